This design comes from an exercise in tuning for small area and a short achievable clock period on the open sky130 flow, not from production work.
Where RTL was checked, it was by simulation tests only, not by an equivalence proof against the original.
Runs are listed by start time; runs that overlapped did not see each other's results, and the first one shown may already differ from the original design.
Not every run is shown, and edits may drop behaviour that the tests do not exercise.
Function not checked in runs 1 to 5, 7, 9 to 31, 33, 34, 36, 39 and 44: the RTL went through the layout flow alone.
Power is estimated from default activity; no workload was simulated.

**flow/config.mk**
```make
export PLATFORM = sky130hd
export DESIGN_NAME = mul32_pipe
export DESIGN_NICKNAME = mul32_pipe
export VERILOG_FILES = /design/flow/design.v
export SDC_FILE = /design/flow/constraint.sdc
export NUM_CORES = 4
export LEC_CHECK = 0
export ABC_AREA = 1
export CAP_MARGIN = 20
export CORE_MARGIN = 2
export CORE_UTILIZATION = 40
export SLEW_MARGIN = 20
```
**flow/constraint.sdc**
```tcl
create_clock -name core_clock -period 2.5 [get_ports {clk}]
set_input_delay 0.5000 -clock core_clock [delete_from_list [all_inputs] [get_ports {clk}]]
set_output_delay 0.5000 -clock core_clock [all_outputs]
set_load 0.01 [all_outputs]
```
**flow/design.v**
```verilog
module mul32_pipe(clk, rst, in_valid, a, b, out_valid, p);
  input clk, rst, in_valid;
  input [31:0] a, b;
  output out_valid;
  output [63:0] p;
  reg [2:0] vpipe;
  always @(posedge clk)
    if (rst) vpipe <= 3'd0;
    else vpipe <= {vpipe[1:0], in_valid};
  assign out_valid = vpipe[2];
  reg [63:0] rk1;
  reg [221:0] rk2;
  reg [63:0] rk3;
  wire n1 = rk1[33] & ~rk1[32];
  wire n2 = ((rk1[32] & rk1[0])) ^ rk1[33];
  wire n3 = ((rk1[32] & rk1[1]) | (n1 & rk1[0])) ^ rk1[33];
  wire n4 = ((rk1[32] & rk1[2]) | (n1 & rk1[1])) ^ rk1[33];
  wire n5 = ((rk1[32] & rk1[3]) | (n1 & rk1[2])) ^ rk1[33];
  wire n6 = ((rk1[32] & rk1[4]) | (n1 & rk1[3])) ^ rk1[33];
  wire n7 = ((rk1[32] & rk1[5]) | (n1 & rk1[4])) ^ rk1[33];
  wire n8 = ((rk1[32] & rk1[6]) | (n1 & rk1[5])) ^ rk1[33];
  wire n9 = ((rk1[32] & rk1[7]) | (n1 & rk1[6])) ^ rk1[33];
  wire n10 = ((rk1[32] & rk1[8]) | (n1 & rk1[7])) ^ rk1[33];
  wire n11 = ((rk1[32] & rk1[9]) | (n1 & rk1[8])) ^ rk1[33];
  wire n12 = ((rk1[32] & rk1[10]) | (n1 & rk1[9])) ^ rk1[33];
  wire n13 = ((rk1[32] & rk1[11]) | (n1 & rk1[10])) ^ rk1[33];
  wire n14 = ((rk1[32] & rk1[12]) | (n1 & rk1[11])) ^ rk1[33];
  wire n15 = ((rk1[32] & rk1[13]) | (n1 & rk1[12])) ^ rk1[33];
  wire n16 = ((rk1[32] & rk1[14]) | (n1 & rk1[13])) ^ rk1[33];
  wire n17 = ((rk1[32] & rk1[15]) | (n1 & rk1[14])) ^ rk1[33];
  wire n18 = ((rk1[32] & rk1[16]) | (n1 & rk1[15])) ^ rk1[33];
  wire n19 = ((rk1[32] & rk1[17]) | (n1 & rk1[16])) ^ rk1[33];
  wire n20 = ((rk1[32] & rk1[18]) | (n1 & rk1[17])) ^ rk1[33];
  wire n21 = ((rk1[32] & rk1[19]) | (n1 & rk1[18])) ^ rk1[33];
  wire n22 = ((rk1[32] & rk1[20]) | (n1 & rk1[19])) ^ rk1[33];
  wire n23 = ((rk1[32] & rk1[21]) | (n1 & rk1[20])) ^ rk1[33];
  wire n24 = ((rk1[32] & rk1[22]) | (n1 & rk1[21])) ^ rk1[33];
  wire n25 = ((rk1[32] & rk1[23]) | (n1 & rk1[22])) ^ rk1[33];
  wire n26 = ((rk1[32] & rk1[24]) | (n1 & rk1[23])) ^ rk1[33];
  wire n27 = ((rk1[32] & rk1[25]) | (n1 & rk1[24])) ^ rk1[33];
  wire n28 = ((rk1[32] & rk1[26]) | (n1 & rk1[25])) ^ rk1[33];
  wire n29 = ((rk1[32] & rk1[27]) | (n1 & rk1[26])) ^ rk1[33];
  wire n30 = ((rk1[32] & rk1[28]) | (n1 & rk1[27])) ^ rk1[33];
  wire n31 = ((rk1[32] & rk1[29]) | (n1 & rk1[28])) ^ rk1[33];
  wire n32 = ((rk1[32] & rk1[30]) | (n1 & rk1[29])) ^ rk1[33];
  wire n33 = ((rk1[32] & rk1[31]) | (n1 & rk1[30])) ^ rk1[33];
  wire n34 = ((n1 & rk1[31])) ^ rk1[33];
  wire n35 = ~rk1[33];
  wire n36 = rk1[34] ^ rk1[33];
  wire n37 = (rk1[35] & ~rk1[34] & ~rk1[33]) | (~rk1[35] & rk1[34] & rk1[33]);
  wire n38 = ((n36 & rk1[0])) ^ rk1[35];
  wire n39 = ((n36 & rk1[1]) | (n37 & rk1[0])) ^ rk1[35];
  wire n40 = ((n36 & rk1[2]) | (n37 & rk1[1])) ^ rk1[35];
  wire n41 = ((n36 & rk1[3]) | (n37 & rk1[2])) ^ rk1[35];
  wire n42 = ((n36 & rk1[4]) | (n37 & rk1[3])) ^ rk1[35];
  wire n43 = ((n36 & rk1[5]) | (n37 & rk1[4])) ^ rk1[35];
  wire n44 = ((n36 & rk1[6]) | (n37 & rk1[5])) ^ rk1[35];
  wire n45 = ((n36 & rk1[7]) | (n37 & rk1[6])) ^ rk1[35];
  wire n46 = ((n36 & rk1[8]) | (n37 & rk1[7])) ^ rk1[35];
  wire n47 = ((n36 & rk1[9]) | (n37 & rk1[8])) ^ rk1[35];
  wire n48 = ((n36 & rk1[10]) | (n37 & rk1[9])) ^ rk1[35];
  wire n49 = ((n36 & rk1[11]) | (n37 & rk1[10])) ^ rk1[35];
  wire n50 = ((n36 & rk1[12]) | (n37 & rk1[11])) ^ rk1[35];
  wire n51 = ((n36 & rk1[13]) | (n37 & rk1[12])) ^ rk1[35];
  wire n52 = ((n36 & rk1[14]) | (n37 & rk1[13])) ^ rk1[35];
  wire n53 = ((n36 & rk1[15]) | (n37 & rk1[14])) ^ rk1[35];
  wire n54 = ((n36 & rk1[16]) | (n37 & rk1[15])) ^ rk1[35];
  wire n55 = ((n36 & rk1[17]) | (n37 & rk1[16])) ^ rk1[35];
  wire n56 = ((n36 & rk1[18]) | (n37 & rk1[17])) ^ rk1[35];
  wire n57 = ((n36 & rk1[19]) | (n37 & rk1[18])) ^ rk1[35];
  wire n58 = ((n36 & rk1[20]) | (n37 & rk1[19])) ^ rk1[35];
  wire n59 = ((n36 & rk1[21]) | (n37 & rk1[20])) ^ rk1[35];
  wire n60 = ((n36 & rk1[22]) | (n37 & rk1[21])) ^ rk1[35];
  wire n61 = ((n36 & rk1[23]) | (n37 & rk1[22])) ^ rk1[35];
  wire n62 = ((n36 & rk1[24]) | (n37 & rk1[23])) ^ rk1[35];
  wire n63 = ((n36 & rk1[25]) | (n37 & rk1[24])) ^ rk1[35];
  wire n64 = ((n36 & rk1[26]) | (n37 & rk1[25])) ^ rk1[35];
  wire n65 = ((n36 & rk1[27]) | (n37 & rk1[26])) ^ rk1[35];
  wire n66 = ((n36 & rk1[28]) | (n37 & rk1[27])) ^ rk1[35];
  wire n67 = ((n36 & rk1[29]) | (n37 & rk1[28])) ^ rk1[35];
  wire n68 = ((n36 & rk1[30]) | (n37 & rk1[29])) ^ rk1[35];
  wire n69 = ((n36 & rk1[31]) | (n37 & rk1[30])) ^ rk1[35];
  wire n70 = ((n37 & rk1[31])) ^ rk1[35];
  wire n71 = ~rk1[35];
  wire n72 = rk1[36] ^ rk1[35];
  wire n73 = (rk1[37] & ~rk1[36] & ~rk1[35]) | (~rk1[37] & rk1[36] & rk1[35]);
  wire n74 = ((n72 & rk1[0])) ^ rk1[37];
  wire n75 = ((n72 & rk1[1]) | (n73 & rk1[0])) ^ rk1[37];
  wire n76 = ((n72 & rk1[2]) | (n73 & rk1[1])) ^ rk1[37];
  wire n77 = ((n72 & rk1[3]) | (n73 & rk1[2])) ^ rk1[37];
  wire n78 = ((n72 & rk1[4]) | (n73 & rk1[3])) ^ rk1[37];
  wire n79 = ((n72 & rk1[5]) | (n73 & rk1[4])) ^ rk1[37];
  wire n80 = ((n72 & rk1[6]) | (n73 & rk1[5])) ^ rk1[37];
  wire n81 = ((n72 & rk1[7]) | (n73 & rk1[6])) ^ rk1[37];
  wire n82 = ((n72 & rk1[8]) | (n73 & rk1[7])) ^ rk1[37];
  wire n83 = ((n72 & rk1[9]) | (n73 & rk1[8])) ^ rk1[37];
  wire n84 = ((n72 & rk1[10]) | (n73 & rk1[9])) ^ rk1[37];
  wire n85 = ((n72 & rk1[11]) | (n73 & rk1[10])) ^ rk1[37];
  wire n86 = ((n72 & rk1[12]) | (n73 & rk1[11])) ^ rk1[37];
  wire n87 = ((n72 & rk1[13]) | (n73 & rk1[12])) ^ rk1[37];
  wire n88 = ((n72 & rk1[14]) | (n73 & rk1[13])) ^ rk1[37];
  wire n89 = ((n72 & rk1[15]) | (n73 & rk1[14])) ^ rk1[37];
  wire n90 = ((n72 & rk1[16]) | (n73 & rk1[15])) ^ rk1[37];
  wire n91 = ((n72 & rk1[17]) | (n73 & rk1[16])) ^ rk1[37];
  wire n92 = ((n72 & rk1[18]) | (n73 & rk1[17])) ^ rk1[37];
  wire n93 = ((n72 & rk1[19]) | (n73 & rk1[18])) ^ rk1[37];
  wire n94 = ((n72 & rk1[20]) | (n73 & rk1[19])) ^ rk1[37];
  wire n95 = ((n72 & rk1[21]) | (n73 & rk1[20])) ^ rk1[37];
  wire n96 = ((n72 & rk1[22]) | (n73 & rk1[21])) ^ rk1[37];
  wire n97 = ((n72 & rk1[23]) | (n73 & rk1[22])) ^ rk1[37];
  wire n98 = ((n72 & rk1[24]) | (n73 & rk1[23])) ^ rk1[37];
  wire n99 = ((n72 & rk1[25]) | (n73 & rk1[24])) ^ rk1[37];
  wire n100 = ((n72 & rk1[26]) | (n73 & rk1[25])) ^ rk1[37];
  wire n101 = ((n72 & rk1[27]) | (n73 & rk1[26])) ^ rk1[37];
  wire n102 = ((n72 & rk1[28]) | (n73 & rk1[27])) ^ rk1[37];
  wire n103 = ((n72 & rk1[29]) | (n73 & rk1[28])) ^ rk1[37];
  wire n104 = ((n72 & rk1[30]) | (n73 & rk1[29])) ^ rk1[37];
  wire n105 = ((n72 & rk1[31]) | (n73 & rk1[30])) ^ rk1[37];
  wire n106 = ((n73 & rk1[31])) ^ rk1[37];
  wire n107 = ~rk1[37];
  wire n108 = rk1[38] ^ rk1[37];
  wire n109 = (rk1[39] & ~rk1[38] & ~rk1[37]) | (~rk1[39] & rk1[38] & rk1[37]);
  wire n110 = ((n108 & rk1[0])) ^ rk1[39];
  wire n111 = ((n108 & rk1[1]) | (n109 & rk1[0])) ^ rk1[39];
  wire n112 = ((n108 & rk1[2]) | (n109 & rk1[1])) ^ rk1[39];
  wire n113 = ((n108 & rk1[3]) | (n109 & rk1[2])) ^ rk1[39];
  wire n114 = ((n108 & rk1[4]) | (n109 & rk1[3])) ^ rk1[39];
  wire n115 = ((n108 & rk1[5]) | (n109 & rk1[4])) ^ rk1[39];
  wire n116 = ((n108 & rk1[6]) | (n109 & rk1[5])) ^ rk1[39];
  wire n117 = ((n108 & rk1[7]) | (n109 & rk1[6])) ^ rk1[39];
  wire n118 = ((n108 & rk1[8]) | (n109 & rk1[7])) ^ rk1[39];
  wire n119 = ((n108 & rk1[9]) | (n109 & rk1[8])) ^ rk1[39];
  wire n120 = ((n108 & rk1[10]) | (n109 & rk1[9])) ^ rk1[39];
  wire n121 = ((n108 & rk1[11]) | (n109 & rk1[10])) ^ rk1[39];
  wire n122 = ((n108 & rk1[12]) | (n109 & rk1[11])) ^ rk1[39];
  wire n123 = ((n108 & rk1[13]) | (n109 & rk1[12])) ^ rk1[39];
  wire n124 = ((n108 & rk1[14]) | (n109 & rk1[13])) ^ rk1[39];
  wire n125 = ((n108 & rk1[15]) | (n109 & rk1[14])) ^ rk1[39];
  wire n126 = ((n108 & rk1[16]) | (n109 & rk1[15])) ^ rk1[39];
  wire n127 = ((n108 & rk1[17]) | (n109 & rk1[16])) ^ rk1[39];
  wire n128 = ((n108 & rk1[18]) | (n109 & rk1[17])) ^ rk1[39];
  wire n129 = ((n108 & rk1[19]) | (n109 & rk1[18])) ^ rk1[39];
  wire n130 = ((n108 & rk1[20]) | (n109 & rk1[19])) ^ rk1[39];
  wire n131 = ((n108 & rk1[21]) | (n109 & rk1[20])) ^ rk1[39];
  wire n132 = ((n108 & rk1[22]) | (n109 & rk1[21])) ^ rk1[39];
  wire n133 = ((n108 & rk1[23]) | (n109 & rk1[22])) ^ rk1[39];
  wire n134 = ((n108 & rk1[24]) | (n109 & rk1[23])) ^ rk1[39];
  wire n135 = ((n108 & rk1[25]) | (n109 & rk1[24])) ^ rk1[39];
  wire n136 = ((n108 & rk1[26]) | (n109 & rk1[25])) ^ rk1[39];
  wire n137 = ((n108 & rk1[27]) | (n109 & rk1[26])) ^ rk1[39];
  wire n138 = ((n108 & rk1[28]) | (n109 & rk1[27])) ^ rk1[39];
  wire n139 = ((n108 & rk1[29]) | (n109 & rk1[28])) ^ rk1[39];
  wire n140 = ((n108 & rk1[30]) | (n109 & rk1[29])) ^ rk1[39];
  wire n141 = ((n108 & rk1[31]) | (n109 & rk1[30])) ^ rk1[39];
  wire n142 = ((n109 & rk1[31])) ^ rk1[39];
  wire n143 = ~rk1[39];
  wire n144 = rk1[40] ^ rk1[39];
  wire n145 = (rk1[41] & ~rk1[40] & ~rk1[39]) | (~rk1[41] & rk1[40] & rk1[39]);
  wire n146 = ((n144 & rk1[0])) ^ rk1[41];
  wire n147 = ((n144 & rk1[1]) | (n145 & rk1[0])) ^ rk1[41];
  wire n148 = ((n144 & rk1[2]) | (n145 & rk1[1])) ^ rk1[41];
  wire n149 = ((n144 & rk1[3]) | (n145 & rk1[2])) ^ rk1[41];
  wire n150 = ((n144 & rk1[4]) | (n145 & rk1[3])) ^ rk1[41];
  wire n151 = ((n144 & rk1[5]) | (n145 & rk1[4])) ^ rk1[41];
  wire n152 = ((n144 & rk1[6]) | (n145 & rk1[5])) ^ rk1[41];
  wire n153 = ((n144 & rk1[7]) | (n145 & rk1[6])) ^ rk1[41];
  wire n154 = ((n144 & rk1[8]) | (n145 & rk1[7])) ^ rk1[41];
  wire n155 = ((n144 & rk1[9]) | (n145 & rk1[8])) ^ rk1[41];
  wire n156 = ((n144 & rk1[10]) | (n145 & rk1[9])) ^ rk1[41];
  wire n157 = ((n144 & rk1[11]) | (n145 & rk1[10])) ^ rk1[41];
  wire n158 = ((n144 & rk1[12]) | (n145 & rk1[11])) ^ rk1[41];
  wire n159 = ((n144 & rk1[13]) | (n145 & rk1[12])) ^ rk1[41];
  wire n160 = ((n144 & rk1[14]) | (n145 & rk1[13])) ^ rk1[41];
  wire n161 = ((n144 & rk1[15]) | (n145 & rk1[14])) ^ rk1[41];
  wire n162 = ((n144 & rk1[16]) | (n145 & rk1[15])) ^ rk1[41];
  wire n163 = ((n144 & rk1[17]) | (n145 & rk1[16])) ^ rk1[41];
  wire n164 = ((n144 & rk1[18]) | (n145 & rk1[17])) ^ rk1[41];
  wire n165 = ((n144 & rk1[19]) | (n145 & rk1[18])) ^ rk1[41];
  wire n166 = ((n144 & rk1[20]) | (n145 & rk1[19])) ^ rk1[41];
  wire n167 = ((n144 & rk1[21]) | (n145 & rk1[20])) ^ rk1[41];
  wire n168 = ((n144 & rk1[22]) | (n145 & rk1[21])) ^ rk1[41];
  wire n169 = ((n144 & rk1[23]) | (n145 & rk1[22])) ^ rk1[41];
  wire n170 = ((n144 & rk1[24]) | (n145 & rk1[23])) ^ rk1[41];
  wire n171 = ((n144 & rk1[25]) | (n145 & rk1[24])) ^ rk1[41];
  wire n172 = ((n144 & rk1[26]) | (n145 & rk1[25])) ^ rk1[41];
  wire n173 = ((n144 & rk1[27]) | (n145 & rk1[26])) ^ rk1[41];
  wire n174 = ((n144 & rk1[28]) | (n145 & rk1[27])) ^ rk1[41];
  wire n175 = ((n144 & rk1[29]) | (n145 & rk1[28])) ^ rk1[41];
  wire n176 = ((n144 & rk1[30]) | (n145 & rk1[29])) ^ rk1[41];
  wire n177 = ((n144 & rk1[31]) | (n145 & rk1[30])) ^ rk1[41];
  wire n178 = ((n145 & rk1[31])) ^ rk1[41];
  wire n179 = ~rk1[41];
  wire n180 = rk1[42] ^ rk1[41];
  wire n181 = (rk1[43] & ~rk1[42] & ~rk1[41]) | (~rk1[43] & rk1[42] & rk1[41]);
  wire n182 = ((n180 & rk1[0])) ^ rk1[43];
  wire n183 = ((n180 & rk1[1]) | (n181 & rk1[0])) ^ rk1[43];
  wire n184 = ((n180 & rk1[2]) | (n181 & rk1[1])) ^ rk1[43];
  wire n185 = ((n180 & rk1[3]) | (n181 & rk1[2])) ^ rk1[43];
  wire n186 = ((n180 & rk1[4]) | (n181 & rk1[3])) ^ rk1[43];
  wire n187 = ((n180 & rk1[5]) | (n181 & rk1[4])) ^ rk1[43];
  wire n188 = ((n180 & rk1[6]) | (n181 & rk1[5])) ^ rk1[43];
  wire n189 = ((n180 & rk1[7]) | (n181 & rk1[6])) ^ rk1[43];
  wire n190 = ((n180 & rk1[8]) | (n181 & rk1[7])) ^ rk1[43];
  wire n191 = ((n180 & rk1[9]) | (n181 & rk1[8])) ^ rk1[43];
  wire n192 = ((n180 & rk1[10]) | (n181 & rk1[9])) ^ rk1[43];
  wire n193 = ((n180 & rk1[11]) | (n181 & rk1[10])) ^ rk1[43];
  wire n194 = ((n180 & rk1[12]) | (n181 & rk1[11])) ^ rk1[43];
  wire n195 = ((n180 & rk1[13]) | (n181 & rk1[12])) ^ rk1[43];
  wire n196 = ((n180 & rk1[14]) | (n181 & rk1[13])) ^ rk1[43];
  wire n197 = ((n180 & rk1[15]) | (n181 & rk1[14])) ^ rk1[43];
  wire n198 = ((n180 & rk1[16]) | (n181 & rk1[15])) ^ rk1[43];
  wire n199 = ((n180 & rk1[17]) | (n181 & rk1[16])) ^ rk1[43];
  wire n200 = ((n180 & rk1[18]) | (n181 & rk1[17])) ^ rk1[43];
  wire n201 = ((n180 & rk1[19]) | (n181 & rk1[18])) ^ rk1[43];
  wire n202 = ((n180 & rk1[20]) | (n181 & rk1[19])) ^ rk1[43];
  wire n203 = ((n180 & rk1[21]) | (n181 & rk1[20])) ^ rk1[43];
  wire n204 = ((n180 & rk1[22]) | (n181 & rk1[21])) ^ rk1[43];
  wire n205 = ((n180 & rk1[23]) | (n181 & rk1[22])) ^ rk1[43];
  wire n206 = ((n180 & rk1[24]) | (n181 & rk1[23])) ^ rk1[43];
  wire n207 = ((n180 & rk1[25]) | (n181 & rk1[24])) ^ rk1[43];
  wire n208 = ((n180 & rk1[26]) | (n181 & rk1[25])) ^ rk1[43];
  wire n209 = ((n180 & rk1[27]) | (n181 & rk1[26])) ^ rk1[43];
  wire n210 = ((n180 & rk1[28]) | (n181 & rk1[27])) ^ rk1[43];
  wire n211 = ((n180 & rk1[29]) | (n181 & rk1[28])) ^ rk1[43];
  wire n212 = ((n180 & rk1[30]) | (n181 & rk1[29])) ^ rk1[43];
  wire n213 = ((n180 & rk1[31]) | (n181 & rk1[30])) ^ rk1[43];
  wire n214 = ((n181 & rk1[31])) ^ rk1[43];
  wire n215 = ~rk1[43];
  wire n216 = rk1[44] ^ rk1[43];
  wire n217 = (rk1[45] & ~rk1[44] & ~rk1[43]) | (~rk1[45] & rk1[44] & rk1[43]);
  wire n218 = ((n216 & rk1[0])) ^ rk1[45];
  wire n219 = ((n216 & rk1[1]) | (n217 & rk1[0])) ^ rk1[45];
  wire n220 = ((n216 & rk1[2]) | (n217 & rk1[1])) ^ rk1[45];
  wire n221 = ((n216 & rk1[3]) | (n217 & rk1[2])) ^ rk1[45];
  wire n222 = ((n216 & rk1[4]) | (n217 & rk1[3])) ^ rk1[45];
  wire n223 = ((n216 & rk1[5]) | (n217 & rk1[4])) ^ rk1[45];
  wire n224 = ((n216 & rk1[6]) | (n217 & rk1[5])) ^ rk1[45];
  wire n225 = ((n216 & rk1[7]) | (n217 & rk1[6])) ^ rk1[45];
  wire n226 = ((n216 & rk1[8]) | (n217 & rk1[7])) ^ rk1[45];
  wire n227 = ((n216 & rk1[9]) | (n217 & rk1[8])) ^ rk1[45];
  wire n228 = ((n216 & rk1[10]) | (n217 & rk1[9])) ^ rk1[45];
  wire n229 = ((n216 & rk1[11]) | (n217 & rk1[10])) ^ rk1[45];
  wire n230 = ((n216 & rk1[12]) | (n217 & rk1[11])) ^ rk1[45];
  wire n231 = ((n216 & rk1[13]) | (n217 & rk1[12])) ^ rk1[45];
  wire n232 = ((n216 & rk1[14]) | (n217 & rk1[13])) ^ rk1[45];
  wire n233 = ((n216 & rk1[15]) | (n217 & rk1[14])) ^ rk1[45];
  wire n234 = ((n216 & rk1[16]) | (n217 & rk1[15])) ^ rk1[45];
  wire n235 = ((n216 & rk1[17]) | (n217 & rk1[16])) ^ rk1[45];
  wire n236 = ((n216 & rk1[18]) | (n217 & rk1[17])) ^ rk1[45];
  wire n237 = ((n216 & rk1[19]) | (n217 & rk1[18])) ^ rk1[45];
  wire n238 = ((n216 & rk1[20]) | (n217 & rk1[19])) ^ rk1[45];
  wire n239 = ((n216 & rk1[21]) | (n217 & rk1[20])) ^ rk1[45];
  wire n240 = ((n216 & rk1[22]) | (n217 & rk1[21])) ^ rk1[45];
  wire n241 = ((n216 & rk1[23]) | (n217 & rk1[22])) ^ rk1[45];
  wire n242 = ((n216 & rk1[24]) | (n217 & rk1[23])) ^ rk1[45];
  wire n243 = ((n216 & rk1[25]) | (n217 & rk1[24])) ^ rk1[45];
  wire n244 = ((n216 & rk1[26]) | (n217 & rk1[25])) ^ rk1[45];
  wire n245 = ((n216 & rk1[27]) | (n217 & rk1[26])) ^ rk1[45];
  wire n246 = ((n216 & rk1[28]) | (n217 & rk1[27])) ^ rk1[45];
  wire n247 = ((n216 & rk1[29]) | (n217 & rk1[28])) ^ rk1[45];
  wire n248 = ((n216 & rk1[30]) | (n217 & rk1[29])) ^ rk1[45];
  wire n249 = ((n216 & rk1[31]) | (n217 & rk1[30])) ^ rk1[45];
  wire n250 = ((n217 & rk1[31])) ^ rk1[45];
  wire n251 = ~rk1[45];
  wire n252 = rk1[46] ^ rk1[45];
  wire n253 = (rk1[47] & ~rk1[46] & ~rk1[45]) | (~rk1[47] & rk1[46] & rk1[45]);
  wire n254 = ((n252 & rk1[0])) ^ rk1[47];
  wire n255 = ((n252 & rk1[1]) | (n253 & rk1[0])) ^ rk1[47];
  wire n256 = ((n252 & rk1[2]) | (n253 & rk1[1])) ^ rk1[47];
  wire n257 = ((n252 & rk1[3]) | (n253 & rk1[2])) ^ rk1[47];
  wire n258 = ((n252 & rk1[4]) | (n253 & rk1[3])) ^ rk1[47];
  wire n259 = ((n252 & rk1[5]) | (n253 & rk1[4])) ^ rk1[47];
  wire n260 = ((n252 & rk1[6]) | (n253 & rk1[5])) ^ rk1[47];
  wire n261 = ((n252 & rk1[7]) | (n253 & rk1[6])) ^ rk1[47];
  wire n262 = ((n252 & rk1[8]) | (n253 & rk1[7])) ^ rk1[47];
  wire n263 = ((n252 & rk1[9]) | (n253 & rk1[8])) ^ rk1[47];
  wire n264 = ((n252 & rk1[10]) | (n253 & rk1[9])) ^ rk1[47];
  wire n265 = ((n252 & rk1[11]) | (n253 & rk1[10])) ^ rk1[47];
  wire n266 = ((n252 & rk1[12]) | (n253 & rk1[11])) ^ rk1[47];
  wire n267 = ((n252 & rk1[13]) | (n253 & rk1[12])) ^ rk1[47];
  wire n268 = ((n252 & rk1[14]) | (n253 & rk1[13])) ^ rk1[47];
  wire n269 = ((n252 & rk1[15]) | (n253 & rk1[14])) ^ rk1[47];
  wire n270 = ((n252 & rk1[16]) | (n253 & rk1[15])) ^ rk1[47];
  wire n271 = ((n252 & rk1[17]) | (n253 & rk1[16])) ^ rk1[47];
  wire n272 = ((n252 & rk1[18]) | (n253 & rk1[17])) ^ rk1[47];
  wire n273 = ((n252 & rk1[19]) | (n253 & rk1[18])) ^ rk1[47];
  wire n274 = ((n252 & rk1[20]) | (n253 & rk1[19])) ^ rk1[47];
  wire n275 = ((n252 & rk1[21]) | (n253 & rk1[20])) ^ rk1[47];
  wire n276 = ((n252 & rk1[22]) | (n253 & rk1[21])) ^ rk1[47];
  wire n277 = ((n252 & rk1[23]) | (n253 & rk1[22])) ^ rk1[47];
  wire n278 = ((n252 & rk1[24]) | (n253 & rk1[23])) ^ rk1[47];
  wire n279 = ((n252 & rk1[25]) | (n253 & rk1[24])) ^ rk1[47];
  wire n280 = ((n252 & rk1[26]) | (n253 & rk1[25])) ^ rk1[47];
  wire n281 = ((n252 & rk1[27]) | (n253 & rk1[26])) ^ rk1[47];
  wire n282 = ((n252 & rk1[28]) | (n253 & rk1[27])) ^ rk1[47];
  wire n283 = ((n252 & rk1[29]) | (n253 & rk1[28])) ^ rk1[47];
  wire n284 = ((n252 & rk1[30]) | (n253 & rk1[29])) ^ rk1[47];
  wire n285 = ((n252 & rk1[31]) | (n253 & rk1[30])) ^ rk1[47];
  wire n286 = ((n253 & rk1[31])) ^ rk1[47];
  wire n287 = ~rk1[47];
  wire n288 = rk1[48] ^ rk1[47];
  wire n289 = (rk1[49] & ~rk1[48] & ~rk1[47]) | (~rk1[49] & rk1[48] & rk1[47]);
  wire n290 = ((n288 & rk1[0])) ^ rk1[49];
  wire n291 = ((n288 & rk1[1]) | (n289 & rk1[0])) ^ rk1[49];
  wire n292 = ((n288 & rk1[2]) | (n289 & rk1[1])) ^ rk1[49];
  wire n293 = ((n288 & rk1[3]) | (n289 & rk1[2])) ^ rk1[49];
  wire n294 = ((n288 & rk1[4]) | (n289 & rk1[3])) ^ rk1[49];
  wire n295 = ((n288 & rk1[5]) | (n289 & rk1[4])) ^ rk1[49];
  wire n296 = ((n288 & rk1[6]) | (n289 & rk1[5])) ^ rk1[49];
  wire n297 = ((n288 & rk1[7]) | (n289 & rk1[6])) ^ rk1[49];
  wire n298 = ((n288 & rk1[8]) | (n289 & rk1[7])) ^ rk1[49];
  wire n299 = ((n288 & rk1[9]) | (n289 & rk1[8])) ^ rk1[49];
  wire n300 = ((n288 & rk1[10]) | (n289 & rk1[9])) ^ rk1[49];
  wire n301 = ((n288 & rk1[11]) | (n289 & rk1[10])) ^ rk1[49];
  wire n302 = ((n288 & rk1[12]) | (n289 & rk1[11])) ^ rk1[49];
  wire n303 = ((n288 & rk1[13]) | (n289 & rk1[12])) ^ rk1[49];
  wire n304 = ((n288 & rk1[14]) | (n289 & rk1[13])) ^ rk1[49];
  wire n305 = ((n288 & rk1[15]) | (n289 & rk1[14])) ^ rk1[49];
  wire n306 = ((n288 & rk1[16]) | (n289 & rk1[15])) ^ rk1[49];
  wire n307 = ((n288 & rk1[17]) | (n289 & rk1[16])) ^ rk1[49];
  wire n308 = ((n288 & rk1[18]) | (n289 & rk1[17])) ^ rk1[49];
  wire n309 = ((n288 & rk1[19]) | (n289 & rk1[18])) ^ rk1[49];
  wire n310 = ((n288 & rk1[20]) | (n289 & rk1[19])) ^ rk1[49];
  wire n311 = ((n288 & rk1[21]) | (n289 & rk1[20])) ^ rk1[49];
  wire n312 = ((n288 & rk1[22]) | (n289 & rk1[21])) ^ rk1[49];
  wire n313 = ((n288 & rk1[23]) | (n289 & rk1[22])) ^ rk1[49];
  wire n314 = ((n288 & rk1[24]) | (n289 & rk1[23])) ^ rk1[49];
  wire n315 = ((n288 & rk1[25]) | (n289 & rk1[24])) ^ rk1[49];
  wire n316 = ((n288 & rk1[26]) | (n289 & rk1[25])) ^ rk1[49];
  wire n317 = ((n288 & rk1[27]) | (n289 & rk1[26])) ^ rk1[49];
  wire n318 = ((n288 & rk1[28]) | (n289 & rk1[27])) ^ rk1[49];
  wire n319 = ((n288 & rk1[29]) | (n289 & rk1[28])) ^ rk1[49];
  wire n320 = ((n288 & rk1[30]) | (n289 & rk1[29])) ^ rk1[49];
  wire n321 = ((n288 & rk1[31]) | (n289 & rk1[30])) ^ rk1[49];
  wire n322 = ((n289 & rk1[31])) ^ rk1[49];
  wire n323 = ~rk1[49];
  wire n324 = rk1[50] ^ rk1[49];
  wire n325 = (rk1[51] & ~rk1[50] & ~rk1[49]) | (~rk1[51] & rk1[50] & rk1[49]);
  wire n326 = ((n324 & rk1[0])) ^ rk1[51];
  wire n327 = ((n324 & rk1[1]) | (n325 & rk1[0])) ^ rk1[51];
  wire n328 = ((n324 & rk1[2]) | (n325 & rk1[1])) ^ rk1[51];
  wire n329 = ((n324 & rk1[3]) | (n325 & rk1[2])) ^ rk1[51];
  wire n330 = ((n324 & rk1[4]) | (n325 & rk1[3])) ^ rk1[51];
  wire n331 = ((n324 & rk1[5]) | (n325 & rk1[4])) ^ rk1[51];
  wire n332 = ((n324 & rk1[6]) | (n325 & rk1[5])) ^ rk1[51];
  wire n333 = ((n324 & rk1[7]) | (n325 & rk1[6])) ^ rk1[51];
  wire n334 = ((n324 & rk1[8]) | (n325 & rk1[7])) ^ rk1[51];
  wire n335 = ((n324 & rk1[9]) | (n325 & rk1[8])) ^ rk1[51];
  wire n336 = ((n324 & rk1[10]) | (n325 & rk1[9])) ^ rk1[51];
  wire n337 = ((n324 & rk1[11]) | (n325 & rk1[10])) ^ rk1[51];
  wire n338 = ((n324 & rk1[12]) | (n325 & rk1[11])) ^ rk1[51];
  wire n339 = ((n324 & rk1[13]) | (n325 & rk1[12])) ^ rk1[51];
  wire n340 = ((n324 & rk1[14]) | (n325 & rk1[13])) ^ rk1[51];
  wire n341 = ((n324 & rk1[15]) | (n325 & rk1[14])) ^ rk1[51];
  wire n342 = ((n324 & rk1[16]) | (n325 & rk1[15])) ^ rk1[51];
  wire n343 = ((n324 & rk1[17]) | (n325 & rk1[16])) ^ rk1[51];
  wire n344 = ((n324 & rk1[18]) | (n325 & rk1[17])) ^ rk1[51];
  wire n345 = ((n324 & rk1[19]) | (n325 & rk1[18])) ^ rk1[51];
  wire n346 = ((n324 & rk1[20]) | (n325 & rk1[19])) ^ rk1[51];
  wire n347 = ((n324 & rk1[21]) | (n325 & rk1[20])) ^ rk1[51];
  wire n348 = ((n324 & rk1[22]) | (n325 & rk1[21])) ^ rk1[51];
  wire n349 = ((n324 & rk1[23]) | (n325 & rk1[22])) ^ rk1[51];
  wire n350 = ((n324 & rk1[24]) | (n325 & rk1[23])) ^ rk1[51];
  wire n351 = ((n324 & rk1[25]) | (n325 & rk1[24])) ^ rk1[51];
  wire n352 = ((n324 & rk1[26]) | (n325 & rk1[25])) ^ rk1[51];
  wire n353 = ((n324 & rk1[27]) | (n325 & rk1[26])) ^ rk1[51];
  wire n354 = ((n324 & rk1[28]) | (n325 & rk1[27])) ^ rk1[51];
  wire n355 = ((n324 & rk1[29]) | (n325 & rk1[28])) ^ rk1[51];
  wire n356 = ((n324 & rk1[30]) | (n325 & rk1[29])) ^ rk1[51];
  wire n357 = ((n324 & rk1[31]) | (n325 & rk1[30])) ^ rk1[51];
  wire n358 = ((n325 & rk1[31])) ^ rk1[51];
  wire n359 = ~rk1[51];
  wire n360 = rk1[52] ^ rk1[51];
  wire n361 = (rk1[53] & ~rk1[52] & ~rk1[51]) | (~rk1[53] & rk1[52] & rk1[51]);
  wire n362 = ((n360 & rk1[0])) ^ rk1[53];
  wire n363 = ((n360 & rk1[1]) | (n361 & rk1[0])) ^ rk1[53];
  wire n364 = ((n360 & rk1[2]) | (n361 & rk1[1])) ^ rk1[53];
  wire n365 = ((n360 & rk1[3]) | (n361 & rk1[2])) ^ rk1[53];
  wire n366 = ((n360 & rk1[4]) | (n361 & rk1[3])) ^ rk1[53];
  wire n367 = ((n360 & rk1[5]) | (n361 & rk1[4])) ^ rk1[53];
  wire n368 = ((n360 & rk1[6]) | (n361 & rk1[5])) ^ rk1[53];
  wire n369 = ((n360 & rk1[7]) | (n361 & rk1[6])) ^ rk1[53];
  wire n370 = ((n360 & rk1[8]) | (n361 & rk1[7])) ^ rk1[53];
  wire n371 = ((n360 & rk1[9]) | (n361 & rk1[8])) ^ rk1[53];
  wire n372 = ((n360 & rk1[10]) | (n361 & rk1[9])) ^ rk1[53];
  wire n373 = ((n360 & rk1[11]) | (n361 & rk1[10])) ^ rk1[53];
  wire n374 = ((n360 & rk1[12]) | (n361 & rk1[11])) ^ rk1[53];
  wire n375 = ((n360 & rk1[13]) | (n361 & rk1[12])) ^ rk1[53];
  wire n376 = ((n360 & rk1[14]) | (n361 & rk1[13])) ^ rk1[53];
  wire n377 = ((n360 & rk1[15]) | (n361 & rk1[14])) ^ rk1[53];
  wire n378 = ((n360 & rk1[16]) | (n361 & rk1[15])) ^ rk1[53];
  wire n379 = ((n360 & rk1[17]) | (n361 & rk1[16])) ^ rk1[53];
  wire n380 = ((n360 & rk1[18]) | (n361 & rk1[17])) ^ rk1[53];
  wire n381 = ((n360 & rk1[19]) | (n361 & rk1[18])) ^ rk1[53];
  wire n382 = ((n360 & rk1[20]) | (n361 & rk1[19])) ^ rk1[53];
  wire n383 = ((n360 & rk1[21]) | (n361 & rk1[20])) ^ rk1[53];
  wire n384 = ((n360 & rk1[22]) | (n361 & rk1[21])) ^ rk1[53];
  wire n385 = ((n360 & rk1[23]) | (n361 & rk1[22])) ^ rk1[53];
  wire n386 = ((n360 & rk1[24]) | (n361 & rk1[23])) ^ rk1[53];
  wire n387 = ((n360 & rk1[25]) | (n361 & rk1[24])) ^ rk1[53];
  wire n388 = ((n360 & rk1[26]) | (n361 & rk1[25])) ^ rk1[53];
  wire n389 = ((n360 & rk1[27]) | (n361 & rk1[26])) ^ rk1[53];
  wire n390 = ((n360 & rk1[28]) | (n361 & rk1[27])) ^ rk1[53];
  wire n391 = ((n360 & rk1[29]) | (n361 & rk1[28])) ^ rk1[53];
  wire n392 = ((n360 & rk1[30]) | (n361 & rk1[29])) ^ rk1[53];
  wire n393 = ((n360 & rk1[31]) | (n361 & rk1[30])) ^ rk1[53];
  wire n394 = ((n361 & rk1[31])) ^ rk1[53];
  wire n395 = ~rk1[53];
  wire n396 = rk1[54] ^ rk1[53];
  wire n397 = (rk1[55] & ~rk1[54] & ~rk1[53]) | (~rk1[55] & rk1[54] & rk1[53]);
  wire n398 = ((n396 & rk1[0])) ^ rk1[55];
  wire n399 = ((n396 & rk1[1]) | (n397 & rk1[0])) ^ rk1[55];
  wire n400 = ((n396 & rk1[2]) | (n397 & rk1[1])) ^ rk1[55];
  wire n401 = ((n396 & rk1[3]) | (n397 & rk1[2])) ^ rk1[55];
  wire n402 = ((n396 & rk1[4]) | (n397 & rk1[3])) ^ rk1[55];
  wire n403 = ((n396 & rk1[5]) | (n397 & rk1[4])) ^ rk1[55];
  wire n404 = ((n396 & rk1[6]) | (n397 & rk1[5])) ^ rk1[55];
  wire n405 = ((n396 & rk1[7]) | (n397 & rk1[6])) ^ rk1[55];
  wire n406 = ((n396 & rk1[8]) | (n397 & rk1[7])) ^ rk1[55];
  wire n407 = ((n396 & rk1[9]) | (n397 & rk1[8])) ^ rk1[55];
  wire n408 = ((n396 & rk1[10]) | (n397 & rk1[9])) ^ rk1[55];
  wire n409 = ((n396 & rk1[11]) | (n397 & rk1[10])) ^ rk1[55];
  wire n410 = ((n396 & rk1[12]) | (n397 & rk1[11])) ^ rk1[55];
  wire n411 = ((n396 & rk1[13]) | (n397 & rk1[12])) ^ rk1[55];
  wire n412 = ((n396 & rk1[14]) | (n397 & rk1[13])) ^ rk1[55];
  wire n413 = ((n396 & rk1[15]) | (n397 & rk1[14])) ^ rk1[55];
  wire n414 = ((n396 & rk1[16]) | (n397 & rk1[15])) ^ rk1[55];
  wire n415 = ((n396 & rk1[17]) | (n397 & rk1[16])) ^ rk1[55];
  wire n416 = ((n396 & rk1[18]) | (n397 & rk1[17])) ^ rk1[55];
  wire n417 = ((n396 & rk1[19]) | (n397 & rk1[18])) ^ rk1[55];
  wire n418 = ((n396 & rk1[20]) | (n397 & rk1[19])) ^ rk1[55];
  wire n419 = ((n396 & rk1[21]) | (n397 & rk1[20])) ^ rk1[55];
  wire n420 = ((n396 & rk1[22]) | (n397 & rk1[21])) ^ rk1[55];
  wire n421 = ((n396 & rk1[23]) | (n397 & rk1[22])) ^ rk1[55];
  wire n422 = ((n396 & rk1[24]) | (n397 & rk1[23])) ^ rk1[55];
  wire n423 = ((n396 & rk1[25]) | (n397 & rk1[24])) ^ rk1[55];
  wire n424 = ((n396 & rk1[26]) | (n397 & rk1[25])) ^ rk1[55];
  wire n425 = ((n396 & rk1[27]) | (n397 & rk1[26])) ^ rk1[55];
  wire n426 = ((n396 & rk1[28]) | (n397 & rk1[27])) ^ rk1[55];
  wire n427 = ((n396 & rk1[29]) | (n397 & rk1[28])) ^ rk1[55];
  wire n428 = ((n396 & rk1[30]) | (n397 & rk1[29])) ^ rk1[55];
  wire n429 = ((n396 & rk1[31]) | (n397 & rk1[30])) ^ rk1[55];
  wire n430 = ((n397 & rk1[31])) ^ rk1[55];
  wire n431 = ~rk1[55];
  wire n432 = rk1[56] ^ rk1[55];
  wire n433 = (rk1[57] & ~rk1[56] & ~rk1[55]) | (~rk1[57] & rk1[56] & rk1[55]);
  wire n434 = ((n432 & rk1[0])) ^ rk1[57];
  wire n435 = ((n432 & rk1[1]) | (n433 & rk1[0])) ^ rk1[57];
  wire n436 = ((n432 & rk1[2]) | (n433 & rk1[1])) ^ rk1[57];
  wire n437 = ((n432 & rk1[3]) | (n433 & rk1[2])) ^ rk1[57];
  wire n438 = ((n432 & rk1[4]) | (n433 & rk1[3])) ^ rk1[57];
  wire n439 = ((n432 & rk1[5]) | (n433 & rk1[4])) ^ rk1[57];
  wire n440 = ((n432 & rk1[6]) | (n433 & rk1[5])) ^ rk1[57];
  wire n441 = ((n432 & rk1[7]) | (n433 & rk1[6])) ^ rk1[57];
  wire n442 = ((n432 & rk1[8]) | (n433 & rk1[7])) ^ rk1[57];
  wire n443 = ((n432 & rk1[9]) | (n433 & rk1[8])) ^ rk1[57];
  wire n444 = ((n432 & rk1[10]) | (n433 & rk1[9])) ^ rk1[57];
  wire n445 = ((n432 & rk1[11]) | (n433 & rk1[10])) ^ rk1[57];
  wire n446 = ((n432 & rk1[12]) | (n433 & rk1[11])) ^ rk1[57];
  wire n447 = ((n432 & rk1[13]) | (n433 & rk1[12])) ^ rk1[57];
  wire n448 = ((n432 & rk1[14]) | (n433 & rk1[13])) ^ rk1[57];
  wire n449 = ((n432 & rk1[15]) | (n433 & rk1[14])) ^ rk1[57];
  wire n450 = ((n432 & rk1[16]) | (n433 & rk1[15])) ^ rk1[57];
  wire n451 = ((n432 & rk1[17]) | (n433 & rk1[16])) ^ rk1[57];
  wire n452 = ((n432 & rk1[18]) | (n433 & rk1[17])) ^ rk1[57];
  wire n453 = ((n432 & rk1[19]) | (n433 & rk1[18])) ^ rk1[57];
  wire n454 = ((n432 & rk1[20]) | (n433 & rk1[19])) ^ rk1[57];
  wire n455 = ((n432 & rk1[21]) | (n433 & rk1[20])) ^ rk1[57];
  wire n456 = ((n432 & rk1[22]) | (n433 & rk1[21])) ^ rk1[57];
  wire n457 = ((n432 & rk1[23]) | (n433 & rk1[22])) ^ rk1[57];
  wire n458 = ((n432 & rk1[24]) | (n433 & rk1[23])) ^ rk1[57];
  wire n459 = ((n432 & rk1[25]) | (n433 & rk1[24])) ^ rk1[57];
  wire n460 = ((n432 & rk1[26]) | (n433 & rk1[25])) ^ rk1[57];
  wire n461 = ((n432 & rk1[27]) | (n433 & rk1[26])) ^ rk1[57];
  wire n462 = ((n432 & rk1[28]) | (n433 & rk1[27])) ^ rk1[57];
  wire n463 = ((n432 & rk1[29]) | (n433 & rk1[28])) ^ rk1[57];
  wire n464 = ((n432 & rk1[30]) | (n433 & rk1[29])) ^ rk1[57];
  wire n465 = ((n432 & rk1[31]) | (n433 & rk1[30])) ^ rk1[57];
  wire n466 = ((n433 & rk1[31])) ^ rk1[57];
  wire n467 = ~rk1[57];
  wire n468 = rk1[58] ^ rk1[57];
  wire n469 = (rk1[59] & ~rk1[58] & ~rk1[57]) | (~rk1[59] & rk1[58] & rk1[57]);
  wire n470 = ((n468 & rk1[0])) ^ rk1[59];
  wire n471 = ((n468 & rk1[1]) | (n469 & rk1[0])) ^ rk1[59];
  wire n472 = ((n468 & rk1[2]) | (n469 & rk1[1])) ^ rk1[59];
  wire n473 = ((n468 & rk1[3]) | (n469 & rk1[2])) ^ rk1[59];
  wire n474 = ((n468 & rk1[4]) | (n469 & rk1[3])) ^ rk1[59];
  wire n475 = ((n468 & rk1[5]) | (n469 & rk1[4])) ^ rk1[59];
  wire n476 = ((n468 & rk1[6]) | (n469 & rk1[5])) ^ rk1[59];
  wire n477 = ((n468 & rk1[7]) | (n469 & rk1[6])) ^ rk1[59];
  wire n478 = ((n468 & rk1[8]) | (n469 & rk1[7])) ^ rk1[59];
  wire n479 = ((n468 & rk1[9]) | (n469 & rk1[8])) ^ rk1[59];
  wire n480 = ((n468 & rk1[10]) | (n469 & rk1[9])) ^ rk1[59];
  wire n481 = ((n468 & rk1[11]) | (n469 & rk1[10])) ^ rk1[59];
  wire n482 = ((n468 & rk1[12]) | (n469 & rk1[11])) ^ rk1[59];
  wire n483 = ((n468 & rk1[13]) | (n469 & rk1[12])) ^ rk1[59];
  wire n484 = ((n468 & rk1[14]) | (n469 & rk1[13])) ^ rk1[59];
  wire n485 = ((n468 & rk1[15]) | (n469 & rk1[14])) ^ rk1[59];
  wire n486 = ((n468 & rk1[16]) | (n469 & rk1[15])) ^ rk1[59];
  wire n487 = ((n468 & rk1[17]) | (n469 & rk1[16])) ^ rk1[59];
  wire n488 = ((n468 & rk1[18]) | (n469 & rk1[17])) ^ rk1[59];
  wire n489 = ((n468 & rk1[19]) | (n469 & rk1[18])) ^ rk1[59];
  wire n490 = ((n468 & rk1[20]) | (n469 & rk1[19])) ^ rk1[59];
  wire n491 = ((n468 & rk1[21]) | (n469 & rk1[20])) ^ rk1[59];
  wire n492 = ((n468 & rk1[22]) | (n469 & rk1[21])) ^ rk1[59];
  wire n493 = ((n468 & rk1[23]) | (n469 & rk1[22])) ^ rk1[59];
  wire n494 = ((n468 & rk1[24]) | (n469 & rk1[23])) ^ rk1[59];
  wire n495 = ((n468 & rk1[25]) | (n469 & rk1[24])) ^ rk1[59];
  wire n496 = ((n468 & rk1[26]) | (n469 & rk1[25])) ^ rk1[59];
  wire n497 = ((n468 & rk1[27]) | (n469 & rk1[26])) ^ rk1[59];
  wire n498 = ((n468 & rk1[28]) | (n469 & rk1[27])) ^ rk1[59];
  wire n499 = ((n468 & rk1[29]) | (n469 & rk1[28])) ^ rk1[59];
  wire n500 = ((n468 & rk1[30]) | (n469 & rk1[29])) ^ rk1[59];
  wire n501 = ((n468 & rk1[31]) | (n469 & rk1[30])) ^ rk1[59];
  wire n502 = ((n469 & rk1[31])) ^ rk1[59];
  wire n503 = ~rk1[59];
  wire n504 = rk1[60] ^ rk1[59];
  wire n505 = (rk1[61] & ~rk1[60] & ~rk1[59]) | (~rk1[61] & rk1[60] & rk1[59]);
  wire n506 = ((n504 & rk1[0])) ^ rk1[61];
  wire n507 = ((n504 & rk1[1]) | (n505 & rk1[0])) ^ rk1[61];
  wire n508 = ((n504 & rk1[2]) | (n505 & rk1[1])) ^ rk1[61];
  wire n509 = ((n504 & rk1[3]) | (n505 & rk1[2])) ^ rk1[61];
  wire n510 = ((n504 & rk1[4]) | (n505 & rk1[3])) ^ rk1[61];
  wire n511 = ((n504 & rk1[5]) | (n505 & rk1[4])) ^ rk1[61];
  wire n512 = ((n504 & rk1[6]) | (n505 & rk1[5])) ^ rk1[61];
  wire n513 = ((n504 & rk1[7]) | (n505 & rk1[6])) ^ rk1[61];
  wire n514 = ((n504 & rk1[8]) | (n505 & rk1[7])) ^ rk1[61];
  wire n515 = ((n504 & rk1[9]) | (n505 & rk1[8])) ^ rk1[61];
  wire n516 = ((n504 & rk1[10]) | (n505 & rk1[9])) ^ rk1[61];
  wire n517 = ((n504 & rk1[11]) | (n505 & rk1[10])) ^ rk1[61];
  wire n518 = ((n504 & rk1[12]) | (n505 & rk1[11])) ^ rk1[61];
  wire n519 = ((n504 & rk1[13]) | (n505 & rk1[12])) ^ rk1[61];
  wire n520 = ((n504 & rk1[14]) | (n505 & rk1[13])) ^ rk1[61];
  wire n521 = ((n504 & rk1[15]) | (n505 & rk1[14])) ^ rk1[61];
  wire n522 = ((n504 & rk1[16]) | (n505 & rk1[15])) ^ rk1[61];
  wire n523 = ((n504 & rk1[17]) | (n505 & rk1[16])) ^ rk1[61];
  wire n524 = ((n504 & rk1[18]) | (n505 & rk1[17])) ^ rk1[61];
  wire n525 = ((n504 & rk1[19]) | (n505 & rk1[18])) ^ rk1[61];
  wire n526 = ((n504 & rk1[20]) | (n505 & rk1[19])) ^ rk1[61];
  wire n527 = ((n504 & rk1[21]) | (n505 & rk1[20])) ^ rk1[61];
  wire n528 = ((n504 & rk1[22]) | (n505 & rk1[21])) ^ rk1[61];
  wire n529 = ((n504 & rk1[23]) | (n505 & rk1[22])) ^ rk1[61];
  wire n530 = ((n504 & rk1[24]) | (n505 & rk1[23])) ^ rk1[61];
  wire n531 = ((n504 & rk1[25]) | (n505 & rk1[24])) ^ rk1[61];
  wire n532 = ((n504 & rk1[26]) | (n505 & rk1[25])) ^ rk1[61];
  wire n533 = ((n504 & rk1[27]) | (n505 & rk1[26])) ^ rk1[61];
  wire n534 = ((n504 & rk1[28]) | (n505 & rk1[27])) ^ rk1[61];
  wire n535 = ((n504 & rk1[29]) | (n505 & rk1[28])) ^ rk1[61];
  wire n536 = ((n504 & rk1[30]) | (n505 & rk1[29])) ^ rk1[61];
  wire n537 = ((n504 & rk1[31]) | (n505 & rk1[30])) ^ rk1[61];
  wire n538 = ((n505 & rk1[31])) ^ rk1[61];
  wire n539 = ~rk1[61];
  wire n540 = rk1[62] ^ rk1[61];
  wire n541 = (rk1[63] & ~rk1[62] & ~rk1[61]) | (~rk1[63] & rk1[62] & rk1[61]);
  wire n542 = ((n540 & rk1[0])) ^ rk1[63];
  wire n543 = ((n540 & rk1[1]) | (n541 & rk1[0])) ^ rk1[63];
  wire n544 = ((n540 & rk1[2]) | (n541 & rk1[1])) ^ rk1[63];
  wire n545 = ((n540 & rk1[3]) | (n541 & rk1[2])) ^ rk1[63];
  wire n546 = ((n540 & rk1[4]) | (n541 & rk1[3])) ^ rk1[63];
  wire n547 = ((n540 & rk1[5]) | (n541 & rk1[4])) ^ rk1[63];
  wire n548 = ((n540 & rk1[6]) | (n541 & rk1[5])) ^ rk1[63];
  wire n549 = ((n540 & rk1[7]) | (n541 & rk1[6])) ^ rk1[63];
  wire n550 = ((n540 & rk1[8]) | (n541 & rk1[7])) ^ rk1[63];
  wire n551 = ((n540 & rk1[9]) | (n541 & rk1[8])) ^ rk1[63];
  wire n552 = ((n540 & rk1[10]) | (n541 & rk1[9])) ^ rk1[63];
  wire n553 = ((n540 & rk1[11]) | (n541 & rk1[10])) ^ rk1[63];
  wire n554 = ((n540 & rk1[12]) | (n541 & rk1[11])) ^ rk1[63];
  wire n555 = ((n540 & rk1[13]) | (n541 & rk1[12])) ^ rk1[63];
  wire n556 = ((n540 & rk1[14]) | (n541 & rk1[13])) ^ rk1[63];
  wire n557 = ((n540 & rk1[15]) | (n541 & rk1[14])) ^ rk1[63];
  wire n558 = ((n540 & rk1[16]) | (n541 & rk1[15])) ^ rk1[63];
  wire n559 = ((n540 & rk1[17]) | (n541 & rk1[16])) ^ rk1[63];
  wire n560 = ((n540 & rk1[18]) | (n541 & rk1[17])) ^ rk1[63];
  wire n561 = ((n540 & rk1[19]) | (n541 & rk1[18])) ^ rk1[63];
  wire n562 = ((n540 & rk1[20]) | (n541 & rk1[19])) ^ rk1[63];
  wire n563 = ((n540 & rk1[21]) | (n541 & rk1[20])) ^ rk1[63];
  wire n564 = ((n540 & rk1[22]) | (n541 & rk1[21])) ^ rk1[63];
  wire n565 = ((n540 & rk1[23]) | (n541 & rk1[22])) ^ rk1[63];
  wire n566 = ((n540 & rk1[24]) | (n541 & rk1[23])) ^ rk1[63];
  wire n567 = ((n540 & rk1[25]) | (n541 & rk1[24])) ^ rk1[63];
  wire n568 = ((n540 & rk1[26]) | (n541 & rk1[25])) ^ rk1[63];
  wire n569 = ((n540 & rk1[27]) | (n541 & rk1[26])) ^ rk1[63];
  wire n570 = ((n540 & rk1[28]) | (n541 & rk1[27])) ^ rk1[63];
  wire n571 = ((n540 & rk1[29]) | (n541 & rk1[28])) ^ rk1[63];
  wire n572 = ((n540 & rk1[30]) | (n541 & rk1[29])) ^ rk1[63];
  wire n573 = ((n540 & rk1[31]) | (n541 & rk1[30])) ^ rk1[63];
  wire n574 = ((n541 & rk1[31])) ^ rk1[63];
  wire n575 = ~rk1[63];
  wire n576 = rk1[0] & rk1[63];
  wire n577 = rk1[1] & rk1[63];
  wire n578 = rk1[2] & rk1[63];
  wire n579 = rk1[3] & rk1[63];
  wire n580 = rk1[4] & rk1[63];
  wire n581 = rk1[5] & rk1[63];
  wire n582 = rk1[6] & rk1[63];
  wire n583 = rk1[7] & rk1[63];
  wire n584 = rk1[8] & rk1[63];
  wire n585 = rk1[9] & rk1[63];
  wire n586 = rk1[10] & rk1[63];
  wire n587 = rk1[11] & rk1[63];
  wire n588 = rk1[12] & rk1[63];
  wire n589 = rk1[13] & rk1[63];
  wire n590 = rk1[14] & rk1[63];
  wire n591 = rk1[15] & rk1[63];
  wire n592 = rk1[16] & rk1[63];
  wire n593 = rk1[17] & rk1[63];
  wire n594 = rk1[18] & rk1[63];
  wire n595 = rk1[19] & rk1[63];
  wire n596 = rk1[20] & rk1[63];
  wire n597 = rk1[21] & rk1[63];
  wire n598 = rk1[22] & rk1[63];
  wire n599 = rk1[23] & rk1[63];
  wire n600 = rk1[24] & rk1[63];
  wire n601 = rk1[25] & rk1[63];
  wire n602 = rk1[26] & rk1[63];
  wire n603 = rk1[27] & rk1[63];
  wire n604 = rk1[28] & rk1[63];
  wire n605 = rk1[29] & rk1[63];
  wire n606 = rk1[30] & rk1[63];
  wire n607 = rk1[31] & rk1[63];
  wire n608 = n4 ^ n38 ^ rk1[35];
  wire n609 = (n4 & n38) | (n38 & rk1[35]) | (n4 & rk1[35]);
  wire n610 = n6 ^ n40 ^ n74;
  wire n611 = (n6 & n40) | (n40 & n74) | (n6 & n74);
  wire n612 = n7 ^ n41 ^ n75;
  wire n613 = (n7 & n41) | (n41 & n75) | (n7 & n75);
  wire n614 = n8 ^ n42 ^ n76;
  wire n615 = (n8 & n42) | (n42 & n76) | (n8 & n76);
  wire n616 = n9 ^ n43 ^ n77;
  wire n617 = (n9 & n43) | (n43 & n77) | (n9 & n77);
  wire n618 = n10 ^ n44 ^ n78;
  wire n619 = (n10 & n44) | (n44 & n78) | (n10 & n78);
  wire n620 = n112 ^ n146 ^ rk1[41];
  wire n621 = (n112 & n146) | (n146 & rk1[41]) | (n112 & rk1[41]);
  wire n622 = n11 ^ n45 ^ n79;
  wire n623 = (n11 & n45) | (n45 & n79) | (n11 & n79);
  wire n624 = n12 ^ n46 ^ n80;
  wire n625 = (n12 & n46) | (n46 & n80) | (n12 & n80);
  wire n626 = n114 ^ n148 ^ n182;
  wire n627 = (n114 & n148) | (n148 & n182) | (n114 & n182);
  wire n628 = n13 ^ n47 ^ n81;
  wire n629 = (n13 & n47) | (n47 & n81) | (n13 & n81);
  wire n630 = n115 ^ n149 ^ n183;
  wire n631 = (n115 & n149) | (n149 & n183) | (n115 & n183);
  wire n632 = n14 ^ n48 ^ n82;
  wire n633 = (n14 & n48) | (n48 & n82) | (n14 & n82);
  wire n634 = n116 ^ n150 ^ n184;
  wire n635 = (n116 & n150) | (n150 & n184) | (n116 & n184);
  wire n636 = n15 ^ n49 ^ n83;
  wire n637 = (n15 & n49) | (n49 & n83) | (n15 & n83);
  wire n638 = n117 ^ n151 ^ n185;
  wire n639 = (n117 & n151) | (n151 & n185) | (n117 & n185);
  wire n640 = n16 ^ n50 ^ n84;
  wire n641 = (n16 & n50) | (n50 & n84) | (n16 & n84);
  wire n642 = n118 ^ n152 ^ n186;
  wire n643 = (n118 & n152) | (n152 & n186) | (n118 & n186);
  wire n644 = n220 ^ n254 ^ rk1[47];
  wire n645 = (n220 & n254) | (n254 & rk1[47]) | (n220 & rk1[47]);
  wire n646 = n17 ^ n51 ^ n85;
  wire n647 = (n17 & n51) | (n51 & n85) | (n17 & n85);
  wire n648 = n119 ^ n153 ^ n187;
  wire n649 = (n119 & n153) | (n153 & n187) | (n119 & n187);
  wire n650 = n18 ^ n52 ^ n86;
  wire n651 = (n18 & n52) | (n52 & n86) | (n18 & n86);
  wire n652 = n120 ^ n154 ^ n188;
  wire n653 = (n120 & n154) | (n154 & n188) | (n120 & n188);
  wire n654 = n222 ^ n256 ^ n290;
  wire n655 = (n222 & n256) | (n256 & n290) | (n222 & n290);
  wire n656 = n19 ^ n53 ^ n87;
  wire n657 = (n19 & n53) | (n53 & n87) | (n19 & n87);
  wire n658 = n121 ^ n155 ^ n189;
  wire n659 = (n121 & n155) | (n155 & n189) | (n121 & n189);
  wire n660 = n223 ^ n257 ^ n291;
  wire n661 = (n223 & n257) | (n257 & n291) | (n223 & n291);
  wire n662 = n20 ^ n54 ^ n88;
  wire n663 = (n20 & n54) | (n54 & n88) | (n20 & n88);
  wire n664 = n122 ^ n156 ^ n190;
  wire n665 = (n122 & n156) | (n156 & n190) | (n122 & n190);
  wire n666 = n224 ^ n258 ^ n292;
  wire n667 = (n224 & n258) | (n258 & n292) | (n224 & n292);
  wire n668 = n21 ^ n55 ^ n89;
  wire n669 = (n21 & n55) | (n55 & n89) | (n21 & n89);
  wire n670 = n123 ^ n157 ^ n191;
  wire n671 = (n123 & n157) | (n157 & n191) | (n123 & n191);
  wire n672 = n225 ^ n259 ^ n293;
  wire n673 = (n225 & n259) | (n259 & n293) | (n225 & n293);
  wire n674 = n22 ^ n56 ^ n90;
  wire n675 = (n22 & n56) | (n56 & n90) | (n22 & n90);
  wire n676 = n124 ^ n158 ^ n192;
  wire n677 = (n124 & n158) | (n158 & n192) | (n124 & n192);
  wire n678 = n226 ^ n260 ^ n294;
  wire n679 = (n226 & n260) | (n260 & n294) | (n226 & n294);
  wire n680 = n328 ^ n362 ^ rk1[53];
  wire n681 = (n328 & n362) | (n362 & rk1[53]) | (n328 & rk1[53]);
  wire n682 = n23 ^ n57 ^ n91;
  wire n683 = (n23 & n57) | (n57 & n91) | (n23 & n91);
  wire n684 = n125 ^ n159 ^ n193;
  wire n685 = (n125 & n159) | (n159 & n193) | (n125 & n193);
  wire n686 = n227 ^ n261 ^ n295;
  wire n687 = (n227 & n261) | (n261 & n295) | (n227 & n295);
  wire n688 = n24 ^ n58 ^ n92;
  wire n689 = (n24 & n58) | (n58 & n92) | (n24 & n92);
  wire n690 = n126 ^ n160 ^ n194;
  wire n691 = (n126 & n160) | (n160 & n194) | (n126 & n194);
  wire n692 = n228 ^ n262 ^ n296;
  wire n693 = (n228 & n262) | (n262 & n296) | (n228 & n296);
  wire n694 = n330 ^ n364 ^ n398;
  wire n695 = (n330 & n364) | (n364 & n398) | (n330 & n398);
  wire n696 = n25 ^ n59 ^ n93;
  wire n697 = (n25 & n59) | (n59 & n93) | (n25 & n93);
  wire n698 = n127 ^ n161 ^ n195;
  wire n699 = (n127 & n161) | (n161 & n195) | (n127 & n195);
  wire n700 = n229 ^ n263 ^ n297;
  wire n701 = (n229 & n263) | (n263 & n297) | (n229 & n297);
  wire n702 = n331 ^ n365 ^ n399;
  wire n703 = (n331 & n365) | (n365 & n399) | (n331 & n399);
  wire n704 = n26 ^ n60 ^ n94;
  wire n705 = (n26 & n60) | (n60 & n94) | (n26 & n94);
  wire n706 = n128 ^ n162 ^ n196;
  wire n707 = (n128 & n162) | (n162 & n196) | (n128 & n196);
  wire n708 = n230 ^ n264 ^ n298;
  wire n709 = (n230 & n264) | (n264 & n298) | (n230 & n298);
  wire n710 = n332 ^ n366 ^ n400;
  wire n711 = (n332 & n366) | (n366 & n400) | (n332 & n400);
  wire n712 = n27 ^ n61 ^ n95;
  wire n713 = (n27 & n61) | (n61 & n95) | (n27 & n95);
  wire n714 = n129 ^ n163 ^ n197;
  wire n715 = (n129 & n163) | (n163 & n197) | (n129 & n197);
  wire n716 = n231 ^ n265 ^ n299;
  wire n717 = (n231 & n265) | (n265 & n299) | (n231 & n299);
  wire n718 = n333 ^ n367 ^ n401;
  wire n719 = (n333 & n367) | (n367 & n401) | (n333 & n401);
  wire n720 = n28 ^ n62 ^ n96;
  wire n721 = (n28 & n62) | (n62 & n96) | (n28 & n96);
  wire n722 = n130 ^ n164 ^ n198;
  wire n723 = (n130 & n164) | (n164 & n198) | (n130 & n198);
  wire n724 = n232 ^ n266 ^ n300;
  wire n725 = (n232 & n266) | (n266 & n300) | (n232 & n300);
  wire n726 = n334 ^ n368 ^ n402;
  wire n727 = (n334 & n368) | (n368 & n402) | (n334 & n402);
  wire n728 = n436 ^ n470 ^ rk1[59];
  wire n729 = (n436 & n470) | (n470 & rk1[59]) | (n436 & rk1[59]);
  wire n730 = n29 ^ n63 ^ n97;
  wire n731 = (n29 & n63) | (n63 & n97) | (n29 & n97);
  wire n732 = n131 ^ n165 ^ n199;
  wire n733 = (n131 & n165) | (n165 & n199) | (n131 & n199);
  wire n734 = n233 ^ n267 ^ n301;
  wire n735 = (n233 & n267) | (n267 & n301) | (n233 & n301);
  wire n736 = n335 ^ n369 ^ n403;
  wire n737 = (n335 & n369) | (n369 & n403) | (n335 & n403);
  wire n738 = n30 ^ n64 ^ n98;
  wire n739 = (n30 & n64) | (n64 & n98) | (n30 & n98);
  wire n740 = n132 ^ n166 ^ n200;
  wire n741 = (n132 & n166) | (n166 & n200) | (n132 & n200);
  wire n742 = n234 ^ n268 ^ n302;
  wire n743 = (n234 & n268) | (n268 & n302) | (n234 & n302);
  wire n744 = n336 ^ n370 ^ n404;
  wire n745 = (n336 & n370) | (n370 & n404) | (n336 & n404);
  wire n746 = n438 ^ n472 ^ n506;
  wire n747 = (n438 & n472) | (n472 & n506) | (n438 & n506);
  wire n748 = n31 ^ n65 ^ n99;
  wire n749 = (n31 & n65) | (n65 & n99) | (n31 & n99);
  wire n750 = n133 ^ n167 ^ n201;
  wire n751 = (n133 & n167) | (n167 & n201) | (n133 & n201);
  wire n752 = n235 ^ n269 ^ n303;
  wire n753 = (n235 & n269) | (n269 & n303) | (n235 & n303);
  wire n754 = n337 ^ n371 ^ n405;
  wire n755 = (n337 & n371) | (n371 & n405) | (n337 & n405);
  wire n756 = n439 ^ n473 ^ n507;
  wire n757 = (n439 & n473) | (n473 & n507) | (n439 & n507);
  wire n758 = n32 ^ n66 ^ n100;
  wire n759 = (n32 & n66) | (n66 & n100) | (n32 & n100);
  wire n760 = n134 ^ n168 ^ n202;
  wire n761 = (n134 & n168) | (n168 & n202) | (n134 & n202);
  wire n762 = n236 ^ n270 ^ n304;
  wire n763 = (n236 & n270) | (n270 & n304) | (n236 & n304);
  wire n764 = n338 ^ n372 ^ n406;
  wire n765 = (n338 & n372) | (n372 & n406) | (n338 & n406);
  wire n766 = n440 ^ n474 ^ n508;
  wire n767 = (n440 & n474) | (n474 & n508) | (n440 & n508);
  wire n768 = n33 ^ n67 ^ n101;
  wire n769 = (n33 & n67) | (n67 & n101) | (n33 & n101);
  wire n770 = n135 ^ n169 ^ n203;
  wire n771 = (n135 & n169) | (n169 & n203) | (n135 & n203);
  wire n772 = n237 ^ n271 ^ n305;
  wire n773 = (n237 & n271) | (n271 & n305) | (n237 & n305);
  wire n774 = n339 ^ n373 ^ n407;
  wire n775 = (n339 & n373) | (n373 & n407) | (n339 & n407);
  wire n776 = n441 ^ n475 ^ n509;
  wire n777 = (n441 & n475) | (n475 & n509) | (n441 & n509);
  wire n778 = n34 ^ n68 ^ n102;
  wire n779 = (n34 & n68) | (n68 & n102) | (n34 & n102);
  wire n780 = n136 ^ n170 ^ n204;
  wire n781 = (n136 & n170) | (n170 & n204) | (n136 & n204);
  wire n782 = n238 ^ n272 ^ n306;
  wire n783 = (n238 & n272) | (n272 & n306) | (n238 & n306);
  wire n784 = n340 ^ n374 ^ n408;
  wire n785 = (n340 & n374) | (n374 & n408) | (n340 & n408);
  wire n786 = n442 ^ n476 ^ n510;
  wire n787 = (n442 & n476) | (n476 & n510) | (n442 & n510);
  wire n788 = n35 ^ n69 ^ n103;
  wire n789 = (n35 & n69) | (n69 & n103) | (n35 & n103);
  wire n790 = n137 ^ n171 ^ n205;
  wire n791 = (n137 & n171) | (n171 & n205) | (n137 & n205);
  wire n792 = n239 ^ n273 ^ n307;
  wire n793 = (n239 & n273) | (n273 & n307) | (n239 & n307);
  wire n794 = n341 ^ n375 ^ n409;
  wire n795 = (n341 & n375) | (n375 & n409) | (n341 & n409);
  wire n796 = n443 ^ n477 ^ n511;
  wire n797 = (n443 & n477) | (n477 & n511) | (n443 & n511);
  wire n798 = n545 ^ n577 ^ 1'b1;
  wire n799 = (n545 & n577) | (n577 & 1'b1) | (n545 & 1'b1);
  wire n800 = n70 ^ n104 ^ n138;
  wire n801 = (n70 & n104) | (n104 & n138) | (n70 & n138);
  wire n802 = n172 ^ n206 ^ n240;
  wire n803 = (n172 & n206) | (n206 & n240) | (n172 & n240);
  wire n804 = n274 ^ n308 ^ n342;
  wire n805 = (n274 & n308) | (n308 & n342) | (n274 & n342);
  wire n806 = n376 ^ n410 ^ n444;
  wire n807 = (n376 & n410) | (n410 & n444) | (n376 & n444);
  wire n808 = n478 ^ n512 ^ n546;
  wire n809 = (n478 & n512) | (n512 & n546) | (n478 & n546);
  wire n810 = n71 ^ n105 ^ n139;
  wire n811 = (n71 & n105) | (n105 & n139) | (n71 & n139);
  wire n812 = n173 ^ n207 ^ n241;
  wire n813 = (n173 & n207) | (n207 & n241) | (n173 & n241);
  wire n814 = n275 ^ n309 ^ n343;
  wire n815 = (n275 & n309) | (n309 & n343) | (n275 & n343);
  wire n816 = n377 ^ n411 ^ n445;
  wire n817 = (n377 & n411) | (n411 & n445) | (n377 & n445);
  wire n818 = n479 ^ n513 ^ n547;
  wire n819 = (n479 & n513) | (n513 & n547) | (n479 & n547);
  wire n820 = n106 ^ n140 ^ n174;
  wire n821 = (n106 & n140) | (n140 & n174) | (n106 & n174);
  wire n822 = n208 ^ n242 ^ n276;
  wire n823 = (n208 & n242) | (n242 & n276) | (n208 & n276);
  wire n824 = n310 ^ n344 ^ n378;
  wire n825 = (n310 & n344) | (n344 & n378) | (n310 & n378);
  wire n826 = n412 ^ n446 ^ n480;
  wire n827 = (n412 & n446) | (n446 & n480) | (n412 & n480);
  wire n828 = n514 ^ n548 ^ n580;
  wire n829 = (n514 & n548) | (n548 & n580) | (n514 & n580);
  wire n830 = n107 ^ n141 ^ n175;
  wire n831 = (n107 & n141) | (n141 & n175) | (n107 & n175);
  wire n832 = n209 ^ n243 ^ n277;
  wire n833 = (n209 & n243) | (n243 & n277) | (n209 & n277);
  wire n834 = n311 ^ n345 ^ n379;
  wire n835 = (n311 & n345) | (n345 & n379) | (n311 & n379);
  wire n836 = n413 ^ n447 ^ n481;
  wire n837 = (n413 & n447) | (n447 & n481) | (n413 & n481);
  wire n838 = n515 ^ n549 ^ n581;
  wire n839 = (n515 & n549) | (n549 & n581) | (n515 & n581);
  wire n840 = n142 ^ n176 ^ n210;
  wire n841 = (n142 & n176) | (n176 & n210) | (n142 & n210);
  wire n842 = n244 ^ n278 ^ n312;
  wire n843 = (n244 & n278) | (n278 & n312) | (n244 & n312);
  wire n844 = n346 ^ n380 ^ n414;
  wire n845 = (n346 & n380) | (n380 & n414) | (n346 & n414);
  wire n846 = n448 ^ n482 ^ n516;
  wire n847 = (n448 & n482) | (n482 & n516) | (n448 & n516);
  wire n848 = n550 ^ n582 ^ 1'b1;
  wire n849 = (n550 & n582) | (n582 & 1'b1) | (n550 & 1'b1);
  wire n850 = n143 ^ n177 ^ n211;
  wire n851 = (n143 & n177) | (n177 & n211) | (n143 & n211);
  wire n852 = n245 ^ n279 ^ n313;
  wire n853 = (n245 & n279) | (n279 & n313) | (n245 & n313);
  wire n854 = n347 ^ n381 ^ n415;
  wire n855 = (n347 & n381) | (n381 & n415) | (n347 & n415);
  wire n856 = n449 ^ n483 ^ n517;
  wire n857 = (n449 & n483) | (n483 & n517) | (n449 & n517);
  wire n858 = n178 ^ n212 ^ n246;
  wire n859 = (n178 & n212) | (n212 & n246) | (n178 & n246);
  wire n860 = n280 ^ n314 ^ n348;
  wire n861 = (n280 & n314) | (n314 & n348) | (n280 & n348);
  wire n862 = n382 ^ n416 ^ n450;
  wire n863 = (n382 & n416) | (n416 & n450) | (n382 & n450);
  wire n864 = n484 ^ n518 ^ n552;
  wire n865 = (n484 & n518) | (n518 & n552) | (n484 & n552);
  wire n866 = n179 ^ n213 ^ n247;
  wire n867 = (n179 & n213) | (n213 & n247) | (n179 & n247);
  wire n868 = n281 ^ n315 ^ n349;
  wire n869 = (n281 & n315) | (n315 & n349) | (n281 & n349);
  wire n870 = n383 ^ n417 ^ n451;
  wire n871 = (n383 & n417) | (n417 & n451) | (n383 & n451);
  wire n872 = n485 ^ n519 ^ n553;
  wire n873 = (n485 & n519) | (n519 & n553) | (n485 & n553);
  wire n874 = n214 ^ n248 ^ n282;
  wire n875 = (n214 & n248) | (n248 & n282) | (n214 & n282);
  wire n876 = n316 ^ n350 ^ n384;
  wire n877 = (n316 & n350) | (n350 & n384) | (n316 & n384);
  wire n878 = n418 ^ n452 ^ n486;
  wire n879 = (n418 & n452) | (n452 & n486) | (n418 & n486);
  wire n880 = n520 ^ n554 ^ n586;
  wire n881 = (n520 & n554) | (n554 & n586) | (n520 & n586);
  wire n882 = n215 ^ n249 ^ n283;
  wire n883 = (n215 & n249) | (n249 & n283) | (n215 & n283);
  wire n884 = n317 ^ n351 ^ n385;
  wire n885 = (n317 & n351) | (n351 & n385) | (n317 & n385);
  wire n886 = n419 ^ n453 ^ n487;
  wire n887 = (n419 & n453) | (n453 & n487) | (n419 & n487);
  wire n888 = n521 ^ n555 ^ n587;
  wire n889 = (n521 & n555) | (n555 & n587) | (n521 & n587);
  wire n890 = n250 ^ n284 ^ n318;
  wire n891 = (n250 & n284) | (n284 & n318) | (n250 & n318);
  wire n892 = n352 ^ n386 ^ n420;
  wire n893 = (n352 & n386) | (n386 & n420) | (n352 & n420);
  wire n894 = n454 ^ n488 ^ n522;
  wire n895 = (n454 & n488) | (n488 & n522) | (n454 & n522);
  wire n896 = n556 ^ n588 ^ 1'b1;
  wire n897 = (n556 & n588) | (n588 & 1'b1) | (n556 & 1'b1);
  wire n898 = n251 ^ n285 ^ n319;
  wire n899 = (n251 & n285) | (n285 & n319) | (n251 & n319);
  wire n900 = n353 ^ n387 ^ n421;
  wire n901 = (n353 & n387) | (n387 & n421) | (n353 & n421);
  wire n902 = n455 ^ n489 ^ n523;
  wire n903 = (n455 & n489) | (n489 & n523) | (n455 & n523);
  wire n904 = n286 ^ n320 ^ n354;
  wire n905 = (n286 & n320) | (n320 & n354) | (n286 & n354);
  wire n906 = n388 ^ n422 ^ n456;
  wire n907 = (n388 & n422) | (n422 & n456) | (n388 & n456);
  wire n908 = n490 ^ n524 ^ n558;
  wire n909 = (n490 & n524) | (n524 & n558) | (n490 & n558);
  wire n910 = n287 ^ n321 ^ n355;
  wire n911 = (n287 & n321) | (n321 & n355) | (n287 & n355);
  wire n912 = n389 ^ n423 ^ n457;
  wire n913 = (n389 & n423) | (n423 & n457) | (n389 & n457);
  wire n914 = n491 ^ n525 ^ n559;
  wire n915 = (n491 & n525) | (n525 & n559) | (n491 & n559);
  wire n916 = n322 ^ n356 ^ n390;
  wire n917 = (n322 & n356) | (n356 & n390) | (n322 & n390);
  wire n918 = n424 ^ n458 ^ n492;
  wire n919 = (n424 & n458) | (n458 & n492) | (n424 & n492);
  wire n920 = n526 ^ n560 ^ n592;
  wire n921 = (n526 & n560) | (n560 & n592) | (n526 & n592);
  wire n922 = n323 ^ n357 ^ n391;
  wire n923 = (n323 & n357) | (n357 & n391) | (n323 & n391);
  wire n924 = n425 ^ n459 ^ n493;
  wire n925 = (n425 & n459) | (n459 & n493) | (n425 & n493);
  wire n926 = n527 ^ n561 ^ n593;
  wire n927 = (n527 & n561) | (n561 & n593) | (n527 & n593);
  wire n928 = n358 ^ n392 ^ n426;
  wire n929 = (n358 & n392) | (n392 & n426) | (n358 & n426);
  wire n930 = n460 ^ n494 ^ n528;
  wire n931 = (n460 & n494) | (n494 & n528) | (n460 & n528);
  wire n932 = n562 ^ n594 ^ 1'b1;
  wire n933 = (n562 & n594) | (n594 & 1'b1) | (n562 & 1'b1);
  wire n934 = n359 ^ n393 ^ n427;
  wire n935 = (n359 & n393) | (n393 & n427) | (n359 & n427);
  wire n936 = n461 ^ n495 ^ n529;
  wire n937 = (n461 & n495) | (n495 & n529) | (n461 & n529);
  wire n938 = n394 ^ n428 ^ n462;
  wire n939 = (n394 & n428) | (n428 & n462) | (n394 & n462);
  wire n940 = n496 ^ n530 ^ n564;
  wire n941 = (n496 & n530) | (n530 & n564) | (n496 & n564);
  wire n942 = n395 ^ n429 ^ n463;
  wire n943 = (n395 & n429) | (n429 & n463) | (n395 & n463);
  wire n944 = n497 ^ n531 ^ n565;
  wire n945 = (n497 & n531) | (n531 & n565) | (n497 & n565);
  wire n946 = n430 ^ n464 ^ n498;
  wire n947 = (n430 & n464) | (n464 & n498) | (n430 & n498);
  wire n948 = n532 ^ n566 ^ n598;
  wire n949 = (n532 & n566) | (n566 & n598) | (n532 & n598);
  wire n950 = n431 ^ n465 ^ n499;
  wire n951 = (n431 & n465) | (n465 & n499) | (n431 & n499);
  wire n952 = n533 ^ n567 ^ n599;
  wire n953 = (n533 & n567) | (n567 & n599) | (n533 & n599);
  wire n954 = n466 ^ n500 ^ n534;
  wire n955 = (n466 & n500) | (n500 & n534) | (n466 & n534);
  wire n956 = n568 ^ n600 ^ 1'b1;
  wire n957 = (n568 & n600) | (n600 & 1'b1) | (n568 & 1'b1);
  wire n958 = n467 ^ n501 ^ n535;
  wire n959 = (n467 & n501) | (n501 & n535) | (n467 & n535);
  wire n960 = n502 ^ n536 ^ n570;
  wire n961 = (n502 & n536) | (n536 & n570) | (n502 & n570);
  wire n962 = n503 ^ n537 ^ n571;
  wire n963 = (n503 & n537) | (n537 & n571) | (n503 & n571);
  wire n964 = n538 ^ n572 ^ n604;
  wire n965 = (n538 & n572) | (n572 & n604) | (n538 & n604);
  wire n966 = n539 ^ n573 ^ n605;
  wire n967 = (n539 & n573) | (n573 & n605) | (n539 & n605);
  wire n968 = n574 ^ n606 ^ 1'b1;
  wire n969 = (n574 & n606) | (n606 & 1'b1) | (n574 & 1'b1);
  wire n970 = n609 ^ n5 ^ n39;
  wire n971 = (n609 & n5) | (n5 & n39) | (n609 & n39);
  wire n972 = n613 ^ n614 ^ n110;
  wire n973 = (n613 & n614) | (n614 & n110) | (n613 & n110);
  wire n974 = n615 ^ n616 ^ n111;
  wire n975 = (n615 & n616) | (n616 & n111) | (n615 & n111);
  wire n976 = n617 ^ n618 ^ n620;
  wire n977 = (n617 & n618) | (n618 & n620) | (n617 & n620);
  wire n978 = n619 ^ n621 ^ n622;
  wire n979 = (n619 & n621) | (n621 & n622) | (n619 & n622);
  wire n980 = n623 ^ n624 ^ n626;
  wire n981 = (n623 & n624) | (n624 & n626) | (n623 & n626);
  wire n982 = n625 ^ n627 ^ n628;
  wire n983 = (n625 & n627) | (n627 & n628) | (n625 & n628);
  wire n984 = n629 ^ n631 ^ n632;
  wire n985 = (n629 & n631) | (n631 & n632) | (n629 & n632);
  wire n986 = n634 ^ n218 ^ rk1[45];
  wire n987 = (n634 & n218) | (n218 & rk1[45]) | (n634 & rk1[45]);
  wire n988 = n633 ^ n635 ^ n636;
  wire n989 = (n633 & n635) | (n635 & n636) | (n633 & n636);
  wire n990 = n637 ^ n639 ^ n640;
  wire n991 = (n637 & n639) | (n639 & n640) | (n637 & n640);
  wire n992 = n641 ^ n643 ^ n645;
  wire n993 = (n641 & n643) | (n643 & n645) | (n641 & n645);
  wire n994 = n646 ^ n648 ^ n221;
  wire n995 = (n646 & n648) | (n648 & n221) | (n646 & n221);
  wire n996 = n647 ^ n649 ^ n650;
  wire n997 = (n647 & n649) | (n649 & n650) | (n647 & n650);
  wire n998 = n652 ^ n654 ^ rk1[49];
  wire n999 = (n652 & n654) | (n654 & rk1[49]) | (n652 & rk1[49]);
  wire n1000 = n651 ^ n653 ^ n655;
  wire n1001 = (n651 & n653) | (n653 & n655) | (n651 & n655);
  wire n1002 = n656 ^ n658 ^ n660;
  wire n1003 = (n656 & n658) | (n658 & n660) | (n656 & n660);
  wire n1004 = n657 ^ n659 ^ n661;
  wire n1005 = (n657 & n659) | (n659 & n661) | (n657 & n661);
  wire n1006 = n662 ^ n664 ^ n666;
  wire n1007 = (n662 & n664) | (n664 & n666) | (n662 & n666);
  wire n1008 = n663 ^ n665 ^ n667;
  wire n1009 = (n663 & n665) | (n665 & n667) | (n663 & n667);
  wire n1010 = n668 ^ n670 ^ n672;
  wire n1011 = (n668 & n670) | (n670 & n672) | (n668 & n672);
  wire n1012 = n669 ^ n671 ^ n673;
  wire n1013 = (n669 & n671) | (n671 & n673) | (n669 & n673);
  wire n1014 = n674 ^ n676 ^ n678;
  wire n1015 = (n674 & n676) | (n676 & n678) | (n674 & n678);
  wire n1016 = n675 ^ n677 ^ n679;
  wire n1017 = (n675 & n677) | (n677 & n679) | (n675 & n679);
  wire n1018 = n681 ^ n682 ^ n684;
  wire n1019 = (n681 & n682) | (n682 & n684) | (n681 & n684);
  wire n1020 = n686 ^ n329 ^ n363;
  wire n1021 = (n686 & n329) | (n329 & n363) | (n686 & n363);
  wire n1022 = n683 ^ n685 ^ n687;
  wire n1023 = (n683 & n685) | (n685 & n687) | (n683 & n687);
  wire n1024 = n688 ^ n690 ^ n692;
  wire n1025 = (n688 & n690) | (n690 & n692) | (n688 & n692);
  wire n1026 = n689 ^ n691 ^ n693;
  wire n1027 = (n689 & n691) | (n691 & n693) | (n689 & n693);
  wire n1028 = n695 ^ n696 ^ n698;
  wire n1029 = (n695 & n696) | (n696 & n698) | (n695 & n698);
  wire n1030 = n697 ^ n699 ^ n701;
  wire n1031 = (n697 & n699) | (n699 & n701) | (n697 & n701);
  wire n1032 = n703 ^ n704 ^ n706;
  wire n1033 = (n703 & n704) | (n704 & n706) | (n703 & n706);
  wire n1034 = n708 ^ n710 ^ n434;
  wire n1035 = (n708 & n710) | (n710 & n434) | (n708 & n434);
  wire n1036 = n705 ^ n707 ^ n709;
  wire n1037 = (n705 & n707) | (n707 & n709) | (n705 & n709);
  wire n1038 = n711 ^ n712 ^ n714;
  wire n1039 = (n711 & n712) | (n712 & n714) | (n711 & n714);
  wire n1040 = n716 ^ n718 ^ n435;
  wire n1041 = (n716 & n718) | (n718 & n435) | (n716 & n435);
  wire n1042 = n713 ^ n715 ^ n717;
  wire n1043 = (n713 & n715) | (n715 & n717) | (n713 & n717);
  wire n1044 = n719 ^ n720 ^ n722;
  wire n1045 = (n719 & n720) | (n720 & n722) | (n719 & n722);
  wire n1046 = n724 ^ n726 ^ n728;
  wire n1047 = (n724 & n726) | (n726 & n728) | (n724 & n728);
  wire n1048 = n721 ^ n723 ^ n725;
  wire n1049 = (n721 & n723) | (n723 & n725) | (n721 & n725);
  wire n1050 = n727 ^ n729 ^ n730;
  wire n1051 = (n727 & n729) | (n729 & n730) | (n727 & n730);
  wire n1052 = n732 ^ n734 ^ n736;
  wire n1053 = (n732 & n734) | (n734 & n736) | (n732 & n736);
  wire n1054 = n731 ^ n733 ^ n735;
  wire n1055 = (n731 & n733) | (n733 & n735) | (n731 & n735);
  wire n1056 = n737 ^ n738 ^ n740;
  wire n1057 = (n737 & n738) | (n738 & n740) | (n737 & n740);
  wire n1058 = n742 ^ n744 ^ n746;
  wire n1059 = (n742 & n744) | (n744 & n746) | (n742 & n746);
  wire n1060 = n739 ^ n741 ^ n743;
  wire n1061 = (n739 & n741) | (n741 & n743) | (n739 & n743);
  wire n1062 = n745 ^ n747 ^ n748;
  wire n1063 = (n745 & n747) | (n747 & n748) | (n745 & n748);
  wire n1064 = n750 ^ n752 ^ n754;
  wire n1065 = (n750 & n752) | (n752 & n754) | (n750 & n754);
  wire n1066 = n749 ^ n751 ^ n753;
  wire n1067 = (n749 & n751) | (n751 & n753) | (n749 & n753);
  wire n1068 = n755 ^ n757 ^ n758;
  wire n1069 = (n755 & n757) | (n757 & n758) | (n755 & n758);
  wire n1070 = n760 ^ n762 ^ n764;
  wire n1071 = (n760 & n762) | (n762 & n764) | (n760 & n764);
  wire n1072 = n766 ^ n542 ^ rk1[63];
  wire n1073 = (n766 & n542) | (n542 & rk1[63]) | (n766 & rk1[63]);
  wire n1074 = n759 ^ n761 ^ n763;
  wire n1075 = (n759 & n761) | (n761 & n763) | (n759 & n763);
  wire n1076 = n765 ^ n767 ^ n768;
  wire n1077 = (n765 & n767) | (n767 & n768) | (n765 & n768);
  wire n1078 = n770 ^ n772 ^ n774;
  wire n1079 = (n770 & n772) | (n772 & n774) | (n770 & n774);
  wire n1080 = n769 ^ n771 ^ n773;
  wire n1081 = (n769 & n771) | (n771 & n773) | (n769 & n773);
  wire n1082 = n775 ^ n777 ^ n778;
  wire n1083 = (n775 & n777) | (n777 & n778) | (n775 & n778);
  wire n1084 = n780 ^ n782 ^ n784;
  wire n1085 = (n780 & n782) | (n782 & n784) | (n780 & n784);
  wire n1086 = n786 ^ n544 ^ n576;
  wire n1087 = (n786 & n544) | (n544 & n576) | (n786 & n576);
  wire n1088 = n779 ^ n781 ^ n783;
  wire n1089 = (n779 & n781) | (n781 & n783) | (n779 & n783);
  wire n1090 = n785 ^ n787 ^ n788;
  wire n1091 = (n785 & n787) | (n787 & n788) | (n785 & n788);
  wire n1092 = n790 ^ n792 ^ n794;
  wire n1093 = (n790 & n792) | (n792 & n794) | (n790 & n794);
  wire n1094 = n789 ^ n791 ^ n793;
  wire n1095 = (n789 & n791) | (n791 & n793) | (n789 & n793);
  wire n1096 = n795 ^ n797 ^ n799;
  wire n1097 = (n795 & n797) | (n797 & n799) | (n795 & n799);
  wire n1098 = n800 ^ n802 ^ n804;
  wire n1099 = (n800 & n802) | (n802 & n804) | (n800 & n804);
  wire n1100 = n806 ^ n808 ^ n578;
  wire n1101 = (n806 & n808) | (n808 & n578) | (n806 & n578);
  wire n1102 = n801 ^ n803 ^ n805;
  wire n1103 = (n801 & n803) | (n803 & n805) | (n801 & n805);
  wire n1104 = n807 ^ n809 ^ n810;
  wire n1105 = (n807 & n809) | (n809 & n810) | (n807 & n810);
  wire n1106 = n812 ^ n814 ^ n816;
  wire n1107 = (n812 & n814) | (n814 & n816) | (n812 & n816);
  wire n1108 = n811 ^ n813 ^ n815;
  wire n1109 = (n811 & n813) | (n813 & n815) | (n811 & n815);
  wire n1110 = n817 ^ n819 ^ n820;
  wire n1111 = (n817 & n819) | (n819 & n820) | (n817 & n820);
  wire n1112 = n822 ^ n824 ^ n826;
  wire n1113 = (n822 & n824) | (n824 & n826) | (n822 & n826);
  wire n1114 = n821 ^ n823 ^ n825;
  wire n1115 = (n821 & n823) | (n823 & n825) | (n821 & n825);
  wire n1116 = n827 ^ n829 ^ n830;
  wire n1117 = (n827 & n829) | (n829 & n830) | (n827 & n830);
  wire n1118 = n832 ^ n834 ^ n836;
  wire n1119 = (n832 & n834) | (n834 & n836) | (n832 & n836);
  wire n1120 = n831 ^ n833 ^ n835;
  wire n1121 = (n831 & n833) | (n833 & n835) | (n831 & n835);
  wire n1122 = n837 ^ n839 ^ n840;
  wire n1123 = (n837 & n839) | (n839 & n840) | (n837 & n840);
  wire n1124 = n842 ^ n844 ^ n846;
  wire n1125 = (n842 & n844) | (n844 & n846) | (n842 & n846);
  wire n1126 = n841 ^ n843 ^ n845;
  wire n1127 = (n841 & n843) | (n843 & n845) | (n841 & n845);
  wire n1128 = n847 ^ n849 ^ n850;
  wire n1129 = (n847 & n849) | (n849 & n850) | (n847 & n850);
  wire n1130 = n852 ^ n854 ^ n856;
  wire n1131 = (n852 & n854) | (n854 & n856) | (n852 & n856);
  wire n1132 = n851 ^ n853 ^ n855;
  wire n1133 = (n851 & n853) | (n853 & n855) | (n851 & n855);
  wire n1134 = n857 ^ n858 ^ n860;
  wire n1135 = (n857 & n858) | (n858 & n860) | (n857 & n860);
  wire n1136 = n862 ^ n864 ^ n584;
  wire n1137 = (n862 & n864) | (n864 & n584) | (n862 & n584);
  wire n1138 = n859 ^ n861 ^ n863;
  wire n1139 = (n859 & n861) | (n861 & n863) | (n859 & n863);
  wire n1140 = n865 ^ n866 ^ n868;
  wire n1141 = (n865 & n866) | (n866 & n868) | (n865 & n868);
  wire n1142 = n870 ^ n872 ^ n585;
  wire n1143 = (n870 & n872) | (n872 & n585) | (n870 & n585);
  wire n1144 = n867 ^ n869 ^ n871;
  wire n1145 = (n867 & n869) | (n869 & n871) | (n867 & n871);
  wire n1146 = n873 ^ n874 ^ n876;
  wire n1147 = (n873 & n874) | (n874 & n876) | (n873 & n876);
  wire n1148 = n878 ^ n880 ^ 1'b1;
  wire n1149 = (n878 & n880) | (n880 & 1'b1) | (n878 & 1'b1);
  wire n1150 = n875 ^ n877 ^ n879;
  wire n1151 = (n875 & n877) | (n877 & n879) | (n875 & n879);
  wire n1152 = n881 ^ n882 ^ n884;
  wire n1153 = (n881 & n882) | (n882 & n884) | (n881 & n884);
  wire n1154 = n883 ^ n885 ^ n887;
  wire n1155 = (n883 & n885) | (n885 & n887) | (n883 & n887);
  wire n1156 = n889 ^ n890 ^ n892;
  wire n1157 = (n889 & n890) | (n890 & n892) | (n889 & n892);
  wire n1158 = n891 ^ n893 ^ n895;
  wire n1159 = (n891 & n893) | (n893 & n895) | (n891 & n895);
  wire n1160 = n897 ^ n898 ^ n900;
  wire n1161 = (n897 & n898) | (n898 & n900) | (n897 & n900);
  wire n1162 = n902 ^ n557 ^ n589;
  wire n1163 = (n902 & n557) | (n557 & n589) | (n902 & n589);
  wire n1164 = n899 ^ n901 ^ n903;
  wire n1165 = (n899 & n901) | (n901 & n903) | (n899 & n903);
  wire n1166 = n904 ^ n906 ^ n908;
  wire n1167 = (n904 & n906) | (n906 & n908) | (n904 & n908);
  wire n1168 = n905 ^ n907 ^ n909;
  wire n1169 = (n905 & n907) | (n907 & n909) | (n905 & n909);
  wire n1170 = n910 ^ n912 ^ n914;
  wire n1171 = (n910 & n912) | (n912 & n914) | (n910 & n914);
  wire n1172 = n911 ^ n913 ^ n915;
  wire n1173 = (n911 & n913) | (n913 & n915) | (n911 & n915);
  wire n1174 = n916 ^ n918 ^ n920;
  wire n1175 = (n916 & n918) | (n918 & n920) | (n916 & n920);
  wire n1176 = n917 ^ n919 ^ n921;
  wire n1177 = (n917 & n919) | (n919 & n921) | (n917 & n921);
  wire n1178 = n922 ^ n924 ^ n926;
  wire n1179 = (n922 & n924) | (n924 & n926) | (n922 & n926);
  wire n1180 = n923 ^ n925 ^ n927;
  wire n1181 = (n923 & n925) | (n925 & n927) | (n923 & n927);
  wire n1182 = n928 ^ n930 ^ n932;
  wire n1183 = (n928 & n930) | (n930 & n932) | (n928 & n932);
  wire n1184 = n929 ^ n931 ^ n933;
  wire n1185 = (n929 & n931) | (n931 & n933) | (n929 & n933);
  wire n1186 = n934 ^ n936 ^ n563;
  wire n1187 = (n934 & n936) | (n936 & n563) | (n934 & n563);
  wire n1188 = n935 ^ n937 ^ n938;
  wire n1189 = (n935 & n937) | (n937 & n938) | (n935 & n938);
  wire n1190 = n940 ^ n596 ^ 1'b1;
  wire n1191 = (n940 & n596) | (n596 & 1'b1) | (n940 & 1'b1);
  wire n1192 = n939 ^ n941 ^ n942;
  wire n1193 = (n939 & n941) | (n941 & n942) | (n939 & n942);
  wire n1194 = n943 ^ n945 ^ n946;
  wire n1195 = (n943 & n945) | (n945 & n946) | (n943 & n946);
  wire n1196 = n947 ^ n949 ^ n950;
  wire n1197 = (n947 & n949) | (n949 & n950) | (n947 & n950);
  wire n1198 = n951 ^ n953 ^ n954;
  wire n1199 = (n951 & n953) | (n953 & n954) | (n951 & n954);
  wire n1200 = n955 ^ n957 ^ n958;
  wire n1201 = (n955 & n957) | (n957 & n958) | (n955 & n958);
  wire n1202 = n959 ^ n960 ^ n602;
  wire n1203 = (n959 & n960) | (n960 & n602) | (n959 & n602);
  wire n1204 = n961 ^ n962 ^ n603;
  wire n1205 = (n961 & n962) | (n962 & n603) | (n961 & n603);
  wire n1206 = n963 ^ n964 ^ 1'b1;
  wire n1207 = (n963 & n964) | (n964 & 1'b1) | (n963 & 1'b1);
  wire n1208 = n969 ^ n575 ^ n607;
  wire n1209 = n971 ^ n610 ^ rk1[37];
  wire n1210 = (n971 & n610) | (n610 & rk1[37]) | (n971 & rk1[37]);
  wire n1211 = n977 ^ n978 ^ n113;
  wire n1212 = (n977 & n978) | (n978 & n113) | (n977 & n113);
  wire n1213 = n979 ^ n980 ^ rk1[43];
  wire n1214 = (n979 & n980) | (n980 & rk1[43]) | (n979 & rk1[43]);
  wire n1215 = n981 ^ n982 ^ n630;
  wire n1216 = (n981 & n982) | (n982 & n630) | (n981 & n630);
  wire n1217 = n983 ^ n984 ^ n986;
  wire n1218 = (n983 & n984) | (n984 & n986) | (n983 & n986);
  wire n1219 = n985 ^ n987 ^ n988;
  wire n1220 = (n985 & n987) | (n987 & n988) | (n985 & n988);
  wire n1221 = n989 ^ n990 ^ n642;
  wire n1222 = (n989 & n990) | (n990 & n642) | (n989 & n642);
  wire n1223 = n991 ^ n992 ^ n994;
  wire n1224 = (n991 & n992) | (n992 & n994) | (n991 & n994);
  wire n1225 = n993 ^ n995 ^ n996;
  wire n1226 = (n993 & n995) | (n995 & n996) | (n993 & n996);
  wire n1227 = n997 ^ n999 ^ n1000;
  wire n1228 = (n997 & n999) | (n999 & n1000) | (n997 & n1000);
  wire n1229 = n1001 ^ n1003 ^ n1004;
  wire n1230 = (n1001 & n1003) | (n1003 & n1004) | (n1001 & n1004);
  wire n1231 = n1006 ^ n326 ^ rk1[51];
  wire n1232 = (n1006 & n326) | (n326 & rk1[51]) | (n1006 & rk1[51]);
  wire n1233 = n1005 ^ n1007 ^ n1008;
  wire n1234 = (n1005 & n1007) | (n1007 & n1008) | (n1005 & n1008);
  wire n1235 = n1009 ^ n1011 ^ n1012;
  wire n1236 = (n1009 & n1011) | (n1011 & n1012) | (n1009 & n1012);
  wire n1237 = n1013 ^ n1015 ^ n1016;
  wire n1238 = (n1013 & n1015) | (n1015 & n1016) | (n1013 & n1016);
  wire n1239 = n1017 ^ n1019 ^ n1021;
  wire n1240 = (n1017 & n1019) | (n1019 & n1021) | (n1017 & n1021);
  wire n1241 = n1022 ^ n1024 ^ n694;
  wire n1242 = (n1022 & n1024) | (n1024 & n694) | (n1022 & n694);
  wire n1243 = n1023 ^ n1025 ^ n1026;
  wire n1244 = (n1023 & n1025) | (n1025 & n1026) | (n1023 & n1026);
  wire n1245 = n1028 ^ n700 ^ n702;
  wire n1246 = (n1028 & n700) | (n700 & n702) | (n1028 & n702);
  wire n1247 = n1027 ^ n1029 ^ n1030;
  wire n1248 = (n1027 & n1029) | (n1029 & n1030) | (n1027 & n1030);
  wire n1249 = n1032 ^ n1034 ^ rk1[57];
  wire n1250 = (n1032 & n1034) | (n1034 & rk1[57]) | (n1032 & rk1[57]);
  wire n1251 = n1031 ^ n1033 ^ n1035;
  wire n1252 = (n1031 & n1033) | (n1033 & n1035) | (n1031 & n1035);
  wire n1253 = n1036 ^ n1038 ^ n1040;
  wire n1254 = (n1036 & n1038) | (n1038 & n1040) | (n1036 & n1040);
  wire n1255 = n1037 ^ n1039 ^ n1041;
  wire n1256 = (n1037 & n1039) | (n1039 & n1041) | (n1037 & n1041);
  wire n1257 = n1042 ^ n1044 ^ n1046;
  wire n1258 = (n1042 & n1044) | (n1044 & n1046) | (n1042 & n1046);
  wire n1259 = n1043 ^ n1045 ^ n1047;
  wire n1260 = (n1043 & n1045) | (n1045 & n1047) | (n1043 & n1047);
  wire n1261 = n1048 ^ n1050 ^ n1052;
  wire n1262 = (n1048 & n1050) | (n1050 & n1052) | (n1048 & n1052);
  wire n1263 = n1049 ^ n1051 ^ n1053;
  wire n1264 = (n1049 & n1051) | (n1051 & n1053) | (n1049 & n1053);
  wire n1265 = n1054 ^ n1056 ^ n1058;
  wire n1266 = (n1054 & n1056) | (n1056 & n1058) | (n1054 & n1058);
  wire n1267 = n1055 ^ n1057 ^ n1059;
  wire n1268 = (n1055 & n1057) | (n1057 & n1059) | (n1055 & n1059);
  wire n1269 = n1060 ^ n1062 ^ n1064;
  wire n1270 = (n1060 & n1062) | (n1062 & n1064) | (n1060 & n1064);
  wire n1271 = n1061 ^ n1063 ^ n1065;
  wire n1272 = (n1061 & n1063) | (n1063 & n1065) | (n1061 & n1065);
  wire n1273 = n1066 ^ n1068 ^ n1070;
  wire n1274 = (n1066 & n1068) | (n1068 & n1070) | (n1066 & n1070);
  wire n1275 = n1067 ^ n1069 ^ n1071;
  wire n1276 = (n1067 & n1069) | (n1069 & n1071) | (n1067 & n1071);
  wire n1277 = n1073 ^ n1074 ^ n1076;
  wire n1278 = (n1073 & n1074) | (n1074 & n1076) | (n1073 & n1076);
  wire n1279 = n1078 ^ n776 ^ n543;
  wire n1280 = (n1078 & n776) | (n776 & n543) | (n1078 & n543);
  wire n1281 = n1075 ^ n1077 ^ n1079;
  wire n1282 = (n1075 & n1077) | (n1077 & n1079) | (n1075 & n1079);
  wire n1283 = n1080 ^ n1082 ^ n1084;
  wire n1284 = (n1080 & n1082) | (n1082 & n1084) | (n1080 & n1084);
  wire n1285 = n1081 ^ n1083 ^ n1085;
  wire n1286 = (n1081 & n1083) | (n1083 & n1085) | (n1081 & n1085);
  wire n1287 = n1087 ^ n1088 ^ n1090;
  wire n1288 = (n1087 & n1088) | (n1088 & n1090) | (n1087 & n1090);
  wire n1289 = n1092 ^ n796 ^ n798;
  wire n1290 = (n1092 & n796) | (n796 & n798) | (n1092 & n798);
  wire n1291 = n1089 ^ n1091 ^ n1093;
  wire n1292 = (n1089 & n1091) | (n1091 & n1093) | (n1089 & n1093);
  wire n1293 = n1094 ^ n1096 ^ n1098;
  wire n1294 = (n1094 & n1096) | (n1096 & n1098) | (n1094 & n1098);
  wire n1295 = n1100 ^ 1'b1;
  wire n1296 = n1100 & 1'b1;
  wire n1297 = n1095 ^ n1097 ^ n1099;
  wire n1298 = (n1095 & n1097) | (n1097 & n1099) | (n1095 & n1099);
  wire n1299 = n1101 ^ n1102 ^ n1104;
  wire n1300 = (n1101 & n1102) | (n1102 & n1104) | (n1101 & n1104);
  wire n1301 = n1106 ^ n818 ^ n579;
  wire n1302 = (n1106 & n818) | (n818 & n579) | (n1106 & n579);
  wire n1303 = n1103 ^ n1105 ^ n1107;
  wire n1304 = (n1103 & n1105) | (n1105 & n1107) | (n1103 & n1107);
  wire n1305 = n1108 ^ n1110 ^ n1112;
  wire n1306 = (n1108 & n1110) | (n1110 & n1112) | (n1108 & n1112);
  wire n1307 = n828 ^ 1'b1;
  wire n1308 = n828 & 1'b1;
  wire n1309 = n1109 ^ n1111 ^ n1113;
  wire n1310 = (n1109 & n1111) | (n1111 & n1113) | (n1109 & n1113);
  wire n1311 = n1114 ^ n1116 ^ n1118;
  wire n1312 = (n1114 & n1116) | (n1116 & n1118) | (n1114 & n1118);
  wire n1313 = n1115 ^ n1117 ^ n1119;
  wire n1314 = (n1115 & n1117) | (n1117 & n1119) | (n1115 & n1119);
  wire n1315 = n1120 ^ n1122 ^ n1124;
  wire n1316 = (n1120 & n1122) | (n1122 & n1124) | (n1120 & n1124);
  wire n1317 = n1121 ^ n1123 ^ n1125;
  wire n1318 = (n1121 & n1123) | (n1123 & n1125) | (n1121 & n1125);
  wire n1319 = n1126 ^ n1128 ^ n1130;
  wire n1320 = (n1126 & n1128) | (n1128 & n1130) | (n1126 & n1130);
  wire n1321 = n1127 ^ n1129 ^ n1131;
  wire n1322 = (n1127 & n1129) | (n1129 & n1131) | (n1127 & n1131);
  wire n1323 = n1132 ^ n1134 ^ n1136;
  wire n1324 = (n1132 & n1134) | (n1134 & n1136) | (n1132 & n1136);
  wire n1325 = n1133 ^ n1135 ^ n1137;
  wire n1326 = (n1133 & n1135) | (n1135 & n1137) | (n1133 & n1137);
  wire n1327 = n1138 ^ n1140 ^ n1142;
  wire n1328 = (n1138 & n1140) | (n1140 & n1142) | (n1138 & n1142);
  wire n1329 = n1139 ^ n1141 ^ n1143;
  wire n1330 = (n1139 & n1141) | (n1141 & n1143) | (n1139 & n1143);
  wire n1331 = n1144 ^ n1146 ^ n1148;
  wire n1332 = (n1144 & n1146) | (n1146 & n1148) | (n1144 & n1148);
  wire n1333 = n1145 ^ n1147 ^ n1149;
  wire n1334 = (n1145 & n1147) | (n1147 & n1149) | (n1145 & n1149);
  wire n1335 = n1150 ^ n1152 ^ n886;
  wire n1336 = (n1150 & n1152) | (n1152 & n886) | (n1150 & n886);
  wire n1337 = n1151 ^ n1153 ^ n1154;
  wire n1338 = (n1151 & n1153) | (n1153 & n1154) | (n1151 & n1154);
  wire n1339 = n1156 ^ n894 ^ n896;
  wire n1340 = (n1156 & n894) | (n894 & n896) | (n1156 & n896);
  wire n1341 = n1155 ^ n1157 ^ n1158;
  wire n1342 = (n1155 & n1157) | (n1157 & n1158) | (n1155 & n1158);
  wire n1343 = n1159 ^ n1161 ^ n1163;
  wire n1344 = (n1159 & n1161) | (n1161 & n1163) | (n1159 & n1163);
  wire n1345 = n1164 ^ n1166 ^ n590;
  wire n1346 = (n1164 & n1166) | (n1166 & n590) | (n1164 & n590);
  wire n1347 = n1165 ^ n1167 ^ n1168;
  wire n1348 = (n1165 & n1167) | (n1167 & n1168) | (n1165 & n1168);
  wire n1349 = n1169 ^ n1171 ^ n1172;
  wire n1350 = (n1169 & n1171) | (n1171 & n1172) | (n1169 & n1172);
  wire n1351 = n1173 ^ n1175 ^ n1176;
  wire n1352 = (n1173 & n1175) | (n1175 & n1176) | (n1173 & n1176);
  wire n1353 = n1177 ^ n1179 ^ n1180;
  wire n1354 = (n1177 & n1179) | (n1179 & n1180) | (n1177 & n1180);
  wire n1355 = n1181 ^ n1183 ^ n1184;
  wire n1356 = (n1181 & n1183) | (n1183 & n1184) | (n1181 & n1184);
  wire n1357 = n1185 ^ n1187 ^ n1188;
  wire n1358 = (n1185 & n1187) | (n1187 & n1188) | (n1185 & n1188);
  wire n1359 = n1189 ^ n1191 ^ n1192;
  wire n1360 = (n1189 & n1191) | (n1191 & n1192) | (n1189 & n1192);
  wire n1361 = n1193 ^ n1194 ^ n948;
  wire n1362 = (n1193 & n1194) | (n1194 & n948) | (n1193 & n948);
  wire n1363 = n1195 ^ n1196 ^ n952;
  wire n1364 = (n1195 & n1196) | (n1196 & n952) | (n1195 & n952);
  wire n1365 = n1197 ^ n1198 ^ n956;
  wire n1366 = (n1197 & n1198) | (n1198 & n956) | (n1197 & n956);
  wire n1367 = n1199 ^ n1200 ^ n569;
  wire n1368 = (n1199 & n1200) | (n1200 & n569) | (n1199 & n569);
  wire n1369 = n1201 ^ n1202 ^ 1'b1;
  wire n1370 = (n1201 & n1202) | (n1202 & 1'b1) | (n1201 & 1'b1);
  wire n1371 = n1207 ^ n965 ^ n966;
  wire n1372 = (n1207 & n965) | (n965 & n966) | (n1207 & n966);
  wire n1373 = rk2[6] ^ rk2[7] ^ rk2[8];
  wire n1374 = (rk2[6] & rk2[7]) | (rk2[7] & rk2[8]) | (rk2[6] & rk2[8]);
  wire n1375 = rk2[23] ^ rk2[24] ^ rk2[25];
  wire n1376 = (rk2[23] & rk2[24]) | (rk2[24] & rk2[25]) | (rk2[23] & rk2[25]);
  wire n1377 = rk2[27] ^ rk2[28] ^ rk2[29];
  wire n1378 = (rk2[27] & rk2[28]) | (rk2[28] & rk2[29]) | (rk2[27] & rk2[29]);
  wire n1379 = rk2[30] ^ rk2[31] ^ rk2[32];
  wire n1380 = (rk2[30] & rk2[31]) | (rk2[31] & rk2[32]) | (rk2[30] & rk2[32]);
  wire n1381 = rk2[33] ^ rk2[34] ^ rk2[35];
  wire n1382 = (rk2[33] & rk2[34]) | (rk2[34] & rk2[35]) | (rk2[33] & rk2[35]);
  wire n1383 = rk2[36] ^ rk2[37] ^ rk2[38];
  wire n1384 = (rk2[36] & rk2[37]) | (rk2[37] & rk2[38]) | (rk2[36] & rk2[38]);
  wire n1385 = rk2[39] ^ rk2[40] ^ rk2[41];
  wire n1386 = (rk2[39] & rk2[40]) | (rk2[40] & rk2[41]) | (rk2[39] & rk2[41]);
  wire n1387 = rk2[42] ^ rk2[43] ^ rk2[44];
  wire n1388 = (rk2[42] & rk2[43]) | (rk2[43] & rk2[44]) | (rk2[42] & rk2[44]);
  wire n1389 = rk2[47] ^ rk2[48] ^ rk2[49];
  wire n1390 = (rk2[47] & rk2[48]) | (rk2[48] & rk2[49]) | (rk2[47] & rk2[49]);
  wire n1391 = rk2[51] ^ rk2[52] ^ rk2[53];
  wire n1392 = (rk2[51] & rk2[52]) | (rk2[52] & rk2[53]) | (rk2[51] & rk2[53]);
  wire n1393 = rk2[55] ^ rk2[56] ^ rk2[57];
  wire n1394 = (rk2[55] & rk2[56]) | (rk2[56] & rk2[57]) | (rk2[55] & rk2[57]);
  wire n1395 = rk2[59] ^ rk2[60] ^ rk2[61];
  wire n1396 = (rk2[59] & rk2[60]) | (rk2[60] & rk2[61]) | (rk2[59] & rk2[61]);
  wire n1397 = rk2[63] ^ rk2[64] ^ rk2[65];
  wire n1398 = (rk2[63] & rk2[64]) | (rk2[64] & rk2[65]) | (rk2[63] & rk2[65]);
  wire n1399 = rk2[67] ^ rk2[68] ^ rk2[69];
  wire n1400 = (rk2[67] & rk2[68]) | (rk2[68] & rk2[69]) | (rk2[67] & rk2[69]);
  wire n1401 = rk2[71] ^ rk2[72] ^ rk2[73];
  wire n1402 = (rk2[71] & rk2[72]) | (rk2[72] & rk2[73]) | (rk2[71] & rk2[73]);
  wire n1403 = rk2[75] ^ rk2[76] ^ rk2[77];
  wire n1404 = (rk2[75] & rk2[76]) | (rk2[76] & rk2[77]) | (rk2[75] & rk2[77]);
  wire n1405 = rk2[78] ^ rk2[79] ^ rk2[80];
  wire n1406 = (rk2[78] & rk2[79]) | (rk2[79] & rk2[80]) | (rk2[78] & rk2[80]);
  wire n1407 = rk2[81] ^ rk2[82] ^ rk2[83];
  wire n1408 = (rk2[81] & rk2[82]) | (rk2[82] & rk2[83]) | (rk2[81] & rk2[83]);
  wire n1409 = rk2[84] ^ rk2[85];
  wire n1410 = rk2[84] & rk2[85];
  wire n1411 = rk2[86] ^ rk2[87] ^ rk2[88];
  wire n1412 = (rk2[86] & rk2[87]) | (rk2[87] & rk2[88]) | (rk2[86] & rk2[88]);
  wire n1413 = rk2[89] ^ rk2[90];
  wire n1414 = rk2[89] & rk2[90];
  wire n1415 = rk2[91] ^ rk2[92] ^ rk2[93];
  wire n1416 = (rk2[91] & rk2[92]) | (rk2[92] & rk2[93]) | (rk2[91] & rk2[93]);
  wire n1417 = rk2[94] ^ rk2[95];
  wire n1418 = rk2[94] & rk2[95];
  wire n1419 = rk2[96] ^ rk2[97] ^ rk2[98];
  wire n1420 = (rk2[96] & rk2[97]) | (rk2[97] & rk2[98]) | (rk2[96] & rk2[98]);
  wire n1421 = rk2[99] ^ rk2[100];
  wire n1422 = rk2[99] & rk2[100];
  wire n1423 = rk2[101] ^ rk2[102] ^ rk2[103];
  wire n1424 = (rk2[101] & rk2[102]) | (rk2[102] & rk2[103]) | (rk2[101] & rk2[103]);
  wire n1425 = rk2[104] ^ rk2[105] ^ rk2[106];
  wire n1426 = (rk2[104] & rk2[105]) | (rk2[105] & rk2[106]) | (rk2[104] & rk2[106]);
  wire n1427 = rk2[107] ^ rk2[108] ^ rk2[109];
  wire n1428 = (rk2[107] & rk2[108]) | (rk2[108] & rk2[109]) | (rk2[107] & rk2[109]);
  wire n1429 = rk2[110] ^ rk2[111];
  wire n1430 = rk2[110] & rk2[111];
  wire n1431 = rk2[112] ^ rk2[113] ^ rk2[114];
  wire n1432 = (rk2[112] & rk2[113]) | (rk2[113] & rk2[114]) | (rk2[112] & rk2[114]);
  wire n1433 = rk2[115] ^ rk2[116] ^ rk2[117];
  wire n1434 = (rk2[115] & rk2[116]) | (rk2[116] & rk2[117]) | (rk2[115] & rk2[117]);
  wire n1435 = rk2[118] ^ rk2[119] ^ rk2[120];
  wire n1436 = (rk2[118] & rk2[119]) | (rk2[119] & rk2[120]) | (rk2[118] & rk2[120]);
  wire n1437 = rk2[121] ^ rk2[122] ^ rk2[123];
  wire n1438 = (rk2[121] & rk2[122]) | (rk2[122] & rk2[123]) | (rk2[121] & rk2[123]);
  wire n1439 = rk2[124] ^ rk2[125] ^ rk2[126];
  wire n1440 = (rk2[124] & rk2[125]) | (rk2[125] & rk2[126]) | (rk2[124] & rk2[126]);
  wire n1441 = rk2[127] ^ rk2[128] ^ rk2[129];
  wire n1442 = (rk2[127] & rk2[128]) | (rk2[128] & rk2[129]) | (rk2[127] & rk2[129]);
  wire n1443 = rk2[130] ^ rk2[131] ^ rk2[132];
  wire n1444 = (rk2[130] & rk2[131]) | (rk2[131] & rk2[132]) | (rk2[130] & rk2[132]);
  wire n1445 = rk2[133] ^ rk2[134] ^ rk2[135];
  wire n1446 = (rk2[133] & rk2[134]) | (rk2[134] & rk2[135]) | (rk2[133] & rk2[135]);
  wire n1447 = rk2[136] ^ rk2[137] ^ rk2[138];
  wire n1448 = (rk2[136] & rk2[137]) | (rk2[137] & rk2[138]) | (rk2[136] & rk2[138]);
  wire n1449 = rk2[139] ^ rk2[140];
  wire n1450 = rk2[139] & rk2[140];
  wire n1451 = rk2[141] ^ rk2[142] ^ rk2[143];
  wire n1452 = (rk2[141] & rk2[142]) | (rk2[142] & rk2[143]) | (rk2[141] & rk2[143]);
  wire n1453 = rk2[144] ^ rk2[145] ^ rk2[146];
  wire n1454 = (rk2[144] & rk2[145]) | (rk2[145] & rk2[146]) | (rk2[144] & rk2[146]);
  wire n1455 = rk2[147] ^ rk2[148] ^ rk2[149];
  wire n1456 = (rk2[147] & rk2[148]) | (rk2[148] & rk2[149]) | (rk2[147] & rk2[149]);
  wire n1457 = rk2[150] ^ 1'b1;
  wire n1458 = rk2[150] & 1'b1;
  wire n1459 = rk2[151] ^ rk2[152] ^ rk2[153];
  wire n1460 = (rk2[151] & rk2[152]) | (rk2[152] & rk2[153]) | (rk2[151] & rk2[153]);
  wire n1461 = rk2[155] ^ rk2[156] ^ rk2[157];
  wire n1462 = (rk2[155] & rk2[156]) | (rk2[156] & rk2[157]) | (rk2[155] & rk2[157]);
  wire n1463 = rk2[159] ^ rk2[160] ^ rk2[161];
  wire n1464 = (rk2[159] & rk2[160]) | (rk2[160] & rk2[161]) | (rk2[159] & rk2[161]);
  wire n1465 = rk2[164] ^ rk2[165] ^ rk2[166];
  wire n1466 = (rk2[164] & rk2[165]) | (rk2[165] & rk2[166]) | (rk2[164] & rk2[166]);
  wire n1467 = rk2[168] ^ rk2[169] ^ rk2[170];
  wire n1468 = (rk2[168] & rk2[169]) | (rk2[169] & rk2[170]) | (rk2[168] & rk2[170]);
  wire n1469 = rk2[173] ^ rk2[174] ^ rk2[175];
  wire n1470 = (rk2[173] & rk2[174]) | (rk2[174] & rk2[175]) | (rk2[173] & rk2[175]);
  wire n1471 = rk2[176] ^ rk2[177] ^ rk2[178];
  wire n1472 = (rk2[176] & rk2[177]) | (rk2[177] & rk2[178]) | (rk2[176] & rk2[178]);
  wire n1473 = rk2[181] ^ rk2[182] ^ rk2[183];
  wire n1474 = (rk2[181] & rk2[182]) | (rk2[182] & rk2[183]) | (rk2[181] & rk2[183]);
  wire n1475 = rk2[184] ^ rk2[185] ^ rk2[186];
  wire n1476 = (rk2[184] & rk2[185]) | (rk2[185] & rk2[186]) | (rk2[184] & rk2[186]);
  wire n1477 = rk2[187] ^ rk2[188] ^ rk2[189];
  wire n1478 = (rk2[187] & rk2[188]) | (rk2[188] & rk2[189]) | (rk2[187] & rk2[189]);
  wire n1479 = rk2[190] ^ rk2[191] ^ rk2[192];
  wire n1480 = (rk2[190] & rk2[191]) | (rk2[191] & rk2[192]) | (rk2[190] & rk2[192]);
  wire n1481 = rk2[194] ^ rk2[195] ^ rk2[196];
  wire n1482 = (rk2[194] & rk2[195]) | (rk2[195] & rk2[196]) | (rk2[194] & rk2[196]);
  wire n1483 = rk2[197] ^ rk2[198] ^ rk2[199];
  wire n1484 = (rk2[197] & rk2[198]) | (rk2[198] & rk2[199]) | (rk2[197] & rk2[199]);
  wire n1485 = rk2[201] ^ rk2[202] ^ 1'b1;
  wire n1486 = (rk2[201] & rk2[202]) | (rk2[202] & 1'b1) | (rk2[201] & 1'b1);
  wire n1487 = rk2[207] ^ rk2[208] ^ rk2[209];
  wire n1488 = (rk2[207] & rk2[208]) | (rk2[208] & rk2[209]) | (rk2[207] & rk2[209]);
  wire n1489 = rk2[212] ^ rk2[213] ^ rk2[214];
  wire n1490 = (rk2[212] & rk2[213]) | (rk2[213] & rk2[214]) | (rk2[212] & rk2[214]);
  wire n1491 = rk2[218] ^ rk2[219] ^ rk2[220];
  wire n1492 = (rk2[218] & rk2[219]) | (rk2[219] & rk2[220]) | (rk2[218] & rk2[220]);
  wire n1493 = n1374 ^ rk2[9] ^ rk2[10];
  wire n1494 = (n1374 & rk2[9]) | (rk2[9] & rk2[10]) | (n1374 & rk2[10]);
  wire n1495 = n1386 ^ n1387 ^ rk2[45];
  wire n1496 = (n1386 & n1387) | (n1387 & rk2[45]) | (n1386 & rk2[45]);
  wire n1497 = n1388 ^ n1389 ^ rk2[50];
  wire n1498 = (n1388 & n1389) | (n1389 & rk2[50]) | (n1388 & rk2[50]);
  wire n1499 = n1390 ^ n1391 ^ rk2[54];
  wire n1500 = (n1390 & n1391) | (n1391 & rk2[54]) | (n1390 & rk2[54]);
  wire n1501 = n1392 ^ n1393 ^ rk2[58];
  wire n1502 = (n1392 & n1393) | (n1393 & rk2[58]) | (n1392 & rk2[58]);
  wire n1503 = n1394 ^ n1395 ^ rk2[62];
  wire n1504 = (n1394 & n1395) | (n1395 & rk2[62]) | (n1394 & rk2[62]);
  wire n1505 = n1396 ^ n1397 ^ rk2[66];
  wire n1506 = (n1396 & n1397) | (n1397 & rk2[66]) | (n1396 & rk2[66]);
  wire n1507 = n1398 ^ n1399 ^ rk2[70];
  wire n1508 = (n1398 & n1399) | (n1399 & rk2[70]) | (n1398 & rk2[70]);
  wire n1509 = n1400 ^ n1401 ^ rk2[74];
  wire n1510 = (n1400 & n1401) | (n1401 & rk2[74]) | (n1400 & rk2[74]);
  wire n1511 = n1402 ^ n1403 ^ n1405;
  wire n1512 = (n1402 & n1403) | (n1403 & n1405) | (n1402 & n1405);
  wire n1513 = n1404 ^ n1406 ^ n1407;
  wire n1514 = (n1404 & n1406) | (n1406 & n1407) | (n1404 & n1407);
  wire n1515 = n1408 ^ n1410 ^ n1411;
  wire n1516 = (n1408 & n1410) | (n1410 & n1411) | (n1408 & n1411);
  wire n1517 = n1412 ^ n1414 ^ n1415;
  wire n1518 = (n1412 & n1414) | (n1414 & n1415) | (n1412 & n1415);
  wire n1519 = n1416 ^ n1418 ^ n1419;
  wire n1520 = (n1416 & n1418) | (n1418 & n1419) | (n1416 & n1419);
  wire n1521 = n1420 ^ n1422 ^ n1423;
  wire n1522 = (n1420 & n1422) | (n1422 & n1423) | (n1420 & n1423);
  wire n1523 = n1424 ^ n1426 ^ n1427;
  wire n1524 = (n1424 & n1426) | (n1426 & n1427) | (n1424 & n1427);
  wire n1525 = n1428 ^ n1430 ^ n1431;
  wire n1526 = (n1428 & n1430) | (n1430 & n1431) | (n1428 & n1431);
  wire n1527 = n1432 ^ n1434 ^ n1435;
  wire n1528 = (n1432 & n1434) | (n1434 & n1435) | (n1432 & n1435);
  wire n1529 = n1436 ^ n1438 ^ n1439;
  wire n1530 = (n1436 & n1438) | (n1438 & n1439) | (n1436 & n1439);
  wire n1531 = n1440 ^ n1442 ^ n1443;
  wire n1532 = (n1440 & n1442) | (n1442 & n1443) | (n1440 & n1443);
  wire n1533 = n1444 ^ n1446 ^ n1447;
  wire n1534 = (n1444 & n1446) | (n1446 & n1447) | (n1444 & n1447);
  wire n1535 = n1448 ^ n1450 ^ n1451;
  wire n1536 = (n1448 & n1450) | (n1450 & n1451) | (n1448 & n1451);
  wire n1537 = n1452 ^ n1454 ^ n1455;
  wire n1538 = (n1452 & n1454) | (n1454 & n1455) | (n1452 & n1455);
  wire n1539 = n1456 ^ n1458 ^ n1459;
  wire n1540 = (n1456 & n1458) | (n1458 & n1459) | (n1456 & n1459);
  wire n1541 = n1460 ^ n1461 ^ rk2[158];
  wire n1542 = (n1460 & n1461) | (n1461 & rk2[158]) | (n1460 & rk2[158]);
  wire n1543 = n1462 ^ n1463 ^ rk2[162];
  wire n1544 = (n1462 & n1463) | (n1463 & rk2[162]) | (n1462 & rk2[162]);
  wire n1545 = n1464 ^ n1465 ^ rk2[167];
  wire n1546 = (n1464 & n1465) | (n1465 & rk2[167]) | (n1464 & rk2[167]);
  wire n1547 = n1466 ^ n1467 ^ rk2[171];
  wire n1548 = (n1466 & n1467) | (n1467 & rk2[171]) | (n1466 & rk2[171]);
  wire n1549 = n1468 ^ n1469 ^ 1'b1;
  wire n1550 = (n1468 & n1469) | (n1469 & 1'b1) | (n1468 & 1'b1);
  wire n1551 = n1470 ^ n1471 ^ rk2[179];
  wire n1552 = (n1470 & n1471) | (n1471 & rk2[179]) | (n1470 & rk2[179]);
  wire n1553 = n1472 ^ n1473 ^ 1'b1;
  wire n1554 = (n1472 & n1473) | (n1473 & 1'b1) | (n1472 & 1'b1);
  wire n1555 = n1478 ^ n1479 ^ rk2[193];
  wire n1556 = (n1478 & n1479) | (n1479 & rk2[193]) | (n1478 & rk2[193]);
  wire n1557 = n1482 ^ n1483 ^ rk2[200];
  wire n1558 = (n1482 & n1483) | (n1483 & rk2[200]) | (n1482 & rk2[200]);
  wire n1559 = n1486 ^ rk2[203] ^ rk2[204];
  wire n1560 = (n1486 & rk2[203]) | (rk2[203] & rk2[204]) | (n1486 & rk2[204]);
  wire n1561 = n1488 ^ rk2[210] ^ rk2[211];
  wire n1562 = (n1488 & rk2[210]) | (rk2[210] & rk2[211]) | (n1488 & rk2[211]);
  wire n1563 = n1490 ^ rk2[215] ^ rk2[216];
  wire n1564 = (n1490 & rk2[215]) | (rk2[215] & rk2[216]) | (n1490 & rk2[216]);
  wire n1565 = n1494 ^ rk2[11] ^ rk2[12];
  wire n1566 = (n1494 & rk2[11]) | (rk2[11] & rk2[12]) | (n1494 & rk2[12]);
  wire n1567 = rk2[13] ^ rk2[14];
  wire n1568 = rk2[13] & rk2[14];
  wire n1569 = rk2[15] ^ rk2[16];
  wire n1570 = rk2[15] & rk2[16];
  wire n1571 = rk2[17] ^ rk2[18];
  wire n1572 = rk2[17] & rk2[18];
  wire n1573 = rk2[19] ^ rk2[20];
  wire n1574 = rk2[19] & rk2[20];
  wire n1575 = rk2[21] ^ rk2[22];
  wire n1576 = rk2[21] & rk2[22];
  wire n1577 = n1375 ^ rk2[26];
  wire n1578 = n1375 & rk2[26];
  wire n1579 = n1376 ^ n1377;
  wire n1580 = n1376 & n1377;
  wire n1581 = n1378 ^ n1379;
  wire n1582 = n1378 & n1379;
  wire n1583 = n1380 ^ n1381;
  wire n1584 = n1380 & n1381;
  wire n1585 = n1382 ^ n1383;
  wire n1586 = n1382 & n1383;
  wire n1587 = n1384 ^ n1385;
  wire n1588 = n1384 & n1385;
  wire n1589 = n1495 ^ rk2[46];
  wire n1590 = n1495 & rk2[46];
  wire n1591 = n1496 ^ n1497;
  wire n1592 = n1496 & n1497;
  wire n1593 = n1498 ^ n1499;
  wire n1594 = n1498 & n1499;
  wire n1595 = n1500 ^ n1501;
  wire n1596 = n1500 & n1501;
  wire n1597 = n1502 ^ n1503;
  wire n1598 = n1502 & n1503;
  wire n1599 = n1504 ^ n1505;
  wire n1600 = n1504 & n1505;
  wire n1601 = n1506 ^ n1507;
  wire n1602 = n1506 & n1507;
  wire n1603 = n1508 ^ n1509;
  wire n1604 = n1508 & n1509;
  wire n1605 = n1510 ^ n1511;
  wire n1606 = n1510 & n1511;
  wire n1607 = n1512 ^ n1513 ^ n1409;
  wire n1608 = (n1512 & n1513) | (n1513 & n1409) | (n1512 & n1409);
  wire n1609 = n1514 ^ n1515 ^ n1413;
  wire n1610 = (n1514 & n1515) | (n1515 & n1413) | (n1514 & n1413);
  wire n1611 = n1516 ^ n1517 ^ n1417;
  wire n1612 = (n1516 & n1517) | (n1517 & n1417) | (n1516 & n1417);
  wire n1613 = n1518 ^ n1519 ^ n1421;
  wire n1614 = (n1518 & n1519) | (n1519 & n1421) | (n1518 & n1421);
  wire n1615 = n1520 ^ n1521 ^ n1425;
  wire n1616 = (n1520 & n1521) | (n1521 & n1425) | (n1520 & n1425);
  wire n1617 = n1522 ^ n1523 ^ n1429;
  wire n1618 = (n1522 & n1523) | (n1523 & n1429) | (n1522 & n1429);
  wire n1619 = n1524 ^ n1525 ^ n1433;
  wire n1620 = (n1524 & n1525) | (n1525 & n1433) | (n1524 & n1433);
  wire n1621 = n1526 ^ n1527 ^ n1437;
  wire n1622 = (n1526 & n1527) | (n1527 & n1437) | (n1526 & n1437);
  wire n1623 = n1528 ^ n1529 ^ n1441;
  wire n1624 = (n1528 & n1529) | (n1529 & n1441) | (n1528 & n1441);
  wire n1625 = n1530 ^ n1531 ^ n1445;
  wire n1626 = (n1530 & n1531) | (n1531 & n1445) | (n1530 & n1445);
  wire n1627 = n1532 ^ n1533 ^ n1449;
  wire n1628 = (n1532 & n1533) | (n1533 & n1449) | (n1532 & n1449);
  wire n1629 = n1534 ^ n1535 ^ n1453;
  wire n1630 = (n1534 & n1535) | (n1535 & n1453) | (n1534 & n1453);
  wire n1631 = n1536 ^ n1537 ^ n1457;
  wire n1632 = (n1536 & n1537) | (n1537 & n1457) | (n1536 & n1457);
  wire n1633 = n1538 ^ n1539 ^ rk2[154];
  wire n1634 = (n1538 & n1539) | (n1539 & rk2[154]) | (n1538 & rk2[154]);
  wire n1635 = n1540 ^ n1541;
  wire n1636 = n1540 & n1541;
  wire n1637 = n1542 ^ n1543 ^ rk2[163];
  wire n1638 = (n1542 & n1543) | (n1543 & rk2[163]) | (n1542 & rk2[163]);
  wire n1639 = n1544 ^ n1545;
  wire n1640 = n1544 & n1545;
  wire n1641 = n1546 ^ n1547 ^ rk2[172];
  wire n1642 = (n1546 & n1547) | (n1547 & rk2[172]) | (n1546 & rk2[172]);
  wire n1643 = n1548 ^ n1549;
  wire n1644 = n1548 & n1549;
  wire n1645 = n1550 ^ n1551 ^ rk2[180];
  wire n1646 = (n1550 & n1551) | (n1551 & rk2[180]) | (n1550 & rk2[180]);
  wire n1647 = n1552 ^ n1553;
  wire n1648 = n1552 & n1553;
  wire n1649 = n1554 ^ n1474 ^ n1475;
  wire n1650 = (n1554 & n1474) | (n1474 & n1475) | (n1554 & n1475);
  wire n1651 = n1476 ^ n1477;
  wire n1652 = n1476 & n1477;
  wire n1653 = n1556 ^ n1480 ^ n1481;
  wire n1654 = (n1556 & n1480) | (n1480 & n1481) | (n1556 & n1481);
  wire n1655 = n1558 ^ n1484 ^ n1485;
  wire n1656 = (n1558 & n1484) | (n1484 & n1485) | (n1558 & n1485);
  wire n1657 = n1560 ^ rk2[205] ^ rk2[206];
  wire n1658 = (n1560 & rk2[205]) | (rk2[205] & rk2[206]) | (n1560 & rk2[206]);
  wire [64:0] s1659;
  assign s1659 = {n1492, n1491, n1564, n1563, n1562, n1561, n1658, n1657, n1656, n1655, n1654, n1653, n1652, n1650, n1648, n1646, n1644, n1642, n1640, n1638, n1636, n1634, n1632, n1630, n1628, n1626, n1624, n1622, n1620, n1618, n1616, n1614, n1612, n1610, n1608, n1606, n1604, n1602, n1600, n1598, n1596, n1594, n1592, n1590, n1588, n1586, n1584, n1582, n1580, n1578, n1576, n1574, n1572, n1570, n1568, n1566, n1565, n1493, n1373, rk2[5], rk2[4], rk2[3], rk2[2], rk2[0]} + {rk2[221], 1'b0, rk2[217], 1'b0, n1489, 1'b0, n1487, 1'b0, n1559, 1'b0, n1557, 1'b0, n1555, n1651, n1649, n1647, n1645, n1643, n1641, n1639, n1637, n1635, n1633, n1631, n1629, n1627, n1625, n1623, n1621, n1619, n1617, n1615, n1613, n1611, n1609, n1607, n1605, n1603, n1601, n1599, n1597, n1595, n1593, n1591, n1589, n1587, n1585, n1583, n1581, n1579, n1577, n1575, n1573, n1571, n1569, n1567, 1'b0, 1'b0, 1'b0, 1'b0, 1'b0, 1'b0, 1'b0, rk2[1]} + 1'b0;
  always @(posedge clk) rk1 <= {b[31], b[30], b[29], b[28], b[27], b[26], b[25], b[24], b[23], b[22], b[21], b[20], b[19], b[18], b[17], b[16], b[15], b[14], b[13], b[12], b[11], b[10], b[9], b[8], b[7], b[6], b[5], b[4], b[3], b[2], b[1], b[0], a[31], a[30], a[29], a[28], a[27], a[26], a[25], a[24], a[23], a[22], a[21], a[20], a[19], a[18], a[17], a[16], a[15], a[14], a[13], a[12], a[11], a[10], a[9], a[8], a[7], a[6], a[5], a[4], a[3], a[2], a[1], a[0]};
  always @(posedge clk) rk2 <= {n1208, n968, n967, n1372, n1371, n1206, n1205, n1204, n1203, n1370, n1369, n1368, n601, n1367, n1366, n1365, n1364, n1363, n1362, n1361, n1360, n597, n944, n1359, n1358, n1190, n1357, n1356, n595, n1186, n1355, n1354, n1182, n1353, n1352, n1178, n1351, n1350, n1174, n1349, n1348, n591, n1170, n1347, n1346, n1344, n1345, n1343, n1342, n1162, n1160, n1341, n1340, n1338, n1339, n1337, n1336, n1334, n888, n1335, n1333, n1332, n1330, n1331, n1329, n1328, n1326, n1327, n1325, n1324, n1322, n1323, n1321, n1320, n1318, n583, n551, n1319, n1317, n1316, n1314, n848, n1315, n1313, n1312, n1310, n838, n1311, n1309, n1308, n1306, n1304, n1307, n1305, n1303, n1302, n1300, n1298, n1301, n1299, n1297, n1296, n1294, n1292, n1295, n1293, n1291, n1290, n1288, n1286, n1289, n1287, n1285, n1284, n1282, n1086, n1283, n1281, n1280, n1278, n1276, n1279, n1277, n1275, n1274, n1272, n1072, n1273, n1271, n1270, n1268, n756, n1269, n1267, n1266, n1264, rk1[61], n1265, n1263, n1262, n1260, n471, n437, n1261, n1259, n1258, n1256, n1257, n1255, n1254, n1252, n1253, n1251, n1250, n1248, n1249, n1247, n1246, n1244, n1245, n1243, n1242, n1240, rk1[55], n1241, n1239, n1238, n1020, n1018, n1237, n1236, n680, n1014, n1235, n1234, n327, n1010, n1233, n1232, n1230, n1231, n1229, n1228, n1002, n1227, n1226, n998, n1225, n1224, n255, n1223, n1222, n644, n1221, n1220, n219, n638, n1219, n1218, n1217, n1216, n1215, n1214, n1213, n1212, n147, n1211, n976, n975, n974, n973, rk1[39], n972, n612, n611, n1210, n1209, n970, n608, n3, rk1[33], n2};
  always @(posedge clk) rk3 <= {s1659[63], s1659[62], s1659[61], s1659[60], s1659[59], s1659[58], s1659[57], s1659[56], s1659[55], s1659[54], s1659[53], s1659[52], s1659[51], s1659[50], s1659[49], s1659[48], s1659[47], s1659[46], s1659[45], s1659[44], s1659[43], s1659[42], s1659[41], s1659[40], s1659[39], s1659[38], s1659[37], s1659[36], s1659[35], s1659[34], s1659[33], s1659[32], s1659[31], s1659[30], s1659[29], s1659[28], s1659[27], s1659[26], s1659[25], s1659[24], s1659[23], s1659[22], s1659[21], s1659[20], s1659[19], s1659[18], s1659[17], s1659[16], s1659[15], s1659[14], s1659[13], s1659[12], s1659[11], s1659[10], s1659[9], s1659[8], s1659[7], s1659[6], s1659[5], s1659[4], s1659[3], s1659[2], s1659[1], s1659[0]};
  assign p = {rk3[63], rk3[62], rk3[61], rk3[60], rk3[59], rk3[58], rk3[57], rk3[56], rk3[55], rk3[54], rk3[53], rk3[52], rk3[51], rk3[50], rk3[49], rk3[48], rk3[47], rk3[46], rk3[45], rk3[44], rk3[43], rk3[42], rk3[41], rk3[40], rk3[39], rk3[38], rk3[37], rk3[36], rk3[35], rk3[34], rk3[33], rk3[32], rk3[31], rk3[30], rk3[29], rk3[28], rk3[27], rk3[26], rk3[25], rk3[24], rk3[23], rk3[22], rk3[21], rk3[20], rk3[19], rk3[18], rk3[17], rk3[16], rk3[15], rk3[14], rk3[13], rk3[12], rk3[11], rk3[10], rk3[9], rk3[8], rk3[7], rk3[6], rk3[5], rk3[4], rk3[3], rk3[2], rk3[1], rk3[0]};
endmodule
```
**flow/run.sh**
```bash
#!/bin/bash
# synth_recipe.tcl (not shown) runs the flow's synth.tcl, then flattens the netlist and writes it again
# the make line also repeats each setting of config.mk as NAME=value (left out here)
make -C /OpenROAD-flow-scripts/flow DESIGN_CONFIG=/design/flow/config.mk WORK_HOME=/design/flow/orfs CLKGATE_MAP_FILE= SYNTH_SCRIPT=/design/flow/synth_recipe.tcl finish
```
==> run summary, run 1 <==
RSZ-0062 raised after global routing=true; area leader, netlist=fa_1; CTS H-tree depth=2; Ports=between 100 and 150; Slew HR=between 50% and 60%; CP endpoint kind=flip-flop; Starting Density=40.43%; number of flops mapped to enable cells by yosys=0; post-synth top area share=between 20% and 30%; share of cells above drive strength 1=49.47%; CTS tree=done; total CTS buffers=between 40 and 50; Core Footprint=between 80000 and 90000 sq um; max_cap viols=0; vias in the first global route=30500; worst setup margin=-0.9110 ns; Fin Setup TNS=-121.50 ns; Final Hold Fails=0; Worst Skew=0.02730 ns; initial antenna violation count=3; Critical Path AT=3.91 ns; DP Worst Slack=-1.033 ns; Hold Crit Class=in -> reg; #FFs+latches synth=around 350; detailed-route via count=between 30000 and 40000; FP Rows=107; Max Root-Sink Buffers=3; dominant cells by area after synthesis=fa_1 (27%), dfxtp_1 (20%), xor2_1 (14%); status=finished with violations; Post-Synth Adder-Cell Area=30.65%; reg-to-reg slack, setup=-0.91 ns; Hold-fix buffers, CTS=0; hold path depth=1; synth warn=1; ANT nets after route=0; DRT Wirelength=roughly 140000 microns; Tightest Pin Transition=0.6514 ns; xor and xnor area share after synthesis=about 14%; final setup fails=between 200 and 250; Clock Tree Root=clkbuf_16; drt drc=0; count of input and output buffers=131; detailed-placement wirelength estimate=98440 microns; final net count=around 5300; Post-Syn Area per Cell=approximately 8.7 sq um; sequential fraction of the synthesis area=about 20%; DRT Pass-1 Iters=6; Distinct cells, synth=44; main combinational cell family by area after synthesis=adder cells; initial DRC count=2536; crit-path max FO=3; Placer Congestion=roughly 0.95; max-slew violations=0; die area=88700 sq um; Max Clock Freq=around 290 MHz; P&R area growth vs syn=52.97%; CP startpoint kind=flip-flop; largest net degree at the start of global routing=33; compound-cell area share of the yosys netlist=a little under an eighth; CTS Sinks=roughly 350; post-synthesis mux area share=less than 1%; Layout Utilization=between 60% and 70%; Die Height=between 200 and 300 microns; die width=roughly 300 microns; Cell Area, Synth=about 35000 sq um; clock latency on the worst-skew pair=~0.61 ns; routed len/inst=about 23 microns; Tot GR Track Use=between 20% and 30%; drt via density=5.263; Post-Syn Instances=about 4000; Async S/R FF share, synth=0%; Top FF cell, synth=dfxtp_1; Worst R2R Path Depth=17; Layout Check Failures=negative setup slack; GR Overflow Total=0; first-pass GRT wire length=approximately 190000 microns; clock slew at reported path FFs=0.08 ns; simple-gate share of the synthesized area=roughly a tenth; post-layout min period=3.411 ns; critical path class=reg -> reg; Required @ worst endpoint=~3.0 ns; fin crit share=136.4%
## final timing paths
path / from / endpoint
setup / recovery: rk2[118] / rk3[57]
hold / removal: b[17] / rk1[49]
setup reg to reg: rk2[118] / rk3[57]
hold reg to reg: vpipe[0] / vpipe[1]
## critical path: stages (launching register included)
cell     delay, ns
dfxtp_2       0.32
inv_2         0.03
fa_1          0.49
fa_1          0.53
inv_2         0.04
fa_1          0.50
ha_4          0.33
nand2_4       0.08
nor2_4        0.12
inv_2         0.06
buf_4         0.13
buf_6         0.11
nor2_4        0.14
nand2_2       0.11
nand2_1       0.10
nand2_1       0.08
nand4_1       0.09
nand2_1       0.06
## Yosys cell counts, drive strengths merged (2+ instances only)
cell and number:
buf 192, nand3 63, nor2 160, clkbuf 66
dfxtp 353, ha 94, and3 2, a22oi 3
nand3b 2, nand4 19, fa 470, nand2 570
mux2i 2, inv 821, and2 3, a21oi 65
xnor2 6, or2 2, clkinv 3, o21bai 10
o22ai 496, o21ai 19, nor3 17, xor2 548
## cell type report
type,instances,area [sq um]
fill,6799,32590
multi-input combinational,2557,29740
timing repair buffer,926,9758
sequential,353,7186
inverter,824,3184
tap,1144,1431
clock buffer,52,1192
clock inverter,23,322.8
timing repair inverter,1,7.507
antenna,2,5.005
## routing by layer
layer | routed length, microns | vias up | part of all wire, % | global-route usage [%]
li1 | - | 13720 | - | -
met1 | 53340 | 15140 | 39 | 36.95
met2 | 60730 | 1629 | 45 | 44.05
met3 | 13900 | 469 | 10 | 7.759
met4 | 7759 | 4 | 5.7 | 9.859
met5 | 30 | - | 0.022 | 0
## placed cells by master (no fill, tap or decap), types with 131 or more instances in the layout
master,n
clkdlybuf4s50_1,131
inv_2,230
fa_2,247
o22ai_2,197
inv_1,566
xor2_1,432
nand2_2,149
dfxtp_1,292
o22ai_1,199
fa_1,223
buf_4,529
nand2_1,332
## stage by stage
step	std cells	instance area, sq um	hold slack (ns)
after floorplan	3991	37110	0.3405
after global placement	5640	44050	0.3952
after detailed placement	5640	44050	0.4034
after CTS	5753	47510	0.2977
after global routing	5880	52820	0.3171
final	5882	52830	0.3170
## sequential cells by signal, indices dropped and copies added, names as in the netlist
signal and cells:
rk2 222, rk1 64, rk3 64, vpipe 3
## repair_timing
item,4_1_cts,5_1_grt
resized for setup,429,945
cloned,7,23
setup endpoints to repair,234,243
setup buffers,35,120
pin swaps,250,514
endpoints found under the hold margin,0,0
## cell families (layout without fill, tap and decap cells)
group,Yosys count,count (layout)
adders and majority gates,564,564
DFF,353,353
other,0,2
buffers and inverters,1082,1826
xor gates and xnor gates,554,554
muxes,2,2
and+or+nand+nor,839,839
AOI/OAI and AO/OA,597,598
Power of run 1 is not shown: default switching activity piles up to over one toggle a cycle in this logic, so the estimate is an artifact.
## Run 2: large edit since run 1, in outline
flow/design.v: 1678 -> 1680 lines; modules unchanged: 0
  mul32_pipe: edited, 1678 -> 1680 lines, shown in part
==> module mul32_pipe, changes in run 2, first 29 of 895 lines <==
@@ -5,10 +5,11 @@
   output [63:0] p;
-  reg [2:0] vpipe;
+  reg [3:0] vpipe;
   always @(posedge clk)
-    if (rst) vpipe <= 3'd0;
-    else vpipe <= {vpipe[1:0], in_valid};
-  assign out_valid = vpipe[2];
+    if (rst) vpipe <= 4'd0;
+    else vpipe <= {vpipe[2:0], in_valid};
+  assign out_valid = vpipe[3];
   reg [63:0] rk1;
-  reg [221:0] rk2;
-  reg [63:0] rk3;
+  reg [298:0] rk2;
+  reg [170:0] rk3;
+  reg [63:0] rk4;
   wire n1 = rk1[33] & ~rk1[32];
@@ -1221,384 +1222,384 @@
   wire n1208 = n969 ^ n575 ^ n607;
-  wire n1209 = n971 ^ n610 ^ rk1[37];
-  wire n1210 = (n971 & n610) | (n610 & rk1[37]) | (n971 & rk1[37]);
-  wire n1211 = n977 ^ n978 ^ n113;
-  wire n1212 = (n977 & n978) | (n978 & n113) | (n977 & n113);
-  wire n1213 = n979 ^ n980 ^ rk1[43];
-  wire n1214 = (n979 & n980) | (n980 & rk1[43]) | (n979 & rk1[43]);
-  wire n1215 = n981 ^ n982 ^ n630;
-  wire n1216 = (n981 & n982) | (n982 & n630) | (n981 & n630);
-  wire n1217 = n983 ^ n984 ^ n986;
==> run 2 against run 1 <==
First-iteration DRC count up 28%. Flip-flop and latch count increased by 249. Still fails the layout checks on negative setup slack. Via count rose by 3.6%. Register-to-register slack better by 0.59 ns. Area after synthesis grew 13%. Non-clock buffer count down 211. Largest cell class unchanged. Sequential share of layout area increased by 8.4 points. Global-route usage is 0.42 points lower. Hold slack got worse by 0.028 ns. Worst setup slack better by 0.59 ns.
==> run summary, run 2 <==
CP cell instances=fa_1 > fa_1 > ha_4 > buf_6 > nand2_4 > nand2_4 > a21oi_4 > buf_4 > nand2_2 > buf_6 > nand2_4 > nand2_2 > nand2_2 > nand3_2 > nand2_1 > nand2_1; max reg flops=around 300; CP top delay family=adder cells; #FFs+latches synth=602; Distinct cells, synth=between 40 and 50; GR Overflow Total=0; Multi-input gate area=~28000 sq um; max_cap viols=0; number of flops mapped to enable cells by yosys=0; largest net degree at the start of global routing=34; CP startpoint kind=flip-flop; die width=between 300 and 400 microns; initial DRC count=approximately 3300; CTS Sinks=approximately 600; Post-Syn Area per Cell=just over 9 sq um; area leader, netlist=dfxtp_1; Cell Area, Synth=~40000 sq um; sequential cell area=roughly 12000 sq um; routed len/inst=23.94 microns; Layout Check Failures=negative setup slack; dominant cells by area after synthesis=dfxtp_1 (31%), fa_1 (24%), xor2_1 (12%); detailed-route via count=~32000; top flop regs=rk2 (299), rk3 (171); Most flops, register=rk2; Starting Density=approximately two fifths; count of input and output buffers=about 130; Tot GR Track Use=between 20% and 30%; crit-path max FO=3; Worst R2R Path Depth=16; Max Clock Freq=between 300 and 400 MHz; Max Root-Sink Buffers=3; sequential fraction of the synthesis area=30.86%; initial antenna violation count=6; Worst Skew=~0.024 ns; clock latency on the worst-skew pair=around 0.65 ns; Clock Tree Root=clkbuf_16; most frequent cells in the layout=inv_1 (663), dfxtp_1 (563), xor2_1 (461); Fin Setup TNS=-14.91 ns; Worst R2R Start=rk3[84]; post-layout min period=roughly 2.8 ns; CP endpoint kind=flip-flop; critical path class=reg -> reg; count leader, synth=inv_1; Hold Crit Class=in -> reg; Ports=132; final net count=5364; clock slew at reported path FFs=roughly 0.060 ns; Core Footprint=96710 sq um; worst setup margin=-0.3206 ns; vias in the first global route=about 32000; CP Buf/Inv Count=3; Final Hold Fails=0; post-synth top area share=30.86%; Top FF cell, synth=dfxtp_1; Required @ worst endpoint=about 3.0 ns; Slew HR=54.04%; Placed Cells=5791; Critical Path AT=around 3.4 ns; DP Worst Slack=-0.5862 ns; Async S/R FF share, synth=0%; share of cells above drive strength 1=about a third; hold path depth=1; Hold-fix buffers, CTS=0; ANT nets after route=0; CP max stage delay=between 0.5 and 0.6 ns; RSZ-0062 raised after global routing=true; hold path start=b[17]; Worst path slowest cell=fa_1; Post-Syn Instances=about 4200; drt drc=0; Non-Filler Instances=a little over 6000; total CTS buffers=70; list of most frequent post-synthesis cells=inv_1 (758), dfxtp_1 (602), nand2_1 (562), xor2_1 (550), fa_1 (471); hold slack=0.2888 ns; max-slew violations=0; P&R area growth vs syn=41.00%; Final Instance Area=55070 sq um; Placer Congestion=~0.9; most common cell after layout, fill and taps aside=inv_1; synth warn=1; final setup fails=124; CTS tree=done; Layout Utilization=a little under three fifths; FP Rows=roughly 110; detailed-placement wirelength estimate=about 97000 microns; fin crit share=112.8%; die area=approximately 100000 sq um; first-pass GRT wire length=a little over 200000 microns; status=finished with violations; worst r2r dst=rk4[60]; DRT Wirelength=145200 microns; reg-to-reg slack, setup=-0.32 ns; drt via density=5.288; # fillers=7935; WHS Endpoint=rk1[49]; CTS H-tree depth=3; Tightest Pin Transition=roughly 0.69 ns; DRT Pass-1 Iters=6; Die Height=approximately 320 microns; DP Area=between 40000 and 50000 sq um
==> run 2: cell count changes in the layout (fill, tap and decap cells not counted), moves of 55 or more <==
cell,delta
buf_4,-198
fa_2,-140
nand2_1,+57
fa_1,+141
o22ai_2,-55
o22ai_1,+83
inv_1,+97
dfxtp_1,+271
inv_2,-120
==> run 2: final cells by class <==
type	instances	share of cell area, %
diodes	4	0.01818
clock inverters	37	0.9042
flip-flops and latches	602	22.04
inverters	789	5.450
well taps	1276	2.899
repair buffers	715	14.86
clock buffers	87	3.556
repair inverters	1	0.01136
multi-input cells	2553	50.26
==> run 2: cells by family (layout without fill, tap and decap cells) <==
| logic type | Yosys count | after routing | share of synthesized area (%) |
|---|---|---|---|
| flops | 602 | 602 | 30.86 |
| xor+xnor | 554 | 554 | 12.42 |
| mux | 1 | 1 | 0.02563 |
| simple gates | 835 | 835 | 8.835 |
| buf+inv | 1043 | 1629 | 10.57 |
| other cells | 0 | 4 | 0 |
| fa+ha+maj | 565 | 565 | 27.15 |
| compound gates | 598 | 598 | 10.14 |
==> run 2: worst max-delay path by stage <==
stage,start,end,cells past startpoint
after detailed placement,rk3[44],rk4[56],15
after floorplan,rk3[114],rk4[63],14
after global placement,rk3[44],rk4[56],15
final,rk3[84],rk4[60],16
after global routing,rk3[84],rk4[60],16
after CTS,rk3[84],rk4[56],14
==> run 2: worst register-to-register path: cells and delay by family, from the launching register on <==
family / cells / cell delay, ns
flops: 1 / 0.32
simple gates: 9 / 0.53
compound gates: 1 / 0.19
fa+ha+maj: 3 / 1.29
buf+inv: 3 / 0.38
==> run 2: timing repair <==
item	CTS	global route
gates resized for setup	462	776
buffers inserted	56	68
pin swaps	223	404
endpoints found under the setup margin	204	237
cloned	18	12
==> run 2: routing by layer <==
metal / global-route usage (%) / part of all wire (%) / up-vias
li1: - / - / 14040
met2: 42.16 / 44 / 1981
met3: 8.738 / 12 / 564
met1: 35.39 / 38 / 15470
met4: 13.30 / 6.2 / 4
met5: 0 / 0.016 / -
Power of run 2 is not shown: the default activity estimate is doubtful for this run.
--- run 3: outline of the changes from run 2 ---
flow/design.v: 1680 -> 1693 lines; modules unchanged: 0
  mul32_pipe: edited, 1680 -> 1681 lines, not shown
  mul_fa: new, 6 lines, not shown
  mul_ha: new, 6 lines
==> module mul_ha as of run 3 <==
module mul_ha(x, y, s, c);
  input x, y;
  output s, c;
  assign s = x ^ y;
  assign c = x & y;
endmodule
removed: flow/run.sh
==> flow/flow/run.sh (new file) <==
#!/bin/bash
# Own layout flow: the standard ORFS flow (standard.sh), unchanged except that the
# port buffers that global placement inserts on every input and output use a plain buffer
# (buf_4) instead of the delay cell buffer_ports picks by default.
set -euo pipefail
export BUFFER_PORTS_ARGS="-buffer_cell sky130_fd_sc_hd__buf_4"
bash standard.sh finish > standard_flow.log 2>&1
==> flow/standard.sh (new file) <==
#!/bin/bash
# synth_recipe.tcl (not shown) runs the flow's synth.tcl, then flattens the netlist and writes it again
# the make line also repeats each setting of config.mk as NAME=value (left out here)
make -C /OpenROAD-flow-scripts/flow DESIGN_CONFIG=/design/flow/config.mk WORK_HOME=/design/flow/orfs CLKGATE_MAP_FILE= SYNTH_SCRIPT=/design/flow/synth_recipe.tcl "${@:-finish}"
--- a/flow/config.mk
+++ b/flow/config.mk
@@ -12 +12,2 @@
 export SLEW_MARGIN = 20
+export SYNTH_HIERARCHICAL = 1
==> run 3 against run 2 <==
Hold slack lost 0.22 ns. The run now finishes clean. Sequential share of layout area grew 6.3 points. Non-clock buffer count shrank 259. Worst setup slack gained 0.58 ns. Clock-buffer cell count grew 3. Register-to-register slack gained 0.64 ns. Largest cell class unchanged. Die area shrank 1.2%. Routed wire length shrank 10%. Final cell count shrank 10%. Utilization shrank 8.6 points. Design area shrank 16%. Critical endpoint is now rk1[241]. Via count shrank 9.3%.
==> run summary, run 3 <==
Post-Route M1 WL=a little over 50000 microns; final setup fails=0; Post-Syn Area per Cell=~10 sq um; DRT Pass-1 Iters=6; CP cell instances=buf_4 > buf_4 > nor2_1 > a21oi_2 > buf_4 > o22ai_1 > xor2_1 > fa_1 > fa_1; clock latency on the worst-skew pair=around 0.64 ns; DRT Wirelength=~130000 microns; main combinational cell family by area after synthesis=adder cells; Non-Filler Instances=roughly 5500; Top FF cell, synth=dfxtp_1; most used cell, CP=buf_4; max_cap viols=0; CP max stage delay=approximately 0.5 ns; reg-to-reg slack, setup=0.32 ns; share of cells above drive strength 1=roughly 17%; Layout Utilization=approximately 48%; sequential cell area=roughly 13000 sq um; Multi-input gate area=~23000 sq um; list of most frequent post-synthesis cells=dfxtp_1 (653), nand2_1 (562), xor2_1 (542), o22ai_1 (496), fa_1 (492); grt met2 use=a little over two fifths; max reg flops=between 200 and 300; GR Overflow Total=0; critical path class=in -> reg; P&R area growth vs syn=19.56%; Final Hold Fails=0; Post-Syn Instances=~3900; Fin Setup TNS=0 ns; fin crit share=between 80% and 90%; Async S/R FF share, synth=0%; Worst path slowest cell=fa_1; gr busiest metal=met2; count of input and output buffers=between 100 and 150; Most flops, register=rk1; clock slew at reported path FFs=approximately 0.06 ns; worst setup margin=between 0.2 and 0.3 ns; RSZ-0062 raised after global routing=false; post-synthesis mux area share=0%; post-CTS setup buffers=0; Worst R2R Path Depth=11; vias in the first global route=about 30000; crit-path max FO=13; CTS H-tree depth=3; uppermost layer routed=met4; initial DRC count=approximately 3000; Placed Cells=roughly 5300; Hold Crit Class=in -> reg; drt drc=0; CTS tree=done; CP startpoint kind=input pin; Required @ worst endpoint=roughly 3.0 ns; die width=around 310 microns; die area=between 90000 and 100000 sq um; drt via density=5.332; area leader, netlist=dfxtp_1; largest net degree at the start of global routing=34; Post-Synth Adder-Cell Area=28.30%; simple-gate share of the synthesized area=between 9 and 10%; CP top delay family=adder cells; post-synth top area share=between 30% and 40%; top flop regs=rk1 (299), rk2 (171), rk3 (115); Cell Area, Synth=approximately 39000 sq um; worst r2r dst=rk4[55]; Critical Path AT=~2.7 ns; hold path depth=2; most frequent cells in the layout=dfxtp_1 (653), nand2_1 (562), xor2_1 (542); Starting Density=40.47%; CP Buf/Inv Count=3; most common cell after layout, fill and taps aside=dfxtp_1; Pwr Density=1287 nW/um^2; Ports=approximately 130; Tot GR Track Use=a little over a quarter; Die Height=314.5 microns; dominant cells by area after synthesis=dfxtp_1 (34%), fa_1 (26%), xor2_1 (12%); DR WL met3=between 10000 and 15000 microns; sequential fraction of the synthesis area=between 30% and 40%; number of flops mapped to enable cells by yosys=0; CP endpoint kind=flip-flop; FP Rows=113; xor and xnor area share after synthesis=~12%; wire length on met2=between 50000 and 60000 microns; Hold-fix buffers, CTS=0; routed len/inst=around 24 microns; CTS Sinks=~650; post-layout min period=between 2 and 2.5 ns; hold path start=rst; Placer Congestion=0.9447; status=finished clean; Leakage Power=approximately 0.021 uW; max-slew violations=0; detailed-route via count=between 20000 and 30000; ANT nets after route=0; Worst R2R Start=rk3[11]; # fillers=roughly 8700; initial antenna violation count=9; Worst Skew=approximately 0.037 ns; Max Clock Freq=between 400 and 500 MHz; first-pass GRT wire length=about 190000 microns; WHS Endpoint=vpipe[2]; detailed-placement wirelength estimate=roughly 99000 microns; Core Footprint=around 95000 sq um; total CTS buffers=70; met1 Usage GRT=between 30% and 40%; compound-cell area share of the yosys netlist=9.613%; Slew HR=59.31%; Distinct cells, synth=36; #FFs+latches synth=about 650; final net count=~4800; DP Worst Slack=-0.3526 ns; cts repair resizes=0; Worst VDD drop=between 0.0006 and 0.0007 V; Clock Tree Root=clkbuf_16; synth warn=7; Max Root-Sink Buffers=3; Tightest Pin Transition=approximately 0.61 ns; met3 Usage GRT=6.199%; count leader, synth=dfxtp_1
==> run 3: cell types whose count changed after synthesis, sizes merged, moves of 5 or more <==
cell / delta
buf: -34
clkbuf: +41
clkinv: -5
dfxtp: +51
fa: +21
ha: -9
inv: -402
nand2: +8
nand3: +6
nor2: -7
xor2: -8
==> run 3: stage by stage <==
stage	total power, uW	instance area (sq um)	hold slack, ns
floorplan	35120	38690	0.3096
global placement	47570	43650	0.3102
detailed placement	48130	43650	0.3121
CTS	59350	46110	0.04018
global route	63970	46110	0.05686
finish	59350	46110	0.07246
==> run 3: power breakdown <==
part / total (uW) / leakage, uW / internal [uW] / switching [uW]
sequential: 18600 / 0.00550 / 16000 / 2570
clock: 11000 / 0.00120 / 6480 / 4540
combinational: 29700 / 0.0142 / 11600 / 18100
==> run 3: per-module statistics from Yosys, one instance, submodules excluded <==
| module | cells | cell area (sq um) | copies in the design | flops+latches |
|---|---|---|---|---|
| mul_fa | 1 | 20.02 | 492 | 0 |
| mul32_pipe | 3325 | 28290 | 1 | 653 |
| mul_ha | 1 | 12.51 | 34 | 0 |
==> run 3: kinds of logic after synthesis <==
kind of cell | after synthesis
other | 1
adder cells (fa/ha/maj) | 577
flip-flops | 653
buffers and inverters | 643
AND/OR/NAND/NOR | 837
AO/OA/AOI/OAI | 595
XOR/XNOR | 545
==> run 3: worst max path at each step <==
| stage | from | endpoint | slack, ns | cells past startpoint |
|---|---|---|---|---|
| floorplan | b[15] | rk1[169] | -0.01 | 9 |
| global placement | b[25] | rk1[241] | -0.34 | 9 |
| detailed placement | b[25] | rk1[241] | -0.35 | 9 |
| CTS | b[25] | rk1[241] | 0.29 | 9 |
| global route | rk3[0] | rk4[54] | 0.19 | 11 |
| finish | b[25] | rk1[241] | 0.26 | 9 |
==> run 3: final cells by class <==
class	instances	share of cell area (%)
Antenna cell	2	0.01085
Clock buffer	90	4.247
Clock inverter	37	1.085
Inverter	382	3.110
Multi-Input combinational cell	2570	49.93
Sequential cell	653	28.35
Tap cell	1265	3.433
Timing Repair Buffer	456	9.839
==> run 4: too many edits to list; what changed since run 3 <==
flow/design.v: 1693 -> 1693 lines; modules unchanged: 2
  mul32_pipe: edited, 1681 -> 1681 lines, not shown
==> run 4 against run 3 <==
Fmax shrank 8.0%. Hold slack lost 0.061 ns. Utilization shrank 0.35 points. Routed wire length shrank 2.1%. First-iteration DRC count shrank 6.1%. Die area shrank 3.7%. Worst setup slack lost 0.20 ns. Global-route usage grew 0.28 points. Non-clock buffer count shrank 121. Synthesized cell count shrank 2.1%.
==> run summary, run 4 <==
status=finished clean; max reg flops=roughly 300; final net count=between 4000 and 5000; count of input and output buffers=131; list of most frequent post-synthesis cells=dfxtp_1 (584), xor2_1 (557), nand2_1 (550), o22ai_1 (496), fa_1 (492); multi-input combinational area share=around 53%; Worst Skew=approximately 0.026 ns; drt via density=~5.4; reg-to-reg slack, setup=approximately 0.060 ns; Cell Area, Synth=37140 sq um; post-layout min period=around 2.4 ns; Starting Density=40.45%; die area=~95000 sq um; Required @ worst endpoint=around 3.0 ns; antenna diode count=2; buffering overhead=under 10%; Critical Path AT=just under 3 ns; top cell category=multi-input gates; Die Height=a little over 300 microns; met1 Usage GRT=approximately a third; crit-path max FO=4; GR Overflow Total=0; vias in the first global route=between 20000 and 30000; layout sequential cell count=584; sequential fraction of the synthesis area=between 30% and 40%; Worst R2R Start=rk3[52]; final setup fails=0; # fillers=~8500; critical path class=reg -> reg; Multi-input gate area=23240 sq um; detailed-route via count=around 28000; detailed-placement wirelength estimate=~90000 microns; met3 Usage GRT=under 10%; Clock Tree Root=clkbuf_16; Tightest Pin Transition=around 0.62 ns; Core Footprint=~92000 sq um; Tot GR Track Use=26.81%; Post-Syn Instances=between 3000 and 4000; most common cell after layout, fill and taps aside=dfxtp_1; max_cap viols=0; Slew HR=between 50% and 60%; gr busiest metal=met2; share of cells above drive strength 1=between 10 and 15%; WHS Endpoint=rk1[46]; routed len/inst=around 24 microns; ANT nets after route=0; Ports=around 130; area leader, netlist=dfxtp_1; DRT Wirelength=roughly 130000 microns; FP Rows=approximately 110; first-pass GRT wire length=approximately 190000 microns; clock buffers=89; total CTS buffers=70; Post-Syn Area per Cell=slightly below 10 sq um; count leader, synth=dfxtp_1; DP Area=about 40000 sq um; Hold Crit Class=in -> reg; #FFs+latches synth=584; Non-clk invs=roughly 400; clk tree area frac=roughly 5.5%; hold path depth=1; CTS H-tree depth=3; number of flops mapped to enable cells by yosys=0; CP endpoint kind=flip-flop; initial DRC count=between 2000 and 3000; Async S/R FF share, synth=0%; worst r2r dst=rk4[61]; Seq area share=a little over a quarter; fin crit share=97.60%; CP startpoint kind=flip-flop; clock slew at reported path FFs=roughly 0.060 ns; hold slack=0.01191 ns; Distinct cells, synth=31; Most flops, register=rk2; Final Instance Area=44100 sq um; CTS Sinks=between 500 and 600; hold path start=b[9]; DRT Pass-1 Iters=6; Non-clk bufs=roughly 340; synth warn=7; Worst R2R Path Depth=14; top flop regs=rk2 (299), rk3 (137), rk1 (80); Multi-In Gates=around 2500; Final Hold Fails=0; Tapcell Cnt=around 1200; P&R area growth vs syn=18.76%; most frequent cells in the layout=dfxtp_1 (568), xor2_1 (557), nand2_1 (544); Top FF cell, synth=dfxtp_1; Max Clock Freq=about 410 MHz; grt met2 use=between 40% and 50%; dominant cells by area after synthesis=dfxtp_1 (31%), fa_1 (27%), xor2_1 (13%); CTS tree=done; clock latency on the worst-skew pair=~0.64 ns; max-slew violations=0; Placer Congestion=between 0.9 and 1; largest net degree at the start of global routing=34; Max Root-Sink Buffers=3; die width=between 300 and 400 microns; drt drc=0; RSZ-0062 raised after global routing=true; post-CTS setup buffers=0; sequential cell area=between 10000 and 15000 sq um; initial antenna violation count=7; post-synth top area share=roughly a third
[run 4: metrics by stage]
stage | utilization, % | setup slack [ns] | setup TNS [ns] | std cells
2_1_floorplan | - | 0.2876 | 0 | 3785
3_5_place_dp | 44.60 | -0.1955 | -0.7529 | 5058
5_1_grt | 48.04 | -0.02628 | -0.08429 | 5232
3_3_place_gp | 44.60 | -0.2366 | -0.9120 | 5058
4_1_cts | 47.78 | 0.01862 | 0 | 5231
6_report | 48.04 | 0.05988 | 0 | 5233
[run 4: routing by layer]
layer | wire length, microns | vias up | share of wire, %
met5 | 14 | - | 0.011
met4 | 7024 | 2 | 5.5
met3 | 14020 | 427 | 11
met2 | 56570 | 1752 | 44
met1 | 49730 | 13860 | 39
li1 | - | 12390 | -
[run 4: worst max-delay path by stage]
stage                          to  slack (ns)  cells after the start  startpoint
final                     rk4[61]        0.06                     14     rk3[52]
after global routing      rk4[47]       -0.03                     11     rk3[52]
after CTS                 rk4[47]        0.02                     11     rk3[52]
after detailed placement  rk4[47]       -0.20                     11     rk3[58]
after global placement    rk4[47]       -0.24                     11     rk3[58]
after floorplan           rk2[49]        0.29                      7      rk1[0]
[run 4: critical path, stage by stage, from the launching register on]
cell,delay (ns)
dfxtp_1,0.32
fa_1,0.54
ha_2,0.31
nand2_1,0.15
inv_1,0.05
nand2_1,0.06
nand2_1,0.10
inv_1,0.07
nand2_1,0.12
a21oi_1,0.18
nand2_2,0.16
nand2_1,0.12
nand2_1,0.05
nand2_1,0.05
nand2_1,0.04
[run 4: repair_timing]
item,CTS,global route
resized for setup,12,47
endpoints found under the hold margin,46,0
hold buffers,46,0
pin swaps,0,1
endpoints found under the setup margin,9,21
[run 4: logic make-up (layout without fill, tap and decap cells)]
kind of cell	Yosys count	after routing	synth area share [%]
DFF	584	584	31.48
AOI/OAI and AO/OA	563	563	9.390
and+or+nand+nor	814	814	9.252
buffers and inverters	655	858	6.792
other	1	18	0.01010
muxes	15	15	0.4548
xor gates and xnor gates	561	561	13.23
adders and majority gates	577	577	29.39
[run 4: per-module statistics from Yosys, one instance, submodules excluded]
| module | cells inside | cell area (sq um) |
|---|---|---|
| mul32_pipe | 3244 | 26860 |
| mul_fa | 1 | 20.02 |
| mul_ha | 1 | 12.51 |
Power of run 4 is not shown: the default activity estimate is doubtful for this run.
==> run 5, diff against run 4 <==
--- a/flow/config.mk
+++ b/flow/config.mk
@@ -11,2 +11,3 @@
 export CORE_UTILIZATION = 40
+export SETUP_SLACK_MARGIN = 0.4
 export SLEW_MARGIN = 20
==> run 5 against run 4 <==
Still clean. Final cell count up 3.0%. Utilization up 7.4 points. Worst setup slack better by 0.033 ns. Die area unchanged. Clock skew up 0.0052 ns. Critical path type unchanged. Critical endpoint is now rk2[169].
==> run summary, run 5 <==
Async S/R FF share, synth=0%; detailed-placement wirelength estimate=between 80000 and 90000 microns; final setup fails=0; CP endpoint kind=flip-flop; xor and xnor area share after synthesis=a little over an eighth; post-layout min period=2.407 ns; Max Clock Freq=approximately 420 MHz; simple-gate share of the synthesized area=9.252%; Worst Skew=about 0.031 ns; count of input and output buffers=131; ANT nets after route=0; CP startpoint kind=flip-flop; initial DRC count=about 4200; Core Footprint=just over 90000 sq um; main combinational cell family by area after synthesis=adder cells; fin crit share=96.30%; clock slew at reported path FFs=0.06 ns; most frequent cells in the layout=dfxtp_1 (510), xor2_1 (476), fa_1 (425); Post-Synth Adder-Cell Area=between 20% and 30%; Die Height=308.7 microns; critical path class=reg -> reg; Worst path slowest cell=fa_1; DP Worst Slack=-0.2131 ns; Hold Crit Class=in -> reg; Post-Syn Instances=3770; clock latency on the worst-skew pair=about 0.66 ns; initial antenna violation count=16; Ports=about 130; synth warn=7; Clock Tree Root=clkbuf_16; Tot GR Track Use=between 20% and 30%; count leader, synth=dfxtp_1; largest net degree at the start of global routing=34; Placer Congestion=0.9304; most used cell, CP=fa_1; max_cap viols=0; Placed Cells=about 5100; Tightest Pin Transition=0.5963 ns; FP Rows=111; die width=between 300 and 400 microns; Most flops, register=rk2; status=finished clean; routed len/inst=between 20 and 30 microns; CP cell instances=clkinvlp_4 > buf_12 > clkbuf_16 > o22ai_1 > xor2_1 > fa_1 > fa_1; final net count=around 4700; Starting Density=between 40 and 50%; detailed-route via count=around 32000; most common cell after layout, fill and taps aside=dfxtp_1; area leader, netlist=dfxtp_1; worst setup margin=0.09254 ns; CTS tree=done; Required @ worst endpoint=a little over 3 ns; Cell Area, Synth=37140 sq um; top flop regs=rk2 (299), rk3 (137), rk1 (80); DRT Pass-1 Iters=9; CTS Sinks=between 500 and 600; Top FF cell, synth=dfxtp_1; post-synth top area share=a little under a third; Distinct cells, synth=31; drt drc=0; crit-path max FO=8; compound-cell area share of the yosys netlist=9.390%; #FFs+latches synth=584; drt via density=5.884; max reg flops=299; GR Overflow Total=0; DRT Wirelength=between 150000 and 200000 microns; CP top delay family=adder cells; CP Buf/Inv Count=3; Critical Path AT=approximately 2.9 ns; post-synthesis mux area share=less than 1%; vias in the first global route=between 30000 and 40000; Non-Filler Instances=between 5000 and 6000; P&R area growth vs syn=37.05%; total CTS buffers=69; share of cells above drive strength 1=35.20%; die area=between 90000 and 100000 sq um; Slew HR=60.21%; list of most frequent post-synthesis cells=dfxtp_1 (584), xor2_1 (557), nand2_1 (550), o22ai_1 (496), fa_1 (492); RSZ-0062 raised after global routing=true; CTS H-tree depth=3; Post-Syn Area per Cell=between 9 and 10 sq um; max-slew violations=0; sequential fraction of the synthesis area=between 30% and 40%; number of flops mapped to enable cells by yosys=0; CP max stage delay=between 0.4 and 0.5 ns; Final Hold Fails=0; dominant cells by area after synthesis=dfxtp_1 (31%), fa_1 (27%), xor2_1 (13%); first-pass GRT wire length=193600 microns; Max Root-Sink Buffers=3
-- run 5: what timing repair did --
item / CTS / global route
resized for setup: 355 / 715
setup buffers: 25 / 49
hold endpoints to repair: 47 / 0
endpoints found under the setup margin: 223 / 277
hold buffers: 47 / 0
gates cloned: 2 / 74
pin swaps: 109 / 312
-- run 5: per-layer routing --
| layer | track usage [%] | share of wire (%) | vias up |
|---|---|---|---|
| met4 | 16.04 | 9.5 | 26 |
| met1 | 34.28 | 34 | 15220 |
| li1 | - | - | 12660 |
| met3 | 8.324 | 15 | 1030 |
| met5 | 0 | 0.33 | - |
| met2 | 42.40 | 41 | 2771 |
-- run 5: cell families after synthesis --
| kind of cell | count (synthesis) |
|---|---|
| multiplexers | 15 |
| adder cells (fa/ha/maj) | 577 |
| flip-flops | 584 |
| AND/OR/NAND/NOR | 814 |
| other | 1 |
| AO/OA/AOI/OAI | 563 |
| XOR/XNOR | 561 |
| buffers and inverters | 655 |
-- run 5: final timing paths --
path	from	slack [ns]	cells past startpoint	end
max	rk1[51]	0.09	7	rk2[169]
min	b[9]	0.02	1	rk1[46]
max reg2reg	rk1[51]	0.09	7	rk2[169]
min reg2reg	rk2[12]	0.32	0	rk3[9]
-- run 5: Yosys stat by module (local to each module, per instance) --
module      copies in the design  area, sq um
mul32_pipe                     1        26860
mul_ha                        34        12.51
mul_fa                       492        20.02
-- run 5: layout make-up --
class | count | area (sq um)
sequential | 584 | 11820
timing repair buffer | 483 | 6060
fill | 7471 | 40910
clock buffer | 97 | 2033
multi-input combinational | 2546 | 27460
clock inverter | 28 | 336.6
tap | 1243 | 1555
antenna | 11 | 27.53
inverter | 396 | 1604
-- run 5: per-stage QoR --
step / area [sq um] / util, % / setup TNS (ns) / hold WS [ns]
2_1_floorplan: 37200 / - / 0 / 0.3096
3_3_place_gp: 40880 / 44.53 / -0.4918 / 0.3112
3_5_place_dp: 40880 / 44.53 / -0.4306 / 0.3121
4_1_cts: 45480 / 49.54 / 0 / 0.01047
5_1_grt: 50870 / 55.41 / 0 / 0.01432
6_report: 50890 / 55.44 / 0 / 0.01936
Power of run 5 is not shown: the default activity estimate is doubtful for this run.
## Run 6: large edit since run 5, in outline
flow/design.v: 1693 -> 1701 lines; modules unchanged: 2
  mul32_pipe: edited, 1681 -> 1679 lines, not shown
  mul_xor2: new, 5 lines
  mul_maj3: new, 5 lines
==> module mul_xor2 as of run 6 <==
module mul_xor2(x, y, s);
  input x, y;
  output s;
  assign s = x ^ y;
endmodule
==> module mul_maj3 as of run 6 <==
module mul_maj3(x, y, z, c);
  input x, y, z;
  output c;
  assign c = (x & y) | (y & z) | (x & z);
endmodule
--- a/flow/config.mk
+++ b/flow/config.mk
@@ -10,4 +10,4 @@
 export CORE_MARGIN = 2
-export CORE_UTILIZATION = 40
-export SETUP_SLACK_MARGIN = 0.4
+export CORE_UTILIZATION = 55
+export GPL_TIMING_DRIVEN = 0
 export SLEW_MARGIN = 20
==> run 6 against run 5 <==
The layout now fails its checks (negative setup slack). Synthesized cell count fell by 1.7%. Area after synthesis fell by 4.0%. Clock skew is 0.011 ns lower. Fmax shrank 5.7%. Worst setup slack got worse by 0.15 ns. Sequential share of layout area grew 1.8 points. Critical path depth rose by 1. Critical path type is now in -> reg. Critical endpoint is now rk1[75]. Largest cell class unchanged. Highest routed layer unchanged.
==> run summary, run 6 <==
status=finished with violations; Layout Check Failures=negative setup slack; CP startpoint kind=input pin; max reg flops=around 310; routed len/inst=approximately 29 microns; Final Hold Fails=0; count leader, synth=nand2_1; #FFs+latches synth=510; total CTS buffers=52; fin crit share=102.1%; Top FF cell, synth=dfxtp_1; number of flops mapped to enable cells by yosys=0; hold path depth=2; P&R area growth vs syn=14.53%; dominant cells by area after synthesis=dfxtp_1 (29%), fa_1 (28%), xor2_1 (13%); most common cell after layout, fill and taps aside=nand2_1; final net count=4565; hold slack=0.03415 ns; Starting Density=approximately 56%; ANT nets after route=0; DP Worst Slack=-1.055 ns; RSZ-0062 raised after global routing=true; reg-to-reg slack, setup=about 0.08 ns; Slew HR=29.08%; largest net degree at the start of global routing=16; detailed-route via count=just under 30000; CP Buf/Inv Count=3; die area=66900 sq um; die width=roughly 260 microns; Fin Setup TNS=-0.4419 ns; Cell Area, Synth=35670 sq um; Worst Skew=0.02004 ns; top flop regs=rk1 (306), rk2 (137), rk3 (64); sequential fraction of the synthesis area=28.63%; CTS H-tree depth=2; Layout Utilization=between 60% and 70%; share of cells above drive strength 1=between 10% and 20%; WHS Endpoint=vpipe[2]; Clock Tree Root=clkbuf_16; crit-path max FO=10; clock latency on the worst-skew pair=approximately 0.63 ns; synth warn=7; initial DRC count=3710; Worst R2R Start=rk2[96]; clock slew at reported path FFs=roughly 0.07 ns; GR Overflow Total=0; Post-Syn Area per Cell=a little under 10 sq um; Post-Syn Instances=3706; Hold Crit Class=in -> reg; Worst R2R Path Depth=9; worst r2r dst=rk3[48]; FP Rows=93; first-pass GRT wire length=roughly 200000 microns; critical path class=in -> reg; CTS Sinks=510; DRT Pass-1 Iters=9; Max Clock Freq=391.7 MHz; Most flops, register=rk1; post-layout min period=between 2 and 3 ns; detailed-placement wirelength estimate=about 110000 microns; Worst path slowest cell=fa_1; DRT Wirelength=around 140000 microns; drt drc=0; Final Instance Area=40850 sq um; Placed Cells=around 4700; list of most frequent post-synthesis cells=nand2_1 (563), xor2_1 (542), dfxtp_1 (510), o22ai_1 (496), fa_1 (492); Critical Path AT=3.06 ns; final setup fails=20; Distinct cells, synth=36; Max Root-Sink Buffers=3; worst setup margin=-0.05289 ns; drt via density=approximately 6.0; max-slew violations=0; Placer Congestion=approximately 1.1; initial antenna violation count=8; Tot GR Track Use=between 40% and 50%; max_cap viols=0; count of input and output buffers=around 130; post-synth top area share=28.63%; DP Area=between 30000 and 40000 sq um; # fillers=5301; Async S/R FF share, synth=0%; Non-Filler Instances=just under 5000; CP max stage delay=~0.55 ns; area leader, netlist=dfxtp_1; Ports=~130; CP cell instances=buf_4 > clkinvlp_4 > nand2_1 > clkbuf_2 > o22ai_2 > xor2_2 > fa_1 > fa_1; Required @ worst endpoint=~3 ns; most used cell, CP=fa_1; Core Footprint=between 60000 and 70000 sq um; most frequent cells in the layout=nand2_1 (550), xor2_1 (527), dfxtp_1 (509); hold path start=rst; Die Height=about 260 microns; CP endpoint kind=flip-flop; vias in the first global route=just under 30000; Tightest Pin Transition=1.064 ns; CTS tree=done; CP top delay family=adder cells
## run 6: cell count changes after synthesis, sizes merged, moves of 15 or more
cell | previous run | this run
buf | 51 | 162
o21ai | 14 | 32
xor2 | 557 | 542
nor2 | 147 | 164
inv | 396 | 376
a21oi | 38 | 53
mux2 | 15 | 0
dfxtp | 584 | 510
clkbuf | 208 | 99
## run 6: how the worst max path moves through the flow
| stage | start | to | slack, ns | cells past startpoint |
|---|---|---|---|---|
| after global routing | rk2[58] | rk3[48] | -0.05 | 13 |
| after CTS | b[1] | rk1[114] | 0.002 | 10 |
| after floorplan | b[13] | rk1[115] | -0.01 | 9 |
| final | b[0] | rk1[75] | -0.05 | 8 |
| after global placement | b[0] | rk1[75] | -1.03 | 7 |
| after detailed placement | b[0] | rk1[75] | -1.05 | 7 |
## run 6: timing repair
action	4_1_cts	5_1_grt
hold buffers	1	1
buffers inserted	5	11
endpoints found under the hold margin	1	1
gates resized for setup	106	202
setup endpoints to repair	155	108
pin swaps	2	28
## run 6: worst register-to-register path, stage by stage (launching register included)
cell     delay [ns]
dfxtp_1        0.32
fa_2           0.57
ha_4           0.35
nand2_1        0.15
nor2_4         0.19
nand2_1        0.13
nor2_2         0.22
nand3_1        0.16
nand4_1        0.14
nand2_1        0.07
## run 6: kinds of logic after synthesis
logic type,Yosys count,synth area share [%]
AO/OA/AOI/OAI,596,10.41
XOR/XNOR,546,13.41
adder cells (fa/ha/maj),577,30.60
buffers and inverters,639,7.213
flip-flops,510,28.63
other,1,0.01051
AND/OR/NAND/NOR,837,9.735
## run 6: final cells by class
cell class	count	area, sq um	area share (%)
Tap cell	855	1070	2.619
Inverter	378	1428	3.495
Antenna cell	1	2.502	0.006126
Multi-Input combinational cell	2572	23770	58.18
Timing Repair Buffer	147	1109	2.714
Sequential cell	510	10210	25.00
Clock inverter	23	446.7	1.093
Clock buffer	73	1460	3.574
Buffer	260	1358	3.323
## run 6: layer usage
| metal | global-route usage, % | wire, microns | vias up |
|---|---|---|---|
| met5 | 0 | 40 | - |
| met4 | 24.34 | 10860 | 6 |
| met3 | 13.25 | 16770 | 532 |
| met2 | 63.01 | 59890 | 2019 |
| met1 | 50.13 | 50130 | 14100 |
| li1 | - | - | 12320 |
Power of run 6 is not shown: the default activity estimate is doubtful for this run.
## Run 7: large edit since run 6, in outline
flow/design.v: 1701 -> 2153 lines; modules unchanged: 4
  mul32_pipe: edited, 1679 -> 2131 lines, shown in part
==> module mul32_pipe, changes in run 7, first 25 of 696 lines <==
@@ -621,5 +621,5 @@
   wire fs608, fc608;
-  mul_fa u608(n34, n66, b[3], fs608, fc608);
+  mul_fa u608(b[3], n34, n66, fs608, fc608);
   wire fs609, fc609;
-  mul_fa u609(n36, n68, n100, fs609, fc609);
+  mul_fa u609(b[5], n36, n68, fs609, fc609);
   wire fs610, fc610;
@@ -627,3 +627,3 @@
   wire fs611, fc611;
-  mul_fa u611(n38, n70, n102, fs611, fc611);
+  mul_fa u611(b[7], n38, n70, fs611, fc611);
   wire fs612, fc612;
@@ -631,5 +631,5 @@
   wire fs613, fc613;
-  mul_fa u613(n40, n72, n104, fs613, fc613);
+  mul_fa u613(b[9], n40, n72, fs613, fc613);
   wire fs614, fc614;
-  mul_fa u614(n136, n168, b[9], fs614, fc614);
+  mul_fa u614(n104, n136, n168, fs614, fc614);
   wire fs615, fc615;
@@ -637,5 +637,5 @@
   wire fs616, fc616;
-  mul_fa u616(n42, n74, n106, fs616, fc616);
+  mul_fa u616(b[11], n42, n74, fs616, fc616);
--- a/flow/config.mk
+++ b/flow/config.mk
@@ -10,4 +10,3 @@
 export CORE_MARGIN = 2
-export CORE_UTILIZATION = 55
-export GPL_TIMING_DRIVEN = 0
+export CORE_UTILIZATION = 40
 export SLEW_MARGIN = 20
==> run 7 against run 6 <==
Utilization fell by 14 points. First-iteration DRC count is 35% lower. Clock-buffer cell count grew 3. Largest cell class unchanged. Highest routed layer unchanged. Sequential share of layout area decreased by 0.33 points. Design area rose by 1.3%. The run now finishes clean. Critical path depth increased by 5. Register-to-register slack got worse by 0.05 ns. Global-route usage is 16 points lower. Non-clock buffer count grew 39.
==> run summary, run 7 <==
worst setup path startpoint=rk2[21]; Worst path slowest cell=fa_2; FP Rows=roughly 110; final setup fails=0; top flop regs=rk1 (306), rk2 (137), rk3 (64); most used cell, CP=nand2_1; CP startpoint kind=flip-flop; CTS tree=done; Most flops, register=rk1; Tot GR Track Use=around 25%; P&R area growth vs syn=22.80%; crit-path max FO=4; detailed-route via count=about 25000; Worst VDD drop=roughly 0.00086 V; initial antenna violation count=8; count of input and output buffers=between 100 and 150; GR Overflow Total=0; Async S/R FF share, synth=0%; Cell Area, Synth=about 34000 sq um; Non-Filler Instances=approximately 4600; Ports=132; sequential fraction of the synthesis area=just over 30%; CTS H-tree depth=2; DRT Wirelength=106000 microns; hold path start=in_valid; routed len/inst=between 20 and 25 microns; clock latency on the worst-skew pair=approximately 0.64 ns; area leader, netlist=dfxtp_1; largest net degree at the start of global routing=37; detailed-placement wirelength estimate=between 70000 and 80000 microns; number of flops mapped to enable cells by yosys=0; Starting Density=~40%; Pwr Density=between 1000 and 1500 nW/um^2; status=finished clean; post-layout min period=approximately 2.5 ns; Placed Cells=about 4500; DP Area=38680 sq um; Final Instance Area=between 40000 and 50000 sq um; die width=294.3 microns; Required @ worst endpoint=between 3 and 4 ns; Pwr Total=around 60000 uW; list of most frequent post-synthesis cells=xor2_1 (527), dfxtp_1 (510), o22ai_1 (496), fa_1 (495), nand2_1 (336); hold slack=~0.076 ns; Max Clock Freq=404.9 MHz; Hold Crit Class=in -> reg; Critical Path AT=3.01 ns; #FFs+latches synth=510; Post-Syn Instances=~3200; CTS Sinks=510; count leader, synth=xor2_1; max-slew violations=0; DRT Pass-1 Iters=5; first-pass GRT wire length=between 150000 and 200000 microns; drt via density=roughly 5.5; CP cell instances=ha_1 > ha_4 > nand2_1 > nor2_2 > inv_1 > nor2_1 > nand2_1 > nand3_4 > nand2_4 > nand2_8 > inv_4 > fa_2 > inv_2; max reg flops=about 310; drt drc=0; reg-to-reg slack, setup=between 0.03 and 0.04 ns; Top FF cell, synth=dfxtp_1; Layout Utilization=49.55%; share of cells above drive strength 1=approximately a fifth; Max Root-Sink Buffers=3; Tightest Pin Transition=around 0.7 ns; Distinct cells, synth=39; ANT nets after route=0; Post-Syn Area per Cell=10.40 sq um; Clock Tree Root=clkbuf_16; Fin Setup TNS=0 ns; CP max stage delay=between 0.5 and 0.6 ns; Die Height=a little under 300 microns; critical path class=reg -> reg; DP Worst Slack=-0.2423 ns; Slew HR=around half; Placer Congestion=0.9193; vias in the first global route=around 27000; Worst Skew=0.03057 ns; Leakage Power=~0.018 uW; fin crit share=between 90 and 100%; worst setup margin=a little over 0.03 ns; CP endpoint kind=flip-flop; clock slew at reported path FFs=approximately 0.06 ns; most common cell after layout, fill and taps aside=xor2_1; final net count=roughly 4100; RSZ-0062 raised after global routing=true; synth warn=7; total CTS buffers=57; most frequent cells in the layout=xor2_1 (527), dfxtp_1 (507), fa_1 (491); post-synth top area share=a little under a third; Core Footprint=83560 sq um; Worst R2R Start=rk2[21]; dominant cells by area after synthesis=dfxtp_1 (30%), fa_1 (29%), xor2_1 (14%); die area=a little under 90000 sq um; max_cap viols=0; Final Hold Fails=0; initial DRC count=between 2000 and 2500
[run 7: cell count changes in the layout (fill, tap and decap cells not counted), moves of 22 or more]
cell,change
buf_2,-71
clkbuf_1,-62
buf_1,-28
clkbuf_2,-48
buf_4,+172
nor2_2,-40
nand2_1,-236
buf_12,+88
inv_2,-22
inv_1,-124
[run 7: power by group]
group	total [uW]	internal (uW)	switching, uW
sequential	14700	12700	2020
combinational	34800	15500	19300
clock	9540	5890	3650
[run 7: final cells by class]
| type | instances | area [sq um] |
|---|---|---|
| tap | 1080 | 1351 |
| fill | 7565 | 42160 |
| multi-input combinational | 2250 | 22350 |
| antenna | 2 | 5.005 |
| clock buffer | 76 | 1618 |
| inverter | 230 | 865.8 |
| timing repair buffer | 446 | 4481 |
| sequential | 510 | 10210 |
| clock inverter | 29 | 513.0 |
[run 7: metal layers]
metal | up-vias | wire [microns] | track usage [%]
li1 | 11100 | - | -
met1 | 12660 | 42600 | 32.70
met2 | 1326 | 47920 | 38.31
met3 | 272 | 11180 | 7.262
met4 | 10 | 4183 | 9.059
met5 | - | 96 | 0.3971
[run 7: Yosys stat by module, one instance, submodules excluded]
| module | flip-flops and latches | cells inside | cell area, sq um |
|---|---|---|---|
| mul32_pipe | 510 | 2716 | 23440 |
| mul_fa | 0 | 1 | 20.02 |
| mul_ha | 0 | 1 | 12.51 |
[run 7: cell families after synthesis]
logic type | synth area share (%)
other cells | 0.01112
xor+xnor | 13.85
flops | 30.28
simple gates | 6.317
compound gates | 10.98
fa+ha+maj | 32.62
buf+inv | 5.942
[run 7: worst paths after layout]
path | to | cells past startpoint
hold reg to reg | rk2[0] | 0
setup / recovery | rk3[32] | 13
hold / removal | vpipe[0] | 3
setup reg to reg | rk3[32] | 13
[run 7: timing repair]
item	4_1_cts	5_1_grt
gates cloned	0	1
hold buffers	1	0
gates resized for setup	9	90
buffers inserted	0	3
setup endpoints to repair	36	37
pin swaps	2	19
endpoints found under the hold margin	1	0
[run 7: critical path, delay by kind of cell (launching register included)]
family / cells / cell delay (ns)
and+or+nand+nor: 7 / 0.81
adders and majority gates: 3 / 1.14
DFF: 1 / 0.30
buffers and inverters: 3 / 0.12
==> run 8, diff against run 7 <==
==> flow/design.v: back to that of run 6 <==
==> run 8 against run 7 <==
Global-route usage increased by 2.8 points. Die area increased by 5.7%. Hold slack got worse by 0.039 ns. Design area increased by 4.4%. Via count increased by 11%. Flip-flop and latch count unchanged. Clock-buffer cell count unchanged. Routed wire length increased by 18%.
==> run summary, run 8 <==
FP Rows=~110; GR Overflow Total=0; Worst R2R Path Depth=11; total CTS buffers=between 50 and 60; DRT Wirelength=125600 microns; max-slew violations=0; worst setup margin=between 0.07 and 0.08 ns; die width=302.6 microns; worst setup path startpoint=rk2[106]; CTS tree=done; RSZ-0062 raised after global routing=true; synth warn=7; ANT nets after route=0; detailed-placement wirelength estimate=about 95000 microns; Die Height=a little over 300 microns; list of most frequent post-synthesis cells=nand2_1 (563), xor2_1 (542), dfxtp_1 (510), o22ai_1 (496), fa_1 (492); Starting Density=between 40% and 50%; die area=between 90000 and 100000 sq um; drt via density=5.411; Cell Area, Synth=35670 sq um; dominant cells by area after synthesis=dfxtp_1 (29%), fa_1 (28%), xor2_1 (13%); worst r2r dst=rk3[48]; count leader, synth=nand2_1; DP Worst Slack=-0.3073 ns; largest net degree at the start of global routing=37; hold slack=approximately 0.036 ns; # fillers=8134; most common cell after layout, fill and taps aside=nand2_1; Top FF cell, synth=dfxtp_1; Distinct cells, synth=36; Required @ worst endpoint=3.02 ns; Max Clock Freq=roughly 400 MHz; CTS Sinks=a little over 500; Placer Congestion=0.9577; WHS Endpoint=vpipe[2]; sequential fraction of the synthesis area=around 29%; max_cap viols=0; max reg flops=just over 300; Critical Path AT=approximately 3.0 ns; initial antenna violation count=2; Tot GR Track Use=27.52%; CTS H-tree depth=2; status=finished clean; Tightest Pin Transition=roughly 0.60 ns; Most flops, register=rk1; vias in the first global route=28900; first-pass GRT wire length=roughly 190000 microns; DP Area=40900 sq um; count of input and output buffers=approximately 130; Worst Skew=around 0.017 ns; drt drc=0; share of cells above drive strength 1=18.65%; hold path start=rst; P&R area growth vs syn=21.20%; Final Hold Fails=0; DRT Pass-1 Iters=6; area leader, netlist=dfxtp_1; Worst R2R Start=rk2[106]; clock slew at reported path FFs=approximately 0.060 ns; Async S/R FF share, synth=0%; initial DRC count=between 2000 and 3000; number of flops mapped to enable cells by yosys=0; Final Instance Area=between 40000 and 50000 sq um; Ports=132; Clock Tree Root=clkbuf_16; Post-Syn Area per Cell=approximately 9.6 sq um; reg-to-reg slack, setup=~0.075 ns; Core Footprint=a little under 90000 sq um; CP endpoint kind=flip-flop; final setup fails=0; CP startpoint kind=flip-flop; Slew HR=about three fifths; detailed-route via count=28150; #FFs+latches synth=between 500 and 600; Max Root-Sink Buffers=3; top flop regs=rk1 (306), rk2 (137), rk3 (64); post-synth top area share=28.63%; crit-path max FO=4; post-layout min period=2.425 ns; critical path class=reg -> reg; Placed Cells=5093; Non-Filler Instances=5202; final net count=4634; antenna diode count=0; hold path depth=2; routed len/inst=about 24 microns; CP endpoint=rk3[48]; fin crit share=97.02%; clock latency on the worst-skew pair=between 0.6 and 0.7 ns; most frequent cells in the layout=nand2_1 (554), xor2_1 (542), dfxtp_1 (510); Post-Syn Instances=3706; Hold Crit Class=in -> reg
run 8: changes by cell type in the layout (fill, tap and decap cells not counted), moves of 15 or more:
cell     before  now
inv_1       219  345
nor2_2       18   53
o22ai_2      36    0
o22ai_1     460  496
inv_2         9   31
nor2_1       82  105
nand4_1       2   17
nand2_1     314  554
buf_12       88  104
xor2_1      527  542
run 8: area by class of cell:
cell class                 instances  area (sq um)  area share [%]
clock buffer                      76          1608           3.719
sequential                       510         10210           23.62
tap                             1165          1458           3.372
multi-input combinational       2572         23330           53.97
inverter                         378          1419           3.282
clock inverter                    30         365.4          0.8452
timing repair buffer             471          4837           11.19
run 8: cell families (layout without fill, tap and decap cells):
| family | Yosys count | count (layout) | synth area share, % |
|---|---|---|---|
| buffers and inverters | 639 | 955 | 7.213 |
| adder cells (fa/ha/maj) | 577 | 577 | 30.60 |
| AND/OR/NAND/NOR | 837 | 837 | 9.735 |
| XOR/XNOR | 546 | 546 | 13.41 |
| other | 1 | 16 | 0.01051 |
| flip-flops | 510 | 510 | 28.63 |
| AO/OA/AOI/OAI | 596 | 596 | 10.41 |
run 8: critical path, stage by stage (launching register included):
cell	delay [ns]
dfxtp_1	0.32
fa_2	0.65
ha_2	0.34
nand2_2	0.11
inv_1	0.06
a21oi_2	0.15
nand2_1	0.13
a21oi_2	0.20
buf_4	0.15
nand3_1	0.07
nand2_1	0.06
nand2_1	0.07
run 8: per-module statistics from Yosys (local to each module, per instance):
module	flops+latches	cells inside
mul32_pipe	510	3180
mul_ha	0	1
mul_fa	0	1
run 8: through the flow:
stage | utilization, % | TNS [ns]
final | 48.91 | 0
after global routing | 48.91 | -0.04147
after CTS | 48.56 | 0
after detailed placement | 46.28 | -29.26
after global placement | 46.28 | -26.19
after floorplan | - | -0.4304
run 8: repair_timing:
action | in CTS | in global routing
buffers inserted | 0 | 3
pin swaps | 0 | 8
gates resized for setup | 4 | 70
hold buffers | 0 | 0
endpoints found under the setup margin | 4 | 25
run 8: layer usage:
layer	global-route usage [%]	wire length, microns	up-vias	part of all wire, %
met2	42.97	55540	1601	44
met3	5.421	12840	371	10
met5	0	0	-	0
met4	12.91	6954	0	5.5
li1	-	-	12470	-
met1	36.88	50240	13700	40
Power of run 8 is not shown: the default activity estimate is doubtful for this run.
## Run 9: large edit since run 8, in outline
flow/design.v: 1701 -> 2009 lines; modules unchanged: 4
  mul32_pipe: edited, 1679 -> 1987 lines, shown in part
==> module mul32_pipe, changes in run 9, first 31 of 552 lines <==
@@ -621,5 +621,5 @@
   wire fs608, fc608;
-  mul_fa u608(n34, n66, b[3], fs608, fc608);
+  mul_fa u608(b[3], n34, n66, fs608, fc608);
   wire fs609, fc609;
-  mul_fa u609(n36, n68, n100, fs609, fc609);
+  mul_fa u609(b[5], n36, n68, fs609, fc609);
   wire fs610, fc610;
@@ -627,3 +627,3 @@
   wire fs611, fc611;
-  mul_fa u611(n38, n70, n102, fs611, fc611);
+  mul_fa u611(b[7], n38, n70, fs611, fc611);
   wire fs612, fc612;
@@ -631,5 +631,5 @@
   wire fs613, fc613;
-  mul_fa u613(n40, n72, n104, fs613, fc613);
+  mul_fa u613(b[9], n40, n72, fs613, fc613);
   wire fs614, fc614;
-  mul_fa u614(n136, n168, b[9], fs614, fc614);
+  mul_fa u614(n104, n136, n168, fs614, fc614);
   wire fs615, fc615;
@@ -637,5 +637,5 @@
   wire fs616, fc616;
-  mul_fa u616(n42, n74, n106, fs616, fc616);
+  mul_fa u616(b[11], n42, n74, fs616, fc616);
   wire fs617, fc617;
-  mul_fa u617(n138, n170, n202, fs617, fc617);
+  mul_fa u617(n106, n138, n170, fs617, fc617);
   wire fs618, fc618;
@@ -645,5 +645,5 @@
   wire fs620, fc620;
==> run 9 against run 8 <==
Synthesized cell count is 22% lower. Sequential share of layout area rose by 1.2 points. Routed wire length down 15%. Global-route usage is 1.9 points lower. Hold slack improved by 0.039 ns. Via count is 14% lower. Worst setup slack got worse by 0.57 ns. Utilization grew 2.1 points. Clock-buffer cell count increased by 6. Area after synthesis is 8.3% lower. Critical endpoint is now rk3[63]. Now fails the layout checks on negative setup slack. Non-clock buffer count rose by 38.
==> run summary, run 9 <==
status=finished with violations; Layout Check Failures=negative setup slack; Sequential Power=roughly 15000 uW; detailed-placement wirelength estimate=75520 microns; Post-Syn Instances=2900; Die Height=between 200 and 300 microns; Gate power share=58.0%; sequential fraction of the synthesis area=about 31%; initial DRC count=2358; Pwr Density=between 1000 and 1500 nW/um^2; Final Hold Fails=0; post-layout min period=~3 ns; CTS tree=done; simple-gate share of the synthesized area=under 10%; worst setup margin=-0.4917 ns; drt drc=0; max_cap viols=0; CTS H-tree depth=2; Comb. pwr=32900 uW; routed len/inst=between 20 and 25 microns; GR Overflow Total=0; final net count=3899; main combinational cell family by area after synthesis=adder cells; clock latency on the worst-skew pair=0.64 ns; Ports=roughly 130; Starting Density=40.52%; critical path class=reg -> reg; most used cell, CP=nand2_4; ANT nets after route=0; post-synth top area share=roughly a third; CP startpoint kind=flip-flop; top power group=combinational logic; DRT Wirelength=107400 microns; number of flops mapped to enable cells by yosys=0; xor and xnor area share after synthesis=14.57%; CP endpoint kind=flip-flop; Seq pwr share=26.0%; Worst R2R Path Depth=18; uppermost layer routed=met4; Layout Utilization=between 50% and 60%; CTS Sinks=510; Clock group=roughly 9100 uW; DR WL met3=9607 microns; Clock Power Share=between 15 and 20%; Cell Area, Synth=roughly 33000 sq um; P&R area growth vs syn=25.82%; DP Worst Slack=-0.6153 ns; Pwr Total=around 57000 uW; Int Pwr=34240 uW; Core Footprint=a little over 80000 sq um; Placer Congestion=around 0.90; RSZ-0062 raised after global routing=true; first-pass GRT wire length=163700 microns; Tot GR Track Use=roughly 26%; clock slew at reported path FFs=0.06 ns; share of cells above drive strength 1=between 20% and 30%; Post-Synth Adder-Cell Area=35.07%; Worst Skew=approximately 0.023 ns; largest net degree at the start of global routing=42; Leakage Power=about 0.018 uW; FP Rows=approximately 100; list of most frequent post-synthesis cells=xor2_1 (537), fa_1 (514), dfxtp_1 (510), o22ai_1 (496), clkbuf_1 (159); post-synthesis mux area share=0%; total CTS buffers=59; Max Clock Freq=approximately 330 MHz; hold path depth=3; max-slew violations=0; Async S/R FF share, synth=0%; Worst VDD drop=approximately 0.0010 V; Most flops, register=rk1; top flop regs=rk1 (306), rk2 (137), rk3 (64); count of input and output buffers=131; Worst path slowest cell=fa_1; Required @ worst endpoint=roughly 3 ns; final setup fails=39; Top FF cell, synth=dfxtp_1; CP cell instances=fa_1 > ha_4 > a21o_1 > nor2_2 > nand2_2 > a21oi_4 > nand2_8 > buf_6 > nand2_4 > nand2_8 > nand2_4 > nand2_8 > nand2_4 > nand2_4 > nand2_2 > nand2_2 > ha_4 > xnor2_1; die area=84040 sq um; most common cell after layout, fill and taps aside=xor2_1; DRT Pass-1 Iters=5; Post-Route M1 WL=40780 microns; #FFs+latches synth=between 500 and 600; Hold Crit Class=in -> reg; compound-cell area share of the yosys netlist=~11%; Sw Share=between 30% and 40%; NetSw=around 22000 uW; Clock Tree Root=clkbuf_16; max reg flops=306; count leader, synth=xor2_1; die width=a little under 300 microns; most frequent cells in the layout=xor2_1 (536), dfxtp_1 (505), fa_1 (499); detailed-route via count=24180; initial antenna violation count=0; Post-Syn Area per Cell=between 10 and 15 sq um; fin crit share=119.7%; vias in the first global route=between 20000 and 30000; CP max stage delay=around 0.60 ns; area leader, netlist=fa_1; dominant cells by area after synthesis=fa_1 (31%), dfxtp_1 (31%), xor2_1 (14%); Max Root-Sink Buffers=3; synth warn=7; wire length on met2=between 50000 and 60000 microns; antenna diode count=0; Distinct cells, synth=36; drt via density=5.581; crit-path max FO=3; Critical Path AT=approximately 3.5 ns
run 9: critical path: cells and delay by family (launching register included):
family / cells / cell delay, ns
fa+ha+maj: 3 / 0.98
simple gates: 11 / 0.89
xor+xnor: 1 / 0.12
compound gates: 2 / 0.42
buf+inv: 1 / 0.13
flops: 1 / 0.32
run 9: final cells by class:
| class | instances | area, sq um |
|---|---|---|
| Clock buffer | 82 | 1674 |
| Fill cell | 7043 | 39540 |
| Timing Repair Buffer | 509 | 4851 |
| Inverter | 158 | 595.6 |
| Tap cell | 1060 | 1326 |
| Sequential cell | 510 | 10220 |
| Clock inverter | 28 | 369.1 |
| Multi-Input combinational cell | 1986 | 22110 |
run 9: worst paths after layout:
check	startpoint	end	slack [ns]
setup reg to reg	rk2[60]	rk3[63]	-0.49
hold / removal	in_valid	vpipe[0]	0.08
setup / recovery	rk2[60]	rk3[63]	-0.49
hold reg to reg	rk1[15]	rk2[12]	0.32
run 9: cells by family (layout without fill, tap and decap cells):
logic type	Yosys count	after routing
xor gates and xnor gates	544	544
other	1	16
buffers and inverters	419	777
adders and majority gates	608	608
and+or+nand+nor	255	255
DFF	510	510
AOI/OAI and AO/OA	563	563
run 9: metal layers:
metal / vias up / global-route usage (%)
met3: 380 / 5.070
met1: 12160 / 32.27
met5: - / 0
met4: 0 / 12.50
met2: 1399 / 42.18
li1: 10240 / -
run 9: per-stage QoR:
| stage | setup TNS (ns) | hold WS, ns | area [sq um] | instances |
|---|---|---|---|---|
| after global routing | -17.40 | 0.08494 | 41140 | 4333 |
| final | -13.08 | 0.07545 | 41140 | 4333 |
| after floorplan | -1.316 | 0.3096 | 33940 | 2915 |
| after global placement | -53.60 | 0.3129 | 38490 | 4214 |
| after CTS | -13.47 | 0.03946 | 40950 | 4331 |
| after detailed placement | -61.17 | 0.3121 | 38490 | 4214 |
run 9: Yosys stat by module (local to each module, per instance):
module	times used	cells inside
mul32_pipe	1	2374
mul_fa	492	1
mul_ha	34	1
run 9: timing repair:
item / CTS / global route
hold endpoints to repair: 1 / 0
gates resized for setup: 70 / 34
pin swaps: 46 / 26
setup endpoints to repair: 46 / 40
setup buffers: 7 / 5
hold buffers: 1 / 0
==> run 10, diff against run 9 <==
==> flow/design.v: back to that of run 7 <==
--- a/flow/config.mk
+++ b/flow/config.mk
@@ -11,2 +11,3 @@
 export CORE_UTILIZATION = 40
+export GPL_TIMING_DRIVEN = 0
 export SLEW_MARGIN = 20
==> run 10 against run 9 <==
The layout still fails its checks (negative setup slack). Critical path depth is 6 lower. Die area is 3.1% higher. Total power is 5.7% higher. Via count is 6.0% higher. Flip-flop and latch count stayed put. Clock-buffer cell count is 4 lower. Sequential share of layout area is 0.48 points higher. Synthesized cell count is 12% higher. Sequential power hardly changed. Final cell count is 6.4% higher. Critical path type unchanged. Largest power group unchanged.
==> run summary, run 10 <==
fin crit share=104.5%; Post-Syn Instances=~3200; dominant cells by area after synthesis=dfxtp_1 (30%), fa_1 (29%), xor2_1 (14%); CTS Sinks=between 500 and 600; NetSw=~26000 uW; clock latency on the worst-skew pair=slightly above 0.6 ns; max_cap viols=0; Tightest Pin Transition=slightly above 1 ns; Post-Route M1 WL=47180 microns; list of most frequent post-synthesis cells=xor2_1 (527), dfxtp_1 (510), o22ai_1 (496), fa_1 (495), nand2_1 (336); GR Overflow Total=0; count leader, synth=xor2_1; Hold Crit Class=in -> reg; CP startpoint kind=flip-flop; crit-path max FO=5; Most flops, register=rk1; critical path class=reg -> reg; Clock group=8860 uW; synth warn=7; most frequent cells in the layout=xor2_1 (511), dfxtp_1 (505), fa_1 (487); Placed Cells=about 4500; die width=roughly 300 microns; max-slew violations=0; final net count=~4100; Critical Path AT=between 3 and 4 ns; drt via density=between 5 and 6; CP endpoint=rk3[32]; Ports=roughly 130; Core Footprint=~84000 sq um; Cell Area, Synth=33710 sq um; Multi-input gate area=22870 sq um; top flop regs=rk1 (306), rk2 (137), rk3 (64); DR WL met3=12290 microns; DRT Pass-1 Iters=7; DRT Wirelength=roughly 120000 microns; Async S/R FF share, synth=0%; first-pass GRT wire length=168500 microns; grt met2 use=roughly two fifths; Hold-fix buffers, CTS=0; # fillers=between 7000 and 8000; Gate power share=61.1%; CTS H-tree depth=2; Worst VDD drop=0.0008781 V; count of input and output buffers=129; number of flops mapped to enable cells by yosys=0; RSZ-0062 raised after global routing=true; DP Area=36660 sq um; DP Worst Slack=-0.9029 ns; largest net degree at the start of global routing=15; Starting Density=40.35%; Leakage Power=between 0.015 and 0.02 uW; number of cells on the critical path=12; Worst R2R Path Depth=12; routed len/inst=25.34 microns; most common cell after layout, fill and taps aside=xor2_1; initial antenna violation count=3; Layout Check Failures=negative setup slack; worst setup path startpoint=rk2[61]; Clock Tree Root=clkbuf_16; hold slack=about 0.056 ns; Final Hold Fails=0; worst setup margin=-0.1114 ns; final setup fails=35; ANT nets after route=0; FP Rows=106; Sw Share=a little over two fifths; CP top delay family=adder cells; Comb. pwr=between 30000 and 40000 uW; Worst R2R Start=rk2[61]; max reg flops=~310; sequential cell area=between 10000 and 15000 sq um; Clock Power Share=about 15%; drt drc=0; Die Height=just under 300 microns; share of cells above drive strength 1=approximately 20%; Top FF cell, synth=dfxtp_1; worst r2r dst=rk3[32]; Post-Syn Area per Cell=~10 sq um; total CTS buffers=between 50 and 60; most used cell, CP=fa_2; reg-to-reg slack, setup=-0.11 ns; met3 Usage GRT=7.330%; #FFs+latches synth=510; area leader, netlist=dfxtp_1; clock slew at reported path FFs=roughly 0.06 ns; top power group=combinational logic; initial DRC count=~2800; Tot GR Track Use=26.72%; Placer Congestion=between 1 and 1.5; CP cell instances=fa_2 > ha_4 > inv_2 > o21bai_1 > nor2_1 > nand2_2 > a21oi_4 > nand2_8 > buf_12 > clkinv_4 > fa_2 > inv_1; post-synth top area share=between 30 and 40%; Int Pwr=roughly 34000 uW; wire length on met2=52030 microns; Worst Skew=about 0.021 ns; Slew HR=roughly a third; gr busiest metal=met2; uppermost layer routed=met4; CP endpoint kind=flip-flop; detailed-route via count=~26000; Layout Utilization=approximately 48%; Required @ worst endpoint=about 3.1 ns; Non-Filler Instances=about 4600; Pwr Density=~1500 nW/um^2; Sequential Power=about 15000 uW; met1 Usage GRT=a little over a third; detailed-placement wirelength estimate=92090 microns; Final Instance Area=around 40000 sq um; status=finished with violations; Distinct cells, synth=39; Seq pwr share=between 20% and 30%; vias in the first global route=roughly 26000; CP Buf/Inv Count=4; die area=just under 90000 sq um; CP max stage delay=about 0.63 ns; sequential fraction of the synthesis area=a little under a third; post-layout min period=approximately 2.6 ns; CTS tree=done; Max Clock Freq=around 380 MHz; Max Root-Sink Buffers=3; Worst path slowest cell=fa_2; P&R area growth vs syn=19.71%
==> run 10: cell count changes in the layout (fill, tap and decap cells not counted), moves of 25 or more <==
cell,before,now
clkbuf_2,0,58
clkbuf_1,13,73
buf_12,80,5
nand3_1,6,44
xor2_1,536,511
a21oi_1,10,41
buf_4,421,220
inv_1,152,208
o22ai_2,79,53
nand2_1,131,311
==> run 10: cell type report <==
type                    instances  area share [%]
clock inverters                26          0.9735
diodes                          2         0.01240
repair buffers                170           3.382
inverters                     230           2.170
multi-input cells            2250           56.66
clock buffers                  78           4.055
well taps                    1080           3.348
plain buffers                 266           4.089
flip-flops and latches        510           25.31
==> run 10: metrics by stage <==
| step | power [uW] | setup TNS [ns] |
|---|---|---|
| final | 59970 | -1.094 |
| after global routing | 65430 | -3.787 |
| after CTS | 57830 | -1.163 |
| after detailed placement | 46010 | -163.46 |
| after global placement | 45560 | -162.72 |
| after floorplan | 35030 | -0.5010 |
==> run 10: kinds of logic (layout without fill, tap and decap cells) <==
group | Yosys count | after routing | share of synthesized area [%]
adder cells (fa/ha/maj) | 582 | 582 | 32.62
AO/OA/AOI/OAI | 601 | 601 | 10.98
buffers and inverters | 497 | 770 | 5.942
AND/OR/NAND/NOR | 518 | 518 | 6.317
flip-flops | 510 | 510 | 30.28
other | 1 | 18 | 0.01112
XOR/XNOR | 533 | 533 | 13.85
==> run 10: Yosys stat by module (local to each module, per instance) <==
module | times used | flip-flops and latches | area (sq um) | cells
mul_fa | 492 | 0 | 20.02 | 1
mul32_pipe | 1 | 510 | 23440 | 2716
mul_ha | 34 | 0 | 12.51 | 1
==> run 10: what timing repair did <==
action	CTS	global route
pin swaps	26	47
gates resized for setup	124	249
cloned	1	3
endpoints found under the setup margin	128	146
setup buffers	9	28
==> run 10: how the worst min path moves through the flow <==
stage / slack [ns] / cells past startpoint / to / start
after floorplan: 0.31 / 0 / rk2[0] / rk1[0]
after global placement: 0.31 / 0 / rk2[10] / rk1[13]
after detailed placement: 0.31 / 0 / rk2[11] / rk1[14]
after CTS: 0.03 / 2 / vpipe[1] / rst
after global routing: 0.04 / 2 / vpipe[2] / rst
final: 0.06 / 2 / vpipe[1] / rst
## Run 11: large edit since run 10, in outline
flow/design.v: 2153 -> 2084 lines; modules unchanged: 4
  mul32_pipe: edited, 2131 -> 2062 lines, shown in part
==> module mul32_pipe, changes in run 11, first 29 of 1814 lines <==
@@ -5,10 +5,12 @@
   output [63:0] p;
-  reg [2:0] vpipe;
+  reg [4:0] vpipe;
   always @(posedge clk)
-    if (rst) vpipe <= 3'd0;
-    else vpipe <= {vpipe[1:0], in_valid};
-  assign out_valid = vpipe[2];
-  reg [305:0] rk1;
-  reg [136:0] rk2;
-  reg [63:0] rk3;
+    if (rst) vpipe <= 5'd0;
+    else vpipe <= {vpipe[3:0], in_valid};
+  assign out_valid = vpipe[4];
+  reg [416:0] rk1;
+  reg [225:0] rk2;
+  reg [136:0] rk3;
+  reg [98:0] rk4;
+  reg [63:0] rk5;
   wire n1 = b[1] & ~b[0];
@@ -983,543 +985,543 @@
   wire fs789, fc789;
-  mul_fa u789(n35, n67, fc608, fs789, fc789);
+  mul_fa u789(rk1[4], rk1[5], rk1[6], fs789, fc789);
   wire fs790, fc790;
-  mul_fa u790(n102, n134, fc610, fs790, fc790);
+  mul_fa u790(rk1[11], rk1[12], rk1[13], fs790, fc790);
   wire fs791, fc791;
-  mul_fa u791(n135, fc611, fs612, fs791, fc791);
--- a/flow/config.mk
+++ b/flow/config.mk
@@ -11,3 +11,2 @@
 export CORE_UTILIZATION = 40
-export GPL_TIMING_DRIVEN = 0
 export SLEW_MARGIN = 20
==> run 11 against run 10 <==
Clock power up 69%. Critical path type unchanged. Flip-flop and latch count rose by 438. Synthesized cell count up 7.5%. Clock-buffer cell count increased by 59. Combinational power decreased by 42%. Utilization decreased by 1.2 points. Clock skew grew 0.013 ns. Design area is 21% higher. Largest cell class unchanged. Global-route usage fell by 5.3 points. The run now finishes clean. Via count up 3.6%. Total power is 2.1% higher. Highest routed layer is now met5.
==> run summary, run 11 <==
crit-path max FO=7; Int Pwr=40210 uW; Sw Share=34.35%; gr busiest metal=met2; Layout Utilization=between 40% and 50%; Clock Tree Root=clkbuf_16; max reg flops=~420; Worst R2R Path Depth=15; routed len/inst=~22 microns; Tightest Pin Transition=between 0.7 and 0.8 ns; CP cell instances=inv_2 > fa_2 > fa_2 > inv_2 > nand2_2 > nand2_2 > nand3_2 > nand2_4 > nand2_2 > nand2_2 > buf_12 > nand2_1 > nand2_4 > ha_4 > xor2_1; CTS tree=done; count of input and output buffers=approximately 130; post-layout min period=about 2.4 ns; Max Root-Sink Buffers=3; CP endpoint kind=flip-flop; Post-Syn Instances=approximately 3500; most used cell, CP=nand2_2; largest net degree at the start of global routing=66; number of cells on the critical path=15; initial DRC count=between 2000 and 2500; NetSw=between 20000 and 25000 uW; grt met2 use=34.37%; P&R area growth vs syn=16.85%; post-synth top area share=between 40% and 50%; Distinct cells, synth=36; fin crit share=94.80%; max-slew violations=0; Comb. pwr=between 20000 and 25000 uW; Post-Syn Area per Cell=11.99 sq um; Sequential Power=25100 uW; final net count=roughly 4300; Ports=132; Final Hold Fails=0; Clock Power Share=approximately 25%; Required @ worst endpoint=about 3.1 ns; Fin Setup TNS=0 ns; Async S/R FF share, synth=0%; clock slew at reported path FFs=about 0.060 ns; total CTS buffers=roughly 100; DRT Pass-1 Iters=5; met3 Usage GRT=around 4.6%; detailed-route via count=26550; hold path depth=3; final setup fails=0; dominant cells by area after synthesis=dfxtp_1 (45%), fa_1 (24%), xor2_1 (11%); number of flops mapped to enable cells by yosys=0; CTS H-tree depth=3; Die Height=roughly 330 microns; #FFs+latches synth=roughly 950; die width=327.3 microns; CP max stage delay=between 0.3 and 0.4 ns; Top FF cell, synth=dfxtp_1; Final Instance Area=between 40000 and 50000 sq um; sequential fraction of the synthesis area=between 40 and 50%; Slew HR=51.59%; Critical Path AT=between 2 and 3 ns; status=finished clean; count leader, synth=dfxtp_1; Pwr Density=roughly 1300 nW/um^2; vias in the first global route=about 28000; Gate power share=between 30% and 40%; max_cap viols=0; die area=107100 sq um; Starting Density=around two fifths; Max Clock Freq=between 400 and 500 MHz; DP Area=approximately 45000 sq um; Cell Area, Synth=between 40000 and 50000 sq um; Leakage Power=0.02109 uW; Worst Skew=0.03356 ns; Seq pwr share=between 40% and 50%; Most flops, register=rk1; top flop regs=rk1 (417), rk2 (226), rk3 (137); CP top delay family=adder cells; drt drc=0; clock latency on the worst-skew pair=between 0.6 and 0.7 ns; top power group=sequential cells; synth warn=7; drt via density=between 5 and 6; RSZ-0062 raised after global routing=true; DRT Wirelength=~110000 microns; Hold Crit Class=in -> reg; Placer Congestion=0.8526; CTS Sinks=approximately 950; detailed-placement wirelength estimate=75930 microns; share of cells above drive strength 1=about 14%; CP startpoint kind=flip-flop; CP Buf/Inv Count=3; met1 Usage GRT=roughly 28%; list of most frequent post-synthesis cells=dfxtp_1 (948), xor2_1 (534), fa_1 (500), o22ai_1 (496), nand2_1 (227); Worst VDD drop=slightly above 0.0008 V; Tot GR Track Use=between 20 and 25%; first-pass GRT wire length=roughly 170000 microns; most common cell after layout, fill and taps aside=dfxtp_1; most frequent cells in the layout=dfxtp_1 (947), xor2_1 (534), fa_1 (498); Worst path slowest cell=fa_2; Core Footprint=103600 sq um; FP Rows=about 120; Clock group=about 15000 uW; initial antenna violation count=5; GR Overflow Total=0; critical path class=reg -> reg; ANT nets after route=0; area leader, netlist=dfxtp_1
==> run 11: what timing repair did <==
| action | 4_1_cts | 5_1_grt |
|---|---|---|
| setup endpoints to repair | 9 | 22 |
| hold buffers | 7 | 0 |
| endpoints found under the hold margin | 10 | 0 |
| pin swaps | 1 | 3 |
| setup buffers | 2 | 0 |
| resized for setup | 4 | 9 |
==> run 11: per-module statistics from Yosys (local to each module, per instance) <==
module	area (sq um)	times used
mul_fa	20.02	492
mul32_pipe	31520	1
mul_ha	12.51	34
==> run 11: layout make-up <==
type	count	area [sq um]
multi-input cells	2087	20990
well taps	1380	1727
diodes	2	5.005
repair buffers	291	3007
flip-flops and latches	948	18980
fillers	9350	54810
clock buffers	137	2884
inverters	204	765.7
clock inverters	51	483.0
==> run 11: final timing paths <==
path                 start       end  slack [ns]
setup / recovery   rk4[98]   rk5[57]        0.13
hold reg to reg   rk3[136]   rk4[73]        0.32
setup reg to reg   rk4[98]   rk5[57]        0.13
hold / removal        a[3]  rk1[243]        0.04
==> run 11: tightest hold or removal path: cells and delay by family <==
kind | cells | cell delay, ns
buffers and inverters | 2 | 0.14
AND/OR/NAND/NOR | 1 | 0.05
==> run 11: metrics by stage <==
step | setup WS (ns) | hold slack (ns) | instances | power [uW]
6_report | 0.1299 | 0.03506 | 5100 | 61250
5_1_grt | -0.003682 | 0.03278 | 5099 | 66140
3_3_place_gp | -0.01827 | 0.3101 | 4901 | 46470
2_1_floorplan | 0.2279 | 0.3096 | 3501 | 37920
4_1_cts | 0.01246 | 0.003928 | 5098 | 62340
3_5_place_dp | -0.06728 | 0.3121 | 4901 | 46950
==> run 11: logic make-up after synthesis <==
| family | Yosys count | synth area share, % |
|---|---|---|
| other | 1 | 0.008972 |
| buffers and inverters | 466 | 4.613 |
| XOR/XNOR | 540 | 11.32 |
| flip-flops | 948 | 45.41 |
| adder cells (fa/ha/maj) | 586 | 26.52 |
| AND/OR/NAND/NOR | 366 | 3.523 |
| AO/OA/AOI/OAI | 579 | 8.612 |
==> run 11: per-layer routing <==
metal	up-vias	wire, microns
met5	-	23
met4	4	4552
met3	272	9704
met2	1283	52930
met1	13310	46570
li1	11690	-
## Run 12: large edit since run 11, in outline
flow/design.v: 2084 -> 2040 lines; modules unchanged: 4
  mul32_pipe: edited, 2062 -> 2018 lines, shown in part
==> module mul32_pipe, changes in run 12, first 33 of 1634 lines <==
@@ -5,12 +5,11 @@
   output [63:0] p;
-  reg [4:0] vpipe;
+  reg [3:0] vpipe;
   always @(posedge clk)
-    if (rst) vpipe <= 5'd0;
-    else vpipe <= {vpipe[3:0], in_valid};
-  assign out_valid = vpipe[4];
-  reg [416:0] rk1;
-  reg [225:0] rk2;
-  reg [136:0] rk3;
-  reg [98:0] rk4;
-  reg [63:0] rk5;
+    if (rst) vpipe <= 4'd0;
+    else vpipe <= {vpipe[2:0], in_valid};
+  assign out_valid = vpipe[3];
+  reg [305:0] rk1;
+  reg [136:0] rk2;
+  reg [92:0] rk3;
+  reg [63:0] rk4;
   wire n1 = b[1] & ~b[0];
@@ -985,543 +984,543 @@
   wire fs789, fc789;
-  mul_fa u789(rk1[4], rk1[5], rk1[6], fs789, fc789);
+  mul_fa u789(n35, n67, fc608, fs789, fc789);
   wire fs790, fc790;
-  mul_fa u790(rk1[11], rk1[12], rk1[13], fs790, fc790);
+  mul_fa u790(n102, n134, fc610, fs790, fc790);
   wire fs791, fc791;
-  mul_fa u791(rk1[15], rk1[16], rk1[17], fs791, fc791);
+  mul_fa u791(n135, fc611, fs612, fs791, fc791);
   wire fs792, fc792;
-  mul_fa u792(rk1[18], rk1[19], rk1[20], fs792, fc792);
==> run 12 against run 11 <==
The layout now fails its checks (negative setup slack). Register-to-register slack lost 0.14 ns. Sequential power decreased by 32%. Final cell count shrank 6.8%. First-iteration DRC count fell by 25%. Area after synthesis is 8.4% lower. Clock power decreased by 29%. Design area down 4.9%. Critical path depth is 1 lower. Clock-buffer cell count fell by 45. Flip-flop and latch count down 344. Critical path type unchanged. Critical endpoint is now rk4[50]. Largest power group is now combinational logic. Highest routed layer is now met4.
==> run summary, run 12 <==
Non-Filler Instances=4753; crit-path max FO=3; Post-Syn Instances=3075; Pwr Total=53730 uW; status=finished with violations; CP max stage delay=~0.42 ns; Clock Power Share=between 20% and 30%; detailed-placement wirelength estimate=between 80000 and 90000 microns; final net count=slightly above 4000; Ports=132; Worst R2R Path Depth=14; Slew HR=a little over half; worst r2r dst=rk4[50]; RSZ-0062 raised after global routing=true; CP endpoint kind=flip-flop; Async S/R FF share, synth=0%; Hold Crit Class=in -> reg; CP endpoint=rk4[50]; DRT Wirelength=110600 microns; reg-to-reg slack, setup=-0.01 ns; Sw Share=a little under two fifths; antenna diode count=0; die width=about 310 microns; NetSw=between 20000 and 25000 uW; DRT Pass-1 Iters=6; GR Overflow Total=0; Int Pwr=roughly 33000 uW; share of cells above drive strength 1=a little over a third; Worst Skew=approximately 0.035 ns; synth warn=7; grt met2 use=between 30% and 40%; Top FF cell, synth=dfxtp_1; drt via density=5.128; number of flops mapped to enable cells by yosys=0; area leader, netlist=dfxtp_1; count of input and output buffers=between 100 and 150; met3 Usage GRT=4.282%; Most flops, register=rk1; P&R area growth vs syn=21.35%; #FFs+latches synth=just over 600; CP cell instances=inv_2 > fa_2 > fa_2 > inv_2 > nand2_2 > nand2_4 > nand3_4 > nand2_8 > nand2_4 > nand2_4 > buf_6 > inv_4 > o21bai_4 > fa_1; CP startpoint kind=flip-flop; Critical Path AT=between 3 and 4 ns; number of cells on the critical path=14; most common cell after layout, fill and taps aside=dfxtp_1; DP Area=~44000 sq um; Starting Density=between 40% and 50%; Final Instance Area=between 40000 and 50000 sq um; gr busiest metal=met2; die area=~100000 sq um; CP Buf/Inv Count=4; CP top delay family=adder cells; total CTS buffers=71; Core Footprint=94870 sq um; Seq pwr share=between 30% and 40%; Tightest Pin Transition=between 0.6 and 0.7 ns; Max Clock Freq=398.3 MHz; Gate power share=48.1%; post-synth top area share=approximately a third; initial DRC count=1685; Comb. pwr=25900 uW; first-pass GRT wire length=168600 microns; max reg flops=slightly above 300; Worst VDD drop=just over 0.0008 V; Worst R2R Start=rk3[92]; final setup fails=2; Placer Congestion=between 0.8 and 0.9; Leakage Power=about 0.020 uW; Worst path slowest cell=fa_1; Die Height=around 310 microns; max_cap viols=0; vias in the first global route=between 20000 and 30000; Sequential Power=around 17000 uW; worst setup margin=-0.01098 ns; Clock group=10700 uW; drt drc=0; CTS tree=done; largest net degree at the start of global routing=49; Final Hold Fails=0; Layout Utilization=around half; Clock Tree Root=clkbuf_16; post-layout min period=about 2.5 ns; fin crit share=100.4%; Tot GR Track Use=23.04%; list of most frequent post-synthesis cells=dfxtp_1 (604), xor2_1 (530), fa_1 (506), o22ai_2 (420), nand2_1 (176); top power group=combinational logic; Placed Cells=about 4600; max-slew violations=0; met1 Usage GRT=about 30%; ANT nets after route=0; dominant cells by area after synthesis=dfxtp_1 (32%), fa_1 (26%), o22ai_2 (14%); clock slew at reported path FFs=approximately 0.060 ns; Required @ worst endpoint=3.03 ns; most used cell, CP=nand2_4; sequential fraction of the synthesis area=31.58%; critical path class=reg -> reg; Layout Check Failures=negative setup slack; Max Root-Sink Buffers=3; FP Rows=approximately 110; Pwr Density=between 1000 and 1500 nW/um^2; worst setup path startpoint=rk3[92]; Cell Area, Synth=between 30000 and 40000 sq um; clock latency on the worst-skew pair=approximately 0.65 ns; top flop regs=rk1 (306), rk2 (137), rk3 (93); CTS H-tree depth=3; detailed-route via count=roughly 24000; DP Worst Slack=-0.3348 ns; count leader, synth=dfxtp_1; initial antenna violation count=1; Distinct cells, synth=41; CTS Sinks=604; Post-Syn Area per Cell=12.45 sq um; routed len/inst=approximately 23 microns; most frequent cells in the layout=dfxtp_1 (603), xor2_1 (530), fa_1 (503)
==> run 12: through the flow <==
step	hold WS (ns)	setup TNS, ns
6_report	0.05327	-0.01403
2_1_floorplan	0.3096	-0.2821
3_3_place_gp	0.3095	-30.88
4_1_cts	0.02379	-0.5374
3_5_place_dp	0.3121	-34.84
5_1_grt	0.06572	-0.8870
==> run 12: Yosys stat by module, one instance, submodules excluded <==
| module | flip-flops and latches | cells inside | cell area (sq um) | times used |
|---|---|---|---|---|
| mul_fa | 0 | 1 | 20.02 | 492 |
| mul32_pipe | 604 | 2549 | 28020 | 1 |
| mul_ha | 0 | 1 | 12.51 | 34 |
==> run 12: final cells by class <==
class / count / area (sq um)
Tap cell: 1265 / 1583
Sequential cell: 604 / 12090
Fill cell: 8446 / 48410
Clock buffer: 92 / 1977
Multi-Input combinational cell: 2036 / 24050
Clock inverter: 33 / 430.4
Timing Repair Buffer: 535 / 5619
Inverter: 188 / 708.2
==> run 12: per-layer routing <==
layer	share of wire, %	vias up
met5	0	-
met4	3.4	0
met3	5.9	229
met2	49	780
met1	42	12570
li1	-	10790
==> run 12: how the worst min path moves through the flow <==
| stage | endpoint | slack [ns] | cells past startpoint | startpoint |
|---|---|---|---|---|
| after floorplan | rk2[0] | 0.31 | 0 | rk1[0] |
| after global placement | rk4[10] | 0.31 | 0 | rk3[72] |
| after detailed placement | rk4[17] | 0.31 | 0 | rk3[79] |
| after CTS | vpipe[0] | 0.02 | 3 | in_valid |
| after global routing | vpipe[0] | 0.07 | 3 | in_valid |
| final | vpipe[0] | 0.05 | 3 | in_valid |
==> run 12: kinds of logic (layout without fill, tap and decap cells) <==
| kind of cell | after synthesis | after routing | synth area share, % |
|---|---|---|---|
| AOI/OAI and AO/OA | 576 | 576 | 16.61 |
| xor gates and xnor gates | 539 | 539 | 12.33 |
| adders and majority gates | 597 | 597 | 29.43 |
| buffers and inverters | 450 | 848 | 6.294 |
| DFF | 604 | 604 | 31.58 |
| other | 1 | 16 | 0.009794 |
| and+or+nand+nor | 308 | 308 | 3.751 |
==> run 12: repair_timing <==
item                                    CTS  global route
pin swaps                                 8            12
hold buffers                              1             0
hold endpoints to repair                  3             0
buffers inserted                          1             2
gates resized for setup                  31            14
endpoints found under the setup margin   24            22
==> run 13: too many edits to list; what changed since run 12 <==
flow/design.v: 2040 -> 1711 lines; modules unchanged: 4
  mul32_pipe: edited, 2018 -> 1683 lines, not shown
  mul_enc: new, 6 lines
==> module mul_enc as of run 13 <==
module mul_enc(b1, b0, bm, one, two);
  input b1, b0, bm;
  output one, two;
  assign one = b0 ^ bm;
  assign two = (b1 & ~b0 & ~bm) | (~b1 & b0 & bm);
endmodule
==> run 13 against run 12 <==
The run now finishes clean. Sequential share of layout area is 11 points higher. Non-clock buffer count is 268 lower. Via count increased by 24%. Final cell count up 23%. Largest power group unchanged. Clock skew shrank 0.0021 ns. Critical path type unchanged. First-iteration DRC count increased by 72%. Fmax is 8.8% higher.
==> run summary, run 13 <==
Tot GR Track Use=24.07%; die width=339.0 microns; GR Overflow Total=0; Fin Setup TNS=0 ns; Tightest Pin Transition=~0.76 ns; Int Pwr=around 43000 uW; Pwr Density=1342 nW/um^2; most common cell after layout, fill and taps aside=dfxtp_1; number of flops mapped to enable cells by yosys=0; max_cap viols=0; Multi-input gate area=between 20000 and 25000 sq um; Hold Crit Class=in -> reg; DRT Pass-1 Iters=7; most frequent cells in the layout=dfxtp_1 (964), nand2_1 (558), xor2_1 (542); Worst R2R Start=rk4[31]; CTS tree=done; critical path class=reg -> reg; Clock Tree Root=clkbuf_16; detailed-route via count=just over 30000; Worst Skew=around 0.033 ns; fin crit share=92.34%; Post-Syn Area per Cell=approximately 11 sq um; RSZ-0062 raised after global routing=false; die area=114900 sq um; CP endpoint kind=flip-flop; Required @ worst endpoint=3.04 ns; worst setup margin=between 0.15 and 0.2 ns; ANT nets after route=0; routed len/inst=23.69 microns; post-synth top area share=around 43%; first-pass GRT wire length=between 200000 and 250000 microns; drt drc=0; Max Root-Sink Buffers=3; Async S/R FF share, synth=0%; dominant cells by area after synthesis=dfxtp_1 (43%), fa_1 (22%), xor2_1 (11%); Seq pwr share=a little under two fifths; NetSw=roughly 27000 uW; Post-Syn Instances=around 4200; DP Worst Slack=roughly 0.2 ns; status=finished clean; crit-path max FO=4; list of most frequent post-synthesis cells=dfxtp_1 (964), nand2_1 (558), xor2_1 (542), o22ai_1 (496), fa_1 (492); Layout Utilization=~47%; DRT Wirelength=138700 microns; initial DRC count=2894; total CTS buffers=around 100; max reg flops=approximately 420; Max Clock Freq=between 400 and 500 MHz; vias in the first global route=approximately 31000; initial antenna violation count=8; Clock Power Share=approximately 23%; post-CTS setup buffers=0; Leakage Power=roughly 0.023 uW; area leader, netlist=dfxtp_1; CTS H-tree depth=3; Non-Filler Instances=slightly below 6000; P&R area growth vs syn=15.74%; Final Hold Fails=0; Placed Cells=roughly 5700; Slew HR=49.60%; largest net degree at the start of global routing=66; hold path start=a[9]; share of cells above drive strength 1=12.64%; Core Footprint=111000 sq um; Critical Path AT=about 2.9 ns; Gate power share=40.5%; sequential cell area=19300 sq um; Cell Area, Synth=44890 sq um; FP Rows=122; #FFs+latches synth=964; Worst VDD drop=0.0006894 V; post-layout min period=approximately 2.3 ns; clock slew at reported path FFs=~0.06 ns; final setup fails=0; count of input and output buffers=131; drt via density=5.156; top flop regs=rk1 (417), rk2 (226), rk3 (137); Die Height=roughly 340 microns; Top FF cell, synth=dfxtp_1; worst setup path startpoint=rk4[31]; final net count=between 4000 and 5000; clock latency on the worst-skew pair=0.69 ns; max-slew violations=0; sequential fraction of the synthesis area=between 40% and 50%; hold slack=0.01966 ns; Most flops, register=rk1; CTS Sinks=approximately 960; Ports=around 130; Distinct cells, synth=39; synth warn=7; Sw Share=between 30 and 40%; Placer Congestion=0.9134; detailed-placement wirelength estimate=around 98000 microns; count leader, synth=dfxtp_1; Starting Density=40.45%; # fillers=approximately 10000; CP startpoint kind=flip-flop
run 13: layer usage:
layer  vias to the layer above  global-route usage (%)  share of wire, %
li1                      13570                       -                 -
met1                     14790                   31.70                41
met2                      1513                   37.96                45
met3                       337                   5.468               9.0
met4                         0                   10.42               4.6
met5                         -                       0                 0
run 13: worst paths after layout:
path	endpoint	slack, ns	cells past startpoint
worst max-delay path	rk5[56]	0.19	11
worst min-delay path	rk1[302]	0.02	3
worst max register to register	rk5[56]	0.19	11
worst min register to register	rk3[16]	0.32	0
run 13: logic make-up (layout without fill, tap and decap cells):
family	after synthesis	in the layout	share of synthesized area, %
compound gates	593	593	8.237
xor+xnor	546	546	10.65
fa+ha+maj	577	577	24.31
buf+inv	638	825	5.770
flops	964	964	42.99
other cells	1	19	0.008355
simple gates	846	846	8.023
run 13: through the flow:
step	power (uW)	cell area, sq um
floorplan	41320	44940
global placement	53620	48390
detailed placement	54150	48390
CTS	69840	51940
global route	74380	51950
finish	69700	51950
run 13: layout make-up:
| type | count | area share (%) |
|---|---|---|
| Multi-Input combinational cell | 2578 | 44.38 |
| Sequential cell | 964 | 37.15 |
| Clock buffer | 138 | 5.518 |
| Timing Repair Buffer | 267 | 5.429 |
| Tap cell | 1488 | 3.584 |
| Inverter | 377 | 2.724 |
| Clock inverter | 43 | 1.202 |
| Antenna cell | 3 | 0.01445 |
run 13: Yosys stat by module, one instance, submodules excluded:
module	copies in the design	cells	area (sq um)
mul_ha	34	1	12.51
mul_fa	492	1	20.02
mul32_pipe	1	3639	34610
run 13: what timing repair did:
action,CTS,global route
endpoints found under the hold margin,9,0
resized for setup,0,0
hold buffers,6,0
run 13: worst max-delay path, stage by stage (launching register included):
cell,delay [ns]
dfxtp_1,0.30
ha_1,0.37
nand2_1,0.16
inv_1,0.05
nand2_1,0.06
nand2_1,0.09
a21oi_1,0.41
nand3_2,0.29
nand2_1,0.21
nand3_1,0.09
nand2_1,0.06
nand2_1,0.08
run 13: power groups by stage:
stage                     Combinational, uW  Clock [uW]  Sequential [uW]
after global placement                27600           0            26000
after CTS                             28100       15900            25800
after detailed placement              28000           0            26100
after global routing                  31400       16500            26400
after floorplan                       16000           0            25300
final                                 28200       15700            25800
==> run 14, diff against run 13 <==
--- a/flow/design.v
+++ b/flow/design.v
@@ -13,3 +13,3 @@
   reg [136:0] rk3;
-  reg [114:0] rk4;
+  reg [98:0] rk4;
   reg [63:0] rk5;
@@ -1674,4 +1674,6 @@
   mul_fa u1133(rk3[124], rk3[125], rk3[126], fs1133, fc1133);
-  wire [64:0] s1134;
-  assign s1134 = {rk4[113], rk4[112], rk4[110], rk4[109], rk4[107], rk4[106], rk4[104], rk4[103], rk4[101], rk4[100], rk4[98], rk4[97], rk4[95], rk4[93], rk4[91], rk4[89], rk4[87], rk4[85], rk4[83], rk4[81], rk4[79], rk4[77], rk4[75], rk4[73], rk4[71], rk4[69], rk4[67], rk4[65], rk4[63], rk4[61], rk4[59], rk4[57], rk4[55], rk4[53], rk4[51], rk4[49], rk4[47], rk4[45], rk4[43], rk4[41], rk4[39], rk4[37], rk4[35], rk4[33], rk4[31], rk4[29], rk4[27], rk4[25], rk4[23], rk4[21], rk4[19], rk4[17], rk4[15], rk4[13], rk4[11], rk4[9], rk4[8], rk4[7], rk4[6], rk4[5], rk4[4], rk4[3], rk4[2], rk4[0]} + {rk4[114], 1'b0, rk4[111], 1'b0, rk4[108], 1'b0, rk4[105], 1'b0, rk4[102], 1'b0, rk4[99], 1'b0, rk4[96], rk4[94], rk4[92], rk4[90], rk4[88], rk4[86], rk4[84], rk4[82], rk4[80], rk4[78], rk4[76], rk4[74], rk4[72], rk4[70], rk4[68], rk4[66], rk4[64], rk4[62], rk4[60], rk4[58], rk4[56], rk4[54], rk4[52], rk4[50], rk4[48], rk4[46], rk4[44], rk4[42], rk4[40], rk4[38], rk4[36], rk4[34], rk4[32], rk4[30], rk4[28], rk4[26], rk4[24], rk4[22], rk4[20], rk4[18], rk4[16], rk4[14], rk4[12], rk4[10], 1'b0, 1'b0, 1'b0, 1'b0, 1'b0, 1'b0, 1'b0, rk4[1]} + 1'b0;
+  wire [24:0] s1134;
+  assign s1134 = {hc1102, hc1101, hc1100, hc1099, hc1098, hc1097, hc1096, hc1095, hc1094, hc1093, hc1092, hc1091, hc1090, hc1089, hc1088, fc1087, fs1087, rk3[7], rk3[6], rk3[5], rk3[4], rk3[3], rk3[2], rk3[0]} + {hs1103, hs1102, hs1101, hs1100, hs1099, hs1098, hs1097, hs1096, hs1095, hs1094, hs1093, hs1092, hs1091, hs1090, hs1089, hs1088, 1'b0, 1'b0, 1'b0, 1'b0, 1'b0, 1'b0, 1'b0, rk3[1]} + 1'b0;
+  wire [40:0] s1135;
+  assign s1135 = {rk4[72], rk4[71], rk4[69], rk4[68], rk4[66], rk4[65], rk4[63], rk4[62], rk4[60], rk4[59], rk4[57], rk4[56], rk4[54], rk4[52], rk4[50], rk4[48], rk4[46], rk4[44], rk4[42], rk4[40], rk4[38], rk4[36], rk4[34], rk4[32], rk4[30], rk4[28], rk4[26], rk4[24], rk4[22], rk4[20], rk4[18], rk4[16], rk4[14], rk4[12], rk4[10], rk4[8], rk4[6], rk4[4], rk4[2], rk4[0]} + {rk4[73], 1'b0, rk4[70], 1'b0, rk4[67], 1'b0, rk4[64], 1'b0, rk4[61], 1'b0, rk4[58], 1'b0, rk4[55], rk4[53], rk4[51], rk4[49], rk4[47], rk4[45], rk4[43], rk4[41], rk4[39], rk4[37], rk4[35], rk4[33], rk4[31], rk4[29], rk4[27], rk4[25], rk4[23], rk4[21], rk4[19], rk4[17], rk4[15], rk4[13], rk4[11], rk4[9], rk4[7], rk4[5], rk4[3], rk4[1]} + rk4[98];
   always @(posedge clk) rk1 <= {n607, n575, fc788, fs788, fc787, fs787, fc786, fs786, fc785, n603, fs785, fc784, n602, fs784, fc783, n601, n569, fs783, fc782, fc781, fs782, fs781, fc780, fc779, fs780, fs779, fc778, fc777, fs778, fs777, fc776, fc775, n597, fs776, fs775, fc774, fc773, n596, fs774, fs773, fc772, fc771, n595, n563, fs772, fs771, fc770, fc769, fc768, fs770, fs769, fs768, fc767, fc766, fc765, fs767, fs766, fs765, fc764, fc763, fc762, fs764, fs763, fs762, fc761, fc760, fc759, n591, fs761, fs760, fs759, fc758, fc757, fc756, n590, fs758, fs757, fs756, fc755, fc754, fc753, n589, n557, fs755, fs754, fs753, fc752, fc751, fc750, fc749, fs752, fs751, fs750, fs749, fc748, fc747, fc746, fc745, fs748, fs747, fs746, fs745, fc744, fc743, fc742, fc741, fs744, fs743, fs742, fs741, fc740, fc739, fc738, fc737, n585, fs740, fs739, fs738, fs737, fc736, fc735, fc734, fc733, n584, fs736, fs735, fs734, fs733, fc732, fc731, fc730, fc729, n583, n551, fs732, fs731, fs730, fs729, fc728, fc727, fc726, fc725, fc724, fs728, fs727, fs726, fs725, fs724, fc723, fc722, fc721, fc720, fc719, fs723, fs722, fs721, fs720, fs719, fc718, fc717, fc716, fc715, fc714, fs718, fs717, fs716, fs715, fs714, fc713, fc712, fc711, fc710, fc709, n579, fs713, fs712, fs711, fs710, fs709, fc708, fc707, fc706, fc705, fc704, n578, fs708, fs707, fs706, fs705, fs704, fc703, fc702, fc701, fc700, fc699, fc698, fs703, fs702, fs701, fs700, fs699, fs698, fc697, fc696, fc695, fc694, fc693, n576, n544, fs697, fs696, fs695, fs694, fs693, fc692, fc691, fc690, fc689, fc688, n543, fs692, fs691, fs690, fs689, fs688, fc687, fc686, fc685, fc684, fc683, n542, n510, fs687, fs686, fs685, fs684, fs683, fc682, fc681, fc680, fc679, fc678, fs682, fs681, fs680, fs679, fs678, fc677, fc676, fc675, fc674, fc673, n508, fs677, fs676, fs675, fs674, fs673, fc672, fc671, fc670, fc669, n475, n443, fs672, fs671, fs670, fs669, fc668, fc667, fc666, fc665, fc664, fs668, fs667, fs666, fs665, fs664, fc663, fc662, fc661, fc660, n441, fs663, fs662, fs661, fs660, fc659, fc658, fc657, fc656, n440, n408, fs659, fs658, fs657, fs656, fc655, fc654, fc653, fc652, fs655, fs654, fs653, fs652, fc651, fc650, fc649, fc648, n406, fs651, fs650, fs649, fs648, fc647, fc646, fc645, n373, n341, fs647, fs646, fs645, fc644, fc643, fc642, fc641, fs644, fs643, fs642, fs641, fc640, fc639, fc638, n339, fs640, fs639, fs638, fc637, fc636, fc635, n338, n306, fs637, fs636, fs635, fc634, fc633, fc632, fs634, fs633, fs632, fc631, fc630, fc629, n304, fs631, fs630, fs629, fc628, fc627, n271, n239, fs628, fs627, fc626, fc625, fc624, fs626, fs625, fs624, fc623, fc622, n237, fs623, fs622, fc621, fc620, n236, n204, fs621, fs620, fc619, fc618, fs619, fs618, fc617, fc616, n202, fs617, fs616, fc615, n169, n137, fs615, fc614, fc613, fs614, fs613, fc612, n135, fs612, fc611, n134, n102, fs611, fc610, fs610, fc609, n100, fs609, n67, n35, fc608, fs608, n33, n32, b[1]};
@@ -1679,4 +1681,4 @@
   always @(posedge clk) rk3 <= {fc1050, rk2[225], fs1050, rk2[221], fc1086, fs1086, fs1049, fc1085, fs1085, fs1048, rk2[210], rk2[209], fc1084, fs1084, fs1047, fc1046, fc1083, fs1083, fs1045, fc1044, fc1082, fs1082, fs1043, fc1042, fs1042, fc1041, fc1081, fs1081, fc1080, fs1040, fs1080, fc1079, fs1079, fc1078, fs1038, fs1078, fc1077, fs1077, fc1076, fs1036, fs1076, fc1075, fs1075, fc1074, fs1034, fs1074, fc1073, fs1032, fs1073, fc1072, fs1031, fs1072, fc1071, fs1028, fs1071, fc1070, fs1027, fs1070, fc1069, fs1025, fs1069, fc1068, fs1023, fs1068, fc1067, fs1021, fs1067, fc1066, fs1018, fs1066, fc1065, fs1017, fs1065, fc1064, fs1014, fs1064, fc1063, fs1012, fs1063, fc1062, fs1010, fs1062, fc1061, fs1008, fs1061, fc1060, fs1060, fc1059, fs1059, fc1058, fs1058, fc1057, fs1057, fc1056, fs1056, fc1055, fs1055, fc1054, fs1054, fc1053, fs1053, fc1052, fs998, fs1052, fs997, fc996, fs996, fc995, fs995, fc994, fs994, fc993, fs993, fc992, fs992, rk2[26], rk2[22], rk2[21], rk2[20], rk2[19], rk2[18], rk2[17], rk2[16], rk2[15], rk2[14], rk2[13], rk2[12], rk2[11], fc1051, fs1051, fs991, rk2[5], rk2[4], rk2[3], rk2[2], rk2[1], rk2[0]};
-  always @(posedge clk) rk4 <= {rk3[136], rk3[135], rk3[134], rk3[133], rk3[132], rk3[131], rk3[130], rk3[129], rk3[128], rk3[127], fc1133, fs1133, rk3[123], fc1132, fs1132, rk3[119], fc1131, fs1131, rk3[115], hc1130, hs1130, fc1129, fs1129, hc1128, hs1128, fc1127, fs1127, hc1126, hs1126, fc1125, fs1125, hc1124, hs1124, fc1123, fs1123, hc1122, hs1122, fc1121, fs1121, fc1120, fs1120, fc1119, fs1119, fc1118, fs1118, fc1117, fs1117, fc1116, fs1116, fc1115, fs1115, fc1114, fs1114, fc1113, fs1113, fc1112, fs1112, fc1111, fs1111, fc1110, fs1110, fc1109, fs1109, fc1108, fs1108, hc1107, hs1107, hc1106, hs1106, hc1105, hs1105, hc1104, hs1104, hc1103, hs1103, hc1102, hs1102, hc1101, hs1101, hc1100, hs1100, hc1099, hs1099, hc1098, hs1098, hc1097, hs1097, hc1096, hs1096, hc1095, hs1095, hc1094, hs1094, hc1093, hs1093, hc1092, hs1092, hc1091, hs1091, hc1090, hs1090, hc1089, hs1089, hc1088, hs1088, fc1087, fs1087, rk3[7], rk3[6], rk3[5], rk3[4], rk3[3], rk3[2], rk3[1], rk3[0]};
-  always @(posedge clk) rk5 <= {s1134[63], s1134[62], s1134[61], s1134[60], s1134[59], s1134[58], s1134[57], s1134[56], s1134[55], s1134[54], s1134[53], s1134[52], s1134[51], s1134[50], s1134[49], s1134[48], s1134[47], s1134[46], s1134[45], s1134[44], s1134[43], s1134[42], s1134[41], s1134[40], s1134[39], s1134[38], s1134[37], s1134[36], s1134[35], s1134[34], s1134[33], s1134[32], s1134[31], s1134[30], s1134[29], s1134[28], s1134[27], s1134[26], s1134[25], s1134[24], s1134[23], s1134[22], s1134[21], s1134[20], s1134[19], s1134[18], s1134[17], s1134[16], s1134[15], s1134[14], s1134[13], s1134[12], s1134[11], s1134[10], s1134[9], s1134[8], s1134[7], s1134[6], s1134[5], s1134[4], s1134[3], s1134[2], s1134[1], s1134[0]};
+  always @(posedge clk) rk4 <= {s1134[24], s1134[23], s1134[22], s1134[21], s1134[20], s1134[19], s1134[18], s1134[17], s1134[16], s1134[15], s1134[14], s1134[13], s1134[12], s1134[11], s1134[10], s1134[9], s1134[8], s1134[7], s1134[6], s1134[5], s1134[4], s1134[3], s1134[2], s1134[1], s1134[0], rk3[136], rk3[135], rk3[134], rk3[133], rk3[132], rk3[131], rk3[130], rk3[129], rk3[128], rk3[127], fc1133, fs1133, rk3[123], fc1132, fs1132, rk3[119], fc1131, fs1131, rk3[115], hc1130, hs1130, fc1129, fs1129, hc1128, hs1128, fc1127, fs1127, hc1126, hs1126, fc1125, fs1125, hc1124, hs1124, fc1123, fs1123, hc1122, hs1122, fc1121, fs1121, fc1120, fs1120, fc1119, fs1119, fc1118, fs1118, fc1117, fs1117, fc1116, fs1116, fc1115, fs1115, fc1114, fs1114, fc1113, fs1113, fc1112, fs1112, fc1111, fs1111, fc1110, fs1110, fc1109, fs1109, fc1108, fs1108, hc1107, hs1107, hc1106, hs1106, hc1105, hs1105, hc1104, hs1104, hc1103};
+  always @(posedge clk) rk5 <= {s1135[39], s1135[38], s1135[37], s1135[36], s1135[35], s1135[34], s1135[33], s1135[32], s1135[31], s1135[30], s1135[29], s1135[28], s1135[27], s1135[26], s1135[25], s1135[24], s1135[23], s1135[22], s1135[21], s1135[20], s1135[19], s1135[18], s1135[17], s1135[16], s1135[15], s1135[14], s1135[13], s1135[12], s1135[11], s1135[10], s1135[9], s1135[8], s1135[7], s1135[6], s1135[5], s1135[4], s1135[3], s1135[2], s1135[1], s1135[0], rk4[97], rk4[96], rk4[95], rk4[94], rk4[93], rk4[92], rk4[91], rk4[90], rk4[89], rk4[88], rk4[87], rk4[86], rk4[85], rk4[84], rk4[83], rk4[82], rk4[81], rk4[80], rk4[79], rk4[78], rk4[77], rk4[76], rk4[75], rk4[74]};
   assign p = {rk5[63], rk5[62], rk5[61], rk5[60], rk5[59], rk5[58], rk5[57], rk5[56], rk5[55], rk5[54], rk5[53], rk5[52], rk5[51], rk5[50], rk5[49], rk5[48], rk5[47], rk5[46], rk5[45], rk5[44], rk5[43], rk5[42], rk5[41], rk5[40], rk5[39], rk5[38], rk5[37], rk5[36], rk5[35], rk5[34], rk5[33], rk5[32], rk5[31], rk5[30], rk5[29], rk5[28], rk5[27], rk5[26], rk5[25], rk5[24], rk5[23], rk5[22], rk5[21], rk5[20], rk5[19], rk5[18], rk5[17], rk5[16], rk5[15], rk5[14], rk5[13], rk5[12], rk5[11], rk5[10], rk5[9], rk5[8], rk5[7], rk5[6], rk5[5], rk5[4], rk5[3], rk5[2], rk5[1], rk5[0]};
==> run 14 against run 13 <==
Design area decreased by 3.0%. Clock skew decreased by 0.0030 ns. Via count decreased by 5.8%.
==> run summary, run 14 <==
Sequential Power=between 20000 and 30000 uW; Seq pwr share=a little under two fifths; most frequent cells in the layout=dfxtp_1 (948), xor2_1 (543), fa_1 (494); Slew HR=between 40% and 50%; Placer Congestion=about 0.85; max-slew violations=0; CP endpoint kind=flip-flop; clock latency on the worst-skew pair=between 0.6 and 0.7 ns; Worst R2R Start=rk3[34]; CP Buf/Inv Count=1; vias in the first global route=29740; critical path class=reg -> reg; hold path start=a[13]; CTS Sinks=948; max reg flops=around 420; detailed-placement wirelength estimate=around 90000 microns; RSZ-0062 raised after global routing=false; most common cell after layout, fill and taps aside=dfxtp_1; max_cap viols=0; Top FF cell, synth=dfxtp_1; CP startpoint kind=flip-flop; count of input and output buffers=131; Hold Crit Class=in -> reg; Gate power share=between 30% and 40%; most used cell, CP=nand2_1; clock slew at reported path FFs=approximately 0.07 ns; cts repair resizes=0; dominant cells by area after synthesis=dfxtp_1 (44%), fa_1 (23%), xor2_1 (11%); Sw Share=a little under two fifths; met1 Usage GRT=31.45%; Clock Power Share=between 20% and 30%; final net count=between 4000 and 5000; P&R area growth vs syn=15.69%; GR Overflow Total=0; Worst Skew=between 0.02 and 0.03 ns; initial DRC count=2567; Pwr Density=about 1300 nW/um^2; Max Clock Freq=~430 MHz; routed len/inst=between 20 and 25 microns; fin crit share=between 90% and 100%; Most flops, register=rk1; Die Height=333.9 microns; Async S/R FF share, synth=0%; Starting Density=40.17%; CTS H-tree depth=3; top power group=sequential cells; met3 Usage GRT=4.668%; DRT Pass-1 Iters=5; Ports=~130; top flop regs=rk1 (417), rk2 (226), rk3 (137); crit-path max FO=6; list of most frequent post-synthesis cells=dfxtp_1 (948), xor2_1 (543), fa_1 (494), o22ai_1 (439), nand2_1 (397); CP top delay family=simple AND/OR/NAND/NOR gates; ANT nets after route=0; #FFs+latches synth=948; worst setup path startpoint=rk3[34]; Worst VDD drop=a little under 0.0006 V; Fin Setup TNS=0 ns; DRT Wirelength=between 100000 and 150000 microns; Critical Path AT=2.93 ns; post-layout min period=roughly 2.3 ns; final setup fails=0; grt met2 use=~35%; largest net degree at the start of global routing=66; worst setup margin=between 0.15 and 0.2 ns; Pwr Total=about 66000 uW; Clock Tree Root=clkbuf_16; FP Rows=121; Worst path slowest cell=ha_1; Layout Utilization=~46%; NetSw=roughly 25000 uW; sequential fraction of the synthesis area=43.58%; synth warn=7; gr busiest metal=met2; detailed-route via count=roughly 28000; CP cell instances=ha_1 > ha_1 > nand2_1 > nor2_1 > nand2_1 > nor2_1 > nand2_1 > o211ai_1 > nand2_1 > nand2_1 > buf_12; die area=111500 sq um; post-synth top area share=between 40% and 50%; drt via density=between 5 and 6; Max Root-Sink Buffers=3; Post-Syn Area per Cell=11.43 sq um; number of flops mapped to enable cells by yosys=0; drt drc=0; Post-Syn Instances=3811; initial antenna violation count=6; Required @ worst endpoint=3.12 ns; Leakage Power=0.02182 uW; CP max stage delay=~0.40 ns; DP Worst Slack=0.1876 ns; CTS tree=done; die width=333.9 microns; reg-to-reg slack, setup=~0.19 ns; Final Hold Fails=0; share of cells above drive strength 1=between 10% and 20%; Distinct cells, synth=39; area leader, netlist=dfxtp_1; Core Footprint=~110000 sq um; count leader, synth=dfxtp_1; Tot GR Track Use=22.84%; Comb. pwr=around 25000 uW; Cell Area, Synth=between 40000 and 50000 sq um; Int Pwr=between 40000 and 50000 uW; status=finished clean; Clock group=about 16000 uW; total CTS buffers=101; Tightest Pin Transition=0.8066 ns; first-pass GRT wire length=~190000 microns
run 14: cell types whose count changed after synthesis, moves of 22 or more:
cell,before,now
o22ai_2,0,57
inv_1,347,244
o22ai_1,496,439
nor2_1,127,99
nand2_1,558,397
clkbuf_1,106,84
run 14: logic make-up after synthesis:
| family | share of synthesized area, % |
|---|---|
| xor gates and xnor gates | 11.06 |
| and+or+nand+nor | 5.750 |
| DFF | 43.58 |
| AOI/OAI and AO/OA | 9.393 |
| other | 0.008612 |
| adders and majority gates | 25.12 |
| buffers and inverters | 5.077 |
run 14: metal layers:
layer	part of all wire, %	vias up
met2	45	1278
met4	3.6	4
met3	7.9	256
met1	44	14290
li1	-	12620
met5	0.017	-
run 14: timing repair:
item | CTS | global route
endpoints found under the hold margin | 9 | 0
buffers inserted | 0 | 0
hold buffers | 6 | 0
run 14: path summary, 6_finish.rpt:
path,end,depth (start not counted)
setup / recovery,rk4[98],11
hold / removal,rk1[335],3
setup reg to reg,rk4[98],11
hold reg to reg,rk3[14],0
run 14: per-stage QoR:
| step | instance area [sq um] | hold slack [ns] | cells |
|---|---|---|---|
| 2_1_floorplan | 43600 | 0.3096 | 3826 |
| 3_3_place_gp | 46850 | 0.3111 | 5226 |
| 3_5_place_dp | 46850 | 0.3121 | 5226 |
| 4_1_cts | 50370 | 0.0005708 | 5419 |
| 5_1_grt | 50380 | 0.01893 | 5422 |
| 6_report | 50380 | 0.03427 | 5422 |
run 14: Yosys stat by module, one instance, submodules excluded:
module	area [sq um]	cells	copies in the design
mul_fa	20.02	1	492
mul_ha	12.51	1	34
mul32_pipe	33270	3285	1
run 14: worst min-delay path: cells and delay by family:
family | cells | cell delay, ns
buffers and inverters | 2 | 0.15
AND/OR/NAND/NOR | 1 | 0.05
run 14: area by class of cell:
cell class	count	area, sq um
Timing Repair Buffer	253	2753
Multi-Input combinational cell	2355	22420
Clock inverter	52	616.8
Fill cell	9929	58020
Clock buffer	135	2845
Antenna cell	3	7.507
Sequential cell	948	18980
Inverter	262	983.4
Tap cell	1414	1769
--- run 15: outline of the changes from run 14 ---
flow/design.v: 1713 -> 1711 lines; modules unchanged: 5
  mul32_pipe: edited, 1685 -> 1683 lines, shown in part
==> module mul32_pipe, changes in run 15, first 33 of 1037 lines <==
@@ -5,12 +5,11 @@
   output [63:0] p;
-  reg [4:0] vpipe;
+  reg [3:0] vpipe;
   always @(posedge clk)
-    if (rst) vpipe <= 5'd0;
-    else vpipe <= {vpipe[3:0], in_valid};
-  assign out_valid = vpipe[4];
-  reg [416:0] rk1;
-  reg [225:0] rk2;
-  reg [136:0] rk3;
-  reg [98:0] rk4;
-  reg [63:0] rk5;
+    if (rst) vpipe <= 4'd0;
+    else vpipe <= {vpipe[2:0], in_valid};
+  assign out_valid = vpipe[3];
+  reg [305:0] rk1;
+  reg [136:0] rk2;
+  reg [92:0] rk3;
+  reg [63:0] rk4;
   wire n1 = b[1] & ~b[0];
@@ -985,543 +984,543 @@
   wire fs789, fc789;
-  mul_fa u789(rk1[4], rk1[5], rk1[6], fs789, fc789);
+  mul_fa u789(n35, n67, fc608, fs789, fc789);
   wire fs790, fc790;
-  mul_fa u790(rk1[11], rk1[12], rk1[13], fs790, fc790);
+  mul_fa u790(n102, n134, fc610, fs790, fc790);
   wire fs791, fc791;
-  mul_fa u791(rk1[15], rk1[16], rk1[17], fs791, fc791);
+  mul_fa u791(n135, fc611, fs612, fs791, fc791);
   wire fs792, fc792;
-  mul_fa u792(rk1[18], rk1[19], rk1[20], fs792, fc792);
==> run 15 against run 14 <==
Largest power group is now combinational logic. Design area is 9.7% lower. Worst setup slack worse by 0.068 ns. Clock power down 31%. Critical endpoint is now rk3[90]. Via count decreased by 7.0%. Global-route usage increased by 0.53 points. Hold slack better by 0.015 ns. Sequential share of layout area fell by 11 points. Die area down 12%. Clock-buffer cell count shrank 43.
==> run summary, run 15 <==
max reg flops=~310; count of input and output buffers=131; count leader, synth=dfxtp_1; Required @ worst endpoint=around 3.0 ns; clock slew at reported path FFs=about 0.060 ns; # fillers=8641; Post-Syn Area per Cell=roughly 11 sq um; Tot GR Track Use=between 20% and 30%; drt via density=roughly 5.2; Slew HR=a little over half; final net count=about 4400; Die Height=between 300 and 400 microns; Worst R2R Start=rk2[9]; post-layout min period=2.374 ns; first-pass GRT wire length=roughly 170000 microns; Fin Setup TNS=0 ns; Top FF cell, synth=dfxtp_1; ANT nets after route=0; Worst Skew=about 0.026 ns; critical path class=reg -> reg; Final Hold Fails=0; Final Instance Area=about 45000 sq um; routed len/inst=roughly 23 microns; met1 Usage GRT=between 30% and 40%; share of cells above drive strength 1=24.85%; reg-to-reg slack, setup=around 0.13 ns; CP endpoint kind=flip-flop; gr busiest metal=met2; Ports=132; DRT Wirelength=between 100000 and 150000 microns; sequential fraction of the synthesis area=about a third; DRT Pass-1 Iters=5; max_cap viols=0; initial DRC count=between 2000 and 2500; Multi-input gate area=roughly 24000 sq um; hold path start=rst; CTS tree=done; total CTS buffers=69; CP endpoint=rk3[90]; Placer Congestion=around 0.9; final setup fails=0; Tightest Pin Transition=between 0.6 and 0.7 ns; fin crit share=94.97%; CTS Sinks=between 600 and 700; Hold Crit Class=in -> reg; GR Overflow Total=0; die width=313.2 microns; max-slew violations=0; most frequent cells in the layout=dfxtp_1 (604), xor2_1 (541), fa_1 (493); Critical Path AT=~2.9 ns; Most flops, register=rk1; Max Clock Freq=421.2 MHz; hold path depth=2; met3 Usage GRT=5.697%; Distinct cells, synth=38; Pwr Density=between 1000 and 1500 nW/um^2; Core Footprint=94870 sq um; grt met2 use=35.63%; top flop regs=rk1 (306), rk2 (137), rk3 (93); area leader, netlist=dfxtp_1; Leakage Power=between 0.015 and 0.02 uW; drt drc=0; Async S/R FF share, synth=0%; post-synth top area share=31.62%; Worst R2R Path Depth=11; number of flops mapped to enable cells by yosys=0; Max Root-Sink Buffers=3; Cell Area, Synth=38250 sq um; Starting Density=between 40% and 50%; crit-path max FO=4; status=finished clean; Clock Tree Root=clkbuf_16; list of most frequent post-synthesis cells=dfxtp_1 (604), xor2_1 (541), fa_1 (494), nand2_1 (338), o22ai_1 (253); die area=just under 100000 sq um; P&R area growth vs syn=18.89%; initial antenna violation count=3; FP Rows=~110; DP Area=between 40000 and 50000 sq um; worst r2r dst=rk3[90]; #FFs+latches synth=a little over 600; vias in the first global route=about 27000; CP startpoint kind=flip-flop; most common cell after layout, fill and taps aside=dfxtp_1; detailed-route via count=26470; detailed-placement wirelength estimate=about 86000 microns; largest net degree at the start of global routing=between 40 and 50; Worst VDD drop=around 0.00065 V; clock latency on the worst-skew pair=~0.64 ns; dominant cells by area after synthesis=dfxtp_1 (32%), fa_1 (26%), xor2_1 (12%); RSZ-0062 raised after global routing=false; CTS H-tree depth=3; post-CTS setup buffers=0; WHS Endpoint=vpipe[0]; Post-Syn Instances=3435; worst setup path startpoint=rk2[9]; sequential cell area=approximately 12000 sq um; synth warn=7
==> run 15: cell count changes after synthesis, moves of 18 or more <==
cell,change
buf_6,+46
clkbuf_1,-50
dfxtp_1,-344
nand2_1,-59
nor2_1,-21
nor2_2,+18
o21ai_0,+20
o22ai_1,-186
o22ai_2,+186
==> run 15: power by group <==
part	internal (uW)	switching [uW]
clock	6450	4280
combinational	12100	17200
sequential	15000	2280
total	33500	23700
==> run 15: critical path, stage by stage (launching register included) <==
cell	delay, ns
dfxtp_1	0.31
fa_1	0.42
ha_1	0.23
a21oi_1	0.26
buf_4	0.16
nor2_1	0.03
nor2_1	0.32
o21ai_2	0.22
nand2_1	0.14
nand3_1	0.07
nand2_1	0.06
nand2_1	0.04
==> run 15: repair_timing <==
action / CTS / global route
endpoints found under the setup margin: 5 / 6
hold endpoints to repair: 1 / 0
hold buffers: 1 / 0
resized for setup: 1 / 6
==> run 15: through the flow <==
step                total power (uW)  setup slack [ns]  std cells  hold slack (ns)  util, %
finish                         57230            0.1258       5049          0.04891    47.93
detailed placement             46860           -0.2380       4921           0.3121    45.31
CTS                            57980           0.02261       5047         0.003530    47.91
global route                   62110           0.01126       5049          0.02651    47.93
global placement               46360           -0.2521       4921           0.3096    45.31
floorplan                      35040          -0.01599       3450           0.3096        -
==> run 15: layout make-up <==
class,instances,area share [%]
antenna,2,0.01101
tap,1265,3.481
sequential,604,26.59
clock buffer,92,4.320
multi-input combinational,2335,52.18
clock inverter,33,1.065
inverter,250,2.064
timing repair buffer,468,10.29
==> run 15: per-module statistics from Yosys (local to each module, per instance) <==
module      flops+latches  times used
mul_ha                  0          34
mul_fa                  0         492
mul32_pipe            604           1
==> run 15: cells by family after synthesis <==
family	synth area share (%)
compound gates	14.19
xor+xnor	12.50
fa+ha+maj	28.61
buf+inv	6.572
flops	31.62
other cells	0.009805
simple gates	6.500
==> run 15: metal layers <==
metal / share of wire (%) / wire, microns / vias up
met1: 44 / 50360 / 13330
met5: 0 / 0 / -
met2: 45 / 50850 / 1149
met4: 2.6 / 3000 / 0
met3: 8.7 / 9987 / 174
li1: - / - / 11820
## Run 16: large edit since run 15, in outline
flow/design.v: 1711 -> 2324 lines; modules unchanged: 5
  mul32_pipe: edited, 1683 -> 2291 lines, shown in part
  mul_ao21: new, 5 lines
==> module mul32_pipe, changes in run 16, first 30 of 1643 lines <==
@@ -5,11 +5,12 @@
   output [63:0] p;
-  reg [3:0] vpipe;
+  reg [4:0] vpipe;
   always @(posedge clk)
-    if (rst) vpipe <= 4'd0;
-    else vpipe <= {vpipe[2:0], in_valid};
-  assign out_valid = vpipe[3];
-  reg [305:0] rk1;
-  reg [136:0] rk2;
-  reg [92:0] rk3;
-  reg [63:0] rk4;
+    if (rst) vpipe <= 5'd0;
+    else vpipe <= {vpipe[3:0], in_valid};
+  assign out_valid = vpipe[4];
+  reg [416:0] rk1;
+  reg [225:0] rk2;
+  reg [136:0] rk3;
+  reg [98:0] rk4;
+  reg [63:0] rk5;
   wire n1 = b[1] & ~b[0];
@@ -984,543 +985,543 @@
   wire fs789, fc789;
-  mul_fa u789(n35, n67, fc608, fs789, fc789);
+  mul_fa u789(rk1[4], rk1[5], rk1[6], fs789, fc789);
   wire fs790, fc790;
-  mul_fa u790(n102, n134, fc610, fs790, fc790);
+  mul_fa u790(rk1[11], rk1[12], rk1[13], fs790, fc790);
   wire fs791, fc791;
-  mul_fa u791(n135, fc611, fs612, fs791, fc791);
==> module mul_ao21 as of run 16 <==
module mul_ao21(g, p, c, y);
  input g, p, c;
  output y;
  assign y = g | (p & c);
endmodule
==> run 16 against run 15 <==
Area after synthesis rose by 18%. Combinational power fell by 11%. Clock-buffer cell count up 46. Utilization down 1.4 points. Critical path type unchanged. Largest cell class unchanged. Largest power group unchanged. Highest routed layer is now met5.
==> run summary, run 16 <==
Clock Power Share=24.4%; most common cell after layout, fill and taps aside=dfxtp_1; drt via density=roughly 5; post-CTS setup buffers=0; initial antenna violation count=7; Post-Route M1 WL=around 56000 microns; P&R area growth vs syn=15.63%; met1 Usage GRT=between 30% and 40%; CTS Sinks=about 950; final setup fails=0; Final Hold Fails=0; Max Clock Freq=between 400 and 500 MHz; die area=around 120000 sq um; Required @ worst endpoint=just over 3 ns; Seq pwr share=a little under two fifths; compound-cell area share of the yosys netlist=between 10% and 20%; dominant cells by area after synthesis=dfxtp_1 (42%), fa_1 (22%), xor2_1 (11%); DRT Wirelength=between 100000 and 150000 microns; post-layout min period=2.254 ns; Slew HR=49.62%; DP Area=between 40000 and 50000 sq um; main combinational cell family by area after synthesis=adder cells; drt drc=0; max-slew violations=0; detailed-placement wirelength estimate=slightly above 90000 microns; met3 Usage GRT=between 3 and 4%; Most flops, register=rk1; most used cell, CP=nand2_1; CP cell instances=ha_1 > nand2_1 > nand2_1 > fa_2 > inv_1 > nor2_2 > or2_4 > nand2_1 > nand2_2 > nand2_1 > nand2_2 > nand2_1 > nand2_1 > nand2_1 > nand2_1; critical path class=reg -> reg; number of cells on the critical path=15; Top FF cell, synth=dfxtp_1; die width=roughly 340 microns; uppermost layer routed=met5; DRT Pass-1 Iters=8; synth warn=7; #FFs+latches synth=approximately 950; RSZ-0062 raised after global routing=false; status=finished clean; max_cap viols=0; count leader, synth=dfxtp_1; Worst VDD drop=roughly 0.0006 V; Core Footprint=roughly 110000 sq um; CP endpoint kind=flip-flop; area leader, netlist=dfxtp_1; crit-path max FO=4; CP top delay family=simple AND/OR/NAND/NOR gates; clock slew at reported path FFs=about 0.060 ns; Distinct cells, synth=between 40 and 50; count of input and output buffers=between 100 and 150; wire length on met2=~59000 microns; Starting Density=approximately two fifths; sequential fraction of the synthesis area=a little over two fifths; xor and xnor area share after synthesis=between 10% and 20%; Worst path slowest cell=fa_2; simple-gate share of the synthesized area=5.712%; Cell Area, Synth=roughly 45000 sq um; vias in the first global route=29440; gr busiest metal=met2; largest net degree at the start of global routing=between 60 and 70; Tot GR Track Use=between 20% and 30%; Post-Syn Instances=3811; Gate power share=38.3%; Placed Cells=5322; top flop regs=rk1 (417), rk2 (226), rk3 (137); list of most frequent post-synthesis cells=dfxtp_1 (948), xor2_1 (543), fa_1 (493), nand2_1 (371), o22ai_1 (254); detailed-route via count=27960; Leakage Power=~0.022 uW; post-synthesis mux area share=0%; Max Root-Sink Buffers=3; initial DRC count=around 2000; CTS H-tree depth=3; Sw Share=a little under two fifths; Non-Filler Instances=approximately 5500; Die Height=roughly 340 microns; hold path depth=3; GR Overflow Total=0; Placer Congestion=~0.9; Tightest Pin Transition=about 0.76 ns; Critical Path AT=2.83 ns; clock latency on the worst-skew pair=around 0.68 ns; Fin Setup TNS=0 ns; NetSw=~25000 uW; Clock Tree Root=clkbuf_16; fin crit share=between 90 and 100%; CP max stage delay=about 0.39 ns; Pwr Total=slightly below 70000 uW; ANT nets after route=0; Worst Skew=between 0.02 and 0.025 ns; Ports=about 130; Hold Crit Class=in -> reg; number of flops mapped to enable cells by yosys=0; CP startpoint kind=flip-flop; first-pass GRT wire length=191400 microns; Post-Syn Area per Cell=between 10 and 15 sq um; Int Pwr=approximately 43000 uW; Async S/R FF share, synth=0%; total CTS buffers=102; most frequent cells in the layout=dfxtp_1 (948), xor2_1 (543), fa_1 (492); routed len/inst=roughly 23 microns; Layout Utilization=between 40% and 50%; FP Rows=about 120; Post-Synth Adder-Cell Area=approximately a quarter; CP Buf/Inv Count=1; grt met2 use=35.57%; max reg flops=between 400 and 500; Final Instance Area=between 50000 and 60000 sq um; DR WL met3=approximately 7400 microns; final net count=about 4600; CTS tree=done; share of cells above drive strength 1=roughly a fifth; Pwr Density=1309 nW/um^2; post-synth top area share=42.00%; Worst R2R Path Depth=15
run 16: cell types whose count changed in the layout (fill, tap and decap cells not counted), sizes merged, moves of 9 or more:
cell / before / now
bufinv: 8 / 19
buf: 467 / 257
inv: 256 / 267
o21ai: 59 / 40
nand4: 18 / 9
a21oi: 71 / 62
clkbuf: 92 / 138
dfxtp: 604 / 948
clkinv: 11 / 26
nand2: 355 / 391
run 16: final timing paths:
kind | slack, ns | start | to
max | 0.25 | rk4[0] | rk5[56]
max reg2reg | 0.25 | rk4[0] | rk5[56]
min reg2reg | 0.32 | rk1[412] | rk2[223]
min | 0.04 | a[3] | rk1[243]
run 16: area by class of cell:
class / count / area [sq um]
Sequential cell: 948 / 18980
Fill cell: 10190 / 60100
Tap cell: 1500 / 1877
Multi-Input combinational cell: 2353 / 23800
Clock inverter: 56 / 843.3
Timing Repair Buffer: 265 / 2823
Clock buffer: 138 / 2934
Antenna cell: 2 / 5.005
Inverter: 264 / 991.0
run 16: power groups by stage:
stage | clock network (uW) | logic, uW | registers, uW
CTS | 17100 | 26900 | 25600
floorplan | 0 | 15800 | 24900
detailed placement | 0 | 26600 | 25900
global placement | 0 | 26400 | 25800
global route | 17700 | 29900 | 26100
finish | 16700 | 26200 | 25500
run 16: what timing repair did:
item | CTS | global route
gates resized for setup | 0 | 2
hold buffers | 8 | 0
endpoints found under the setup margin | 0 | 3
endpoints found under the hold margin | 11 | 0
run 16: stage by stage:
step	hold slack, ns	setup slack [ns]
6_report	0.03683	0.2458
5_1_grt	0.02645	0.05227
4_1_cts	0.002891	0.1268
3_5_place_dp	0.3121	0.1281
3_3_place_gp	0.3106	0.1307
2_1_floorplan	0.3096	0.4259
run 16: cell families after synthesis:
| logic type | Yosys count |
|---|---|
| DFF | 948 |
| AOI/OAI and AO/OA | 614 |
| and+or+nand+nor | 593 |
| adders and majority gates | 578 |
| xor gates and xnor gates | 552 |
| buffers and inverters | 525 |
| other | 1 |
run 16: modules after synthesis (local to each module, per instance):
module / times used / flops+latches / cells inside
mul_ao21: 1 / 0 / 3
mul_fa: 492 / 0 / 1
mul_ha: 34 / 0 / 1
mul32_pipe: 1 / 948 / 3282
==> run 17, diff against run 16 <==
==> flow/design.v: back to that of run 14 <==
--- a/flow/config.mk
+++ b/flow/config.mk
@@ -11,2 +11,3 @@
 export CORE_UTILIZATION = 40
+export SETUP_SLACK_MARGIN = 0.5
 export SLEW_MARGIN = 20
==> run 17 against run 16 <==
Via count up 2.7%. Final cell count down 1.5%. Clock-buffer cell count down 9. Still clean. Non-clock buffer count up 15. Utilization up 0.81 points. Critical path depth down 3.
==> run summary, run 17 <==
Worst Skew=0.05161 ns; drt via density=between 5 and 6; ANT nets after route=0; hold path start=a[21]; CTS Sinks=between 900 and 1000; count of input and output buffers=roughly 130; max-slew violations=0; detailed-route via count=28730; Hold-fix buffers, CTS=7; Distinct cells, synth=39; Max Root-Sink Buffers=3; Most flops, register=rk1; first-pass GRT wire length=195000 microns; status=finished clean; die area=~110000 sq um; CP cell instances=fa_2 > fa_2 > nand3_2 > nand3_4 > nand2_2 > nand2_2 > nand2_2 > nand3_4 > nand2_4 > nand2_1 > nand2_1 > nand2_1; Layout Utilization=a little under half; # fillers=9766; max_cap viols=0; met1 Usage GRT=a little under a third; share of cells above drive strength 1=between 15 and 20%; synth warn=7; Slew HR=a little under half; list of most frequent post-synthesis cells=dfxtp_1 (948), xor2_1 (543), fa_1 (494), o22ai_1 (439), nand2_1 (397); P&R area growth vs syn=17.79%; Worst R2R Path Depth=12; drt drc=0; CP startpoint kind=flip-flop; most frequent cells in the layout=dfxtp_1 (939), xor2_1 (540), fa_1 (491); worst r2r dst=rk5[62]; critical path class=reg -> reg; RSZ-0062 raised after global routing=true; clock latency on the worst-skew pair=0.71 ns; max reg flops=417; DRT Wirelength=129600 microns; initial DRC count=2335; number of cells on the critical path=12; CP top delay family=adder cells; Ports=between 100 and 150; Async S/R FF share, synth=0%; CP endpoint=rk5[62]; initial antenna violation count=6; most common cell after layout, fill and taps aside=dfxtp_1; final setup fails=0; CTS tree=done; post-CTS setup buffers=12; wire length on met2=57990 microns; Critical Path AT=2.66 ns; clock slew at reported path FFs=0.06 ns; Starting Density=between 40% and 50%; post-layout min period=between 2 and 2.5 ns; grt met2 use=around 36%; Pwr Density=about 1400 nW/um^2; Worst path slowest cell=fa_2; number of flops mapped to enable cells by yosys=0; die width=around 330 microns; Worst R2R Start=rk4[98]; cts repair resizes=67; met3 Usage GRT=roughly 4.9%; Cell Area, Synth=43540 sq um; detailed-placement wirelength estimate=around 90000 microns; top flop regs=rk1 (417), rk2 (226), rk3 (137); antenna diode count=0; Clock Tree Root=clkbuf_16; gr busiest metal=met2; dominant cells by area after synthesis=dfxtp_1 (44%), fa_1 (23%), xor2_1 (11%); Required @ worst endpoint=a little over 3 ns; Fin Setup TNS=0 ns; WHS Endpoint=rk1[384]; routed len/inst=about 24 microns; CTS H-tree depth=3; worst setup path startpoint=rk4[98]; hold path depth=3; Die Height=approximately 330 microns; uppermost layer routed=met5; Final Hold Fails=0; vias in the first global route=between 30000 and 40000; Post-Route M1 WL=55450 microns; Post-Syn Area per Cell=approximately 11 sq um; Core Footprint=around 110000 sq um; CP endpoint kind=flip-flop; FP Rows=roughly 120; Placer Congestion=0.8588; DRT Pass-1 Iters=9; final net count=roughly 4600; fin crit share=83.44%; Top FF cell, synth=dfxtp_1; post-synth top area share=roughly 44%; GR Overflow Total=0; DR WL met3=10770 microns; crit-path max FO=3; CP max stage delay=about 0.44 ns; Tot GR Track Use=between 20% and 30%; reg-to-reg slack, setup=0.41 ns; total CTS buffers=101; Tightest Pin Transition=0.7846 ns; Hold Crit Class=in -> reg; largest net degree at the start of global routing=66; Post-Syn Instances=around 3800; count leader, synth=dfxtp_1; area leader, netlist=dfxtp_1; Worst VDD drop=approximately 0.00076 V; sequential fraction of the synthesis area=between 40% and 50%; Max Clock Freq=roughly 480 MHz; CP Buf/Inv Count=0; #FFs+latches synth=approximately 950; Leakage Power=between 0.02 and 0.025 uW
run 17: changes by cell type in the layout (fill, tap and decap cells not counted), moves of 13 or more:
cell	delta
o22ai_2	-185
buf_4	+22
nor2_2	-13
ha_1	-29
nand2_2	+20
ha_4	+17
nand2_1	-19
a21oi_1	-14
a21oi_2	+18
o22ai_1	+185
run 17: final cells by class:
type / count / area (sq um) / share of cell area (%)
multi-input cells: 2355 / 23150 / 45.14
flip-flops and latches: 948 / 18990 / 37.02
repair buffers: 280 / 2849 / 5.554
clock buffers: 129 / 2794 / 5.447
well taps: 1414 / 1769 / 3.449
inverters: 262 / 983.4 / 1.917
clock inverters: 56 / 752.0 / 1.466
run 17: logic make-up (layout without fill, tap and decap cells):
logic type / count (synthesis) / count (layout) / share of synthesized area, %
compound gates: 605 / 605 / 9.393
xor+xnor: 550 / 550 / 11.06
fa+ha+maj: 578 / 578 / 25.12
buf+inv: 523 / 727 / 5.077
flops: 948 / 948 / 43.58
other cells: 1 / 16 / 0.008612
simple gates: 606 / 606 / 5.750
run 17: report_power, final:
| part | switching [uW] | internal (uW) | total [uW] | leakage [uW] |
|---|---|---|---|---|
| sequential | 3410 | 22100 | 25500 | 0.00799 |
| clock | 6440 | 9400 | 15800 | 0.00172 |
| combinational | 16400 | 11900 | 28300 | 0.0124 |
run 17: tightest hold or removal path: cells and delay by family:
| kind | cells | cell delay, ns |
|---|---|---|
| buf+inv | 2 | 0.14 |
| simple gates | 1 | 0.04 |
run 17: modules after synthesis (local to each module, per instance):
module	area, sq um	times used	flip-flops and latches
mul32_pipe	33270	1	948
mul_fa	20.02	492	0
mul_ha	12.51	34	0
run 17: per-stage QoR:
stage | setup slack [ns] | cells | area (sq um) | total power, uW | hold slack [ns]
after global routing | 0.3011 | 5444 | 51290 | 74980 | 0.04231
final | 0.4141 | 5444 | 51290 | 69680 | 0.02210
after CTS | 0.3784 | 5438 | 50860 | 69080 | 0.0004219
after detailed placement | 0.01848 | 5234 | 46820 | 51640 | 0.3121
after global placement | 0.08282 | 5234 | 46820 | 51230 | 0.3112
after floorplan | 0.4908 | 3826 | 43640 | 40240 | 0.3096
==> run 18, diff against run 17 <==
==> flow/design.v: back to that of run 15 <==
--- a/flow/config.mk
+++ b/flow/config.mk
@@ -11,3 +11,3 @@
 export CORE_UTILIZATION = 40
-export SETUP_SLACK_MARGIN = 0.5
+export SETUP_SLACK_MARGIN = 0.3
 export SLEW_MARGIN = 20
==> run 18 against run 17 <==
Flip-flop and latch count fell by 344. Final cell count fell by 5.8%. Non-clock buffer count rose by 269. Global-route usage rose by 1.3 points. Hold slack improved by 0.019 ns. First-iteration DRC count fell by 9.7%. Still clean on timing, DRC and antenna.
==> run summary, run 18 <==
hold path depth=1; uppermost layer routed=met5; Final Instance Area=47410 sq um; wire length on met2=roughly 55000 microns; Max Clock Freq=roughly 460 MHz; compound-cell area share of the yosys netlist=14.19%; share of cells above drive strength 1=around a third; top flop regs=rk1 (306), rk2 (137), rk3 (93); dominant cells by area after synthesis=dfxtp_1 (32%), fa_1 (26%), xor2_1 (12%); Die Height=roughly 310 microns; count leader, synth=dfxtp_1; detailed-route via count=around 27000; max reg flops=306; Core Footprint=94870 sq um; final net count=4455; most frequent cells in the layout=dfxtp_1 (603), xor2_1 (541), buf_4 (436); xor and xnor area share after synthesis=approximately an eighth; Starting Density=between 40% and 50%; die width=around 310 microns; Sw Share=slightly above 40%; Placer Congestion=~0.93; hold slack=slightly above 0.04 ns; max-slew violations=0; count of input and output buffers=between 100 and 150; critical path class=in -> reg; synth warn=7; Int Pwr=34380 uW; Post-Syn Instances=around 3400; Gate power share=a little over half; DP Area=around 45000 sq um; total CTS buffers=70; Worst R2R Path Depth=8; initial antenna violation count=3; Pwr Total=between 50000 and 60000 uW; GR Overflow Total=0; crit-path max FO=6; post-synth top area share=31.62%; Worst Skew=around 0.028 ns; Tightest Pin Transition=0.6243 ns; Async S/R FF share, synth=0%; detailed-placement wirelength estimate=92400 microns; Final Hold Fails=0; Leakage Power=approximately 0.020 uW; max_cap viols=0; CP endpoint kind=flip-flop; FP Rows=113; Post-Syn Area per Cell=roughly 11 sq um; CTS Sinks=slightly above 600; Placed Cells=about 5000; Top FF cell, synth=dfxtp_1; NetSw=between 20000 and 25000 uW; die area=about 98000 sq um; worst setup margin=~0.33 ns; status=finished clean; RSZ-0062 raised after global routing=true; CTS tree=done; #FFs+latches synth=604; CTS H-tree depth=3; fin crit share=about 87%; vias in the first global route=roughly 28000; ANT nets after route=0; routed len/inst=between 20 and 25 microns; Tot GR Track Use=between 20% and 30%; DR WL met3=slightly below 9000 microns; Clock Tree Root=clkbuf_16; Post-Route M1 WL=about 50000 microns; largest net degree at the start of global routing=49; DP Worst Slack=-0.3106 ns; Distinct cells, synth=38; Pwr Density=1235 nW/um^2; number of flops mapped to enable cells by yosys=0; Hold Crit Class=in -> reg; drt via density=5.237; sequential fraction of the synthesis area=a little under a third; clock slew at reported path FFs=~0.060 ns; Max Root-Sink Buffers=3; clock latency on the worst-skew pair=around 0.64 ns; final setup fails=0; first-pass GRT wire length=around 180000 microns; CP startpoint kind=input pin; initial DRC count=about 2100; Slew HR=58.38%; post-layout min period=between 2 and 2.5 ns; Fin Setup TNS=0 ns; DRT Pass-1 Iters=5; DRT Wirelength=~120000 microns; Non-Filler Instances=about 5100; list of most frequent post-synthesis cells=dfxtp_1 (604), xor2_1 (541), fa_1 (494), nand2_1 (338), o22ai_1 (253); Most flops, register=rk1; P&R area growth vs syn=23.96%; Cell Area, Synth=around 38000 sq um; drt drc=0; Layout Utilization=between 40 and 50%; Clock Power Share=18.2%; simple-gate share of the synthesized area=between 6 and 7%; Required @ worst endpoint=between 3 and 4 ns; Ports=around 130; Critical Path AT=approximately 2.7 ns; Seq pwr share=29.4%; most common cell after layout, fill and taps aside=dfxtp_1; Worst VDD drop=0.0006250 V; area leader, netlist=dfxtp_1; main combinational cell family by area after synthesis=adder cells; Hold-fix buffers, CTS=0; Post-Synth Adder-Cell Area=around 29%; post-synthesis mux area share=0%
-- run 18: timing repair --
item	in CTS	in global routing
gates resized for setup	20	47
endpoints found under the setup margin	18	22
setup buffers	1	5
pin swaps	3	13
-- run 18: power by group through the flow --
stage	Combinational (uW)	Clock [uW]	Sequential, uW
2_1_floorplan	18300	0	17000
3_3_place_gp	29800	0	17400
3_5_place_dp	30200	0	17500
4_1_cts	30600	11000	17300
5_1_grt	34700	11400	17700
6_report	30600	10700	17200
-- run 18: path summary, 6_finish.rpt --
check / start / end / slack, ns
max reg2reg: rk2[34] / rk3[92] / 0.37
min reg2reg: rk2[133] / rk3[58] / 0.32
max: b[23] / rk1[260] / 0.33
min: b[1] / rk1[0] / 0.04
-- run 18: area by class of cell --
| type | count | area [sq um] |
|---|---|---|
| fillers | 8471 | 47460 |
| multi-input cells | 2335 | 24860 |
| flip-flops and latches | 604 | 12090 |
| repair buffers | 549 | 5527 |
| clock buffers | 88 | 1939 |
| well taps | 1265 | 1583 |
| inverters | 250 | 938.4 |
| clock inverters | 38 | 470.5 |
| diodes | 1 | 2.502 |
-- run 18: cells by family (layout without fill, tap and decap cells) --
kind of cell | count (synthesis) | after routing
XOR/XNOR | 546 | 546
flip-flops | 604 | 604
buffers and inverters | 511 | 925
other | 1 | 17
AO/OA/AOI/OAI | 631 | 631
AND/OR/NAND/NOR | 564 | 564
adder cells (fa/ha/maj) | 578 | 578
-- run 18: modules after synthesis, one instance, submodules excluded --
| module | flip-flops and latches | area (sq um) | cells inside |
|---|---|---|---|
| mul32_pipe | 604 | 27970 | 2909 |
| mul_fa | 0 | 20.02 | 1 |
| mul_ha | 0 | 12.51 | 1 |
-- run 18: worst max-delay path, stage by stage --
cell and delay [ns]:
buf_4 0.17, nand2_4 0.06, nor2_2 0.15, a21oi_4 0.06
buf_4 0.17, buf_4 0.16, o22ai_2 0.10, xor2_1 0.33
fa_2 0.53, fa_1 0.44
-- run 18: metal layers --
layer | GRT usage [%] | vias to the layer above
li1 | - | 11990
met5 | 0 | -
met4 | 12.47 | 2
met3 | 5.028 | 270
met2 | 39.16 | 1063
met1 | 32.24 | 13540
--- run 19: outline of the changes from run 18 ---
flow/design.v: 1711 -> 2310 lines; modules unchanged: 5
  mul32_pipe: edited, 1683 -> 2277 lines, shown in part
  mul_ao21: new, 5 lines
==> module mul32_pipe, changes in run 19, first 3 of 602 lines <==
@@ -1674,5 +1674,599 @@
   wire [30:0] s1134;
-  assign s1134 = {fc1108, hc1107, hc1106, hc1105, hc1104, hc1103, hc1102, hc1101, hc1100, hc1099, hc1098, hc1097, hc1096, hc1095, hc1094, hc1093, hc1092, hc1091, hc1090, hc1089, hc1088, fc1087, fs1087, rk2[7], rk2[6], rk2[5], rk2[4], rk2[3], rk2[2], rk2[0]} + {fs1109, fs1108, hs1107, hs1106, hs1105, hs1104, hs1103, hs1102, hs1101, hs1100, hs1099, hs1098, hs1097, hs1096, hs1095, hs1094, hs1093, hs1092, hs1091, hs1090, hs1089, hs1088, 1'b0, 1'b0, 1'b0, 1'b0, 1'b0, 1'b0, 1'b0, rk2[1]} + 1'b0;
==> module mul_ao21 as of run 19 <==
module mul_ao21(g, p, c, y);
  input g, p, c;
  output y;
  assign y = g | (p & c);
endmodule
--- a/flow/config.mk
+++ b/flow/config.mk
@@ -11,3 +11,2 @@
 export CORE_UTILIZATION = 40
-export SETUP_SLACK_MARGIN = 0.3
 export SLEW_MARGIN = 20
==> run 19 against run 18 <==
Die area decreased by 2.9%. Combinational power decreased by 3%. Fmax decreased by 4.9%. Global-route usage increased by 0.20 points. Hold slack improved by 0.014 ns. Clock-buffer cell count decreased by 1.
==> run summary, run 19 <==
CTS tree=done; total CTS buffers=between 70 and 80; Clock group=~11000 uW; synth warn=7; crit-path max FO=5; GR Overflow Total=0; Worst path slowest cell=ha_1; Pwr Density=1324 nW/um^2; detailed-route via count=roughly 27000; CP endpoint kind=flip-flop; Sequential Power=~17000 uW; fin crit share=a little over 90%; Tot GR Track Use=between 20% and 30%; vias in the first global route=~28000; CP startpoint kind=flip-flop; max reg flops=~300; Layout Utilization=47.97%; Required @ worst endpoint=just over 3 ns; reg-to-reg slack, setup=roughly 0.21 ns; Sw Share=a little over two fifths; Seq pwr share=a little under 30%; Die Height=~310 microns; Worst VDD drop=approximately 0.00067 V; initial DRC count=2300; share of cells above drive strength 1=about a fifth; first-pass GRT wire length=around 180000 microns; CP cell instances=ha_1 > ha_1 > a21oi_1 > o21ai_0 > a21oi_1 > nand3_1 > nand2_1 > nand3_1; clock slew at reported path FFs=roughly 0.060 ns; final net count=4302; clock latency on the worst-skew pair=approximately 0.67 ns; Comb. pwr=29700 uW; Distinct cells, synth=41; Clock Tree Root=clkbuf_16; CP top delay family=compound AO/OA/AOI/OAI gates; critical path class=reg -> reg; Int Pwr=~34000 uW; drt drc=0; largest net degree at the start of global routing=39; Slew HR=~54%; Tightest Pin Transition=between 0.6 and 0.7 ns; status=finished clean; count leader, synth=dfxtp_1; Starting Density=between 40% and 50%; Post-Syn Instances=about 3400; #FFs+latches synth=around 600; Worst Skew=around 0.034 ns; hold slack=between 0.05 and 0.06 ns; Hold Crit Class=in -> reg; most common cell after layout, fill and taps aside=dfxtp_1; initial antenna violation count=4; post-layout min period=about 2.3 ns; max_cap viols=0; top flop regs=rk1 (306), rk2 (137), rk3 (93); list of most frequent post-synthesis cells=dfxtp_1 (604), xor2_1 (539), fa_1 (493), o22ai_1 (388), nand2_1 (331); Core Footprint=91800 sq um; Hold-fix buffers, CTS=1; final setup fails=0; NetSw=between 20000 and 25000 uW; Final Hold Fails=0; Post-Syn Area per Cell=about 11 sq um; count of input and output buffers=between 100 and 150; P&R area growth vs syn=18.67%; Clock Power Share=19.5%; area leader, netlist=dfxtp_1; post-synth top area share=between 30% and 40%; cts repair resizes=0; RSZ-0062 raised after global routing=false; detailed-placement wirelength estimate=between 80000 and 90000 microns; Max Root-Sink Buffers=3; most frequent cells in the layout=dfxtp_1 (604), xor2_1 (539), fa_1 (492); Cell Area, Synth=about 37000 sq um; Leakage Power=approximately 0.019 uW; CTS H-tree depth=3; Max Clock Freq=between 400 and 500 MHz; dominant cells by area after synthesis=dfxtp_1 (33%), fa_1 (27%), xor2_1 (13%); Placer Congestion=approximately 0.90; CP max stage delay=~0.41 ns; Ports=between 100 and 150; DRT Wirelength=about 120000 microns; CTS Sinks=between 600 and 700; DRT Pass-1 Iters=5; FP Rows=111; Fin Setup TNS=0 ns; die width=about 310 microns; die area=around 95000 sq um; ANT nets after route=0; routed len/inst=23.50 microns; top power group=combinational logic; Critical Path AT=between 2 and 3 ns; Async S/R FF share, synth=0%; post-CTS setup buffers=0; Top FF cell, synth=dfxtp_1; number of flops mapped to enable cells by yosys=0; CP Buf/Inv Count=0; Most flops, register=rk1; Gate power share=50.9%; sequential fraction of the synthesis area=about a third; drt via density=~5.4; max-slew violations=0
## run 19: cell types whose count changed after synthesis, moves of 5 or more
cell      delta
a21oi_2      +5
nor2_1      +15
clkbuf_1    +22
nand3_2      -6
o22ai_2    -135
nand2_1      -7
buf_6       -21
nor2_2       -6
inv_1       -13
a21oi_4      -5
o22ai_1    +135
nand3_1      +8
## run 19: cell families after synthesis
family | synth area share (%)
AO/OA/AOI/OAI | 12.48
XOR/XNOR | 12.91
adder cells (fa/ha/maj) | 29.46
buffers and inverters | 6.198
flip-flops | 32.59
other | 0.01011
AND/OR/NAND/NOR | 6.346
## run 19: final cells by class
| type | instances | area [sq um] |
|---|---|---|
| antenna | 4 | 10.01 |
| clock buffer | 87 | 1938 |
| clock inverter | 47 | 654.4 |
| fill | 8447 | 47770 |
| inverter | 237 | 889.6 |
| multi-input combinational | 2341 | 22810 |
| sequential | 604 | 12090 |
| tap | 1243 | 1555 |
| timing repair buffer | 401 | 4089 |
## run 19: metal layers
layer  GRT usage [%]  vias to the layer above  wire, microns
met5           1.163                        -              0
met4           11.07                        0           5103
met3           5.358                      294           9966
met2           39.79                     1225          53740
met1           32.54                    13330          47850
li1                -                    11750              -
## run 19: per-stage QoR
step	cell area (sq um)	worst slack (ns)	cells	total power, uW
2_1_floorplan	37200	-0.02673	3443	34810
3_3_place_gp	41420	-0.3136	4825	47010
3_5_place_dp	41420	-0.3119	4825	47390
4_1_cts	44020	0.09683	4960	59010
5_1_grt	44030	0.04028	4963	63170
6_report	44030	0.2143	4964	58290
## run 19: final timing paths
path / start / endpoint / depth (start not counted)
worst max-delay path: rk2[30] / rk3[92] / 8
worst min-delay path: in_valid / vpipe[0] / 3
worst max register to register: rk2[30] / rk3[92] / 8
worst min register to register: rk2[133] / rk3[58] / 0
## run 19: Yosys stat by module, one instance, submodules excluded
module / times used / flops+latches / cells inside / cell area [sq um]
mul_ao21: 1 / 0 / 3 / 11.26
mul32_pipe: 1 / 604 / 2899 / 26820
mul_fa: 492 / 0 / 1 / 20.02
mul_ha: 34 / 0 / 1 / 12.51
## run 19: tightest hold or removal path: stages
cell    delay (ns)
buf_4         0.07
inv_1         0.03
nor2_1        0.06
==> run 20, diff against run 19 <==
==> flow/design.v: back to that of run 7 <==
--- a/flow/config.mk
+++ b/flow/config.mk
@@ -11,2 +11,3 @@
 export CORE_UTILIZATION = 40
+export SETUP_SLACK_MARGIN = 0.25
 export SLEW_MARGIN = 20
==> run 20 against run 19 <==
Fmax fell by 6.2%. Final cell count fell by 4.8%. Die area down 9.0%. Still clean on timing, DRC and antenna. Largest cell class unchanged. Clock-buffer cell count decreased by 10. Register-to-register slack worse by 0.15 ns.
==> run summary, run 20 <==
Worst Skew=0.02450 ns; wire length on met2=about 50000 microns; Critical Path AT=a little under 3 ns; CP endpoint kind=flip-flop; Leakage Power=roughly 0.019 uW; detailed-route via count=25100; area leader, netlist=dfxtp_1; max reg flops=slightly above 300; Non-Filler Instances=4726; CTS Sinks=about 500; count leader, synth=xor2_1; crit-path max FO=30; Async S/R FF share, synth=0%; CP Buf/Inv Count=3; DP Worst Slack=-0.3287 ns; Most flops, register=rk1; Worst VDD drop=0.0008780 V; Tot GR Track Use=24.64%; DRT Wirelength=105400 microns; Max Clock Freq=just over 400 MHz; max-slew violations=0; detailed-placement wirelength estimate=between 70000 and 80000 microns; Worst R2R Start=rk2[60]; Cell Area, Synth=around 34000 sq um; P&R area growth vs syn=30.31%; Fin Setup TNS=0 ns; Pwr Density=approximately 1400 nW/um^2; initial DRC count=~1800; number of cells on the critical path=14; Multi-input gate area=between 20000 and 25000 sq um; FP Rows=approximately 110; Pwr Total=59430 uW; Max Root-Sink Buffers=3; Placed Cells=about 4600; simple-gate share of the synthesized area=6.317%; synth warn=7; CP cell instances=fa_1 > ha_4 > buf_6 > inv_4 > o21bai_1 > nor2_1 > nand2_1 > a21oi_2 > nand2_4 > buf_12 > nand2_1 > nand2_1 > nand2_1 > nand2_1; Required @ worst endpoint=just over 3 ns; Post-Route M1 WL=45820 microns; total CTS buffers=a little under 60; vias in the first global route=26230; largest net degree at the start of global routing=just over 40; most used cell, CP=nand2_1; Hold Crit Class=in -> reg; CP startpoint kind=flip-flop; uppermost layer routed=met5; Clock Tree Root=clkbuf_16; CP top delay family=adder cells; reg-to-reg slack, setup=between 0.06 and 0.07 ns; top flop regs=rk1 (306), rk2 (137), rk3 (64); Final Hold Fails=0; Starting Density=between 40% and 50%; Worst path slowest cell=fa_1; Worst R2R Path Depth=14; RSZ-0062 raised after global routing=true; DP Area=40980 sq um; Placer Congestion=roughly 0.94; Tightest Pin Transition=between 0.5 and 0.6 ns; clock slew at reported path FFs=0.06 ns; worst r2r dst=rk3[51]; Post-Syn Area per Cell=10.40 sq um; worst setup path startpoint=rk2[60]; main combinational cell family by area after synthesis=adder cells; fin crit share=a little over nine tenths; drt via density=around 5.3; xor and xnor area share after synthesis=13.85%; compound-cell area share of the yosys netlist=between 10% and 20%; status=finished clean; Final Instance Area=about 44000 sq um; max_cap viols=0; hold slack=between 0.06 and 0.07 ns; most common cell after layout, fill and taps aside=xor2_1; Slew HR=between 60% and 70%; number of flops mapped to enable cells by yosys=0; worst setup margin=between 0.06 and 0.07 ns; post-layout min period=2.438 ns; critical path class=reg -> reg; Post-Synth Adder-Cell Area=between 30% and 40%; Ports=around 130; Die Height=around 300 microns; final net count=around 4200; share of cells above drive strength 1=between 30% and 40%; most frequent cells in the layout=xor2_1 (523), dfxtp_1 (505), fa_1 (458); routed len/inst=around 22 microns; ANT nets after route=0; DR WL met3=about 7600 microns; initial antenna violation count=4; drt drc=0; #FFs+latches synth=between 500 and 600; CTS H-tree depth=2; Layout Utilization=between 50% and 60%; DRT Pass-1 Iters=5; clock latency on the worst-skew pair=0.64 ns; post-synthesis mux area share=0%; sequential cell area=between 10000 and 15000 sq um; sequential fraction of the synthesis area=30.28%; CTS tree=done; # fillers=~7300; Distinct cells, synth=39; Post-Syn Instances=3242; first-pass GRT wire length=about 160000 microns; Core Footprint=around 84000 sq um; post-synth top area share=a little under a third; GR Overflow Total=0; die area=around 87000 sq um; final setup fails=0; die width=294.3 microns; count of input and output buffers=between 100 and 150; CP max stage delay=around 0.59 ns; dominant cells by area after synthesis=dfxtp_1 (30%), fa_1 (29%), xor2_1 (14%); CP endpoint=rk3[51]; list of most frequent post-synthesis cells=xor2_1 (527), dfxtp_1 (510), o22ai_1 (496), fa_1 (495), nand2_1 (336); Top FF cell, synth=dfxtp_1
## run 20: cell types whose count changed in the layout (fill, tap and decap cells not counted), moves of 21 or more
cell     change
buf_4      +127
dfxtp_1     -99
o22ai_1     -94
o22ai_2     +94
nand2_1     -50
nor2_1      -40
fa_2        +36
o21ai_0     -35
fa_1        -34
nand2_2     +34
a21oi_1     -26
nand2_4     +26
inv_1       -24
nor2_4      +21
## run 20: timing repair
action / 4_1_cts / 5_1_grt
hold endpoints to repair: 3 / 0
hold buffers: 1 / 0
cloned: 1 / 1
pin swaps: 17 / 30
gates resized for setup: 53 / 103
buffers inserted: 4 / 12
setup endpoints to repair: 48 / 43
## run 20: final cells by class
cell class | instances | area share, %
diodes | 1 | 0.005696
repair buffers | 549 | 12.31
multi-input cells | 2251 | 54.70
inverters | 230 | 1.971
flip-flops and latches | 510 | 23.25
clock buffers | 77 | 3.765
clock inverters | 28 | 0.9228
well taps | 1080 | 3.076
## run 20: logic make-up (layout without fill, tap and decap cells)
kind of cell             Yosys count  after routing
adder cells (fa/ha/maj)          582            582
AO/OA/AOI/OAI                    601            601
flip-flops                       510            510
buffers and inverters            497            884
AND/OR/NAND/NOR                  518            519
XOR/XNOR                         533            533
other                              1             17
## run 20: per-module statistics from Yosys, one instance, submodules excluded
module | flops+latches | area, sq um | times used
mul32_pipe | 510 | 23440 | 1
mul_fa | 0 | 20.02 | 492
mul_ha | 0 | 12.51 | 34
## run 20: routing by layer
| layer | GRT usage [%] | vias up |
|---|---|---|
| li1 | - | 11310 |
| met1 | 34.21 | 12680 |
| met2 | 39.47 | 935 |
| met3 | 4.328 | 175 |
| met4 | 7.118 | 6 |
| met5 | 0 | - |
## run 20: report_power, final
group / internal (uW) / switching [uW]
Clock: 5580 / 3620
Combinational: 16200 / 19300
Sequential: 12700 / 2020
## run 20: how the worst min path moves through the flow
stage	startpoint	end	slack [ns]	depth (start not counted)
finish	in_valid	vpipe[0]	0.07	3
global route	b[1]	rk1[0]	0.05	1
CTS	in_valid	vpipe[0]	0.04	3
detailed placement	rk1[13]	rk2[10]	0.31	0
global placement	rk1[0]	rk2[0]	0.31	0
floorplan	rk1[0]	rk2[0]	0.31	0
==> run 21, diff against run 20 <==
--- a/flow/config.mk
+++ b/flow/config.mk
@@ -8,7 +8,6 @@
 export ABC_AREA = 1
-export CAP_MARGIN = 20
+export CAP_MARGIN = 5
 export CORE_MARGIN = 2
 export CORE_UTILIZATION = 40
-export SETUP_SLACK_MARGIN = 0.25
-export SLEW_MARGIN = 20
+export SLEW_MARGIN = 5
 export SYNTH_HIERARCHICAL = 1
==> run 21 against run 20 <==
Worst setup slack lost 0.032 ns. Die area did not move. Clock-buffer cell count is 1 lower. Flip-flop and latch count stayed put. Final cell count shrank 2.2%. Utilization decreased by 3.0 points. Clock power is 3.7% higher. Synthesized cell count unchanged. Register-to-register slack worse by 0.03 ns.
==> run summary, run 21 <==
status=finished clean; Critical Path AT=roughly 3 ns; CP Buf/Inv Count=3; Post-Syn Area per Cell=about 10 sq um; synth warn=7; number of flops mapped to enable cells by yosys=0; final setup fails=0; CP max stage delay=roughly 0.52 ns; Non-Filler Instances=between 4000 and 5000; total CTS buffers=57; Fin Setup TNS=0 ns; FP Rows=around 110; post-synthesis mux area share=0%; Leakage Power=between 0.015 and 0.02 uW; top flop regs=rk1 (306), rk2 (137), rk3 (64); Slew HR=between 50% and 60%; Required @ worst endpoint=between 3 and 4 ns; max_cap viols=0; Pwr Density=around 1400 nW/um^2; list of most frequent post-synthesis cells=xor2_1 (527), dfxtp_1 (510), o22ai_1 (496), fa_1 (495), nand2_1 (336); ANT nets after route=0; max reg flops=306; Final Hold Fails=0; Final Instance Area=a little over 40000 sq um; Tightest Pin Transition=around 0.7 ns; area leader, netlist=dfxtp_1; dominant cells by area after synthesis=dfxtp_1 (30%), fa_1 (29%), xor2_1 (14%); die area=roughly 87000 sq um; Ports=between 100 and 150; CP endpoint kind=flip-flop; CTS tree=done; Top FF cell, synth=dfxtp_1; routed len/inst=22.92 microns; largest net degree at the start of global routing=37; main combinational cell family by area after synthesis=adder cells; count of input and output buffers=around 130; detailed-route via count=approximately 25000; sequential fraction of the synthesis area=30.28%; Starting Density=slightly above 40%; Core Footprint=83560 sq um; count leader, synth=xor2_1; post-synth top area share=between 30% and 40%; Clock Tree Root=clkbuf_16; Die Height=roughly 290 microns; critical path class=reg -> reg; clock latency on the worst-skew pair=between 0.6 and 0.7 ns; P&R area growth vs syn=22.80%; Worst VDD drop=approximately 0.00086 V; final net count=around 4100; Worst path slowest cell=fa_2; Cell Area, Synth=between 30000 and 40000 sq um; CTS Sinks=between 500 and 600; clock slew at reported path FFs=approximately 0.06 ns; Max Root-Sink Buffers=3; Post-Synth Adder-Cell Area=about a third; Async S/R FF share, synth=0%; GR Overflow Total=0; Distinct cells, synth=39; first-pass GRT wire length=around 160000 microns; CP top delay family=adder cells; DP Area=38680 sq um; fin crit share=98.78%; detailed-placement wirelength estimate=roughly 75000 microns; most frequent cells in the layout=xor2_1 (527), dfxtp_1 (507), fa_1 (491); RSZ-0062 raised after global routing=true; CTS H-tree depth=2; most used cell, CP=nand2_1; Placed Cells=between 4000 and 5000; hold slack=approximately 0.076 ns; die width=a little under 300 microns; xor and xnor area share after synthesis=between 10% and 20%; CP cell instances=ha_1 > ha_4 > nand2_1 > nor2_2 > inv_1 > nor2_1 > nand2_1 > nand3_4 > nand2_4 > nand2_8 > inv_4 > fa_2 > inv_2; simple-gate share of the synthesized area=under 10%; Tot GR Track Use=about a quarter; most common cell after layout, fill and taps aside=xor2_1; initial DRC count=approximately 2400; Max Clock Freq=approximately 400 MHz; crit-path max FO=4; share of cells above drive strength 1=between 20% and 30%; max-slew violations=0; CP startpoint kind=flip-flop; #FFs+latches synth=510; Worst Skew=0.03057 ns; drt drc=0; drt via density=approximately 5.5; Most flops, register=rk1; Post-Syn Instances=~3200; vias in the first global route=~27000; post-layout min period=about 2.5 ns; compound-cell area share of the yosys netlist=a little over a tenth; DRT Wirelength=around 110000 microns; Hold Crit Class=in -> reg; initial antenna violation count=8; DRT Pass-1 Iters=5; Placer Congestion=0.9193
[run 21: tightest hold or removal path: cells and delay by family]
| family | cells | cell delay [ns] |
|---|---|---|
| AND/OR/NAND/NOR | 1 | 0.08 |
| buffers and inverters | 2 | 0.10 |
[run 21: power by group]
| group | internal [uW] | switching, uW | total, uW |
|---|---|---|---|
| logic | 15500 | 19300 | 34800 |
| registers | 12700 | 2020 | 14700 |
| clock network | 5890 | 3650 | 9540 |
[run 21: through the flow]
stage               power, uW  worst slack, ns  utilization [%]
floorplan               35030         -0.01987                -
finish                  59060          0.03055            49.55
CTS                     57090         0.003568            48.91
detailed placement      47040          -0.2423            46.29
global route            64820         -0.06034            49.55
global placement        46450          -0.2204            46.29
[run 21: repair_timing]
item                                   in CTS  in global routing
cloned                                      0                  1
gates resized for setup                     9                 90
hold buffers                                1                  0
buffers inserted                            0                  3
setup endpoints to repair                  36                 37
pin swaps                                   2                 19
endpoints found under the hold margin       1                  0
[run 21: kinds of logic (layout without fill, tap and decap cells)]
logic type | Yosys count | count (layout)
AOI/OAI and AO/OA | 601 | 601
DFF | 510 | 510
xor gates and xnor gates | 533 | 533
and+or+nand+nor | 518 | 518
buffers and inverters | 497 | 781
other | 1 | 18
adders and majority gates | 582 | 582
[run 21: per-layer routing]
metal / GRT usage [%] / routed length (microns)
met1: 32.70 / 42600
met5: 0.3971 / 96
met4: 9.059 / 4183
met2: 38.31 / 47920
met3: 7.262 / 11180
[run 21: area by class of cell]
| class | instances | area [sq um] |
|---|---|---|
| fill | 7565 | 42160 |
| multi-input combinational | 2250 | 22350 |
| sequential | 510 | 10210 |
| timing repair buffer | 446 | 4481 |
| clock buffer | 76 | 1618 |
| tap | 1080 | 1351 |
| inverter | 230 | 865.8 |
| clock inverter | 29 | 513.0 |
| antenna | 2 | 5.005 |
[run 21: final timing paths]
kind / from / end / cells past startpoint / slack [ns]
worst max-delay path: rk2[21] / rk3[32] / 13 / 0.03
worst min-delay path: in_valid / vpipe[0] / 3 / 0.08
worst max register to register: rk2[21] / rk3[32] / 13 / 0.03
worst min register to register: rk1[0] / rk2[0] / 0 / 0.31
## Run 22: large edit since run 21, in outline
flow/design.v: 2153 -> 2227 lines; modules unchanged: 4
  mul32_pipe: edited, 2131 -> 2194 lines, shown in part
  mul_ao21: new, 5 lines
  mul_enc: new, 6 lines
==> module mul32_pipe, changes in run 22, first 8 of 913 lines <==
@@ -12,3 +12,3 @@
   reg [136:0] rk2;
-  reg [63:0] rk3;
+  reg [64:0] rk3;
   wire n1 = b[1] & ~b[0];
@@ -1672,7 +1672,7 @@
   mul_fa u1133(rk2[124], rk2[125], rk2[126], fs1133, fc1133);
-  wire [64:0] s1134;
==> module mul_ao21 as of run 22 <==
module mul_ao21(g, p, c, y);
  input g, p, c;
  output y;
  assign y = g | (p & c);
endmodule
==> module mul_enc as of run 22 <==
module mul_enc(b1, b0, bm, one, two);
  input b1, b0, bm;
  output one, two;
  assign one = b0 ^ bm;
  assign two = (b1 & ~b0 & ~bm) | (~b1 & b0 & bm);
endmodule
--- a/flow/config.mk
+++ b/flow/config.mk
@@ -8,6 +8,6 @@
 export ABC_AREA = 1
-export CAP_MARGIN = 5
+export CAP_MARGIN = 20
 export CORE_MARGIN = 2
 export CORE_UTILIZATION = 40
-export SLEW_MARGIN = 5
+export SLEW_MARGIN = 20
 export SYNTH_HIERARCHICAL = 1
==> run 22 against run 21 <==
The layout now fails its checks (negative setup slack). Total power is 6.0% lower. Utilization is 0.70 points lower. Area after synthesis is 1.5% higher. Critical endpoint is now p[63]. Largest power group unchanged. Critical path depth is 5 lower.
==> run summary, run 22 <==
status=finished with violations; Layout Check Failures=negative setup slack; GR Overflow Total=0; CP max stage delay=between 0.3 and 0.4 ns; DP Worst Slack=-0.2750 ns; post-synth top area share=29.90%; Core Footprint=85010 sq um; Pwr Total=about 56000 uW; first-pass GRT wire length=157400 microns; share of cells above drive strength 1=between 20% and 30%; Worst R2R Path Depth=11; Max Clock Freq=between 300 and 400 MHz; most used cell, CP=nor3_4; number of flops mapped to enable cells by yosys=0; Multi-input gate area=22340 sq um; worst setup path startpoint=rk3[48]; crit-path max FO=4; simple-gate share of the synthesized area=approximately 5.5%; Distinct cells, synth=slightly above 40; CP Buf/Inv Count=1; routed len/inst=~23 microns; Ports=between 100 and 150; Slew HR=around 53%; #FFs+latches synth=511; max_cap viols=0; Most flops, register=rk1; Post-Synth Adder-Cell Area=between 30% and 40%; detailed-placement wirelength estimate=around 74000 microns; WHS Endpoint=vpipe[0]; Max Root-Sink Buffers=3; Worst path slowest cell=dfxtp_2; initial antenna violation count=6; Worst VDD drop=between 0.0006 and 0.0007 V; max-slew violations=0; clock latency on the worst-skew pair=roughly 0.65 ns; Starting Density=between 40% and 50%; CP cell instances=nand2_4 > nor2_4 > nand2_2 > nor3_4 > nand3_4 > nor3_4 > xor2_1 > buf_4; max reg flops=slightly above 300; post-synthesis mux area share=0%; post-layout min period=around 2.7 ns; vias in the first global route=roughly 26000; Cell Area, Synth=between 30000 and 40000 sq um; CTS tree=done; list of most frequent post-synthesis cells=xor2_1 (549), dfxtp_1 (511), fa_1 (499), o22ai_1 (496), nand2_1 (267); initial DRC count=roughly 2100; critical path class=reg -> out; Layout Utilization=between 40 and 50%; most common cell after layout, fill and taps aside=xor2_1; largest net degree at the start of global routing=45; # fillers=around 7700; clock slew at reported path FFs=roughly 0.070 ns; area leader, netlist=dfxtp_1; CP top delay family=simple AND/OR/NAND/NOR gates; worst r2r dst=rk3[44]; Top FF cell, synth=dfxtp_1; DRT Wirelength=~100000 microns; Hold Crit Class=in -> reg; Leakage Power=roughly 0.018 uW; hold slack=roughly 0.064 ns; Fin Setup TNS=-2.111 ns; DRT Pass-1 Iters=5; Worst Skew=between 0.02 and 0.03 ns; Placer Congestion=between 0.9 and 1; RSZ-0062 raised after global routing=true; hold path depth=3; sequential cell area=10270 sq um; main combinational cell family by area after synthesis=adder cells; synth warn=7; count of input and output buffers=around 130; Die Height=296.5 microns; CP endpoint kind=primary output; Worst R2R Start=rk2[76]; hold path start=in_valid; dominant cells by area after synthesis=dfxtp_1 (30%), fa_1 (29%), xor2_1 (14%); Post-Syn Instances=between 3000 and 4000; Async S/R FF share, synth=0%; drt via density=approximately 5.3; count leader, synth=xor2_1; drt drc=0; top flop regs=rk1 (306), rk2 (137), rk3 (65); CP startpoint kind=flip-flop; final setup fails=32; total CTS buffers=between 50 and 60; Tot GR Track Use=about a quarter; reg-to-reg slack, setup=-0.07 ns; detailed-route via count=between 20000 and 25000; die width=~300 microns; Pwr Density=1337 nW/um^2; compound-cell area share of the yosys netlist=between 10% and 20%; Post-Syn Area per Cell=between 10 and 15 sq um; die area=approximately 90000 sq um; CTS Sinks=511; Tightest Pin Transition=slightly above 0.7 ns; FP Rows=between 100 and 150; Final Hold Fails=0; P&R area growth vs syn=21.37%; Clock Tree Root=clkbuf_16; most frequent cells in the layout=xor2_1 (549), fa_1 (493), dfxtp_1 (489); sequential fraction of the synthesis area=29.90%; final net count=4086; xor and xnor area share after synthesis=between 10% and 20%; Required @ worst endpoint=about 2 ns; worst setup margin=-0.1669 ns; Critical Path AT=around 2.2 ns; fin crit share=106.7%; ANT nets after route=0; CTS H-tree depth=2
-- run 22: cell count changes after synthesis, sizes merged, moves of 2 or more --
| cell | change |
|---|---|
| buf | +106 |
| nand2 | -79 |
| clkbuf | -46 |
| xor2 | +22 |
| a21oi | -21 |
| xnor2 | +11 |
| inv | -5 |
| nand4 | +5 |
| fa | +4 |
| a31oi | -3 |
| nand3 | -2 |
| nand3b | +2 |
| nor3 | -2 |
| o21bai | -2 |
-- run 22: worst max path at each step --
stage | depth (start not counted) | slack [ns] | endpoint
global route | 8 | -0.29 | p[63]
detailed placement | 10 | -0.28 | rk1[232]
global placement | 10 | -0.26 | rk1[232]
floorplan | 9 | -0.02 | rk1[75]
CTS | 8 | -0.21 | p[57]
finish | 8 | -0.17 | p[63]
-- run 22: cell type report --
class / count / area share, %
diodes: 3 / 0.01808
clock buffers: 66 / 3.712
clock inverters: 40 / 1.208
inverters: 225 / 2.034
multi-input cells: 2187 / 53.78
flip-flops and latches: 511 / 24.72
well taps: 1144 / 3.447
repair buffers: 450 / 11.08
-- run 22: kinds of logic after synthesis --
kind of cell             count (synthesis)
AO/OA/AOI/OAI                          576
XOR/XNOR                               566
adder cells (fa/ha/maj)                587
buffers and inverters                  552
flip-flops                             511
other                                    1
AND/OR/NAND/NOR                        442
-- run 22: through the flow --
stage                     cell area [sq um]  cells
final                                 41530   4626
after CTS                             41070   4614
after global placement                38490   4475
after detailed placement              38490   4475
after floorplan                       34590   3250
after global routing                  41530   4625
-- run 22: power by group --
group / switching, uW / internal, uW / leakage [uW]
clock: 3810 / 5320 / 0.000998
sequential: 2120 / 12800 / 0.00431
combinational: 17000 / 14500 / 0.0130
-- run 22: per-module statistics from Yosys, one instance, submodules excluded --
module,times used,flip-flops and latches
mul_fa,492,0
mul_ha,34,0
mul32_pipe,1,511
-- run 22: per-layer routing --
metal	track usage, %	wire length, microns
met4	9.054	3985
met5	0	41
met1	31.62	41730
met3	5.873	10090
met2	38.06	48390
-- run 22: what timing repair did --
item,4_1_cts,5_1_grt
endpoints found under the setup margin,41,51
gates cloned,1,0
buffers inserted,31,12
endpoints found under the hold margin,2,0
resized for setup,85,86
hold buffers,1,0
pin swaps,26,42
==> run 23: too many edits to list; what changed since run 22 <==
flow/design.v: 2227 -> 2447 lines; modules unchanged: 6
  mul32_pipe: edited, 2194 -> 2414 lines, not shown
==> run 23 against run 22 <==
Still fails the layout checks on negative setup slack. Area after synthesis up 3.9%. Final cell count up 8.1%. Flip-flop and latch count unchanged. Clock skew up 0.0089 ns. Clock power up 2.2%. Routed wire length up 11%. Combinational power up 11%. Largest power group unchanged. Design area up 1.8%. Synthesized cell count up 11%. Critical path depth unchanged.
==> run summary, run 23 <==
reg-to-reg slack, setup=0.11 ns; crit-path max FO=4; Final Instance Area=between 40000 and 50000 sq um; P&R area growth vs syn=18.91%; largest net degree at the start of global routing=between 40 and 50; number of flops mapped to enable cells by yosys=0; vias in the first global route=~29000; Post-Syn Instances=approximately 3600; wire length on met2=roughly 50000 microns; Hold-fix buffers, CTS=0; number of cells on the critical path=8; fin crit share=100.7%; detailed-placement wirelength estimate=roughly 84000 microns; worst r2r dst=rk3[64]; Post-Syn Area per Cell=between 9 and 10 sq um; RSZ-0062 raised after global routing=true; first-pass GRT wire length=between 150000 and 200000 microns; DP Area=between 30000 and 40000 sq um; Clock Tree Root=clkbuf_16; drt drc=0; initial antenna violation count=2; Post-Route M1 WL=approximately 48000 microns; DRT Pass-1 Iters=7; Required @ worst endpoint=~2.0 ns; Non-Filler Instances=5002; routed len/inst=about 23 microns; area leader, netlist=dfxtp_1; CP cell instances=nand2_2 > nor2_2 > nand2_1 > nor2_2 > nand3_2 > buf_4 > xnor2_2 > buf_4; CP endpoint kind=primary output; ANT nets after route=0; Distinct cells, synth=40; initial DRC count=~3000; Most flops, register=rk1; Async S/R FF share, synth=0%; Pwr Density=between 1000 and 1500 nW/um^2; hold path start=rst; most frequent cells in the layout=xor2_1 (554), fa_1 (492), dfxtp_1 (487); # fillers=~8100; Worst path slowest cell=dfxtp_2; status=finished with violations; main combinational cell family by area after synthesis=adder cells; GR Overflow Total=0; critical path class=reg -> out; hold slack=0.04663 ns; Hold Crit Class=in -> reg; Top FF cell, synth=dfxtp_1; CP endpoint=p[55]; CP top delay family=simple AND/OR/NAND/NOR gates; Worst R2R Path Depth=9; clock slew at reported path FFs=0.06 ns; sequential fraction of the synthesis area=28.77%; count leader, synth=xor2_1; worst setup margin=-0.01626 ns; Die Height=around 300 microns; total CTS buffers=58; Max Clock Freq=slightly below 400 MHz; dominant cells by area after synthesis=dfxtp_1 (29%), fa_1 (28%), xor2_1 (14%); clock latency on the worst-skew pair=approximately 0.65 ns; Slew HR=46.81%; Core Footprint=88240 sq um; detailed-route via count=between 20000 and 30000; Ports=~130; CP Buf/Inv Count=2; Placed Cells=4871; compound-cell area share of the yosys netlist=10.48%; die width=~300 microns; post-layout min period=2.516 ns; CP max stage delay=0.37 ns; max-slew violations=0; top flop regs=rk1 (306), rk2 (137), rk3 (65); CTS Sinks=511; list of most frequent post-synthesis cells=xor2_1 (554), dfxtp_1 (511), o22ai_1 (497), fa_1 (493), nand2_1 (455); post-CTS setup buffers=13; uppermost layer routed=met5; xor and xnor area share after synthesis=roughly 14%; #FFs+latches synth=approximately 510; die area=approximately 91000 sq um; CP startpoint kind=flip-flop; max_cap viols=0; post-synthesis mux area share=0%; DR WL met3=~13000 microns; Placer Congestion=slightly above 0.9; worst setup path startpoint=rk3[45]; post-synth top area share=roughly 29%; Worst Skew=around 0.035 ns; final setup fails=4; FP Rows=approximately 110; count of input and output buffers=131; share of cells above drive strength 1=17.08%; Layout Check Failures=negative setup slack; cts repair resizes=45; Tot GR Track Use=around 26%; CTS tree=done; Worst VDD drop=0.0008030 V; drt via density=about 5.5; Cell Area, Synth=35550 sq um; Critical Path AT=2.02 ns; Tightest Pin Transition=just under 0.8 ns; Final Hold Fails=0; max reg flops=306; Post-Synth Adder-Cell Area=between 30% and 40%; Leakage Power=between 0.015 and 0.02 uW; simple-gate share of the synthesized area=approximately 8.6%; synth warn=7; DP Worst Slack=-0.3412 ns; Max Root-Sink Buffers=3; Starting Density=40.29%; DRT Wirelength=between 100000 and 150000 microns; Worst R2R Start=rk2[55]; CTS H-tree depth=2; final net count=approximately 4400; most common cell after layout, fill and taps aside=xor2_1
[run 23: per-layer routing]
metal	vias up	track usage, %
met1	13600	35.49
met4	4	9.795
met2	1602	38.47
met5	-	0.4141
li1	12050	-
met3	303	6.507
[run 23: power by group]
part           total [uW]  leakage (uW)  switching, uW  internal (uW)
clock                9330       0.00102           3700           5630
combinational       35100        0.0135          20800          14300
sequential          15100       0.00431           2250          12800
[run 23: how the worst min path moves through the flow]
stage / depth (start not counted) / endpoint
6_report: 2 / vpipe[1]
2_1_floorplan: 0 / rk2[0]
4_1_cts: 2 / vpipe[1]
3_5_place_dp: 0 / rk2[2]
3_3_place_gp: 0 / rk2[2]
5_1_grt: 2 / vpipe[2]
[run 23: modules after synthesis, one instance, submodules excluded]
| module | cells | flops+latches | copies in the design |
|---|---|---|---|
| mul32_pipe | 3078 | 511 | 1 |
| mul_fa | 1 | 0 | 492 |
| mul_ha | 1 | 0 | 34 |
[run 23: stage by stage]
stage | utilization [%] | total power (uW) | setup TNS [ns]
2_1_floorplan | - | 36980 | -0.3524
3_3_place_gp | 45.02 | 49140 | -36.61
3_5_place_dp | 45.02 | 49720 | -40.00
4_1_cts | 47.69 | 59550 | -0.3932
5_1_grt | 47.91 | 64890 | -1.235
6_report | 47.91 | 59450 | -0.04635
[run 23: worst reg2reg max path, stage by stage, from the launching register on]
cell,delay (ns)
dfxtp_1,0.35
fa_1,0.60
ha_2,0.34
a21oi_1,0.21
nor2_1,0.07
nor2_1,0.18
nor2_1,0.07
a211oi_1,0.17
nand2_1,0.13
buf_12,0.16
[run 23: kinds of logic after synthesis]
| group | Yosys count |
|---|---|
| compound gates | 602 |
| xor+xnor | 568 |
| fa+ha+maj | 579 |
| buf+inv | 596 |
| flops | 511 |
| other cells | 1 |
| simple gates | 747 |
[run 23: layout make-up]
type                            instances  area, sq um  share of cell area [%]
Clock inverter                         39        553.0                   1.308
Clock buffer                           71         1560                   3.691
Antenna cell                            1        2.502                0.005919
Multi-Input combinational cell       2512        23090                   54.63
Sequential cell                       511        10270                   24.29
Timing Repair Buffer                  432         4313                   10.20
Inverter                              271         1025                   2.424
Tap cell                             1165         1458                   3.448
## Run 24: large edit since run 23, in outline
flow/design.v: 2447 -> 2974 lines; modules unchanged: 6
  mul32_pipe: edited, 2414 -> 2941 lines, not shown
==> run 24 against run 23 <==
Now clean on timing, DRC and antenna. Global-route usage shrank 1.0 points. Utilization decreased by 0.44 points. Clock-buffer cell count rose by 4. Combinational power fell by 3%. Hold slack gained 0.0033 ns. Critical path depth grew 1. Critical path type unchanged. Critical endpoint is now p[61].
==> run summary, run 24 <==
status=finished clean; routed len/inst=approximately 23 microns; Clock Tree Root=clkbuf_16; Non-Filler Instances=approximately 5000; CP cell instances=nand2_4 > nor2_4 > nand2_4 > nor2_4 > nand3_4 > nor2_4 > nand2_1 > xor2_1 > buf_4; Top FF cell, synth=dfxtp_1; area leader, netlist=dfxtp_1; antenna diode count=0; Required @ worst endpoint=~2.0 ns; CP max stage delay=roughly 0.37 ns; initial DRC count=~2600; Worst path slowest cell=dfxtp_4; Placed Cells=approximately 4800; CTS H-tree depth=2; most common cell after layout, fill and taps aside=o22ai_1; Tightest Pin Transition=between 0.5 and 0.6 ns; drt via density=between 5 and 6; detailed-route via count=between 20000 and 30000; CP endpoint kind=primary output; max-slew violations=0; DP Worst Slack=-0.1421 ns; clock slew at reported path FFs=~0.060 ns; CP top delay family=simple AND/OR/NAND/NOR gates; fin crit share=between 90 and 100%; Post-Route M1 WL=around 47000 microns; hold path depth=2; Die Height=between 300 and 400 microns; GR Overflow Total=0; CTS Sinks=a little over 500; sequential cell area=between 10000 and 15000 sq um; post-layout min period=2.492 ns; top flop regs=rk1 (306), rk2 (137), rk3 (65); # fillers=8269; CP startpoint kind=flip-flop; DRT Wirelength=about 110000 microns; CTS tree=done; Async S/R FF share, synth=0%; Leakage Power=between 0.015 and 0.02 uW; dominant cells by area after synthesis=dfxtp_1 (29%), fa_1 (28%), xnor2_1 (12%); detailed-placement wirelength estimate=89170 microns; Final Hold Fails=0; first-pass GRT wire length=roughly 170000 microns; clock latency on the worst-skew pair=about 0.63 ns; worst setup margin=approximately 0.0078 ns; count of input and output buffers=131; Slew HR=roughly two thirds; Worst VDD drop=0.0009739 V; Max Clock Freq=between 400 and 500 MHz; max reg flops=approximately 300; CP Buf/Inv Count=1; uppermost layer routed=met5; ANT nets after route=0; Worst Skew=0.01494 ns; Post-Syn Instances=approximately 3500; wire length on met2=49830 microns; number of flops mapped to enable cells by yosys=0; DR WL met3=roughly 10000 microns; #FFs+latches synth=slightly above 500; Max Root-Sink Buffers=3; Placer Congestion=around 0.94; final net count=between 4000 and 5000; total CTS buffers=between 50 and 60; P&R area growth vs syn=17.95%; Pwr Density=about 1400 nW/um^2; die width=301.7 microns; list of most frequent post-synthesis cells=o22ai_1 (512), dfxtp_1 (511), xnor2_1 (497), fa_1 (493), nand2_1 (384); count leader, synth=o22ai_1; Post-Syn Area per Cell=10.18 sq um; crit-path max FO=4; vias in the first global route=27020; critical path class=reg -> out; Hold Crit Class=in -> reg; max_cap viols=0; die area=91040 sq um; post-synth top area share=~29%; Cell Area, Synth=35460 sq um; initial antenna violation count=8; FP Rows=approximately 110; drt drc=0; synth warn=7; largest net degree at the start of global routing=34; most frequent cells in the layout=o22ai_1 (512), dfxtp_1 (495), xnor2_1 (493), fa_1 (493), nand2_1 (376); Ports=about 130; sequential fraction of the synthesis area=28.85%; Starting Density=a little over 40%; Most flops, register=rk1; final setup fails=0; Critical Path AT=1.99 ns; Distinct cells, synth=37; share of cells above drive strength 1=between 10% and 20%; DRT Pass-1 Iters=6; Tot GR Track Use=around 25%; most used cell, CP=nor2_4; Core Footprint=88100 sq um; number of cells on the critical path=9; Hold-fix buffers, CTS=0; RSZ-0062 raised after global routing=true; Multi-input gate area=~23000 sq um; Worst R2R Path Depth=10
[run 24: cell types whose count changed in the layout (fill, tap and decap cells not counted), moves of 17 or more]
cell	before	now
ha_1	83	132
o22ai_1	481	512
xnor2_1	11	493
nand2_1	443	376
xor2_1	554	39
inv_1	262	245
[run 24: kinds of logic after synthesis]
kind of cell,after synthesis,synth area share (%)
AOI/OAI and AO/OA,604,10.46
xor gates and xnor gates,538,13.29
adders and majority gates,626,32.53
buffers and inverters,530,6.885
DFF,511,28.85
other,1,0.01058
and+or+nand+nor,674,7.975
[run 24: layout make-up]
class	count	share of cell area, %
multi-input cells	2458	55.07
clock inverters	25	0.7420
inverters	246	2.208
clock buffers	75	3.731
repair buffers	424	10.23
well taps	1165	3.486
flip-flops and latches	511	24.53
[run 24: stage by stage]
stage / TNS [ns] / total power [uW] / hold WS, ns / area (sq um) / util (%)
after global routing: -1.255 / 62090 / 0.03550 / 41820 / 47.47
after floorplan: 0 / 35290 / 0.3096 / 35510 / -
after CTS: -0.6111 / 56900 / 0.02111 / 41620 / 47.25
after detailed placement: -5.466 / 48140 / 0.3121 / 39610 / 44.96
after global placement: -3.363 / 47660 / 0.3113 / 39610 / 44.96
final: 0 / 57210 / 0.04998 / 41820 / 47.47
[run 24: repair_timing]
action	4_1_cts	5_1_grt
resized for setup	22	41
pin swaps	9	15
setup endpoints to repair	17	28
buffers inserted	9	6
[run 24: power by group]
part	internal, uW	leakage [uW]	switching [uW]
logic	13700	0.0125	20400
clock network	4900	0.000889	3470
registers	12500	0.00430	2140
[run 24: routing by layer]
| metal | track usage [%] | vias up |
|---|---|---|
| li1 | - | 11940 |
| met4 | 7.921 | 10 |
| met1 | 33.43 | 12990 |
| met3 | 5.979 | 238 |
| met2 | 38.58 | 1215 |
| met5 | 0 | - |
[run 24: worst paths after layout]
| check | startpoint | end | slack, ns |
|---|---|---|---|
| max | rk3[37] | p[61] | 0.008 |
| min | rst | vpipe[1] | 0.05 |
| max reg2reg | rk2[88] | rk3[63] | 0.15 |
| min reg2reg | rk1[19] | rk2[13] | 0.32 |
==> run 25, diff against run 24 <==
--- a/flow/design.v
+++ b/flow/design.v
@@ -12,3 +12,3 @@
   reg [136:0] rk2;
-  reg [64:0] rk3;
+  reg [91:0] rk3;
   wire n1 = b[1] & ~b[0];
@@ -2799,143 +2799,34 @@
   assign s1662[28] = s1662_G109;
-  wire n1663 = rk3[37] & rk3[36];
-  wire n1664 = rk3[38] & rk3[37];
-  wire n1665 = rk3[39] & rk3[38];
-  wire n1666 = rk3[40] & rk3[39];
-  wire n1667 = rk3[41] & rk3[40];
-  wire n1668 = rk3[42] & rk3[41];
-  wire n1669 = rk3[43] & rk3[42];
-  wire n1670 = rk3[44] & rk3[43];
-  wire n1671 = rk3[45] & rk3[44];
-  wire n1672 = rk3[46] & rk3[45];
-  wire n1673 = rk3[47] & rk3[46];
-  wire n1674 = rk3[48] & rk3[47];
-  wire n1675 = rk3[49] & rk3[48];
-  wire n1676 = rk3[50] & rk3[49];
-  wire n1677 = rk3[51] & rk3[50];
-  wire n1678 = rk3[52] & rk3[51];
-  wire n1679 = rk3[53] & rk3[52];
-  wire n1680 = rk3[54] & rk3[53];
-  wire n1681 = rk3[55] & rk3[54];
-  wire n1682 = rk3[56] & rk3[55];
-  wire n1683 = rk3[57] & rk3[56];
-  wire n1684 = rk3[58] & rk3[57];
-  wire n1685 = rk3[59] & rk3[58];
-  wire n1686 = rk3[60] & rk3[59];
-  wire n1687 = rk3[61] & rk3[60];
-  wire n1688 = rk3[62] & rk3[61];
-  wire n1689 = rk3[63] & rk3[62];
-  wire n1690 = n1664 & rk3[36];
-  wire n1691 = n1665 & n1663;
-  wire n1692 = n1666 & n1664;
-  wire n1693 = n1667 & n1665;
-  wire n1694 = n1668 & n1666;
-  wire n1695 = n1669 & n1667;
-  wire n1696 = n1670 & n1668;
-  wire n1697 = n1671 & n1669;
-  wire n1698 = n1672 & n1670;
-  wire n1699 = n1673 & n1671;
-  wire n1700 = n1674 & n1672;
-  wire n1701 = n1675 & n1673;
-  wire n1702 = n1676 & n1674;
-  wire n1703 = n1677 & n1675;
-  wire n1704 = n1678 & n1676;
-  wire n1705 = n1679 & n1677;
-  wire n1706 = n1680 & n1678;
-  wire n1707 = n1681 & n1679;
-  wire n1708 = n1682 & n1680;
-  wire n1709 = n1683 & n1681;
-  wire n1710 = n1684 & n1682;
-  wire n1711 = n1685 & n1683;
-  wire n1712 = n1686 & n1684;
-  wire n1713 = n1687 & n1685;
-  wire n1714 = n1688 & n1686;
-  wire n1715 = n1689 & n1687;
-  wire n1716 = n1692 & rk3[36];
-  wire n1717 = n1693 & n1663;
-  wire n1718 = n1694 & n1690;
-  wire n1719 = n1695 & n1691;
-  wire n1720 = n1696 & n1692;
-  wire n1721 = n1697 & n1693;
-  wire n1722 = n1698 & n1694;
-  wire n1723 = n1699 & n1695;
-  wire n1724 = n1700 & n1696;
-  wire n1725 = n1701 & n1697;
-  wire n1726 = n1702 & n1698;
-  wire n1727 = n1703 & n1699;
-  wire n1728 = n1704 & n1700;
-  wire n1729 = n1705 & n1701;
-  wire n1730 = n1706 & n1702;
-  wire n1731 = n1707 & n1703;
-  wire n1732 = n1708 & n1704;
-  wire n1733 = n1709 & n1705;
-  wire n1734 = n1710 & n1706;
-  wire n1735 = n1711 & n1707;
-  wire n1736 = n1712 & n1708;
-  wire n1737 = n1713 & n1709;
-  wire n1738 = n1714 & n1710;
-  wire n1739 = n1715 & n1711;
-  wire n1740 = n1720 & rk3[36];
-  wire n1741 = n1721 & n1663;
-  wire n1742 = n1722 & n1690;
-  wire n1743 = n1723 & n1691;
-  wire n1744 = n1724 & n1716;
-  wire n1745 = n1725 & n1717;
-  wire n1746 = n1726 & n1718;
-  wire n1747 = n1727 & n1719;
-  wire n1748 = n1728 & n1720;
-  wire n1749 = n1729 & n1721;
-  wire n1750 = n1730 & n1722;
-  wire n1751 = n1731 & n1723;
-  wire n1752 = n1732 & n1724;
-  wire n1753 = n1733 & n1725;
-  wire n1754 = n1734 & n1726;
-  wire n1755 = n1735 & n1727;
-  wire n1756 = n1736 & n1728;
-  wire n1757 = n1737 & n1729;
-  wire n1758 = n1738 & n1730;
-  wire n1759 = n1739 & n1731;
-  wire n1760 = n1748 & rk3[36];
-  wire n1761 = n1749 & n1663;
-  wire n1762 = n1750 & n1690;
-  wire n1763 = n1751 & n1691;
-  wire n1764 = n1752 & n1716;
-  wire n1765 = n1753 & n1717;
-  wire n1766 = n1754 & n1718;
-  wire n1767 = n1755 & n1719;
-  wire n1768 = n1756 & n1740;
-  wire n1769 = n1757 & n1741;
-  wire n1770 = n1758 & n1742;
-  wire n1771 = n1759 & n1743;
-  wire n1772 = rk3[36] ^ rk3[64];
-  wire n1773 = rk3[37] ^ (rk3[64] & rk3[36]);
-  wire n1774 = rk3[38] ^ (rk3[64] & n1663);
-  wire n1775 = rk3[39] ^ (rk3[64] & n1690);
-  wire n1776 = rk3[40] ^ (rk3[64] & n1691);
-  wire n1777 = rk3[41] ^ (rk3[64] & n1716);
-  wire n1778 = rk3[42] ^ (rk3[64] & n1717);
-  wire n1779 = rk3[43] ^ (rk3[64] & n1718);
-  wire n1780 = rk3[44] ^ (rk3[64] & n1719);
-  wire n1781 = rk3[45] ^ (rk3[64] & n1740);
-  wire n1782 = rk3[46] ^ (rk3[64] & n1741);
-  wire n1783 = rk3[47] ^ (rk3[64] & n1742);
-  wire n1784 = rk3[48] ^ (rk3[64] & n1743);
-  wire n1785 = rk3[49] ^ (rk3[64] & n1744);
-  wire n1786 = rk3[50] ^ (rk3[64] & n1745);
-  wire n1787 = rk3[51] ^ (rk3[64] & n1746);
-  wire n1788 = rk3[52] ^ (rk3[64] & n1747);
-  wire n1789 = rk3[53] ^ (rk3[64] & n1760);
-  wire n1790 = rk3[54] ^ (rk3[64] & n1761);
-  wire n1791 = rk3[55] ^ (rk3[64] & n1762);
-  wire n1792 = rk3[56] ^ (rk3[64] & n1763);
-  wire n1793 = rk3[57] ^ (rk3[64] & n1764);
-  wire n1794 = rk3[58] ^ (rk3[64] & n1765);
-  wire n1795 = rk3[59] ^ (rk3[64] & n1766);
-  wire n1796 = rk3[60] ^ (rk3[64] & n1767);
-  wire n1797 = rk3[61] ^ (rk3[64] & n1768);
-  wire n1798 = rk3[62] ^ (rk3[64] & n1769);
-  wire n1799 = rk3[63] ^ (rk3[64] & n1770);
+  wire n1663 = rk3[36] ^ rk3[64];
+  wire n1664 = rk3[37] ^ (rk3[64] & rk3[65]);
+  wire n1665 = rk3[38] ^ (rk3[64] & rk3[66]);
+  wire n1666 = rk3[39] ^ (rk3[64] & rk3[67]);
+  wire n1667 = rk3[40] ^ (rk3[64] & rk3[68]);
+  wire n1668 = rk3[41] ^ (rk3[64] & rk3[69]);
+  wire n1669 = rk3[42] ^ (rk3[64] & rk3[70]);
+  wire n1670 = rk3[43] ^ (rk3[64] & rk3[71]);
+  wire n1671 = rk3[44] ^ (rk3[64] & rk3[72]);
+  wire n1672 = rk3[45] ^ (rk3[64] & rk3[73]);
+  wire n1673 = rk3[46] ^ (rk3[64] & rk3[74]);
+  wire n1674 = rk3[47] ^ (rk3[64] & rk3[75]);
+  wire n1675 = rk3[48] ^ (rk3[64] & rk3[76]);
+  wire n1676 = rk3[49] ^ (rk3[64] & rk3[77]);
+  wire n1677 = rk3[50] ^ (rk3[64] & rk3[78]);
+  wire n1678 = rk3[51] ^ (rk3[64] & rk3[79]);
+  wire n1679 = rk3[52] ^ (rk3[64] & rk3[80]);
+  wire n1680 = rk3[53] ^ (rk3[64] & rk3[81]);
+  wire n1681 = rk3[54] ^ (rk3[64] & rk3[82]);
+  wire n1682 = rk3[55] ^ (rk3[64] & rk3[83]);
+  wire n1683 = rk3[56] ^ (rk3[64] & rk3[84]);
+  wire n1684 = rk3[57] ^ (rk3[64] & rk3[85]);
+  wire n1685 = rk3[58] ^ (rk3[64] & rk3[86]);
+  wire n1686 = rk3[59] ^ (rk3[64] & rk3[87]);
+  wire n1687 = rk3[60] ^ (rk3[64] & rk3[88]);
+  wire n1688 = rk3[61] ^ (rk3[64] & rk3[89]);
+  wire n1689 = rk3[62] ^ (rk3[64] & rk3[90]);
+  wire n1690 = rk3[63] ^ (rk3[64] & rk3[91]);
   always @(posedge clk) rk1 <= {fs1435, fs1315, fc1314, fs1314, fc1313, fc1434, fs1434, fc1433, fs1433, fc1432, fs1311, fs1432, fc1431, fs1310, fc1309, fs1431, fc1430, fs1309, fs1430, fc1429, fs1307, fs1429, fc1428, fs1305, fs1304, fs1428, fc1427, fs1303, fs1302, fs1427, fc1426, fc1425, fs1426, fs1425, fc1424, fc1423, fs1299, fs1424, fs1423, fc1422, fc1421, fs1422, fs1421, fc1420, fc1419, fs1420, fs1419, fc1418, fc1417, fs1291, fs1418, fs1417, fc1416, fc1415, fs1288, fs1416, fs1415, fc1414, fc1413, fs1285, fs1284, fs1414, fs1413, fc1412, fc1411, fc1410, fs1412, fs1411, fs1410, fc1409, fc1408, fs1279, fs1278, fs1409, fs1408, fc1407, fc1406, fs1275, fs1274, fs1407, fs1406, fc1405, fc1404, fc1403, fs1405, fs1404, fs1403, fc1402, fc1401, fc1400, fs1402, fs1401, fs1400, fc1399, fc1398, fc1397, fs1263, fs1399, fs1398, fs1397, fc1396, fc1395, fc1394, fs1259, fs1258, fs1396, fs1395, fs1394, fc1393, fc1392, fc1391, fs1255, fs1393, fs1392, fs1391, fc1390, fc1389, fc1388, fs1250, fs1390, fs1389, fs1388, fc1387, fc1386, fc1385, fs1245, fs1244, fs1387, fs1386, fs1385, fc1384, fc1383, fc1382, fs1240, fs1239, fs1384, fs1383, fs1382, fc1381, fc1380, fc1379, fc1378, fs1235, fs1381, fs1380, fs1379, fs1378, fc1377, fc1376, fc1375, fs1230, fs1229, fs1377, fs1376, fs1375, fc1374, fc1373, fc1372, fc1371, fs1374, fs1373, fs1372, fs1371, fc1370, fc1369, fc1368, fs1219, fs1218, fs1370, fs1369, fs1368, fc1367, fc1366, fc1365, fc1364, fs1367, fs1366, fs1365, fs1364, fc1363, fc1362, fc1361, fs1209, fs1363, fs1362, fs1361, fc1360, fc1359, fc1358, fs1204, fs1360, fs1359, fs1358, fc1357, fc1356, fc1355, fs1199, fs1198, fs1357, fs1356, fs1355, fc1354, fc1353, fc1352, fs1354, fs1353, fs1352, fc1351, fc1350, fc1349, fs1351, fs1350, fs1349, fc1348, fc1347, fc1346, fs1186, fs1348, fs1347, fs1346, fc1345, fc1344, fs1182, fs1181, fs1345, fs1344, fc1343, fc1342, fs1178, fs1177, fs1343, fs1342, fc1341, fc1340, fc1339, fs1341, fs1340, fs1339, fc1338, fc1337, fs1171, fs1338, fs1337, fc1336, fc1335, fs1167, fs1336, fs1335, fc1334, fc1333, fs1164, fs1163, fs1334, fs1333, fc1332, fc1331, fs1332, fs1331, fc1330, fc1329, fs1330, fs1329, fc1328, fc1327, fs1155, fs1328, fs1327, fc1326, fs1153, fs1152, fs1326, fc1325, fs1150, fs1149, fs1325, fc1324, fc1323, fs1324, fs1323, fc1322, fs1146, fs1322, fc1321, fs1144, fs1321, fc1320, fs1142, fc1141, fs1320, fc1319, fs1319, fc1318, fs1318, fc1317, fs1138, fs1317, fs1137, fc1136, fs1136, n197, fc1316, fs1316, fs1135, n65, b[1], n64};
   always @(posedge clk) rk2 <= {fc1577, rk1[305], fs1577, fs1517, fc1613, fs1613, fs1576, fc1612, fs1612, fs1575, fs1514, fc1513, fc1611, fs1611, fs1574, fc1573, fc1610, fs1610, fs1572, fc1571, fc1609, fs1609, fs1570, fc1569, fs1569, fc1568, fc1608, fs1608, fc1607, fs1567, fs1607, fc1606, fs1606, fc1605, fs1565, fs1605, fc1604, fs1604, fc1603, fs1563, fs1603, fc1602, fs1602, fc1601, fs1561, fs1601, fc1600, fs1559, fs1600, fc1599, fs1558, fs1599, fc1598, fs1555, fs1598, fc1597, fs1554, fs1597, fc1596, fs1552, fs1596, fc1595, fs1550, fs1595, fc1594, fs1548, fs1594, fc1593, fs1545, fs1593, fc1592, fs1544, fs1592, fc1591, fs1541, fs1591, fc1590, fs1539, fs1590, fc1589, fs1537, fs1589, fc1588, fs1535, fs1588, fc1587, fs1587, fc1586, fs1586, fc1585, fs1585, fc1584, fs1584, fc1583, fs1583, fc1582, fs1582, fc1581, fs1581, fc1580, fs1580, fc1579, fs1525, fs1579, fs1524, fc1523, fs1523, fc1522, fs1522, fc1521, fs1521, fc1520, fs1520, fc1519, fs1519, fs1441, fs1440, fc1439, fs1439, fc1438, fs1438, fc1437, fs1437, rk1[19], rk1[15], rk1[14], rk1[13], rk1[12], fc1578, fs1578, fs1518, fs1436, rk1[4], rk1[3], rk1[2], rk1[1], rk1[0]};
-  always @(posedge clk) rk3 <= {s1661[36], s1662[27], s1662[26], s1662[25], s1662[24], s1662[23], s1662[22], s1662[21], s1662[20], s1662[19], s1662[18], s1662[17], s1662[16], s1662[15], s1662[14], s1662[13], s1662[12], s1662[11], s1662[10], s1662[9], s1662[8], s1662[7], s1662[6], s1662[5], s1662[4], s1662[3], s1662[2], s1662[1], s1662[0], s1661[35], s1661[34], s1661[33], s1661[32], s1661[31], s1661[30], s1661[29], s1661[28], s1661[27], s1661[26], s1661[25], s1661[24], s1661[23], s1661[22], s1661[21], s1661[20], s1661[19], s1661[18], s1661[17], s1661[16], s1661[15], s1661[14], s1661[13], s1661[12], s1661[11], s1661[10], s1661[9], s1661[8], s1661[7], s1661[6], s1661[5], s1661[4], s1661[3], s1661[2], s1661[1], s1661[0]};
-  assign p = {n1799, n1798, n1797, n1796, n1795, n1794, n1793, n1792, n1791, n1790, n1789, n1788, n1787, n1786, n1785, n1784, n1783, n1782, n1781, n1780, n1779, n1778, n1777, n1776, n1775, n1774, n1773, n1772, rk3[35], rk3[34], rk3[33], rk3[32], rk3[31], rk3[30], rk3[29], rk3[28], rk3[27], rk3[26], rk3[25], rk3[24], rk3[23], rk3[22], rk3[21], rk3[20], rk3[19], rk3[18], rk3[17], rk3[16], rk3[15], rk3[14], rk3[13], rk3[12], rk3[11], rk3[10], rk3[9], rk3[8], rk3[7], rk3[6], rk3[5], rk3[4], rk3[3], rk3[2], rk3[1], rk3[0]};
+  always @(posedge clk) rk3 <= {s1662_P108, s1662_P107, s1662_P106, s1662_P105, s1662_P104, s1662_P103, s1662_P102, s1662_P101, s1662_P100, s1662_P99, s1662_P98, s1662_P85, s1662_P84, s1662_P83, s1662_P82, s1662_P81, s1662_P80, s1662_P79, s1662_P78, s1662_P57, s1662_P56, s1662_P55, s1662_P54, s1662_P29, s1662_P28, s1662_P1, s1662_p0[0], s1661[36], s1662[27], s1662[26], s1662[25], s1662[24], s1662[23], s1662[22], s1662[21], s1662[20], s1662[19], s1662[18], s1662[17], s1662[16], s1662[15], s1662[14], s1662[13], s1662[12], s1662[11], s1662[10], s1662[9], s1662[8], s1662[7], s1662[6], s1662[5], s1662[4], s1662[3], s1662[2], s1662[1], s1662[0], s1661[35], s1661[34], s1661[33], s1661[32], s1661[31], s1661[30], s1661[29], s1661[28], s1661[27], s1661[26], s1661[25], s1661[24], s1661[23], s1661[22], s1661[21], s1661[20], s1661[19], s1661[18], s1661[17], s1661[16], s1661[15], s1661[14], s1661[13], s1661[12], s1661[11], s1661[10], s1661[9], s1661[8], s1661[7], s1661[6], s1661[5], s1661[4], s1661[3], s1661[2], s1661[1], s1661[0]};
+  assign p = {n1690, n1689, n1688, n1687, n1686, n1685, n1684, n1683, n1682, n1681, n1680, n1679, n1678, n1677, n1676, n1675, n1674, n1673, n1672, n1671, n1670, n1669, n1668, n1667, n1666, n1665, n1664, n1663, rk3[35], rk3[34], rk3[33], rk3[32], rk3[31], rk3[30], rk3[29], rk3[28], rk3[27], rk3[26], rk3[25], rk3[24], rk3[23], rk3[22], rk3[21], rk3[20], rk3[19], rk3[18], rk3[17], rk3[16], rk3[15], rk3[14], rk3[13], rk3[12], rk3[11], rk3[10], rk3[9], rk3[8], rk3[7], rk3[6], rk3[5], rk3[4], rk3[3], rk3[2], rk3[1], rk3[0]};
 endmodule
==> run 25 against run 24 <==
Hold slack gained 0.0026 ns. Die area grew 1.5%. Synthesized cell count shrank 0.17%. Fmax grew 6.8%. Clock skew grew 0.023 ns. Critical path type is now reg -> reg. Largest cell class unchanged. Largest power group unchanged.
==> run summary, run 25 <==
final net count=roughly 4400; Worst R2R Start=rk2[76]; critical path class=reg -> reg; most used cell, CP=nand2_1; Ports=~130; DR WL met3=about 11000 microns; Non-Filler Instances=about 4900; ANT nets after route=0; CTS tree=done; # fillers=~8200; DP Area=~40000 sq um; total CTS buffers=just under 60; clock slew at reported path FFs=~0.060 ns; Starting Density=roughly two fifths; Max Clock Freq=approximately 430 MHz; Tightest Pin Transition=0.5294 ns; Clock Tree Root=clkbuf_16; Core Footprint=89600 sq um; Pwr Total=slightly below 60000 uW; max reg flops=just over 300; Tot GR Track Use=around a quarter; FP Rows=110; vias in the first global route=between 20000 and 30000; antenna diode count=0; detailed-route via count=between 20000 and 30000; detailed-placement wirelength estimate=90130 microns; number of cells on the critical path=11; Top FF cell, synth=dfxtp_1; Die Height=304.0 microns; CTS Sinks=approximately 540; Placed Cells=4811; Async S/R FF share, synth=0%; post-layout min period=about 2.3 ns; count leader, synth=dfxtp_1; post-synth top area share=between 20% and 30%; Max Root-Sink Buffers=3; Cell Area, Synth=36000 sq um; CP startpoint kind=flip-flop; DRT Pass-1 Iters=6; Worst R2R Path Depth=11; sequential fraction of the synthesis area=29.86%; Final Hold Fails=0; Critical Path AT=roughly 2.8 ns; Placer Congestion=0.9499; drt via density=roughly 5.4; CP max stage delay=between 0.5 and 0.6 ns; most common cell after layout, fill and taps aside=dfxtp_1; Distinct cells, synth=40; worst setup margin=0.1676 ns; CP Buf/Inv Count=1; number of flops mapped to enable cells by yosys=0; Pwr Density=around 1400 nW/um^2; area leader, netlist=dfxtp_1; sequential cell area=roughly 11000 sq um; max-slew violations=0; Final Instance Area=42450 sq um; post-CTS setup buffers=0; Worst Skew=approximately 0.038 ns; P&R area growth vs syn=17.91%; Fin Setup TNS=0 ns; Required @ worst endpoint=about 3.0 ns; CP top delay family=adder cells; Layout Utilization=a little under half; worst r2r dst=rk3[54]; first-pass GRT wire length=approximately 170000 microns; dominant cells by area after synthesis=dfxtp_1 (30%), fa_1 (27%), xnor2_1 (12%); Post-Syn Area per Cell=a little over 10 sq um; share of cells above drive strength 1=between 10% and 20%; RSZ-0062 raised after global routing=false; Post-Syn Instances=between 3000 and 4000; drt drc=0; Hold Crit Class=in -> reg; #FFs+latches synth=~540; final setup fails=0; die area=92420 sq um; worst setup path startpoint=rk2[76]; count of input and output buffers=about 130; DRT Wirelength=about 110000 microns; synth warn=7; CP endpoint kind=flip-flop; reg-to-reg slack, setup=0.17 ns; Slew HR=about 64%; initial DRC count=~2500; wire length on met2=49400 microns; crit-path max FO=3; status=finished clean; die width=304.0 microns; Worst VDD drop=0.0009862 V; largest net degree at the start of global routing=34; fin crit share=93.30%; CP cell instances=fa_1 > ha_2 > fa_2 > nand3_2 > buf_4 > nor2_1 > nand2_1 > nand3_4 > nand2_1 > nand2_1 > xor2_1; clock latency on the worst-skew pair=about 0.65 ns; DP Worst Slack=-0.2821 ns; hold slack=roughly 0.053 ns; max_cap viols=0; initial antenna violation count=7; GR Overflow Total=0; list of most frequent post-synthesis cells=dfxtp_1 (537), o22ai_1 (512), xnor2_1 (510), fa_1 (493), nand2_1 (372); routed len/inst=between 20 and 25 microns; Multi-input gate area=between 20000 and 25000 sq um; CTS H-tree depth=2; Worst path slowest cell=fa_1; CP endpoint=rk3[54]; uppermost layer routed=met5; Leakage Power=about 0.018 uW; Most flops, register=rk1; top flop regs=rk1 (306), rk2 (137), rk3 (91); Post-Route M1 WL=between 40000 and 50000 microns; most frequent cells in the layout=dfxtp_1 (537), o22ai_1 (512), xnor2_1 (510); Hold-fix buffers, CTS=0
[run 25: changes by cell type after synthesis, sizes merged, moves of 5 or more]
| cell | before | now |
|---|---|---|
| a21oi | 48 | 41 |
| dfxtp | 511 | 537 |
| nand2 | 387 | 392 |
| nand3 | 87 | 71 |
| nor2 | 154 | 133 |
| xnor2 | 497 | 510 |
| xor2 | 41 | 33 |
[run 25: cells by family after synthesis]
| family | count (synthesis) | synth area share, % |
|---|---|---|
| flops | 537 | 29.86 |
| simple gates | 638 | 7.778 |
| other cells | 1 | 0.01042 |
| xor+xnor | 543 | 13.21 |
| buf+inv | 536 | 6.854 |
| fa+ha+maj | 626 | 32.04 |
| compound gates | 597 | 10.25 |
[run 25: power breakdown]
group	internal, uW	switching (uW)	total, uW
sequential	12900	1970	14900
combinational	13800	20300	34100
clock	5240	3740	8980
total	32000	26000	58000
[run 25: worst register-to-register path: stages, from the launching register on]
cell and delay [ns]:
dfxtp_1 0.32, fa_1 0.54, ha_2 0.23, fa_2 0.35, nand3_2 0.10, buf_4 0.12, nor2_1 0.04, nand2_1 0.11
nand3_4 0.14, nand2_1 0.10, nand2_1 0.06, xor2_1 0.14
[run 25: layout make-up]
class / count / share of cell area [%]
repair buffers: 430 / 10.38
clock inverters: 35 / 1.023
clock buffers: 72 / 3.711
flip-flops and latches: 537 / 25.33
multi-input cells: 2420 / 53.90
well taps: 1176 / 3.466
inverters: 248 / 2.193
[run 25: routing by layer]
layer	global-route usage, %	vias to the layer above
met1	32.92	13070
met2	37.81	1325
li1	-	11880
met3	6.045	226
met4	7.659	8
met5	0	-
[run 25: repair_timing]
| action | 4_1_cts | 5_1_grt |
|---|---|---|
| pin swaps | 0 | 0 |
| endpoints found under the hold margin | 0 | 0 |
| gates resized for setup | 2 | 9 |
| setup endpoints to repair | 1 | 11 |
[run 25: worst min path at each step]
stage | startpoint | to | depth (start not counted)
after detailed placement | rk1[4] | rk2[4] | 0
after floorplan | rk1[0] | rk2[0] | 0
final | rst | vpipe[1] | 2
after global routing | rst | vpipe[1] | 2
after CTS | rst | vpipe[1] | 2
after global placement | rk1[19] | rk2[13] | 0
--- run 26: outline of the changes from run 25 ---
flow/design.v: 2865 -> 2645 lines; modules unchanged: 6
  mul32_pipe: edited, 2832 -> 2612 lines, not shown
==> run 26 against run 25 <==
Clock power increased by 5.0%. Worst setup slack worse by 0.11 ns. Clock-buffer cell count rose by 1. Sequential power hardly changed. Largest power group unchanged. First-iteration DRC count is 39% lower. Non-clock buffer count down 24. Flip-flop and latch count unchanged. Highest routed layer unchanged. Hold slack gained 0.028 ns. Design area shrank 4.4%. Global-route usage is 2.7 points lower. Combinational power down about 20%. Critical path type unchanged.
==> run summary, run 26 <==
initial DRC count=between 1500 and 2000; CTS Sinks=approximately 540; fin crit share=~98%; max_cap viols=0; clock latency on the worst-skew pair=approximately 0.65 ns; post-synthesis mux area share=0%; main combinational cell family by area after synthesis=adder cells; post-synth top area share=between 30% and 40%; drt drc=0; die width=between 200 and 300 microns; DRT Wirelength=~94000 microns; #FFs+latches synth=537; die area=between 80000 and 90000 sq um; CTS tree=done; CP startpoint kind=flip-flop; Max Root-Sink Buffers=3; Tightest Pin Transition=~0.69 ns; Most flops, register=rk1; Pwr Density=approximately 1300 nW/um^2; GR Overflow Total=0; crit-path max FO=10; Die Height=between 200 and 300 microns; Post-Synth Adder-Cell Area=between 30% and 40%; total CTS buffers=60; area leader, netlist=dfxtp_1; CP endpoint kind=flip-flop; DRT Pass-1 Iters=5; most frequent cells in the layout=dfxtp_1 (536), xnor2_1 (513), o22ai_1 (511); count leader, synth=dfxtp_1; max reg flops=around 310; detailed-route via count=between 20000 and 25000; Placer Congestion=0.9308; Worst VDD drop=0.0006928 V; Cell Area, Synth=between 30000 and 40000 sq um; largest net degree at the start of global routing=34; RSZ-0062 raised after global routing=true; Worst Skew=between 0.02 and 0.025 ns; Final Hold Fails=0; worst setup margin=around 0.056 ns; number of flops mapped to enable cells by yosys=0; final setup fails=0; drt via density=~5.2; detailed-placement wirelength estimate=75250 microns; most common cell after layout, fill and taps aside=dfxtp_1; Critical Path AT=2.99 ns; initial antenna violation count=8; Required @ worst endpoint=about 3.0 ns; critical path class=reg -> reg; list of most frequent post-synthesis cells=dfxtp_1 (537), xnor2_1 (513), o22ai_1 (511), fa_1 (499), nand2_1 (215); Pwr Total=51640 uW; Clock Tree Root=clkbuf_16; ANT nets after route=0; P&R area growth vs syn=17.32%; Max Clock Freq=409.2 MHz; FP Rows=roughly 110; Non-Filler Instances=roughly 4500; max-slew violations=0; CTS H-tree depth=2; Async S/R FF share, synth=0%; Top FF cell, synth=dfxtp_1; routed len/inst=roughly 21 microns; compound-cell area share of the yosys netlist=between 10% and 20%; share of cells above drive strength 1=between 10% and 20%; post-layout min period=about 2.4 ns; Hold Crit Class=in -> reg; Distinct cells, synth=38; clock slew at reported path FFs=roughly 0.060 ns; Starting Density=between 40% and 50%; Post-Syn Instances=~3100; status=finished clean; first-pass GRT wire length=147100 microns; xor and xnor area share after synthesis=a little over an eighth; Slew HR=around 54%; Leakage Power=0.01690 uW; synth warn=7; Ports=about 130; sequential fraction of the synthesis area=a little under a third; DP Worst Slack=-0.2968 ns; Core Footprint=~85000 sq um; Placed Cells=around 4400; top flop regs=rk1 (306), rk2 (137), rk3 (91); count of input and output buffers=~130; simple-gate share of the synthesized area=between 4 and 5%; Tot GR Track Use=21.47%; final net count=4034; Post-Syn Area per Cell=11.02 sq um; dominant cells by area after synthesis=dfxtp_1 (31%), fa_1 (29%), xnor2_1 (13%); vias in the first global route=between 20000 and 25000
[run 26: timing repair]
item / CTS / global route
gates resized for setup: 13 / 21
setup buffers: 2 / 3
pin swaps: 4 / 8
setup endpoints to repair: 18 / 31
hold buffers: 1 / 0
endpoints found under the hold margin: 3 / 0
[run 26: path summary, 6_finish.rpt]
| kind | from | to | slack (ns) | cells after the start |
|---|---|---|---|---|
| max | rk2[101] | rk3[63] | 0.06 | 11 |
| min | in_valid | vpipe[0] | 0.08 | 3 |
| max reg2reg | rk2[101] | rk3[63] | 0.06 | 11 |
| min reg2reg | rk1[15] | rk2[12] | 0.33 | 0 |
[run 26: area by class of cell]
type	count	area, sq um
repair buffers	406	3742
flip-flops and latches	537	10750
fillers	7917	44850
inverters	191	716.9
well taps	1144	1431
diodes	1	2.502
clock inverters	39	523.0
clock buffers	73	1620
multi-input cells	2136	21780
[run 26: modules after synthesis (local to each module, per instance)]
module,copies in the design,cells
mul32_pipe,1,2612
mul_ha,34,1
mul_fa,492,1
[run 26: worst max-delay path: stages (launching register included)]
cell	delay, ns
dfxtp_1	0.31
fa_1	0.48
ha_1	0.34
a21oi_1	0.27
o21ai_1	0.16
a21oi_1	0.26
nand2_4	0.11
buf_12	0.16
nand2_1	0.08
nand2_1	0.05
nand2_1	0.06
nand2_1	0.05
[run 26: through the flow]
step	hold slack, ns	utilization, %	instance area, sq um	setup TNS, ns
finish	0.08033	47.49	40570	0
global route	0.1028	47.49	40570	-0.4099
CTS	0.03988	47.37	40460	-0.006648
detailed placement	0.3139	44.75	38230	-17.54
global placement	0.3113	44.75	38230	-15.02
floorplan	0.3096	-	34640	0
[run 26: layer usage]
layer,global-route usage (%),up-vias,routed length [microns]
met5,0,-,77
met4,6.676,10,2969
met3,3.901,183,6542
met2,34.86,837,43630
met1,29.15,11650,40760
li1,-,10780,-
[run 26: power breakdown]
group	leakage [uW]	internal [uW]	switching [uW]
clock	0.00103	5620	3820
combinational	0.0114	12500	14900
sequential	0.00451	12900	1830
==> run 27, diff against run 26 <==
--- a/flow/config.mk
+++ b/flow/config.mk
@@ -11,2 +11,3 @@
 export CORE_UTILIZATION = 40
+export SETUP_SLACK_MARGIN = 0.3
 export SLEW_MARGIN = 20
==> run 27 against run 26 <==
Design area up 11%. Critical path type unchanged. Utilization grew 5.1 points. Combinational power up about 20%. Non-clock buffer count grew 98. Largest cell class unchanged. Worst setup slack lost 0.021 ns. Still clean. Clock-buffer cell count decreased by 4. Largest power group unchanged. Hold slack worse by 0.034 ns.
==> run summary, run 27 <==
status=finished clean; final setup fails=0; count leader, synth=dfxtp_1; Clock Tree Root=clkbuf_16; simple-gate share of the synthesized area=roughly 4.7%; Ports=between 100 and 150; number of flops mapped to enable cells by yosys=0; P&R area growth vs syn=29.83%; detailed-placement wirelength estimate=around 82000 microns; area leader, netlist=dfxtp_1; die width=just under 300 microns; top flop regs=rk1 (306), rk2 (137), rk3 (91); post-layout min period=about 2.5 ns; hold slack=between 0.04 and 0.05 ns; initial DRC count=1999; compound-cell area share of the yosys netlist=between 10% and 20%; list of most frequent post-synthesis cells=dfxtp_1 (537), xnor2_1 (513), o22ai_1 (511), fa_1 (499), nand2_1 (215); CP startpoint kind=flip-flop; FP Rows=around 110; Comb. pwr=approximately 33000 uW; Worst Skew=about 0.020 ns; Top FF cell, synth=dfxtp_1; CTS H-tree depth=2; Post-Syn Instances=between 3000 and 4000; dominant cells by area after synthesis=dfxtp_1 (31%), fa_1 (29%), xnor2_1 (13%); first-pass GRT wire length=roughly 160000 microns; NetSw=between 20000 and 25000 uW; Critical Path AT=about 3.0 ns; crit-path max FO=3; Async S/R FF share, synth=0%; vias in the first global route=~25000; detailed-route via count=between 20000 and 25000; max_cap viols=0; Sw Share=40.69%; initial antenna violation count=4; Post-Syn Area per Cell=11.02 sq um; CTS tree=done; final net count=slightly above 4000; GR Overflow Total=0; Clock Power Share=between 10% and 20%; Gate power share=about three fifths; Hold Crit Class=in -> reg; Placed Cells=about 4500; Distinct cells, synth=38; DRT Wirelength=around 100000 microns; Max Clock Freq=just over 400 MHz; Die Height=298.0 microns; Starting Density=between 40 and 50%; post-synth top area share=between 30% and 40%; drt via density=roughly 5.2; sequential fraction of the synthesis area=31.09%; Post-Synth Adder-Cell Area=about a third; Placer Congestion=roughly 0.94; die area=roughly 90000 sq um; share of cells above drive strength 1=31.21%; Sequential Power=15000 uW; routed len/inst=22.45 microns; Non-Filler Instances=~4600; clock latency on the worst-skew pair=between 0.6 and 0.7 ns; largest net degree at the start of global routing=33; clock slew at reported path FFs=about 0.06 ns; drt drc=0; total CTS buffers=58; Cell Area, Synth=34580 sq um; main combinational cell family by area after synthesis=adder cells; CP endpoint kind=flip-flop; CTS Sinks=537; Worst VDD drop=between 0.001 and 0.0015 V; xor and xnor area share after synthesis=13.68%; Int Pwr=around 34000 uW; top power group=combinational logic; Final Instance Area=44890 sq um; Core Footprint=between 80000 and 90000 sq um; max reg flops=~310; DP Area=41200 sq um; #FFs+latches synth=537; post-synthesis mux area share=0%; count of input and output buffers=~130; Pwr Density=1258 nW/um^2; fin crit share=a little over nine tenths; Most flops, register=rk1; most frequent cells in the layout=dfxtp_1 (528), fa_1 (488), o22ai_1 (411); synth warn=7; Required @ worst endpoint=~3 ns; Slew HR=around 63%; Tot GR Track Use=between 20% and 30%; Clock group=8660 uW; Seq pwr share=between 20% and 30%; ANT nets after route=0; RSZ-0062 raised after global routing=true; max-slew violations=0; Max Root-Sink Buffers=3; critical path class=reg -> reg; DRT Pass-1 Iters=5; Final Hold Fails=0; Tightest Pin Transition=around 0.56 ns; Leakage Power=approximately 0.019 uW; most common cell after layout, fill and taps aside=dfxtp_1
## run 27: worst max-delay path: stages, from the launching register on
cell     delay, ns
dfxtp_2       0.32
fa_1          0.51
ha_4          0.18
fa_2          0.35
nand3_2       0.09
nand2_4       0.07
nand3_4       0.08
nand3_4       0.11
buf_6         0.16
fa_2          0.33
xor2_1        0.16
## run 27: repair_timing
item | in CTS | in global routing
endpoints found under the setup margin | 64 | 84
resized for setup | 119 | 172
gates cloned | 1 | 2
hold buffers | 0 | 0
buffers inserted | 29 | 11
pin swaps | 37 | 71
## run 27: final timing paths
path	from	to	slack [ns]	cells past startpoint
max	rk2[76]	rk3[45]	0.04	10
min	rst	vpipe[0]	0.05	2
max reg2reg	rk2[76]	rk3[45]	0.04	10
min reg2reg	rk1[0]	rk2[0]	0.33	0
## run 27: logic make-up after synthesis
| family | after synthesis |
|---|---|
| adders and majority gates | 635 |
| AOI/OAI and AO/OA | 575 |
| xor gates and xnor gates | 540 |
| DFF | 537 |
| buffers and inverters | 480 |
| and+or+nand+nor | 370 |
| other | 1 |
## run 27: area by class of cell
type | instances | area (sq um)
multi-input cells | 2136 | 24770
clock buffers | 69 | 1583
diodes | 1 | 2.502
inverters | 191 | 749.5
flip-flops and latches | 537 | 10760
clock inverters | 33 | 339.1
well taps | 1144 | 1431
repair buffers | 504 | 5251
fillers | 7445 | 40520
## run 27: per-layer routing
| layer | vias to the layer above | track usage [%] | share of wire, % |
|---|---|---|---|
| met2 | 782 | 38.17 | 47 |
| met3 | 168 | 3.872 | 7.0 |
| met4 | 8 | 5.492 | 2.2 |
| li1 | 11020 | - | - |
| met1 | 12120 | 33.05 | 44 |
| met5 | - | 0 | 0.055 |
## run 27: metrics by stage
step | setup slack [ns] | total power, uW | setup TNS [ns] | utilization [%]
3_3_place_gp | -0.2420 | 42530 | -13.79 | 48.24
2_1_floorplan | 0.1625 | 34140 | 0 | -
5_1_grt | -0.05333 | 61900 | -0.3486 | 52.55
4_1_cts | 0.05849 | 54730 | 0 | 51.52
3_5_place_dp | -0.2671 | 42960 | -16.39 | 48.24
6_report | 0.03538 | 56490 | 0 | 52.56
==> run 28, diff against run 27 <==
==> flow/design.v: back to that of run 25 <==
--- a/flow/config.mk
+++ b/flow/config.mk
@@ -11,3 +11,3 @@
 export CORE_UTILIZATION = 40
-export SETUP_SLACK_MARGIN = 0.3
+export SETUP_SLACK_MARGIN = 0.35
 export SLEW_MARGIN = 20
==> run 28 against run 27 <==
Still clean on timing, DRC and antenna. Final cell count up 8.2%. Hold slack better by 0.029 ns. Synthesized cell count is 11% higher. Die area rose by 4.1%. Clock-buffer cell count up 3. Combinational power grew 21%. Register-to-register slack gained 0.31 ns. Sequential power about the same. Area after synthesis increased by 4.1%. Clock skew is 0.017 ns higher. Sequential share of layout area shrank 1.4 points. Critical path type is now reg -> out. Largest power group unchanged.
==> run summary, run 28 <==
count leader, synth=dfxtp_1; initial antenna violation count=10; P&R area growth vs syn=32.24%; detailed-placement wirelength estimate=slightly below 100000 microns; total CTS buffers=59; Fin Setup TNS=0 ns; count of input and output buffers=approximately 130; CTS Sinks=537; Distinct cells, synth=40; Most flops, register=rk1; CTS tree=done; Max Clock Freq=roughly 460 MHz; Final Hold Fails=0; Clock group=approximately 9300 uW; Cell Area, Synth=around 36000 sq um; Comb. pwr=~40000 uW; sequential cell area=about 11000 sq um; final net count=about 4500; Non-Filler Instances=approximately 5000; most common cell after layout, fill and taps aside=dfxtp_1; Post-Syn Instances=approximately 3500; CP startpoint kind=flip-flop; post-synth top area share=29.86%; clock slew at reported path FFs=0.06 ns; Multi-input gate area=27190 sq um; max_cap viols=0; NetSw=28560 uW; CP top delay family=buffers and inverters; Max Root-Sink Buffers=3; synth warn=7; DP Worst Slack=-0.2067 ns; Tot GR Track Use=between 20% and 30%; area leader, netlist=dfxtp_1; Clock Tree Root=clkbuf_16; list of most frequent post-synthesis cells=dfxtp_1 (537), o22ai_1 (512), xnor2_1 (510), fa_1 (493), nand2_1 (372); Pwr Density=roughly 1300 nW/um^2; DP Area=approximately 44000 sq um; CP cell instances=buf_12 > buf_16 > nand2_2 > xnor2_2 > buf_4; # fillers=around 7700; Ports=132; #FFs+latches synth=about 540; routed len/inst=roughly 23 microns; max reg flops=between 300 and 400; Worst Skew=about 0.036 ns; Hold Crit Class=in -> reg; DRT Wirelength=117400 microns; vias in the first global route=27490; first-pass GRT wire length=around 180000 microns; Seq pwr share=between 20% and 30%; top power group=combinational logic; worst setup margin=between 0.3 and 0.4 ns; Required @ worst endpoint=around 2.0 ns; Critical Path AT=1.66 ns; Top FF cell, synth=dfxtp_1; share of cells above drive strength 1=33.54%; detailed-route via count=around 26000; Placed Cells=approximately 4900; initial DRC count=~2100; ANT nets after route=0; most frequent cells in the layout=dfxtp_1 (530), fa_1 (450), buf_4 (400); CP Buf/Inv Count=3; Slew HR=between 50% and 60%; Starting Density=between 40% and 50%; die width=304.0 microns; DRT Pass-1 Iters=7; crit-path max FO=7; Leakage Power=a little over 0.02 uW; top flop regs=rk1 (306), rk2 (137), rk3 (91); die area=92420 sq um; Clock Power Share=14.5%; FP Rows=110; number of flops mapped to enable cells by yosys=0; drt drc=0; hold slack=around 0.076 ns; Sw Share=around 44%; max-slew violations=0; Gate power share=roughly 62%; Worst VDD drop=0.001005 V; GR Overflow Total=0; Die Height=between 300 and 400 microns; clock latency on the worst-skew pair=between 0.6 and 0.7 ns; CTS H-tree depth=2; Core Footprint=approximately 90000 sq um; Post-Syn Area per Cell=around 10 sq um; status=finished clean; largest net degree at the start of global routing=31; CP endpoint kind=primary output; critical path class=reg -> out; fin crit share=86.33%; drt via density=between 5 and 6; Int Pwr=between 30000 and 40000 uW; Tightest Pin Transition=0.6451 ns; CP max stage delay=between 0.3 and 0.4 ns; RSZ-0062 raised after global routing=true; final setup fails=0; Sequential Power=about 15000 uW; Layout Utilization=53.13%; Worst path slowest cell=dfxtp_4; Final Instance Area=between 40000 and 50000 sq um; post-layout min period=approximately 2.2 ns; Placer Congestion=around 0.95; Pwr Total=between 60000 and 70000 uW; dominant cells by area after synthesis=dfxtp_1 (30%), fa_1 (27%), xnor2_1 (12%); Async S/R FF share, synth=0%; sequential fraction of the synthesis area=29.86%
run 28: path summary, 6_finish.rpt:
kind / startpoint / end / slack [ns] / depth (start not counted)
setup / recovery: rk3[64] / p[42] / 0.34 / 5
hold reg to reg: rk1[2] / rk2[2] / 0.33 / 0
setup reg to reg: rk2[100] / rk3[62] / 0.35 / 10
hold / removal: in_valid / vpipe[0] / 0.08 / 3
run 28: cells by family after synthesis:
| group | after synthesis | synth area share, % |
|---|---|---|
| xor gates and xnor gates | 543 | 13.21 |
| and+or+nand+nor | 638 | 7.778 |
| AOI/OAI and AO/OA | 597 | 10.25 |
| buffers and inverters | 536 | 6.854 |
| DFF | 537 | 29.86 |
| adders and majority gates | 626 | 32.04 |
| other | 1 | 0.01042 |
run 28: worst reg2reg max path: stages (launching register included):
cell,delay (ns)
dfxtp_1,0.31
fa_1,0.53
ha_4,0.33
buf_4,0.15
nand2_4,0.10
nor2_4,0.18
nand2_1,0.08
nand3_2,0.11
nand2_1,0.10
nand4_1,0.09
nand2_1,0.06
run 28: timing repair:
action                                 4_1_cts  5_1_grt
pin swaps                                   18       69
hold buffers                                 1        0
buffers inserted                             5       22
setup endpoints to repair                   70       64
endpoints found under the hold margin        1        0
gates cloned                                 2        0
resized for setup                           82      141
run 28: per-module statistics from Yosys, one instance, submodules excluded:
module / area (sq um) / flip-flops and latches / times used
mul32_pipe: 25730 / 537 / 1
mul_fa: 20.02 / 0 / 492
mul_ha: 12.51 / 0 / 34
run 28: area by class of cell:
| cell class | instances | area share, % |
|---|---|---|
| Multi-Input combinational cell | 2420 | 57.13 |
| Clock inverter | 32 | 1.017 |
| Clock buffer | 72 | 3.309 |
| Inverter | 248 | 2.055 |
| Tap cell | 1176 | 3.091 |
| Sequential cell | 537 | 22.61 |
| Timing Repair Buffer | 507 | 10.78 |
| Antenna cell | 3 | 0.01577 |
run 28: per-layer routing:
| metal | wire [microns] | part of all wire, % | GRT usage (%) |
|---|---|---|---|
| met1 | 52660 | 45 | 36.15 |
| met2 | 50310 | 43 | 37.48 |
| met3 | 10480 | 8.9 | 7.250 |
| met4 | 3855 | 3.3 | 8.145 |
| met5 | 68 | 0.058 | 0 |
--- run 29: outline of the changes from run 28 ---
flow/design.v: 2865 -> 2641 lines; modules unchanged: 6
  mul32_pipe: edited, 2832 -> 2608 lines, not shown
--- a/flow/config.mk
+++ b/flow/config.mk
@@ -11,3 +11,2 @@
 export CORE_UTILIZATION = 40
-export SETUP_SLACK_MARGIN = 0.35
 export SLEW_MARGIN = 20
==> run 29 against run 28 <==
Register-to-register slack worse by 0.27 ns. Utilization is 5.7 points lower. Still clean on timing, DRC and antenna. Critical path type is now reg -> reg. Hold slack worse by 0.037 ns. Worst setup slack worse by 0.26 ns. Critical path depth is 10 higher. Die area is 4.7% lower. Synthesized cell count is 10% lower.
==> run summary, run 29 <==
routed len/inst=around 21 microns; Hold Crit Class=in -> reg; Tightest Pin Transition=slightly above 0.6 ns; status=finished clean; Layout Utilization=a little under half; reg-to-reg slack, setup=0.08 ns; die width=296.8 microns; worst r2r dst=rk3[61]; Post-Syn Area per Cell=roughly 11 sq um; Pwr Total=a little over 50000 uW; Placed Cells=approximately 4400; Int Pwr=31040 uW; Die Height=just under 300 microns; DP Worst Slack=-0.2165 ns; max-slew violations=0; Cell Area, Synth=about 34000 sq um; DRT Wirelength=about 94000 microns; CTS tree=done; dominant cells by area after synthesis=dfxtp_1 (31%), fa_1 (29%), xnor2_1 (13%); initial DRC count=1796; Clock Tree Root=clkbuf_16; critical path class=reg -> reg; uppermost layer routed=met5; final setup fails=0; CP startpoint kind=flip-flop; NetSw=about 20000 uW; first-pass GRT wire length=146500 microns; Core Footprint=about 85000 sq um; Post-Route M1 WL=roughly 40000 microns; Clock Power Share=approximately 18%; clock slew at reported path FFs=around 0.06 ns; most common cell after layout, fill and taps aside=dfxtp_1; area leader, netlist=dfxtp_1; Slew HR=between 50% and 60%; Fin Setup TNS=0 ns; fin crit share=approximately 97%; largest net degree at the start of global routing=34; Worst R2R Start=rk2[87]; Ports=between 100 and 150; top flop regs=rk1 (306), rk2 (137), rk3 (87); drt via density=5.216; CTS Sinks=533; most used cell, CP=nand2_1; Async S/R FF share, synth=0%; final net count=4012; Final Instance Area=between 40000 and 50000 sq um; CP max stage delay=roughly 0.48 ns; Worst VDD drop=between 0.0007 and 0.0008 V; Pwr Density=between 1000 and 1500 nW/um^2; initial antenna violation count=5; DR WL met3=7288 microns; Gate power share=a little over half; Hold-fix buffers, CTS=0; RSZ-0062 raised after global routing=true; Distinct cells, synth=37; Most flops, register=rk1; post-layout min period=2.421 ns; GR Overflow Total=0; die area=88090 sq um; CP endpoint kind=flip-flop; FP Rows=107; most frequent cells in the layout=dfxtp_1 (531), o22ai_1 (511), xnor2_1 (510); sequential fraction of the synthesis area=a little under a third; Max Root-Sink Buffers=3; count leader, synth=dfxtp_1; vias in the first global route=24790; Leakage Power=approximately 0.017 uW; Sw Share=about two fifths; max_cap viols=0; Critical Path AT=2.94 ns; DP Area=~38000 sq um; share of cells above drive strength 1=approximately 17%; Worst path slowest cell=fa_2; number of flops mapped to enable cells by yosys=0; Final Hold Fails=0; ANT nets after route=0; hold slack=a little under 0.04 ns; detailed-placement wirelength estimate=roughly 76000 microns; hold path start=rst; DRT Pass-1 Iters=7; hold path depth=2; drt drc=0; Post-Syn Instances=between 3000 and 4000; Non-Filler Instances=4503; #FFs+latches synth=~530; Top FF cell, synth=dfxtp_1; P&R area growth vs syn=17.69%; Required @ worst endpoint=3.02 ns; Tot GR Track Use=a little over a fifth; worst setup margin=just under 0.08 ns; detailed-route via count=23490; total CTS buffers=between 50 and 60; wire length on met2=~44000 microns; Worst R2R Path Depth=15; WHS Endpoint=vpipe[1]; count of input and output buffers=roughly 130; Seq pwr share=approximately 29%; list of most frequent post-synthesis cells=dfxtp_1 (533), o22ai_1 (511), xnor2_1 (510), fa_1 (499), nand2_1 (201); clock latency on the worst-skew pair=0.63 ns; max reg flops=just over 300; crit-path max FO=6; CTS H-tree depth=2; synth warn=7; Worst Skew=0.01933 ns; Max Clock Freq=~410 MHz; post-synth top area share=between 30% and 40%; Placer Congestion=between 0.9 and 1; CP cell instances=fa_2 > ha_4 > fa_2 > nand3_2 > nand2_2 > nand2_2 > nand3_2 > buf_6 > nand3_2 > nand2_4 > buf_12 > nand2_1 > nand2_1 > nand2_1 > nand2_1; Starting Density=about two fifths
run 29: changes by cell type after synthesis, sizes merged, moves of 17 or more:
cell / before / now
inv: 247 / 189
buf: 237 / 191
nand2: 392 / 215
clkbuf: 51 / 96
nand4: 18 / 1
nand3: 71 / 50
nor2: 133 / 82
run 29: layer usage:
layer | track usage (%) | vias up
met5 | 0 | -
li1 | - | 10690
met4 | 6.780 | 8
met2 | 35.05 | 892
met1 | 28.88 | 11700
met3 | 4.162 | 192
run 29: timing repair:
item	4_1_cts	5_1_grt
gates resized for setup	8	32
setup endpoints to repair	13	25
buffers inserted	0	2
pin swaps	1	11
run 29: layout make-up:
type,count,area [sq um]
fill,7745,44660
multi-input combinational,2118,21680
clock inverter,32,466.7
tap,1144,1431
inverter,190,713.2
clock buffer,76,1632
timing repair buffer,408,3759
antenna,2,5.005
sequential,533,10670
run 29: power by group through the flow:
stage,Combinational (uW),Sequential [uW],Clock (uW)
2_1_floorplan,18400,14400,0
3_3_place_gp,26400,14900,0
3_5_place_dp,26700,14900,0
4_1_cts,27100,14800,9560
5_1_grt,31400,15100,9900
6_report,27100,14700,9330
run 29: kinds of logic after synthesis:
logic type,count (synthesis),share of synthesized area (%)
DFF,533,31.12
buffers and inverters,477,6.400
xor gates and xnor gates,535,13.66
adders and majority gates,635,34.09
AOI/OAI and AO/OA,575,10.36
and+or+nand+nor,357,4.357
other,1,0.01094
run 29: modules after synthesis (local to each module, per instance):
module / cell area, sq um / flops+latches / times used
mul_fa: 20.02 / 0 / 492
mul_ha: 12.51 / 0 / 34
mul32_pipe: 24020 / 533 / 1
run 29: how the worst max path moves through the flow:
stage / start / endpoint / slack (ns) / cells after the start
after floorplan: b[19] / rk1[101] / -0.01 / 10
after global placement: b[13] / rk1[232] / -0.17 / 10
after detailed placement: b[5] / rk1[45] / -0.22 / 9
after CTS: rk2[88] / rk3[61] / -0.002 / 15
after global routing: rk2[87] / rk3[60] / -0.04 / 15
final: rk2[87] / rk3[61] / 0.08 / 15
run 29: worst max-delay path, delay by kind of cell, from the launching register on:
family                   cells  cell delay, ns
adder cells (fa/ha/maj)      3            1.03
AND/OR/NAND/NOR             10            0.67
flip-flops                   1            0.32
buffers and inverters        2            0.29
==> run 30: too many edits to list; what changed since run 29 <==
flow/design.v: 2641 -> 2735 lines; modules unchanged: 6
  mul32_pipe: edited, 2608 -> 2702 lines, not shown
==> run 30 against run 29 <==
Still clean on timing, DRC and antenna. Utilization grew 0.12 points. Critical path depth shrank 4. Die area grew 1.7%. Hold slack gained 0.012 ns. Final cell count grew 3.5%. Design area grew 2.1%. Sequential power is essentially flat. Flip-flop and latch count grew 4. Highest routed layer unchanged.
==> run summary, run 30 <==
status=finished clean; CP cell instances=ha_1 > ha_4 > nand2_1 > buf_4 > nor2_4 > nand4_1 > nand3_4 > buf_6 > nand2_1 > nand2_2 > fa_2; Cell Area, Synth=roughly 35000 sq um; Required @ worst endpoint=~3.0 ns; Clock Power Share=16.2%; fin crit share=96.19%; Placed Cells=roughly 4600; sequential fraction of the synthesis area=between 30% and 40%; Sw Share=41.69%; #FFs+latches synth=537; routed len/inst=between 20 and 25 microns; Hold-fix buffers, CTS=0; final net count=between 4000 and 5000; clock slew at reported path FFs=roughly 0.06 ns; clock latency on the worst-skew pair=0.65 ns; post-layout min period=2.405 ns; detailed-placement wirelength estimate=a little over 80000 microns; CTS tree=done; Distinct cells, synth=between 40 and 50; synth warn=7; max-slew violations=0; Core Footprint=approximately 87000 sq um; Hold Crit Class=in -> reg; Worst path slowest cell=fa_2; share of cells above drive strength 1=between 15 and 20%; critical path class=reg -> reg; drt via density=5.245; hold slack=0.05042 ns; Final Instance Area=around 41000 sq um; Critical Path AT=just under 3 ns; count leader, synth=dfxtp_1; FP Rows=around 110; Clock Tree Root=clkbuf_16; Most flops, register=rk1; crit-path max FO=2; Leakage Power=0.01710 uW; DRT Wirelength=~100000 microns; Final Hold Fails=0; hold path depth=2; DP Area=39140 sq um; initial antenna violation count=2; top flop regs=rk1 (306), rk2 (137), rk3 (91); Async S/R FF share, synth=0%; post-synth top area share=30.83%; Die Height=about 300 microns; most frequent cells in the layout=dfxtp_1 (537), xnor2_1 (518), o22ai_1 (511); Worst R2R Path Depth=11; Top FF cell, synth=dfxtp_1; Post-Syn Area per Cell=10.85 sq um; max_cap viols=0; Seq pwr share=27.9%; Pwr Density=1291 nW/um^2; final setup fails=0; sequential cell area=around 11000 sq um; CTS H-tree depth=2; initial DRC count=1951; DP Worst Slack=-0.2479 ns; Ports=132; number of flops mapped to enable cells by yosys=0; Placer Congestion=roughly 0.96; ANT nets after route=0; Max Root-Sink Buffers=3; count of input and output buffers=approximately 130; largest net degree at the start of global routing=33; Starting Density=between 40% and 50%; DRT Pass-1 Iters=6; total CTS buffers=57; Slew HR=50.87%; most used cell, CP=nand2_1; detailed-route via count=around 24000; worst setup margin=between 0.09 and 0.1 ns; Layout Utilization=a little under half; NetSw=22180 uW; max reg flops=between 300 and 400; Gate power share=around 56%; P&R area growth vs syn=18.20%; dominant cells by area after synthesis=dfxtp_1 (31%), fa_1 (28%), xnor2_1 (13%); drt drc=0; Worst Skew=around 0.036 ns; most common cell after layout, fill and taps aside=dfxtp_1; CP startpoint kind=flip-flop; Multi-input gate area=roughly 22000 sq um; Worst VDD drop=0.0007948 V; Post-Syn Instances=3214; CP endpoint kind=flip-flop; area leader, netlist=dfxtp_1; Max Clock Freq=415.9 MHz; Int Pwr=31020 uW; # fillers=approximately 8000; CP max stage delay=between 0.4 and 0.5 ns; die width=299.3 microns; Non-Filler Instances=4660; antenna diode count=0; Tightest Pin Transition=between 0.7 and 0.8 ns; Tot GR Track Use=between 20% and 30%; first-pass GRT wire length=154700 microns; vias in the first global route=about 25000; die area=89560 sq um; list of most frequent post-synthesis cells=dfxtp_1 (537), xnor2_1 (518), o22ai_1 (511), fa_1 (496), nand2_1 (235); CTS Sinks=537; GR Overflow Total=0
-- run 30: cell type report --
class | count | share of cell area (%)
clock buffer | 81 | 4.046
clock inverter | 25 | 0.5919
inverter | 186 | 1.694
multi-input combinational | 2218 | 53.60
sequential | 537 | 26.08
tap | 1155 | 3.506
timing repair buffer | 458 | 10.48
-- run 30: kinds of logic after synthesis --
family | share of synthesized area, %
other cells | 0.01075
simple gates | 5.170
buf+inv | 6.415
compound gates | 10.52
fa+ha+maj | 33.32
flops | 30.83
xor+xnor | 13.74
-- run 30: repair_timing --
action / CTS / global route
pin swaps: 1 / 4
setup buffers: 0 / 2
hold endpoints to repair: 0 / 0
endpoints found under the setup margin: 3 / 21
resized for setup: 3 / 31
gates cloned: 0 / 0
-- run 30: power groups by stage --
stage	combinational (uW)	sequential (uW)	clock [uW]
floorplan	19600	14500	0
global placement	29100	15000	0
detailed placement	29400	15100	0
CTS	29700	14900	8800
global route	34100	15200	9140
finish	29800	14800	8610
-- run 30: Yosys stat by module, one instance, submodules excluded --
module / times used / flip-flops and latches / cells
mul_ha: 34 / 0 / 1
mul_fa: 492 / 0 / 1
mul32_pipe: 1 / 537 / 2688
-- run 30: worst paths after layout --
check        slack, ns        to     from
min reg2reg       0.31    rk2[2]   rk1[2]
max reg2reg        0.1   rk3[32]  rk2[24]
min               0.05  vpipe[2]      rst
max                0.1   rk3[32]  rk2[24]
-- run 30: routing by layer --
layer  global-route usage [%]  vias to the layer above  wire length [microns]
li1                         -                    11140                      -
met1                    30.72                    12060                  43190
met2                    36.33                     1024                  46530
met3                    5.211                      217                   8253
met4                    8.095                        4                   3847
met5                        0                        -                     33
-- run 30: stage by stage --
stage	power [uW]	TNS [ns]
2_1_floorplan	34040	0
3_3_place_gp	44080	-17.27
3_5_place_dp	44490	-20.91
4_1_cts	53380	0
5_1_grt	58480	-0.1053
6_report	53200	0
-- run 30: critical path, delay by kind of cell, from the launching register on --
| kind | cells | cell delay (ns) |
|---|---|---|
| buffers and inverters | 2 | 0.26 |
| AND/OR/NAND/NOR | 6 | 0.66 |
| flip-flops | 1 | 0.30 |
| adder cells (fa/ha/maj) | 3 | 1.03 |
==> run 31, diff against run 30 <==
==> flow/design.v: back to that of run 26 <==
--- a/flow/config.mk
+++ b/flow/config.mk
@@ -10,3 +10,4 @@
 export CORE_MARGIN = 2
-export CORE_UTILIZATION = 40
+export CORE_UTILIZATION = 50
+export PLACE_DENSITY = 0.75
 export SLEW_MARGIN = 20
==> run 31 against run 30 <==
Fmax decreased by 0.52%. First-iteration DRC count increased by 19%. Largest power group unchanged. Die area decreased by 20%. Global-route usage increased by 3.5 points. Combinational power decreased by 5%. Hold slack got worse by 0.010 ns. Largest cell class unchanged. Utilization increased by 11 points. Clock skew increased by 0.0063 ns. Still clean on timing, DRC and antenna. Clock power decreased by 0.8%.
==> run summary, run 31 <==
status=finished clean; Hold Crit Class=in -> reg; Worst path slowest cell=fa_2; Worst VDD drop=about 0.00090 V; initial DRC count=~2300; RSZ-0062 raised after global routing=true; Worst R2R Start=rk2[76]; Slew HR=approximately three fifths; largest net degree at the start of global routing=34; synth warn=7; hold path start=b[1]; hold path depth=1; Starting Density=just over 50%; clock latency on the worst-skew pair=0.62 ns; Critical Path AT=2.92 ns; detailed-placement wirelength estimate=71660 microns; vias in the first global route=around 26000; WHS Endpoint=rk1[1]; final setup fails=0; Clock Tree Root=clkbuf_16; initial antenna violation count=2; Layout Utilization=between 50% and 60%; count leader, synth=dfxtp_1; Top FF cell, synth=dfxtp_1; # fillers=5517; critical path class=reg -> reg; CTS tree=done; die width=approximately 270 microns; Non-Filler Instances=4274; CTS Sinks=roughly 540; worst setup path startpoint=rk2[76]; Max Clock Freq=413.7 MHz; detailed-route via count=24300; post-synth top area share=~31%; max reg flops=around 310; die area=between 70000 and 80000 sq um; CP cell instances=fa_2 > ha_4 > fa_2 > nand3_2 > nand2_4 > nand3_4 > nand3_4 > fa_1 > xor2_1; Max Root-Sink Buffers=3; Worst Skew=around 0.042 ns; #FFs+latches synth=537; sequential fraction of the synthesis area=a little under a third; Pwr Density=1291 nW/um^2; post-layout min period=2.417 ns; P&R area growth vs syn=15.46%; clock slew at reported path FFs=roughly 0.06 ns; worst setup margin=0.08268 ns; list of most frequent post-synthesis cells=dfxtp_1 (537), xnor2_1 (513), o22ai_1 (511), fa_1 (499), nand2_1 (215); DRT Pass-1 Iters=5; Placer Congestion=roughly 1; final net count=around 4000; DP Worst Slack=-0.2709 ns; GR Overflow Total=0; Post-Syn Instances=about 3100; Post-Syn Area per Cell=around 11 sq um; Pwr Total=51520 uW; CP top delay family=adder cells; Required @ worst endpoint=roughly 3.0 ns; FP Rows=96; CP endpoint kind=flip-flop; Tot GR Track Use=a little over a quarter; top flop regs=rk1 (306), rk2 (137), rk3 (91); crit-path max FO=3; Core Footprint=between 60000 and 70000 sq um; max-slew violations=0; Worst R2R Path Depth=9; number of flops mapped to enable cells by yosys=0; dominant cells by area after synthesis=dfxtp_1 (31%), fa_1 (29%), xnor2_1 (13%); Final Hold Fails=0; Distinct cells, synth=38; Async S/R FF share, synth=0%; Hold-fix buffers, CTS=0; routed len/inst=roughly 22 microns; CTS H-tree depth=2; share of cells above drive strength 1=16.19%; Most flops, register=rk1; Cell Area, Synth=between 30000 and 40000 sq um; most frequent cells in the layout=dfxtp_1 (532), xnor2_1 (513), o22ai_1 (511); Tightest Pin Transition=roughly 0.58 ns; most common cell after layout, fill and taps aside=dfxtp_1; worst r2r dst=rk3[45]; Leakage Power=between 0.015 and 0.02 uW; total CTS buffers=56; reg-to-reg slack, setup=0.08 ns; ANT nets after route=0; first-pass GRT wire length=roughly 140000 microns; fin crit share=between 90% and 100%; Ports=roughly 130; CP startpoint kind=flip-flop; DRT Wirelength=91900 microns; drt drc=0; CP Buf/Inv Count=0; max_cap viols=0; drt via density=between 5 and 6; CP max stage delay=roughly 0.49 ns; Fin Setup TNS=0 ns; Placed Cells=between 4000 and 5000; count of input and output buffers=roughly 130; Die Height=~270 microns; area leader, netlist=dfxtp_1
run 31: metal layers:
metal	share of wire [%]	global-route usage, %	vias to the layer above
met5	0.033	0	-
met4	4.3	10.61	4
met3	9.9	6.283	308
met2	47	42.85	1306
met1	39	34.13	11980
li1	-	-	10700
run 31: logic make-up (layout without fill, tap and decap cells):
family          after synthesis  in the layout  synth area share [%]
fa+ha+maj                   635            635                 33.81
compound gates              575            575                 10.26
xor+xnor                    540            540                 13.68
flops                       537            537                 31.09
buf+inv                     480            669                 6.499
simple gates                370            370                 4.653
other cells                   1             17               0.01084
run 31: power by group:
| group | leakage (uW) | switching, uW | internal (uW) |
|---|---|---|---|
| sequential | 0.00451 | 1860 | 12900 |
| combinational | 0.0112 | 15400 | 12800 |
| clock | 0.000938 | 3530 | 5010 |
| total | 0.0167 | 20800 | 30800 |
run 31: worst max-delay path by stage:
| stage | slack (ns) | endpoint | cells after the start |
|---|---|---|---|
| 2_1_floorplan | 0.001 | rk1[49] | 10 |
| 3_3_place_gp | -0.24 | rk3[62] | 14 |
| 3_5_place_dp | -0.27 | rk3[59] | 14 |
| 4_1_cts | 0.01 | rk3[60] | 14 |
| 5_1_grt | -0.05 | rk3[91] | 12 |
| 6_report | 0.08 | rk3[45] | 9 |
run 31: final cells by class:
cell class	instances	area (sq um)	area share, %
Clock buffer	74	1590	3.983
Tap cell	931	1165	2.918
Sequential cell	537	10760	26.94
Timing Repair Buffer	375	3536	8.857
Multi-Input combinational cell	2136	21840	54.70
Clock inverter	29	316.6	0.7929
Inverter	191	716.9	1.796
Antenna cell	1	2.502	0.006268
run 31: timing repair:
action                     4_1_cts  5_1_grt
pin swaps                        8       19
setup buffers                    3        7
setup endpoints to repair       21       28
resized for setup               13       37
run 31: per-stage QoR:
step / cell area (sq um) / hold slack [ns]
2_1_floorplan: 34640 / 0.3096
3_3_place_gp: 37720 / 0.3105
3_5_place_dp: 37720 / 0.3144
4_1_cts: 39710 / 0.01235
5_1_grt: 39920 / 0.02035
6_report: 39920 / 0.04038
## Run 32: large edit since run 31, in outline
flow/design.v: 2645 -> 2652 lines; modules unchanged: 6
  mul32_pipe: edited, 2612 -> 2619 lines, not shown
--- a/flow/config.mk
+++ b/flow/config.mk
@@ -10,4 +10,3 @@
 export CORE_MARGIN = 2
-export CORE_UTILIZATION = 50
-export PLACE_DENSITY = 0.75
+export CORE_UTILIZATION = 40
 export SLEW_MARGIN = 20
==> run 32 against run 31 <==
Still clean on timing, DRC and antenna. Critical path depth rose by 1. Via count decreased by 2.9%. Global-route usage down 4.7 points. Utilization down 11 points. Register-to-register slack improved by 0.04 ns. Area after synthesis down 0.80%. Die area grew 24%. Sequential power hardly changed. Synthesized cell count is essentially flat. Clock skew shrank 0.016 ns. First-iteration DRC count decreased by 16%. Critical endpoint is now rk3[85].
==> run summary, run 32 <==
status=finished clean; CTS H-tree depth=2; Final Hold Fails=0; DRT Pass-1 Iters=6; die area=between 80000 and 90000 sq um; count leader, synth=dfxtp_1; Max Clock Freq=420.8 MHz; total CTS buffers=60; reg-to-reg slack, setup=0.12 ns; most frequent cells in the layout=dfxtp_1 (533), o22ai_1 (511), xnor2_1 (507); GR Overflow Total=0; ANT nets after route=0; drt via density=5.236; met3 Usage GRT=3.848%; list of most frequent post-synthesis cells=dfxtp_1 (533), o22ai_1 (511), xnor2_1 (507), fa_1 (492), nand2_1 (226); Leakage Power=~0.017 uW; count of input and output buffers=131; Starting Density=roughly two fifths; Distinct cells, synth=35; DR WL met3=6905 microns; largest net degree at the start of global routing=34; FP Rows=roughly 110; share of cells above drive strength 1=about 15%; vias in the first global route=24510; initial antenna violation count=4; worst setup path startpoint=rk2[91]; crit-path max FO=4; post-layout min period=between 2 and 2.5 ns; area leader, netlist=dfxtp_1; detailed-route via count=roughly 24000; met1 Usage GRT=roughly 30%; Post-Syn Instances=between 3000 and 4000; Pwr Density=~1200 nW/um^2; Worst VDD drop=approximately 0.0008 V; first-pass GRT wire length=roughly 150000 microns; fin crit share=between 90% and 100%; Post-Route M1 WL=between 40000 and 50000 microns; Most flops, register=rk1; critical path class=reg -> reg; Ports=approximately 130; max_cap viols=0; gr busiest metal=met2; dominant cells by area after synthesis=dfxtp_1 (31%), fa_1 (29%), xnor2_1 (13%); final setup fails=0; Placer Congestion=around 0.93; worst r2r dst=rk3[85]; Cell Area, Synth=~34000 sq um; CP startpoint kind=flip-flop; synth warn=7; Top FF cell, synth=dfxtp_1; initial DRC count=about 2000; wire length on met2=approximately 44000 microns; post-synth top area share=a little under a third; CTS Sinks=around 530; Non-Filler Instances=~4500; Layout Utilization=a little under half; hold path depth=3; Die Height=296.8 microns; routed len/inst=21.25 microns; number of flops mapped to enable cells by yosys=0; DRT Wirelength=95700 microns; Hold Crit Class=in -> reg; Placed Cells=approximately 4400; P&R area growth vs syn=16.62%; top flop regs=rk1 (306), rk2 (137), rk3 (87); most common cell after layout, fill and taps aside=dfxtp_1; WHS Endpoint=vpipe[0]; clock slew at reported path FFs=roughly 0.060 ns; Required @ worst endpoint=3.05 ns; CTS tree=done; sequential fraction of the synthesis area=31.11%; Critical Path AT=about 2.9 ns; Max Root-Sink Buffers=3; CP endpoint=rk3[85]; grt met2 use=between 30 and 40%; Worst R2R Start=rk2[91]; Worst Skew=0.02620 ns; Clock Tree Root=clkbuf_16; uppermost layer routed=met5; Tot GR Track Use=about 22%; Worst R2R Path Depth=10; Core Footprint=roughly 85000 sq um; detailed-placement wirelength estimate=~76000 microns; max reg flops=between 300 and 400; drt drc=0; hold path start=in_valid; CP endpoint kind=flip-flop; max-slew violations=0; RSZ-0062 raised after global routing=true; #FFs+latches synth=533; Post-Syn Area per Cell=about 11 sq um; clock latency on the worst-skew pair=0.64 ns; Async S/R FF share, synth=0%; die width=296.8 microns; final net count=between 3000 and 4000
-- run 32: modules after synthesis (local to each module, per instance) --
| module | flip-flops and latches | area (sq um) |
|---|---|---|
| mul32_pipe | 533 | 23900 |
| mul_ha | 0 | 12.51 |
| mul_ao21 | 0 | 11.26 |
| mul_fa | 0 | 20.02 |
-- run 32: cell type report --
| class | count | area (sq um) |
|---|---|---|
| Clock inverter | 38 | 416.7 |
| Antenna cell | 3 | 7.507 |
| Inverter | 191 | 716.9 |
| Tap cell | 1144 | 1431 |
| Clock buffer | 76 | 1683 |
| Fill cell | 7781 | 45010 |
| Multi-Input combinational cell | 2144 | 21510 |
| Sequential cell | 533 | 10670 |
| Timing Repair Buffer | 375 | 3568 |
-- run 32: stage by stage --
step                hold slack [ns]  setup WS (ns)  power, uW  setup TNS [ns]  area (sq um)
floorplan                    0.3096        0.03515      32800               0         34370
global placement             0.3114        -0.1940      40400          -14.79         37840
detailed placement           0.3121        -0.2078      40820          -17.69         37840
CTS                         0.03475       0.006342      50420               0         39950
global route                0.06758      -0.008448      54790        -0.02274         40000
finish                      0.07606         0.1234      49620               0         40000
-- run 32: cells by family (layout without fill, tap and decap cells) --
| family | after synthesis | after routing | synth area share, % |
|---|---|---|---|
| adders and majority gates | 624 | 624 | 33.53 |
| AOI/OAI and AO/OA | 576 | 576 | 10.35 |
| xor gates and xnor gates | 545 | 545 | 13.92 |
| DFF | 533 | 533 | 31.11 |
| buffers and inverters | 478 | 680 | 6.515 |
| and+or+nand+nor | 379 | 379 | 4.560 |
| other | 2 | 23 | 0.02189 |
-- run 32: critical path, cell delays in order (launching register included) --
cell and delay, ns:
dfxtp_1 0.31, fa_1 0.47, ha_1 0.34, nand2_1 0.12
nor2_2 0.18, nand2_1 0.23, nor2_4 0.24, inv_1 0.10
nor2_2 0.11, nand2_2 0.09, nor3_2 0.10
-- run 32: where the power goes --
part | leakage (uW) | switching, uW | internal [uW]
clock network | 0.00103 | 3760 | 5510
registers | 0.00448 | 1910 | 12800
logic | 0.0111 | 14200 | 11400
total | 0.0166 | 19900 | 29700
-- run 32: what timing repair did --
item	in CTS	in global routing
hold endpoints to repair	2	0
hold buffers	1	0
gates resized for setup	0	11
setup endpoints to repair	0	25
setup buffers	0	0
## Run 33: large edit since run 32, in outline
flow/design.v: 2652 -> 2656 lines; modules unchanged: 6
  mul32_pipe: edited, 2619 -> 2623 lines, not shown
==> run 33 against run 32 <==
Clock skew shrank 0.0045 ns. Critical path depth grew 2. Worst setup slack gained 0.019 ns. Die area grew 0.50%. Total power grew 1.8%. Highest routed layer unchanged. Clock power shrank 2.4%. Non-clock buffer count grew 15. Critical endpoint is now rk3[62]. Fmax grew 0.81%. Design area grew 1.0%. Sequential share of layout area shrank 0.065 points.
==> run summary, run 33 <==
status=finished clean; hold path start=rst; Cell Area, Synth=34470 sq um; top flop regs=rk1 (306), rk2 (137), rk3 (91); die area=just under 90000 sq um; clock slew at reported path FFs=roughly 0.060 ns; Distinct cells, synth=39; CP Buf/Inv Count=1; fin crit share=between 90% and 100%; first-pass GRT wire length=148400 microns; DRT Pass-1 Iters=7; total CTS buffers=59; CP startpoint kind=flip-flop; WHS Endpoint=vpipe[2]; max-slew violations=0; DP Area=approximately 38000 sq um; Sw Share=around two fifths; GR Overflow Total=0; crit-path max FO=4; Post-Syn Area per Cell=approximately 11 sq um; drt via density=slightly above 5; P&R area growth vs syn=17.19%; number of flops mapped to enable cells by yosys=0; Tot GR Track Use=21.72%; area leader, netlist=dfxtp_1; Worst R2R Path Depth=12; share of cells above drive strength 1=between 15 and 20%; Clock Power Share=17.9%; Post-Syn Instances=3159; CP max stage delay=about 0.43 ns; Leakage Power=around 0.017 uW; Worst VDD drop=0.0007871 V; initial antenna violation count=6; DR WL met3=7310 microns; met3 Usage GRT=about 3.9%; max reg flops=approximately 300; Max Clock Freq=424.2 MHz; Gate power share=a little over half; most frequent cells in the layout=dfxtp_1 (537), xnor2_1 (512), o22ai_1 (511); hold slack=between 0.05 and 0.06 ns; sequential fraction of the synthesis area=between 30 and 40%; Critical Path AT=approximately 3 ns; Required @ worst endpoint=between 3 and 4 ns; DP Worst Slack=-0.2991 ns; detailed-route via count=roughly 24000; Worst R2R Start=rk2[121]; die width=~300 microns; list of most frequent post-synthesis cells=dfxtp_1 (537), xnor2_1 (512), o22ai_1 (511), fa_1 (492), nand2_1 (230); hold path depth=2; Async S/R FF share, synth=0%; routed len/inst=20.99 microns; NetSw=about 20000 uW; synth warn=7; CP cell instances=fa_1 > ha_1 > nand2_1 > o21ai_1 > nand2_1 > nand3b_1 > inv_1 > nor2_1 > nor2_1 > nand2_1 > nor2_1 > nor2_1; Pwr Density=approximately 1300 nW/um^2; Int Pwr=between 30000 and 40000 uW; Layout Utilization=a little under half; CTS tree=done; post-synth top area share=31.18%; Clock Tree Root=clkbuf_16; dominant cells by area after synthesis=dfxtp_1 (31%), fa_1 (29%), xnor2_1 (13%); Final Hold Fails=0; FP Rows=107; wire length on met2=between 40000 and 50000 microns; final net count=between 4000 and 5000; Worst Skew=~0.022 ns; detailed-placement wirelength estimate=~76000 microns; RSZ-0062 raised after global routing=true; Die Height=roughly 300 microns; count leader, synth=dfxtp_1; CP endpoint kind=flip-flop; Final Instance Area=40400 sq um; final setup fails=0; CTS Sinks=approximately 540; largest net degree at the start of global routing=33; Pwr Total=50520 uW; clock latency on the worst-skew pair=around 0.64 ns; reg-to-reg slack, setup=around 0.14 ns; most used cell, CP=nor2_1; Post-Route M1 WL=41000 microns; uppermost layer routed=met5; Slew HR=between 60% and 70%; worst setup margin=0.1425 ns; Core Footprint=~85000 sq um; Top FF cell, synth=dfxtp_1; critical path class=reg -> reg; Most flops, register=rk1; vias in the first global route=about 25000; Max Root-Sink Buffers=3; post-layout min period=around 2.4 ns; Starting Density=about two fifths; Hold Crit Class=in -> reg; Worst path slowest cell=fa_1; Seq pwr share=29.3%; Ports=132; met1 Usage GRT=between 20% and 30%; count of input and output buffers=~130; Tightest Pin Transition=~0.50 ns; CP top delay family=simple AND/OR/NAND/NOR gates; max_cap viols=0; Placer Congestion=between 0.9 and 1; gr busiest metal=met2; initial DRC count=~1800; most common cell after layout, fill and taps aside=dfxtp_1; CTS H-tree depth=2; #FFs+latches synth=between 500 and 600; worst r2r dst=rk3[62]; DRT Wirelength=95140 microns; ANT nets after route=0; drt drc=0; grt met2 use=a little over a third
## run 33: changes by cell type after synthesis, sizes merged, moves of 5 or more
cell and delta:
nor2 +5, clkbuf +33, xnor2 +5, buf -31
## run 33: how the worst max path moves through the flow
stage	from	endpoint	slack (ns)	cells after the start
final	rk2[121]	rk3[62]	0.14	12
after global routing	rk2[78]	rk3[47]	-0.03	15
after CTS	rk2[79]	rk3[47]	0.04	15
after detailed placement	b[9]	rk1[45]	-0.30	11
after global placement	b[9]	rk1[45]	-0.28	11
after floorplan	b[13]	rk1[115]	-0.01	10
## run 33: Yosys stat by module, one instance, submodules excluded
module | cell area (sq um) | flops+latches | times used | cells
mul_ao21 | 11.26 | 0 | 11 | 3
mul_fa | 20.02 | 0 | 492 | 1
mul_ha | 12.51 | 0 | 34 | 1
mul32_pipe | 24080 | 537 | 1 | 2600
## run 33: layout make-up
cell class	count	area, sq um
Antenna cell	1	2.502
Clock buffer	88	1737
Clock inverter	21	307.8
Fill cell	7762	44880
Inverter	193	724.4
Multi-Input combinational cell	2158	21680
Sequential cell	537	10750
Tap cell	1144	1431
Timing Repair Buffer	390	3770
## run 33: power groups by stage
stage / combinational, uW / clock [uW] / sequential, uW
after global routing: 30900 / 9630 / 15200
after CTS: 26700 / 9270 / 14800
after global placement: 26100 / 0 / 14900
after floorplan: 18600 / 0 / 14500
after detailed placement: 26400 / 0 / 15000
final: 26700 / 9050 / 14800
## run 33: metrics by stage
stage	instances	TNS, ns
4_1_cts	4530	0
6_report	4532	0
3_5_place_dp	4421	-23.10
3_3_place_gp	4421	-22.08
2_1_floorplan	3177	-0.3436
5_1_grt	4532	-0.02975
## run 33: kinds of logic after synthesis
family	after synthesis	share of synthesized area (%)
adders and majority gates	624	33.36
AOI/OAI and AO/OA	571	10.21
xor gates and xnor gates	550	13.97
DFF	537	31.18
buffers and inverters	482	6.449
and+or+nand+nor	393	4.802
other	2	0.02178
## run 33: repair_timing
item                       CTS  global route
setup endpoints to repair    4            23
hold buffers                 0             0
setup buffers                0             1
pin swaps                    0             3
resized for setup            1            19
## Run 34: large edit since run 33, in outline
flow/design.v: 2656 -> 2736 lines; modules unchanged: 6
  mul32_pipe: edited, 2623 -> 2703 lines, not shown
--- a/flow/config.mk
+++ b/flow/config.mk
@@ -10,3 +10,4 @@
 export CORE_MARGIN = 2
-export CORE_UTILIZATION = 40
+export CORE_UTILIZATION = 50
+export PLACE_DENSITY = 0.75
 export SLEW_MARGIN = 20
==> run 34 against run 33 <==
Still clean on timing, DRC and antenna. Clock-buffer cell count fell by 14. Register-to-register slack got worse by 0.06 ns. Clock skew down 0.0016 ns. Die area shrank 20%. Largest power group unchanged.
==> run summary, run 34 <==
CTS H-tree depth=2; Gate power share=a little over half; Slew HR=between 60% and 70%; die width=between 200 and 300 microns; Pwr Density=1274 nW/um^2; DRT Wirelength=between 90000 and 100000 microns; max reg flops=roughly 310; Int Pwr=around 30000 uW; clock slew at reported path FFs=roughly 0.06 ns; Die Height=between 200 and 300 microns; # fillers=between 5000 and 6000; top power group=combinational logic; FP Rows=96; Hold Crit Class=in -> reg; CP top delay family=adder cells; Final Instance Area=around 40000 sq um; Post-Syn Area per Cell=around 11 sq um; max_cap viols=0; Leakage Power=0.01678 uW; worst setup margin=approximately 0.086 ns; CTS tree=done; area leader, netlist=dfxtp_1; ANT nets after route=0; clock latency on the worst-skew pair=0.63 ns; Required @ worst endpoint=3.05 ns; Sw Share=40.78%; first-pass GRT wire length=between 100000 and 150000 microns; Max Root-Sink Buffers=3; Max Clock Freq=slightly above 400 MHz; Worst R2R Path Depth=13; Clock Power Share=16.9%; Sequential Power=~15000 uW; Clock group=between 8000 and 9000 uW; NetSw=roughly 21000 uW; Critical Path AT=around 3.0 ns; count leader, synth=dfxtp_1; P&R area growth vs syn=16.40%; drt drc=0; initial DRC count=2230; post-synth top area share=a little under a third; CP max stage delay=0.52 ns; most used cell, CP=nand2_1; final net count=roughly 4000; Comb. pwr=approximately 28000 uW; DP Worst Slack=-0.2223 ns; #FFs+latches synth=~530; Most flops, register=rk1; synth warn=7; most common cell after layout, fill and taps aside=dfxtp_1; status=finished clean; fin crit share=between 90% and 100%; Distinct cells, synth=36; count of input and output buffers=around 130; max-slew violations=0; Worst Skew=approximately 0.02 ns; vias in the first global route=~26000; Starting Density=between 50% and 60%; detailed-route via count=24450; post-layout min period=between 2 and 2.5 ns; detailed-placement wirelength estimate=around 75000 microns; list of most frequent post-synthesis cells=dfxtp_1 (533), o22ai_1 (511), xnor2_1 (507), fa_1 (492), nand2_1 (226); Worst VDD drop=a little under 0.0008 V; dominant cells by area after synthesis=dfxtp_1 (31%), fa_1 (29%), xnor2_1 (13%); hold path depth=2; number of flops mapped to enable cells by yosys=0; Fin Setup TNS=0 ns; final setup fails=0; Ports=around 130; GR Overflow Total=0; initial antenna violation count=5; CP startpoint kind=flip-flop; Cell Area, Synth=about 34000 sq um; Core Footprint=slightly below 70000 sq um; Seq pwr share=between 20% and 30%; hold slack=~0.049 ns; most frequent cells in the layout=dfxtp_1 (530), o22ai_1 (511), xnor2_1 (507); CP cell instances=fa_1 > ha_4 > nand2_1 > nand2_1 > nand2_1 > nand2_2 > nand3_1 > nand2_2 > buf_4 > nand2_1 > a21oi_2 > nor2_1 > a21oi_1; Pwr Total=50940 uW; Post-Syn Instances=3147; CP endpoint kind=flip-flop; RSZ-0062 raised after global routing=true; largest net degree at the start of global routing=34; Hold-fix buffers, CTS=0; Tightest Pin Transition=between 0.5 and 0.6 ns; share of cells above drive strength 1=roughly 16%; CP Buf/Inv Count=1; top flop regs=rk1 (306), rk2 (137), rk3 (87); Worst path slowest cell=fa_1; Clock Tree Root=clkbuf_16; total CTS buffers=between 50 and 60; Async S/R FF share, synth=0%; Non-Filler Instances=roughly 4300; CTS Sinks=around 530; sequential fraction of the synthesis area=between 30 and 40%; die area=between 70000 and 80000 sq um; Top FF cell, synth=dfxtp_1; Tot GR Track Use=roughly 27%; DP Area=37870 sq um; DRT Pass-1 Iters=8; Placer Congestion=1.013; number of cells on the critical path=13; Layout Utilization=about three fifths; crit-path max FO=4; Placed Cells=4149; routed len/inst=22.55 microns; critical path class=reg -> reg; Final Hold Fails=0; drt via density=5.746
[run 34: cell count changes in the layout (fill, tap and decap cells not counted), sizes merged, moves of 4 or more]
| cell | change |
|---|---|
| xnor2 | -5 |
| dfxtp | -4 |
| nand2 | +4 |
| buf | +5 |
| nor2 | -7 |
| clkbuf | -14 |
| clkinvlp | +4 |
[run 34: path summary, 6_finish.rpt]
path,startpoint,end,slack [ns]
setup / recovery,rk2[90],rk3[53],0.09
setup reg to reg,rk2[90],rk3[53],0.09
hold / removal,rst,vpipe[0],0.05
hold reg to reg,rk1[12],rk2[9],0.33
[run 34: logic make-up (layout without fill, tap and decap cells)]
kind of cell               Yosys count  count (layout)  share of synthesized area [%]
DFF                                533             533                          31.07
buffers and inverters              482             690                          6.445
AOI/OAI and AO/OA                  574             574                          10.31
xor gates and xnor gates           544             544                          13.87
other                                2              21                        0.02187
adders and majority gates          624             624                          33.49
and+or+nand+nor                    388             388                          4.784
[run 34: per-layer routing]
layer	routed length (microns)	track usage, %
met3	9388	5.739
met2	44110	44.08
met4	4761	11.77
met1	37650	36.20
met5	44	0
[run 34: worst register-to-register path, stage by stage, from the launching register on]
cell and delay, ns:
dfxtp_2 0.32, fa_1 0.52, ha_4 0.31, nand2_1 0.05
nand2_1 0.11, nand2_1 0.09, nand2_2 0.08, nand3_1 0.10
nand2_2 0.15, buf_4 0.17, nand2_1 0.09, a21oi_2 0.17
nor2_1 0.05, a21oi_1 0.12
[run 34: per-module statistics from Yosys (local to each module, per instance)]
module	cells inside	flip-flops and latches	cell area [sq um]	times used
mul_ao21	3	0	11.26	11
mul_fa	1	0	20.02	492
mul32_pipe	2588	533	23940	1
mul_ha	1	0	12.51	34
[run 34: repair_timing]
item                                    in CTS  in global routing
endpoints found under the setup margin       0                 21
buffers inserted                             0                  6
resized for setup                            0                 26
[run 34: final cells by class]
type | count | area, sq um | share of cell area, %
Clock buffer | 74 | 1559 | 3.900
Timing Repair Buffer | 395 | 3879 | 9.704
Sequential cell | 533 | 10670 | 26.70
Clock inverter | 26 | 336.6 | 0.8420
Inverter | 195 | 739.5 | 1.850
Multi-Input combinational cell | 2150 | 21680 | 54.23
Antenna cell | 1 | 2.502 | 0.006260
Tap cell | 882 | 1104 | 2.761
==> run 35, diff against run 34 <==
==> flow/design.v: back to that of run 32 <==
==> run 35 against run 34 <==
Synthesized cell count decreased by 0.32%. Routed wire length decreased by 0.48%. Largest power group unchanged. Highest routed layer unchanged. Critical path type unchanged. Sequential share of layout area rose by 0.26 points. Non-clock buffer count down 11.
==> run summary, run 35 <==
P&R area growth vs syn=15.36%; final setup fails=0; Final Hold Fails=0; Post-Syn Instances=approximately 3100; Tightest Pin Transition=approximately 0.63 ns; Max Clock Freq=419.3 MHz; worst r2r dst=rk3[57]; Required @ worst endpoint=3.01 ns; crit-path max FO=8; Cell Area, Synth=34300 sq um; Hold-fix buffers, CTS=0; Most flops, register=rk1; Leakage Power=between 0.015 and 0.02 uW; CP max stage delay=roughly 0.48 ns; Max Root-Sink Buffers=3; xor and xnor area share after synthesis=between 10% and 20%; RSZ-0062 raised after global routing=true; WHS Endpoint=vpipe[1]; Ports=about 130; final net count=4002; Starting Density=around half; ANT nets after route=0; fin crit share=between 90% and 100%; hold path start=rst; simple-gate share of the synthesized area=roughly 4.6%; Worst VDD drop=0.0006921 V; CTS H-tree depth=2; GR Overflow Total=0; Async S/R FF share, synth=0%; wire length on met2=~43000 microns; DRT Wirelength=about 95000 microns; CP endpoint kind=flip-flop; clock latency on the worst-skew pair=between 0.6 and 0.7 ns; Core Footprint=about 68000 sq um; first-pass GRT wire length=148500 microns; max-slew violations=0; initial antenna violation count=1; die width=roughly 270 microns; count of input and output buffers=roughly 130; Layout Utilization=between 50% and 60%; antenna diode count=0; sequential fraction of the synthesis area=between 30% and 40%; Worst path slowest cell=fa_1; hold path depth=2; Critical Path AT=a little under 3 ns; FP Rows=between 90 and 100; initial DRC count=about 2400; area leader, netlist=dfxtp_1; Tot GR Track Use=about 28%; Die Height=265.9 microns; status=finished clean; DR WL met3=around 10000 microns; CP Buf/Inv Count=0; post-layout min period=between 2 and 2.5 ns; top flop regs=rk1 (306), rk2 (137), rk3 (87); vias in the first global route=approximately 26000; max_cap viols=0; sequential cell area=between 10000 and 15000 sq um; Slew HR=slightly below 60%; Post-Route M1 WL=approximately 38000 microns; list of most frequent post-synthesis cells=dfxtp_1 (533), o22ai_1 (511), xnor2_1 (507), fa_1 (492), nand2_1 (226); #FFs+latches synth=533; post-synthesis mux area share=0%; Worst R2R Path Depth=9; CTS Sinks=~530; largest net degree at the start of global routing=34; reg-to-reg slack, setup=about 0.11 ns; CTS tree=done; synth warn=7; CP startpoint kind=flip-flop; main combinational cell family by area after synthesis=adder cells; Distinct cells, synth=35; total CTS buffers=57; CP top delay family=adder cells; dominant cells by area after synthesis=dfxtp_1 (31%), fa_1 (29%), xnor2_1 (13%); post-synth top area share=31.11%; compound-cell area share of the yosys netlist=between 10% and 20%; # fillers=roughly 5600; detailed-route via count=around 24000; share of cells above drive strength 1=about 15%; count leader, synth=dfxtp_1; max reg flops=306; Hold Crit Class=in -> reg; number of flops mapped to enable cells by yosys=0; most common cell after layout, fill and taps aside=dfxtp_1; Pwr Density=between 1000 and 1500 nW/um^2; Post-Synth Adder-Cell Area=between 30% and 40%; clock slew at reported path FFs=about 0.060 ns; Placer Congestion=1.002; drt via density=about 5.7; Clock Tree Root=clkbuf_16; Post-Syn Area per Cell=approximately 11 sq um; Pwr Total=around 50000 uW; DRT Pass-1 Iters=6; uppermost layer routed=met5; most frequent cells in the layout=dfxtp_1 (533), o22ai_1 (511), xnor2_1 (507); critical path class=reg -> reg; routed len/inst=approximately 23 microns; Worst R2R Start=rk2[111]; Multi-input gate area=21490 sq um; die area=approximately 70000 sq um; Worst Skew=between 0.02 and 0.03 ns; detailed-placement wirelength estimate=~75000 microns; CP cell instances=fa_1 > ha_1 > a21oi_1 > o21ai_1 > a21oi_1 > nand2_4 > nand2_1 > nand2_1 > xor2_1; Top FF cell, synth=dfxtp_1; drt drc=0
## run 35: changes by cell type in the layout (fill, tap and decap cells not counted), moves of 3 or more
cell,delta
buf_12,-11
clkbuf_16,+3
clkinvlp_4,-3
dfxtp_1,+3
dfxtp_2,-3
ha_1,+9
ha_4,-8
inv_4,-3
inv_6,+3
nand2_4,-6
nand3_1,-4
nor2_1,+3
## run 35: cells by family (layout without fill, tap and decap cells)
logic type,count (synthesis),count (layout)
buf+inv,478,676
xor+xnor,545,545
other cells,2,20
simple gates,379,379
fa+ha+maj,624,624
flops,533,533
compound gates,576,576
## run 35: cell type report
type / count / share of cell area [%]
timing repair buffer: 384 / 9.245
sequential: 533 / 26.96
clock buffer: 76 / 4.069
multi-input combinational: 2144 / 54.31
tap: 882 / 2.789
inverter: 191 / 1.812
clock inverter: 25 / 0.8094
## run 35: per-stage QoR
step           hold slack, ns  instance area (sq um)  TNS, ns  setup slack, ns  std cells
2_1_floorplan          0.3096                  34370        0          0.03515       3155
3_3_place_gp           0.3133                  37610   -14.53          -0.4260       4134
3_5_place_dp           0.3121                  37610   -19.53          -0.3888       4134
4_1_cts               0.03410                  39540        0          0.02047       4235
5_1_grt               0.04748                  39570  -0.1487         -0.03662       4235
6_report              0.06297                  39570        0           0.1149       4235
## run 35: worst max-delay path by stage
stage,startpoint,end,slack (ns),cells past startpoint
floorplan,b[29],rk1[264],0.04,10
global placement,b[27],rk1[130],-0.43,6
detailed placement,b[27],rk1[130],-0.39,6
CTS,rk2[91],rk3[59],0.02,14
global route,rk2[91],rk3[57],-0.04,13
finish,rk2[111],rk3[57],0.11,9
## run 35: metal layers
metal / up-vias / track usage, %
li1: 10720 / -
met1: 11910 / 36.42
met2: 1360 / 43.73
met3: 302 / 6.867
met4: 2 / 10.80
met5: - / 0
## run 35: repair_timing
item                                    in CTS  in global routing
endpoints found under the setup margin       0                 23
gates resized for setup                      0                  7
buffers inserted                             0                  0
## run 35: power by group
part           internal, uW  total (uW)  switching [uW]  leakage, uW
sequential            12800       14800            2000      0.00448
clock                  5160        8780            3620     0.000947
combinational         11500       26000           14500       0.0112
==> run 36, diff against run 35 <==
==> flow/design.v: back to that of run 33 <==
--- a/flow/config.mk
+++ b/flow/config.mk
@@ -12,2 +12,3 @@
 export PLACE_DENSITY = 0.75
+export SETUP_SLACK_MARGIN = 0.2
 export SLEW_MARGIN = 20
==> run 36 against run 35 <==
Still clean. Worst setup slack improved by 0.049 ns. Sequential share of layout area fell by 0.53 points. Non-clock buffer count is 14 higher. Total power grew 5.5%. Flip-flop and latch count up 4. Register-to-register slack gained 0.05 ns. Sequential power is essentially flat. Design area grew 2.8%. Critical path depth fell by 1. Critical endpoint is now rk3[52]. Largest cell class unchanged. Highest routed layer unchanged.
==> run summary, run 36 <==
clock slew at reported path FFs=approximately 0.06 ns; detailed-placement wirelength estimate=between 70000 and 80000 microns; CP startpoint kind=flip-flop; DRT Pass-1 Iters=9; share of cells above drive strength 1=around 20%; max_cap viols=0; Hold Crit Class=in -> reg; die area=71060 sq um; GR Overflow Total=0; max-slew violations=0; CP cell instances=fa_1 > ha_2 > a21oi_4 > o21ai_1 > a21oi_4 > nand2_4 > buf_4 > xor2_1; CTS Sinks=approximately 540; met1 Usage GRT=between 30 and 40%; DRT Wirelength=~100000 microns; Top FF cell, synth=dfxtp_1; initial DRC count=around 2600; max reg flops=~300; reg-to-reg slack, setup=roughly 0.16 ns; worst setup margin=around 0.16 ns; most frequent cells in the layout=dfxtp_1 (534), xnor2_1 (509), fa_1 (491); DP Worst Slack=-0.2948 ns; FP Rows=96; die width=between 200 and 300 microns; post-layout min period=between 2 and 2.5 ns; count leader, synth=dfxtp_1; fin crit share=93.43%; Fin Setup TNS=0 ns; Die Height=266.6 microns; Final Hold Fails=0; most used cell, CP=a21oi_4; vias in the first global route=between 20000 and 30000; Worst VDD drop=0.0008053 V; Async S/R FF share, synth=0%; Cell Area, Synth=34470 sq um; synth warn=7; Required @ worst endpoint=3.01 ns; CP max stage delay=0.55 ns; Leakage Power=about 0.017 uW; gr busiest metal=met2; DR WL met3=approximately 9700 microns; Pwr Density=about 1300 nW/um^2; Post-Syn Area per Cell=10.91 sq um; final net count=just over 4000; clock latency on the worst-skew pair=between 0.6 and 0.7 ns; first-pass GRT wire length=between 100000 and 150000 microns; RSZ-0062 raised after global routing=true; dominant cells by area after synthesis=dfxtp_1 (31%), fa_1 (29%), xnor2_1 (13%); final setup fails=0; status=finished clean; largest net degree at the start of global routing=34; P&R area growth vs syn=18.03%; Worst path slowest cell=fa_1; sequential fraction of the synthesis area=roughly 31%; hold slack=roughly 0.053 ns; antenna diode count=0; Max Root-Sink Buffers=3; total CTS buffers=56; CP endpoint kind=flip-flop; Most flops, register=rk1; CTS H-tree depth=2; grt met2 use=roughly 44%; Clock Tree Root=clkbuf_16; Tightest Pin Transition=between 0.4 and 0.5 ns; Max Clock Freq=roughly 430 MHz; Distinct cells, synth=39; Worst Skew=0.02895 ns; routed len/inst=between 20 and 25 microns; Placer Congestion=around 0.98; Critical Path AT=2.85 ns; CTS tree=done; ANT nets after route=0; Tot GR Track Use=between 20% and 30%; Post-Route M1 WL=approximately 38000 microns; list of most frequent post-synthesis cells=dfxtp_1 (537), xnor2_1 (512), o22ai_1 (511), fa_1 (492), nand2_1 (230); most common cell after layout, fill and taps aside=dfxtp_1; post-synth top area share=a little under a third; Post-Syn Instances=between 3000 and 4000; Slew HR=around two thirds; top flop regs=rk1 (306), rk2 (137), rk3 (91); count of input and output buffers=roughly 130; number of flops mapped to enable cells by yosys=0; area leader, netlist=dfxtp_1; drt via density=about 5.7; Pwr Total=52400 uW; met3 Usage GRT=5.609%; #FFs+latches synth=537; wire length on met2=~45000 microns; Ports=~130; detailed-route via count=around 25000; critical path class=reg -> reg; drt drc=0; Core Footprint=~70000 sq um; crit-path max FO=6; uppermost layer routed=met5; Starting Density=~50%; initial antenna violation count=5
==> run 36: final timing paths <==
path | cells past startpoint | to | from
max | 8 | rk3[52] | rk2[111]
min | 2 | vpipe[0] | rst
max reg2reg | 8 | rk3[52] | rk2[111]
min reg2reg | 0 | rk2[11] | rk1[14]
==> run 36: kinds of logic after synthesis <==
kind of cell    count (synthesis)  share of synthesized area [%]
buf+inv                       482                          6.449
flops                         537                          31.18
fa+ha+maj                     624                          33.36
compound gates                571                          10.21
other cells                     2                        0.02178
simple gates                  393                          4.802
xor+xnor                      550                          13.97
==> run 36: modules after synthesis (local to each module, per instance) <==
| module | cell area, sq um | flops+latches |
|---|---|---|
| mul32_pipe | 24080 | 537 |
| mul_ao21 | 11.26 | 0 |
| mul_fa | 20.02 | 0 |
| mul_ha | 12.51 | 0 |
==> run 36: timing repair <==
action / in CTS / in global routing
pin swaps: 12 / 23
endpoints found under the setup margin: 37 / 44
setup buffers: 6 / 7
gates cloned: 0 / 1
gates resized for setup: 27 / 56
hold buffers: 0 / 0
==> run 36: area by class of cell <==
| class | instances | area (sq um) |
|---|---|---|
| Multi-Input combinational cell | 2159 | 22420 |
| Fill cell | 5444 | 27780 |
| Sequential cell | 537 | 10750 |
| Clock buffer | 75 | 1604 |
| Inverter | 193 | 726.9 |
| Tap cell | 882 | 1104 |
| Clock inverter | 29 | 292.8 |
| Timing Repair Buffer | 398 | 3787 |
==> run 36: critical path, delay by kind of cell, from the launching register on <==
kind | cells | cell delay [ns]
adders and majority gates | 2 | 0.87
AOI/OAI and AO/OA | 3 | 0.59
DFF | 1 | 0.31
buffers and inverters | 1 | 0.16
and+or+nand+nor | 1 | 0.15
xor gates and xnor gates | 1 | 0.13
==> run 36: power breakdown <==
group / switching (uW) / internal, uW / leakage (uW)
combinational: 15900 / 13100 / 0.0115
clock: 3590 / 4940 / 0.000927
sequential: 1910 / 12900 / 0.00451
total: 21400 / 31000 / 0.0170
==> run 36: stage by stage <==
step	instance area, sq um	cells	util (%)
2_1_floorplan	35660	3177	-
3_3_place_gp	38260	4155	55.88
3_5_place_dp	38260	4155	55.88
4_1_cts	40330	4265	58.91
5_1_grt	40690	4273	59.43
6_report	40690	4273	59.43
==> run 37, diff against run 36 <==
==> flow/design.v: back to that of run 32 <==
--- a/flow/config.mk
+++ b/flow/config.mk
@@ -11,4 +11,5 @@
 export CORE_UTILIZATION = 50
+export CTS_CLUSTER_DIAMETER = 100
+export CTS_CLUSTER_SIZE = 24
 export PLACE_DENSITY = 0.75
-export SETUP_SLACK_MARGIN = 0.2
 export SLEW_MARGIN = 20
==> run 37 against run 36 <==
Still clean on timing, DRC and antenna. Final cell count down 2.4%. Area after synthesis down 0.50%. Global-route usage down 1.0 points. Sequential power about the same. Largest cell class unchanged. Highest routed layer unchanged.
==> run summary, run 37 <==
status=finished clean; DP Worst Slack=-0.3888 ns; fin crit share=96.39%; Placed Cells=between 4000 and 5000; most frequent cells in the layout=dfxtp_1 (533), o22ai_1 (511), xnor2_1 (507); max reg flops=roughly 310; Ports=around 130; share of cells above drive strength 1=13.62%; ANT nets after route=0; antenna diode count=0; most used cell, CP=nand2_1; Required @ worst endpoint=between 3 and 4 ns; Final Instance Area=approximately 39000 sq um; Distinct cells, synth=35; Non-Filler Instances=~4200; first-pass GRT wire length=143900 microns; cts repair resizes=0; Critical Path AT=slightly below 3 ns; post-CTS setup buffers=0; #FFs+latches synth=~530; Layout Utilization=approximately 56%; total CTS buffers=28; Hold Crit Class=in -> reg; DRT Wirelength=just over 90000 microns; clock latency on the worst-skew pair=around 0.63 ns; CTS H-tree depth=1; synth warn=7; worst setup path startpoint=rk2[111]; sequential fraction of the synthesis area=a little under a third; die area=around 71000 sq um; GR Overflow Total=0; largest net degree at the start of global routing=34; Worst R2R Start=rk2[111]; Pwr Density=1191 nW/um^2; post-layout min period=2.410 ns; DP Area=~38000 sq um; CP startpoint kind=flip-flop; Final Hold Fails=0; Starting Density=around half; Placer Congestion=1.002; top flop regs=rk1 (306), rk2 (137), rk3 (87); list of most frequent post-synthesis cells=dfxtp_1 (533), o22ai_1 (511), xnor2_1 (507), fa_1 (492), nand2_1 (226); drt drc=0; crit-path max FO=8; detailed-placement wirelength estimate=about 75000 microns; final setup fails=0; CP top delay family=adder cells; Pwr Total=roughly 46000 uW; Most flops, register=rk1; Worst VDD drop=0.0007899 V; Max Root-Sink Buffers=3; max-slew violations=0; CTS Sinks=approximately 530; Tot GR Track Use=between 20% and 30%; Worst Skew=0.02268 ns; final net count=between 3000 and 4000; Fin Setup TNS=0 ns; Async S/R FF share, synth=0%; Max Clock Freq=between 400 and 500 MHz; Die Height=about 270 microns; CTS tree=done; DRT Pass-1 Iters=5; count leader, synth=dfxtp_1; hold path start=rst; area leader, netlist=dfxtp_1; P&R area growth vs syn=12.24%; worst setup margin=0.09022 ns; critical path class=reg -> reg; Post-Syn Area per Cell=10.93 sq um; dominant cells by area after synthesis=dfxtp_1 (31%), fa_1 (29%), xnor2_1 (13%); clock slew at reported path FFs=~0.090 ns; Post-Syn Instances=~3100; Tightest Pin Transition=between 0.6 and 0.7 ns; Core Footprint=68230 sq um; Clock Tree Root=clkbuf_16; Hold-fix buffers, CTS=0; drt via density=roughly 5.7; count of input and output buffers=approximately 130; CP max stage delay=between 0.4 and 0.5 ns; CP cell instances=fa_1 > ha_1 > a21oi_1 > o21ai_0 > a21oi_2 > nand2_4 > nand2_1 > nand2_1 > xor2_1; Cell Area, Synth=roughly 34000 sq um; number of flops mapped to enable cells by yosys=0; Worst path slowest cell=fa_1; die width=roughly 270 microns; most common cell after layout, fill and taps aside=dfxtp_1; hold slack=between 0.04 and 0.05 ns; vias in the first global route=about 25000; initial DRC count=~2300; routed len/inst=between 20 and 25 microns; max_cap viols=0; CP Buf/Inv Count=0; Top FF cell, synth=dfxtp_1; CP endpoint kind=flip-flop; Slew HR=56.20%; FP Rows=96; post-synth top area share=31.11%; initial antenna violation count=2; detailed-route via count=~24000; Leakage Power=0.01606 uW; RSZ-0062 raised after global routing=true
-- run 37: cell types whose count changed in the layout (fill, tap and decap cells not counted), sizes merged, moves of 2 or more --
cell / change
a21oi: +4
buf: -14
bufinv: -4
clkbuf: -44
clkinv: -10
clkinvlp: -6
dfxtp: -4
inv: -5
nand2: -5
nand3: -4
nor2: -5
or2: +2
xnor2: -5
-- run 37: cell type report --
type / instances / area, sq um
Sequential cell: 533 / 10670
Inverter: 191 / 716.9
Clock buffer: 31 / 753.2
Clock inverter: 6 / 76.32
Timing Repair Buffer: 384 / 3659
Tap cell: 882 / 1104
Multi-Input combinational cell: 2144 / 21520
Fill cell: 5701 / 29720
-- run 37: final timing paths --
path	endpoint	slack, ns	depth (start not counted)
max	rk3[57]	0.09	9
min	vpipe[1]	0.04	2
max reg2reg	rk3[57]	0.09	9
min reg2reg	rk2[135]	0.33	0
-- run 37: kinds of logic (layout without fill, tap and decap cells) --
family                   after synthesis  count (layout)  synth area share (%)
AND/OR/NAND/NOR                      379             379                 4.560
adder cells (fa/ha/maj)              624             624                 33.53
XOR/XNOR                             545             545                 13.92
other                                  2              20               0.02189
flip-flops                           533             533                 31.11
buffers and inverters                478             612                 6.515
AO/OA/AOI/OAI                        576             576                 10.35
-- run 37: modules after synthesis (local to each module, per instance) --
module / cell area, sq um / flip-flops and latches / cells inside
mul32_pipe: 23900 / 533 / 2578
mul_fa: 20.02 / 0 / 1
mul_ha: 12.51 / 0 / 1
mul_ao21: 11.26 / 0 / 3
-- run 37: worst reg2reg max path, stage by stage (launching register included) --
cell and delay, ns:
dfxtp_1 0.33, fa_1 0.48, ha_1 0.35, a21oi_1 0.24
o21ai_0 0.25, a21oi_2 0.25, nand2_4 0.13, nand2_1 0.09
nand2_1 0.06, xor2_1 0.13
-- run 37: power breakdown --
group	internal [uW]	switching (uW)
clock network	2200	2910
registers	12800	2000
logic	11500	14400
-- run 37: layer usage --
metal	vias up	global-route usage, %	share of wire (%)
li1	10610	-	-
met1	11790	36.03	40
met2	1232	42.20	45
met3	239	6.100	10
met4	2	9.566	4.0
met5	-	0	0.015
==> run 38, diff against run 37 <==
--- a/flow/config.mk
+++ b/flow/config.mk
@@ -11,4 +11,4 @@
 export CORE_UTILIZATION = 50
-export CTS_CLUSTER_DIAMETER = 100
-export CTS_CLUSTER_SIZE = 24
+export CTS_CLUSTER_DIAMETER = 120
+export CTS_CLUSTER_SIZE = 20
 export PLACE_DENSITY = 0.75
==> run 38 against run 37 <==
Flip-flop and latch count stayed put. Non-clock buffer count stayed put. Clock power is 0.8% lower. Sequential power hardly changed. Largest power group unchanged. Fmax is 2.3% higher. Via count is 0.30% lower. Die area stayed put. Register-to-register slack better by 0.07 ns. Synthesized cell count stayed put. Largest cell class unchanged. Routed wire length is 0.26% higher.
==> run summary, run 38 <==
CP startpoint kind=input pin; Post-Route M1 WL=roughly 38000 microns; clock latency on the worst-skew pair=between 0.6 and 0.7 ns; Core Footprint=just under 70000 sq um; first-pass GRT wire length=144400 microns; Placed Cells=around 4100; critical path class=in -> reg; clock slew at reported path FFs=around 0.08 ns; Most flops, register=rk1; list of most frequent post-synthesis cells=dfxtp_1 (533), o22ai_1 (511), xnor2_1 (507), fa_1 (492), nand2_1 (226); drt via density=approximately 5.7; status=finished clean; Max Root-Sink Buffers=3; Gate power share=a little under three fifths; Cell Area, Synth=between 30000 and 40000 sq um; uppermost layer routed=met5; Max Clock Freq=roughly 420 MHz; share of cells above drive strength 1=a little over an eighth; P&R area growth vs syn=12.18%; Seq pwr share=32.3%; dominant cells by area after synthesis=dfxtp_1 (31%), fa_1 (29%), xnor2_1 (13%); Async S/R FF share, synth=0%; DRT Pass-1 Iters=6; die area=just over 70000 sq um; CTS H-tree depth=1; Required @ worst endpoint=2.99 ns; final net count=between 3000 and 4000; GR Overflow Total=0; Pwr Density=1191 nW/um^2; routed len/inst=around 22 microns; Worst Skew=~0.020 ns; Hold-fix buffers, CTS=0; Final Instance Area=approximately 38000 sq um; NetSw=about 19000 uW; met3 Usage GRT=6.174%; Post-Syn Instances=3137; post-synth top area share=a little under a third; top flop regs=rk1 (306), rk2 (137), rk3 (87); CP cell instances=buf_4 > buf_4 > xnor2_1 > o22ai_1 > fa_1 > fa_1; gr busiest metal=met2; fin crit share=94.23%; Final Hold Fails=0; worst setup path startpoint=b[27]; Critical Path AT=between 2 and 3 ns; max reg flops=roughly 300; CP endpoint kind=flip-flop; Worst R2R Start=rk2[26]; Worst VDD drop=roughly 0.00068 V; total CTS buffers=31; DR WL met3=approximately 9500 microns; Top FF cell, synth=dfxtp_1; most common cell after layout, fill and taps aside=dfxtp_1; Ports=~130; post-layout min period=between 2 and 2.5 ns; Die Height=around 270 microns; max_cap viols=0; Placer Congestion=1.002; most frequent cells in the layout=dfxtp_1 (533), o22ai_1 (511), xnor2_1 (507); initial antenna violation count=2; number of flops mapped to enable cells by yosys=0; sequential fraction of the synthesis area=a little under a third; Pwr Total=45830 uW; Tot GR Track Use=26.76%; Post-Syn Area per Cell=10.93 sq um; die width=approximately 270 microns; count leader, synth=dfxtp_1; CTS Sinks=533; detailed-placement wirelength estimate=75400 microns; met1 Usage GRT=a little over a third; grt met2 use=a little over two fifths; wire length on met2=42270 microns; Sw Share=a little over two fifths; DP Area=approximately 38000 sq um; CP max stage delay=roughly 0.54 ns; Clock Power Share=between 10% and 20%; CTS tree=done; Starting Density=approximately 50%; Leakage Power=approximately 0.016 uW; antenna diode count=0; vias in the first global route=24930; final setup fails=0; #FFs+latches synth=roughly 530; hold path start=rst; count of input and output buffers=between 100 and 150; largest net degree at the start of global routing=34; Fin Setup TNS=0 ns; ANT nets after route=0; crit-path max FO=28; synth warn=7; area leader, netlist=dfxtp_1; initial DRC count=2385; Worst path slowest cell=fa_1; max-slew violations=0; Distinct cells, synth=35; drt drc=0; FP Rows=96; # fillers=around 5700; Tightest Pin Transition=0.6304 ns; Int Pwr=approximately 27000 uW; Clock Tree Root=clkbuf_16; DRT Wirelength=just over 90000 microns; Non-Filler Instances=4168; Slew HR=between 50 and 60%; Hold Crit Class=in -> reg; detailed-route via count=~24000
run 38: cell counts after synthesis:
Identical to the previous run, type by type.
run 38: power by group through the flow:
stage,logic [uW],registers [uW],clock network [uW]
after floorplan,18400,14400,0
after global placement,25000,14900,0
after detailed placement,25900,15000,0
after CTS,26200,14800,5180
after global routing,30000,15200,5500
final,25900,14800,5070
run 38: stage by stage:
stage / utilization [%] / setup slack, ns / hold slack, ns
2_1_floorplan: - / 0.03515 / 0.3096
3_3_place_gp: 55.13 / -0.4260 / 0.3133
3_5_place_dp: 55.13 / -0.3888 / 0.3121
4_1_cts: 56.32 / 0.02844 / 0.02921
5_1_grt: 56.40 / -0.01854 / 0.03249
6_report: 56.40 / 0.1444 / 0.05266
run 38: worst max-delay path, delay by kind of cell:
family          cells  cell delay [ns]
xor+xnor            1             0.28
fa+ha+maj           2             1.00
compound gates      1             0.47
buf+inv             2             0.58
run 38: worst paths after layout:
kind / slack [ns] / cells after the start / endpoint
setup reg to reg: 0.16 / 12 / rk3[19]
hold reg to reg: 0.33 / 0 / rk2[13]
setup / recovery: 0.14 / 6 / rk1[130]
hold / removal: 0.05 / 2 / vpipe[1]
run 38: Yosys stat by module (local to each module, per instance):
module      flip-flops and latches  copies in the design
mul_fa                           0                   492
mul_ha                           0                    34
mul32_pipe                     533                     1
mul_ao21                         0                    11
run 38: cells by family (layout without fill, tap and decap cells):
family          count (synthesis)  after routing  synth area share (%)
xor+xnor                      545            545                 13.92
fa+ha+maj                     624            624                 33.53
other cells                     2             20               0.02189
simple gates                  379            379                 4.560
buf+inv                       478            609                 6.515
flops                         533            533                 31.11
compound gates                576            576                 10.35
run 38: final cells by class:
type | count | area [sq um] | share of cell area, %
Clock inverter | 3 | 36.28 | 0.09430
Clock buffer | 31 | 775.7 | 2.016
Inverter | 191 | 716.9 | 1.863
Tap cell | 882 | 1104 | 2.868
Sequential cell | 533 | 10670 | 27.73
Multi-Input combinational cell | 2144 | 21520 | 55.92
Timing Repair Buffer | 384 | 3659 | 9.508
run 38: what timing repair did:
| action | in CTS | in global routing |
|---|---|---|
| setup endpoints to repair | 0 | 21 |
| resized for setup | 0 | 8 |
| setup buffers | 0 | 0 |
==> run 39, diff against run 38 <==
==> flow/design.v: back to that of run 33 <==
==> run 39 against run 38 <==
Critical path depth up 5. Flip-flop and latch count up 4. Global-route usage down 0.092 points. Non-clock buffer count up 11. Routed wire length up 0.24%.
==> run summary, run 39 <==
status=finished clean; first-pass GRT wire length=roughly 140000 microns; list of most frequent post-synthesis cells=dfxtp_1 (537), xnor2_1 (512), o22ai_1 (511), fa_1 (492), nand2_1 (230); Distinct cells, synth=39; Leakage Power=about 0.016 uW; ANT nets after route=0; Int Pwr=27300 uW; Worst path slowest cell=fa_1; crit-path max FO=12; Clock Power Share=between 10% and 20%; Clock group=~5200 uW; Max Root-Sink Buffers=3; Seq pwr share=31.7%; CP top delay family=simple AND/OR/NAND/NOR gates; Hold Crit Class=in -> reg; Hold-fix buffers, CTS=0; FP Rows=96; final setup fails=0; Starting Density=around half; Cell Area, Synth=approximately 34000 sq um; Pwr Density=1204 nW/um^2; top power group=combinational logic; count of input and output buffers=between 100 and 150; post-layout min period=2.434 ns; CTS Sinks=about 540; Slew HR=approximately three fifths; critical path class=reg -> reg; routed len/inst=~22 microns; Worst Skew=0.01982 ns; max reg flops=about 310; share of cells above drive strength 1=about 14%; Worst VDD drop=between 0.0008 and 0.0009 V; largest net degree at the start of global routing=34; initial antenna violation count=1; DRT Wirelength=between 90000 and 100000 microns; detailed-route via count=24060; Tightest Pin Transition=between 0.6 and 0.7 ns; Die Height=266.6 microns; count leader, synth=dfxtp_1; number of flops mapped to enable cells by yosys=0; Sequential Power=14800 uW; area leader, netlist=dfxtp_1; antenna diode count=0; Placer Congestion=approximately 1; synth warn=7; dominant cells by area after synthesis=dfxtp_1 (31%), fa_1 (29%), xnor2_1 (13%); most used cell, CP=nand2_2; CTS H-tree depth=1; Post-Syn Instances=roughly 3200; #FFs+latches synth=around 540; reg-to-reg slack, setup=about 0.066 ns; drt via density=approximately 5.7; GR Overflow Total=0; clock latency on the worst-skew pair=0.63 ns; Post-Syn Area per Cell=~11 sq um; detailed-placement wirelength estimate=roughly 75000 microns; Async S/R FF share, synth=0%; CP cell instances=fa_1 > ha_4 > nand2_2 > nor2_4 > nand2_2 > nor3_4 > nand2_2 > nand2_8 > nand3_1 > nand2_1 > nor2_1; CTS tree=done; Max Clock Freq=410.8 MHz; CP endpoint kind=flip-flop; initial DRC count=~2200; Final Instance Area=roughly 40000 sq um; CP startpoint kind=flip-flop; final net count=approximately 4000; most common cell after layout, fill and taps aside=dfxtp_1; Ports=around 130; vias in the first global route=25220; DP Area=roughly 38000 sq um; sequential fraction of the synthesis area=31.18%; Clock Tree Root=clkbuf_16; P&R area growth vs syn=12.95%; Comb. pwr=approximately 27000 uW; CP Buf/Inv Count=0; Final Hold Fails=0; Most flops, register=rk1; max_cap viols=0; clock slew at reported path FFs=around 0.08 ns; total CTS buffers=31; die area=around 71000 sq um; Tot GR Track Use=a little over a quarter; most frequent cells in the layout=dfxtp_1 (536), xnor2_1 (512), o22ai_1 (511); Core Footprint=68470 sq um; Layout Utilization=a little under three fifths; Critical Path AT=approximately 3 ns; Required @ worst endpoint=3.02 ns; Gate power share=between 50% and 60%; Top FF cell, synth=dfxtp_1; max-slew violations=0; drt drc=0; DRT Pass-1 Iters=6; CP max stage delay=around 0.52 ns; # fillers=5670; NetSw=just under 20000 uW; die width=266.6 microns; fin crit share=a little over nine tenths; post-synth top area share=a little under a third; top flop regs=rk1 (306), rk2 (137), rk3 (91); Sw Share=about two fifths
## run 39: timing repair
action	in CTS	in global routing
gates resized for setup	2	21
buffers inserted	0	3
setup endpoints to repair	3	15
gates cloned	0	0
pin swaps	0	8
## run 39: layout make-up
class / count / area [sq um] / share of cell area (%)
timing repair buffer: 395 / 3832 / 9.842
clock buffer: 33 / 783.3 / 2.012
multi-input combinational: 2158 / 21690 / 55.71
inverter: 193 / 726.9 / 1.867
clock inverter: 3 / 50.05 / 0.1285
sequential: 537 / 10750 / 27.61
tap: 882 / 1104 / 2.834
## run 39: per-layer routing
metal	global-route usage [%]	part of all wire, %	vias to the layer above
met5	0	0.017	-
met4	10.16	4.2	2
met3	5.065	10	238
met2	42.45	45	1233
met1	36.21	40	11900
li1	-	-	10680
## run 39: worst paths after layout
path                  from        to  depth (start not counted)
hold / removal         rst  vpipe[0]                          2
setup / recovery  rk2[100]   rk3[60]                         11
setup reg to reg  rk2[100]   rk3[60]                         11
hold reg to reg     rk1[2]    rk2[2]                          0
## run 39: metrics by stage
stage / setup WS [ns] / hold slack, ns / power [uW] / std cells / setup TNS (ns)
detailed placement: -0.2844 / 0.3143 / 41470 / 4162 / -22.64
floorplan: -0.01006 / 0.3096 / 33120 / 3177 / -0.3436
finish: 0.06581 / 0.04115 / 46890 / 4201 / 0
CTS: 0.02090 / 0.01137 / 46850 / 4198 / 0
global route: -0.04855 / 0.01842 / 51620 / 4201 / -0.1627
global placement: -0.2582 / 0.3115 / 40290 / 4162 / -16.41
## run 39: cell families (layout without fill, tap and decap cells)
family                     after synthesis  count (layout)  share of synthesized area, %
adders and majority gates              624             624                         33.36
AOI/OAI and AO/OA                      571             571                         10.21
xor gates and xnor gates               550             550                         13.97
DFF                                    537             537                         31.18
buffers and inverters                  482             624                         6.449
and+or+nand+nor                        393             393                         4.802
other                                    2              20                       0.02178
## run 39: modules after synthesis, one instance, submodules excluded
| module | times used | flops+latches | cells |
|---|---|---|---|
| mul_ha | 34 | 0 | 1 |
| mul_fa | 492 | 0 | 1 |
| mul_ao21 | 11 | 0 | 3 |
| mul32_pipe | 1 | 537 | 2600 |
==> run 40, diff against run 39 <==
==> flow/design.v: back to that of run 32 <==
--- a/flow/config.mk
+++ b/flow/config.mk
@@ -12,3 +12,3 @@
 export CTS_CLUSTER_DIAMETER = 120
-export CTS_CLUSTER_SIZE = 20
+export CTS_CLUSTER_SIZE = 26
 export PLACE_DENSITY = 0.75
==> run 40 against run 39 <==
Fmax grew 2.3%. Total power decreased by 3.4%. Critical endpoint is now rk1[130]. Register-to-register slack improved by 0.08 ns. Routed wire length is 0.78% lower. Utilization is 0.67 points lower. Clock skew rose by 0.013 ns. Worst setup slack better by 0.055 ns. Synthesized cell count is 0.70% lower.
==> run summary, run 40 <==
Critical Path AT=between 2 and 3 ns; Ports=around 130; DP Area=~38000 sq um; reg-to-reg slack, setup=0.15 ns; Distinct cells, synth=35; Leakage Power=roughly 0.016 uW; count leader, synth=dfxtp_1; Slew HR=about 60%; Clock Tree Root=clkbuf_16; detailed-route via count=23750; total CTS buffers=25; vias in the first global route=about 25000; number of flops mapped to enable cells by yosys=0; detailed-placement wirelength estimate=approximately 75000 microns; critical path class=in -> reg; Post-Syn Instances=between 3000 and 4000; largest net degree at the start of global routing=34; share of cells above drive strength 1=about an eighth; Placer Congestion=approximately 1; antenna diode count=0; Worst Skew=0.03234 ns; ANT nets after route=0; worst r2r dst=rk3[57]; hold path start=rst; synth warn=7; area leader, netlist=dfxtp_1; Async S/R FF share, synth=0%; die area=70710 sq um; Post-Syn Area per Cell=between 10 and 15 sq um; Hold-fix buffers, CTS=0; DRT Wirelength=between 90000 and 100000 microns; list of most frequent post-synthesis cells=dfxtp_1 (533), o22ai_1 (511), xnor2_1 (507), fa_1 (492), nand2_1 (226); Worst R2R Start=rk2[111]; Pwr Density=1182 nW/um^2; Most flops, register=rk1; die width=between 200 and 300 microns; fin crit share=a little over nine tenths; RSZ-0062 raised after global routing=true; top flop regs=rk1 (306), rk2 (137), rk3 (87); most common cell after layout, fill and taps aside=dfxtp_1; Top FF cell, synth=dfxtp_1; max reg flops=306; #FFs+latches synth=about 530; routed len/inst=between 20 and 25 microns; most frequent cells in the layout=dfxtp_1 (533), o22ai_1 (511), xnor2_1 (507); max_cap viols=0; DRT Pass-1 Iters=6; Placed Cells=4134; Max Clock Freq=420.4 MHz; CP endpoint kind=flip-flop; Hold Crit Class=in -> reg; CTS Sinks=533; drt via density=approximately 5.7; Final Hold Fails=0; Final Instance Area=38340 sq um; drt drc=0; worst setup path startpoint=b[27]; CP startpoint kind=input pin; count of input and output buffers=~130; hold path depth=2; FP Rows=96; clock latency on the worst-skew pair=0.62 ns; final net count=3970; Non-Filler Instances=between 4000 and 5000; Worst VDD drop=between 0.0007 and 0.0008 V; Core Footprint=68230 sq um; CTS H-tree depth=1; dominant cells by area after synthesis=dfxtp_1 (31%), fa_1 (29%), xnor2_1 (13%); CTS tree=done; Starting Density=about half; initial DRC count=between 2000 and 2500; Tot GR Track Use=26.65%; final setup fails=0; clock slew at reported path FFs=approximately 0.10 ns; Cell Area, Synth=around 34000 sq um; max-slew violations=0; Fin Setup TNS=0 ns; Tightest Pin Transition=approximately 0.6 ns; post-synth top area share=31.11%; WHS Endpoint=vpipe[1]; first-pass GRT wire length=around 140000 microns; Required @ worst endpoint=about 3.0 ns; P&R area growth vs syn=11.78%; crit-path max FO=28; hold slack=~0.063 ns; Max Root-Sink Buffers=3; status=finished clean; Die Height=265.9 microns; sequential fraction of the synthesis area=a little under a third; initial antenna violation count=4; post-layout min period=about 2.4 ns; Worst R2R Path Depth=9; GR Overflow Total=0
-- run 40: changes by cell type after synthesis, moves of 4 or more --
cell,delta
a21oi_1,+4
buf_2,+34
clkbuf_1,-32
dfxtp_1,-4
inv_2,-4
nand2_1,-4
nor2_1,-4
xnor2_1,-5
-- run 40: layout make-up --
class	instances	area, sq um
fillers	5757	29880
multi-input cells	2144	21510
flip-flops and latches	533	10670
repair buffers	384	3659
well taps	882	1104
inverters	191	716.9
clock buffers	25	625.6
clock inverters	3	58.81
-- run 40: power breakdown --
part	total, uW	internal, uW	switching (uW)
clock	4650	1850	2810
combinational	25900	11500	14400
sequential	14800	12800	1970
-- run 40: worst max-delay path by stage --
| stage | cells after the start | endpoint | slack [ns] |
|---|---|---|---|
| finish | 6 | rk1[130] | 0.12 |
| floorplan | 10 | rk1[264] | 0.04 |
| detailed placement | 6 | rk1[130] | -0.39 |
| global placement | 6 | rk1[130] | -0.43 |
| global route | 12 | rk3[84] | -0.05 |
| CTS | 9 | rk3[28] | 0.05 |
-- run 40: metal layers --
metal	GRT usage, %	wire [microns]	vias up	part of all wire [%]
met4	9.459	3664	10	4.0
li1	-	-	10590	-
met3	5.980	9385	238	10
met1	35.99	37560	11720	41
met2	42.26	41920	1195	45
met5	0.8316	127	-	0.14
-- run 40: through the flow --
step                worst slack (ns)  util, %  power, uW
global route                -0.04542    56.20      50120
floorplan                    0.03515        -      32800
finish                        0.1212    56.20      45310
global placement             -0.4260    55.13      39860
CTS                          0.05385    56.15      45720
detailed placement           -0.3888    55.13      40880
-- run 40: cell families (layout without fill, tap and decap cells) --
group / count (synthesis) / in the layout / synth area share, %
AO/OA/AOI/OAI: 576 / 576 / 10.35
adder cells (fa/ha/maj): 624 / 624 / 33.53
AND/OR/NAND/NOR: 379 / 379 / 4.560
XOR/XNOR: 545 / 545 / 13.92
flip-flops: 533 / 533 / 31.11
buffers and inverters: 478 / 603 / 6.515
other: 2 / 20 / 0.02189
-- run 40: timing repair --
action,CTS,global route
gates resized for setup,1,6
endpoints found under the setup margin,1,21
buffers inserted,0,0
-- run 40: worst max-delay path, cell delays in order --
cell and delay (ns):
buf_4 0.12, buf_4 0.46, xnor2_1 0.28, o22ai_1 0.49
fa_1 0.54, fa_1 0.48
==> run 41, diff against run 40 <==
--- a/flow/config.mk
+++ b/flow/config.mk
@@ -10,6 +10,6 @@
 export CORE_MARGIN = 2
-export CORE_UTILIZATION = 50
+export CORE_UTILIZATION = 60
 export CTS_CLUSTER_DIAMETER = 120
-export CTS_CLUSTER_SIZE = 26
-export PLACE_DENSITY = 0.75
+export CTS_CLUSTER_SIZE = 20
+export PLACE_DENSITY = 0.85
 export SLEW_MARGIN = 20
==> run 41 against run 40 <==
Still clean. Combinational power grew 2%. Sequential power is essentially flat. Synthesized cell count is the same. Register-to-register slack lost 0.07 ns. Non-clock buffer count shrank 19. Utilization grew 11 points. Clock power grew 7.1%. Highest routed layer unchanged.
==> run summary, run 41 <==
synth warn=7; Slew HR=around three fifths; ANT nets after route=0; Post-Syn Instances=~3100; fin crit share=between 90 and 100%; FP Rows=87; DRT Wirelength=94850 microns; crit-path max FO=8; vias in the first global route=between 20000 and 30000; count leader, synth=dfxtp_1; Pwr Density=roughly 1200 nW/um^2; top flop regs=rk1 (306), rk2 (137), rk3 (87); Hold-fix buffers, CTS=0; die width=approximately 240 microns; CTS tree=done; Final Instance Area=between 30000 and 40000 sq um; clock latency on the worst-skew pair=around 0.63 ns; max_cap viols=0; Max Root-Sink Buffers=3; Final Hold Fails=0; final setup fails=0; Starting Density=approximately 60%; Placer Congestion=roughly 1.0; Core Footprint=roughly 56000 sq um; post-synth top area share=between 30% and 40%; #FFs+latches synth=533; drt via density=between 6 and 7; detailed-route via count=about 25000; most frequent cells in the layout=dfxtp_1 (533), o22ai_1 (511), xnor2_1 (507); reg-to-reg slack, setup=about 0.083 ns; initial antenna violation count=1; Critical Path AT=2.93 ns; P&R area growth vs syn=11.17%; Async S/R FF share, synth=0%; list of most frequent post-synthesis cells=dfxtp_1 (533), o22ai_1 (511), xnor2_1 (507), fa_1 (492), nand2_1 (226); critical path class=reg -> reg; Leakage Power=0.01594 uW; CP startpoint kind=flip-flop; most common cell after layout, fill and taps aside=dfxtp_1; Top FF cell, synth=dfxtp_1; drt drc=0; status=finished clean; CP endpoint kind=flip-flop; CTS Sinks=~530; die area=~59000 sq um; max reg flops=just over 300; Worst VDD drop=between 0.0008 and 0.0009 V; Ports=approximately 130; Max Clock Freq=413.8 MHz; number of flops mapped to enable cells by yosys=0; worst setup margin=approximately 0.083 ns; first-pass GRT wire length=~150000 microns; count of input and output buffers=131; GR Overflow Total=0; final net count=a little under 4000; Pwr Total=roughly 46000 uW; area leader, netlist=dfxtp_1; DRT Pass-1 Iters=8; Most flops, register=rk1; hold slack=between 0.04 and 0.05 ns; share of cells above drive strength 1=13.05%; most used cell, CP=nand2_1; post-CTS setup buffers=0; DP Area=37300 sq um; CP cell instances=fa_1 > ha_2 > a21oi_2 > o21ai_1 > a21oi_1 > nand2_4 > nand2_1 > nand2_1 > nand2_1 > nand2_1; post-layout min period=2.417 ns; DP Worst Slack=-0.3328 ns; routed len/inst=23.58 microns; CP max stage delay=0.54 ns; detailed-placement wirelength estimate=74630 microns; initial DRC count=approximately 3000; largest net degree at the start of global routing=34; Hold Crit Class=in -> reg; Tot GR Track Use=roughly a third; Worst path slowest cell=fa_1; Cell Area, Synth=approximately 34000 sq um; # fillers=between 3000 and 4000; Tightest Pin Transition=between 0.5 and 0.6 ns; total CTS buffers=30; Layout Utilization=about two thirds; Post-Syn Area per Cell=10.93 sq um; clock slew at reported path FFs=roughly 0.08 ns; Clock Tree Root=clkbuf_16; max-slew violations=0; Distinct cells, synth=35; sequential fraction of the synthesis area=between 30% and 40%; Worst Skew=0.02655 ns; Required @ worst endpoint=3.02 ns; dominant cells by area after synthesis=dfxtp_1 (31%), fa_1 (29%), xnor2_1 (13%); Die Height=between 200 and 250 microns; CTS H-tree depth=1
==> run 41: cell counts after synthesis <==
No cell type changed its count.
==> run 41: per-layer routing <==
layer  part of all wire [%]  track usage [%]  up-vias
met5                  0.014                0        -
met4                    6.5            17.50        2
met3                     12            8.481      531
met2                     45            51.30     1738
met1                     36            40.82    12000
li1                       -                -    10550
==> run 41: kinds of logic (layout without fill, tap and decap cells) <==
group	count (synthesis)	count (layout)	share of synthesized area, %
adder cells (fa/ha/maj)	624	624	33.53
AO/OA/AOI/OAI	576	576	10.35
XOR/XNOR	545	545	13.92
flip-flops	533	533	31.11
buffers and inverters	478	588	6.515
AND/OR/NAND/NOR	379	379	4.560
other	2	21	0.02189
==> run 41: final cells by class <==
cell class	count	area, sq um	share of cell area (%)
multi-input cells	2144	21510	56.41
diodes	1	2.502	0.006562
repair buffers	365	3503	9.187
clock buffers	31	775.7	2.034
inverters	191	716.9	1.880
flip-flops and latches	533	10670	27.98
well taps	756	945.9	2.480
clock inverters	1	8.758	0.02297
==> run 41: worst paths after layout <==
check        startpoint        to  cells after the start
min reg2reg     rk1[13]   rk2[10]                      0
max            rk2[111]   rk3[59]                     10
max reg2reg    rk2[111]   rk3[59]                     10
min                 rst  vpipe[2]                      2
==> run 41: what timing repair did <==
| item | 4_1_cts | 5_1_grt |
|---|---|---|
| pin swaps | 1 | 1 |
| endpoints found under the setup margin | 5 | 21 |
| resized for setup | 2 | 11 |
==> run 41: metrics by stage <==
step / setup TNS (ns) / cells
finish: 0 / 4022
global route: -0.01303 / 4021
CTS: 0 / 4021
detailed placement: -21.69 / 3989
global placement: -11.93 / 3989
floorplan: 0 / 3155
==> run 41: worst max-delay path: cells and delay by family (launching register included) <==
family	cells	cell delay, ns
compound gates	3	0.66
fa+ha+maj	2	0.84
flops	1	0.32
simple gates	5	0.50
==> run 41: per-module statistics from Yosys, one instance, submodules excluded <==
module,cells inside,times used
mul_ha,1,34
mul_fa,1,492
mul_ao21,3,11
mul32_pipe,2578,1
==> run 41: power breakdown <==
group	internal (uW)	switching [uW]	total (uW)
clock	2190	2790	4980
sequential	12800	1940	14800
combinational	11600	14800	26500
total	26700	19600	46200
==> run 42, diff against run 41 <==
--- a/flow/config.mk
+++ b/flow/config.mk
@@ -10,6 +10,6 @@
 export CORE_MARGIN = 2
-export CORE_UTILIZATION = 60
-export CTS_CLUSTER_DIAMETER = 120
-export CTS_CLUSTER_SIZE = 20
-export PLACE_DENSITY = 0.85
+export CORE_UTILIZATION = 50
+export CTS_CLUSTER_DIAMETER = 100
+export CTS_CLUSTER_SIZE = 22
+export PLACE_DENSITY = 0.75
 export SLEW_MARGIN = 20
==> run 42 against run 41 <==
Clock power increased by 8.8%. Combinational power decreased by 3%. Sequential power about the same. Clock-buffer cell count increased by 1. Still clean on timing, DRC and antenna. Global-route usage decreased by 5.6 points. Total power decreased by 0.39%.
==> run summary, run 42 <==
status=finished clean; FP Rows=96; drt via density=between 5 and 6; CTS tree=done; most common cell after layout, fill and taps aside=dfxtp_1; drt drc=0; max_cap viols=0; largest net degree at the start of global routing=34; Distinct cells, synth=35; post-CTS setup buffers=0; Worst path slowest cell=fa_1; synth warn=7; count of input and output buffers=131; routed len/inst=about 22 microns; Pwr Total=~46000 uW; Hold Crit Class=in -> reg; RSZ-0062 raised after global routing=true; antenna diode count=0; Hold-fix buffers, CTS=0; Leakage Power=approximately 0.016 uW; Slew HR=between 50 and 60%; sequential fraction of the synthesis area=between 30 and 40%; Starting Density=between 50% and 60%; Pwr Density=between 1000 and 1500 nW/um^2; Post-Syn Instances=between 3000 and 4000; DP Area=roughly 38000 sq um; Die Height=265.9 microns; CP top delay family=adder cells; clock latency on the worst-skew pair=a little over 0.6 ns; fin crit share=a little over nine tenths; Placer Congestion=approximately 1.0; Final Hold Fails=0; detailed-route via count=23840; max reg flops=306; Non-Filler Instances=about 4200; Top FF cell, synth=dfxtp_1; #FFs+latches synth=around 530; GR Overflow Total=0; most frequent cells in the layout=dfxtp_1 (533), o22ai_1 (511), xnor2_1 (507); count leader, synth=dfxtp_1; ANT nets after route=0; DRT Wirelength=roughly 94000 microns; CP max stage delay=about 0.48 ns; post-layout min period=roughly 2.4 ns; Async S/R FF share, synth=0%; hold slack=between 0.05 and 0.06 ns; initial antenna violation count=3; critical path class=reg -> reg; Critical Path AT=slightly below 3 ns; dominant cells by area after synthesis=dfxtp_1 (31%), fa_1 (29%), xnor2_1 (13%); area leader, netlist=dfxtp_1; Ports=~130; Worst VDD drop=between 0.0006 and 0.0007 V; CP endpoint kind=flip-flop; Final Instance Area=~39000 sq um; Max Clock Freq=~420 MHz; Core Footprint=68230 sq um; Tightest Pin Transition=0.6184 ns; final net count=3976; CP startpoint kind=flip-flop; CTS H-tree depth=1; DRT Pass-1 Iters=6; CP Buf/Inv Count=0; Cell Area, Synth=approximately 34000 sq um; CP cell instances=fa_1 > ha_1 > a21oi_1 > o21ai_0 > a21oi_2 > nand2_4 > nand2_1 > nand2_1 > xor2_1; most used cell, CP=nand2_1; post-synth top area share=between 30% and 40%; share of cells above drive strength 1=between 10% and 20%; clock slew at reported path FFs=0.09 ns; Clock Tree Root=clkbuf_16; Most flops, register=rk1; Max Root-Sink Buffers=3; number of flops mapped to enable cells by yosys=0; detailed-placement wirelength estimate=approximately 75000 microns; top flop regs=rk1 (306), rk2 (137), rk3 (87); Post-Syn Area per Cell=roughly 11 sq um; final setup fails=0; die area=70710 sq um; crit-path max FO=8; total CTS buffers=31; Required @ worst endpoint=3.01 ns; max-slew violations=0; P&R area growth vs syn=12.41%; Placed Cells=slightly above 4000; cts repair resizes=0; Tot GR Track Use=26.77%; first-pass GRT wire length=144700 microns; list of most frequent post-synthesis cells=dfxtp_1 (533), o22ai_1 (511), xnor2_1 (507), fa_1 (492), nand2_1 (226); die width=around 270 microns; CTS Sinks=533; Worst Skew=around 0.016 ns; initial DRC count=2408; vias in the first global route=about 25000
==> run 42: cell counts after synthesis <==
No cell type changed its count.
==> run 42: cell families (layout without fill, tap and decap cells) <==
logic type / after synthesis / after routing / synth area share, %
flip-flops: 533 / 533 / 31.11
AO/OA/AOI/OAI: 576 / 576 / 10.35
XOR/XNOR: 545 / 545 / 13.92
adder cells (fa/ha/maj): 624 / 624 / 33.53
buffers and inverters: 478 / 616 / 6.515
AND/OR/NAND/NOR: 379 / 379 / 4.560
other: 2 / 20 / 0.02189
==> run 42: per-module statistics from Yosys (local to each module, per instance) <==
module / times used / flops+latches
mul32_pipe: 1 / 533
mul_ao21: 11 / 0
mul_fa: 492 / 0
mul_ha: 34 / 0
==> run 42: cell type report <==
type	instances	area, sq um
clock inverters	9	127.6
fillers	5717	29670
multi-input cells	2144	21490
well taps	882	1104
flip-flops and latches	533	10670
repair buffers	384	3659
clock buffers	32	789.5
inverters	191	716.9
==> run 42: final timing paths <==
check | from | endpoint | slack, ns | cells after the start
setup / recovery | rk2[111] | rk3[57] | 0.10 | 9
hold / removal | rst | vpipe[1] | 0.05 | 2
setup reg to reg | rk2[111] | rk3[57] | 0.10 | 9
hold reg to reg | rk1[19] | rk2[13] | 0.33 | 0
==> run 42: through the flow <==
step	setup TNS (ns)	utilization, %	worst slack [ns]
4_1_cts	0	56.48	0.01487
5_1_grt	-0.2544	56.52	-0.07148
3_3_place_gp	-14.53	55.13	-0.4260
3_5_place_dp	-19.53	55.13	-0.3888
2_1_floorplan	0	-	0.03515
6_report	0	56.52	0.1006
==> run 42: metal layers <==
metal | vias up | wire length (microns) | GRT usage (%)
met4 | 6 | 3925 | 9.596
li1 | 10620 | - | -
met2 | 1242 | 42380 | 42.47
met5 | - | 41 | 0
met1 | 11700 | 37070 | 35.60
met3 | 277 | 10100 | 6.858
==> run 42: report_power, final <==
group / internal [uW] / switching (uW) / leakage [uW]
logic: 11400 / 14400 / 0.0112
clock network: 2430 / 2990 / 0.000448
registers: 12800 / 1980 / 0.00448
total: 26700 / 19300 / 0.0161
==> run 43, diff against run 42 <==
--- a/flow/config.mk
+++ b/flow/config.mk
@@ -8,2 +8,3 @@
 export ABC_AREA = 1
+export ABC_CLOCK_PERIOD_IN_PS = 2000
 export CAP_MARGIN = 20
@@ -11,4 +12,4 @@
 export CORE_UTILIZATION = 50
-export CTS_CLUSTER_DIAMETER = 100
-export CTS_CLUSTER_SIZE = 22
+export CTS_CLUSTER_DIAMETER = 120
+export CTS_CLUSTER_SIZE = 20
 export PLACE_DENSITY = 0.75
==> run 43 against run 42 <==
Hold slack lost 0.00074 ns. Design area shrank 0.21%. Non-clock buffer count is the same. Largest cell class unchanged. Highest routed layer unchanged.
==> run summary, run 43 <==
Most flops, register=rk1; critical path class=in -> reg; reg-to-reg slack, setup=0.16 ns; Die Height=~270 microns; most frequent cells in the layout=dfxtp_1 (533), o22ai_1 (511), xnor2_1 (507); max_cap viols=0; Pwr Total=45830 uW; CTS Sinks=about 530; grt met2 use=between 40% and 50%; Max Clock Freq=~420 MHz; Worst R2R Start=rk2[26]; wire length on met2=42270 microns; FP Rows=96; die area=70710 sq um; worst r2r dst=rk3[19]; hold path depth=2; GR Overflow Total=0; DRT Wirelength=between 90000 and 100000 microns; Worst VDD drop=0.0006760 V; Fin Setup TNS=0 ns; Pwr Density=about 1200 nW/um^2; final setup fails=0; Worst Skew=0.02031 ns; final net count=approximately 4000; Ports=between 100 and 150; die width=265.9 microns; Cell Area, Synth=about 34000 sq um; Required @ worst endpoint=~3 ns; Sw Share=between 40% and 50%; detailed-placement wirelength estimate=around 75000 microns; CP cell instances=buf_4 > buf_4 > xnor2_1 > o22ai_1 > fa_1 > fa_1; P&R area growth vs syn=12.18%; detailed-route via count=between 20000 and 25000; clock slew at reported path FFs=0.08 ns; ANT nets after route=0; CTS H-tree depth=1; total CTS buffers=31; Top FF cell, synth=dfxtp_1; crit-path max FO=28; met3 Usage GRT=between 6 and 7%; area leader, netlist=dfxtp_1; CP endpoint kind=flip-flop; initial DRC count=between 2000 and 2500; count of input and output buffers=131; Sequential Power=about 15000 uW; Max Root-Sink Buffers=3; status=finished clean; Gate power share=56.6%; met1 Usage GRT=between 30% and 40%; Post-Syn Area per Cell=approximately 11 sq um; sequential fraction of the synthesis area=between 30% and 40%; Multi-input gate area=~22000 sq um; Final Hold Fails=0; Critical Path AT=2.85 ns; initial antenna violation count=2; list of most frequent post-synthesis cells=dfxtp_1 (533), o22ai_1 (511), xnor2_1 (507), fa_1 (492), nand2_1 (226); clock latency on the worst-skew pair=~0.63 ns; Int Pwr=26590 uW; max reg flops=around 310; Worst path slowest cell=fa_1; Slew HR=approximately 58%; post-layout min period=~2.4 ns; top flop regs=rk1 (306), rk2 (137), rk3 (87); Leakage Power=0.01605 uW; # fillers=approximately 5700; share of cells above drive strength 1=between 10% and 20%; number of flops mapped to enable cells by yosys=0; Worst R2R Path Depth=12; fin crit share=94.23%; Starting Density=between 50 and 60%; sequential cell area=10670 sq um; Clock group=between 5000 and 6000 uW; count leader, synth=dfxtp_1; DRT Pass-1 Iters=6; #FFs+latches synth=roughly 530; post-CTS setup buffers=0; Tot GR Track Use=approximately 27%; Core Footprint=between 60000 and 70000 sq um; Distinct cells, synth=35; DR WL met3=roughly 9500 microns; first-pass GRT wire length=approximately 140000 microns; drt via density=5.711; uppermost layer routed=met5; vias in the first global route=24930; Hold-fix buffers, CTS=0; antenna diode count=0; gr busiest metal=met2; CTS tree=done; Comb. pwr=25900 uW; CP startpoint kind=input pin; CP max stage delay=0.54 ns; Placer Congestion=around 1.0; max-slew violations=0; Async S/R FF share, synth=0%; Clock Power Share=around 11%; Seq pwr share=32.3%; Hold Crit Class=in -> reg; Post-Route M1 WL=37530 microns; post-synth top area share=a little under a third; synth warn=7; Tightest Pin Transition=about 0.63 ns; most common cell after layout, fill and taps aside=dfxtp_1; hold path start=rst; Clock Tree Root=clkbuf_16; drt drc=0; WHS Endpoint=vpipe[1]; NetSw=~19000 uW; top power group=combinational logic; dominant cells by area after synthesis=dfxtp_1 (31%), fa_1 (29%), xnor2_1 (13%); routed len/inst=22.35 microns; largest net degree at the start of global routing=34; Post-Syn Instances=between 3000 and 4000
run 43: cell counts after synthesis:
No cell type changed its count.
run 43: critical path: cells and delay by family:
family,cells,cell delay (ns)
xor gates and xnor gates,1,0.28
buffers and inverters,2,0.58
AOI/OAI and AO/OA,1,0.47
adders and majority gates,2,1.00
run 43: layout make-up:
type | count | share of cell area, %
Clock buffer | 31 | 2.016
Sequential cell | 533 | 27.73
Multi-Input combinational cell | 2144 | 55.92
Clock inverter | 3 | 0.09430
Tap cell | 882 | 2.868
Inverter | 191 | 1.863
Timing Repair Buffer | 384 | 9.508
run 43: modules after synthesis, one instance, submodules excluded:
module | cells inside | area, sq um | flops+latches
mul32_pipe | 2578 | 23900 | 533
mul_ao21 | 3 | 11.26 | 0
mul_fa | 1 | 20.02 | 0
mul_ha | 1 | 12.51 | 0
run 43: worst max path at each step:
stage / slack [ns] / endpoint / startpoint
floorplan: 0.04 / rk1[264] / b[29]
global placement: -0.43 / rk1[130] / b[27]
detailed placement: -0.39 / rk1[130] / b[27]
CTS: 0.03 / rk3[57] / rk2[91]
global route: -0.02 / rk3[84] / rk2[106]
finish: 0.14 / rk1[130] / b[27]
run 43: cells by family (layout without fill, tap and decap cells):
family	after synthesis	after routing	share of synthesized area, %
AOI/OAI and AO/OA	576	576	10.35
and+or+nand+nor	379	379	4.560
buffers and inverters	478	609	6.515
other	2	20	0.02189
DFF	533	533	31.11
xor gates and xnor gates	545	545	13.92
adders and majority gates	624	624	33.53
run 43: timing repair:
| item | 4_1_cts | 5_1_grt |
|---|---|---|
| setup endpoints to repair | 0 | 21 |
| endpoints found under the hold margin | 0 | 0 |
| resized for setup | 0 | 8 |
run 43: metrics by stage:
step	util, %	setup slack, ns	instances	hold WS, ns	instance area (sq um)
5_1_grt	56.40	-0.01854	4168	0.03249	38480
4_1_cts	56.32	0.02844	4168	0.02921	38430
2_1_floorplan	-	0.03515	3155	0.3096	34370
6_report	56.40	0.1444	4168	0.05266	38480
3_3_place_gp	55.13	-0.4260	4134	0.3133	37610
3_5_place_dp	55.13	-0.3888	4134	0.3121	37610
## Run 44: large edit since run 43, in outline
flow/design.v: 2652 -> 2712 lines; modules unchanged: 6
  mul32_pipe: edited, 2619 -> 2679 lines, not shown
--- a/flow/config.mk
+++ b/flow/config.mk
@@ -8,3 +8,2 @@
 export ABC_AREA = 1
-export ABC_CLOCK_PERIOD_IN_PS = 2000
 export CAP_MARGIN = 20
==> run 44 against run 43 <==
Still clean on timing, DRC and antenna. Register-to-register slack got worse by 0.06 ns. Worst setup slack worse by 0.047 ns. Hold slack worse by 0.0095 ns. Design area increased by 3.5%. Sequential share of layout area is 0.94 points lower. Fmax is 2.0% lower. Synthesized cell count increased by 4.3%. Area after synthesis is 1.8% higher. Utilization up 1.5 points.
==> run summary, run 44 <==
status=finished clean; max reg flops=between 300 and 400; FP Rows=96; CP cell instances=fa_1 > ha_1 > nand2_1 > nor2_1 > nand2_1 > nand3_4 > nand3_2 > nand2_4 > nand2_1 > nand2_1 > xor2_1; Distinct cells, synth=35; drt via density=about 5.6; CTS Sinks=533; Worst VDD drop=approximately 0.00089 V; most common cell after layout, fill and taps aside=dfxtp_1; clock slew at reported path FFs=roughly 0.09 ns; synth warn=7; final net count=about 4100; Top FF cell, synth=dfxtp_1; Worst Skew=0.02121 ns; sequential fraction of the synthesis area=~30%; detailed-placement wirelength estimate=roughly 77000 microns; number of flops mapped to enable cells by yosys=0; Most flops, register=rk1; crit-path max FO=8; Post-Syn Instances=about 3300; die width=between 200 and 300 microns; final setup fails=0; detailed-route via count=~25000; Cell Area, Synth=34930 sq um; Post-Syn Area per Cell=approximately 11 sq um; Max Root-Sink Buffers=3; area leader, netlist=dfxtp_1; CP Buf/Inv Count=0; post-layout min period=2.403 ns; routed len/inst=roughly 22 microns; # fillers=5644; Clock Tree Root=clkbuf_16; fin crit share=96.12%; Critical Path AT=slightly below 3 ns; Final Instance Area=roughly 40000 sq um; most used cell, CP=nand2_1; die area=71980 sq um; ANT nets after route=0; CP startpoint kind=flip-flop; Hold-fix buffers, CTS=0; initial DRC count=between 2000 and 2500; DRT Pass-1 Iters=6; dominant cells by area after synthesis=dfxtp_1 (31%), fa_1 (28%), xnor2_1 (13%); total CTS buffers=30; share of cells above drive strength 1=between 10% and 20%; CTS tree=done; list of most frequent post-synthesis cells=dfxtp_1 (533), o22ai_1 (526), xnor2_1 (507), fa_1 (492), inv_1 (277); most frequent cells in the layout=dfxtp_1 (533), o22ai_1 (526), xnor2_1 (507); largest net degree at the start of global routing=33; worst setup margin=between 0.09 and 0.1 ns; P&R area growth vs syn=14.02%; Hold Crit Class=in -> reg; Placer Congestion=0.9779; vias in the first global route=~26000; first-pass GRT wire length=around 150000 microns; reg-to-reg slack, setup=between 0.09 and 0.1 ns; Async S/R FF share, synth=0%; Core Footprint=just under 70000 sq um; #FFs+latches synth=~530; CTS H-tree depth=1; top flop regs=rk1 (306), rk2 (137), rk3 (87); drt drc=0; DP Area=38930 sq um; GR Overflow Total=0; Final Hold Fails=0; Max Clock Freq=416.1 MHz; Die Height=268.3 microns; count of input and output buffers=between 100 and 150; DP Worst Slack=-0.2154 ns; max-slew violations=0; post-synth top area share=between 30% and 40%; CP top delay family=simple AND/OR/NAND/NOR gates; CP max stage delay=0.43 ns; max_cap viols=0; Required @ worst endpoint=a little over 3 ns; Worst path slowest cell=fa_1; Ports=around 130; Tightest Pin Transition=slightly above 0.6 ns; clock latency on the worst-skew pair=0.63 ns; Starting Density=slightly above 50%; initial antenna violation count=6; Slew HR=between 50% and 60%; DRT Wirelength=approximately 95000 microns; count leader, synth=dfxtp_1; critical path class=reg -> reg; Tot GR Track Use=27.24%; CP endpoint kind=flip-flop; Leakage Power=between 0.015 and 0.02 uW; Pwr Density=between 1000 and 1500 nW/um^2
run 44: logic make-up (layout without fill, tap and decap cells):
group                    after synthesis  after routing  synth area share (%)
adder cells (fa/ha/maj)              609            609                 32.39
AO/OA/AOI/OAI                        591            591                 10.44
XOR/XNOR                             575            575                 14.42
buffers and inverters                568            748                 7.262
flip-flops                           533            533                 30.55
AND/OR/NAND/NOR                      395            395                 4.911
other                                  2             21               0.02150
run 44: path summary, 6_finish.rpt:
check,to,startpoint,depth (start not counted)
worst max-delay path,rk3[57],rk2[96],11
worst min register to register,rk2[1],rk1[1],0
worst min-delay path,vpipe[0],rst,2
worst max register to register,rk3[57],rk2[96],11
run 44: cell type report:
class | count | area, sq um | share of cell area (%)
timing repair buffer | 403 | 4151 | 10.42
antenna | 1 | 2.502 | 0.006284
clock buffer | 33 | 783.3 | 1.967
inverter | 311 | 1167 | 2.931
clock inverter | 1 | 7.507 | 0.01885
tap | 931 | 1165 | 2.925
multi-input combinational | 2190 | 21880 | 54.93
sequential | 533 | 10670 | 26.79
run 44: timing repair:
action,CTS,global route
gates resized for setup,1,14
endpoints found under the setup margin,3,24
pin swaps,0,1
buffers inserted,0,1
run 44: layer usage:
metal  routed length [microns]  GRT usage (%)  share of wire [%]  up-vias
met5                        92              0              0.096        -
met4                      4302          10.67                4.5       12
met3                      9238          6.268                9.7      330
met2                     43690          43.91                 46     1278
met1                     38170          35.70                 40    12110
li1                          -              -                  -    11120
run 44: per-stage QoR:
step	TNS (ns)	cells	utilization (%)	power, uW	hold slack (ns)
2_1_floorplan	0	3291	-	33030	0.3096
3_3_place_gp	-6.446	4367	56.57	40050	0.3103
3_5_place_dp	-9.282	4367	56.57	41320	0.3121
4_1_cts	0	4401	57.72	46630	0.01293
5_1_grt	-0.07017	4402	57.86	51120	0.02540
6_report	0	4403	57.86	46420	0.04314
run 44: report_power, final:
| part | leakage, uW | internal, uW | total (uW) | switching, uW |
|---|---|---|---|---|
| registers | 0.00448 | 12800 | 14700 | 1890 |
| logic | 0.0121 | 11900 | 26700 | 14800 |
| clock network | 0.000385 | 2200 | 4970 | 2770 |
| total | 0.0169 | 26900 | 46400 | 19500 |

what the ideal ports hide:
No port has a modelled driver above. Below, the same layouts with a new extraction and two added sets of constraints. Step 1, drivers: a clkbuf_16 drives clk and a buf_2 each remaining input, both assumed. Step 2 adds t to the input delays and takes it off the output delays; t is the mean of the earliest and latest rising clock arrival at the registers after step 1. Input paths then give back, and output paths get back, about the clock's delay inside the block. a / b / c = no drivers / after step 1 / after step 2; a / b = the first two.
| run | t (ns) | setup slack, ns | hold WS [ns] | worst setup path at the end | worst register clock-pin slew, ns |
|---|---|---|---|---|---|
| run 1 | 0.660 | -0.911 / -0.911 / -0.911 | 0.317 / 0.275 / 0.409 | register to register | 0.08 / 0.08 |
| run 2 | 0.708 | -0.321 / -0.321 / -0.321 | 0.289 / 0.240 / 0.325 | register to register | 0.07 / 0.07 |
| run 3 | 0.692 | 0.256 / 0.253 / -0.439 | 0.072 / 0.029 / 0.323 | input to register | 0.07 / 0.07 |
| run 4 | 0.704 | 0.060 / 0.060 / 0.060 | 0.012 / -0.031 / 0.326 | register to register | 0.06 / 0.06 |
| run 5 | 0.711 | 0.093 / 0.093 / 0.093 | 0.019 / -0.023 / 0.324 | register to register | 0.08 / 0.08 |
| run 6 | 0.695 | -0.053 / -0.011 / -0.706 | 0.034 / -0.007 / 0.312 | input to register | 0.08 / 0.08 |
| run 7 | 0.687 | 0.031 / 0.031 / -0.390 | 0.076 / 0.042 / 0.307 | input to register | 0.07 / 0.07 |
| run 8 | 0.696 | 0.075 / 0.075 / -0.403 | 0.036 / -0.004 / 0.326 | input to register | 0.06 / 0.06 |
| run 9 | 0.690 | -0.492 / -0.492 / -0.492 | 0.075 / 0.044 / 0.323 | register to register | 0.07 / 0.07 |
| run 10 | 0.678 | -0.111 / -0.111 / -0.723 | 0.056 / 0.016 / 0.326 | input to register | 0.06 / 0.06 |
| run 11 | 0.739 | 0.130 / 0.130 / -0.120 | 0.035 / -0.003 / 0.324 | input to register | 0.07 / 0.07 |
| run 12 | 0.705 | -0.011 / -0.011 / -0.336 | 0.053 / 0.013 / 0.320 | input to register | 0.07 / 0.07 |
| run 13 | 0.752 | 0.191 / 0.191 / -0.081 | 0.020 / -0.020 / 0.322 | input to register | 0.07 / 0.07 |
| run 14 | 0.756 | 0.194 / 0.194 / -0.096 | 0.034 / -0.010 / 0.320 | input to register | 0.07 / 0.07 |
| run 15 | 0.693 | 0.126 / 0.126 / -0.355 | 0.049 / 0.010 / 0.315 | input to register | 0.07 / 0.07 |
| run 16 | 0.752 | 0.246 / 0.246 / -0.115 | 0.037 / -0.005 / 0.324 | input to register | 0.07 / 0.07 |
| run 17 | 0.754 | 0.414 / 0.414 / -0.112 | 0.022 / -0.015 / 0.322 | input to register | 0.07 / 0.07 |
| run 18 | 0.700 | 0.327 / 0.107 / -0.592 | 0.041 / -0.003 / 0.318 | input to register | 0.07 / 0.07 |
| run 19 | 0.723 | 0.214 / 0.214 / -0.440 | 0.054 / 0.016 / 0.321 | input to register | 0.07 / 0.07 |
| run 20 | 0.698 | 0.062 / 0.062 / -0.351 | 0.066 / 0.024 / 0.326 | input to register | 0.08 / 0.08 |
| run 21 | 0.687 | 0.031 / 0.031 / -0.390 | 0.076 / 0.042 / 0.307 | input to register | 0.07 / 0.07 |
| run 22 | 0.698 | -0.167 / -0.232 / -0.398 | 0.064 / 0.024 / 0.326 | input to register | 0.08 / 0.08 |
| run 23 | 0.697 | -0.016 / -0.082 / -0.420 | 0.047 / 0.008 / 0.324 | input to register | 0.07 / 0.07 |
| run 24 | 0.682 | 0.008 / -0.053 / -0.229 | 0.050 / 0.018 / 0.324 | input to register | 0.07 / 0.07 |
| run 25 | 0.693 | 0.168 / 0.168 / -0.382 | 0.053 / 0.010 / 0.327 | input to register | 0.07 / 0.07 |
| run 26 | 0.703 | 0.056 / 0.056 / -0.429 | 0.080 / 0.040 / 0.329 | input to register | 0.08 / 0.08 |
| run 27 | 0.686 | 0.035 / 0.035 / -0.344 | 0.046 / 0.004 / 0.326 | input to register | 0.08 / 0.08 |
| run 28 | 0.707 | 0.342 / 0.273 / -0.300 | 0.076 / 0.033 / 0.326 | input to register | 0.08 / 0.08 |
| run 29 | 0.693 | 0.079 / 0.079 / -0.284 | 0.038 / -0.001 / 0.326 | input to register | 0.07 / 0.07 |
| run 30 | 0.704 | 0.095 / 0.095 / -0.302 | 0.050 / 0.009 / 0.308 | input to register | 0.08 / 0.08 |
| run 31 | 0.669 | 0.083 / 0.083 / -0.240 | 0.040 / 0.004 / 0.328 | input to register | 0.08 / 0.08 |
| run 32 | 0.692 | 0.123 / 0.123 / -0.275 | 0.076 / 0.036 / 0.325 | input to register | 0.08 / 0.08 |
| run 33 | 0.690 | 0.143 / 0.143 / -0.407 | 0.055 / 0.017 / 0.326 | input to register | 0.06 / 0.06 |
| run 34 | 0.682 | 0.086 / 0.086 / -0.277 | 0.049 / 0.011 / 0.326 | input to register | 0.08 / 0.08 |
| run 35 | 0.674 | 0.115 / 0.115 / -0.504 | 0.063 / 0.025 / 0.326 | input to register | 0.07 / 0.07 |
| run 36 | 0.685 | 0.164 / 0.164 / -0.419 | 0.053 / 0.010 / 0.329 | input to register | 0.07 / 0.07 |
| run 37 | 0.675 | 0.090 / 0.090 / -0.532 | 0.044 / 0.008 / 0.330 | input to register | 0.11 / 0.11 |
| run 38 | 0.677 | 0.144 / 0.127 / -0.491 | 0.053 / 0.013 / 0.328 | input to register | 0.10 / 0.10 |
| run 39 | 0.683 | 0.066 / 0.066 / -0.330 | 0.041 / 0.003 / 0.312 | input to register | 0.10 / 0.10 |
| run 40 | 0.671 | 0.121 / 0.146 / -0.506 | 0.063 / 0.021 / 0.329 | input to register | 0.12 / 0.12 |
| run 41 | 0.677 | 0.083 / 0.083 / -0.359 | 0.042 / 0.002 / 0.324 | input to register | 0.10 / 0.10 |
| run 42 | 0.677 | 0.101 / 0.101 / -0.525 | 0.053 / 0.016 / 0.332 | input to register | 0.10 / 0.10 |
| run 43 | 0.677 | 0.144 / 0.127 / -0.491 | 0.053 / 0.013 / 0.328 | input to register | 0.10 / 0.10 |
| run 44 | 0.677 | 0.097 / 0.097 / -0.274 | 0.043 / 0.008 / 0.330 | input to register | 0.10 / 0.10 |
With both steps, setup timing fails in 34 of these runs, where it was met with ideal ports. The setup slack of run 18, which loses most, moves by -0.220 ns with the drivers and by -0.919 ns with both steps.
